Context: an optimization exercise on an open-source flow, tuned for small area and a short achievable clock period. The choices shown serve that exercise and are no tape-out recipe. At most, simulation tests tie the RTL to the original design; equivalence was not proved. Order is by start time. A run may have started before the one above it ended, and the first run may already hold edits. Some runs may be left out. An edit can pass the tests and still lose a function that they never use. Function not checked in runs 2, 3, 7 to 9, 14 to 16, 19, 27, 29 to 32, 41, 42 and 44: the RTL went through the layout flow alone. Power is estimated from default activity; no workload was simulated.

===== design/flow/run.sh =====
#!/bin/bash
# synth_recipe.tcl (not shown) runs the flow's synth.tcl, then flattens the netlist and writes it again
# the make line also repeats each setting of config.mk as NAME=value (left out here)
make -C /OpenROAD-flow-scripts/flow DESIGN_CONFIG=/design/flow/config.mk WORK_HOME=/design/flow/orfs CLKGATE_MAP_FILE= SYNTH_SCRIPT=/design/flow/synth_recipe.tcl finish

===== design/flow/config.mk =====
export PLATFORM = sky130hd
export DESIGN_NAME = cpu8
export DESIGN_NICKNAME = cpu8
export VERILOG_FILES = /design/flow/design.v
export SDC_FILE = /design/flow/constraint.sdc
export NUM_CORES = 4
export LEC_CHECK = 0
export CAP_MARGIN = 20
export CORE_MARGIN = 2
export CORE_UTILIZATION = 40
export SLEW_MARGIN = 20

===== design/flow/constraint.sdc =====
create_clock -name core_clock -period 7.0 [get_ports {clk}]
set_input_delay 1.4000 -clock core_clock [delete_from_list [all_inputs] [get_ports {clk}]]
set_output_delay 1.4000 -clock core_clock [all_outputs]
set_load 0.01 [all_outputs]

===== design/flow/design.v =====
module register
#(parameter WIDTH=8)
(
    input                clk,
    input                load,
    input  [WIDTH-1: 0]  load_data,
    output [WIDTH-1: 0]  data
);
reg [WIDTH-1: 0]  d;
always @(posedge clk) begin
        if(load == 1'b1) begin
            d <= load_data;
        end
        else begin
            d <= d;
        end
    end
assign data = d;
endmodule
module mux (in1, in0, sel, out);
	input	[7:0]	in1;
	input	[7:0]	in0;
	input	sel;
	output	[7:0]	out;
	reg		[7:0]	out;
	always @(*) begin
		case (sel)
			1'b0:	out = in0;
			1'b1:	out = in1;
		endcase
	end
endmodule
module mux_8to1 (in7,in6,in5,in4,in3, in2, in1, in0, sel, out);
	input	[7:0]	in7,in6,in5,in4,in3,in2,in1,in0;
	input	[2:0]	sel;
	output	[7:0]	out;
	reg		[7:0]	out;
	always @(*) begin
		case (sel)
			3'b000:	out = in0;
			3'b001:	out = in1;
			3'b010:	out = in2;
			3'b011:	out = in3;
			3'b100:	out = in4;
			3'b101:	out = in5;
			3'b110:	out = in6;
			3'b111:	out = in7;
		endcase
	end
endmodule
module function_unit(G,A,B,Cin,S0,S1,S2,N,Z);
input [7:0] A,B;
input Cin,S0,S1,S2;
output [7:0] G;
output N,Z;
reg N,Z;
reg [7:0] G;
always @(*)begin
	case({S2,S1,S0,Cin})
	4'b0000:
		G=A;
	4'b0001:
		begin
		G=A+1;
		end
	4'b0010:
		begin
		G=A+B;
		end
	4'b0011:
		begin
		G=A+B+1;
		end
	4'b0100:
		begin
		G=A+~B;
		end
	4'b0101:
		begin
		G=A+~B+1;
		end
	4'b0110:
		begin
		G=A-1;
		end
	4'b0111:
		G=A;
	4'b1000:
		G=A&B;	
	4'b1001:
		G=A|B;
	4'b1010:
		G=A^B;
	4'b1011:
		G=~A;
	4'b1100:
		G=B;
   4'b1101:
		G={1'b0, B[7:1]};
   4'b1110:
		G={B[6:0], 1'b0};
   4'b1111:
		G=8'h00;
	endcase
	if(G[7]==1)
	N=1;
	else
	N=0;
	if(G==8'b00000000)
	Z=1;
	else
	Z=0;
end
endmodule
module datapath(AA,BA,DA,FS,CI,DI,LE,MD,MB,clk,BusD,Address_out,Data_out,N,Z,Bus_A,R0d,R1d,R2d,R3d,R4d,R5d,R6d,R7d);
input [2:0]AA,BA,DA;
input [3:0]FS;
input [7:0]CI,DI;
input LE,MD,MB,clk;
output[7:0]BusD,Data_out,R0d,R1d,R2d,R3d,R4d,R5d,R6d,R7d;
output[7:0]Address_out,Bus_A;
output N,Z;
reg [7:0]R0E,R1E,R2E,R3E,R4E,R5E,R6E,R7E;
wire[7:0]BusD,F,A,B_data,B,G,R0d,R1d,R2d,R3d,R4d,R5d,R6d,R7d,Bus_A;
wire[7:0]Address_out;
wire N,Z;
mux muxD(
	.in1(DI),
	.in0(F),
	.sel(MD),
	.out(BusD)
);
always @(*) begin
if(LE==1)begin
case(DA)
3'b000:
	begin
	R0E=1;
	R1E=0;
	R2E=0;
	R3E=0;
	R4E=0;
	R5E=0;
	R6E=0;
	R7E=0;
	end
3'b001:
	begin
	R0E=0;
	R1E=1;
	R2E=0;
	R3E=0;
	R4E=0;
	R5E=0;
	R6E=0;
	R7E=0;
	end
3'b010:
	begin
	R0E=0;
	R1E=0;
	R2E=1;
	R3E=0;
	R4E=0;
	R5E=0;
	R6E=0;
	R7E=0;
	end
3'b011:
	begin
	R0E=0;
	R1E=0;
	R2E=0;
	R3E=1;
	R4E=0;
	R5E=0;
	R6E=0;
	R7E=0;
	end
3'b100:
	begin
	R0E=0;
	R1E=0;
	R2E=0;
	R3E=0;
	R4E=1;
	R5E=0;
	R6E=0;
	R7E=0;
	end
3'b101:
	begin
	R0E=0;
	R1E=0;
	R2E=0;
	R3E=0;
	R4E=0;
	R5E=1;
	R6E=0;
	R7E=0;
	end
3'b110:
	begin
	R0E=0;
	R1E=0;
	R2E=0;
	R3E=0;
	R4E=0;
	R5E=0;
	R6E=1;
	R7E=0;
	end
3'b111:
	begin
	R0E=0;
	R1E=0;
	R2E=0;
	R3E=0;
	R4E=0;
	R5E=0;
	R6E=0;
	R7E=1;
	end
endcase
end
else begin
R0E=0;
R1E=0;
R2E=0;
R3E=0;
R4E=0;
R5E=0;
R6E=0;
R7E=0;
end
end
register R0(
	.clk(clk),
   .load(R0E),
   .load_data(BusD),
   .data(R0d)
);
register R1(
	.clk(clk),
   .load(R1E),
   .load_data(BusD),
   .data(R1d)
);
register R2(
	.clk(clk),
   .load(R2E),
   .load_data(BusD),
   .data(R2d)
);
register R3(
	.clk(clk),
   .load(R3E),
   .load_data(BusD),
   .data(R3d)
);
register R4(
	.clk(clk),
   .load(R4E),
   .load_data(BusD),
   .data(R4d)
);
register R5(
	.clk(clk),
   .load(R5E),
   .load_data(BusD),
   .data(R5d)
);
register R6(
	.clk(clk),
   .load(R6E),
   .load_data(BusD),
   .data(R6d)
);
register R7(
	.clk(clk),
   .load(R7E),
   .load_data(BusD),
   .data(R7d)
);
mux_8to1 MUXA(
	.in7(R7d),
	.in6(R6d),
	.in5(R5d),
	.in4(R4d),
	.in3(R3d),
	.in2(R2d),
	.in1(R1d),
	.in0(R0d),
	.sel(AA),
	.out(A)
);
assign Address_out=A;
assign Bus_A=A;
mux_8to1 MUXB(
	.in7(R7d),
	.in6(R6d),
	.in5(R5d),
	.in4(R4d),
	.in3(R3d),
	.in2(R2d),
	.in1(R1d),
	.in0(R0d),
	.sel(BA),
	.out(B_data)
);
mux muxB(
	.in1(CI),
	.in0(B_data),
	.sel(MB),
	.out(B)
);
assign Data_out=B;
function_unit FU(
	.A(A),
	.B(B),
	.Cin(FS[0]),
	.S0(FS[1]),
	.S1(FS[2]),
	.S2(FS[3]),
	.G(F),
	.N(N),
	.Z(Z)
);
endmodule
module instruction_decoder(IR,DA,AA,BA,FS,MB,MD,RW,MW,PL,JB,BC);
input [15:0]IR;
output[2:0]DA,AA,BA;
output[3:0]FS;
output MB,MD,RW,MW,PL,JB,BC;
reg	[2:0]DA,AA,BA;
reg	[3:0]FS;
reg	MB,MD,RW,MW,PL,JB,BC;
always @(*) begin
DA=IR[8:6];
AA=IR[5:3];
BA=IR[2:0];
MB=IR[15];
MD=IR[13];
RW=~IR[14];
JB=IR[13];
BC=IR[9];
MW=IR[14]&~IR[15];
PL=IR[14]&IR[15];
FS[3:1]=IR[12:10];
FS[0]=~PL&IR[9];
end
endmodule
module branch_control(PL,JB,BC,N,Z,IR,Bus_A,PC,clk,rst,CI);
input PL,JB,BC,N,Z,clk,rst;
input [15:0] IR;
input [7:0] Bus_A;
output [7:0] PC,CI;
reg [7:0] PC,M1,A_out,constant,CI;
reg S1,S2;
always @(*) begin
	constant={2'b00,IR[8:6],IR[2:0]};
	CI={5'b00000,IR[2:0]};
	if(PL==1&JB==1)
		begin 
		S1=0;
		S2=1;
		end
	else	if(PL==1&BC==0&Z==1)
		begin 
		S1=1;
		S2=0;
		end
	else if(PL==1&BC==1&N==1)
		begin
		S1=1;
		S2=0;
		end
	else
		begin
		S1=0;
		S2=0;
		end
end
always @(*) begin
case({S1,S2})
	2'b00:
		begin
		M1=8'b00000001;
		A_out=M1+PC;
		end
	2'b01:
		begin
		M1=8'b00000001;
		A_out=Bus_A;
		end
	2'b10:
		begin
		M1=constant;
		A_out=M1+PC;
		end
	default:
		begin
		M1=constant;
		A_out=Bus_A;
		end
endcase
end
always @(posedge clk) begin
	if(rst)
		PC<=8'b00000000;
	else
		PC<=A_out;
end
endmodule
module cpu8(clk,rst,IR,Data_in,PC,MW_out,Address,Data_out,R0d,R1d,R2d,R3d,R4d,R5d,R6d,R7d);
input clk,rst;
input [15:0] IR;
input [7:0] Data_in;
output [7:0] PC;
output MW_out;
output [7:0] Address,Data_out,R0d,R1d,R2d,R3d,R4d,R5d,R6d,R7d;
wire [2:0] DA,AA,BA;
wire [3:0] FS;
wire PL,JB,BC,N,Z,MB,MD,RW,MW;
wire [7:0] Bus_A,BusD,CI;
branch_control branch(
.PL(PL),
.JB(JB),
.BC(BC),
.N(N),
.Z(Z),
.IR(IR),
.Bus_A(Bus_A),
.PC(PC),
.clk(clk),
.rst(rst),
.CI(CI)
);
instruction_decoder ID(
.IR(IR),
.DA(DA),
.AA(AA),
.BA(BA),
.FS(FS),
.MB(MB),
.MD(MD),
.RW(RW),
.MW(MW),
.PL(PL),
.JB(JB),
.BC(BC)
);
assign MW_out = MW & ~rst;
datapath datapath(
.AA(AA),
.BA(BA),
.DA(DA),
.FS(FS),
.CI(CI),
.DI(Data_in),
.LE(RW & ~rst),
.MD(MD),
.MB(MB),
.clk(clk),
.BusD(BusD),
.Bus_A(Bus_A),
.Address_out(Address),
.Data_out(Data_out),
.N(N),
.Z(Z),
.R0d(R0d),
.R1d(R1d),
.R2d(R2d),
.R3d(R3d),
.R4d(R4d),
.R5d(R5d),
.R6d(R6d),
.R7d(R7d)
);
endmodule

==> results.sh, run 1 <==
export IMPL_vdd_drop_max_mv=0.142
export IMPL_crit_family="compound AO/OA/AOI/OAI gates"
export IMPL_syn_to_final_growth_pct=46.1
export IMPL_nets=996
export IMPL_cp_buffers_inverters=5
export IMPL_worst_hold_slack_ns=0.608
export IMPL_setup_viol_count_final=0
export IMPL_synth_ff_type="edfxtp_1"
export IMPL_wl_met2_um=11500
export IMPL_muxShareOfSynthArea_pct=9.23
export IMPL_dp_cells=1117
export IMPL_gr_total_overflow=0
export IMPL_holdPathEnd="branch.PC[7]"
export IMPL_final_cells=1144
export IMPL_start_util_pct=41.0
export IMPL_antenna_found_initial=0
export IMPL_cts_root_buffer="clkbuf_16"
export IMPL_grt_pass1_vias=6597
export IMPL_max_stage_delay_ns=0.41
export IMPL_cts_sink_count=72
export IMPL_synth_top_family_by_area="compound AO/OA/AOI/OAI gates"
export IMPL_r2r_end="branch.PC[6]"
export IMPL_worstRegToRegCells=30
export IMPL_p_leak_nw=3.74
export IMPL_synth_top_area_cell="edfxtp_1"
export IMPL_holdCritStartpoint="branch.PC[7]"
export IMPL_cp_max_fo=3
export IMPL_die_area_mm2=0.0166
export IMPL_power_density_mw_per_mm2=166
export IMPL_relSlewSlack_pct=26.3
export IMPL_met3_length_um=1680
export IMPL_fin_tns_setup_ns=0
export IMPL_drc_errors=0
export IMPL_htreeDepth=3
export IMPL_regArea_mm2=0.00208
export IMPL_avgSynthCellArea_um2=9.04
export IMPL_die_h_um=129
export IMPL_synth_area_mm2=0.00625
export IMPL_die_w_um=129
export IMPL_worst_pin_slew_ns=1.10
export IMPL_ant_nets=0
export IMPL_min_path_cells=2
export IMPL_grt_pass1_wl_um=37100
export IMPL_fillCellCount=1366
export IMPL_drtPass1Iterations=5
export IMPL_critPathCaptureType="flop"
export IMPL_maxUsedRoutingLayer="met4"
export IMPL_yosys_warnings=15
export IMPL_r2r_slack_ns=1.01
export IMPL_synth_edf_count=64
export IMPL_grt_max_degree=32
export IMPL_synthCells=691
export IMPL_antenna_cells=0
export IMPL_port_buffers=114
export IMPL_wire_per_inst_um=21.6
export IMPL_maxCapViolations=0
export IMPL_cp_slowest_cell="a2111o_1"
export IMPL_timing_rr_start="datapath.R7.d[0]"
export IMPL_clk_latency_ns=0.35
export IMPL_min_path_type="reg -> reg"
export IMPL_synthTopCellsByArea="edfxtp_1 (31%), ha_1 (7.6%), mux2i_1 (4.5%), a21oi_1 (3.3%), nor2_1 (3.1%)"
export IMPL_drt_wl_total_um=24700
export IMPL_clk_pin_slew_ns=0.06
export IMPL_via_per_inst=5.85
export IMPL_fmax_mhz=148
export IMPL_drt_met1_wl_um=10600
export IMPL_vias=6691
export IMPL_multiInputGateArea_mm2=0.00398
export IMPL_rows=45
export IMPL_dp_hpwl_um=19100
export IMPL_finalMaxSlewViolations=0
export IMPL_hold_buffers=0
export IMPL_cts_made_buffers=9
export IMPL_fin_crit_sh_pct=96.8
export IMPL_place_area_mm2=0.00859
export IMPL_timing_final_ws_setup_ns=0.221
export IMPL_synthSimpleGateAreaFrac_pct=18.8
export IMPL_coreArea_mm2=0.0153
export IMPL_synth_compound_area_share_pct=21.1
export IMPL_cp_required_ns=7.22
export IMPL_cts_tree="done"
export IMPL_arrival_ns=7.00
export IMPL_ys_types=80
export IMPL_pin_count=115
export IMPL_fin_crit_ns=6.78
export IMPL_ys_seq_elements=72
export IMPL_start_kind="input pin"
export IMPL_clock_path_buffers=2
export IMPL_synth_fa_ha_area_share_pct=9.05
export IMPL_drt_initial_drc_count=698
export IMPL_gp_congestion=0.938
export IMPL_stdcell_area_mm2=0.00913
export IMPL_drive_gt1_share_pct=26.8
export IMPL_globalRouteTotalUtil_pct=29.5
export IMPL_synth_top_area_share_pct=30.8
export IMPL_ys_seq_area_share_pct=33.3
export IMPL_place_ws_ns=-1.01
export IMPL_fin_skew_ns=0.0115
export IMPL_postSynth_asyncResetShare_pct=0
export IMPL_hold_viol_final=0
export IMPL_synth_fp_nets=759
export IMPL_crit_type="in -> reg"
export IMPL_status="no timing/DRC/antenna violations"
export IMPL_synthXorXnorAreaFrac_pct=2.52
state kept, by name, indices dropped and copies added, names as in the netlist:
| signal | cells |
|---|---|
| branch.PC | 8 |
| datapath.R0.d | 8 |
| datapath.R3.d | 8 |
| datapath.R6.d | 8 |
| datapath.R1.d | 8 |
| datapath.R7.d | 8 |
| datapath.R4.d | 8 |
| datapath.R2.d | 8 |
| datapath.R5.d | 8 |
how the worst max path moves through the flow:
| stage | end | cells past startpoint | slack [ns] | startpoint |
|---|---|---|---|---|
| 2_1_floorplan | branch.PC[7] | 31 | 0.04 | IR[1] |
| 3_3_place_gp | branch.PC[7] | 28 | -1.0 | IR[1] |
| 3_5_place_dp | branch.PC[7] | 28 | -1.01 | IR[1] |
| 4_1_cts | branch.PC[6] | 32 | 0.01 | IR[0] |
| 5_1_grt | branch.PC[6] | 31 | -0.03 | IR[1] |
| 6_report | branch.PC[6] | 31 | 0.22 | IR[1] |
where the power goes:
part	switching (W)	total (W)	internal [W]
Clock	0.000191	0.000432	0.000241
Sequential	0.00000842	0.000498	0.000489
Combinational	0.000306	0.000583	0.000277
synth_stat cells, types with 6 or more instances:
library cell / instances
edfxtp_1: 64
nor2_1: 52
nand2_1: 44
a21oi_1: 41
ha_1: 38
inv_1: 38
nand3_1: 38
o21ai_0: 35
clkbuf_1: 33
mux2i_1: 28
nor3_1: 23
a211oi_1: 15
nand2b_1: 14
mux2_2: 13
xnor2_1: 13
nor2b_1: 12
o22ai_1: 9
dfxtp_1: 8
o221ai_1: 8
a31oi_1: 7
nand3b_1: 7
a211o_1: 6
a21o_1: 6
a22oi_1: 6
o31ai_1: 6
or3_1: 6
tightest hold or removal path: stages, from the launching register on:
cell and delay [ns]:
dfxtp_1 0.33, xor2_1 0.15, a211oi_1 0.08
placed cells by master (no fill, tap or decap), drive strengths merged, types with 28 or more instances in the layout:
cell type,instances
buf,159
clkdlybuf4s50,108
edfxtp,64
nor2,54
nand2,44
inv,42
a21oi,42
nand3,38
ha,38
o21ai,35
mux2i,28
layer usage:
layer  vias to the layer above  track usage (%)
met5                         -                0
met4                         0             12.5
met3                        58             3.99
met2                       317             48.7
met1                      3235             39.0
li1                       3081                -
cells by family (layout without fill, tap and decap cells):
logic type                 Yosys count  count (layout)
and+or+nand+nor                    229             229
AOI/OAI and AO/OA                  191             191
buffers and inverters               89             331
DFF                                 72              72
muxes                               49              49
adders and majority gates           43              43
xor gates and xnor gates            18              18
per-stage QoR:
stage	total power, W	utilization [%]
2_1_floorplan	0.000789	-
3_3_place_gp	0.00104	56.3
3_5_place_dp	0.00104	56.3
4_1_cts	0.00149	58.8
5_1_grt	0.00158	59.8
6_report	0.00151	59.8
area by class of cell:
cell class	instances	area share, %
multi-input cells	530	43.6
repair buffers	273	26.0
flip-flops and latches	72	22.8
well taps	211	2.89
clock buffers	10	2.51
inverters	42	1.75
clock inverters	6	0.480
what timing repair did:
| item | CTS | global route |
|---|---|---|
| pin swaps | 8 | 14 |
| setup endpoints to repair | 7 | 4 |
| buffers inserted | 5 | 5 |
| cloned | 0 | 1 |
| gates resized for setup | 18 | 37 |
==> run 2: changes to the inputs <==
==> design/flow/design.v (replaced) <==
module cpu8(clk,rst,IR,Data_in,PC,MW_out,Address,Data_out,R0d,R1d,R2d,R3d,R4d,R5d,R6d,R7d);
input clk,rst;
input [15:0] IR;
input [7:0] Data_in;
output [7:0] PC;
output MW_out;
output [7:0] Address,Data_out,R0d,R1d,R2d,R3d,R4d,R5d,R6d,R7d;
reg [7:0] PC;
reg [7:0] R0d,R1d,R2d,R3d,R4d,R5d,R6d,R7d;
wire [2:0] DA = IR[8:6];
wire [2:0] AA = IR[5:3];
wire [2:0] BA = IR[2:0];
wire MB = IR[15];
wire MD = IR[13];
wire RW = ~IR[14];
wire MW = IR[14] & ~IR[15];
wire PL = IR[14] & IR[15];
wire JB = IR[13];
wire BC = IR[9];
wire [3:0] FS = {IR[12:10], ~PL & IR[9]};
reg [7:0] A, Bd;
always @(*) begin
	case (AA)
	3'd0: A = R0d; 3'd1: A = R1d; 3'd2: A = R2d; 3'd3: A = R3d;
	3'd4: A = R4d; 3'd5: A = R5d; 3'd6: A = R6d; default: A = R7d;
	endcase
	case (BA)
	3'd0: Bd = R0d; 3'd1: Bd = R1d; 3'd2: Bd = R2d; 3'd3: Bd = R3d;
	3'd4: Bd = R4d; 3'd5: Bd = R5d; 3'd6: Bd = R6d; default: Bd = R7d;
	endcase
end
wire [7:0] B = MB ? {5'b00000, IR[2:0]} : Bd;
wire [7:0] X = FS[2] ? (FS[1] ? 8'hFF : ~B) : (FS[1] ? B : 8'h00);
wire [8:0] S9 = {A, 1'b1} + {X, FS[0]};
wire [7:0] S = S9[8:1];
reg [7:0] L;
always @(*) begin
	case (FS[2:0])
	3'd0: L = A & B;
	3'd1: L = A | B;
	3'd2: L = A ^ B;
	3'd3: L = ~A;
	3'd4: L = B;
	3'd5: L = {1'b0, B[7:1]};
	3'd6: L = {B[6:0], 1'b0};
	default: L = 8'h00;
	endcase
end
wire [7:0] G = FS[3] ? L : S;
wire Z = ~|G;
wire N = G[7];
wire [7:0] BusD = MD ? Data_in : G;
wire WE = RW & ~rst;
always @(posedge clk) begin
	if (WE && DA == 3'd0) R0d <= BusD;
	if (WE && DA == 3'd1) R1d <= BusD;
	if (WE && DA == 3'd2) R2d <= BusD;
	if (WE && DA == 3'd3) R3d <= BusD;
	if (WE && DA == 3'd4) R4d <= BusD;
	if (WE && DA == 3'd5) R5d <= BusD;
	if (WE && DA == 3'd6) R6d <= BusD;
	if (WE && DA == 3'd7) R7d <= BusD;
end
assign MW_out = MW & ~rst;
assign Address = A;
assign Data_out = B;
wire jump = PL & JB;
wire branch = PL & ((~BC & Z) | (BC & N));
wire [7:0] PC_inc = PC + 8'd1;
wire [7:0] PC_br = PC + {2'b00, IR[8:6], IR[2:0]};
always @(posedge clk) begin
	if (rst) PC <= 8'd0;
	else if (jump) PC <= A;
	else if (branch) PC <= PC_br;
	else PC <= PC_inc;
end
endmodule
==> results.sh, run 2 <==
export IMPL_synth_compound_area_share_pct=22.2
export IMPL_syn_to_final_growth_pct=39.4
export IMPL_layout_commonest_cell="clkdlybuf4s50_1"
export IMPL_synthTopCellsByArea="edfxtp_1 (35%), ha_1 (6.6%), mux2i_1 (4.6%), mux2_2 (3.9%), o21ai_0 (3.4%)"
export IMPL_yosysMostFrequentCell="edfxtp_1"
export IMPL_rows=42
export IMPL_drt_met1_wl_um=9050
export IMPL_grt_pass1_vias=5389
export IMPL_postSynth_asyncResetShare_pct=0
export IMPL_fin_crit_sh_pct=94.9
export IMPL_cts_sink_count=72
export IMPL_ys_seq_area_share_pct=38.1
export IMPL_ant_nets=0
export IMPL_die_w_um=121
export IMPL_vdd_drop_max_mv=0.141
export IMPL_antenna_cells=0
export IMPL_drive_gt1_share_pct=20.6
export IMPL_critPathCaptureType="flop"
export IMPL_p_leak_nw=3.03
export IMPL_synth_edf_count=64
export IMPL_nets=796
export IMPL_drt_wl_total_um=21700
export IMPL_gr_total_overflow=0
export IMPL_synth_top_area_share_pct=35.2
export IMPL_pin_count=115
export IMPL_place_ws_ns=-0.00347
export IMPL_timing_final_ws_setup_ns=0.360
export IMPL_power_density_mw_per_mm2=182
export IMPL_synth_ff_type="edfxtp_1"
export IMPL_fmax_mhz=151
export IMPL_cp_required_ns=7.27
export IMPL_htreeDepth=3
export IMPL_globalRouteTotalUtil_pct=30.4
export IMPL_grt_setup_unrepaired="no"
export IMPL_synth_area_mm2=0.00546
export IMPL_coreArea_mm2=0.0133
export IMPL_antenna_found_initial=0
export IMPL_hold_buffers=0
export IMPL_maxCapViolations=0
export IMPL_cp_max_fo=24
export IMPL_avgSynthCellArea_um2=9.68
export IMPL_wl_met2_um=10600
export IMPL_cts_root_buffer="clkbuf_16"
export IMPL_ys_types=78
export IMPL_wire_per_inst_um=23.6
export IMPL_hold_viol_final=0
export IMPL_status="no timing/DRC/antenna violations"
export IMPL_die_area_mm2=0.0146
export IMPL_ys_seq_elements=72
export IMPL_yosys_warnings=1
export IMPL_cts_made_buffers=9
export IMPL_relSlewSlack_pct=22.8
export IMPL_arrival_ns=6.91
export IMPL_clk_pin_slew_ns=0.06
export IMPL_start_util_pct=41.1
export IMPL_finalMaxSlewViolations=0
export IMPL_synthSimpleGateAreaFrac_pct=15.5
export IMPL_cts_tree="done"
export IMPL_drt_initial_drc_count=379
export IMPL_met3_length_um=1380
export IMPL_muxShareOfSynthArea_pct=9.40
export IMPL_fin_skew_ns=0.00747
export IMPL_vias=5396
export IMPL_synth_fa_ha_area_share_pct=7.38
export IMPL_synth_fp_nets=621
export IMPL_grt_pass1_wl_um=32700
export IMPL_drc_errors=0
export IMPL_synthTopCellsByCount="edfxtp_1 (64), nor2_1 (47), nand2_1 (46), o21ai_0 (37), inv_1 (32)"
export IMPL_clk_latency_ns=0.34
export IMPL_synth_top_family_by_area="compound AO/OA/AOI/OAI gates"
export IMPL_synthXorXnorAreaFrac_pct=1.44
export IMPL_via_per_inst=5.87
export IMPL_crit_type="in -> reg"
export IMPL_min_path_type="reg -> reg"
export IMPL_synthCells=564
export IMPL_die_h_um=121
export IMPL_utilization_pct=57.2
export IMPL_place_area_mm2=0.00729
export IMPL_worst_pin_slew_ns=1.15
export IMPL_gp_congestion=0.983
export IMPL_start_kind="input pin"
export IMPL_grt_max_degree=25
export IMPL_synth_top_area_cell="edfxtp_1"
export IMPL_dp_hpwl_um=17100
export IMPL_port_buffers=114
export IMPL_worst_hold_slack_ns=0.588
export IMPL_stdcell_area_mm2=0.00761
export IMPL_clock_path_buffers=2
export IMPL_fin_crit_ns=6.64
export IMPL_setup_viol_count_final=0
export IMPL_drtPass1Iterations=5
export IMPL_layout_common_cells="clkdlybuf4s50_1 (114), buf_4 (80), edfxtp_1 (64), nor2_1 (47), nand2_1 (46)"
export IMPL_maxUsedRoutingLayer="met4"
run 2: cell count changes after synthesis, moves of 9 or more:
cell      before  now
a21oi_1       41   30
nor3_1        23   13
nand3_1       38   19
clkbuf_1      33    8
a211oi_1      15    4
ha_1          38   29
run 2: layer usage:
metal  track usage (%)  vias up
met5                 0        -
met4              9.96        0
met3              4.34       40
met2              51.7      239
met1              39.6     2643
li1                  -     2474
run 2: cell families after synthesis:
logic type,count (synthesis)
DFF,72
AOI/OAI and AO/OA,162
muxes,47
adders and majority gates,31
buffers and inverters,69
xor gates and xnor gates,9
and+or+nand+nor,174
run 2: path summary, 6_finish.rpt:
kind	from	endpoint	slack [ns]	depth (start not counted)
worst min-delay path	PC[7]	PC[7]	0.59	2
worst min register to register	PC[7]	PC[7]	0.59	2
worst max-delay path	IR[2]	PC[6]	0.36	27
worst max register to register	R1d[0]	PC[6]	1.58	27
run 2: layout make-up:
cell class / count / area (µm²)
repair buffers: 196 / 1780
fillers: 1169 / 5690
clock inverters: 6 / 50.0
inverters: 37 / 139
clock buffers: 10 / 229
well taps: 176 / 220
multi-input cells: 423 / 3110
flip-flops and latches: 72 / 2080
run 2: repair_timing:
action | CTS | global route
setup buffers | 0 | 0
resized for setup | 0 | 8
endpoints found under the setup margin | 0 | 2
run 2: worst max-delay path, stage by stage:
cell             delay (ns)
clkdlybuf4s50_1        0.51
buf_12                 0.18
buf_4                  0.17
mux2i_1                0.09
o311ai_0               0.41
a21oi_1                0.17
nor3_1                 0.34
inv_1                  0.09
ha_1                   0.29
mux2_2                 0.26
a21oi_1                0.15
o22ai_1                0.10
a221oi_2               0.36
o32ai_2                0.16
a21o_2                 0.28
o41a_1                 0.39
ha_1                   0.22
inv_1                  0.07
fa_1                   0.18
inv_1                  0.04
a21oi_1                0.16
o21bai_1               0.11
a21o_1                 0.18
a21oi_1                0.20
xnor2_1                0.15
nand2_1                0.07
a21oi_1                0.15
run 2: metrics by stage:
step / setup TNS, ns / total power [W] / instances
floorplan: 0 / 0.000743 / 564
global placement: 0 / 0.000945 / 904
detailed placement: -0.00411 / 0.000946 / 904
CTS: 0 / 0.00138 / 920
global route: 0 / 0.00144 / 920
finish: 0 / 0.00138 / 920
run 2: power by group:
group	leakage (nW)	internal, W	switching, W
Combinational	2.26	0.000202	0.000245
Sequential	0.645	0.000491	0.00000917
Clock	0.130	0.000244	0.000191
==> run 3: changes to the inputs <==
==> design/flow/flow/run.sh (new file) <==
#!/bin/bash
set -o pipefail
export BUFFER_PORTS_ARGS="-buffer_cell sky130_fd_sc_hd__buf_2"
bash standard.sh finish > standard.log 2>&1
==> design/flow/standard.sh (new file) <==
#!/bin/bash
# synth_recipe.tcl (not shown) runs the flow's synth.tcl, then flattens the netlist and writes it again
# the make line also repeats each setting of config.mk as NAME=value (left out here)
make -C /OpenROAD-flow-scripts/flow DESIGN_CONFIG=/design/flow/config.mk WORK_HOME=/design/flow/orfs CLKGATE_MAP_FILE= SYNTH_SCRIPT=/design/flow/synth_recipe.tcl "${@:-finish}"
removed: design/flow/run.sh
==> results.sh, run 3 <==
export IMPL_cts_tree="done"
export IMPL_synth_ff_type="edfxtp_1"
export IMPL_switchingPower_w=0.000413
export IMPL_worst_hold_slack_ns=0.585
export IMPL_synth_fp_nets=621
export IMPL_finalPower_w=0.00128
export IMPL_clk_latency_ns=0.34
export IMPL_start_kind="input pin"
export IMPL_gp_congestion=1.01
export IMPL_grt_pass1_vias=4956
export IMPL_layout_commonest_cell="buf_2"
export IMPL_clock_path_buffers=2
export IMPL_min_path_cells=2
export IMPL_cp_slowest_cell="a221o_1"
export IMPL_drt_initial_drc_count=488
export IMPL_relSlewSlack_pct=27.3
export IMPL_maxCapViolations=0
export IMPL_crit_family="compound AO/OA/AOI/OAI gates"
export IMPL_drc_errors=0
export IMPL_grt_max_degree=24
export IMPL_coreArea_mm2=0.0133
export IMPL_syn_to_final_growth_pct=20.8
export IMPL_die_area_mm2=0.0146
export IMPL_grt_pass1_wl_um=29100
export IMPL_cts_setup_buffers=0
export IMPL_pwr_share_comb_pct=28.1
export IMPL_vdd_drop_max_mv=0.122
export IMPL_clk_pin_slew_ns=0.06
export IMPL_grt_setup_unrepaired="no"
export IMPL_cp_max_fo=17
export IMPL_finalMaxSlewViolations=0
export IMPL_cts_made_buffers=9
export IMPL_cp_buffers_inverters=2
export IMPL_path_cells="buf_2 -> inv_1 -> a221o_1 -> a211oi_2 -> o21ai_0 -> ha_1 -> a21o_1 -> a221oi_1 -> o21ai_0 -> xnor2_1 -> and3_1 -> o32ai_2 -> a21o_2 -> o41ai_1 -> ha_1 -> a21o_1 -> a21oi_1 -> o21bai_1 -> a21oi_1 -> nor2b_1 -> o21ai_0 -> xor2_1 -> a211oi_1"
export IMPL_max_stage_delay_ns=0.45
export IMPL_layout_common_cells="buf_2 (113), edfxtp_1 (64), nor2_1 (47), nand2_1 (46), o21ai_0 (37)"
export IMPL_fmax_mhz=150
export IMPL_dp_cells=852
export IMPL_worstRegToRegCells=24
export IMPL_gr_total_overflow=0
export IMPL_hold_buffers=0
export IMPL_synthTopCellsByArea="edfxtp_1 (35%), ha_1 (6.6%), mux2i_1 (4.6%), mux2_2 (3.9%), o21ai_0 (3.4%)"
export IMPL_pwr_share_seq_pct=38.9
export IMPL_antenna_found_initial=2
export IMPL_cts_root_buffer="clkbuf_16"
export IMPL_via_per_inst=5.99
export IMPL_dp_hpwl_um=15000
export IMPL_fin_skew_ns=0.00956
export IMPL_cp_required_ns=7.26
export IMPL_synth_area_mm2=0.00546
export IMPL_ys_types=78
export IMPL_p_int_w=0.000870
export IMPL_timing_rr_start="R1d[0]"
export IMPL_vias=5203
export IMPL_fin_crit_ns=6.65
export IMPL_holdCritStartpoint="PC[7]"
export IMPL_cts_sink_count=72
export IMPL_fin_crit_sh_pct=95.0
export IMPL_worst_path_most_repeated_cell="o21ai_0"
export IMPL_ant_nets=0
export IMPL_crit_type="in -> reg"
export IMPL_ys_seq_elements=72
export IMPL_start_util_pct=41.1
export IMPL_p_leak_nw=2.79
export IMPL_setup_viol_count_final=0
export IMPL_critPathCaptureType="flop"
export IMPL_synth_top_area_share_pct=35.2
export IMPL_synthTopCellsByCount="edfxtp_1 (64), nor2_1 (47), nand2_1 (46), o21ai_0 (37), inv_1 (32)"
export IMPL_synth_top_area_cell="edfxtp_1"
export IMPL_arrival_ns=6.91
export IMPL_r2r_slack_ns=1.34
export IMPL_final_cells=869
export IMPL_die_h_um=121
export IMPL_p_sw_share_pct=32.2
export IMPL_avgSynthCellArea_um2=9.68
export IMPL_worst_pin_slew_ns=1.09
export IMPL_clock_power_share_pct=33.0
export IMPL_nets=744
export IMPL_hold_viol_final=0
export IMPL_globalRouteTotalUtil_pct=26.4
export IMPL_ys_seq_area_share_pct=38.1
export IMPL_htreeDepth=3
export IMPL_drt_wl_total_um=19200
export IMPL_port_buffers=114
export IMPL_wire_per_inst_um=22.1
export IMPL_r2r_end="PC[7]"
export IMPL_status="no timing/DRC/antenna violations"
export IMPL_min_path_type="reg -> reg"
export IMPL_pin_count=115
export IMPL_synth_edf_count=64
export IMPL_die_w_um=121
export IMPL_holdPathEnd="PC[7]"
export IMPL_power_density_mw_per_mm2=195
export IMPL_rows=42
export IMPL_drtPass1Iterations=6
export IMPL_synthCells=564
export IMPL_drive_gt1_share_pct=30.2
export IMPL_yosys_warnings=1
export IMPL_postSynth_asyncResetShare_pct=0
export IMPL_yosysMostFrequentCell="edfxtp_1"
==> run 3: cell counts after synthesis <==
No cell type changed its count.
==> run 3: power by group through the flow <==
stage / Sequential, W / Clock [W] / Combinational, W
finish: 0.000500 / 0.000423 / 0.000361
global placement: 0.000508 / 0 / 0.000352
CTS: 0.000499 / 0.000430 / 0.000357
global route: 0.000500 / 0.000446 / 0.000392
floorplan: 0.000510 / 0 / 0.000233
detailed placement: 0.000508 / 0 / 0.000356
==> run 3: logic make-up (layout without fill, tap and decap cells) <==
| logic type | Yosys count | count (layout) | share of synthesized area, % |
|---|---|---|---|
| AOI/OAI and AO/OA | 162 | 162 | 22.2 |
| xor gates and xnor gates | 9 | 9 | 1.44 |
| adders and majority gates | 31 | 31 | 7.38 |
| buffers and inverters | 69 | 197 | 5.96 |
| DFF | 72 | 72 | 38.1 |
| muxes | 47 | 47 | 9.40 |
| other | 0 | 1 | 0 |
| and+or+nand+nor | 174 | 174 | 15.5 |
==> run 3: worst max path at each step <==
stage,slack [ns],cells after the start,startpoint,endpoint
3_3_place_gp,0.14,24,IR[2],PC[7]
5_1_grt,0.009,24,IR[1],PC[7]
4_1_cts,0.31,23,IR[2],PC[7]
2_1_floorplan,0.47,24,IR[0],PC[7]
3_5_place_dp,-0.008,23,IR[2],PC[7]
6_report,0.35,23,IR[1],PC[7]
==> run 3: cell type report <==
type | instances | area, µm²
timing repair buffer | 144 | 798
tap | 176 | 220
fill | 1268 | 6700
clock buffer | 10 | 229
inverter | 37 | 139
sequential | 72 | 2080
antenna | 1 | 2.50
clock inverter | 6 | 42.5
multi-input combinational | 423 | 3080
==> run 3: per-stage QoR <==
| step | instance area [µm²] | util [%] | setup slack (ns) | setup TNS, ns |
|---|---|---|---|---|
| floorplan | 5460 | - | 0.474 | 0 |
| global placement | 6310 | 47.4 | 0.141 | 0 |
| detailed placement | 6310 | 47.4 | -0.00766 | -0.00766 |
| CTS | 6580 | 49.5 | 0.314 | 0 |
| global route | 6600 | 49.6 | 0.00900 | 0 |
| finish | 6600 | 49.6 | 0.349 | 0 |
==> run 3: worst min-delay path: stages, from the launching register on <==
cell and delay (ns):
dfxtp_1 0.32, xor2_1 0.14, a211oi_1 0.08
==> run 3: timing repair <==
| action | CTS | global route |
|---|---|---|
| setup endpoints to repair | 0 | 2 |
| endpoints found under the hold margin | 0 | 0 |
| gates resized for setup | 0 | 3 |
==> run 3: metal layers <==
layer  global-route usage [%]  wire (µm)
met1                     35.2       8030
met2                     42.4       9090
met3                     4.58       1520
met4                     10.6        583
met5                        0         11
==> run 4: changes to the inputs <==
--- a/design/flow/design.v
+++ b/design/flow/design.v
@@ -47,8 +47,6 @@
 	endcase
 end
 wire [7:0] G = FS[3] ? L : S;
-wire Z = ~|G;
-wire N = G[7];
 wire [7:0] BusD = MD ? Data_in : G;
 wire WE = RW & ~rst;
 always @(posedge clk) begin
@@ -64,9 +62,40 @@
 assign MW_out = MW & ~rst;
 assign Address = A;
 assign Data_out = B;
+wire [2:0] f = IR[12:10];
+wire [2:0] K = IR[2:0];
+wire hz = ~|A[7:3];
+wire h1 = (A[7:3] == 5'b00001);
+wire ho = &A[7:3];
+wire t0 = ~|A[6:3];
+wire t1 = &A[6:3];
+wire [3:0] lp = {1'b0, A[2:0]} + {1'b0, K};
+wire Zp = (lp[2:0] == 3'd0) & (lp[3] ? ho : hz);
+wire Np = A[7] ^ (lp[3] & t1);
+wire [2:0] Km = f[0] ? 3'd0 : K;
+wire [3:0] lm = {1'b0, A[2:0]} + {1'b0, ~Km};
+wire Zm = (lm[2:0] == 3'd0) & (lm[3] ? hz : h1);
+wire Nm = A[7] ^ (~lm[3] & t0);
+reg Zb, Nb;
+always @(*) begin
+	case (f)
+	3'd0: begin Zb = hz & (A[2:0] == 3'd0); Nb = A[7]; end
+	3'd1: begin Zb = Zp; Nb = Np; end
+	3'd2, 3'd3: begin Zb = Zm; Nb = Nm; end
+	3'd4: begin Zb = ((A[2:0] & K) == 3'd0); Nb = 1'b0; end
+	3'd5: begin Zb = hz & (A[2:0] == K); Nb = A[7]; end
+	default: begin Zb = (K == 3'd0); Nb = 1'b0; end
+	endcase
+end
 wire jump = PL & JB;
-wire branch = PL & ((~BC & Z) | (BC & N));
-wire [7:0] PC_inc = PC + 8'd1;
+wire branch = PL & ~JB & (BC ? Nb : Zb);
+wire [7:0] ic;
+assign ic[0] = 1'b1;
+genvar gi;
+generate for (gi = 1; gi < 8; gi = gi + 1) begin : inc
+	assign ic[gi] = ic[gi-1] & PC[gi-1];
+end endgenerate
+wire [7:0] PC_inc = PC ^ ic;
 wire [7:0] PC_br = PC + {2'b00, IR[8:6], IR[2:0]};
 always @(posedge clk) begin
 	if (rst) PC <= 8'd0;
==> results.sh, run 4 <==
export IMPL_drive_gt1_share_pct=27.9
export IMPL_coreArea_mm2=0.0139
export IMPL_stdcell_area_mm2=0.00671
export IMPL_synth_top_family_by_area="compound AO/OA/AOI/OAI gates"
export IMPL_avgSynthCellArea_um2=9.78
export IMPL_synth_top_area_cell="edfxtp_1"
export IMPL_cts_tree="done"
export IMPL_grt_pass1_vias=4765
export IMPL_postSynth_asyncResetShare_pct=0
export IMPL_finalPower_w=0.00137
export IMPL_grt_max_degree=44
export IMPL_relSlewSlack_pct=26.8
export IMPL_vias=5061
export IMPL_min_path_cells=2
export IMPL_hold_viol_final=0
export IMPL_synth_edf_count=64
export IMPL_drtPass1Iterations=5
export IMPL_muxShareOfSynthArea_pct=9.73
export IMPL_fin_skew_ns=0.00573
export IMPL_p_int_w=0.000976
export IMPL_yosysMostFrequentCell="edfxtp_1"
export IMPL_hold_buffers=0
export IMPL_wire_per_inst_um=20.6
export IMPL_port_buffers=114
export IMPL_holdPathEnd="PC[7]"
export IMPL_synthTopCellsByArea="edfxtp_1 (34%), ha_1 (9.4%), mux2_2 (3.8%), nor2_1 (3.6%), mux2i_1 (3.3%)"
export IMPL_finalMaxSlewViolations=0
export IMPL_fmax_mhz=172
export IMPL_start_kind="input pin"
export IMPL_ys_types=79
export IMPL_grt_pass1_wl_um=26800
export IMPL_synth_fp_nets=655
export IMPL_r2r_slack_ns=2.55
export IMPL_syn_to_final_growth_pct=17.8
export IMPL_p_sw_share_pct=29.0
export IMPL_cts_made_buffers=9
export IMPL_layout_commonest_cell="buf_2"
export IMPL_yosys_warnings=1
export IMPL_synth_ff_type="edfxtp_1"
export IMPL_dp_hpwl_um=13300
export IMPL_setup_viol_count_final=0
export IMPL_cts_root_buffer="clkbuf_16"
export IMPL_synthTopCellsByCount="edfxtp_1 (64), nor2_1 (55), ha_1 (43), nand2_1 (39), o21ai_0 (36)"
export IMPL_die_area_mm2=0.0152
export IMPL_htreeDepth=3
export IMPL_synth_top_area_share_pct=33.8
export IMPL_ys_seq_elements=72
export IMPL_grt_setup_unrepaired="no"
export IMPL_globalRouteTotalUtil_pct=23.3
export IMPL_vdd_drop_max_mv=0.126
export IMPL_critPathCaptureType="flop"
export IMPL_synthCells=582
export IMPL_power_density_mw_per_mm2=205
export IMPL_ys_seq_area_share_pct=36.6
export IMPL_layout_common_cells="buf_2 (114), edfxtp_1 (64), nor2_1 (55), ha_1 (43), nand2_1 (39)"
export IMPL_holdCritStartpoint="PC[7]"
export IMPL_nets=749
export IMPL_pwr_share_seq_pct=36.6
export IMPL_drc_errors=0
export IMPL_gp_congestion=0.861
export IMPL_synth_fa_ha_area_share_pct=10.9
export IMPL_antenna_cells=0
export IMPL_synth_compound_area_share_pct=19.6
export IMPL_clk_latency_ns=0.33
export IMPL_fillCellCount=1326
export IMPL_status="no timing/DRC/antenna violations"
export IMPL_synthSimpleGateAreaFrac_pct=15.4
export IMPL_utilization_pct=48.3
export IMPL_min_path_type="reg -> reg"
export IMPL_die_h_um=123
export IMPL_ant_nets=0
export IMPL_p_leak_nw=2.83
export IMPL_cp_max_fo=43
export IMPL_maxCapViolations=0
export IMPL_worstRegToRegCells=18
export IMPL_crit_type="in -> reg"
export IMPL_timing_rr_start="R3d[1]"
export IMPL_die_w_um=123
export IMPL_start_util_pct=41.0
export IMPL_rows=43
export IMPL_gr_total_overflow=0
export IMPL_antenna_found_initial=0
export IMPL_clk_pin_slew_ns=0.06
export IMPL_fin_tns_setup_ns=0
export IMPL_drt_wl_total_um=17800
export IMPL_synthXorXnorAreaFrac_pct=2.46
export IMPL_worst_hold_slack_ns=0.632
export IMPL_clock_power_share_pct=38.5
export IMPL_cp_required_ns=7.00
export IMPL_via_per_inst=5.88
export IMPL_drt_initial_drc_count=451
export IMPL_cts_sink_count=72
export IMPL_worst_pin_slew_ns=1.09
export IMPL_fin_crit_sh_pct=83.1
export IMPL_fin_crit_ns=5.82
export IMPL_clock_path_buffers=2
export IMPL_synth_area_mm2=0.00569
export IMPL_switchingPower_w=0.000398
export IMPL_cts_resized=0
export IMPL_r2r_end="R7d[7]"
export IMPL_pin_count=115
export IMPL_pwr_share_comb_pct=25.0
export IMPL_arrival_ns=5.81
export IMPL_place_area_mm2=0.00636
export IMPL_cts_setup_buffers=0
## run 4: worst max-delay path: stages
cell      delay [ns]
buf_2           0.57
nand3_1         0.39
nor2_1          0.19
a211oi_1        0.07
a21oi_1         0.42
inv_1           0.17
nand2_1         0.11
nand2_1         0.06
ha_1            0.34
nor2b_1         0.14
o21ai_0         0.19
a21oi_1         0.11
o21ai_0         0.15
nand2b_1        0.11
a21o_1          0.19
a21oi_1         0.18
xnor2_1         0.14
o21ai_0         0.09
o21ai_0         0.78
## run 4: routing by layer
layer	up-vias	track usage [%]	routed length, µm
met5	-	0	0
met4	0	5.82	234
met3	17	4.20	1050
met2	182	36.5	8300
met1	2513	33.4	8200
li1	2349	-	-
## run 4: metrics by stage
step / cells / setup slack [ns]
6_report: 861 / 1.18
2_1_floorplan: 582 / 1.79
3_3_place_gp: 845 / 1.21
5_1_grt: 861 / 0.740
3_5_place_dp: 845 / 0.952
4_1_cts: 861 / 1.28
## run 4: worst max-delay path by stage
stage	start	end	slack, ns	cells past startpoint
6_report	IR[0]	R7d[7]	1.18	19
5_1_grt	IR[0]	R4d[7]	0.74	19
4_1_cts	IR[0]	R5d[7]	1.28	19
3_5_place_dp	IR[0]	R3d[7]	0.95	19
3_3_place_gp	IR[0]	R0d[7]	1.21	19
2_1_floorplan	IR[2]	R0d[7]	1.79	20
## run 4: area by class of cell
type | count | area (µm²) | area share (%)
Tap cell | 180 | 225 | 3.36
Timing Repair Buffer | 120 | 616 | 9.18
Sequential cell | 72 | 2080 | 31.0
Multi-Input combinational cell | 441 | 3320 | 49.5
Clock buffer | 9 | 225 | 3.36
Clock inverter | 7 | 120 | 1.79
Inverter | 32 | 120 | 1.79
## run 4: cell families after synthesis
kind of cell	count (synthesis)
simple gates	175
compound gates	158
flops	72
buf+inv	69
fa+ha+maj	47
mux	45
xor+xnor	16
## run 4: power groups by stage
| stage | Clock [W] | Combinational [W] | Sequential (W) |
|---|---|---|---|
| 2_1_floorplan | 0 | 0.000239 | 0.000512 |
| 3_3_place_gp | 0 | 0.000331 | 0.000511 |
| 3_5_place_dp | 0 | 0.000339 | 0.000511 |
| 4_1_cts | 0.000533 | 0.000341 | 0.000502 |
| 5_1_grt | 0.000552 | 0.000381 | 0.000503 |
| 6_report | 0.000529 | 0.000343 | 0.000502 |
==> run 5: changes to the inputs <==
--- a/design/flow/config.mk
+++ b/design/flow/config.mk
@@ -8,4 +8,5 @@
 export CAP_MARGIN = 20
 export CORE_MARGIN = 2
 export CORE_UTILIZATION = 40
+export SETUP_SLACK_MARGIN = 3
 export SLEW_MARGIN = 20
==> results.sh, run 5 <==
export IMPL_status="no timing/DRC/antenna violations"
export IMPL_vdd_drop_max_mv=0.153
export IMPL_ys_seq_area_share_pct=36.6
export IMPL_layout_commonest_cell="buf_2"
export IMPL_drc_errors=0
export IMPL_grt_setup_unrepaired="yes"
export IMPL_fin_crit_sh_pct=62.1
export IMPL_yosysMostFrequentCell="edfxtp_1"
export IMPL_clock_path_buffers=2
export IMPL_ys_types=79
export IMPL_antenna_found_initial=0
export IMPL_fillCellCount=1153
export IMPL_worst_pin_slew_ns=1.12
export IMPL_setup_viol_count_final=0
export IMPL_rows=43
export IMPL_die_h_um=123
export IMPL_cp_required_ns=5.60
export IMPL_fin_skew_ns=0.00992
export IMPL_cts_sink_count=72
export IMPL_grt_pass1_vias=5159
export IMPL_clk_pin_slew_ns=0.06
export IMPL_port_buffers=114
export IMPL_avgSynthCellArea_um2=9.78
export IMPL_r2r_slack_ns=3.51
export IMPL_fin_crit_ns=4.35
export IMPL_ant_nets=0
export IMPL_cp_max_fo=5
export IMPL_synthTopCellsByArea="edfxtp_1 (34%), ha_1 (9.4%), mux2_2 (3.8%), nor2_1 (3.6%), mux2i_1 (3.3%)"
export IMPL_drt_initial_drc_count=615
export IMPL_utilization_pct=60.3
export IMPL_p_leak_nw=3.54
export IMPL_critPathCaptureType="primary output"
export IMPL_gp_congestion=0.884
export IMPL_wire_per_inst_um=22.7
export IMPL_htreeDepth=3
export IMPL_synthCells=582
export IMPL_power_density_mw_per_mm2=177
export IMPL_crit_type="in -> out"
export IMPL_ys_seq_elements=72
export IMPL_synth_edf_count=64
export IMPL_cts_tree="done"
export IMPL_cts_made_buffers=9
export IMPL_pin_count=115
export IMPL_syn_to_final_growth_pct=46.9
export IMPL_min_path_type="reg -> reg"
export IMPL_synthTopCellsByCount="edfxtp_1 (64), nor2_1 (55), ha_1 (43), nand2_1 (39), o21ai_0 (36)"
export IMPL_relSlewSlack_pct=24.9
export IMPL_drive_gt1_share_pct=47.1
export IMPL_grt_max_degree=47
export IMPL_coreArea_mm2=0.0139
export IMPL_layout_common_cells="buf_2 (102), buf_4 (67), edfxtp_1 (64), nor2_1 (50), ha_1 (37)"
export IMPL_maxCapViolations=0
export IMPL_synth_fp_nets=655
export IMPL_drt_wl_total_um=21400
export IMPL_die_area_mm2=0.0152
export IMPL_postSynth_asyncResetShare_pct=0
export IMPL_vias=5655
export IMPL_finalMaxSlewViolations=0
export IMPL_gr_total_overflow=0
export IMPL_start_kind="input pin"
export IMPL_start_util_pct=41.0
export IMPL_drtPass1Iterations=5
export IMPL_synth_area_mm2=0.00569
export IMPL_globalRouteTotalUtil_pct=27.3
export IMPL_dp_hpwl_um=13200
export IMPL_fmax_mhz=230
export IMPL_grt_pass1_wl_um=30600
export IMPL_via_per_inst=5.98
export IMPL_nets=833
export IMPL_clk_latency_ns=0.34
export IMPL_hold_viol_final=0
export IMPL_synth_ff_type="edfxtp_1"
export IMPL_fin_tns_setup_ns=0
export IMPL_cts_root_buffer="clkbuf_16"
export IMPL_antenna_cells=0
export IMPL_synth_top_area_cell="edfxtp_1"
export IMPL_yosys_warnings=1
export IMPL_synth_top_area_share_pct=33.8
export IMPL_die_w_um=123
export IMPL_arrival_ns=2.95
-- run 5: cells by family after synthesis --
group | Yosys count | synth area share, %
and+or+nand+nor | 175 | 15.4
AOI/OAI and AO/OA | 158 | 19.6
DFF | 72 | 36.6
buffers and inverters | 69 | 5.32
adders and majority gates | 47 | 10.9
muxes | 45 | 9.73
xor gates and xnor gates | 16 | 2.46
-- run 5: area by class of cell --
| class | instances | area (µm²) | share of cell area (%) |
|---|---|---|---|
| timing repair inverter | 1 | 5.00 | 0.0598 |
| tap | 180 | 225 | 2.69 |
| inverter | 32 | 144 | 1.72 |
| clock inverter | 7 | 77.6 | 0.927 |
| clock buffer | 9 | 225 | 2.69 |
| multi-input combinational | 442 | 3960 | 47.3 |
| timing repair buffer | 202 | 1650 | 19.7 |
| sequential | 72 | 2080 | 24.9 |
-- run 5: stage by stage --
stage	hold slack, ns	setup slack (ns)	cell area (µm²)	std cells	power (W)
final	0.619	2.65	8370	945	0.00148
after floorplan	0.628	2.43	5960	582	0.000771
after global placement	0.585	1.63	6510	840	0.000855
after detailed placement	0.604	1.50	6510	840	0.000863
after global routing	0.662	2.58	8370	945	0.00153
after CTS	0.613	2.75	7900	913	0.00142
-- run 5: final timing paths --
check,from,endpoint,depth (start not counted)
worst max-delay path,IR[0],Data_out[1],10
worst min-delay path,PC[7],PC[7],2
worst max register to register,R2d[0],R6d[7],19
worst min register to register,PC[7],PC[7],2
-- run 5: critical path: stages --
cell and delay (ns):
buf_16 0.12, nand2b_4 0.13, mux4_2 0.50, a211oi_2 0.23
a21oi_2 0.10, inv_2 0.09, buf_4 0.11, buf_6 0.08
buf_6 0.08, buf_6 0.09
-- run 5: layer usage --
metal	share of wire, %	up-vias	track usage (%)
met5	0	-	0
met4	2.9	0	9.80
met2	48	296	43.4
met1	41	2777	38.2
li1	-	2528	-
met3	8.0	54	3.69
-- run 5: where the power goes --
group / total [W] / switching [W] / internal, W / leakage [nW]
clock network: 0.000470 / 0.000191 / 0.000279 / 0.146
registers: 0.000503 / 0.0000106 / 0.000492 / 0.646
logic: 0.000506 / 0.000264 / 0.000242 / 2.75
total: 0.00148 / 0.000465 / 0.00101 / 3.54
-- run 5: timing repair --
| action | CTS | global route |
|---|---|---|
| setup buffers | 48 | 30 |
| gates cloned | 9 | 2 |
| hold buffers | 0 | 0 |
| gates resized for setup | 117 | 40 |
| setup endpoints to repair | 88 | 70 |
| pin swaps | 42 | 33 |
==> run 6: changes to the inputs <==
--- a/design/flow/config.mk
+++ b/design/flow/config.mk
@@ -8,5 +8,5 @@
 export CAP_MARGIN = 20
 export CORE_MARGIN = 2
 export CORE_UTILIZATION = 40
-export SETUP_SLACK_MARGIN = 3
+export SETUP_SLACK_MARGIN = 2
 export SLEW_MARGIN = 20
==> results.sh, run 6 <==
export IMPL_fmax_mhz=208
export IMPL_p_int_w=0.000904
export IMPL_synth_top_area_share_pct=33.8
export IMPL_fin_tns_setup_ns=0
export IMPL_yosys_warnings=1
export IMPL_yosysMostFrequentCell="edfxtp_1"
export IMPL_min_path_type="reg -> reg"
export IMPL_drt_initial_drc_count=473
export IMPL_htreeDepth=3
export IMPL_utilization_pct=48.2
export IMPL_place_area_mm2=0.00635
export IMPL_layout_commonest_cell="buf_2"
export IMPL_gp_congestion=0.898
export IMPL_pin_count=115
export IMPL_vdd_drop_max_mv=0.131
export IMPL_clk_latency_ns=0.34
export IMPL_fillCellCount=1333
export IMPL_maxCapViolations=0
export IMPL_min_path_cells=2
export IMPL_relSlewSlack_pct=28.5
export IMPL_setup_viol_count_final=0
export IMPL_synthTopCellsByCount="edfxtp_1 (64), nor2_1 (55), ha_1 (43), nand2_1 (39), o21ai_0 (36)"
export IMPL_vias=5109
export IMPL_clk_pin_slew_ns=0.06
export IMPL_drive_gt1_share_pct=28.3
export IMPL_clock_power_share_pct=34.3
export IMPL_nets=748
export IMPL_syn_to_final_growth_pct=17.6
export IMPL_switchingPower_w=0.000392
export IMPL_postSynth_asyncResetShare_pct=0
export IMPL_dp_hpwl_um=13200
export IMPL_synthTopCellsByArea="edfxtp_1 (34%), ha_1 (9.4%), mux2_2 (3.8%), nor2_1 (3.6%), mux2i_1 (3.3%)"
export IMPL_crit_type="in -> reg"
export IMPL_ant_nets=0
export IMPL_die_area_mm2=0.0152
export IMPL_hold_buffers=0
export IMPL_drtPass1Iterations=5
export IMPL_grt_pass1_vias=4703
export IMPL_grt_pass1_wl_um=27400
export IMPL_cp_required_ns=7.25
export IMPL_ys_seq_elements=72
export IMPL_antenna_found_initial=0
export IMPL_grt_max_degree=47
export IMPL_layout_common_cells="buf_2 (110), edfxtp_1 (64), nor2_1 (55), ha_1 (43), nand2_1 (39)"
export IMPL_rows=43
export IMPL_fin_skew_ns=0.00728
export IMPL_die_h_um=123
export IMPL_avgSynthCellArea_um2=9.78
export IMPL_antenna_cells=0
export IMPL_grt_setup_unrepaired="no"
export IMPL_pwr_share_comb_pct=27.0
export IMPL_via_per_inst=5.95
export IMPL_port_buffers=114
export IMPL_globalRouteTotalUtil_pct=24.0
export IMPL_fin_crit_sh_pct=68.7
export IMPL_critPathCaptureType="flop"
export IMPL_stdcell_area_mm2=0.00670
export IMPL_ys_seq_area_share_pct=36.6
export IMPL_worst_pin_slew_ns=1.07
export IMPL_coreArea_mm2=0.0139
export IMPL_die_w_um=123
export IMPL_drt_wl_total_um=17800
export IMPL_synthCells=582
export IMPL_synth_ff_type="edfxtp_1"
export IMPL_cts_made_buffers=9
export IMPL_gr_total_overflow=0
export IMPL_ys_types=79
export IMPL_synth_fp_nets=655
export IMPL_finalMaxSlewViolations=0
export IMPL_synth_edf_count=64
export IMPL_arrival_ns=5.06
export IMPL_hold_viol_final=0
export IMPL_worstRegToRegCells=15
export IMPL_p_sw_share_pct=30.3
export IMPL_pwr_share_seq_pct=38.8
export IMPL_wire_per_inst_um=20.8
export IMPL_drc_errors=0
export IMPL_p_leak_nw=2.81
export IMPL_cts_tree="done"
export IMPL_start_util_pct=41.0
export IMPL_cp_max_fo=31
export IMPL_cts_root_buffer="clkbuf_16"
export IMPL_fin_crit_ns=4.81
export IMPL_clock_path_buffers=2
export IMPL_power_density_mw_per_mm2=194
export IMPL_cts_sink_count=72
export IMPL_synth_area_mm2=0.00569
export IMPL_start_kind="input pin"
export IMPL_synth_top_area_cell="edfxtp_1"
export IMPL_status="no timing/DRC/antenna violations"
## run 6: cell types whose count changed in the layout (fill, tap and decap cells not counted), sizes merged
cell,previous run,this run
inv,33,32
buf,197,119
bufbuf,3,0
clkinv,3,2
a21oi,34,33
clkinvlp,3,1
## run 6: worst max-delay path, cell delays in order
cell       delay, ns
buf_4           0.33
mux2_2          0.38
a22oi_1         0.28
o2111ai_4       0.28
ha_1            0.33
fa_1            0.42
xnor2_1         0.19
nand3_1         0.09
a21oi_1         0.21
a311oi_1        0.12
o311ai_4        0.38
nand2_4         0.17
or2_0           0.25
a311oi_2        0.23
## run 6: logic make-up (layout without fill, tap and decap cells)
family	after synthesis	in the layout	synth area share [%]
and+or+nand+nor	175	175	15.4
AOI/OAI and AO/OA	158	158	19.6
DFF	72	72	36.6
buffers and inverters	69	166	5.32
adders and majority gates	47	47	10.9
muxes	45	45	9.73
xor gates and xnor gates	16	16	2.46
## run 6: routing by layer
layer / GRT usage [%] / routed length, µm
met1: 35.5 / 8150
met2: 35.8 / 7940
met3: 4.66 / 1450
met4: 6.75 / 303
met5: 0 / 0
## run 6: power by group through the flow
stage          combinational, W  clock [W]  sequential [W]
3_3_place_gp           0.000331          0        0.000511
6_report               0.000350   0.000444        0.000502
2_1_floorplan          0.000240          0        0.000512
3_5_place_dp           0.000340          0        0.000511
5_1_grt                0.000389   0.000468        0.000503
4_1_cts                0.000343   0.000449        0.000502
## run 6: stage by stage
stage | power (W) | hold WS, ns | worst slack (ns) | cells
2_1_floorplan | 0.000752 | 0.625 | 2.02 | 582
3_3_place_gp | 0.000842 | 0.582 | 1.43 | 843
3_5_place_dp | 0.000850 | 0.581 | 1.24 | 843
4_1_cts | 0.00129 | 0.589 | 2.02 | 858
5_1_grt | 0.00136 | 0.616 | 2.01 | 859
6_report | 0.00130 | 0.584 | 2.19 | 859
## run 6: cell type report
| type | instances | area [µm²] | area share [%] |
|---|---|---|---|
| clock buffer | 11 | 233 | 3.48 |
| clock inverter | 4 | 46.3 | 0.691 |
| inverter | 32 | 125 | 1.87 |
| multi-input combinational | 441 | 3350 | 50.1 |
| sequential | 72 | 2080 | 31.1 |
| tap | 180 | 225 | 3.36 |
| timing repair buffer | 119 | 631 | 9.42 |
## run 6: worst paths after layout
kind | from | endpoint | slack, ns
hold / removal | PC[7] | PC[7] | 0.58
setup reg to reg | R3d[0] | R4d[6] | 3.19
setup / recovery | IR[5] | PC[1] | 2.19
hold reg to reg | PC[7] | PC[7] | 0.58
## run 6: timing repair
action / CTS / global route
resized for setup: 5 / 14
buffers inserted: 0 / 1
hold endpoints to repair: 0 / 0
pin swaps: 0 / 1
gates cloned: 0 / 0
setup endpoints to repair: 26 / 41
==> run 7: changes to the inputs <==
--- a/design/flow/design.v
+++ b/design/flow/design.v
@@ -64,27 +64,38 @@
 assign Data_out = B;
 wire [2:0] f = IR[12:10];
 wire [2:0] K = IR[2:0];
-wire hz = ~|A[7:3];
+wire hz = ~|A[7:3];                  
+wire ho = &A[7:3];                   
 wire h1 = (A[7:3] == 5'b00001);
-wire ho = &A[7:3];
 wire t0 = ~|A[6:3];
 wire t1 = &A[6:3];
-wire [3:0] lp = {1'b0, A[2:0]} + {1'b0, K};
-wire Zp = (lp[2:0] == 3'd0) & (lp[3] ? ho : hz);
-wire Np = A[7] ^ (lp[3] & t1);
-wire [2:0] Km = f[0] ? 3'd0 : K;
-wire [3:0] lm = {1'b0, A[2:0]} + {1'b0, ~Km};
-wire Zm = (lm[2:0] == 3'd0) & (lm[3] ? hz : h1);
-wire Nm = A[7] ^ (~lm[3] & t0);
+wire kz = (K == 3'd0);
+wire [2:0] negK = 3'd0 - K;          
+wire [2:0] Km = f[0] ? 3'd0 : K;     
+wire [2:0] Km1 = Km + 3'd1;
+wire km7 = (Km == 3'd7);
+reg [2:0] tlo;
+reg sz, so, s1;
+always @(*) begin
+	tlo = 3'd0; sz = 1'b1; so = 1'b0; s1 = 1'b0;
+	case (f)
+	3'd1: begin tlo = negK; sz = kz; so = ~kz; end
+	3'd2, 3'd3: begin tlo = Km1; sz = ~km7; s1 = km7; end
+	3'd5: tlo = K;
+	default: ;
+	endcase
+end
+wire Zc = (A[2:0] == tlo) & ((sz & hz) | (so & ho) | (s1 & h1));
+wire c3p = ~kz & (A[2:0] >= negK);   
+wire c3m = ~km7 & (A[2:0] >= Km1);   
 reg Zb, Nb;
 always @(*) begin
 	case (f)
-	3'd0: begin Zb = hz & (A[2:0] == 3'd0); Nb = A[7]; end
-	3'd1: begin Zb = Zp; Nb = Np; end
-	3'd2, 3'd3: begin Zb = Zm; Nb = Nm; end
+	3'd0, 3'd5: begin Zb = Zc; Nb = A[7]; end
+	3'd1: begin Zb = Zc; Nb = A[7] ^ (c3p & t1); end
+	3'd2, 3'd3: begin Zb = Zc; Nb = A[7] ^ (~c3m & t0); end
 	3'd4: begin Zb = ((A[2:0] & K) == 3'd0); Nb = 1'b0; end
-	3'd5: begin Zb = hz & (A[2:0] == K); Nb = A[7]; end
-	default: begin Zb = (K == 3'd0); Nb = 1'b0; end
+	default: begin Zb = kz; Nb = 1'b0; end
 	endcase
 end
 wire jump = PL & JB;
--- a/design/flow/config.mk
+++ b/design/flow/config.mk
@@ -5,6 +5,7 @@
 export SDC_FILE = /design/flow/constraint.sdc
 export NUM_CORES = 4
 export LEC_CHECK = 0
+export ABC_AREA = 1
 export CAP_MARGIN = 20
 export CORE_MARGIN = 2
 export CORE_UTILIZATION = 40
==> results.sh, run 7 <==
export IMPL_status="no timing/DRC/antenna violations"
export IMPL_via_per_inst=5.69
export IMPL_fin_crit_sh_pct=68.2
export IMPL_cts_root_buffer="clkbuf_16"
export IMPL_port_buffers=114
export IMPL_synthTopCellsByArea="edfxtp_1 (34%), nand2_1 (11%), ha_1 (10%), nor2_1 (6.8%), inv_1 (6.0%)"
export IMPL_clk_latency_ns=0.34
export IMPL_ys_seq_area_share_pct=37.1
export IMPL_start_util_pct=40.8
export IMPL_p_leak_nw=3.25
export IMPL_fin_tns_setup_ns=0
export IMPL_crit_family="simple AND/OR/NAND/NOR gates"
export IMPL_antenna_cells=0
export IMPL_avgSynthCellArea_um2=7.68
export IMPL_grt_setup_unrepaired="no"
export IMPL_synth_top_area_share_pct=34.2
export IMPL_relSlewSlack_pct=26.3
export IMPL_cts_made_buffers=9
export IMPL_grt_pass1_vias=5439
export IMPL_yosys_warnings=1
export IMPL_hold_buffers=0
export IMPL_drt_initial_drc_count=643
export IMPL_maxCapViolations=0
export IMPL_synth_edf_count=64
export IMPL_postSynth_asyncResetShare_pct=0
export IMPL_crit_type="in -> reg"
export IMPL_fin_skew_ns=0.00667
export IMPL_synth_ff_type="edfxtp_1"
export IMPL_cts_sink_count=72
export IMPL_setup_viol_count_final=0
export IMPL_coreArea_mm2=0.0138
export IMPL_gr_total_overflow=0
export IMPL_fin_crit_ns=4.77
export IMPL_htreeDepth=3
export IMPL_finalMaxSlewViolations=0
export IMPL_synth_fp_nets=806
export IMPL_cts_tree="done"
export IMPL_syn_to_final_growth_pct=23.4
export IMPL_layout_common_cells="nand2_1 (156), buf_2 (111), nor2_1 (96), inv_1 (82), edfxtp_1 (64)"
export IMPL_cp_required_ns=7.05
export IMPL_start_kind="input pin"
export IMPL_globalRouteTotalUtil_pct=28.0
export IMPL_critPathCaptureType="flop"
export IMPL_grt_pass1_wl_um=31100
export IMPL_drtPass1Iterations=7
export IMPL_dp_hpwl_um=16300
export IMPL_min_path_type="reg -> reg"
export IMPL_cp_buffers_inverters=3
export IMPL_drc_errors=0
export IMPL_synth_top_area_cell="edfxtp_1"
export IMPL_power_density_mw_per_mm2=199
export IMPL_die_w_um=122
export IMPL_synthTopCellsByCount="nand2_1 (158), nor2_1 (101), inv_1 (89), edfxtp_1 (64), ha_1 (47)"
export IMPL_nets=928
export IMPL_place_area_mm2=0.00631
export IMPL_yosysMostFrequentCell="nand2_1"
export IMPL_ys_types=46
export IMPL_grt_max_degree=25
export IMPL_rows=43
export IMPL_worst_pin_slew_ns=1.10
export IMPL_ant_nets=0
export IMPL_hold_viol_final=0
export IMPL_antenna_found_initial=0
export IMPL_vias=5897
export IMPL_clk_pin_slew_ns=0.06
export IMPL_clock_path_buffers=2
export IMPL_worst_path_most_repeated_cell="nand2_1"
export IMPL_cp_max_fo=15
export IMPL_arrival_ns=4.83
export IMPL_die_area_mm2=0.0150
export IMPL_cp_slowest_cell="buf_2"
export IMPL_drt_wl_total_um=21100
export IMPL_fmax_mhz=210
export IMPL_layout_commonest_cell="nand2_1"
export IMPL_wire_per_inst_um=20.3
export IMPL_vdd_drop_max_mv=0.122
export IMPL_synthCells=731
export IMPL_die_h_um=122
export IMPL_path_cells="buf_2 -> nand2_2 -> nor2_2 -> nand2_1 -> o21ai_0 -> nor2_1 -> nand2_1 -> nand2_2 -> inv_1 -> ha_1 -> buf_4 -> a21oi_1 -> nand2_1 -> nand2_1 -> nand2_1 -> a21oi_1 -> nor2_1 -> nor2_1 -> o21bai_1 -> or2_2 -> nand3_1 -> a21oi_2"
export IMPL_ys_seq_elements=72
export IMPL_synth_area_mm2=0.00561
export IMPL_pin_count=115
export IMPL_gp_congestion=1.01
export IMPL_max_stage_delay_ns=0.34
export IMPL_finalPower_w=0.00138
export IMPL_stdcell_area_mm2=0.00693
export IMPL_drive_gt1_share_pct=23.8
## run 7: cell count changes after synthesis, moves of 31 or more
cell and delta:
nand2_1 +119, nand3_1 +31, nor2_1 +46, nand4_1 +34, inv_1 +62
## run 7: logic make-up (layout without fill, tap and decap cells)
kind of cell    count (synthesis)  in the layout  synth area share, %
xor+xnor                        9              9                 1.40
simple gates                  364            364                 28.5
buf+inv                       120            245                 8.51
compound gates                117            117                 13.3
fa+ha+maj                      49             49                 11.2
flops                          72             72                 37.1
## run 7: worst register-to-register path, cell delays in order (launching register included)
cell      delay, ns
edfxtp_1       0.43
nand2_1        0.10
nand2_1        0.06
a221oi_2       0.20
nand4_1        0.15
o21ai_2        0.13
o21a_1         0.18
inv_1          0.07
fa_1           0.50
o31ai_4        0.21
and2_1         0.17
nor2_1         0.04
nor2_1         0.09
nor2_1         0.06
nor2_1         0.14
nor2_1         0.06
inv_1          0.07
a21oi_2        0.05
or2_2          0.30
nand3_2        0.10
a21oi_4        0.10
## run 7: worst paths after layout
kind	from	endpoint	slack (ns)	cells past startpoint
setup / recovery	IR[4]	R2d[6]	2.23	22
hold / removal	PC[0]	PC[0]	0.63	3
setup reg to reg	R5d[0]	R5d[7]	3.52	20
hold reg to reg	PC[0]	PC[0]	0.63	3
## run 7: layout make-up
type | count | area [µm²]
Clock buffer | 9 | 225
Clock inverter | 5 | 97.6
Fill cell | 1402 | 6850
Inverter | 101 | 393
Multi-Input combinational cell | 539 | 3200
Sequential cell | 72 | 2080
Tap cell | 180 | 225
Timing Repair Buffer | 130 | 702
## run 7: layer usage
metal  global-route usage (%)  vias to the layer above  share of wire [%]  wire [µm]
li1                         -                     2745                  -          -
met4                     9.63                        0                3.2        677
met5                        0                        -                  0          0
met2                     42.4                      328                 45       9470
met1                     39.5                     2767                 43       9160
met3                     5.95                       57                8.4       1770
## run 7: metrics by stage
step | worst slack (ns) | std cells | hold slack [ns] | utilization [%]
finish | 2.23 | 1036 | 0.626 | 50.3
CTS | 2.00 | 1020 | 0.627 | 48.5
floorplan | 2.04 | 731 | 0.608 | -
global placement | 1.48 | 1006 | 0.613 | 45.8
detailed placement | 1.16 | 1006 | 0.607 | 45.8
global route | 1.97 | 1036 | 0.700 | 50.3
## run 7: report_power, final
group	total [W]	internal [W]	switching, W
Combinational	0.000371	0.000125	0.000245
Sequential	0.000500	0.000491	0.00000971
Clock	0.000509	0.000341	0.000168
## run 7: what timing repair did
| action | in CTS | in global routing |
|---|---|---|
| buffers inserted | 0 | 16 |
| hold endpoints to repair | 0 | 0 |
| gates cloned | 0 | 0 |
| pin swaps | 0 | 9 |
| resized for setup | 12 | 36 |
| endpoints found under the setup margin | 43 | 58 |
==> run 8: changes to the inputs <==
--- a/design/flow/config.mk
+++ b/design/flow/config.mk
@@ -5,7 +5,6 @@
 export SDC_FILE = /design/flow/constraint.sdc
 export NUM_CORES = 4
 export LEC_CHECK = 0
-export ABC_AREA = 1
 export CAP_MARGIN = 20
 export CORE_MARGIN = 2
 export CORE_UTILIZATION = 40
==> results.sh, run 8 <==
export IMPL_grt_setup_unrepaired="yes"
export IMPL_drive_gt1_share_pct=32.4
export IMPL_synth_edf_count=64
export IMPL_die_h_um=122
export IMPL_worstRegToRegCells=16
export IMPL_synthTopCellsByCount="edfxtp_1 (64), nand2_1 (48), ha_1 (47), inv_1 (35), o21ai_0 (35)"
export IMPL_via_per_inst=6.01
export IMPL_fin_crit_sh_pct=74.7
export IMPL_start_kind="input pin"
export IMPL_drt_initial_drc_count=404
export IMPL_fin_crit_ns=5.23
export IMPL_pin_count=115
export IMPL_layout_common_cells="buf_2 (108), edfxtp_1 (64), nand2_1 (48), ha_1 (42), inv_1 (32)"
export IMPL_ys_seq_elements=72
export IMPL_layout_commonest_cell="buf_2"
export IMPL_min_path_type="reg -> reg"
export IMPL_grt_pass1_vias=4916
export IMPL_avgSynthCellArea_um2=10.1
export IMPL_coreArea_mm2=0.0134
export IMPL_port_buffers=114
export IMPL_cts_tree="done"
export IMPL_synth_area_mm2=0.00553
export IMPL_wl_met2_um=9020
export IMPL_start_util_pct=41.3
export IMPL_globalRouteTotalUtil_pct=25.0
export IMPL_power_density_mw_per_mm2=204
export IMPL_synthCells=550
export IMPL_min_path_cells=1
export IMPL_synth_ff_type="edfxtp_1"
export IMPL_htreeDepth=3
export IMPL_finalMaxSlewViolations=0
export IMPL_synth_fp_nets=625
export IMPL_yosys_warnings=1
export IMPL_arrival_ns=3.83
export IMPL_cp_max_fo=7
export IMPL_postSynth_asyncResetShare_pct=0
export IMPL_syn_to_final_growth_pct=24.3
export IMPL_ant_nets=0
export IMPL_die_w_um=122
export IMPL_cts_made_buffers=9
export IMPL_fin_skew_ns=0.00593
export IMPL_clock_path_buffers=2
export IMPL_cp_required_ns=5.60
export IMPL_drtPass1Iterations=6
export IMPL_nets=739
export IMPL_gp_congestion=0.862
export IMPL_hold_viol_final=0
export IMPL_final_cells=845
export IMPL_ys_types=69
export IMPL_yosysMostFrequentCell="edfxtp_1"
export IMPL_drt_wl_total_um=18400
export IMPL_critPathCaptureType="primary output"
export IMPL_maxUsedRoutingLayer="met4"
export IMPL_antenna_cells=0
export IMPL_clk_latency_ns=0.34
export IMPL_grt_max_degree=45
export IMPL_met3_length_um=1570
export IMPL_drt_met1_wl_um=7380
export IMPL_drc_errors=0
export IMPL_relSlewSlack_pct=23.5
export IMPL_fin_tns_setup_ns=0
export IMPL_cts_sink_count=72
export IMPL_synth_top_area_share_pct=34.7
export IMPL_setup_viol_count_final=0
export IMPL_hold_buffers=0
export IMPL_worst_pin_slew_ns=1.14
export IMPL_vias=5079
export IMPL_dp_cells=811
export IMPL_crit_type="in -> out"
export IMPL_rows=42
export IMPL_wire_per_inst_um=21.8
export IMPL_utilization_pct=51.3
export IMPL_p_leak_nw=2.90
export IMPL_die_area_mm2=0.0148
export IMPL_synth_top_area_cell="edfxtp_1"
export IMPL_vdd_drop_max_mv=0.143
export IMPL_antenna_found_initial=0
export IMPL_place_ws_ns=0.972
export IMPL_gr_total_overflow=0
export IMPL_fmax_mhz=191
export IMPL_ys_seq_area_share_pct=37.6
export IMPL_clk_pin_slew_ns=0.06
export IMPL_timing_final_ws_setup_ns=1.77
export IMPL_synthTopCellsByArea="edfxtp_1 (35%), ha_1 (11%), mux2_2 (5.5%), mux2i_1 (3.4%), nand2_1 (3.3%)"
export IMPL_cts_root_buffer="clkbuf_16"
export IMPL_dp_hpwl_um=13300
export IMPL_maxCapViolations=0
export IMPL_grt_pass1_wl_um=27900
export IMPL_status="no timing/DRC/antenna violations"
export IMPL_r2r_slack_ns=3.09
==> run 8: cell count changes after synthesis, sizes merged, moves of 11 or more <==
cell    change
clkbuf     +15
nand4      -33
mux2       +28
nor2       -77
nand2     -116
mux2i      +19
a211oi     +11
inv        -64
a221oi     -11
a21o       +12
nand3      -40
==> run 8: worst max-delay path, cell delays in order <==
cell and delay [ns]:
buf_12 0.09, clkinvlp_4 0.13, ha_4 0.21, ha_4 0.17, or4_4 0.50, nor2_4 0.17
buf_4 0.16, nand2_1 0.05, a41oi_1 0.67, buf_2 0.27
==> run 8: per-layer routing <==
metal  vias up  GRT usage, %
met2       254          42.1
li1       2311             -
met1      2476          32.3
met4         0          7.90
met3        38          5.10
met5         -             0
==> run 8: logic make-up (layout without fill, tap and decap cells) <==
kind of cell    Yosys count  count (layout)  synth area share (%)
compound gates          155             155                  19.5
xor+xnor                 17              17                  2.69
fa+ha+maj                51              51                  11.7
buf+inv                  68             187                  5.18
flops                    72              72                  37.6
mux                      53              53                  11.6
simple gates            134             134                  11.6
==> run 8: final timing paths <==
| check | from | endpoint |
|---|---|---|
| min reg2reg | PC[0] | PC[0] |
| max | IR[1] | Data_out[5] |
| max reg2reg | R1d[2] | R7d[7] |
| min | PC[0] | PC[0] |
==> run 8: final cells by class <==
cell class	instances	area (µm²)
fillers	1244	6520
clock buffers	9	225
well taps	176	220
clock inverters	7	118
flip-flops and latches	72	2080
inverters	36	143
repair buffers	135	787
multi-input cells	410	3300
==> run 8: timing repair <==
item / CTS / global route
resized for setup: 20 / 6
pin swaps: 9 / 8
buffers inserted: 12 / 5
hold endpoints to repair: 0 / 0
endpoints found under the setup margin: 67 / 56
==> run 8: stage by stage <==
| stage | total power, W | instance area [µm²] | hold WS, ns |
|---|---|---|---|
| floorplan | 0.000757 | 5650 | 0.544 |
| global placement | 0.000849 | 6280 | 0.511 |
| detailed placement | 0.000857 | 6290 | 0.521 |
| CTS | 0.00140 | 6810 | 0.530 |
| global route | 0.00146 | 6880 | 0.576 |
| finish | 0.00140 | 6880 | 0.529 |
==> run 8: where the power goes <==
group	switching (W)	leakage (nW)	internal, W
Combinational	0.000215	2.08	0.000156
Sequential	0.00000912	0.647	0.000493
Clock	0.000181	0.170	0.000349
==> run 9: changes to the inputs <==
--- a/design/flow/design.v
+++ b/design/flow/design.v
@@ -70,24 +70,29 @@
 wire t0 = ~|A[6:3];
 wire t1 = &A[6:3];
 wire kz = (K == 3'd0);
-wire [2:0] negK = 3'd0 - K;          
-wire [2:0] Km = f[0] ? 3'd0 : K;     
-wire [2:0] Km1 = Km + 3'd1;
-wire km7 = (Km == 3'd7);
-reg [2:0] tlo;
-reg sz, so, s1;
-always @(*) begin
-	tlo = 3'd0; sz = 1'b1; so = 1'b0; s1 = 1'b0;
-	case (f)
-	3'd1: begin tlo = negK; sz = kz; so = ~kz; end
-	3'd2, 3'd3: begin tlo = Km1; sz = ~km7; s1 = km7; end
-	3'd5: tlo = K;
-	default: ;
-	endcase
-end
-wire Zc = (A[2:0] == tlo) & ((sz & hz) | (so & ho) | (s1 & h1));
-wire c3p = ~kz & (A[2:0] >= negK);   
-wire c3m = ~km7 & (A[2:0] >= Km1);   
+wire km7 = ~f[0] & (K == 3'd7);      
+wire [7:0] Ad, Kd, Kmd;              
+wire [7:0] Mz, Cp, Cm;               
+genvar gj;
+generate for (gj = 0; gj < 8; gj = gj + 1) begin : dec
+	assign Ad[gj] = (A[2:0] == gj);
+	assign Kd[gj] = (K == gj);
+	assign Kmd[gj] = f[0] ? (gj == 0) : Kd[gj];
+end endgenerate
+generate for (gj = 0; gj < 8; gj = gj + 1) begin : msk
+	assign Mz[gj] = (f == 3'd0) ? (gj == 0) :
+	                (f == 3'd1) ? Kd[(8 - gj) % 8] :
+	                (f == 3'd5) ? Kd[gj] :
+	                              Kmd[(gj + 7) % 8];
+	assign Cp[gj] = |(Kd >> (8 - gj)) ;
+	assign Cm[gj] = |(Kmd & ((8'd1 << gj) - 8'd1));
+end endgenerate
+wire Zlo = |(Ad & Mz);
+wire c3p = |(Ad & Cp);
+wire c3m = |(Ad & Cm);
+wire hsel = (f == 3'd1) ? (kz ? hz : ho) :
+            (f[2:1] == 2'b01) ? (km7 ? h1 : hz) : hz;
+wire Zc = Zlo & hsel;
 reg Zb, Nb;
 always @(*) begin
 	case (f)
==> results.sh, run 9 <==
export IMPL_status="no timing/DRC/antenna violations"
export IMPL_globalRouteTotalUtil_pct=24.5
export IMPL_synth_compound_area_share_pct=22.8
export IMPL_crit_type="in -> out"
export IMPL_critPathCaptureType="primary output"
export IMPL_die_w_um=126
export IMPL_worst_pin_slew_ns=0.978
export IMPL_arrival_ns=3.37
export IMPL_stdcell_area_mm2=0.00713
export IMPL_setup_viol_count_final=0
export IMPL_finalMaxSlewViolations=0
export IMPL_cp_slowest_cell="o21ai_0"
export IMPL_crit_family="compound AO/OA/AOI/OAI gates"
export IMPL_cp_required_ns=5.60
export IMPL_cp_buffers_inverters=4
export IMPL_hold_viol_final=0
export IMPL_cts_sink_count=72
export IMPL_drt_wl_total_um=19500
export IMPL_met3_length_um=1250
export IMPL_syn_to_final_growth_pct=20.5
export IMPL_gr_total_overflow=0
export IMPL_finalPower_w=0.00144
export IMPL_synth_top_family_by_area="compound AO/OA/AOI/OAI gates"
export IMPL_max_stage_delay_ns=0.69
export IMPL_utilization_pct=49.2
export IMPL_cts_root_buffer="clkbuf_16"
export IMPL_p_leak_nw=2.88
export IMPL_clk_pin_slew_ns=0.06
export IMPL_vdd_drop_max_mv=0.127
export IMPL_place_area_mm2=0.00655
export IMPL_pin_count=115
export IMPL_drive_gt1_share_pct=29.9
export IMPL_postSynth_asyncResetShare_pct=0
export IMPL_ant_nets=0
export IMPL_via_per_inst=6.10
export IMPL_synth_top_area_cell="edfxtp_1"
export IMPL_clock_path_buffers=2
export IMPL_fin_tns_setup_ns=0
export IMPL_ys_seq_area_share_pct=35.2
export IMPL_start_util_pct=40.9
export IMPL_drc_errors=0
export IMPL_port_buffers=114
export IMPL_rows=44
export IMPL_coreArea_mm2=0.0145
export IMPL_relSlewSlack_pct=34.6
export IMPL_synthSimpleGateAreaFrac_pct=15.2
export IMPL_path_cells="buf_12 -> clkinvlp_4 -> a311oi_1 -> a31oi_1 -> o21ai_0 -> inv_1 -> buf_2"
export IMPL_wl_met2_um=9480
export IMPL_regArea_mm2=0.00208
export IMPL_clk_latency_ns=0.34
export IMPL_synthCells=613
export IMPL_cts_tree="done"
export IMPL_drt_met1_wl_um=8330
export IMPL_gp_congestion=0.899
export IMPL_grt_max_degree=43
export IMPL_fillCellCount=1357
export IMPL_layout_common_cells="buf_2 (108), nor2_1 (66), edfxtp_1 (64), nand2_1 (46), ha_1 (35)"
export IMPL_synthTopCellsByCount="nor2_1 (66), edfxtp_1 (64), nand2_1 (46), a21oi_1 (35), ha_1 (35)"
export IMPL_nets=783
export IMPL_cts_made_buffers=9
export IMPL_min_path_type="reg -> reg"
export IMPL_worst_hold_slack_ns=0.637
export IMPL_ys_types=86
export IMPL_drt_initial_drc_count=621
export IMPL_synth_fp_nets=676
export IMPL_fin_skew_ns=0.00855
export IMPL_die_area_mm2=0.0158
export IMPL_fin_crit_sh_pct=68.2
export IMPL_avgSynthCellArea_um2=9.66
export IMPL_layout_commonest_cell="buf_2"
export IMPL_power_density_mw_per_mm2=202
export IMPL_synth_ff_type="edfxtp_1"
export IMPL_yosysMostFrequentCell="nor2_1"
export IMPL_dp_hpwl_um=14400
export IMPL_cp_max_fo=34
export IMPL_grt_setup_unrepaired="no"
export IMPL_vias=5553
export IMPL_yosys_warnings=1
export IMPL_muxShareOfSynthArea_pct=10.7
export IMPL_synthTopCellsByArea="edfxtp_1 (32%), ha_1 (7.4%), mux2i_1 (4.6%), nor2_1 (4.2%), a21oi_1 (3.0%)"
export IMPL_htreeDepth=3
export IMPL_start_kind="input pin"
export IMPL_grt_pass1_wl_um=30400
export IMPL_synth_edf_count=64
export IMPL_fmax_mhz=210
export IMPL_maxUsedRoutingLayer="met4"
export IMPL_maxCapViolations=0
export IMPL_grt_pass1_vias=5442
export IMPL_antenna_found_initial=1
export IMPL_synth_area_mm2=0.00592
export IMPL_drtPass1Iterations=5
export IMPL_synthXorXnorAreaFrac_pct=2.22
export IMPL_hold_buffers=0
export IMPL_die_h_um=126
export IMPL_ys_seq_elements=72
export IMPL_synth_fa_ha_area_share_pct=8.26
export IMPL_fin_crit_ns=4.77
export IMPL_synth_top_area_share_pct=32.5
export IMPL_multiInputGateArea_mm2=0.00354
export IMPL_wire_per_inst_um=21.4
-- run 9: cell types whose count changed in the layout (fill, tap and decap cells not counted), moves of 9 or more --
cell / delta
mux2_2: -9
nor2_1: +37
a222oi_1: -9
inv_1: -13
mux2i_1: +9
-- run 9: repair_timing --
action                                  4_1_cts  5_1_grt
setup buffers                                 0       15
resized for setup                             6       20
pin swaps                                     0        3
endpoints found under the setup margin       26       26
-- run 9: stage by stage --
stage,instances,setup WS [ns]
after global placement,877,1.35
after floorplan,613,2.07
final,910,2.23
after global routing,910,2.01
after detailed placement,877,1.26
after CTS,893,2.02
-- run 9: kinds of logic (layout without fill, tap and decap cells) --
family / count (synthesis) / count (layout)
AO/OA/AOI/OAI: 185 / 185
XOR/XNOR: 15 / 15
adder cells (fa/ha/maj): 38 / 38
buffers and inverters: 69 / 181
flip-flops: 72 / 72
multiplexers: 52 / 52
other: 0 / 1
AND/OR/NAND/NOR: 182 / 182
-- run 9: path summary, 6_finish.rpt --
| path | to | from | cells after the start | slack [ns] |
|---|---|---|---|---|
| worst max register to register | R5d[7] | R5d[1] | 19 | 3.24 |
| worst min register to register | PC[7] | PC[7] | 3 | 0.64 |
| worst max-delay path | Data_out[5] | IR[1] | 7 | 2.23 |
| worst min-delay path | PC[7] | PC[7] | 3 | 0.64 |
-- run 9: metal layers --
metal	track usage, %	up-vias
met1	33.6	2760
met5	0	-
li1	-	2536
met3	3.74	30
met4	8.69	0
met2	39.7	227
-- run 9: cell type report --
class,instances,area share (%)
Timing Repair Buffer,135,10.9
Multi-Input combinational cell,472,49.6
Inverter,30,1.77
Sequential cell,72,29.2
Clock inverter,7,2.02
Tap cell,184,3.23
Clock buffer,9,3.16
Antenna cell,1,0.0351
-- run 9: worst min-delay path, stage by stage, from the launching register on --
cell and delay (ns):
dfxtp_1 0.32, nand3b_1 0.07, or3_1 0.10, o311ai_1 0.08
-- run 9: power breakdown --
part,leakage [nW],internal (W),total (W),switching (W)
registers,0.646,0.000492,0.000501,0.00000949
clock network,0.172,0.000384,0.000567,0.000182
logic,2.07,0.000151,0.000375,0.000224
total,2.88,0.00103,0.00144,0.000416
==> run 10: changes to the inputs <==
--- a/design/flow/design.v
+++ b/design/flow/design.v
@@ -64,43 +64,27 @@
 assign Data_out = B;
 wire [2:0] f = IR[12:10];
 wire [2:0] K = IR[2:0];
-wire hz = ~|A[7:3];                  
-wire ho = &A[7:3];                   
+wire hz = ~|A[7:3];
 wire h1 = (A[7:3] == 5'b00001);
+wire ho = &A[7:3];
 wire t0 = ~|A[6:3];
 wire t1 = &A[6:3];
-wire kz = (K == 3'd0);
-wire km7 = ~f[0] & (K == 3'd7);      
-wire [7:0] Ad, Kd, Kmd;              
-wire [7:0] Mz, Cp, Cm;               
-genvar gj;
-generate for (gj = 0; gj < 8; gj = gj + 1) begin : dec
-	assign Ad[gj] = (A[2:0] == gj);
-	assign Kd[gj] = (K == gj);
-	assign Kmd[gj] = f[0] ? (gj == 0) : Kd[gj];
-end endgenerate
-generate for (gj = 0; gj < 8; gj = gj + 1) begin : msk
-	assign Mz[gj] = (f == 3'd0) ? (gj == 0) :
-	                (f == 3'd1) ? Kd[(8 - gj) % 8] :
-	                (f == 3'd5) ? Kd[gj] :
-	                              Kmd[(gj + 7) % 8];
-	assign Cp[gj] = |(Kd >> (8 - gj)) ;
-	assign Cm[gj] = |(Kmd & ((8'd1 << gj) - 8'd1));
-end endgenerate
-wire Zlo = |(Ad & Mz);
-wire c3p = |(Ad & Cp);
-wire c3m = |(Ad & Cm);
-wire hsel = (f == 3'd1) ? (kz ? hz : ho) :
-            (f[2:1] == 2'b01) ? (km7 ? h1 : hz) : hz;
-wire Zc = Zlo & hsel;
+wire [3:0] lp = {1'b0, A[2:0]} + {1'b0, K};
+wire Zp = (lp[2:0] == 3'd0) & (lp[3] ? ho : hz);
+wire Np = A[7] ^ (lp[3] & t1);
+wire [2:0] Km = f[0] ? 3'd0 : K;
+wire [3:0] lm = {1'b0, A[2:0]} + {1'b0, ~Km};
+wire Zm = (lm[2:0] == 3'd0) & (lm[3] ? hz : h1);
+wire Nm = A[7] ^ (~lm[3] & t0);
 reg Zb, Nb;
 always @(*) begin
 	case (f)
-	3'd0, 3'd5: begin Zb = Zc; Nb = A[7]; end
-	3'd1: begin Zb = Zc; Nb = A[7] ^ (c3p & t1); end
-	3'd2, 3'd3: begin Zb = Zc; Nb = A[7] ^ (~c3m & t0); end
+	3'd0: begin Zb = hz & (A[2:0] == 3'd0); Nb = A[7]; end
+	3'd1: begin Zb = Zp; Nb = Np; end
+	3'd2, 3'd3: begin Zb = Zm; Nb = Nm; end
 	3'd4: begin Zb = ((A[2:0] & K) == 3'd0); Nb = 1'b0; end
-	default: begin Zb = kz; Nb = 1'b0; end
+	3'd5: begin Zb = hz & (A[2:0] == K); Nb = A[7]; end
+	default: begin Zb = (K == 3'd0); Nb = 1'b0; end
 	endcase
 end
 wire jump = PL & JB;
--- a/design/flow/config.mk
+++ b/design/flow/config.mk
@@ -7,6 +7,6 @@
 export LEC_CHECK = 0
 export CAP_MARGIN = 20
 export CORE_MARGIN = 2
-export CORE_UTILIZATION = 40
+export CORE_UTILIZATION = 60
 export SETUP_SLACK_MARGIN = 2
 export SLEW_MARGIN = 20
==> results.sh, run 10 <==
export IMPL_status="no timing/DRC/antenna violations"
export IMPL_wire_per_inst_um=20.6
export IMPL_p_int_w=0.000797
export IMPL_cp_max_fo=31
export IMPL_synthTopCellsByArea="edfxtp_1 (34%), ha_1 (9.4%), mux2_2 (3.8%), nor2_1 (3.6%), mux2i_1 (3.3%)"
export IMPL_worstRegToRegCells=18
export IMPL_port_buffers=114
export IMPL_maxCapViolations=0
export IMPL_synth_fp_nets=655
export IMPL_grt_max_degree=47
export IMPL_synthSimpleGateAreaFrac_pct=15.4
export IMPL_die_w_um=101
export IMPL_pwr_share_seq_pct=42.1
export IMPL_yosysMostFrequentCell="edfxtp_1"
export IMPL_hold_viol_final=0
export IMPL_min_path_type="reg -> reg"
export IMPL_clk_latency_ns=0.36
export IMPL_synthCells=582
export IMPL_grt_pass1_vias=4604
export IMPL_timing_rr_start="R2d[0]"
export IMPL_synth_top_family_by_area="compound AO/OA/AOI/OAI gates"
export IMPL_finalMaxSlewViolations=0
export IMPL_cts_made_buffers=9
export IMPL_pwr_share_comb_pct=28.9
export IMPL_relSlewSlack_pct=22.7
export IMPL_finalPower_w=0.00119
export IMPL_drtPass1Iterations=7
export IMPL_p_leak_nw=2.77
export IMPL_critPathCaptureType="flop"
export IMPL_place_ws_ns=1.21
export IMPL_drt_initial_drc_count=489
export IMPL_ys_seq_area_share_pct=36.6
export IMPL_p_sw_share_pct=33.1
export IMPL_die_h_um=101
export IMPL_setup_viol_count_final=0
export IMPL_synth_top_area_cell="edfxtp_1"
export IMPL_fmax_mhz=209
export IMPL_clk_pin_slew_ns=0.09
export IMPL_pin_count=115
export IMPL_fin_crit_ns=4.79
export IMPL_hold_buffers=0
export IMPL_synth_top_area_share_pct=33.8
export IMPL_layout_common_cells="buf_2 (110), edfxtp_1 (64), nor2_1 (55), ha_1 (43), nand2_1 (39)"
export IMPL_cts_tree="done"
export IMPL_coreArea_mm2=0.00924
export IMPL_nets=747
export IMPL_rows=35
export IMPL_start_util_pct=61.6
export IMPL_antenna_cells=0
export IMPL_ys_seq_elements=72
export IMPL_fin_crit_sh_pct=68.4
export IMPL_globalRouteTotalUtil_pct=32.3
export IMPL_drc_errors=0
export IMPL_antenna_found_initial=0
export IMPL_timing_final_ws_setup_ns=2.21
export IMPL_start_kind="input pin"
export IMPL_synth_area_mm2=0.00569
export IMPL_fin_tns_setup_ns=0
export IMPL_gp_congestion=0.993
export IMPL_endpoint="PC[1]"
export IMPL_switchingPower_w=0.000394
export IMPL_yosys_warnings=1
export IMPL_muxShareOfSynthArea_pct=9.73
export IMPL_power_density_mw_per_mm2=182
export IMPL_die_area_mm2=0.0103
export IMPL_worst_pin_slew_ns=1.15
export IMPL_syn_to_final_growth_pct=15.0
export IMPL_vdd_drop_max_mv=0.112
export IMPL_cts_sink_count=72
export IMPL_drt_wl_total_um=16600
export IMPL_drive_gt1_share_pct=29.0
export IMPL_synthXorXnorAreaFrac_pct=2.46
export IMPL_crit_start="IR[5]"
export IMPL_fin_skew_ns=0.0144
export IMPL_r2r_end="R4d[7]"
export IMPL_synthTopCellsByCount="edfxtp_1 (64), nor2_1 (55), ha_1 (43), nand2_1 (39), o21ai_0 (36)"
export IMPL_cp_required_ns=7.28
export IMPL_grt_pass1_wl_um=25000
export IMPL_ys_types=79
export IMPL_grt_setup_unrepaired="no"
export IMPL_cts_root_buffer="clkbuf_8"
export IMPL_vias=5129
export IMPL_arrival_ns=5.07
export IMPL_htreeDepth=3
export IMPL_gr_total_overflow=0
export IMPL_layout_commonest_cell="buf_2"
export IMPL_via_per_inst=6.35
export IMPL_clock_path_buffers=2
export IMPL_crit_type="in -> reg"
export IMPL_ant_nets=0
export IMPL_clock_power_share_pct=29.1
export IMPL_synth_compound_area_share_pct=19.6
export IMPL_synth_ff_type="edfxtp_1"
export IMPL_avgSynthCellArea_um2=9.78
export IMPL_synth_edf_count=64
export IMPL_dp_hpwl_um=12000
export IMPL_postSynth_asyncResetShare_pct=0
export IMPL_synth_fa_ha_area_share_pct=10.9
export IMPL_r2r_slack_ns=3.20
run 10: how the worst min path moves through the flow:
stage                from     to  slack [ns]  cells past startpoint
floorplan           PC[7]  PC[7]        0.63                      2
global placement    PC[7]  PC[7]        0.57                      2
detailed placement  PC[7]  PC[7]        0.59                      2
CTS                 PC[7]  PC[7]        0.62                      2
global route        PC[7]  PC[7]        0.64                      2
finish              PC[7]  PC[7]        0.62                      2
run 10: power by group through the flow:
stage,sequential [W],combinational (W),clock [W]
3_3_place_gp,0.000510,0.000326,0
5_1_grt,0.000502,0.000378,0.000361
3_5_place_dp,0.000510,0.000335,0
6_report,0.000501,0.000344,0.000346
2_1_floorplan,0.000512,0.000240,0
4_1_cts,0.000501,0.000339,0.000348
run 10: area by class of cell:
class                   instances  area (µm²)
inverters                      32         123
fillers                       724        2690
clock inverters                 7        77.6
repair buffers                118         627
well taps                     129         161
multi-input cells             441        3360
flip-flops and latches         72        2080
clock buffers                   9         124
run 10: critical path, stage by stage:
cell       delay, ns
clkbuf_4        0.36
mux2_2          0.38
a22oi_1         0.19
o2111ai_2       0.36
ha_1            0.39
fa_1            0.41
xnor2_1         0.16
nand3_1         0.09
a21oi_1         0.18
a311oi_1        0.10
o311ai_4        0.38
nand2_4         0.16
or2_0           0.26
a311oi_2        0.23
run 10: metrics by stage:
stage	cells	instance area [µm²]	hold WS [ns]	utilization [%]
global route	808	6550	0.644	70.9
CTS	808	6510	0.615	70.5
finish	808	6550	0.617	70.9
global placement	792	6290	0.569	68.0
detailed placement	792	6290	0.591	68.0
floorplan	582	5700	0.625	-
run 10: routing by layer:
metal	vias up	GRT usage, %	part of all wire [%]
li1	2348	-	-
met1	2464	45.7	42
met2	280	51.7	47
met3	37	5.59	8.4
met4	0	8.63	2.4
met5	-	0	0
run 10: logic make-up (layout without fill, tap and decap cells):
logic type | Yosys count | after routing
DFF | 72 | 72
adders and majority gates | 47 | 47
buffers and inverters | 69 | 166
xor gates and xnor gates | 16 | 16
AOI/OAI and AO/OA | 158 | 158
muxes | 45 | 45
and+or+nand+nor | 175 | 175
run 10: timing repair:
item,4_1_cts,5_1_grt
setup buffers,0,0
gates resized for setup,6,11
setup endpoints to repair,25,33
pin swaps,0,2
==> run 11: changes to the inputs <==
==> design/flow/flow/run.sh (replaced) <==
#!/bin/bash
set -o pipefail
export BUFFER_PORTS_ARGS="-buffer_cell sky130_fd_sc_hd__buf_2"
export SETUP_MOVE_SEQUENCE="unbuffer,sizeup,swap"
bash standard.sh finish > standard.log 2>&1
--- a/design/flow/config.mk
+++ b/design/flow/config.mk
@@ -7,6 +7,6 @@
 export LEC_CHECK = 0
 export CAP_MARGIN = 20
 export CORE_MARGIN = 2
-export CORE_UTILIZATION = 60
-export SETUP_SLACK_MARGIN = 2
+export CORE_UTILIZATION = 40
+export SETUP_SLACK_MARGIN = 3
 export SLEW_MARGIN = 20
==> results.sh, run 11 <==
export IMPL_status="no timing/DRC/antenna violations"
export IMPL_power_density_mw_per_mm2=188
export IMPL_synth_area_mm2=0.00569
export IMPL_hold_viol_final=0
export IMPL_drive_gt1_share_pct=36.5
export IMPL_cts_tree="done"
export IMPL_ys_types=79
export IMPL_maxCapViolations=0
export IMPL_fin_crit_ns=4.39
export IMPL_synth_fp_nets=655
export IMPL_p_leak_nw=2.97
export IMPL_fillCellCount=1272
export IMPL_cts_setup_buffers=0
export IMPL_relSlewSlack_pct=24.5
export IMPL_yosys_warnings=1
export IMPL_hold_buffers=0
export IMPL_clk_latency_ns=0.34
export IMPL_syn_to_final_growth_pct=27.4
export IMPL_fin_skew_ns=0.0125
export IMPL_port_buffers=114
export IMPL_die_h_um=123
export IMPL_synthTopCellsByCount="edfxtp_1 (64), nor2_1 (55), ha_1 (43), nand2_1 (39), o21ai_0 (36)"
export IMPL_drt_wl_total_um=18100
export IMPL_ant_nets=0
export IMPL_htreeDepth=3
export IMPL_cts_sink_count=72
export IMPL_rows=43
export IMPL_clock_path_buffers=2
export IMPL_regArea_mm2=0.00208
export IMPL_grt_pass1_wl_um=27500
export IMPL_clk_pin_slew_ns=0.06
export IMPL_synth_top_area_cell="edfxtp_1"
export IMPL_drt_initial_drc_count=348
export IMPL_synth_ff_type="edfxtp_1"
export IMPL_synth_edf_count=64
export IMPL_layout_common_cells="buf_2 (100), edfxtp_1 (64), nor2_1 (53), ha_1 (39), nand2_1 (36)"
export IMPL_avgSynthCellArea_um2=9.78
export IMPL_coreArea_mm2=0.0139
export IMPL_fin_crit_sh_pct=62.7
export IMPL_nets=744
export IMPL_start_kind="input pin"
export IMPL_ys_seq_area_share_pct=36.6
export IMPL_setup_viol_count_final=0
export IMPL_gr_total_overflow=0
export IMPL_via_per_inst=5.89
export IMPL_critPathCaptureType="flop"
export IMPL_min_path_type="reg -> reg"
export IMPL_ys_seq_elements=72
export IMPL_yosysMostFrequentCell="edfxtp_1"
export IMPL_postSynth_asyncResetShare_pct=0
export IMPL_dp_hpwl_um=13200
export IMPL_worst_pin_slew_ns=1.13
export IMPL_gp_congestion=0.884
export IMPL_vias=5039
export IMPL_grt_setup_unrepaired="yes"
export IMPL_die_w_um=123
export IMPL_synthTopCellsByArea="edfxtp_1 (34%), ha_1 (9.4%), mux2_2 (3.8%), nor2_1 (3.6%), mux2i_1 (3.3%)"
export IMPL_grt_max_degree=47
export IMPL_arrival_ns=4.51
export IMPL_die_area_mm2=0.0152
export IMPL_cts_root_buffer="clkbuf_16"
export IMPL_crit_type="in -> reg"
export IMPL_drtPass1Iterations=5
export IMPL_cp_required_ns=7.12
export IMPL_wire_per_inst_um=21.2
export IMPL_vdd_drop_max_mv=0.110
export IMPL_synth_top_area_share_pct=33.8
export IMPL_finalPower_w=0.00136
export IMPL_multiInputGateArea_mm2=0.00374
export IMPL_finalMaxSlewViolations=0
export IMPL_globalRouteTotalUtil_pct=24.2
export IMPL_cts_made_buffers=9
export IMPL_grt_pass1_vias=4729
export IMPL_start_util_pct=41.0
export IMPL_layout_commonest_cell="buf_2"
export IMPL_fin_tns_setup_ns=0
export IMPL_pin_count=115
export IMPL_synthCells=582
export IMPL_fmax_mhz=228
export IMPL_drc_errors=0
export IMPL_antenna_cells=0
export IMPL_cp_max_fo=43
export IMPL_antenna_found_initial=1
run 11: cell counts after synthesis:
No cell type changed its count.
run 11: layer usage:
layer	routed length, µm	share of wire (%)	GRT usage [%]
met4	350	1.9	6.46
met3	1110	6.1	3.69
met1	7950	44	34.2
met2	8730	48	38.9
met5	0	0	0
run 11: path summary, 6_finish.rpt:
path / end / startpoint / slack [ns] / cells past startpoint
min: PC[7] / PC[7] / 0.63 / 2
max: R6d[7] / IR[0] / 2.61 / 19
min reg2reg: PC[7] / PC[7] / 0.63 / 2
max reg2reg: R3d[6] / R2d[0] / 3.46 / 15
run 11: logic make-up after synthesis:
logic type	after synthesis	share of synthesized area, %
multiplexers	45	9.73
buffers and inverters	69	5.32
flip-flops	72	36.6
AO/OA/AOI/OAI	158	19.6
AND/OR/NAND/NOR	175	15.4
XOR/XNOR	16	2.46
adder cells (fa/ha/maj)	47	10.9
run 11: through the flow:
stage	std cells	utilization [%]	instance area, µm²	setup WS [ns]	hold slack [ns]
after detailed placement	840	46.9	6510	1.50	0.604
after floorplan	582	-	5960	2.43	0.628
after CTS	856	51.6	7170	2.60	0.613
final	856	52.3	7260	2.61	0.632
after global routing	856	52.3	7260	2.41	0.657
after global placement	840	46.9	6510	1.63	0.585
run 11: critical path, stage by stage:
cell      delay, ns
buf_16         0.16
nand2b_4       0.16
mux4_2         0.50
a211oi_2       0.24
a21oi_2        0.12
inv_2          0.11
nand2_2        0.06
nand2_2        0.11
ha_4           0.21
nor2b_4        0.12
o21ai_2        0.17
a21oi_2        0.08
o21ai_1        0.14
nand2b_1       0.10
a21o_1         0.18
a21oi_2        0.13
xnor2_1        0.13
o21ai_1        0.10
o21ai_2        0.28
run 11: cell type report:
cell class,count,area share [%]
Clock buffer,9,3.10
Clock inverter,7,1.07
Inverter,32,1.98
Multi-Input combinational cell,441,51.6
Sequential cell,72,28.7
Tap cell,180,3.10
Timing Repair Buffer,115,10.4
run 11: report_power, final:
group | leakage, nW | switching [W] | internal [W]
registers | 0.646 | 0.0000103 | 0.000492
logic | 2.18 | 0.000229 | 0.000169
clock network | 0.146 | 0.000184 | 0.000279
total | 2.97 | 0.000423 | 0.000940
run 11: timing repair:
action,CTS,global route
hold endpoints to repair,0,0
resized for setup,84,20
pin swaps,40,16
endpoints found under the setup margin,88,72
==> run 12: changes to the inputs <==
--- a/design/flow/config.mk
+++ b/design/flow/config.mk
@@ -8,5 +8,5 @@
 export CAP_MARGIN = 20
 export CORE_MARGIN = 2
 export CORE_UTILIZATION = 40
-export SETUP_SLACK_MARGIN = 3
+export SETUP_SLACK_MARGIN = 4
 export SLEW_MARGIN = 20
==> results.sh, run 12 <==
export IMPL_status="no timing/DRC/antenna violations"
export IMPL_clk_latency_ns=0.35
export IMPL_avgSynthCellArea_um2=9.78
export IMPL_grt_setup_unrepaired="yes"
export IMPL_grt_max_degree=47
export IMPL_drive_gt1_share_pct=37.0
export IMPL_synthTopCellsByArea="edfxtp_1 (34%), ha_1 (9.4%), mux2_2 (3.8%), nor2_1 (3.6%), mux2i_1 (3.3%)"
export IMPL_relSlewSlack_pct=23.0
export IMPL_synthTopCellsByCount="edfxtp_1 (64), nor2_1 (55), ha_1 (43), nand2_1 (39), o21ai_0 (36)"
export IMPL_synth_ff_type="edfxtp_1"
export IMPL_coreArea_mm2=0.0139
export IMPL_antenna_found_initial=0
export IMPL_synth_edf_count=64
export IMPL_crit_type="in -> reg"
export IMPL_fin_skew_ns=0.00805
export IMPL_vias=5083
export IMPL_fin_crit_ns=4.39
export IMPL_max_stage_delay_ns=0.44
export IMPL_fin_tns_setup_ns=0
export IMPL_syn_to_final_growth_pct=29.4
export IMPL_muxShareOfSynthArea_pct=9.73
export IMPL_power_density_mw_per_mm2=180
export IMPL_cp_buffers_inverters=1
export IMPL_gp_congestion=0.908
export IMPL_ant_nets=0
export IMPL_grt_pass1_wl_um=27900
export IMPL_fmax_mhz=228
export IMPL_synth_fa_ha_area_share_pct=10.9
export IMPL_worst_pin_slew_ns=1.15
export IMPL_synth_top_area_cell="edfxtp_1"
export IMPL_globalRouteTotalUtil_pct=24.7
export IMPL_cts_root_buffer="clkbuf_16"
export IMPL_crit_family="compound AO/OA/AOI/OAI gates"
export IMPL_arrival_ns=4.65
export IMPL_clock_path_buffers=2
export IMPL_maxCapViolations=0
export IMPL_finalMaxSlewViolations=0
export IMPL_hold_viol_final=0
export IMPL_critPathCaptureType="flop"
export IMPL_final_cells=858
export IMPL_worst_hold_slack_ns=0.593
export IMPL_p_leak_nw=3.00
export IMPL_synth_top_family_by_area="compound AO/OA/AOI/OAI gates"
export IMPL_cp_required_ns=7.26
export IMPL_start_util_pct=41.0
export IMPL_cts_made_buffers=9
export IMPL_worst_path_most_repeated_cell="a311oi_2"
export IMPL_synthCells=582
export IMPL_die_h_um=123
export IMPL_clk_pin_slew_ns=0.06
export IMPL_synth_compound_area_share_pct=19.6
export IMPL_die_area_mm2=0.0152
export IMPL_port_buffers=114
export IMPL_ys_seq_area_share_pct=36.6
export IMPL_cts_tree="done"
export IMPL_layout_commonest_cell="buf_2"
export IMPL_synthSimpleGateAreaFrac_pct=15.4
export IMPL_gr_total_overflow=0
export IMPL_wire_per_inst_um=21.3
export IMPL_fillCellCount=1245
export IMPL_start_kind="input pin"
export IMPL_place_ws_ns=1.57
export IMPL_synthXorXnorAreaFrac_pct=2.46
export IMPL_min_path_type="reg -> reg"
export IMPL_utilization_pct=53.1
export IMPL_ys_seq_elements=72
export IMPL_htreeDepth=3
export IMPL_nets=746
export IMPL_cts_sink_count=72
export IMPL_yosys_warnings=1
export IMPL_antenna_cells=0
export IMPL_rows=43
export IMPL_vdd_drop_max_mv=0.129
export IMPL_postSynth_asyncResetShare_pct=0
export IMPL_cp_slowest_cell="o311ai_4"
export IMPL_die_w_um=123
export IMPL_cp_max_fo=31
export IMPL_yosysMostFrequentCell="edfxtp_1"
export IMPL_hold_buffers=0
export IMPL_synth_fp_nets=655
export IMPL_ys_types=79
export IMPL_timing_final_ws_setup_ns=2.61
export IMPL_fin_crit_sh_pct=62.7
export IMPL_layout_common_cells="buf_2 (96), edfxtp_1 (64), nor2_1 (51), ha_1 (39), nand2_1 (36)"
export IMPL_via_per_inst=5.92
export IMPL_dp_cells=842
export IMPL_drc_errors=0
export IMPL_drt_initial_drc_count=449
export IMPL_grt_pass1_vias=4903
export IMPL_pin_count=115
export IMPL_setup_viol_count_final=0
export IMPL_path_cells="buf_16 -> mux2_4 -> a22oi_2 -> o2111ai_4 -> ha_4 -> fa_2 -> nor2_2 -> nand3_1 -> a21oi_2 -> a311oi_2 -> o311ai_4 -> nand2_4 -> or2_0 -> a311oi_2"
export IMPL_drtPass1Iterations=4
export IMPL_synth_top_area_share_pct=33.8
export IMPL_dp_hpwl_um=13300
export IMPL_drt_wl_total_um=18300
export IMPL_synth_area_mm2=0.00569
==> run 12: cells by family after synthesis <==
family / count (synthesis)
xor gates and xnor gates: 16
DFF: 72
muxes: 45
and+or+nand+nor: 175
AOI/OAI and AO/OA: 158
adders and majority gates: 47
buffers and inverters: 69
==> run 12: layout make-up <==
type | instances | area, µm² | area share (%)
multi-input combinational | 441 | 3830 | 52.0
tap | 180 | 225 | 3.06
inverter | 32 | 154 | 2.09
clock buffer | 9 | 225 | 3.06
clock inverter | 7 | 47.5 | 0.645
timing repair buffer | 117 | 806 | 10.9
sequential | 72 | 2080 | 28.3
==> run 12: per-stage QoR <==
stage	instance area, µm²	total power [W]
final	7370	0.00133
after global routing	7370	0.00140
after CTS	7270	0.00132
after detailed placement	6620	0.000871
after global placement	6620	0.000864
after floorplan	6110	0.000783
==> run 12: path summary, 6_finish.rpt <==
path | startpoint | end | slack [ns] | depth (start not counted)
worst max-delay path | IR[5] | PC[1] | 2.61 | 14
worst min-delay path | PC[7] | PC[7] | 0.59 | 2
worst max register to register | R4d[0] | PC[1] | 3.44 | 13
worst min register to register | PC[7] | PC[7] | 0.59 | 2
==> run 12: worst min-delay path: stages, from the launching register on <==
cell and delay, ns:
dfxtp_1 0.35, o21a_1 0.14, o31ai_2 0.06
==> run 12: per-layer routing <==
layer	wire length, µm	track usage [%]
met2	8820	39.9
met1	8080	34.2
met4	238	5.54
met5	0	0
met3	1160	5.17
==> run 12: what timing repair did <==
item	in CTS	in global routing
pin swaps	40	25
buffers inserted	0	0
hold endpoints to repair	0	0
endpoints found under the setup margin	89	89
gates resized for setup	84	20
==> run 12: power by group <==
part           total (W)  leakage (nW)  switching (W)  internal (W)
Combinational   0.000408          2.23       0.000232      0.000177
Sequential      0.000502         0.646      0.0000103      0.000492
Clock           0.000419         0.123       0.000180      0.000239
==> run 13: changes to the inputs <==
==> design/flow/flow/run.sh (replaced) <==
#!/bin/bash
set -o pipefail
export BUFFER_PORTS_ARGS="-buffer_cell sky130_fd_sc_hd__buf_2"
bash standard.sh finish > standard.log 2>&1
--- a/design/flow/config.mk
+++ b/design/flow/config.mk
@@ -8,5 +8,5 @@
 export CAP_MARGIN = 20
 export CORE_MARGIN = 2
 export CORE_UTILIZATION = 40
-export SETUP_SLACK_MARGIN = 4
+export SETUP_SLACK_MARGIN = 2.5
 export SLEW_MARGIN = 20
==> results.sh, run 13 <==
export IMPL_p_int_w=0.000923
export IMPL_cts_sink_count=72
export IMPL_globalRouteTotalUtil_pct=23.9
export IMPL_clk_pin_slew_ns=0.06
export IMPL_drt_initial_drc_count=458
export IMPL_worst_pin_slew_ns=1.06
export IMPL_crit_type="in -> reg"
export IMPL_synth_area_mm2=0.00569
export IMPL_fin_crit_ns=4.41
export IMPL_timing_rr_start="R2d[0]"
export IMPL_die_area_mm2=0.0152
export IMPL_path_cells="buf_16 -> nand2b_1 -> mux4_2 -> a211oi_4 -> a21oi_4 -> inv_2 -> nand2_1 -> nand2_2 -> ha_4 -> nor2b_1 -> o21ai_1 -> a21oi_2 -> o21ai_1 -> nand2b_1 -> buf_4 -> xnor2_1 -> o22ai_1 -> mux2_4"
export IMPL_cts_tree="done"
export IMPL_ys_seq_elements=72
export IMPL_gp_congestion=0.874
export IMPL_max_stage_delay_ns=0.51
export IMPL_pin_count=115
export IMPL_fin_skew_ns=0.0103
export IMPL_min_path_type="reg -> reg"
export IMPL_ys_types=79
export IMPL_fin_crit_sh_pct=62.9
export IMPL_min_path_cells=2
export IMPL_grt_setup_unrepaired="no"
export IMPL_die_h_um=123
export IMPL_vdd_drop_max_mv=0.130
export IMPL_grt_pass1_wl_um=27100
export IMPL_maxCapViolations=0
export IMPL_p_sw_share_pct=31.4
export IMPL_rows=43
export IMPL_start_kind="input pin"
export IMPL_gr_total_overflow=0
export IMPL_synthTopCellsByCount="edfxtp_1 (64), nor2_1 (55), ha_1 (43), nand2_1 (39), o21ai_0 (36)"
export IMPL_cts_root_buffer="clkbuf_16"
export IMPL_nets=756
export IMPL_cp_required_ns=7.08
export IMPL_drt_wl_total_um=18600
export IMPL_yosys_warnings=1
export IMPL_synth_ff_type="edfxtp_1"
export IMPL_fmax_mhz=227
export IMPL_syn_to_final_growth_pct=22.7
export IMPL_arrival_ns=4.48
export IMPL_hold_viol_final=0
export IMPL_layout_commonest_cell="buf_2"
export IMPL_antenna_found_initial=0
export IMPL_die_w_um=123
export IMPL_pwr_share_seq_pct=37.3
export IMPL_pwr_share_comb_pct=28.2
export IMPL_holdPathEnd="PC[7]"
export IMPL_synth_fp_nets=655
export IMPL_via_per_inst=6.00
export IMPL_grt_pass1_vias=4710
export IMPL_antenna_cells=0
export IMPL_wire_per_inst_um=21.4
export IMPL_grt_max_degree=47
export IMPL_r2r_end="R6d[6]"
export IMPL_ant_nets=0
export IMPL_synth_edf_count=64
export IMPL_r2r_slack_ns=3.43
export IMPL_worstRegToRegCells=15
export IMPL_cp_slowest_cell="mux4_2"
export IMPL_status="no timing/DRC/antenna violations"
export IMPL_synthTopCellsByArea="edfxtp_1 (34%), ha_1 (9.4%), mux2_2 (3.8%), nor2_1 (3.6%), mux2i_1 (3.3%)"
export IMPL_drive_gt1_share_pct=32.3
export IMPL_setup_viol_count_final=0
export IMPL_utilization_pct=50.4
export IMPL_drc_errors=0
export IMPL_ys_seq_area_share_pct=36.6
export IMPL_synth_top_area_share_pct=33.8
export IMPL_dp_hpwl_um=13100
export IMPL_synth_top_area_cell="edfxtp_1"
export IMPL_p_leak_nw=2.89
export IMPL_yosysMostFrequentCell="edfxtp_1"
export IMPL_switchingPower_w=0.000423
export IMPL_finalMaxSlewViolations=0
export IMPL_power_density_mw_per_mm2=193
export IMPL_htreeDepth=3
export IMPL_coreArea_mm2=0.0139
export IMPL_clock_path_buffers=2
export IMPL_postSynth_asyncResetShare_pct=0
export IMPL_drtPass1Iterations=5
export IMPL_holdCritStartpoint="PC[7]"
export IMPL_synthCells=582
export IMPL_fin_tns_setup_ns=0
export IMPL_cp_max_fo=22
export IMPL_critPathCaptureType="flop"
export IMPL_start_util_pct=41.0
export IMPL_clk_latency_ns=0.35
export IMPL_port_buffers=114
export IMPL_layout_common_cells="buf_2 (108), edfxtp_1 (64), nor2_1 (55), ha_1 (41), nand2_1 (38)"
export IMPL_clock_power_share_pct=34.5
export IMPL_relSlewSlack_pct=29.0
export IMPL_cts_made_buffers=9
export IMPL_vias=5210
export IMPL_avgSynthCellArea_um2=9.78
## run 13: cell counts after synthesis
Identical to the previous run, type by type.
## run 13: critical path: cells and delay by family
family                   cells  cell delay (ns)
AO/OA/AOI/OAI                6             0.93
multiplexers                 2             0.87
AND/OR/NAND/NOR              5             0.55
buffers and inverters        3             0.36
adder cells (fa/ha/maj)      1             0.21
XOR/XNOR                     1             0.15
## run 13: metrics by stage
step / instances / total power [W] / setup slack (ns) / hold slack [ns] / cell area [µm²]
after global placement: 841 / 0.000846 / 1.58 / 0.581 / 6380
after floorplan: 582 / 0.000759 / 2.43 / 0.625 / 5800
final: 868 / 0.00135 / 2.59 / 0.597 / 6990
after global routing: 868 / 0.00140 / 2.46 / 0.645 / 6990
after detailed placement: 841 / 0.000853 / 1.45 / 0.589 / 6380
after CTS: 862 / 0.00133 / 2.50 / 0.597 / 6830
## run 13: routing by layer
metal	global-route usage [%]	wire length (µm)
met1	34.2	8510
met2	36.8	8530
met3	4.11	1190
met4	7.67	314
met5	0	0
## run 13: what timing repair did
item	in CTS	in global routing
hold buffers	0	0
gates cloned	0	2
pin swaps	5	13
setup endpoints to repair	71	34
resized for setup	28	23
setup buffers	5	4
## run 13: layout make-up
cell class                 instances  area [µm²]
multi-input combinational        441        3500
timing repair buffer             126         744
timing repair inverter             1        5.00
fill                            1307        6890
clock inverter                     7        71.3
sequential                        72        2080
clock buffer                       9         225
tap                              180         225
inverter                          32         136
## run 13: how the worst max path moves through the flow
stage / to / slack (ns) / startpoint
floorplan: R0d[6] / 2.43 / IR[2]
global placement: R2d[7] / 1.58 / IR[0]
detailed placement: R1d[7] / 1.45 / IR[0]
CTS: R0d[7] / 2.50 / IR[0]
global route: R3d[7] / 2.46 / IR[0]
finish: R4d[5] / 2.59 / IR[0]
## run 13: cell families (layout without fill, tap and decap cells)
logic type,count (synthesis),after routing,share of synthesized area (%)
compound gates,158,158,19.6
xor+xnor,16,16,2.46
fa+ha+maj,47,47,10.9
buf+inv,69,175,5.32
flops,72,72,36.6
mux,45,45,9.73
simple gates,175,175,15.4
## run 13: power groups by stage
stage          sequential, W  combinational [W]  clock [W]
4_1_cts             0.000502           0.000357   0.000470
2_1_floorplan       0.000512           0.000247          0
3_3_place_gp        0.000510           0.000335          0
3_5_place_dp        0.000511           0.000342          0
6_report            0.000502           0.000380   0.000464
5_1_grt             0.000503           0.000414   0.000483
==> run 14: changes to the inputs <==
--- a/design/flow/design.v
+++ b/design/flow/design.v
@@ -30,22 +30,58 @@
 	endcase
 end
 wire [7:0] B = MB ? {5'b00000, IR[2:0]} : Bd;
-wire [7:0] X = FS[2] ? (FS[1] ? 8'hFF : ~B) : (FS[1] ? B : 8'h00);
-wire [8:0] S9 = {A, 1'b1} + {X, FS[0]};
-wire [7:0] S = S9[8:1];
-reg [7:0] L;
+wire [7:0] x1, x0;    
+genvar gx;
+generate for (gx = 0; gx < 8; gx = gx + 1) begin : xs
+	if (gx < 3) begin : lo
+		wire xk = IR[gx] ? FS[1] : FS[2];    
+		assign x1[gx] = MB ? xk : FS[1];
+		assign x0[gx] = MB ? xk : FS[2];
+	end else begin : hi
+		assign x1[gx] = MB ? FS[2] : FS[1];
+		assign x0[gx] = FS[2];
+	end
+end endgenerate
+wire [7:0] X = (Bd & x1) | (~Bd & x0);
+wire ci = FS[0];
+wire [7:0] g = A & X;
+wire [7:0] t = A | X;
+wire [7:0] G1, T1, G2, T2, G3;
+assign G1[0] = g[0] | (t[0] & ci);
+assign T1[0] = 1'b0;
+generate for (gx = 1; gx < 8; gx = gx + 1) begin : k1
+	assign G1[gx] = g[gx] | (t[gx] & g[gx-1]);
+	assign T1[gx] = t[gx] & t[gx-1];
+end endgenerate
+assign G2[0] = G1[0];
+assign T2[0] = 1'b0;
+assign G2[1] = G1[1] | (T1[1] & ci);
+assign T2[1] = 1'b0;
+generate for (gx = 2; gx < 8; gx = gx + 1) begin : k2
+	assign G2[gx] = G1[gx] | (T1[gx] & G1[gx-2]);
+	assign T2[gx] = T1[gx] & T1[gx-2];
+end endgenerate
+assign G3[1:0] = G2[1:0];
+assign G3[3:2] = G2[3:2] | (T2[3:2] & {2{ci}});
+generate for (gx = 4; gx < 8; gx = gx + 1) begin : k3
+	assign G3[gx] = G2[gx] | (T2[gx] & G2[gx-4]);
+end endgenerate
+wire [7:0] c = {G3[6:0], ci};          
+wire [7:0] S = A ^ (X ^ c);
+reg [3:0] tt;
 always @(*) begin
-	case (FS[2:0])
-	3'd0: L = A & B;
-	3'd1: L = A | B;
-	3'd2: L = A ^ B;
-	3'd3: L = ~A;
-	3'd4: L = B;
-	3'd5: L = {1'b0, B[7:1]};
-	3'd6: L = {B[6:0], 1'b0};
-	default: L = 8'h00;
+	case (FS[1:0])
+	2'd0: tt = 4'b1000;    
+	2'd1: tt = 4'b1110;    
+	2'd2: tt = 4'b0110;    
+	default: tt = 4'b0011;  
 	endcase
 end
+wire [7:0] Bs = FS[1] ? (FS[0] ? 8'h00 : {B[6:0], 1'b0}) : (FS[0] ? {1'b0, B[7:1]} : B);
+wire [7:0] L;
+generate for (gx = 0; gx < 8; gx = gx + 1) begin : lu
+	assign L[gx] = FS[2] ? Bs[gx] : tt[{A[gx], B[gx]}];
+end endgenerate
 wire [7:0] G = FS[3] ? L : S;
 wire [7:0] BusD = MD ? Data_in : G;
 wire WE = RW & ~rst;
@@ -97,10 +133,9 @@
 end endgenerate
 wire [7:0] PC_inc = PC ^ ic;
 wire [7:0] PC_br = PC + {2'b00, IR[8:6], IR[2:0]};
-always @(posedge clk) begin
-	if (rst) PC <= 8'd0;
-	else if (jump) PC <= A;
-	else if (branch) PC <= PC_br;
-	else PC <= PC_inc;
-end
+wire sj = ~rst & jump;
+wire sb = ~rst & branch;
+wire si = ~rst & ~jump & ~branch;
+always @(posedge clk)
+	PC <= ({8{sj}} & A) | ({8{sb}} & PC_br) | ({8{si}} & PC_inc);
 endmodule
==> results.sh, run 14 <==
export IMPL_synth_edf_count=64
export IMPL_dp_hpwl_um=13600
export IMPL_cts_sink_count=72
export IMPL_arrival_ns=4.82
export IMPL_drive_gt1_share_pct=33.4
export IMPL_cts_root_buffer="clkbuf_16"
export IMPL_cts_made_buffers=9
export IMPL_synthTopCellsByCount="edfxtp_1 (64), nand2_1 (59), nor2_1 (40), a21oi_1 (31), mux2i_1 (29)"
export IMPL_fmax_mhz=217
export IMPL_yosys_warnings=1
export IMPL_postSynth_asyncResetShare_pct=0
export IMPL_avgSynthCellArea_um2=9.53
export IMPL_status="no timing/DRC/antenna violations"
export IMPL_clk_latency_ns=0.34
export IMPL_finalPower_w=0.00133
export IMPL_antenna_found_initial=0
export IMPL_grt_max_degree=37
export IMPL_synth_top_family_by_area="compound AO/OA/AOI/OAI gates"
export IMPL_die_area_mm2=0.0147
export IMPL_clock_path_buffers=2
export IMPL_synth_fa_ha_area_share_pct=7.48
export IMPL_coreArea_mm2=0.0133
export IMPL_synth_fp_nets=631
export IMPL_relSlewSlack_pct=35.0
export IMPL_drt_initial_drc_count=624
export IMPL_synth_top_area_share_pct=34.9
export IMPL_vdd_drop_max_mv=0.137
export IMPL_port_buffers=114
export IMPL_clk_pin_slew_ns=0.06
export IMPL_drt_wl_total_um=19500
export IMPL_htreeDepth=3
export IMPL_min_path_type="reg -> reg"
export IMPL_drtPass1Iterations=5
export IMPL_worst_pin_slew_ns=0.971
export IMPL_antenna_cells=0
export IMPL_power_density_mw_per_mm2=185
export IMPL_final_cells=888
export IMPL_critPathCaptureType="flop"
export IMPL_vias=5474
export IMPL_synth_compound_area_share_pct=21.8
export IMPL_cp_max_fo=30
export IMPL_ant_nets=0
export IMPL_fin_crit_ns=4.60
export IMPL_synthXorXnorAreaFrac_pct=2.39
export IMPL_synthSimpleGateAreaFrac_pct=16.8
export IMPL_globalRouteTotalUtil_pct=25.7
export IMPL_ys_seq_elements=72
export IMPL_layout_common_cells="buf_2 (109), edfxtp_1 (64), nand2_1 (58), nor2_1 (38), buf_4 (35)"
export IMPL_muxShareOfSynthArea_pct=8.76
export IMPL_wire_per_inst_um=21.9
export IMPL_worst_hold_slack_ns=0.617
export IMPL_gp_congestion=0.929
export IMPL_die_h_um=121
export IMPL_p_leak_nw=2.89
export IMPL_finalMaxSlewViolations=0
export IMPL_start_kind="input pin"
export IMPL_maxCapViolations=0
export IMPL_via_per_inst=6.16
export IMPL_pin_count=115
export IMPL_synth_ff_type="edfxtp_1"
export IMPL_rows=42
export IMPL_cts_tree="done"
export IMPL_drc_errors=0
export IMPL_fin_tns_setup_ns=0
export IMPL_fin_skew_ns=0.00629
export IMPL_synth_area_mm2=0.00550
export IMPL_layout_commonest_cell="buf_2"
export IMPL_syn_to_final_growth_pct=30.5
export IMPL_ys_types=83
export IMPL_die_w_um=121
export IMPL_nets=761
export IMPL_synthTopCellsByArea="edfxtp_1 (35%), ha_1 (5.5%), mux2i_1 (5.3%), nand2_1 (4.0%), dfxtp_1 (2.9%)"
export IMPL_grt_pass1_wl_um=28600
export IMPL_yosysMostFrequentCell="edfxtp_1"
export IMPL_grt_setup_unrepaired="yes"
export IMPL_crit_type="in -> reg"
export IMPL_grt_pass1_vias=4993
export IMPL_hold_viol_final=0
export IMPL_setup_viol_count_final=0
export IMPL_cp_required_ns=7.22
export IMPL_gr_total_overflow=0
export IMPL_synthCells=577
export IMPL_start_util_pct=41.2
export IMPL_dp_cells=838
export IMPL_ys_seq_area_share_pct=37.9
export IMPL_utilization_pct=53.8
export IMPL_fin_crit_sh_pct=65.7
export IMPL_synth_top_area_cell="edfxtp_1"
[run 14: cell type report]
| type | instances | area [µm²] |
|---|---|---|
| Clock buffer | 9 | 225 |
| Clock inverter | 7 | 60.1 |
| Fill cell | 1217 | 6170 |
| Inverter | 25 | 106 |
| Multi-Input combinational cell | 444 | 3460 |
| Sequential cell | 72 | 2080 |
| Tap cell | 176 | 220 |
| Timing Repair Buffer | 155 | 1020 |
[run 14: cell families (layout without fill, tap and decap cells)]
kind of cell               after synthesis  after routing
xor gates and xnor gates                15             15
muxes                                   44             44
and+or+nand+nor                        183            183
buffers and inverters                   61            196
AOI/OAI and AO/OA                      171            171
DFF                                     72             72
adders and majority gates               31             31
[run 14: worst paths after layout]
kind         startpoint  endpoint  slack (ns)  depth (start not counted)
min reg2reg       PC[7]     PC[7]        0.62                          3
max reg2reg      R3d[0]     PC[7]        3.17                         17
min               PC[7]     PC[7]        0.62                          3
max               IR[4]     PC[7]        2.40                         18
[run 14: report_power, final]
| group | leakage [nW] | switching [W] | internal (W) |
|---|---|---|---|
| logic | 2.11 | 0.000229 | 0.000162 |
| registers | 0.646 | 0.00000939 | 0.000489 |
| clock network | 0.131 | 0.000191 | 0.000246 |
| total | 2.89 | 0.000430 | 0.000896 |
[run 14: worst max-delay path, cell delays in order]
cell and delay, ns:
buf_8 0.16, nor2_4 0.17, a21oi_1 0.10, o22ai_1 0.17, o22ai_2 0.15, inv_2 0.17
ha_4 0.17, inv_2 0.04, fa_1 0.44, xor2_1 0.19, and4b_1 0.23, a311oi_2 0.23
nand3_1 0.17, a221oi_4 0.37, nor2_1 0.11, mux2i_1 0.13, nor4b_1 0.32, nor3_1 0.09
[run 14: what timing repair did]
action,4_1_cts,5_1_grt
resized for setup,39,31
pin swaps,7,22
endpoints found under the setup margin,85,74
gates cloned,0,2
hold buffers,0,0
setup buffers,12,20
[run 14: routing by layer]
metal | routed length (µm) | track usage, % | vias up | share of wire (%)
met5 | 0 | 0 | - | 0
met4 | 572 | 10.1 | 0 | 2.9
met3 | 1520 | 3.81 | 40 | 7.8
met2 | 9140 | 40.5 | 269 | 47
met1 | 8260 | 35.5 | 2704 | 42
li1 | - | - | 2461 | -
[run 14: per-stage QoR]
step           setup WS (ns)  cell area, µm²
3_5_place_dp            1.33            6260
5_1_grt                 2.26            7180
4_1_cts                 2.50            6820
2_1_floorplan           2.28            5630
6_report                2.40            7180
3_3_place_gp            1.40            6250
==> run 15: changes to the inputs <==
--- a/design/flow/design.v
+++ b/design/flow/design.v
@@ -30,44 +30,9 @@
 	endcase
 end
 wire [7:0] B = MB ? {5'b00000, IR[2:0]} : Bd;
-wire [7:0] x1, x0;    
-genvar gx;
-generate for (gx = 0; gx < 8; gx = gx + 1) begin : xs
-	if (gx < 3) begin : lo
-		wire xk = IR[gx] ? FS[1] : FS[2];    
-		assign x1[gx] = MB ? xk : FS[1];
-		assign x0[gx] = MB ? xk : FS[2];
-	end else begin : hi
-		assign x1[gx] = MB ? FS[2] : FS[1];
-		assign x0[gx] = FS[2];
-	end
-end endgenerate
-wire [7:0] X = (Bd & x1) | (~Bd & x0);
-wire ci = FS[0];
-wire [7:0] g = A & X;
-wire [7:0] t = A | X;
-wire [7:0] G1, T1, G2, T2, G3;
-assign G1[0] = g[0] | (t[0] & ci);
-assign T1[0] = 1'b0;
-generate for (gx = 1; gx < 8; gx = gx + 1) begin : k1
-	assign G1[gx] = g[gx] | (t[gx] & g[gx-1]);
-	assign T1[gx] = t[gx] & t[gx-1];
-end endgenerate
-assign G2[0] = G1[0];
-assign T2[0] = 1'b0;
-assign G2[1] = G1[1] | (T1[1] & ci);
-assign T2[1] = 1'b0;
-generate for (gx = 2; gx < 8; gx = gx + 1) begin : k2
-	assign G2[gx] = G1[gx] | (T1[gx] & G1[gx-2]);
-	assign T2[gx] = T1[gx] & T1[gx-2];
-end endgenerate
-assign G3[1:0] = G2[1:0];
-assign G3[3:2] = G2[3:2] | (T2[3:2] & {2{ci}});
-generate for (gx = 4; gx < 8; gx = gx + 1) begin : k3
-	assign G3[gx] = G2[gx] | (T2[gx] & G2[gx-4]);
-end endgenerate
-wire [7:0] c = {G3[6:0], ci};          
-wire [7:0] S = A ^ (X ^ c);
+wire [7:0] X = FS[2] ? (FS[1] ? 8'hFF : ~B) : (FS[1] ? B : 8'h00);
+wire [8:0] S9 = {A, 1'b1} + {X, FS[0]};
+wire [7:0] S = S9[8:1];
 reg [3:0] tt;
 always @(*) begin
 	case (FS[1:0])
@@ -79,8 +44,9 @@
 end
 wire [7:0] Bs = FS[1] ? (FS[0] ? 8'h00 : {B[6:0], 1'b0}) : (FS[0] ? {1'b0, B[7:1]} : B);
 wire [7:0] L;
-generate for (gx = 0; gx < 8; gx = gx + 1) begin : lu
-	assign L[gx] = FS[2] ? Bs[gx] : tt[{A[gx], B[gx]}];
+genvar gl;
+generate for (gl = 0; gl < 8; gl = gl + 1) begin : lu
+	assign L[gl] = FS[2] ? Bs[gl] : tt[{A[gl], B[gl]}];
 end endgenerate
 wire [7:0] G = FS[3] ? L : S;
 wire [7:0] BusD = MD ? Data_in : G;
==> results.sh, run 15 <==
export IMPL_layout_common_cells="buf_2 (107), edfxtp_1 (64), mux2i_1 (46), nor2_1 (35), buf_4 (35)"
export IMPL_finalMaxSlewViolations=0
export IMPL_dp_cells=787
export IMPL_wire_per_inst_um=22.0
export IMPL_use_met2_pct=41.4
export IMPL_clk_pin_slew_ns=0.06
export IMPL_synth_area_mm2=0.00539
export IMPL_synth_ff_type="edfxtp_1"
export IMPL_drtPass1Iterations=5
export IMPL_grt_setup_unrepaired="yes"
export IMPL_min_path_type="reg -> reg"
export IMPL_dp_hpwl_um=13100
export IMPL_setup_viol_count_final=0
export IMPL_layout_commonest_cell="buf_2"
export IMPL_postSynth_asyncResetShare_pct=0
export IMPL_cts_made_buffers=9
export IMPL_die_area_mm2=0.0144
export IMPL_cts_tree="done"
export IMPL_vias=4966
export IMPL_busiest_layer="met2"
export IMPL_pin_count=115
export IMPL_fin_crit_ns=4.59
export IMPL_antenna_cells=0
export IMPL_drive_gt1_share_pct=38.7
export IMPL_grt_pass1_vias=5005
export IMPL_critPathCaptureType="flop"
export IMPL_drt_initial_drc_count=374
export IMPL_port_buffers=114
export IMPL_cts_sink_count=72
export IMPL_crit_type="in -> reg"
export IMPL_ys_seq_area_share_pct=38.7
export IMPL_clock_path_buffers=2
export IMPL_synth_edf_count=64
export IMPL_fillCellCount=1177
export IMPL_yosysMostFrequentCell="edfxtp_1"
export IMPL_fin_crit_sh_pct=65.6
export IMPL_use_met1_pct=34.8
export IMPL_gp_congestion=0.918
export IMPL_synthTopCellsByCount="edfxtp_1 (64), mux2i_1 (47), nor2_1 (36), nand2_1 (31), ha_1 (29)"
export IMPL_final_cells=843
export IMPL_drt_wl_total_um=18500
export IMPL_ys_seq_elements=72
export IMPL_gr_total_overflow=0
export IMPL_regArea_mm2=0.00208
export IMPL_syn_to_final_growth_pct=33.7
export IMPL_min_path_cells=2
export IMPL_cts_root_buffer="clkbuf_16"
export IMPL_cp_max_fo=8
export IMPL_grt_pass1_wl_um=28200
export IMPL_htreeDepth=3
export IMPL_maxCapViolations=0
export IMPL_fin_tns_setup_ns=0
export IMPL_coreArea_mm2=0.0132
export IMPL_hold_buffers=0
export IMPL_place_ws_ns=1.10
export IMPL_cp_required_ns=7.09
export IMPL_antenna_found_initial=0
export IMPL_finalPower_w=0.00138
export IMPL_relSlewSlack_pct=21.2
export IMPL_worstRegToRegCells=16
export IMPL_worst_pin_slew_ns=1.18
export IMPL_fmax_mhz=218
export IMPL_synthTopCellsByArea="edfxtp_1 (36%), mux2i_1 (8.7%), ha_1 (6.7%), dfxtp_1 (3.0%), nor2_1 (2.5%)"
export IMPL_yosys_warnings=1
export IMPL_clk_latency_ns=0.34
export IMPL_grt_util_met3_pct=4.52
export IMPL_synth_fp_nets=580
export IMPL_nets=721
export IMPL_synth_top_area_share_pct=35.7
export IMPL_multiInputGateArea_mm2=0.00340
export IMPL_via_per_inst=5.89
export IMPL_fin_skew_ns=0.00749
export IMPL_synth_top_area_cell="edfxtp_1"
export IMPL_power_density_mw_per_mm2=191
export IMPL_hold_viol_final=0
export IMPL_arrival_ns=4.69
export IMPL_ant_nets=0
export IMPL_p_leak_nw=3.01
export IMPL_rows=42
export IMPL_die_h_um=120
export IMPL_avgSynthCellArea_um2=10.3
export IMPL_status="no timing/DRC/antenna violations"
export IMPL_vdd_drop_max_mv=0.158
export IMPL_start_kind="input pin"
export IMPL_die_w_um=120
export IMPL_ys_types=70
export IMPL_timing_final_ws_setup_ns=2.41
export IMPL_grt_max_degree=29
export IMPL_globalRouteTotalUtil_pct=25.8
export IMPL_drc_errors=0
export IMPL_start_util_pct=40.8
export IMPL_synthCells=521
-- run 15: worst max-delay path, stage by stage --
cell	delay [ns]
buf_16	0.12
or3b_4	0.40
a21oi_4	0.15
a221oi_4	0.06
o31ai_4	0.31
mux2_4	0.35
ha_4	0.22
nor2b_1	0.14
o21ai_2	0.17
a21boi_2	0.08
o21ai_1	0.14
nand2b_1	0.10
maj3_2	0.30
maj3_2	0.32
xnor2_2	0.19
a21oi_4	0.08
buf_12	0.15
-- run 15: what timing repair did --
action	in CTS	in global routing
gates resized for setup	40	28
setup endpoints to repair	73	64
pin swaps	20	21
setup buffers	22	14
gates cloned	3	1
-- run 15: power by group --
part | internal [W] | total, W | switching (W) | leakage, nW
registers | 0.000491 | 0.000502 | 0.0000110 | 0.645
logic | 0.000193 | 0.000425 | 0.000232 | 2.22
clock network | 0.000276 | 0.000452 | 0.000176 | 0.143
total | 0.000960 | 0.00138 | 0.000419 | 3.01
-- run 15: final cells by class --
| type | instances | share of cell area [%] |
|---|---|---|
| inverter | 27 | 1.53 |
| clock inverter | 5 | 0.799 |
| clock buffer | 11 | 3.23 |
| sequential | 72 | 28.9 |
| tap | 176 | 3.06 |
| timing repair buffer | 156 | 15.2 |
| multi-input combinational | 396 | 47.2 |
-- run 15: per-layer routing --
metal  vias up  part of all wire [%]
li1       2278                     -
met4         0                   2.3
met1      2449                    43
met5         -                     0
met3        28                   6.9
met2       211                    48
-- run 15: kinds of logic after synthesis --
group           Yosys count  share of synthesized area (%)
fa+ha+maj                35                           8.59
flops                    72                           38.7
xor+xnor                 18                           2.93
mux                      65                           13.5
simple gates            141                           13.4
compound gates          137                           18.6
buf+inv                  53                           4.30
-- run 15: through the flow --
stage | area (µm²) | hold WS [ns] | util [%]
after global placement | 6220 | 0.569 | 47.2
after CTS | 6960 | 0.598 | 52.8
final | 7200 | 0.611 | 54.6
after detailed placement | 6220 | 0.582 | 47.2
after global routing | 7200 | 0.622 | 54.6
after floorplan | 5560 | 0.580 | -
-- run 15: worst paths after layout --
check / slack (ns) / start / endpoint
max: 2.41 / IR[1] / R3d[7]
min: 0.61 / PC[0] / PC[0]
max reg2reg: 3.20 / R1d[1] / R3d[7]
min reg2reg: 0.61 / PC[0] / PC[0]
==> run 16: changes to the inputs <==
--- a/design/flow/design.v
+++ b/design/flow/design.v
@@ -66,26 +66,157 @@
 assign Data_out = B;
 wire [2:0] f = IR[12:10];
 wire [2:0] K = IR[2:0];
-wire hz = ~|A[7:3];
-wire h1 = (A[7:3] == 5'b00001);
-wire ho = &A[7:3];
+reg [7:0] T8, MC;
+always @(*) begin
+	case ({f, K})
+	6'd0: T8 = 8'h00;
+	6'd1: T8 = 8'h00;
+	6'd2: T8 = 8'h00;
+	6'd3: T8 = 8'h00;
+	6'd4: T8 = 8'h00;
+	6'd5: T8 = 8'h00;
+	6'd6: T8 = 8'h00;
+	6'd7: T8 = 8'h00;
+	6'd8: T8 = 8'h00;
+	6'd9: T8 = 8'hff;
+	6'd10: T8 = 8'hfe;
+	6'd11: T8 = 8'hfd;
+	6'd12: T8 = 8'hfc;
+	6'd13: T8 = 8'hfb;
+	6'd14: T8 = 8'hfa;
+	6'd15: T8 = 8'hf9;
+	6'd16: T8 = 8'h01;
+	6'd17: T8 = 8'h02;
+	6'd18: T8 = 8'h03;
+	6'd19: T8 = 8'h04;
+	6'd20: T8 = 8'h05;
+	6'd21: T8 = 8'h06;
+	6'd22: T8 = 8'h07;
+	6'd23: T8 = 8'h08;
+	6'd24: T8 = 8'h01;
+	6'd25: T8 = 8'h01;
+	6'd26: T8 = 8'h01;
+	6'd27: T8 = 8'h01;
+	6'd28: T8 = 8'h01;
+	6'd29: T8 = 8'h01;
+	6'd30: T8 = 8'h01;
+	6'd31: T8 = 8'h01;
+	6'd32: T8 = 8'h00;
+	6'd33: T8 = 8'h00;
+	6'd34: T8 = 8'h00;
+	6'd35: T8 = 8'h00;
+	6'd36: T8 = 8'h00;
+	6'd37: T8 = 8'h00;
+	6'd38: T8 = 8'h00;
+	6'd39: T8 = 8'h00;
+	6'd40: T8 = 8'h00;
+	6'd41: T8 = 8'h01;
+	6'd42: T8 = 8'h02;
+	6'd43: T8 = 8'h03;
+	6'd44: T8 = 8'h04;
+	6'd45: T8 = 8'h05;
+	6'd46: T8 = 8'h06;
+	6'd47: T8 = 8'h07;
+	6'd48: T8 = 8'h00;
+	6'd49: T8 = 8'h00;
+	6'd50: T8 = 8'h00;
+	6'd51: T8 = 8'h00;
+	6'd52: T8 = 8'h00;
+	6'd53: T8 = 8'h00;
+	6'd54: T8 = 8'h00;
+	6'd55: T8 = 8'h00;
+	6'd56: T8 = 8'h00;
+	6'd57: T8 = 8'h00;
+	6'd58: T8 = 8'h00;
+	6'd59: T8 = 8'h00;
+	6'd60: T8 = 8'h00;
+	6'd61: T8 = 8'h00;
+	6'd62: T8 = 8'h00;
+	6'd63: T8 = 8'h00;
+	endcase
+	case ({f, K})
+	6'd0: MC = 8'hfe;
+	6'd1: MC = 8'hfc;
+	6'd2: MC = 8'hf8;
+	6'd3: MC = 8'hf0;
+	6'd4: MC = 8'he0;
+	6'd5: MC = 8'hc0;
+	6'd6: MC = 8'h80;
+	6'd7: MC = 8'h00;
+	6'd8: MC = 8'h00;
+	6'd9: MC = 8'h80;
+	6'd10: MC = 8'hc0;
+	6'd11: MC = 8'he0;
+	6'd12: MC = 8'hf0;
+	6'd13: MC = 8'hf8;
+	6'd14: MC = 8'hfc;
+	6'd15: MC = 8'hfe;
+	6'd16: MC = 8'hfe;
+	6'd17: MC = 8'hfc;
+	6'd18: MC = 8'hf8;
+	6'd19: MC = 8'hf0;
+	6'd20: MC = 8'he0;
+	6'd21: MC = 8'hc0;
+	6'd22: MC = 8'h80;
+	6'd23: MC = 8'h00;
+	6'd24: MC = 8'hfe;
+	6'd25: MC = 8'hfe;
+	6'd26: MC = 8'hfe;
+	6'd27: MC = 8'hfe;
+	6'd28: MC = 8'hfe;
+	6'd29: MC = 8'hfe;
+	6'd30: MC = 8'hfe;
+	6'd31: MC = 8'hfe;
+	6'd32: MC = 8'hfe;
+	6'd33: MC = 8'hfc;
+	6'd34: MC = 8'hf8;
+	6'd35: MC = 8'hf0;
+	6'd36: MC = 8'he0;
+	6'd37: MC = 8'hc0;
+	6'd38: MC = 8'h80;
+	6'd39: MC = 8'h00;
+	6'd40: MC = 8'hfe;
+	6'd41: MC = 8'hfe;
+	6'd42: MC = 8'hfe;
+	6'd43: MC = 8'hfe;
+	6'd44: MC = 8'hfe;
+	6'd45: MC = 8'hfe;
+	6'd46: MC = 8'hfe;
+	6'd47: MC = 8'hfe;
+	6'd48: MC = 8'hfe;
+	6'd49: MC = 8'hfc;
+	6'd50: MC = 8'hf8;
+	6'd51: MC = 8'hf0;
+	6'd52: MC = 8'he0;
+	6'd53: MC = 8'hc0;
+	6'd54: MC = 8'h80;
+	6'd55: MC = 8'h00;
+	6'd56: MC = 8'hfe;
+	6'd57: MC = 8'hfe;
+	6'd58: MC = 8'hfe;
+	6'd59: MC = 8'hfe;
+	6'd60: MC = 8'hfe;
+	6'd61: MC = 8'hfe;
+	6'd62: MC = 8'hfe;
+	6'd63: MC = 8'hfe;
+	endcase
+end
+wire [7:0] Ad;
+genvar gj;
+generate for (gj = 0; gj < 8; gj = gj + 1) begin : dec
+	assign Ad[gj] = (A[2:0] == gj);
+end endgenerate
+wire c3 = |(Ad & MC);
 wire t0 = ~|A[6:3];
 wire t1 = &A[6:3];
-wire [3:0] lp = {1'b0, A[2:0]} + {1'b0, K};
-wire Zp = (lp[2:0] == 3'd0) & (lp[3] ? ho : hz);
-wire Np = A[7] ^ (lp[3] & t1);
-wire [2:0] Km = f[0] ? 3'd0 : K;
-wire [3:0] lm = {1'b0, A[2:0]} + {1'b0, ~Km};
-wire Zm = (lm[2:0] == 3'd0) & (lm[3] ? hz : h1);
-wire Nm = A[7] ^ (~lm[3] & t0);
+wire Zc = (A == T8);
 reg Zb, Nb;
 always @(*) begin
 	case (f)
-	3'd0: begin Zb = hz & (A[2:0] == 3'd0); Nb = A[7]; end
-	3'd1: begin Zb = Zp; Nb = Np; end
-	3'd2, 3'd3: begin Zb = Zm; Nb = Nm; end
+	3'd0, 3'd5: begin Zb = Zc; Nb = A[7]; end
+	3'd1: begin Zb = Zc; Nb = A[7] ^ (c3 & t1); end
+	3'd2, 3'd3: begin Zb = Zc; Nb = A[7] ^ (~c3 & t0); end
 	3'd4: begin Zb = ((A[2:0] & K) == 3'd0); Nb = 1'b0; end
-	3'd5: begin Zb = hz & (A[2:0] == K); Nb = A[7]; end
 	default: begin Zb = (K == 3'd0); Nb = 1'b0; end
 	endcase
 end
==> results.sh, run 16 <==
export IMPL_antenna_found_initial=0
export IMPL_wire_per_inst_um=21.7
export IMPL_holdCritStartpoint="PC[0]"
export IMPL_grt_pass1_vias=4923
export IMPL_drt_wl_total_um=18800
export IMPL_yosys_warnings=1
export IMPL_yosysMostFrequentCell="edfxtp_1"
export IMPL_maxCapViolations=0
export IMPL_cts_tree="done"
export IMPL_nets=746
export IMPL_finalMaxSlewViolations=0
export IMPL_synthTopCellsByCount="edfxtp_1 (64), a21oi_1 (43), nand2_1 (43), nor2_1 (43), ha_1 (31)"
export IMPL_clock_power_share_pct=34.0
export IMPL_synth_top_area_cell="edfxtp_1"
export IMPL_fmax_mhz=225
export IMPL_grt_setup_unrepaired="yes"
export IMPL_ys_seq_area_share_pct=38.1
export IMPL_power_density_mw_per_mm2=192
export IMPL_worstRegToRegCells=17
export IMPL_layout_common_cells="buf_2 (108), edfxtp_1 (64), nand2_1 (42), buf_4 (41), nor2_1 (38)"
export IMPL_path_cells="buf_12 -> inv_8 -> ha_4 -> buf_4 -> a222oi_1 -> nand2_1 -> a222oi_1 -> nor2_2 -> buf_2"
export IMPL_r2r_slack_ns=3.54
export IMPL_rows=42
export IMPL_synth_ff_type="edfxtp_1"
export IMPL_p_leak_nw=2.92
export IMPL_setup_viol_count_final=0
export IMPL_grt_max_degree=41
export IMPL_synth_edf_count=64
export IMPL_synth_area_mm2=0.00546
export IMPL_fin_crit_sh_pct=63.5
export IMPL_globalRouteTotalUtil_pct=25.4
export IMPL_relSlewSlack_pct=25.5
export IMPL_drt_initial_drc_count=512
export IMPL_synthTopCellsByArea="edfxtp_1 (35%), ha_1 (7.1%), mux2i_1 (5.1%), a21oi_1 (3.9%), nand2_1 (3.0%)"
export IMPL_max_stage_delay_ns=0.42
export IMPL_avgSynthCellArea_um2=9.81
export IMPL_worst_pin_slew_ns=1.11
export IMPL_timing_rr_start="R6d[1]"
export IMPL_hold_viol_final=0
export IMPL_drive_gt1_share_pct=35.1
export IMPL_clock_path_buffers=2
export IMPL_postSynth_asyncResetShare_pct=0
export IMPL_dp_cells=809
export IMPL_clk_pin_slew_ns=0.06
export IMPL_start_util_pct=41.1
export IMPL_die_h_um=121
export IMPL_cts_sink_count=72
export IMPL_cp_slowest_cell="a222oi_1"
export IMPL_gp_congestion=0.878
export IMPL_fin_crit_ns=4.45
export IMPL_hold_buffers=0
export IMPL_gr_total_overflow=0
export IMPL_pwr_share_seq_pct=37.2
export IMPL_via_per_inst=5.98
export IMPL_p_sw_share_pct=30.8
export IMPL_p_int_w=0.000933
export IMPL_pin_count=115
export IMPL_critPathCaptureType="primary output"
export IMPL_crit_type="in -> out"
export IMPL_start_kind="input pin"
export IMPL_vdd_drop_max_mv=0.169
export IMPL_antenna_cells=0
export IMPL_ys_types=70
export IMPL_worst_path_most_repeated_cell="a222oi_1"
export IMPL_die_area_mm2=0.0146
export IMPL_port_buffers=114
export IMPL_vias=5189
export IMPL_grt_pass1_wl_um=28100
export IMPL_dp_hpwl_um=13000
export IMPL_switchingPower_w=0.000415
export IMPL_drc_errors=0
export IMPL_cts_root_buffer="clkbuf_16"
export IMPL_cp_required_ns=5.60
export IMPL_fin_skew_ns=0.00850
export IMPL_synth_fp_nets=616
export IMPL_clk_latency_ns=0.34
export IMPL_min_path_type="reg -> reg"
export IMPL_layout_commonest_cell="buf_2"
export IMPL_coreArea_mm2=0.0133
export IMPL_utilization_pct=52.8
export IMPL_htreeDepth=3
export IMPL_fin_tns_setup_ns=0
export IMPL_ant_nets=0
export IMPL_cts_made_buffers=9
export IMPL_drtPass1Iterations=5
export IMPL_cp_max_fo=12
export IMPL_synth_top_area_share_pct=35.2
export IMPL_holdPathEnd="PC[0]"
export IMPL_r2r_end="R7d[7]"
export IMPL_die_w_um=121
export IMPL_status="no timing/DRC/antenna violations"
export IMPL_min_path_cells=2
export IMPL_ys_seq_elements=72
export IMPL_arrival_ns=3.05
export IMPL_final_cells=868
export IMPL_syn_to_final_growth_pct=28.5
export IMPL_synthCells=557
export IMPL_pwr_share_comb_pct=28.8
[run 16: critical path: cells and delay by family]
kind	cells	cell delay, ns
fa+ha+maj	1	0.19
simple gates	2	0.20
compound gates	2	0.74
buf+inv	4	0.51
[run 16: metrics by stage]
step / power, W / setup slack, ns / instance area, µm² / hold slack (ns)
2_1_floorplan: 0.000748 / 2.27 / 5580 / 0.548
3_3_place_gp: 0.000834 / 1.67 / 6180 / 0.527
3_5_place_dp: 0.000841 / 1.47 / 6180 / 0.532
4_1_cts: 0.00132 / 2.52 / 6730 / 0.547
5_1_grt: 0.00141 / 2.38 / 7020 / 0.593
6_report: 0.00135 / 2.55 / 7020 / 0.542
[run 16: layer usage]
metal	track usage, %	share of wire (%)	up-vias
met1	35.2	43	2533
met4	8.28	1.9	0
met5	0	0	-
li1	-	-	2389
met2	40.8	48	244
met3	3.67	7.4	23
[run 16: logic make-up after synthesis]
family	synth area share [%]
XOR/XNOR	2.89
AO/OA/AOI/OAI	21.9
AND/OR/NAND/NOR	13.7
multiplexers	10.8
buffers and inverters	4.72
adder cells (fa/ha/maj)	7.83
flip-flops	38.1
[run 16: how the worst max path moves through the flow]
stage          slack [ns]   start  cells after the start          end
6_report             2.55   IR[1]                      9  Data_out[6]
4_1_cts              2.52  IR[15]                     11       R0d[0]
3_5_place_dp         1.47   IR[0]                     18       R5d[7]
5_1_grt              2.38   IR[0]                     20       R5d[7]
3_3_place_gp         1.67   IR[0]                     18       R0d[7]
2_1_floorplan        2.27   IR[1]                     20       R0d[7]
[run 16: final cells by class]
type                       count  area [µm²]
tap                          176         220
fill                        1195        6270
inverter                      21        96.3
sequential                    72        2080
multi-input combinational    425        3350
clock inverter                 6        67.6
clock buffer                  10         229
timing repair buffer         158         972
[run 16: timing repair]
action	CTS	global route
setup buffers	16	26
gates resized for setup	30	28
endpoints found under the setup margin	79	61
gates cloned	1	0
pin swaps	9	22
[run 16: power by group through the flow]
stage / combinational (W) / clock, W / sequential, W
after floorplan: 0.000237 / 0 / 0.000512
after global placement: 0.000324 / 0 / 0.000510
after detailed placement: 0.000331 / 0 / 0.000510
after CTS: 0.000357 / 0.000466 / 0.000501
after global routing: 0.000420 / 0.000485 / 0.000502
final: 0.000388 / 0.000458 / 0.000501
==> run 17: changes to the inputs <==
==> design/flow/design.v: back to that of run 4 <==
==> design/flow/flow/run.sh (replaced) <==
#!/bin/bash
set -o pipefail
export BUFFER_PORTS_ARGS="-buffer_cell sky130_fd_sc_hd__buf_2"
export POST_GLOBAL_PLACE_TCL=$(pwd)/flow/small_out_bufs.tcl
export CTS_ARGS="-sink_clustering_enable -repair_clock_nets -dont_use_dummy_load -buf_list sky130_fd_sc_hd__clkbuf_8"
bash standard.sh finish > standard.log 2>&1
==> design/flow/flow/small_out_bufs.tcl (new file) <==
# Ports fed straight from registers (R0d..R7d, PC) are not timing-critical:
# give them the smallest buffer instead of the one buffer_ports used.
set db [ord::get_db]
set block [ord::get_db_block]
set small [$db findMaster sky130_fd_sc_hd__buf_1]
set n 0
foreach bt [$block getBTerms] {
  if {![regexp {^(R[0-7]d|PC)\[} [$bt getName]]} { continue }
  set net [$bt getNet]
  if {$net eq "NULL"} { continue }
  foreach it [$net getITerms] {
    if {[$it isOutputSignal]} {
      set inst [$it getInst]
      if {[[$inst getMaster] getName] eq "sky130_fd_sc_hd__buf_2"} { $inst swapMaster $small; incr n }
    }
  }
}
puts "small_out_bufs: $n output buffers resized to buf_1"
==> results.sh, run 17 <==
export IMPL_cp_buffers_inverters=3
export IMPL_cts_sink_count=72
export IMPL_drtPass1Iterations=6
export IMPL_arrival_ns=4.48
export IMPL_path_cells="buf_16 -> nand2b_1 -> mux4_2 -> a211oi_4 -> a21oi_4 -> inv_2 -> nand2_1 -> nand2_2 -> ha_4 -> nor2b_1 -> o21ai_1 -> a21oi_2 -> o21ai_1 -> nand2b_1 -> a21o_1 -> a21oi_2 -> xnor2_1 -> o21ai_1 -> o21ai_2 -> buf_6"
export IMPL_synth_top_area_cell="edfxtp_1"
export IMPL_yosysMostFrequentCell="edfxtp_1"
export IMPL_drt_initial_drc_count=472
export IMPL_avgSynthCellArea_um2=9.78
export IMPL_ys_seq_elements=72
export IMPL_cts_made_buffers=9
export IMPL_synth_ff_type="edfxtp_1"
export IMPL_cts_tree="done"
export IMPL_power_density_mw_per_mm2=168
export IMPL_fin_skew_ns=0.0163
export IMPL_cts_root_buffer="clkbuf_8"
export IMPL_start_util_pct=41.0
export IMPL_synthTopCellsByArea="edfxtp_1 (34%), ha_1 (9.4%), mux2_2 (3.8%), nor2_1 (3.6%), mux2i_1 (3.3%)"
export IMPL_drt_wl_total_um=18400
export IMPL_clk_latency_ns=0.36
export IMPL_ys_seq_area_share_pct=36.6
export IMPL_grt_max_degree=47
export IMPL_grt_setup_unrepaired="no"
export IMPL_synth_top_area_share_pct=33.8
export IMPL_p_leak_nw=2.63
export IMPL_ys_types=79
export IMPL_globalRouteTotalUtil_pct=23.6
export IMPL_antenna_found_initial=0
export IMPL_drive_gt1_share_pct=21.5
export IMPL_yosys_warnings=1
export IMPL_via_per_inst=6.00
export IMPL_ant_nets=0
export IMPL_cp_slowest_cell="mux4_2"
export IMPL_die_w_um=123
export IMPL_grt_pass1_vias=4731
export IMPL_crit_family="compound AO/OA/AOI/OAI gates"
export IMPL_rows=43
export IMPL_port_buffers=114
export IMPL_coreArea_mm2=0.0139
export IMPL_hold_buffers=0
export IMPL_clock_path_buffers=2
export IMPL_die_area_mm2=0.0152
export IMPL_layout_commonest_cell="buf_1"
export IMPL_htreeDepth=3
export IMPL_wire_per_inst_um=21.3
export IMPL_synth_edf_count=64
export IMPL_gr_total_overflow=0
export IMPL_critPathCaptureType="flop"
export IMPL_maxCapViolations=0
export IMPL_grt_pass1_wl_um=26800
export IMPL_postSynth_asyncResetShare_pct=0
export IMPL_fin_crit_sh_pct=62.5
export IMPL_timing_final_ws_setup_ns=2.62
export IMPL_antenna_cells=0
export IMPL_drc_errors=0
export IMPL_max_stage_delay_ns=0.51
export IMPL_nets=759
export IMPL_finalMaxSlewViolations=0
export IMPL_vdd_drop_max_mv=0.0830
export IMPL_synth_area_mm2=0.00569
export IMPL_clk_pin_slew_ns=0.07
export IMPL_syn_to_final_growth_pct=18.4
export IMPL_place_ws_ns=1.45
export IMPL_synthTopCellsByCount="edfxtp_1 (64), nor2_1 (55), ha_1 (43), nand2_1 (39), o21ai_0 (36)"
export IMPL_crit_type="in -> reg"
export IMPL_synth_fp_nets=655
export IMPL_fin_tns_setup_ns=0
export IMPL_die_h_um=123
export IMPL_dp_hpwl_um=13100
export IMPL_cp_required_ns=7.10
export IMPL_min_path_type="reg -> reg"
export IMPL_synthCells=582
export IMPL_status="no timing/DRC/antenna violations"
export IMPL_hold_viol_final=0
export IMPL_cp_max_fo=22
export IMPL_fin_crit_ns=4.38
export IMPL_worst_path_most_repeated_cell="o21ai_1"
export IMPL_layout_common_cells="buf_1 (72), edfxtp_1 (64), nor2_1 (55), ha_1 (41), nand2_1 (38)"
export IMPL_pin_count=115
export IMPL_relSlewSlack_pct=31.1
export IMPL_start_kind="input pin"
export IMPL_fmax_mhz=228
export IMPL_setup_viol_count_final=0
export IMPL_vias=5180
export IMPL_worst_pin_slew_ns=1.03
[run 17: layout make-up]
cell class / instances / area (µm²)
tap: 180 / 225
clock buffer: 9 / 124
fill: 1323 / 7140
inverter: 32 / 131
sequential: 72 / 2080
multi-input combinational: 441 / 3500
timing repair inverter: 1 / 5.00
timing repair buffer: 129 / 672
[run 17: stage by stage]
| stage | hold WS [ns] | total power (W) | instances | cell area (µm²) | utilization, % |
|---|---|---|---|---|---|
| after global routing | 0.649 | 0.00119 | 864 | 6740 | 48.6 |
| after floorplan | 0.625 | 0.000759 | 582 | 5800 | - |
| after CTS | 0.600 | 0.00112 | 856 | 6560 | 47.3 |
| final | 0.596 | 0.00113 | 864 | 6740 | 48.6 |
| after detailed placement | 0.589 | 0.000852 | 841 | 6290 | 45.3 |
| after global placement | 0.581 | 0.000846 | 841 | 6380 | 46.0 |
[run 17: what timing repair did]
action,CTS,global route
endpoints found under the setup margin,71,35
cloned,0,2
pin swaps,4,13
setup buffers,6,6
gates resized for setup,27,23
[run 17: where the power goes]
part | internal, W | switching, W | total [W]
registers | 0.000492 | 0.0000100 | 0.000502
logic | 0.000154 | 0.000224 | 0.000378
clock network | 0.000115 | 0.000138 | 0.000252
total | 0.000761 | 0.000372 | 0.00113
[run 17: kinds of logic after synthesis]
group                    share of synthesized area, %
XOR/XNOR                                         2.46
multiplexers                                     9.73
AND/OR/NAND/NOR                                  15.4
AO/OA/AOI/OAI                                    19.6
flip-flops                                       36.6
buffers and inverters                            5.32
adder cells (fa/ha/maj)                          10.9
[run 17: worst paths after layout]
| kind | startpoint | to | slack [ns] | depth (start not counted) |
|---|---|---|---|---|
| worst max-delay path | IR[0] | R1d[7] | 2.62 | 20 |
| worst min-delay path | PC[7] | PC[7] | 0.60 | 2 |
| worst max register to register | R2d[0] | R5d[6] | 3.42 | 15 |
| worst min register to register | PC[7] | PC[7] | 0.60 | 2 |
[run 17: per-layer routing]
layer	vias to the layer above	GRT usage (%)	part of all wire, %
met2	230	37.2	47
li1	2369	-	-
met5	-	0	0
met4	0	5.26	1.4
met1	2559	34.0	45
met3	22	4.15	6.9
[run 17: tightest hold or removal path: stages (launching register included)]
cell     delay (ns)
dfxtp_1        0.35
o21a_1         0.14
o31ai_2        0.06
==> run 18: changes to the inputs <==
--- a/design/flow/config.mk
+++ b/design/flow/config.mk
@@ -7,6 +7,6 @@
 export LEC_CHECK = 0
 export CAP_MARGIN = 20
 export CORE_MARGIN = 2
-export CORE_UTILIZATION = 40
+export CORE_UTILIZATION = 65
 export SETUP_SLACK_MARGIN = 2.5
 export SLEW_MARGIN = 20
==> results.sh, run 18 <==
export IMPL_status="no timing/DRC/antenna violations"
export IMPL_worst_pin_slew_ns=1.14
export IMPL_start_util_pct=66.3
export IMPL_p_sw_share_pct=32.8
export IMPL_gr_total_overflow=0
export IMPL_grt_pass1_vias=4863
export IMPL_fin_skew_ns=0.0305
export IMPL_dp_hpwl_um=11700
export IMPL_synth_ff_type="edfxtp_1"
export IMPL_drtPass1Iterations=7
export IMPL_ant_nets=0
export IMPL_cts_sink_count=72
export IMPL_cts_root_buffer="clkbuf_8"
export IMPL_yosysMostFrequentCell="edfxtp_1"
export IMPL_clock_path_buffers=2
export IMPL_htreeDepth=3
export IMPL_ys_seq_elements=72
export IMPL_cp_required_ns=7.06
export IMPL_fin_crit_ns=4.44
export IMPL_rows=34
export IMPL_clk_pin_slew_ns=0.07
export IMPL_ys_seq_area_share_pct=36.6
export IMPL_drc_errors=0
export IMPL_avgSynthCellArea_um2=9.78
export IMPL_synth_area_mm2=0.00569
export IMPL_crit_type="in -> reg"
export IMPL_crit_family="compound AO/OA/AOI/OAI gates"
export IMPL_clock_power_share_pct=22.8
export IMPL_switchingPower_w=0.000373
export IMPL_relSlewSlack_pct=23.9
export IMPL_maxCapViolations=0
export IMPL_grt_max_degree=47
export IMPL_clk_latency_ns=0.36
export IMPL_holdCritStartpoint="PC[7]"
export IMPL_synthTopCellsByCount="edfxtp_1 (64), nor2_1 (55), ha_1 (43), nand2_1 (39), o21ai_0 (36)"
export IMPL_drt_wl_total_um=17000
export IMPL_hold_viol_final=0
export IMPL_drive_gt1_share_pct=22.4
export IMPL_power_density_mw_per_mm2=170
export IMPL_via_per_inst=6.74
export IMPL_cp_max_fo=22
export IMPL_port_buffers=114
export IMPL_cts_made_buffers=9
export IMPL_r2r_end="R7d[6]"
export IMPL_fin_crit_sh_pct=63.5
export IMPL_pwr_share_comb_pct=33.0
export IMPL_pwr_share_seq_pct=44.2
export IMPL_vias=5339
export IMPL_path_cells="buf_16 -> mux2_2 -> a211oi_2 -> a31oi_1 -> o22ai_2 -> o21ai_4 -> mux2_4 -> ha_4 -> a21o_1 -> a21o_1 -> a21oi_2 -> o21bai_1 -> a31o_2 -> xnor2_1 -> o22ai_1 -> mux2_4"
export IMPL_grt_setup_unrepaired="no"
export IMPL_r2r_slack_ns=3.37
export IMPL_pin_count=115
export IMPL_hold_buffers=0
export IMPL_cp_buffers_inverters=1
export IMPL_synth_edf_count=64
export IMPL_syn_to_final_growth_pct=17.2
export IMPL_min_path_cells=2
export IMPL_critPathCaptureType="flop"
export IMPL_die_area_mm2=0.00952
export IMPL_holdPathEnd="PC[7]"
export IMPL_setup_viol_count_final=0
export IMPL_p_leak_nw=2.64
export IMPL_layout_commonest_cell="buf_1"
export IMPL_synth_top_area_share_pct=33.8
export IMPL_p_int_w=0.000762
export IMPL_synthCells=582
export IMPL_cts_tree="done"
export IMPL_wire_per_inst_um=21.5
export IMPL_finalMaxSlewViolations=0
export IMPL_antenna_found_initial=0
export IMPL_nets=759
export IMPL_fin_tns_setup_ns=0
export IMPL_fmax_mhz=225
export IMPL_synth_top_area_cell="edfxtp_1"
export IMPL_globalRouteTotalUtil_pct=35.1
export IMPL_worstRegToRegCells=15
export IMPL_postSynth_asyncResetShare_pct=0
export IMPL_start_kind="input pin"
export IMPL_die_w_um=97.6
export IMPL_max_stage_delay_ns=0.36
export IMPL_vdd_drop_max_mv=0.116
export IMPL_ys_types=79
export IMPL_cp_slowest_cell="mux2_2"
export IMPL_arrival_ns=4.51
export IMPL_grt_pass1_wl_um=26100
export IMPL_worst_hold_slack_ns=0.614
export IMPL_synthTopCellsByArea="edfxtp_1 (34%), ha_1 (9.4%), mux2_2 (3.8%), nor2_1 (3.6%), mux2i_1 (3.3%)"
export IMPL_die_h_um=97.6
export IMPL_coreArea_mm2=0.00859
export IMPL_min_path_type="reg -> reg"
export IMPL_layout_common_cells="buf_1 (72), edfxtp_1 (64), nor2_1 (55), ha_1 (40), nand2_1 (38)"
export IMPL_drt_initial_drc_count=503
export IMPL_synth_fp_nets=655
export IMPL_antenna_cells=0
export IMPL_yosys_warnings=1
export IMPL_timing_rr_start="R2d[0]"
## run 18: per-stage QoR
| stage | utilization (%) | std cells | cell area (µm²) | power, W | setup WS, ns |
|---|---|---|---|---|---|
| 5_1_grt | 77.7 | 792 | 6680 | 0.00118 | 2.46 |
| 6_report | 77.7 | 792 | 6680 | 0.00113 | 2.56 |
| 3_5_place_dp | 72.1 | 768 | 6190 | 0.000840 | 1.46 |
| 2_1_floorplan | - | 582 | 5800 | 0.000759 | 2.43 |
| 3_3_place_gp | 73.1 | 768 | 6280 | 0.000834 | 1.59 |
| 4_1_cts | 75.8 | 784 | 6510 | 0.00111 | 2.50 |
## run 18: routing by layer
| layer | GRT usage [%] | share of wire (%) | routed length, µm |
|---|---|---|---|
| met1 | 48.8 | 39 | 6710 |
| met2 | 55.2 | 47 | 7990 |
| met3 | 8.56 | 11 | 1870 |
| met4 | 9.72 | 2.7 | 468 |
| met5 | 0 | 0 | 0 |
## run 18: worst reg2reg max path, cell delays in order, from the launching register on
cell and delay (ns):
edfxtp_1 0.44, mux2_2 0.31, a211oi_2 0.22, a31oi_1 0.07, o22ai_2 0.22, o21ai_4 0.11, mux2_4 0.34, ha_4 0.21
a21o_1 0.16, a21o_1 0.19, a21oi_2 0.13, o21bai_1 0.11, a31o_2 0.25, xnor2_1 0.16, o22ai_1 0.09, mux2_4 0.35
## run 18: what timing repair did
action	in CTS	in global routing
pin swaps	7	12
endpoints found under the setup margin	77	37
buffers inserted	6	7
gates cloned	1	1
gates resized for setup	29	26
## run 18: how the worst max path moves through the flow
stage	startpoint	end	slack, ns	cells past startpoint
6_report	IR[0]	R7d[6]	2.56	16
5_1_grt	IR[0]	R0d[7]	2.46	20
4_1_cts	IR[1]	R0d[7]	2.50	20
3_5_place_dp	IR[0]	R5d[7]	1.46	19
3_3_place_gp	IR[0]	R5d[7]	1.59	19
2_1_floorplan	IR[2]	R0d[6]	2.43	17
## run 18: area by class of cell
class                      count  area [µm²]
clock buffer                   9         124
tap                          108         135
sequential                    72        2080
inverter                      32         131
timing repair inverter         1        5.00
fill                         605        1920
timing repair buffer         129         693
multi-input combinational    441        3500
## run 18: power groups by stage
stage	clock network (W)	logic (W)	registers (W)
global route	0.000271	0.000409	0.000503
detailed placement	0	0.000329	0.000510
floorplan	0	0.000247	0.000512
CTS	0.000257	0.000348	0.000501
global placement	0	0.000324	0.000510
finish	0.000259	0.000374	0.000502
## run 18: cells by family (layout without fill, tap and decap cells)
family / count (synthesis) / count (layout) / synth area share [%]
adders and majority gates: 47 / 47 / 10.9
muxes: 45 / 45 / 9.73
buffers and inverters: 69 / 171 / 5.32
xor gates and xnor gates: 16 / 16 / 2.46
and+or+nand+nor: 175 / 175 / 15.4
AOI/OAI and AO/OA: 158 / 158 / 19.6
DFF: 72 / 72 / 36.6
==> run 19: changes to the inputs <==
==> design/flow/design.v: back to that of run 16 <==
--- a/design/flow/config.mk
+++ b/design/flow/config.mk
@@ -7,6 +7,6 @@
 export LEC_CHECK = 0
 export CAP_MARGIN = 20
 export CORE_MARGIN = 2
-export CORE_UTILIZATION = 65
+export CORE_UTILIZATION = 40
 export SETUP_SLACK_MARGIN = 2.5
 export SLEW_MARGIN = 20
==> results.sh, run 19 <==
export IMPL_synth_top_area_share_pct=35.2
export IMPL_drive_gt1_share_pct=22.1
export IMPL_gr_total_overflow=0
export IMPL_synth_fp_nets=616
export IMPL_layout_commonest_cell="buf_1"
export IMPL_hold_viol_final=0
export IMPL_htreeDepth=3
export IMPL_dp_hpwl_um=12900
export IMPL_setup_viol_count_final=0
export IMPL_yosysMostFrequentCell="edfxtp_1"
export IMPL_grt_max_degree=41
export IMPL_arrival_ns=3.13
export IMPL_synthCells=557
export IMPL_timing_rr_start="R4d[1]"
export IMPL_multiInputGateArea_mm2=0.00335
export IMPL_relSlewSlack_pct=25.2
export IMPL_fin_tns_setup_ns=0
export IMPL_fmax_mhz=221
export IMPL_drc_errors=0
export IMPL_critPathCaptureType="primary output"
export IMPL_hold_buffers=0
export IMPL_cp_slowest_cell="a222oi_1"
export IMPL_grt_util_met3_pct=2.87
export IMPL_min_path_cells=2
export IMPL_via_per_inst=6.15
export IMPL_cts_root_buffer="clkbuf_8"
export IMPL_cp_max_fo=10
export IMPL_ys_seq_area_share_pct=38.1
export IMPL_r2r_slack_ns=3.54
export IMPL_globalRouteTotalUtil_pct=24.6
export IMPL_grt_pass1_wl_um=27400
export IMPL_dp_cells=809
export IMPL_wire_per_inst_um=21.6
export IMPL_min_path_type="reg -> reg"
export IMPL_final_cells=846
export IMPL_synth_area_mm2=0.00546
export IMPL_cts_tree="done"
export IMPL_use_met1_pct=35.8
export IMPL_cts_sink_count=72
export IMPL_synthTopCellsByCount="edfxtp_1 (64), a21oi_1 (43), nand2_1 (43), nor2_1 (43), ha_1 (31)"
export IMPL_worst_pin_slew_ns=1.12
export IMPL_die_w_um=121
export IMPL_max_stage_delay_ns=0.41
export IMPL_fin_crit_sh_pct=64.8
export IMPL_vdd_drop_max_mv=0.116
export IMPL_postSynth_asyncResetShare_pct=0
export IMPL_path_cells="buf_12 -> inv_8 -> ha_4 -> buf_4 -> buf_6 -> a222oi_1 -> nand2_1 -> a222oi_1 -> nor2_2 -> buf_2"
export IMPL_drtPass1Iterations=6
export IMPL_pin_count=115
export IMPL_synthTopCellsByArea="edfxtp_1 (35%), ha_1 (7.1%), mux2i_1 (5.1%), a21oi_1 (3.9%), nand2_1 (3.0%)"
export IMPL_layout_common_cells="buf_1 (72), edfxtp_1 (64), nand2_1 (42), nor2_1 (39)"
export IMPL_coreArea_mm2=0.0133
export IMPL_vias=5203
export IMPL_drt_wl_total_um=18300
export IMPL_fin_skew_ns=0.0263
export IMPL_holdCritStartpoint="PC[0]"
export IMPL_clk_latency_ns=0.35
export IMPL_p_leak_nw=2.56
export IMPL_die_h_um=121
export IMPL_die_area_mm2=0.0146
export IMPL_finalMaxSlewViolations=0
export IMPL_use_met2_pct=37.9
export IMPL_port_buffers=114
export IMPL_status="no timing/DRC/antenna violations"
export IMPL_r2r_end="PC[1]"
export IMPL_fin_crit_ns=4.53
export IMPL_worst_path_most_repeated_cell="a222oi_1"
export IMPL_worstRegToRegCells=10
export IMPL_utilization_pct=49.9
export IMPL_grt_setup_unrepaired="yes"
export IMPL_synth_edf_count=64
export IMPL_synth_ff_type="edfxtp_1"
export IMPL_maxCapViolations=0
export IMPL_start_util_pct=41.1
export IMPL_nets=731
export IMPL_antenna_found_initial=0
export IMPL_cp_required_ns=5.60
export IMPL_antenna_cells=0
export IMPL_ys_seq_elements=72
export IMPL_syn_to_final_growth_pct=21.6
export IMPL_yosys_warnings=1
export IMPL_power_density_mw_per_mm2=169
export IMPL_crit_type="in -> out"
export IMPL_ys_types=70
export IMPL_clock_path_buffers=2
export IMPL_grt_pass1_vias=4829
export IMPL_start_kind="input pin"
export IMPL_regArea_mm2=0.00208
export IMPL_clk_pin_slew_ns=0.06
export IMPL_ant_nets=0
export IMPL_synth_top_area_cell="edfxtp_1"
export IMPL_worst_hold_slack_ns=0.543
export IMPL_drt_initial_drc_count=566
export IMPL_cts_made_buffers=9
export IMPL_holdPathEnd="PC[0]"
export IMPL_fillCellCount=1219
export IMPL_busiest_layer="met2"
export IMPL_rows=42
export IMPL_avgSynthCellArea_um2=9.81
-- run 19: cell types whose count changed in the layout (fill, tap and decap cells not counted), moves of 11 or more --
cell	before	now
nor2_1	55	39
a21oi_1	25	36
a22oi_1	2	15
buf_4	13	28
ha_1	40	27
-- run 19: cell type report --
| cell class | count | share of cell area (%) |
|---|---|---|
| Clock buffer | 9 | 1.87 |
| Inverter | 21 | 1.45 |
| Multi-Input combinational cell | 425 | 50.4 |
| Sequential cell | 72 | 31.4 |
| Tap cell | 176 | 3.32 |
| Timing Repair Buffer | 143 | 11.6 |
-- run 19: worst max path at each step --
stage          start     endpoint
3_5_place_dp   IR[1]       R5d[7]
5_1_grt        IR[0]       R3d[7]
2_1_floorplan  IR[1]       R0d[7]
4_1_cts        IR[0]  Data_out[6]
3_3_place_gp   IR[0]       R0d[7]
6_report       IR[0]  Data_out[6]
-- run 19: cells by family after synthesis --
logic type | count (synthesis) | synth area share [%]
xor gates and xnor gates | 18 | 2.89
AOI/OAI and AO/OA | 173 | 21.9
and+or+nand+nor | 151 | 13.7
buffers and inverters | 61 | 4.72
DFF | 72 | 38.1
adders and majority gates | 33 | 7.83
muxes | 49 | 10.8
-- run 19: critical path: cells and delay by family --
kind | cells | cell delay [ns]
buffers and inverters | 5 | 0.60
AOI/OAI and AO/OA | 2 | 0.74
adders and majority gates | 1 | 0.19
and+or+nand+nor | 2 | 0.18
-- run 19: through the flow --
step | power [W] | setup WS [ns] | instance area, µm²
3_3_place_gp | 0.000834 | 1.67 | 6180
3_5_place_dp | 0.000839 | 1.46 | 6090
4_1_cts | 0.00111 | 2.51 | 6460
6_report | 0.00112 | 2.47 | 6640
2_1_floorplan | 0.000748 | 2.27 | 5580
5_1_grt | 0.00117 | 2.33 | 6640
-- run 19: report_power, final --
part           switching (W)  leakage, nW  total, W  internal [W]
combinational       0.000220         1.85  0.000372      0.000153
sequential         0.0000100        0.646  0.000501      0.000491
clock               0.000133       0.0647  0.000248      0.000115
-- run 19: metal layers --
metal	routed length (µm)	vias up
met3	1530	48
met4	609	0
li1	-	2354
met2	8180	312
met1	7940	2489
met5	0	-
-- run 19: what timing repair did --
item                       in CTS  in global routing
cloned                          1                  0
setup endpoints to repair      81                 51
pin swaps                      10                 19
gates resized for setup        31                 20
setup buffers                  12                 15
==> run 20: changes to the inputs <==
==> design/flow/design.v: back to that of run 4 <==
--- a/design/flow/config.mk
+++ b/design/flow/config.mk
@@ -8,5 +8,5 @@
 export CAP_MARGIN = 20
 export CORE_MARGIN = 2
 export CORE_UTILIZATION = 40
-export SETUP_SLACK_MARGIN = 2.5
+export SETUP_SLACK_MARGIN = 2.75
 export SLEW_MARGIN = 20
==> results.sh, run 20 <==
export IMPL_cts_sink_count=72
export IMPL_hold_viol_final=0
export IMPL_worst_pin_slew_ns=1.07
export IMPL_synth_area_mm2=0.00569
export IMPL_coreArea_mm2=0.0139
export IMPL_synth_ff_type="edfxtp_1"
export IMPL_vias=5367
export IMPL_synth_top_area_share_pct=33.8
export IMPL_wire_per_inst_um=21.4
export IMPL_die_w_um=123
export IMPL_drt_initial_drc_count=500
export IMPL_clk_latency_ns=0.36
export IMPL_clk_pin_slew_ns=0.06
export IMPL_antenna_cells=0
export IMPL_fin_tns_setup_ns=0
export IMPL_cts_tree="done"
export IMPL_clock_path_buffers=2
export IMPL_cts_root_buffer="clkbuf_8"
export IMPL_port_buffers=114
export IMPL_holdPathEnd="PC[7]"
export IMPL_power_density_mw_per_mm2=163
export IMPL_die_h_um=123
export IMPL_vdd_drop_max_mv=0.0976
export IMPL_grt_pass1_wl_um=27800
export IMPL_fin_crit_sh_pct=62.0
export IMPL_holdCritStartpoint="PC[7]"
export IMPL_globalRouteTotalUtil_pct=24.7
export IMPL_drtPass1Iterations=5
export IMPL_gr_total_overflow=0
export IMPL_cts_made_buffers=9
export IMPL_synth_edf_count=64
export IMPL_drc_errors=0
export IMPL_grt_pass1_vias=4841
export IMPL_min_path_type="reg -> reg"
export IMPL_via_per_inst=5.96
export IMPL_cp_required_ns=7.10
export IMPL_finalPower_w=0.00119
export IMPL_synthCells=582
export IMPL_fmax_mhz=230
export IMPL_layout_commonest_cell="buf_1"
export IMPL_ys_types=79
export IMPL_fin_crit_ns=4.34
export IMPL_nets=795
export IMPL_rows=43
export IMPL_hold_buffers=0
export IMPL_path_cells="buf_8 -> mux2i_1 -> or3_1 -> a311oi_4 -> mux2_2 -> ha_1 -> inv_1 -> a21oi_2 -> o21ai_1 -> nand2b_1 -> a21o_1 -> a21oi_2 -> xnor2_1 -> o21ai_1 -> o21ai_2 -> buf_6"
export IMPL_critPathCaptureType="flop"
export IMPL_setup_viol_count_final=0
export IMPL_maxCapViolations=0
export IMPL_pin_count=115
export IMPL_timing_rr_start="R2d[0]"
export IMPL_crit_type="in -> reg"
export IMPL_syn_to_final_growth_pct=28.1
export IMPL_fin_skew_ns=0.0185
export IMPL_synth_fp_nets=655
export IMPL_synthTopCellsByArea="edfxtp_1 (34%), ha_1 (9.4%), mux2_2 (3.8%), nor2_1 (3.6%), mux2i_1 (3.3%)"
export IMPL_timing_final_ws_setup_ns=2.66
export IMPL_htreeDepth=3
export IMPL_place_ws_ns=1.43
export IMPL_max_stage_delay_ns=0.39
export IMPL_layout_common_cells="buf_1 (72), edfxtp_1 (64), nor2_1 (54), buf_4 (44), ha_1 (40)"
export IMPL_cp_buffers_inverters=3
export IMPL_min_path_cells=2
export IMPL_grt_setup_unrepaired="yes"
export IMPL_relSlewSlack_pct=28.4
export IMPL_avgSynthCellArea_um2=9.78
export IMPL_synthTopCellsByCount="edfxtp_1 (64), nor2_1 (55), ha_1 (43), nand2_1 (39), o21ai_0 (36)"
export IMPL_ys_seq_area_share_pct=36.6
export IMPL_drive_gt1_share_pct=28.3
export IMPL_grt_max_degree=47
export IMPL_dp_hpwl_um=13300
export IMPL_yosys_warnings=1
export IMPL_antenna_found_initial=0
export IMPL_p_leak_nw=2.92
export IMPL_r2r_slack_ns=3.36
export IMPL_start_util_pct=41.0
export IMPL_ant_nets=0
export IMPL_cp_max_fo=36
export IMPL_worstRegToRegCells=19
export IMPL_arrival_ns=4.44
export IMPL_postSynth_asyncResetShare_pct=0
export IMPL_drt_wl_total_um=19300
export IMPL_synth_top_area_cell="edfxtp_1"
export IMPL_status="no timing/DRC/antenna violations"
export IMPL_yosysMostFrequentCell="edfxtp_1"
export IMPL_crit_family="compound AO/OA/AOI/OAI gates"
export IMPL_die_area_mm2=0.0152
export IMPL_start_kind="input pin"
export IMPL_finalMaxSlewViolations=0
export IMPL_ys_seq_elements=72
export IMPL_r2r_end="R7d[7]"
export IMPL_cp_slowest_cell="a311oi_4"
[run 20: changes by cell type in the layout (fill, tap and decap cells not counted), moves of 10 or more]
cell	previous run	this run
ha_1	27	40
nor3_1	14	4
nor2_1	39	54
a21oi_1	36	26
buf_4	28	44
a22oi_1	15	2
[run 20: how the worst max path moves through the flow]
stage	startpoint	end	slack (ns)	cells past startpoint
floorplan	IR[2]	R0d[6]	2.43	17
global placement	IR[0]	R1d[7]	1.67	19
detailed placement	IR[0]	R6d[7]	1.43	19
CTS	IR[0]	R7d[7]	2.73	20
global route	IR[0]	R7d[7]	2.51	20
finish	IR[2]	R7d[7]	2.66	16
[run 20: cell families (layout without fill, tap and decap cells)]
kind of cell	count (synthesis)	after routing	synth area share, %
buffers and inverters	69	207	5.32
DFF	72	72	36.6
adders and majority gates	47	47	10.9
xor gates and xnor gates	16	16	2.46
and+or+nand+nor	175	175	15.4
muxes	45	45	9.73
AOI/OAI and AO/OA	158	158	19.6
[run 20: worst reg2reg max path: stages, from the launching register on]
cell and delay [ns]:
edfxtp_1 0.49, mux2_4 0.32, a211oi_2 0.23, a31oi_1 0.06, o22ai_1 0.17, o21ai_2 0.10, mux2_4 0.33, inv_1 0.07
fa_2 0.23, nor2b_4 0.05, o21ai_2 0.15, a21oi_2 0.09, o21ai_1 0.14, nand2b_1 0.10, a21o_1 0.19, a21oi_2 0.15
xnor2_1 0.09, o21ai_1 0.19, o21ai_2 0.08, buf_6 0.15
[run 20: power by group]
| group | total [W] | switching (W) | internal (W) |
|---|---|---|---|
| registers | 0.000502 | 0.0000101 | 0.000492 |
| logic | 0.000428 | 0.000235 | 0.000193 |
| clock network | 0.000260 | 0.000146 | 0.000115 |
| total | 0.00119 | 0.000391 | 0.000799 |
[run 20: per-stage QoR]
step	util [%]	area, µm²	cells	hold WS (ns)
after floorplan	-	5900	582	0.625
after global placement	46.6	6470	840	0.572
after detailed placement	46.0	6380	840	0.598
after CTS	50.0	6940	873	0.608
after global routing	52.6	7300	900	0.679
final	52.6	7300	900	0.625
[run 20: layout make-up]
cell class | instances | area, µm²
Inverter | 32 | 136
Clock buffer | 9 | 124
Tap cell | 180 | 225
Timing Repair Buffer | 165 | 1090
Fill cell | 1288 | 6580
Timing Repair inverter | 1 | 5.00
Sequential cell | 72 | 2080
Multi-Input combinational cell | 441 | 3640
[run 20: routing by layer]
layer,share of wire (%),GRT usage [%]
met2,46,38.3
met4,2.6,8.66
met1,43,34.7
met3,7.9,4.34
met5,0,0
[run 20: repair_timing]
| item | in CTS | in global routing |
|---|---|---|
| pin swaps | 19 | 31 |
| cloned | 3 | 2 |
| buffers inserted | 21 | 25 |
| setup endpoints to repair | 88 | 65 |
| gates resized for setup | 46 | 32 |
| hold endpoints to repair | 0 | 0 |
==> run 21: changes to the inputs <==
--- a/design/flow/config.mk
+++ b/design/flow/config.mk
@@ -8,5 +8,5 @@
 export CAP_MARGIN = 20
 export CORE_MARGIN = 2
 export CORE_UTILIZATION = 40
-export SETUP_SLACK_MARGIN = 2.75
+export SETUP_SLACK_MARGIN = 3.0
 export SLEW_MARGIN = 20
==> results.sh, run 21 <==
export IMPL_drtPass1Iterations=7
export IMPL_nets=832
export IMPL_met3_length_um=1760
export IMPL_cts_root_buffer="clkbuf_8"
export IMPL_fin_crit_ns=4.36
export IMPL_synthTopCellsByArea="edfxtp_1 (34%), ha_1 (9.4%), mux2_2 (3.8%), nor2_1 (3.6%), mux2i_1 (3.3%)"
export IMPL_wire_per_inst_um=22.6
export IMPL_p_sw_share_pct=32.7
export IMPL_antenna_cells=0
export IMPL_synth_fp_nets=655
export IMPL_r2r_slack_ns=3.37
export IMPL_layout_common_cells="buf_1 (72), edfxtp_1 (64), buf_4 (57), nor2_1 (50), nand2_1 (37)"
export IMPL_fin_skew_ns=0.0380
export IMPL_ys_seq_area_share_pct=36.6
export IMPL_yosys_warnings=1
export IMPL_rows=43
export IMPL_crit_type="in -> reg"
export IMPL_setup_viol_count_final=0
export IMPL_stdcell_area_mm2=0.00817
export IMPL_switchingPower_w=0.000416
export IMPL_drc_errors=0
export IMPL_path_cells="buf_16 -> buf_4 -> nor3b_4 -> a211oi_2 -> a31oi_1 -> o22ai_2 -> o21ai_4 -> mux2_4 -> ha_4 -> a21o_1 -> a21o_1 -> a21oi_2 -> o21bai_1 -> a31o_2 -> xnor2_1 -> o22ai_1 -> mux2_4"
export IMPL_worst_pin_slew_ns=1.20
export IMPL_dp_hpwl_um=13200
export IMPL_avgSynthCellArea_um2=9.78
export IMPL_status="no timing/DRC/antenna violations"
export IMPL_port_buffers=114
export IMPL_drt_met1_wl_um=8650
export IMPL_cts_tree="done"
export IMPL_vias=5704
export IMPL_place_area_mm2=0.00642
export IMPL_postSynth_asyncResetShare_pct=0
export IMPL_ant_nets=0
export IMPL_crit_start="IR[0]"
export IMPL_drive_gt1_share_pct=36.9
export IMPL_die_area_mm2=0.0152
export IMPL_gr_total_overflow=0
export IMPL_min_path_cells=2
export IMPL_p_int_w=0.000854
export IMPL_via_per_inst=6.09
export IMPL_clock_power_share_pct=19.7
export IMPL_synth_edf_count=64
export IMPL_grt_pass1_vias=5218
export IMPL_globalRouteTotalUtil_pct=27.5
export IMPL_synth_top_area_share_pct=33.8
export IMPL_fin_tns_setup_ns=0
export IMPL_synthCells=582
export IMPL_pwr_share_seq_pct=39.6
export IMPL_antenna_found_initial=0
export IMPL_clk_latency_ns=0.37
export IMPL_max_stage_delay_ns=0.35
export IMPL_htreeDepth=3
export IMPL_start_util_pct=41.0
export IMPL_cts_sink_count=72
export IMPL_cts_made_buffers=9
export IMPL_grt_pass1_wl_um=30800
export IMPL_wl_met2_um=10100
export IMPL_drt_wl_total_um=21200
export IMPL_coreArea_mm2=0.0139
export IMPL_hold_viol_final=0
export IMPL_synth_ff_type="edfxtp_1"
export IMPL_fmax_mhz=229
export IMPL_grt_max_degree=47
export IMPL_vdd_drop_max_mv=0.0750
export IMPL_worstRegToRegCells=15
export IMPL_timing_rr_start="R2d[0]"
export IMPL_ys_seq_elements=72
export IMPL_synthTopCellsByCount="edfxtp_1 (64), nor2_1 (55), ha_1 (43), nand2_1 (39), o21ai_0 (36)"
export IMPL_cp_slowest_cell="mux2_4"
export IMPL_maxCapViolations=0
export IMPL_clk_pin_slew_ns=0.06
export IMPL_place_ws_ns=1.53
export IMPL_cp_depth=17
export IMPL_die_w_um=123
export IMPL_drt_initial_drc_count=564
export IMPL_ys_types=79
export IMPL_pwr_share_comb_pct=40.7
export IMPL_die_h_um=123
export IMPL_critPathCaptureType="flop"
export IMPL_synth_area_mm2=0.00569
export IMPL_cp_max_fo=8
export IMPL_yosysMostFrequentCell="edfxtp_1"
export IMPL_holdCritStartpoint="PC[7]"
export IMPL_arrival_ns=4.44
export IMPL_timing_final_ws_setup_ns=2.64
export IMPL_grt_setup_unrepaired="yes"
export IMPL_p_leak_nw=3.27
export IMPL_maxUsedRoutingLayer="met4"
export IMPL_fillCellCount=1181
export IMPL_layout_commonest_cell="buf_1"
export IMPL_min_path_type="reg -> reg"
export IMPL_holdPathEnd="PC[7]"
export IMPL_r2r_end="R7d[6]"
export IMPL_fin_crit_sh_pct=62.3
export IMPL_clock_path_buffers=2
export IMPL_finalMaxSlewViolations=0
export IMPL_cp_required_ns=7.08
export IMPL_start_kind="input pin"
export IMPL_power_density_mw_per_mm2=155
export IMPL_synth_top_area_cell="edfxtp_1"
export IMPL_relSlewSlack_pct=19.6
export IMPL_syn_to_final_growth_pct=43.4
export IMPL_cp_buffers_inverters=2
export IMPL_crit_family="compound AO/OA/AOI/OAI gates"
export IMPL_pin_count=115
==> run 21: worst min-delay path, cell delays in order, from the launching register on <==
cell,delay (ns)
dfxtp_1,0.37
nor3_2,0.07
o31ai_2,0.15
==> run 21: worst max-delay path by stage <==
stage | to | slack, ns
after floorplan | R0d[6] | 2.43
after global placement | R6d[7] | 1.63
after detailed placement | R3d[7] | 1.53
after CTS | Data_out[1] | 2.72
after global routing | R4d[7] | 2.56
final | R7d[6] | 2.64
==> run 21: cells by family (layout without fill, tap and decap cells) <==
family,Yosys count,after routing,synth area share [%]
AOI/OAI and AO/OA,158,159,19.6
adders and majority gates,47,47,10.9
DFF,72,72,36.6
and+or+nand+nor,175,175,15.4
xor gates and xnor gates,16,16,2.46
buffers and inverters,69,243,5.32
muxes,45,45,9.73
==> run 21: routing by layer <==
| metal | GRT usage (%) | vias up |
|---|---|---|
| met3 | 4.75 | 60 |
| li1 | - | 2529 |
| met1 | 37.4 | 2815 |
| met2 | 44.8 | 300 |
| met5 | 0 | - |
| met4 | 8.03 | 0 |
==> run 21: cell type report <==
type	instances	area, µm²	share of cell area (%)
Clock buffer	9	124	1.52
Timing Repair Buffer	201	1580	19.4
Sequential cell	72	2080	25.5
Timing Repair inverter	1	5.00	0.0613
Inverter	32	141	1.73
Multi-Input combinational cell	442	4000	49.0
Tap cell	180	225	2.76
==> run 21: timing repair <==
| item | CTS | global route |
|---|---|---|
| hold buffers | 0 | 0 |
| gates cloned | 9 | 0 |
| setup endpoints to repair | 88 | 71 |
| gates resized for setup | 123 | 45 |
| pin swaps | 60 | 48 |
| buffers inserted | 57 | 21 |
==> run 21: per-stage QoR <==
step	power [W]	hold WS (ns)	util, %	instances
finish	0.00127	0.626	58.8	937
global route	0.00132	0.680	58.8	937
CTS	0.00122	0.613	56.1	915
detailed placement	0.000861	0.611	46.3	840
global placement	0.000855	0.585	46.9	840
floorplan	0.000771	0.628	-	582
==> run 21: power by group through the flow <==
stage / Combinational, W / Clock [W] / Sequential [W]
after CTS: 0.000466 / 0.000251 / 0.000502
after floorplan: 0.000259 / 0 / 0.000512
after detailed placement: 0.000350 / 0 / 0.000511
final: 0.000517 / 0.000250 / 0.000502
after global routing: 0.000553 / 0.000268 / 0.000503
after global placement: 0.000344 / 0 / 0.000511
==> run 22: changes to the inputs <==
--- a/design/flow/design.v
+++ b/design/flow/design.v
@@ -30,22 +30,58 @@
 	endcase
 end
 wire [7:0] B = MB ? {5'b00000, IR[2:0]} : Bd;
-wire [7:0] X = FS[2] ? (FS[1] ? 8'hFF : ~B) : (FS[1] ? B : 8'h00);
-wire [8:0] S9 = {A, 1'b1} + {X, FS[0]};
-wire [7:0] S = S9[8:1];
-reg [7:0] L;
-always @(*) begin
-	case (FS[2:0])
-	3'd0: L = A & B;
-	3'd1: L = A | B;
-	3'd2: L = A ^ B;
-	3'd3: L = ~A;
-	3'd4: L = B;
-	3'd5: L = {1'b0, B[7:1]};
-	3'd6: L = {B[6:0], 1'b0};
-	default: L = 8'h00;
-	endcase
-end
+wire [7:0] x1, x0;    
+genvar gx;
+generate for (gx = 0; gx < 8; gx = gx + 1) begin : xs
+	if (gx < 3) begin : lo
+		wire xk = IR[gx] ? FS[1] : FS[2];    
+		assign x1[gx] = MB ? xk : FS[1];
+		assign x0[gx] = MB ? xk : FS[2];
+	end else begin : hi
+		assign x1[gx] = MB ? FS[2] : FS[1];
+		assign x0[gx] = FS[2];
+	end
+end endgenerate
+wire [7:0] X = (Bd & x1) | (~Bd & x0);
+wire ci = FS[0];
+wire [7:0] g = A & X;
+wire [7:0] t = A | X;
+wire [7:0] G1, T1, G2, T2, G3;
+assign G1[0] = g[0] | (t[0] & ci);
+assign T1[0] = 1'b0;
+generate for (gx = 1; gx < 8; gx = gx + 1) begin : k1
+	assign G1[gx] = g[gx] | (t[gx] & g[gx-1]);
+	assign T1[gx] = t[gx] & t[gx-1];
+end endgenerate
+assign G2[0] = G1[0];
+assign T2[0] = 1'b0;
+assign G2[1] = G1[1] | (T1[1] & ci);
+assign T2[1] = 1'b0;
+generate for (gx = 2; gx < 8; gx = gx + 1) begin : k2
+	assign G2[gx] = G1[gx] | (T1[gx] & G1[gx-2]);
+	assign T2[gx] = T1[gx] & T1[gx-2];
+end endgenerate
+assign G3[1:0] = G2[1:0];
+assign G3[3:2] = G2[3:2] | (T2[3:2] & {2{ci}});
+generate for (gx = 4; gx < 8; gx = gx + 1) begin : k3
+	assign G3[gx] = G2[gx] | (T2[gx] & G2[gx-4]);
+end endgenerate
+wire [7:0] c = {G3[6:0], ci};          
+wire [7:0] S = A ^ (X ^ c);
+reg [3:0] tt;
+always @(*) begin
+	case (FS[1:0])
+	2'd0: tt = 4'b1000;    
+	2'd1: tt = 4'b1110;    
+	2'd2: tt = 4'b0110;    
+	default: tt = 4'b0011;  
+	endcase
+end
+wire [7:0] Bs = FS[1] ? (FS[0] ? 8'h00 : {B[6:0], 1'b0}) : (FS[0] ? {1'b0, B[7:1]} : B);
+wire [7:0] L;
+generate for (gx = 0; gx < 8; gx = gx + 1) begin : lu
+	assign L[gx] = FS[2] ? Bs[gx] : tt[{A[gx], B[gx]}];
+end endgenerate
 wire [7:0] G = FS[3] ? L : S;
 wire [7:0] BusD = MD ? Data_in : G;
 wire WE = RW & ~rst;
@@ -64,26 +100,157 @@
 assign Data_out = B;
 wire [2:0] f = IR[12:10];
 wire [2:0] K = IR[2:0];
-wire hz = ~|A[7:3];
-wire h1 = (A[7:3] == 5'b00001);
-wire ho = &A[7:3];
+reg [7:0] T8, MC;
+always @(*) begin
+	case ({f, K})
+	6'd0: T8 = 8'h00;
+	6'd1: T8 = 8'h00;
+	6'd2: T8 = 8'h00;
+	6'd3: T8 = 8'h00;
+	6'd4: T8 = 8'h00;
+	6'd5: T8 = 8'h00;
+	6'd6: T8 = 8'h00;
+	6'd7: T8 = 8'h00;
+	6'd8: T8 = 8'h00;
+	6'd9: T8 = 8'hff;
+	6'd10: T8 = 8'hfe;
+	6'd11: T8 = 8'hfd;
+	6'd12: T8 = 8'hfc;
+	6'd13: T8 = 8'hfb;
+	6'd14: T8 = 8'hfa;
+	6'd15: T8 = 8'hf9;
+	6'd16: T8 = 8'h01;
+	6'd17: T8 = 8'h02;
+	6'd18: T8 = 8'h03;
+	6'd19: T8 = 8'h04;
+	6'd20: T8 = 8'h05;
+	6'd21: T8 = 8'h06;
+	6'd22: T8 = 8'h07;
+	6'd23: T8 = 8'h08;
+	6'd24: T8 = 8'h01;
+	6'd25: T8 = 8'h01;
+	6'd26: T8 = 8'h01;
+	6'd27: T8 = 8'h01;
+	6'd28: T8 = 8'h01;
+	6'd29: T8 = 8'h01;
+	6'd30: T8 = 8'h01;
+	6'd31: T8 = 8'h01;
+	6'd32: T8 = 8'h00;
+	6'd33: T8 = 8'h00;
+	6'd34: T8 = 8'h00;
+	6'd35: T8 = 8'h00;
+	6'd36: T8 = 8'h00;
+	6'd37: T8 = 8'h00;
+	6'd38: T8 = 8'h00;
+	6'd39: T8 = 8'h00;
+	6'd40: T8 = 8'h00;
+	6'd41: T8 = 8'h01;
+	6'd42: T8 = 8'h02;
+	6'd43: T8 = 8'h03;
+	6'd44: T8 = 8'h04;
+	6'd45: T8 = 8'h05;
+	6'd46: T8 = 8'h06;
+	6'd47: T8 = 8'h07;
+	6'd48: T8 = 8'h00;
+	6'd49: T8 = 8'h00;
+	6'd50: T8 = 8'h00;
+	6'd51: T8 = 8'h00;
+	6'd52: T8 = 8'h00;
+	6'd53: T8 = 8'h00;
+	6'd54: T8 = 8'h00;
+	6'd55: T8 = 8'h00;
+	6'd56: T8 = 8'h00;
+	6'd57: T8 = 8'h00;
+	6'd58: T8 = 8'h00;
+	6'd59: T8 = 8'h00;
+	6'd60: T8 = 8'h00;
+	6'd61: T8 = 8'h00;
+	6'd62: T8 = 8'h00;
+	6'd63: T8 = 8'h00;
+	endcase
+	case ({f, K})
+	6'd0: MC = 8'hfe;
+	6'd1: MC = 8'hfc;
+	6'd2: MC = 8'hf8;
+	6'd3: MC = 8'hf0;
+	6'd4: MC = 8'he0;
+	6'd5: MC = 8'hc0;
+	6'd6: MC = 8'h80;
+	6'd7: MC = 8'h00;
+	6'd8: MC = 8'h00;
+	6'd9: MC = 8'h80;
+	6'd10: MC = 8'hc0;
+	6'd11: MC = 8'he0;
+	6'd12: MC = 8'hf0;
+	6'd13: MC = 8'hf8;
+	6'd14: MC = 8'hfc;
+	6'd15: MC = 8'hfe;
+	6'd16: MC = 8'hfe;
+	6'd17: MC = 8'hfc;
+	6'd18: MC = 8'hf8;
+	6'd19: MC = 8'hf0;
+	6'd20: MC = 8'he0;
+	6'd21: MC = 8'hc0;
+	6'd22: MC = 8'h80;
+	6'd23: MC = 8'h00;
+	6'd24: MC = 8'hfe;
+	6'd25: MC = 8'hfe;
+	6'd26: MC = 8'hfe;
+	6'd27: MC = 8'hfe;
+	6'd28: MC = 8'hfe;
+	6'd29: MC = 8'hfe;
+	6'd30: MC = 8'hfe;
+	6'd31: MC = 8'hfe;
+	6'd32: MC = 8'hfe;
+	6'd33: MC = 8'hfc;
+	6'd34: MC = 8'hf8;
+	6'd35: MC = 8'hf0;
+	6'd36: MC = 8'he0;
+	6'd37: MC = 8'hc0;
+	6'd38: MC = 8'h80;
+	6'd39: MC = 8'h00;
+	6'd40: MC = 8'hfe;
+	6'd41: MC = 8'hfe;
+	6'd42: MC = 8'hfe;
+	6'd43: MC = 8'hfe;
+	6'd44: MC = 8'hfe;
+	6'd45: MC = 8'hfe;
+	6'd46: MC = 8'hfe;
+	6'd47: MC = 8'hfe;
+	6'd48: MC = 8'hfe;
+	6'd49: MC = 8'hfc;
+	6'd50: MC = 8'hf8;
+	6'd51: MC = 8'hf0;
+	6'd52: MC = 8'he0;
+	6'd53: MC = 8'hc0;
+	6'd54: MC = 8'h80;
+	6'd55: MC = 8'h00;
+	6'd56: MC = 8'hfe;
+	6'd57: MC = 8'hfe;
+	6'd58: MC = 8'hfe;
+	6'd59: MC = 8'hfe;
+	6'd60: MC = 8'hfe;
+	6'd61: MC = 8'hfe;
+	6'd62: MC = 8'hfe;
+	6'd63: MC = 8'hfe;
+	endcase
+end
+wire [7:0] Ad;
+genvar gj;
+generate for (gj = 0; gj < 8; gj = gj + 1) begin : dec
+	assign Ad[gj] = (A[2:0] == gj);
+end endgenerate
+wire c3 = |(Ad & MC);
 wire t0 = ~|A[6:3];
 wire t1 = &A[6:3];
-wire [3:0] lp = {1'b0, A[2:0]} + {1'b0, K};
-wire Zp = (lp[2:0] == 3'd0) & (lp[3] ? ho : hz);
-wire Np = A[7] ^ (lp[3] & t1);
-wire [2:0] Km = f[0] ? 3'd0 : K;
-wire [3:0] lm = {1'b0, A[2:0]} + {1'b0, ~Km};
-wire Zm = (lm[2:0] == 3'd0) & (lm[3] ? hz : h1);
-wire Nm = A[7] ^ (~lm[3] & t0);
+wire Zc = (A == T8);
 reg Zb, Nb;
 always @(*) begin
 	case (f)
-	3'd0: begin Zb = hz & (A[2:0] == 3'd0); Nb = A[7]; end
-	3'd1: begin Zb = Zp; Nb = Np; end
-	3'd2, 3'd3: begin Zb = Zm; Nb = Nm; end
+	3'd0, 3'd5: begin Zb = Zc; Nb = A[7]; end
+	3'd1: begin Zb = Zc; Nb = A[7] ^ (c3 & t1); end
+	3'd2, 3'd3: begin Zb = Zc; Nb = A[7] ^ (~c3 & t0); end
 	3'd4: begin Zb = ((A[2:0] & K) == 3'd0); Nb = 1'b0; end
-	3'd5: begin Zb = hz & (A[2:0] == K); Nb = A[7]; end
 	default: begin Zb = (K == 3'd0); Nb = 1'b0; end
 	endcase
 end
@@ -97,10 +264,9 @@
 end endgenerate
 wire [7:0] PC_inc = PC ^ ic;
 wire [7:0] PC_br = PC + {2'b00, IR[8:6], IR[2:0]};
-always @(posedge clk) begin
-	if (rst) PC <= 8'd0;
-	else if (jump) PC <= A;
-	else if (branch) PC <= PC_br;
-	else PC <= PC_inc;
-end
+wire sj = ~rst & jump;
+wire sb = ~rst & branch;
+wire si = ~rst & ~jump & ~branch;
+always @(posedge clk)
+	PC <= ({8{sj}} & A) | ({8{sb}} & PC_br) | ({8{si}} & PC_inc);
 endmodule
--- a/design/flow/config.mk
+++ b/design/flow/config.mk
@@ -8,5 +8,5 @@
 export CAP_MARGIN = 20
 export CORE_MARGIN = 2
 export CORE_UTILIZATION = 40
-export SETUP_SLACK_MARGIN = 3.0
+export SETUP_SLACK_MARGIN = 2.5
 export SLEW_MARGIN = 20
==> results.sh, run 22 <==
export IMPL_status="no timing/DRC/antenna violations"
export IMPL_globalRouteTotalUtil_pct=26.9
export IMPL_synthSimpleGateAreaFrac_pct=16.2
export IMPL_clk_latency_ns=0.36
export IMPL_worst_hold_slack_ns=0.651
export IMPL_grt_pass1_wl_um=33300
export IMPL_synth_ff_type="edfxtp_1"
export IMPL_syn_to_final_growth_pct=19.5
export IMPL_layout_common_cells="buf_1 (72), edfxtp_1 (64), nor2_1 (47), nand2_1 (39), buf_4 (38)"
export IMPL_synthCells=615
export IMPL_via_per_inst=6.43
export IMPL_synth_edf_count=64
export IMPL_synthTopCellsByCount="edfxtp_1 (64), nor2_1 (51), nand2_1 (41), mux2i_1 (31), o21ai_0 (26)"
export IMPL_pin_count=115
export IMPL_fin_tns_setup_ns=0
export IMPL_relSlewSlack_pct=34.9
export IMPL_setup_viol_count_final=0
export IMPL_synth_fa_ha_area_share_pct=6.62
export IMPL_coreArea_mm2=0.0150
export IMPL_ys_types=94
export IMPL_start_util_pct=40.3
export IMPL_stdcell_area_mm2=0.00725
export IMPL_grt_max_degree=33
export IMPL_drtPass1Iterations=5
export IMPL_fin_crit_ns=4.56
export IMPL_ys_seq_area_share_pct=34.3
export IMPL_port_buffers=114
export IMPL_cts_sink_count=72
export IMPL_wire_per_inst_um=23.7
export IMPL_die_h_um=127
export IMPL_cts_root_buffer="clkbuf_8"
export IMPL_nets=788
export IMPL_drive_gt1_share_pct=23.3
export IMPL_clock_path_buffers=2
export IMPL_drt_initial_drc_count=505
export IMPL_synthTopCellsByArea="edfxtp_1 (32%), mux2i_1 (5.1%), ha_1 (5.0%), nor2_1 (3.2%), dfxtp_1 (2.6%)"
export IMPL_arrival_ns=3.16
export IMPL_synth_fp_nets=667
export IMPL_timing_rr_start="R5d[2]"
export IMPL_start_kind="input pin"
export IMPL_min_path_type="reg -> reg"
export IMPL_avgSynthCellArea_um2=9.86
export IMPL_htreeDepth=3
export IMPL_synth_compound_area_share_pct=25.2
export IMPL_worstRegToRegCells=11
export IMPL_fmax_mhz=219
export IMPL_crit_type="in -> out"
export IMPL_synth_top_area_share_pct=31.7
export IMPL_fin_crit_sh_pct=65.1
export IMPL_synth_top_family_by_area="compound AO/OA/AOI/OAI gates"
export IMPL_critPathCaptureType="primary output"
export IMPL_antenna_cells=0
export IMPL_ys_seq_elements=72
export IMPL_utilization_pct=48.2
export IMPL_grt_pass1_vias=5682
export IMPL_drt_wl_total_um=21800
export IMPL_yosys_warnings=1
export IMPL_place_area_mm2=0.00661
export IMPL_cts_made_buffers=9
export IMPL_worst_pin_slew_ns=0.971
export IMPL_cp_required_ns=5.60
export IMPL_hold_viol_final=0
export IMPL_muxShareOfSynthArea_pct=9.82
export IMPL_layout_commonest_cell="buf_1"
export IMPL_cts_tree="done"
export IMPL_maxCapViolations=0
export IMPL_rows=45
export IMPL_cp_max_fo=9
export IMPL_r2r_slack_ns=3.66
export IMPL_finalMaxSlewViolations=0
export IMPL_endpoint="Data_out[2]"
export IMPL_gr_total_overflow=0
export IMPL_r2r_end="PC[1]"
export IMPL_clk_pin_slew_ns=0.07
export IMPL_synthXorXnorAreaFrac_pct=2.45
export IMPL_postSynth_asyncResetShare_pct=0
export IMPL_dp_hpwl_um=15800
export IMPL_grt_setup_unrepaired="yes"
export IMPL_power_density_mw_per_mm2=163
export IMPL_synth_top_area_cell="edfxtp_1"
export IMPL_drc_errors=0
export IMPL_antenna_found_initial=0
export IMPL_die_area_mm2=0.0162
export IMPL_fin_skew_ns=0.0212
export IMPL_crit_start="IR[1]"
export IMPL_ant_nets=0
export IMPL_synth_area_mm2=0.00607
export IMPL_p_leak_nw=2.67
export IMPL_vias=5925
export IMPL_vdd_drop_max_mv=0.112
export IMPL_yosysMostFrequentCell="edfxtp_1"
export IMPL_die_w_um=127
-- run 22: critical path, stage by stage --
cell	delay (ns)
buf_12	0.09
clkinvlp_4	0.14
ha_4	0.23
buf_4	0.14
buf_4	0.15
a22o_1	0.22
a211oi_1	0.39
o22ai_4	0.20
buf_2	0.19
-- run 22: logic make-up after synthesis --
logic type / after synthesis
muxes: 48
and+or+nand+nor: 190
adders and majority gates: 32
DFF: 72
AOI/OAI and AO/OA: 191
xor gates and xnor gates: 17
buffers and inverters: 65
-- run 22: area by class of cell --
class / instances / area (µm²)
Timing Repair Buffer: 151 / 815
Fill cell: 1435 / 7790
Multi-Input combinational cell: 478 / 3890
Inverter: 24 / 98.8
Clock buffer: 9 / 124
Sequential cell: 72 / 2080
Tap cell: 188 / 235
-- run 22: worst min-delay path by stage --
stage / to / from / cells past startpoint
floorplan: PC[7] / PC[7] / 2
global placement: PC[4] / PC[4] / 2
detailed placement: PC[4] / PC[4] / 2
CTS: PC[3] / PC[3] / 2
global route: PC[4] / PC[4] / 2
finish: PC[3] / PC[3] / 2
-- run 22: report_power, final --
group / switching (W) / internal, W / leakage, nW
Combinational: 0.000258 / 0.000169 / 1.96
Sequential: 0.00000897 / 0.000489 / 0.644
Clock: 0.000142 / 0.000115 / 0.0647
-- run 22: metrics by stage --
stage / worst slack [ns] / std cells / total power [W]
final: 2.44 / 922 / 0.00118
after global routing: 2.38 / 922 / 0.00124
after CTS: 2.40 / 898 / 0.00116
after detailed placement: 1.43 / 880 / 0.000874
after global placement: 1.56 / 880 / 0.000872
after floorplan: 2.51 / 615 / 0.000771
-- run 22: timing repair --
action,4_1_cts,5_1_grt
hold buffers,0,0
endpoints found under the setup margin,84,71
setup buffers,9,24
endpoints found under the hold margin,0,0
pin swaps,10,16
resized for setup,44,17
-- run 22: layer usage --
layer	vias up	track usage [%]	wire length, µm
met5	-	0	0
met1	2923	37.5	9520
li1	2634	-	-
met2	318	41.1	9890
met4	0	12.6	793
met3	50	4.40	1640
==> run 23: changes to the inputs <==
--- a/design/flow/config.mk
+++ b/design/flow/config.mk
@@ -8,5 +8,5 @@
 export CAP_MARGIN = 20
 export CORE_MARGIN = 2
 export CORE_UTILIZATION = 40
-export SETUP_SLACK_MARGIN = 2.5
+export SETUP_SLACK_MARGIN = 3.0
 export SLEW_MARGIN = 20
==> results.sh, run 23 <==
export IMPL_status="no timing/DRC/antenna violations"
export IMPL_dp_hpwl_um=15500
export IMPL_worstRegToRegCells=11
export IMPL_cts_tree="done"
export IMPL_crit_type="in -> out"
export IMPL_synthTopCellsByArea="edfxtp_1 (32%), mux2i_1 (5.1%), ha_1 (5.0%), nor2_1 (3.2%), dfxtp_1 (2.6%)"
export IMPL_grt_pass1_vias=5770
export IMPL_globalRouteTotalUtil_pct=27.7
export IMPL_use_met2_pct=44.4
export IMPL_cp_depth=8
export IMPL_cts_sink_count=72
export IMPL_crit_family="compound AO/OA/AOI/OAI gates"
export IMPL_layout_commonest_cell="buf_1"
export IMPL_synth_top_area_cell="edfxtp_1"
export IMPL_dp_cells=881
export IMPL_drt_initial_drc_count=650
export IMPL_layout_common_cells="buf_1 (72), edfxtp_1 (64), buf_4 (62), nor2_1 (46), nand2_1 (39)"
export IMPL_syn_to_final_growth_pct=34.3
export IMPL_avgSynthCellArea_um2=9.86
export IMPL_synth_fp_nets=667
export IMPL_grt_max_degree=32
export IMPL_finalMaxSlewViolations=0
export IMPL_vias=6195
export IMPL_critPathCaptureType="primary output"
export IMPL_fmax_mhz=222
export IMPL_path_cells="buf_12 -> clkinvlp_4 -> buf_6 -> ha_4 -> a222oi_1 -> a21oi_1 -> a211o_4 -> buf_6"
export IMPL_grt_pass1_wl_um=34000
export IMPL_synth_ff_type="edfxtp_1"
export IMPL_setup_viol_count_final=0
export IMPL_postSynth_asyncResetShare_pct=0
export IMPL_maxCapViolations=0
export IMPL_worst_path_most_repeated_cell="buf_6"
export IMPL_synthTopCellsByCount="edfxtp_1 (64), nor2_1 (51), nand2_1 (41), mux2i_1 (31), o21ai_0 (26)"
export IMPL_coreArea_mm2=0.0150
export IMPL_arrival_ns=3.10
export IMPL_via_per_inst=6.42
export IMPL_antenna_cells=0
export IMPL_clk_latency_ns=0.37
export IMPL_htreeDepth=3
export IMPL_vdd_drop_max_mv=0.153
export IMPL_fin_skew_ns=0.0184
export IMPL_synthCells=615
export IMPL_cp_buffers_inverters=4
export IMPL_pin_count=115
export IMPL_start_kind="input pin"
export IMPL_wire_per_inst_um=24.2
export IMPL_yosysMostFrequentCell="edfxtp_1"
export IMPL_ant_nets=0
export IMPL_synth_edf_count=64
export IMPL_rows=45
export IMPL_nets=831
export IMPL_cp_slowest_cell="a211o_4"
export IMPL_cts_root_buffer="clkbuf_8"
export IMPL_die_h_um=127
export IMPL_busiest_layer="met2"
export IMPL_grt_util_met3_pct=5.07
export IMPL_die_area_mm2=0.0162
export IMPL_port_buffers=114
export IMPL_cp_max_fo=6
export IMPL_start_util_pct=40.3
export IMPL_gr_total_overflow=0
export IMPL_hold_buffers=0
export IMPL_relSlewSlack_pct=38.7
export IMPL_min_path_type="reg -> reg"
export IMPL_fin_crit_sh_pct=64.3
export IMPL_max_stage_delay_ns=0.43
export IMPL_p_leak_nw=3.03
export IMPL_yosys_warnings=1
export IMPL_crit_start="IR[0]"
export IMPL_synth_top_area_share_pct=31.7
export IMPL_power_density_mw_per_mm2=157
export IMPL_worst_pin_slew_ns=0.917
export IMPL_use_met1_pct=36.2
export IMPL_cts_made_buffers=9
export IMPL_grt_setup_unrepaired="yes"
export IMPL_drtPass1Iterations=5
export IMPL_drt_wl_total_um=23400
export IMPL_min_path_cells=2
export IMPL_utilization_pct=54.2
export IMPL_timing_rr_start="R4d[0]"
export IMPL_antenna_found_initial=0
export IMPL_drc_errors=0
export IMPL_cp_required_ns=5.60
export IMPL_fin_crit_ns=4.50
export IMPL_die_w_um=127
export IMPL_clock_path_buffers=2
export IMPL_ys_types=94
export IMPL_hold_viol_final=0
export IMPL_final_cells=965
export IMPL_synth_area_mm2=0.00607
export IMPL_fin_tns_setup_ns=0
export IMPL_ys_seq_area_share_pct=34.3
export IMPL_drive_gt1_share_pct=31.8
export IMPL_clk_pin_slew_ns=0.08
export IMPL_ys_seq_elements=72
export IMPL_holdCritStartpoint="PC[7]"
## run 23: cell counts after synthesis
No cell type changed its count.
## run 23: power breakdown
part | switching, W | leakage (nW) | internal, W | total (W)
Sequential | 0.00000937 | 0.644 | 0.000489 | 0.000499
Combinational | 0.000291 | 2.32 | 0.000229 | 0.000520
Clock | 0.000147 | 0.0647 | 0.000115 | 0.000262
Total | 0.000448 | 3.03 | 0.000833 | 0.00128
## run 23: final timing paths
path | endpoint | slack [ns]
worst max-delay path | Data_out[1] | 2.50
worst min-delay path | PC[7] | 0.65
worst max register to register | R5d[5] | 3.62
worst min register to register | PC[7] | 0.65
## run 23: metrics by stage
step	hold WS (ns)	total power (W)	setup WS [ns]	area [µm²]
finish	0.654	0.00128	2.50	8140
global placement	0.624	0.000877	1.68	6790
detailed placement	0.643	0.000880	1.51	6700
global route	0.706	0.00134	2.47	8140
CTS	0.662	0.00122	2.51	7640
floorplan	0.643	0.000784	2.54	6210
## run 23: final cells by class
| cell class | instances | area, µm² |
|---|---|---|
| fill | 1307 | 6890 |
| multi-input combinational | 478 | 4190 |
| sequential | 72 | 2080 |
| timing repair buffer | 194 | 1390 |
| tap | 188 | 235 |
| inverter | 24 | 125 |
| clock buffer | 9 | 124 |
## run 23: logic make-up (layout without fill, tap and decap cells)
family,after synthesis,in the layout,synth area share (%)
simple gates,190,190,16.2
mux,48,48,9.82
compound gates,191,191,25.2
xor+xnor,17,17,2.45
fa+ha+maj,32,32,6.62
buf+inv,65,227,5.38
flops,72,72,34.3
## run 23: what timing repair did
action                     4_1_cts  5_1_grt
setup buffers                   46       26
cloned                           1        2
resized for setup               93       52
setup endpoints to repair       88       87
pin swaps                       33       39
## run 23: metal layers
layer | share of wire (%) | up-vias | routed length (µm)
li1 | - | 2729 | -
met1 | 41 | 3007 | 9530
met2 | 46 | 370 | 10800
met3 | 7.7 | 89 | 1790
met4 | 5.3 | 0 | 1230
met5 | 0 | - | 0
## run 23: worst min-delay path, cell delays in order (launching register included)
cell	delay [ns]
dfxtp_1	0.34
xor2_1	0.13
a221o_1	0.15
==> run 24: changes to the inputs <==
==> design/flow/design.v: back to that of run 4 <==
==> design/flow/flow/run.sh (replaced) <==
#!/bin/bash
# Layout flow: the standard ORFS flow (standard.sh) with these changes:
#  - synthesis leaves adders to ABC (no half/full adder cell extraction), so
#    the carry logic is mapped for delay together with the rest; registers
#    are the same as in the standard synthesis
#  - plain buffers (not delay cells) on the ports; the smallest one on ports
#    driven straight by registers (R0d..R7d, PC)
#  - a clock tree of clkbuf_8 without dummy loads
# Every tool's output is in the ORFS logs under orfs/logs; make's in standard.log.
set -o pipefail
export ADDER_MAP_FILE=
export BUFFER_PORTS_ARGS="-buffer_cell sky130_fd_sc_hd__buf_2"
export POST_GLOBAL_PLACE_TCL=$(pwd)/flow/small_out_bufs.tcl
export CTS_ARGS="-sink_clustering_enable -repair_clock_nets -dont_use_dummy_load -buf_list sky130_fd_sc_hd__clkbuf_8"
bash standard.sh finish > standard.log 2>&1
--- a/design/flow/config.mk
+++ b/design/flow/config.mk
@@ -8,5 +8,5 @@
 export CAP_MARGIN = 20
 export CORE_MARGIN = 2
 export CORE_UTILIZATION = 40
-export SETUP_SLACK_MARGIN = 3.0
+export SETUP_SLACK_MARGIN = 2.5
 export SLEW_MARGIN = 20
==> results.sh, run 24 <==
export IMPL_status="no timing/DRC/antenna violations"
export IMPL_ys_seq_area_share_pct=36.6
export IMPL_start_kind="input pin"
export IMPL_synth_top_area_share_pct=33.8
export IMPL_vias=5675
export IMPL_yosysMostFrequentCell="edfxtp_1"
export IMPL_clock_path_buffers=2
export IMPL_clk_latency_ns=0.35
export IMPL_holdPathEnd="PC[7]"
export IMPL_port_buffers=114
export IMPL_clk_pin_slew_ns=0.06
export IMPL_synth_top_area_cell="edfxtp_1"
export IMPL_fmax_mhz=226
export IMPL_fin_crit_ns=4.43
export IMPL_place_ws_ns=1.42
export IMPL_antenna_cells=0
export IMPL_crit_type="in -> reg"
export IMPL_antenna_found_initial=0
export IMPL_drt_initial_drc_count=503
export IMPL_drt_wl_total_um=19600
export IMPL_cts_sink_count=72
export IMPL_min_path_type="reg -> reg"
export IMPL_crit_family="compound AO/OA/AOI/OAI gates"
export IMPL_cp_slowest_cell="or4_1"
export IMPL_postSynth_asyncResetShare_pct=0
export IMPL_cp_buffers_inverters=1
export IMPL_finalMaxSlewViolations=0
export IMPL_pwr_share_comb_pct=32.5
export IMPL_min_path_cells=2
export IMPL_grt_pass1_wl_um=29600
export IMPL_relSlewSlack_pct=31.3
export IMPL_synthTopCellsByCount="edfxtp_1 (64), nor2_1 (56), nand2_1 (50), a21oi_1 (46), clkbuf_1 (29)"
export IMPL_drc_errors=0
export IMPL_p_leak_nw=2.30
export IMPL_max_stage_delay_ns=0.53
export IMPL_setup_viol_count_final=0
export IMPL_drive_gt1_share_pct=21.3
export IMPL_finalPower_w=0.00113
export IMPL_rows=43
export IMPL_grt_max_degree=44
export IMPL_via_per_inst=6.33
export IMPL_synth_ff_type="edfxtp_1"
export IMPL_drtPass1Iterations=7
export IMPL_nets=745
export IMPL_grt_pass1_vias=5285
export IMPL_hold_viol_final=0
export IMPL_cts_root_buffer="clkbuf_8"
export IMPL_timing_final_ws_setup_ns=2.57
export IMPL_pin_count=115
export IMPL_die_w_um=123
export IMPL_die_h_um=123
export IMPL_layout_common_cells="buf_1 (72), edfxtp_1 (64), nor2_1 (56), nand2_1 (49), a21oi_1 (42)"
export IMPL_syn_to_final_growth_pct=19.1
export IMPL_layout_commonest_cell="buf_1"
export IMPL_ant_nets=0
export IMPL_dp_hpwl_um=13900
export IMPL_synth_edf_count=64
export IMPL_gr_total_overflow=0
export IMPL_avgSynthCellArea_um2=9.08
export IMPL_cp_required_ns=7.12
export IMPL_fin_skew_ns=0.0174
export IMPL_coreArea_mm2=0.0139
export IMPL_r2r_slack_ns=3.41
export IMPL_synth_area_mm2=0.00569
export IMPL_fin_tns_setup_ns=0
export IMPL_grt_setup_unrepaired="yes"
export IMPL_die_area_mm2=0.0152
export IMPL_start_util_pct=41.0
export IMPL_clock_power_share_pct=22.9
export IMPL_synthCells=626
export IMPL_critPathCaptureType="flop"
export IMPL_wire_per_inst_um=21.9
export IMPL_arrival_ns=4.55
export IMPL_yosys_warnings=1
export IMPL_globalRouteTotalUtil_pct=25.7
export IMPL_crit_start="IR[5]"
export IMPL_fin_crit_sh_pct=63.3
export IMPL_path_cells="buf_12 -> mux2_2 -> a21oi_1 -> o21ai_1 -> a21oi_2 -> mux2_2 -> a211oi_2 -> o31ai_2 -> maj3_2 -> a21oi_2 -> or4_1 -> a32oi_4"
export IMPL_power_density_mw_per_mm2=166
export IMPL_cts_made_buffers=9
export IMPL_r2r_end="PC[0]"
export IMPL_p_int_w=0.000744
export IMPL_timing_rr_start="R1d[0]"
export IMPL_maxCapViolations=0
export IMPL_cp_max_fo=41
export IMPL_worst_pin_slew_ns=1.02
export IMPL_switchingPower_w=0.000383
export IMPL_p_sw_share_pct=34.0
export IMPL_htreeDepth=3
export IMPL_synth_fp_nets=652
export IMPL_ys_seq_elements=72
export IMPL_cts_tree="done"
export IMPL_pwr_share_seq_pct=44.5
export IMPL_vdd_drop_max_mv=0.0875
export IMPL_synthTopCellsByArea="edfxtp_1 (34%), a21oi_1 (4.0%), nor2_1 (3.7%), mux2i_1 (3.5%), nand2_1 (3.3%)"
export IMPL_worstRegToRegCells=14
export IMPL_ys_types=88
export IMPL_holdCritStartpoint="PC[7]"
export IMPL_worst_hold_slack_ns=0.550
[run 24: cells by family after synthesis]
kind of cell             after synthesis  synth area share, %
AO/OA/AOI/OAI                        200                 25.2
XOR/XNOR                              16                 2.46
adder cells (fa/ha/maj)               12                 2.13
buffers and inverters                 72                 6.03
flip-flops                            72                 36.6
multiplexers                          40                 8.08
AND/OR/NAND/NOR                      214                 19.5
[run 24: layer usage]
metal / up-vias / part of all wire [%] / global-route usage (%)
met5: - / 0 / 0
met4: 0 / 2.1 / 7.46
met3: 34 / 8.7 / 5.26
met2: 262 / 45 / 38.9
met1: 2779 / 44 / 36.9
li1: 2600 / - / -
[run 24: power groups by stage]
stage                     Sequential, W  Combinational, W  Clock, W
after floorplan                0.000511          0.000241         0
after global placement         0.000510          0.000321         0
after detailed placement       0.000511          0.000325         0
after CTS                      0.000501          0.000340  0.000261
after global routing           0.000503          0.000399  0.000277
final                          0.000502          0.000366  0.000258
[run 24: worst reg2reg max path: cells and delay by family, from the launching register on]
family                 cells  cell delay (ns)
buffers and inverters      3             0.52
AOI/OAI and AO/OA          5             0.97
DFF                        1             0.46
and+or+nand+nor            6             1.52
[run 24: layout make-up]
cell class / instances / area (µm²)
Fill cell: 1351 / 7110
Multi-Input combinational cell: 482 / 3550
Sequential cell: 72 / 2080
Timing Repair Buffer: 133 / 694
Tap cell: 180 / 225
Clock buffer: 9 / 124
Inverter: 20 / 88.8
Timing Repair inverter: 1 / 5.00
[run 24: how the worst max path moves through the flow]
stage | end | slack [ns] | cells past startpoint
finish | R3d[7] | 2.57 | 12
global route | R3d[7] | 2.41 | 13
detailed placement | R2d[7] | 1.42 | 12
floorplan | PC[1] | 2.53 | 15
CTS | R3d[7] | 2.51 | 12
global placement | PC[1] | 1.48 | 13
[run 24: timing repair]
action	CTS	global route
resized for setup	30	27
cloned	0	1
setup buffers	4	13
setup endpoints to repair	71	39
pin swaps	2	11
hold buffers	0	0
[run 24: stage by stage]
stage | utilization [%] | instances | instance area [µm²]
global route | 48.8 | 897 | 6770
global placement | 45.7 | 870 | 6350
floorplan | - | 626 | 5790
CTS | 47.1 | 883 | 6540
detailed placement | 45.1 | 870 | 6260
finish | 48.8 | 897 | 6770
==> run 25: changes to the inputs <==
==> design/flow/design.v: back to that of run 22 <==
--- a/design/flow/config.mk
+++ b/design/flow/config.mk
@@ -8,5 +8,5 @@
 export CAP_MARGIN = 20
 export CORE_MARGIN = 2
 export CORE_UTILIZATION = 40
-export SETUP_SLACK_MARGIN = 2.5
+export SETUP_SLACK_MARGIN = 3.0
 export SLEW_MARGIN = 20
==> results.sh, run 25 <==
export IMPL_status="no timing/DRC/antenna violations"
export IMPL_coreArea_mm2=0.0138
export IMPL_dp_cells=852
export IMPL_synthCells=599
export IMPL_cts_tree="done"
export IMPL_drc_errors=0
export IMPL_htreeDepth=3
export IMPL_cts_root_buffer="clkbuf_8"
export IMPL_dp_hpwl_um=13400
export IMPL_layout_common_cells="buf_4 (74), buf_1 (72), edfxtp_1 (64), nand2_1 (60), nor2_1 (54)"
export IMPL_vdd_drop_max_mv=0.116
export IMPL_nets=798
export IMPL_worst_pin_slew_ns=1.06
export IMPL_use_met2_pct=41.3
export IMPL_fin_crit_sh_pct=58.6
export IMPL_critPathCaptureType="primary output"
export IMPL_synth_ff_type="edfxtp_1"
export IMPL_min_path_type="reg -> reg"
export IMPL_start_util_pct=40.6
export IMPL_cts_sink_count=72
export IMPL_wire_per_inst_um=22.5
export IMPL_synth_edf_count=64
export IMPL_die_w_um=122
export IMPL_synthXorXnorAreaFrac_pct=4.54
export IMPL_globalRouteTotalUtil_pct=26.9
export IMPL_final_cells=951
export IMPL_busiest_layer="met2"
export IMPL_start_kind="input pin"
export IMPL_cp_required_ns=5.60
export IMPL_grt_pass1_wl_um=30600
export IMPL_grt_setup_unrepaired="yes"
export IMPL_ys_seq_elements=72
export IMPL_synth_area_mm2=0.00560
export IMPL_die_h_um=122
export IMPL_drive_gt1_share_pct=32.9
export IMPL_gr_total_overflow=0
export IMPL_hold_viol_final=0
export IMPL_ys_seq_area_share_pct=37.2
export IMPL_clock_path_buffers=2
export IMPL_regArea_mm2=0.00208
export IMPL_clk_latency_ns=0.35
export IMPL_pin_count=115
export IMPL_use_met1_pct=38.0
export IMPL_power_density_mw_per_mm2=154
export IMPL_synth_top_area_cell="edfxtp_1"
export IMPL_holdCritStartpoint="PC[4]"
export IMPL_vias=5951
export IMPL_crit_start="IR[0]"
export IMPL_arrival_ns=2.70
export IMPL_yosysMostFrequentCell="edfxtp_1"
export IMPL_timing_rr_start="R5d[2]"
export IMPL_drt_wl_total_um=21400
export IMPL_fillCellCount=1192
export IMPL_synth_fa_ha_area_share_pct=1.81
export IMPL_synth_compound_area_share_pct=22.5
export IMPL_drtPass1Iterations=6
export IMPL_fin_crit_ns=4.10
export IMPL_avgSynthCellArea_um2=9.34
export IMPL_synthTopCellsByCount="edfxtp_1 (64), nand2_1 (63), nor2_1 (58), a21oi_1 (38), o21ai_0 (33)"
export IMPL_drt_initial_drc_count=617
export IMPL_relSlewSlack_pct=29.1
export IMPL_layout_commonest_cell="buf_4"
export IMPL_grt_max_degree=41
export IMPL_grt_util_met3_pct=5.02
export IMPL_finalMaxSlewViolations=0
export IMPL_synthSimpleGateAreaFrac_pct=18.1
export IMPL_antenna_found_initial=0
export IMPL_syn_to_final_growth_pct=41.1
export IMPL_synth_top_area_share_pct=34.3
export IMPL_yosys_warnings=1
export IMPL_postSynth_asyncResetShare_pct=0
export IMPL_cts_made_buffers=9
export IMPL_ant_nets=0
export IMPL_ys_types=83
export IMPL_rows=43
export IMPL_maxCapViolations=0
export IMPL_via_per_inst=6.26
export IMPL_setup_viol_count_final=0
export IMPL_synth_fp_nets=625
export IMPL_finalPower_w=0.00121
export IMPL_fin_tns_setup_ns=0
export IMPL_hold_buffers=0
export IMPL_crit_type="in -> out"
export IMPL_multiInputGateArea_mm2=0.00381
export IMPL_synthTopCellsByArea="edfxtp_1 (34%), nand2_1 (4.2%), mux2i_1 (4.1%), mux4_2 (4.0%), xnor2_1 (3.9%)"
export IMPL_clk_pin_slew_ns=0.07
export IMPL_cp_max_fo=7
export IMPL_muxShareOfSynthArea_pct=10.7
export IMPL_p_leak_nw=2.86
export IMPL_fmax_mhz=244
export IMPL_synth_top_family_by_area="compound AO/OA/AOI/OAI gates"
export IMPL_fin_skew_ns=0.0204
export IMPL_grt_pass1_vias=5428
export IMPL_die_area_mm2=0.0150
export IMPL_port_buffers=114
-- run 25: timing repair --
item,CTS,global route
cloned,6,3
setup endpoints to repair,88,84
resized for setup,89,53
setup buffers,36,44
pin swaps,26,25
-- run 25: report_power, final --
group | switching, W | internal [W] | total (W)
clock network | 0.000138 | 0.000115 | 0.000253
registers | 0.0000118 | 0.000488 | 0.000500
logic | 0.000250 | 0.000209 | 0.000459
total | 0.000400 | 0.000812 | 0.00121
-- run 25: cells by family after synthesis --
logic type | Yosys count
multiplexers | 45
buffers and inverters | 61
flip-flops | 72
XOR/XNOR | 29
adder cells (fa/ha/maj) | 10
AND/OR/NAND/NOR | 205
AO/OA/AOI/OAI | 177
-- run 25: per-layer routing --
metal	wire length [µm]	share of wire, %
met1	8810	41
met5	0	0
met4	687	3.2
met2	9920	46
met3	1960	9.1
-- run 25: final cells by class --
cell class	count	area share [%]
Multi-Input combinational cell	467	48.2
Sequential cell	72	26.4
Timing Repair Buffer	203	19.8
Tap cell	180	2.85
Clock buffer	9	1.57
Inverter	19	1.11
Antenna cell	1	0.0317
-- run 25: metrics by stage --
stage / setup slack (ns) / utilization (%) / hold slack (ns) / area (µm²)
after floorplan: 2.74 / - / 0.594 / 5700
after global placement: 1.59 / 45.5 / 0.589 / 6260
after detailed placement: 1.38 / 44.8 / 0.606 / 6170
after CTS: 2.95 / 52.4 / 0.620 / 7210
after global routing: 2.83 / 57.3 / 0.658 / 7890
final: 2.90 / 57.3 / 0.615 / 7900
-- run 25: worst max-delay path, stage by stage --
cell and delay, ns:
buf_16 0.12, buf_12 0.13, buf_4 0.14, mux4_2 0.32, nand2_1 0.09, a21oi_4 0.30, buf_2 0.19
-- run 25: path summary, 6_finish.rpt --
| path | end | cells after the start | slack, ns |
|---|---|---|---|
| max | Data_out[5] | 7 | 2.90 |
| min | PC[4] | 2 | 0.61 |
| max reg2reg | R7d[6] | 11 | 3.65 |
| min reg2reg | PC[4] | 2 | 0.61 |
==> run 26: changes to the inputs <==
--- a/design/flow/config.mk
+++ b/design/flow/config.mk
@@ -8,5 +8,5 @@
 export CAP_MARGIN = 20
 export CORE_MARGIN = 2
 export CORE_UTILIZATION = 40
-export SETUP_SLACK_MARGIN = 3.0
+export SETUP_SLACK_MARGIN = 2.75
 export SLEW_MARGIN = 20
==> results.sh, run 26 <==
export IMPL_dp_cells=852
export IMPL_worstRegToRegCells=13
export IMPL_synth_area_mm2=0.00560
export IMPL_drc_errors=0
export IMPL_antenna_cells=0
export IMPL_syn_to_final_growth_pct=24.6
export IMPL_vias=5546
export IMPL_cts_made_buffers=9
export IMPL_avgSynthCellArea_um2=9.34
export IMPL_synth_ff_type="edfxtp_1"
export IMPL_crit_type="in -> reg"
export IMPL_ys_seq_area_share_pct=37.2
export IMPL_setup_viol_count_final=0
export IMPL_globalRouteTotalUtil_pct=25.0
export IMPL_holdPathEnd="PC[4]"
export IMPL_wire_per_inst_um=21.5
export IMPL_muxShareOfSynthArea_pct=10.7
export IMPL_p_sw_share_pct=33.1
export IMPL_postSynth_asyncResetShare_pct=0
export IMPL_final_cells=894
export IMPL_pwr_share_seq_pct=44.4
export IMPL_vdd_drop_max_mv=0.121
export IMPL_synth_edf_count=64
export IMPL_maxCapViolations=0
export IMPL_start_kind="input pin"
export IMPL_drtPass1Iterations=8
export IMPL_synthXorXnorAreaFrac_pct=4.54
export IMPL_fin_crit_ns=4.20
export IMPL_synth_fp_nets=625
export IMPL_cp_max_fo=36
export IMPL_clock_path_buffers=2
export IMPL_layout_common_cells="buf_1 (72), edfxtp_1 (64), nand2_1 (62), nor2_1 (57), buf_2 (34)"
export IMPL_synth_top_family_by_area="compound AO/OA/AOI/OAI gates"
export IMPL_drt_wl_total_um=19300
export IMPL_pwr_share_comb_pct=33.0
export IMPL_min_path_cells=2
export IMPL_via_per_inst=6.20
export IMPL_fillCellCount=1311
export IMPL_die_area_mm2=0.0150
export IMPL_grt_pass1_vias=5000
export IMPL_r2r_end="PC[2]"
export IMPL_die_h_um=122
export IMPL_htreeDepth=3
export IMPL_finalMaxSlewViolations=0
export IMPL_cp_required_ns=7.06
export IMPL_pin_count=115
export IMPL_synthTopCellsByCount="edfxtp_1 (64), nand2_1 (63), nor2_1 (58), a21oi_1 (38), o21ai_0 (33)"
export IMPL_clk_pin_slew_ns=0.08
export IMPL_antenna_found_initial=0
export IMPL_p_leak_nw=2.42
export IMPL_r2r_slack_ns=3.58
export IMPL_port_buffers=114
export IMPL_synthSimpleGateAreaFrac_pct=18.1
export IMPL_clk_latency_ns=0.36
export IMPL_hold_viol_final=0
export IMPL_fmax_mhz=238
export IMPL_drive_gt1_share_pct=23.2
export IMPL_yosys_warnings=1
export IMPL_grt_pass1_wl_um=28400
export IMPL_ant_nets=0
export IMPL_fin_skew_ns=0.0264
export IMPL_synth_top_area_share_pct=34.3
export IMPL_min_path_type="reg -> reg"
export IMPL_worst_pin_slew_ns=1.09
export IMPL_hold_buffers=0
export IMPL_switchingPower_w=0.000372
export IMPL_grt_max_degree=41
export IMPL_arrival_ns=4.27
export IMPL_synth_top_area_cell="edfxtp_1"
export IMPL_dp_hpwl_um=13300
export IMPL_synthTopCellsByArea="edfxtp_1 (34%), nand2_1 (4.2%), mux2i_1 (4.1%), mux4_2 (4.0%), xnor2_1 (3.9%)"
export IMPL_status="no timing/DRC/antenna violations"
export IMPL_cts_sink_count=72
export IMPL_fin_tns_setup_ns=0
export IMPL_layout_commonest_cell="buf_1"
export IMPL_gr_total_overflow=0
export IMPL_start_util_pct=40.6
export IMPL_rows=43
export IMPL_critPathCaptureType="flop"
export IMPL_yosysMostFrequentCell="edfxtp_1"
export IMPL_coreArea_mm2=0.0138
export IMPL_synth_compound_area_share_pct=22.5
export IMPL_cts_root_buffer="clkbuf_8"
export IMPL_grt_setup_unrepaired="yes"
export IMPL_synthCells=599
export IMPL_die_w_um=122
export IMPL_utilization_pct=50.6
export IMPL_timing_rr_start="R3d[2]"
export IMPL_ys_types=83
export IMPL_drt_initial_drc_count=478
export IMPL_clock_power_share_pct=22.6
export IMPL_holdCritStartpoint="PC[4]"
export IMPL_finalPower_w=0.00113
export IMPL_relSlewSlack_pct=27.0
export IMPL_p_int_w=0.000753
export IMPL_ys_seq_elements=72
export IMPL_cts_tree="done"
export IMPL_nets=742
export IMPL_fin_crit_sh_pct=60.1
export IMPL_power_density_mw_per_mm2=161
export IMPL_synth_fa_ha_area_share_pct=1.81
==> run 26: cell count changes in the layout (fill, tap and decap cells not counted), moves of 4 or more <==
cell,change
o21ai_4,-4
mux2i_1,+4
o31ai_4,+5
buf_16,-4
buf_2,+4
buf_6,-6
bufbuf_16,-5
o31ai_2,-4
buf_4,-43
==> run 26: power groups by stage <==
stage / Combinational, W / Clock, W / Sequential (W)
CTS: 0.000338 / 0.000257 / 0.000499
global route: 0.000404 / 0.000271 / 0.000501
global placement: 0.000307 / 0 / 0.000508
floorplan: 0.000230 / 0 / 0.000509
finish: 0.000372 / 0.000254 / 0.000500
detailed placement: 0.000311 / 0 / 0.000509
==> run 26: area by class of cell <==
type / count / area [µm²] / area share, %
Inverter: 19 / 86.3 / 1.24
Sequential cell: 72 / 2080 / 29.8
Tap cell: 180 / 225 / 3.23
Timing Repair Buffer: 147 / 890 / 12.8
Multi-Input combinational cell: 467 / 3570 / 51.2
Clock buffer: 9 / 124 / 1.78
==> run 26: layer usage <==
layer,global-route usage (%),up-vias,part of all wire [%]
li1,-,2503,-
met3,3.53,34,7.1
met5,0,-,0
met2,38.4,273,47
met4,8.55,0,2.1
met1,36.0,2736,44
==> run 26: what timing repair did <==
action | CTS | global route
cloned | 1 | 3
setup buffers | 9 | 20
resized for setup | 50 | 34
pin swaps | 7 | 18
setup endpoints to repair | 80 | 61
endpoints found under the hold margin | 0 | 0
==> run 26: worst max-delay path by stage <==
stage          slack [ns]  depth (start not counted)   from      to
2_1_floorplan        2.74                         14  IR[5]  R0d[6]
3_3_place_gp         1.59                         12  IR[5]   PC[3]
3_5_place_dp         1.43                         12  IR[5]   PC[3]
5_1_grt              2.66                         13  IR[0]  R2d[6]
4_1_cts              2.73                         13  IR[4]  R2d[6]
6_report             2.80                         12  IR[2]  R2d[6]
==> run 26: worst max-delay path: stages <==
cell	delay, ns
buf_12	0.15
or2_2	0.31
o22ai_1	0.25
o21ai_2	0.14
mux2i_1	0.18
maj3_2	0.35
o31a_1	0.34
maj3_2	0.36
a21oi_4	0.22
maj3_2	0.25
xor2_2	0.19
a21oi_4	0.13
==> run 26: cell families after synthesis <==
| group | count (synthesis) |
|---|---|
| simple gates | 205 |
| mux | 45 |
| buf+inv | 61 |
| compound gates | 177 |
| xor+xnor | 29 |
| flops | 72 |
| fa+ha+maj | 10 |
==> run 26: per-stage QoR <==
stage | cell area [µm²] | hold WS (ns) | setup slack (ns)
after floorplan | 5650 | 0.594 | 2.74
after global placement | 6240 | 0.588 | 1.59
after detailed placement | 6150 | 0.615 | 1.43
after CTS | 6580 | 0.639 | 2.73
after global routing | 6980 | 0.659 | 2.66
final | 6980 | 0.634 | 2.80
==> run 27: changes to the inputs <==
--- a/design/flow/design.v
+++ b/design/flow/design.v
@@ -34,12 +34,12 @@
 genvar gx;
 generate for (gx = 0; gx < 8; gx = gx + 1) begin : xs
 	if (gx < 3) begin : lo
-		wire xk = IR[gx] ? FS[1] : FS[2];    
-		assign x1[gx] = MB ? xk : FS[1];
-		assign x0[gx] = MB ? xk : FS[2];
+		wire xk = IR[gx] ? (FS[3] | FS[1]) : (~FS[3] & FS[2]);    
+		assign x1[gx] = MB ? xk : (FS[3] | FS[1]);
+		assign x0[gx] = MB ? xk : (~FS[3] & FS[2]);
 	end else begin : hi
-		assign x1[gx] = MB ? FS[2] : FS[1];
-		assign x0[gx] = FS[2];
+		assign x1[gx] = MB ? (~FS[3] & FS[2]) : (FS[3] | FS[1]);
+		assign x0[gx] = ~FS[3] & FS[2];
 	end
 end endgenerate
 wire [7:0] X = (Bd & x1) | (~Bd & x0);
@@ -68,20 +68,17 @@
 end endgenerate
 wire [7:0] c = {G3[6:0], ci};          
 wire [7:0] S = A ^ (X ^ c);
-reg [3:0] tt;
-always @(*) begin
-	case (FS[1:0])
-	2'd0: tt = 4'b1000;    
-	2'd1: tt = 4'b1110;    
-	2'd2: tt = 4'b0110;    
-	default: tt = 4'b0011;  
-	endcase
-end
 wire [7:0] Bs = FS[1] ? (FS[0] ? 8'h00 : {B[6:0], 1'b0}) : (FS[0] ? {1'b0, B[7:1]} : B);
-wire [7:0] L;
-generate for (gx = 0; gx < 8; gx = gx + 1) begin : lu
-	assign L[gx] = FS[2] ? Bs[gx] : tt[{A[gx], B[gx]}];
-end endgenerate
+reg [7:0] L;
+always @(*) begin
+	case (FS[2:0])
+	3'd0: L = g;           
+	3'd1: L = t;           
+	3'd2: L = t & ~g;      
+	3'd3: L = ~A;
+	default: L = Bs;
+	endcase
+end
 wire [7:0] G = FS[3] ? L : S;
 wire [7:0] BusD = MD ? Data_in : G;
 wire WE = RW & ~rst;
--- a/design/flow/config.mk
+++ b/design/flow/config.mk
@@ -8,5 +8,5 @@
 export CAP_MARGIN = 20
 export CORE_MARGIN = 2
 export CORE_UTILIZATION = 40
-export SETUP_SLACK_MARGIN = 2.75
+export SETUP_SLACK_MARGIN = 2.5
 export SLEW_MARGIN = 20
==> results.sh, run 27 <==
export IMPL_die_h_um=122
export IMPL_finalPower_w=0.00109
export IMPL_antenna_found_initial=0
export IMPL_power_density_mw_per_mm2=170
export IMPL_fin_crit_ns=4.39
export IMPL_p_leak_nw=2.18
export IMPL_drt_wl_total_um=18000
export IMPL_worstRegToRegCells=11
export IMPL_vdd_drop_max_mv=0.0988
export IMPL_synth_ff_type="edfxtp_1"
export IMPL_syn_to_final_growth_pct=15.8
export IMPL_port_buffers=114
export IMPL_gr_total_overflow=0
export IMPL_drtPass1Iterations=5
export IMPL_finalMaxSlewViolations=0
export IMPL_r2r_slack_ns=3.60
export IMPL_cp_max_fo=26
export IMPL_ant_nets=0
export IMPL_holdCritStartpoint="PC[6]"
export IMPL_coreArea_mm2=0.0137
export IMPL_grt_pass1_vias=4813
export IMPL_fin_crit_sh_pct=62.7
export IMPL_synth_fp_nets=627
export IMPL_fin_skew_ns=0.0297
export IMPL_avgSynthCellArea_um2=9.25
export IMPL_status="no timing/DRC/antenna violations"
export IMPL_globalRouteTotalUtil_pct=24.0
export IMPL_setup_viol_count_final=0
export IMPL_die_w_um=122
export IMPL_cts_tree="done"
export IMPL_dp_cells=853
export IMPL_clk_latency_ns=0.35
export IMPL_cp_required_ns=5.60
export IMPL_synth_top_area_share_pct=34.6
export IMPL_wire_per_inst_um=20.7
export IMPL_clock_path_buffers=2
export IMPL_crit_type="in -> out"
export IMPL_synthCells=601
export IMPL_nets=719
export IMPL_cts_sink_count=72
export IMPL_cp_slowest_cell="a221o_1"
export IMPL_antenna_cells=0
export IMPL_fin_tns_setup_ns=0
export IMPL_htreeDepth=3
export IMPL_rows=43
export IMPL_worst_pin_slew_ns=1.12
export IMPL_ys_seq_area_share_pct=37.5
export IMPL_ys_types=77
export IMPL_grt_pass1_wl_um=27300
export IMPL_synth_area_mm2=0.00556
export IMPL_dp_hpwl_um=13100
export IMPL_yosysMostFrequentCell="nor2_1"
export IMPL_maxCapViolations=0
export IMPL_drt_initial_drc_count=501
export IMPL_cp_buffers_inverters=3
export IMPL_critPathCaptureType="primary output"
export IMPL_relSlewSlack_pct=24.9
export IMPL_pin_count=115
export IMPL_synth_top_area_cell="edfxtp_1"
export IMPL_max_stage_delay_ns=0.31
export IMPL_r2r_end="R7d[5]"
export IMPL_clk_pin_slew_ns=0.06
export IMPL_grt_max_degree=40
export IMPL_hold_buffers=0
export IMPL_path_cells="buf_4 -> nand2b_2 -> o221a_1 -> a221o_1 -> o21ai_2 -> inv_2 -> buf_2"
export IMPL_yosys_warnings=1
export IMPL_ys_seq_elements=72
export IMPL_min_path_type="reg -> reg"
export IMPL_cts_made_buffers=9
export IMPL_start_util_pct=40.5
export IMPL_drc_errors=0
export IMPL_final_cells=871
export IMPL_fmax_mhz=228
export IMPL_layout_common_cells="nor2_1 (78), buf_1 (72), edfxtp_1 (64), a21oi_1 (43), nand2_1 (42)"
export IMPL_via_per_inst=6.11
export IMPL_crit_family="compound AO/OA/AOI/OAI gates"
export IMPL_min_path_cells=2
export IMPL_vias=5322
export IMPL_layout_commonest_cell="nor2_1"
export IMPL_timing_rr_start="R7d[0]"
export IMPL_arrival_ns=2.99
export IMPL_drive_gt1_share_pct=17.8
export IMPL_postSynth_asyncResetShare_pct=0
export IMPL_synthTopCellsByArea="edfxtp_1 (35%), nor2_1 (5.5%), mux2i_1 (5.2%), a21oi_1 (4.1%), xnor2_1 (3.8%)"
export IMPL_holdPathEnd="PC[6]"
export IMPL_synth_edf_count=64
export IMPL_cts_root_buffer="clkbuf_8"
export IMPL_synthTopCellsByCount="nor2_1 (81), edfxtp_1 (64), a21oi_1 (46), nand2_1 (42), mux2i_1 (29)"
export IMPL_start_kind="input pin"
export IMPL_die_area_mm2=0.0149
export IMPL_grt_setup_unrepaired="no"
export IMPL_hold_viol_final=0
run 27: power by group:
part,internal [W],leakage (nW),switching (W)
Clock,0.000115,0.0647,0.000137
Combinational,0.000133,1.47,0.000207
Sequential,0.000490,0.645,0.0000112
Total,0.000737,2.18,0.000355
run 27: tightest hold or removal path, stage by stage, from the launching register on:
cell and delay [ns]:
dfxtp_1 0.34, mux2i_1 0.15, a21oi_1 0.07
run 27: layout make-up:
| class | count | area, µm² |
|---|---|---|
| inverter | 18 | 70.1 |
| multi-input combinational | 466 | 3300 |
| fill | 1337 | 7280 |
| clock buffer | 9 | 124 |
| sequential | 72 | 2080 |
| timing repair buffer | 126 | 636 |
| tap | 180 | 225 |
run 27: routing by layer:
layer	GRT usage, %	wire length [µm]	vias to the layer above
li1	-	-	2416
met1	34.4	7830	2588
met2	37.6	8240	287
met3	3.56	1570	31
met4	7.47	393	0
met5	0	0	-
run 27: logic make-up (layout without fill, tap and decap cells):
logic type / after synthesis / count (layout) / synth area share, %
XOR/XNOR: 33 / 33 / 5.20
buffers and inverters: 63 / 153 / 5.31
AND/OR/NAND/NOR: 197 / 197 / 16.6
adder cells (fa/ha/maj): 9 / 9 / 1.73
multiplexers: 56 / 56 / 12.2
flip-flops: 72 / 72 / 37.5
AO/OA/AOI/OAI: 171 / 171 / 21.5
run 27: repair_timing:
action                     4_1_cts  5_1_grt
gates cloned                     0        0
pin swaps                        2        1
setup endpoints to repair       77       63
resized for setup               19       21
buffers inserted                 5        4
run 27: worst max path at each step:
stage,from,cells after the start,to,slack [ns]
final,IR[4],7,Address[2],2.61
after global routing,IR[4],15,PC[7],2.51
after CTS,IR[0],12,R7d[5],2.51
after detailed placement,IR[4],12,PC[3],1.60
after global placement,IR[4],12,PC[5],1.59
after floorplan,IR[0],10,R0d[6],2.55
run 27: stage by stage:
step           util [%]  cell area [µm²]  hold WS [ns]  setup slack (ns)
3_5_place_dp       44.3             6070         0.602              1.60
5_1_grt            46.9             6440         0.640              2.51
2_1_floorplan         -             5560         0.609              2.55
3_3_place_gp       44.9             6160         0.588              1.59
6_report           46.9             6440         0.606              2.61
4_1_cts            46.0             6310         0.611              2.51
==> run 28: changes to the inputs <==
--- a/design/flow/design.v
+++ b/design/flow/design.v
@@ -34,12 +34,12 @@
 genvar gx;
 generate for (gx = 0; gx < 8; gx = gx + 1) begin : xs
 	if (gx < 3) begin : lo
-		wire xk = IR[gx] ? (FS[3] | FS[1]) : (~FS[3] & FS[2]);    
-		assign x1[gx] = MB ? xk : (FS[3] | FS[1]);
-		assign x0[gx] = MB ? xk : (~FS[3] & FS[2]);
+		wire xk = IR[gx] ? FS[1] : FS[2];    
+		assign x1[gx] = MB ? xk : FS[1];
+		assign x0[gx] = MB ? xk : FS[2];
 	end else begin : hi
-		assign x1[gx] = MB ? (~FS[3] & FS[2]) : (FS[3] | FS[1]);
-		assign x0[gx] = ~FS[3] & FS[2];
+		assign x1[gx] = MB ? FS[2] : FS[1];
+		assign x0[gx] = FS[2];
 	end
 end endgenerate
 wire [7:0] X = (Bd & x1) | (~Bd & x0);
@@ -68,17 +68,20 @@
 end endgenerate
 wire [7:0] c = {G3[6:0], ci};          
 wire [7:0] S = A ^ (X ^ c);
+reg [3:0] tt;
+always @(*) begin
+	case (FS[1:0])
+	2'd0: tt = 4'b1000;    
+	2'd1: tt = 4'b1110;    
+	2'd2: tt = 4'b0110;    
+	default: tt = 4'b0011;  
+	endcase
+end
 wire [7:0] Bs = FS[1] ? (FS[0] ? 8'h00 : {B[6:0], 1'b0}) : (FS[0] ? {1'b0, B[7:1]} : B);
-reg [7:0] L;
-always @(*) begin
-	case (FS[2:0])
-	3'd0: L = g;           
-	3'd1: L = t;           
-	3'd2: L = t & ~g;      
-	3'd3: L = ~A;
-	default: L = Bs;
-	endcase
-end
+wire [7:0] L;
+generate for (gx = 0; gx < 8; gx = gx + 1) begin : lu
+	assign L[gx] = FS[2] ? Bs[gx] : tt[{A[gx], B[gx]}];
+end endgenerate
 wire [7:0] G = FS[3] ? L : S;
 wire [7:0] BusD = MD ? Data_in : G;
 wire WE = RW & ~rst;
==> results.sh, run 28 <==
export IMPL_status="no timing/DRC/antenna violations"
export IMPL_path_cells="buf_6 -> inv_1 -> nand2_1 -> a21oi_1 -> buf_2"
export IMPL_multiInputGateArea_mm2=0.00338
export IMPL_antenna_cells=0
export IMPL_utilization_pct=47.4
export IMPL_vdd_drop_max_mv=0.105
export IMPL_vias=5392
export IMPL_synth_fp_nets=625
export IMPL_timing_rr_start="R5d[2]"
export IMPL_power_density_mw_per_mm2=167
export IMPL_clock_path_buffers=2
export IMPL_regArea_mm2=0.00208
export IMPL_cts_root_buffer="clkbuf_8"
export IMPL_die_h_um=122
export IMPL_grt_max_degree=41
export IMPL_clk_pin_slew_ns=0.08
export IMPL_ys_seq_elements=72
export IMPL_r2r_slack_ns=3.49
export IMPL_max_stage_delay_ns=0.73
export IMPL_ant_nets=0
export IMPL_layout_commonest_cell="buf_1"
export IMPL_crit_start="IR[2]"
export IMPL_nets=720
export IMPL_ys_types=83
export IMPL_grt_setup_unrepaired="yes"
export IMPL_min_path_type="reg -> reg"
export IMPL_fmax_mhz=223
export IMPL_fin_tns_setup_ns=0
export IMPL_layout_common_cells="buf_1 (72), edfxtp_1 (64), nand2_1 (63), nor2_1 (58), buf_2 (35)"
export IMPL_drt_initial_drc_count=561
export IMPL_fillCellCount=1379
export IMPL_yosysMostFrequentCell="edfxtp_1"
export IMPL_antenna_found_initial=0
export IMPL_grt_pass1_vias=4969
export IMPL_cp_required_ns=5.60
export IMPL_cp_max_fo=36
export IMPL_relSlewSlack_pct=25.3
export IMPL_cts_tree="done"
export IMPL_hold_viol_final=0
export IMPL_globalRouteTotalUtil_pct=24.5
export IMPL_ys_seq_area_share_pct=37.2
export IMPL_fin_crit_sh_pct=63.9
export IMPL_grt_util_met3_pct=4.32
export IMPL_cts_sink_count=72
export IMPL_cp_slowest_cell="a21oi_1"
export IMPL_finalMaxSlewViolations=0
export IMPL_worst_pin_slew_ns=1.12
export IMPL_die_area_mm2=0.0150
export IMPL_r2r_end="R7d[6]"
export IMPL_yosys_warnings=1
export IMPL_die_w_um=122
export IMPL_min_path_cells=2
export IMPL_use_met2_pct=39.2
export IMPL_crit_type="in -> out"
export IMPL_critPathCaptureType="primary output"
export IMPL_grt_pass1_wl_um=28000
export IMPL_port_buffers=114
export IMPL_arrival_ns=3.08
export IMPL_clk_latency_ns=0.35
export IMPL_holdPathEnd="PC[2]"
export IMPL_drc_errors=0
export IMPL_synthCells=599
export IMPL_fin_skew_ns=0.0153
export IMPL_synthTopCellsByCount="edfxtp_1 (64), nand2_1 (63), nor2_1 (58), a21oi_1 (38), o21ai_0 (33)"
export IMPL_synth_top_area_cell="edfxtp_1"
export IMPL_gr_total_overflow=0
export IMPL_p_leak_nw=2.25
export IMPL_fin_crit_ns=4.48
export IMPL_setup_viol_count_final=0
export IMPL_cts_made_buffers=9
export IMPL_htreeDepth=3
export IMPL_synthTopCellsByArea="edfxtp_1 (34%), nand2_1 (4.2%), mux2i_1 (4.1%), mux4_2 (4.0%), xnor2_1 (3.9%)"
export IMPL_pin_count=115
export IMPL_drt_wl_total_um=18500
export IMPL_drive_gt1_share_pct=18.1
export IMPL_worstRegToRegCells=11
export IMPL_syn_to_final_growth_pct=16.5
export IMPL_maxCapViolations=0
export IMPL_drtPass1Iterations=7
export IMPL_synth_area_mm2=0.00560
export IMPL_avgSynthCellArea_um2=9.34
export IMPL_synth_edf_count=64
export IMPL_start_kind="input pin"
export IMPL_start_util_pct=40.6
export IMPL_use_met1_pct=34.9
export IMPL_postSynth_asyncResetShare_pct=0
export IMPL_coreArea_mm2=0.0138
export IMPL_synth_ff_type="edfxtp_1"
export IMPL_busiest_layer="met2"
export IMPL_holdCritStartpoint="PC[2]"
export IMPL_via_per_inst=6.18
export IMPL_wire_per_inst_um=21.2
export IMPL_worst_hold_slack_ns=0.619
export IMPL_rows=43
export IMPL_dp_hpwl_um=13200
export IMPL_synth_top_area_share_pct=34.3
-- run 28: cell type report --
type | count | area share (%)
inverters | 19 | 1.11
well taps | 180 | 3.45
repair buffers | 126 | 9.80
clock buffers | 9 | 1.90
flip-flops and latches | 72 | 31.9
multi-input cells | 466 | 51.8
-- run 28: repair_timing --
action / CTS / global route
hold buffers: 0 / 0
buffers inserted: 4 / 6
setup endpoints to repair: 62 / 58
pin swaps: 2 / 5
gates resized for setup: 20 / 25
-- run 28: worst max path at each step --
stage	to	slack, ns
floorplan	Data_out[7]	2.51
CTS	PC[4]	2.39
global route	PC[4]	2.43
detailed placement	PC[5]	1.19
global placement	PC[5]	1.30
finish	Data_out[4]	2.52
-- run 28: worst max-delay path: cells and delay by family --
kind            cells  cell delay [ns]
compound gates      1             0.73
simple gates        1             0.10
buf+inv             3             0.81
-- run 28: stage by stage --
stage	power [W]	instance area [µm²]	instances	setup WS, ns
final	0.00109	6520	872	2.52
after global routing	0.00114	6520	872	2.43
after CTS	0.00108	6350	866	2.39
after detailed placement	0.000814	6110	853	1.19
after global placement	0.000810	6200	853	1.30
after floorplan	0.000732	5600	599	2.51
-- run 28: cell families after synthesis --
logic type | count (synthesis) | synth area share (%)
muxes | 45 | 10.7
adders and majority gates | 10 | 1.81
buffers and inverters | 61 | 5.19
AOI/OAI and AO/OA | 177 | 22.5
DFF | 72 | 37.2
and+or+nand+nor | 205 | 18.1
xor gates and xnor gates | 29 | 4.54
-- run 28: metal layers --
metal	vias up	wire, µm
met5	-	0
met4	0	258
met3	23	1310
met2	258	8690
met1	2655	8240
li1	2456	-
-- run 28: report_power, final --
group          total [W]  internal (W)  leakage (nW)  switching, W
Combinational   0.000336      0.000129          1.54      0.000207
Sequential      0.000499      0.000488         0.644     0.0000109
Clock           0.000255      0.000115        0.0647      0.000140
Total            0.00109      0.000732          2.25      0.000359
==> run 29: changes to the inputs <==
--- a/design/flow/design.v
+++ b/design/flow/design.v
@@ -34,12 +34,12 @@
 genvar gx;
 generate for (gx = 0; gx < 8; gx = gx + 1) begin : xs
 	if (gx < 3) begin : lo
-		wire xk = IR[gx] ? FS[1] : FS[2];    
-		assign x1[gx] = MB ? xk : FS[1];
-		assign x0[gx] = MB ? xk : FS[2];
+		wire xk = IR[gx] ? (FS[3] | FS[1]) : (~FS[3] & FS[2]);    
+		assign x1[gx] = MB ? xk : (FS[3] | FS[1]);
+		assign x0[gx] = MB ? xk : (~FS[3] & FS[2]);
 	end else begin : hi
-		assign x1[gx] = MB ? FS[2] : FS[1];
-		assign x0[gx] = FS[2];
+		assign x1[gx] = MB ? (~FS[3] & FS[2]) : (FS[3] | FS[1]);
+		assign x0[gx] = ~FS[3] & FS[2];
 	end
 end endgenerate
 wire [7:0] X = (Bd & x1) | (~Bd & x0);
@@ -68,20 +68,17 @@
 end endgenerate
 wire [7:0] c = {G3[6:0], ci};          
 wire [7:0] S = A ^ (X ^ c);
-reg [3:0] tt;
-always @(*) begin
-	case (FS[1:0])
-	2'd0: tt = 4'b1000;    
-	2'd1: tt = 4'b1110;    
-	2'd2: tt = 4'b0110;    
-	default: tt = 4'b0011;  
-	endcase
-end
 wire [7:0] Bs = FS[1] ? (FS[0] ? 8'h00 : {B[6:0], 1'b0}) : (FS[0] ? {1'b0, B[7:1]} : B);
-wire [7:0] L;
-generate for (gx = 0; gx < 8; gx = gx + 1) begin : lu
-	assign L[gx] = FS[2] ? Bs[gx] : tt[{A[gx], B[gx]}];
-end endgenerate
+reg [7:0] L;
+always @(*) begin
+	case (FS[2:0])
+	3'd0: L = g;           
+	3'd1: L = t;           
+	3'd2: L = t & ~g;      
+	3'd3: L = ~A;
+	default: L = Bs;
+	endcase
+end
 wire [7:0] G = FS[3] ? L : S;
 wire [7:0] BusD = MD ? Data_in : G;
 wire WE = RW & ~rst;
--- a/design/flow/config.mk
+++ b/design/flow/config.mk
@@ -5,8 +5,9 @@
 export SDC_FILE = /design/flow/constraint.sdc
 export NUM_CORES = 4
 export LEC_CHECK = 0
+export ABC_AREA = 1
 export CAP_MARGIN = 20
 export CORE_MARGIN = 2
 export CORE_UTILIZATION = 40
-export SETUP_SLACK_MARGIN = 2.5
+export SETUP_SLACK_MARGIN = 3.0
 export SLEW_MARGIN = 20
==> results.sh, run 29 <==
export IMPL_maxCapViolations=0
export IMPL_vias=6632
export IMPL_antenna_found_initial=0
export IMPL_grt_pass1_wl_um=32800
export IMPL_start_kind="input pin"
export IMPL_rows=43
export IMPL_postSynth_asyncResetShare_pct=0
export IMPL_r2r_end="R4d[6]"
export IMPL_cts_sink_count=72
export IMPL_ant_nets=0
export IMPL_finalMaxSlewViolations=0
export IMPL_dp_hpwl_um=16700
export IMPL_cts_root_buffer="clkbuf_8"
export IMPL_min_path_cells=3
export IMPL_cp_required_ns=5.60
export IMPL_regArea_mm2=0.00208
export IMPL_power_density_mw_per_mm2=161
export IMPL_place_area_mm2=0.00628
export IMPL_setup_viol_count_final=0
export IMPL_worstRegToRegCells=15
export IMPL_hold_viol_final=0
export IMPL_syn_to_final_growth_pct=29.1
export IMPL_die_area_mm2=0.0151
export IMPL_globalRouteTotalUtil_pct=29.2
export IMPL_synthTopCellsByCount="nand2_1 (324), nor2_1 (96), inv_1 (87), nand3_1 (73), edfxtp_1 (64)"
export IMPL_worst_pin_slew_ns=1.19
export IMPL_cts_tree="done"
export IMPL_port_buffers=114
export IMPL_min_path_type="reg -> reg"
export IMPL_critPathCaptureType="primary output"
export IMPL_cts_made_buffers=9
export IMPL_wire_per_inst_um=18.6
export IMPL_status="no timing/DRC/antenna violations"
export IMPL_relSlewSlack_pct=20.1
export IMPL_r2r_slack_ns=4.22
export IMPL_ys_seq_elements=72
export IMPL_synthCells=865
export IMPL_antenna_cells=0
export IMPL_coreArea_mm2=0.0139
export IMPL_layout_common_cells="nand2_1 (302), nor2_1 (89), inv_1 (75), buf_1 (72), nand3_1 (69)"
export IMPL_grt_setup_unrepaired="yes"
export IMPL_fin_crit_ns=4.10
export IMPL_drt_wl_total_um=22200
export IMPL_yosys_warnings=1
export IMPL_synth_ff_type="edfxtp_1"
export IMPL_htreeDepth=3
export IMPL_fin_crit_sh_pct=58.6
export IMPL_synth_top_area_cell="edfxtp_1"
export IMPL_ys_types=40
export IMPL_stdcell_area_mm2=0.00732
export IMPL_yosysMostFrequentCell="nand2_1"
export IMPL_grt_max_degree=21
export IMPL_die_h_um=123
export IMPL_fillCellCount=1399
export IMPL_cp_max_fo=7
export IMPL_crit_type="in -> out"
export IMPL_clk_latency_ns=0.37
export IMPL_pin_count=115
export IMPL_holdCritStartpoint="PC[0]"
export IMPL_start_util_pct=40.8
export IMPL_gr_total_overflow=0
export IMPL_fin_skew_ns=0.0186
export IMPL_holdPathEnd="PC[0]"
export IMPL_vdd_drop_max_mv=0.111
export IMPL_multiInputGateArea_mm2=0.00340
export IMPL_synth_edf_count=64
export IMPL_drc_errors=0
export IMPL_synth_fp_nets=891
export IMPL_synth_area_mm2=0.00567
export IMPL_synthTopCellsByArea="edfxtp_1 (34%), nand2_1 (21%), nand3_1 (6.4%), nor2_1 (6.4%), inv_1 (5.8%)"
export IMPL_die_w_um=123
export IMPL_clock_path_buffers=2
export IMPL_via_per_inst=5.55
export IMPL_drive_gt1_share_pct=18.9
export IMPL_fmax_mhz=244
export IMPL_drt_initial_drc_count=958
export IMPL_clk_pin_slew_ns=0.08
export IMPL_nets=1043
export IMPL_drtPass1Iterations=8
export IMPL_arrival_ns=2.70
export IMPL_grt_pass1_vias=5855
export IMPL_ys_seq_area_share_pct=36.7
export IMPL_layout_commonest_cell="nand2_1"
export IMPL_fin_tns_setup_ns=0
export IMPL_avgSynthCellArea_um2=6.55
export IMPL_p_leak_nw=3.41
export IMPL_timing_rr_start="R6d[4]"
export IMPL_synth_top_area_share_pct=33.9
==> run 29: cell count changes after synthesis, moves of 13 or more <==
cell,delta
nand4_1,+43
nor2_1,+38
a21oi_1,-15
xnor2_1,-18
mux2i_1,-23
nand2_1,+261
nand3_1,+58
inv_1,+72
inv_2,+13
==> run 29: repair_timing <==
item                                    CTS  global route
resized for setup                        99            44
pin swaps                                22            23
cloned                                    1             1
endpoints found under the setup margin   53            72
hold buffers                              0             0
setup buffers                            30            12
==> run 29: per-layer routing <==
| layer | global-route usage (%) | routed length, µm | vias to the layer above |
|---|---|---|---|
| li1 | - | - | 3152 |
| met1 | 41.4 | 9560 | 3024 |
| met2 | 44.8 | 9990 | 394 |
| met3 | 6.00 | 2020 | 62 |
| met4 | 9.09 | 623 | 0 |
| met5 | 0 | 0 | - |
==> run 29: worst max path at each step <==
stage           from          end  cells past startpoint
2_1_floorplan  IR[2]  Data_out[1]                      9
3_3_place_gp   IR[0]  Data_out[0]                      8
3_5_place_dp   IR[0]  Data_out[0]                      8
4_1_cts        IR[1]  Data_out[0]                     11
5_1_grt        IR[1]  Data_out[1]                     10
6_report       IR[1]  Data_out[1]                     10
==> run 29: final cells by class <==
| class | instances | share of cell area (%) |
|---|---|---|
| timing repair inverter | 1 | 0.103 |
| inverter | 104 | 6.16 |
| tap | 180 | 3.08 |
| timing repair buffer | 158 | 14.0 |
| clock buffer | 9 | 1.69 |
| multi-input combinational | 671 | 46.5 |
| sequential | 72 | 28.5 |
==> run 29: kinds of logic (layout without fill, tap and decap cells) <==
group                     count (synthesis)  in the layout  synth area share, %
AOI/OAI and AO/OA                        78             78                 7.86
xor gates and xnor gates                 19             19                 2.94
buffers and inverters                   122            272                 8.61
DFF                                      72             72                 36.7
and+or+nand+nor                         574            574                 43.9
==> run 29: report_power, final <==
part           leakage (nW)  internal [W]  total, W  switching (W)
Sequential            0.644      0.000490  0.000502      0.0000122
Clock                0.0647      0.000114  0.000249       0.000134
Combinational          2.70      0.000147  0.000424       0.000278
Total                  3.41      0.000751   0.00118       0.000424
==> run 29: worst max-delay path: stages <==
cell,delay [ns]
buf_12,0.13
nor2_4,0.16
nand2_4,0.10
buf_12,0.14
clkinvlp_4,0.14
nand2_1,0.09
nand3_2,0.13
nand2_2,0.08
o21ai_2,0.18
buf_2,0.16
==> run 29: metrics by stage <==
step	total power, W	worst slack (ns)	util, %	hold WS (ns)	std cells
2_1_floorplan	0.000744	3.05	-	0.564	865
3_3_place_gp	0.000857	2.29	45.9	0.592	1142
3_5_place_dp	0.000850	2.29	45.3	0.590	1142
4_1_cts	0.00114	2.90	50.4	0.612	1182
5_1_grt	0.00124	2.84	52.7	0.663	1195
6_report	0.00118	2.90	52.7	0.613	1195
==> run 30: changes to the inputs <==
--- a/design/flow/design.v
+++ b/design/flow/design.v
@@ -30,55 +30,24 @@
 	endcase
 end
 wire [7:0] B = MB ? {5'b00000, IR[2:0]} : Bd;
-wire [7:0] x1, x0;    
-genvar gx;
-generate for (gx = 0; gx < 8; gx = gx + 1) begin : xs
-	if (gx < 3) begin : lo
-		wire xk = IR[gx] ? (FS[3] | FS[1]) : (~FS[3] & FS[2]);    
-		assign x1[gx] = MB ? xk : (FS[3] | FS[1]);
-		assign x0[gx] = MB ? xk : (~FS[3] & FS[2]);
-	end else begin : hi
-		assign x1[gx] = MB ? (~FS[3] & FS[2]) : (FS[3] | FS[1]);
-		assign x0[gx] = ~FS[3] & FS[2];
-	end
+wire [7:0] X = FS[2] ? (FS[1] ? 8'hFF : ~B) : (FS[1] ? B : 8'h00);
+wire [8:0] S9 = {A, 1'b1} + {X, FS[0]};
+wire [7:0] S = S9[8:1];
+reg [3:0] tt;
+always @(*) begin
+	case (FS[1:0])
+	2'd0: tt = 4'b1000;    
+	2'd1: tt = 4'b1110;    
+	2'd2: tt = 4'b0110;    
+	default: tt = 4'b0011;  
+	endcase
+end
+wire [7:0] Bs = FS[1] ? (FS[0] ? 8'h00 : {B[6:0], 1'b0}) : (FS[0] ? {1'b0, B[7:1]} : B);
+wire [7:0] L;
+genvar gl;
+generate for (gl = 0; gl < 8; gl = gl + 1) begin : lu
+	assign L[gl] = FS[2] ? Bs[gl] : tt[{A[gl], B[gl]}];
 end endgenerate
-wire [7:0] X = (Bd & x1) | (~Bd & x0);
-wire ci = FS[0];
-wire [7:0] g = A & X;
-wire [7:0] t = A | X;
-wire [7:0] G1, T1, G2, T2, G3;
-assign G1[0] = g[0] | (t[0] & ci);
-assign T1[0] = 1'b0;
-generate for (gx = 1; gx < 8; gx = gx + 1) begin : k1
-	assign G1[gx] = g[gx] | (t[gx] & g[gx-1]);
-	assign T1[gx] = t[gx] & t[gx-1];
-end endgenerate
-assign G2[0] = G1[0];
-assign T2[0] = 1'b0;
-assign G2[1] = G1[1] | (T1[1] & ci);
-assign T2[1] = 1'b0;
-generate for (gx = 2; gx < 8; gx = gx + 1) begin : k2
-	assign G2[gx] = G1[gx] | (T1[gx] & G1[gx-2]);
-	assign T2[gx] = T1[gx] & T1[gx-2];
-end endgenerate
-assign G3[1:0] = G2[1:0];
-assign G3[3:2] = G2[3:2] | (T2[3:2] & {2{ci}});
-generate for (gx = 4; gx < 8; gx = gx + 1) begin : k3
-	assign G3[gx] = G2[gx] | (T2[gx] & G2[gx-4]);
-end endgenerate
-wire [7:0] c = {G3[6:0], ci};          
-wire [7:0] S = A ^ (X ^ c);
-wire [7:0] Bs = FS[1] ? (FS[0] ? 8'h00 : {B[6:0], 1'b0}) : (FS[0] ? {1'b0, B[7:1]} : B);
-reg [7:0] L;
-always @(*) begin
-	case (FS[2:0])
-	3'd0: L = g;           
-	3'd1: L = t;           
-	3'd2: L = t & ~g;      
-	3'd3: L = ~A;
-	default: L = Bs;
-	endcase
-end
 wire [7:0] G = FS[3] ? L : S;
 wire [7:0] BusD = MD ? Data_in : G;
 wire WE = RW & ~rst;
==> results.sh, run 30 <==
export IMPL_synth_area_mm2=0.00556
export IMPL_synthCells=816
export IMPL_clock_path_buffers=2
export IMPL_drt_wl_total_um=19800
export IMPL_status="no timing/DRC/antenna violations"
export IMPL_grt_max_degree=19
export IMPL_p_leak_nw=3.13
export IMPL_cp_max_fo=8
export IMPL_stdcell_area_mm2=0.00673
export IMPL_avgSynthCellArea_um2=6.82
export IMPL_ys_seq_area_share_pct=37.4
export IMPL_crit_type="in -> out"
export IMPL_hold_viol_final=0
export IMPL_die_w_um=122
export IMPL_setup_viol_count_final=0
export IMPL_gr_total_overflow=0
export IMPL_drive_gt1_share_pct=17.4
export IMPL_worstRegToRegCells=16
export IMPL_synth_fp_nets=842
export IMPL_vdd_drop_max_mv=0.0878
export IMPL_power_density_mw_per_mm2=165
export IMPL_ys_seq_elements=72
export IMPL_maxCapViolations=0
export IMPL_arrival_ns=2.61
export IMPL_synth_top_area_cell="edfxtp_1"
export IMPL_ant_nets=0
export IMPL_worst_pin_slew_ns=0.989
export IMPL_r2r_end="R5d[7]"
export IMPL_cts_tree="done"
export IMPL_drt_initial_drc_count=726
export IMPL_layout_common_cells="nand2_1 (265), nor2_1 (104), inv_1 (72), buf_1 (72)"
export IMPL_min_path_type="reg -> reg"
export IMPL_final_cells=1131
export IMPL_nets=979
export IMPL_crit_start="IR[1]"
export IMPL_die_h_um=122
export IMPL_ys_types=44
export IMPL_r2r_slack_ns=4.11
export IMPL_drc_errors=0
export IMPL_coreArea_mm2=0.0137
export IMPL_timing_rr_start="R3d[6]"
export IMPL_clk_pin_slew_ns=0.07
export IMPL_synthTopCellsByArea="edfxtp_1 (35%), nand2_1 (18%), nor2_1 (7.2%), nand3_1 (6.0%), inv_1 (5.2%)"
export IMPL_port_buffers=114
export IMPL_fin_crit_ns=4.01
export IMPL_synthTopCellsByCount="nand2_1 (272), nor2_1 (106), inv_1 (77), nand3_1 (67), edfxtp_1 (64)"
export IMPL_synth_top_area_share_pct=34.5
export IMPL_layout_commonest_cell="nand2_1"
export IMPL_start_util_pct=40.5
export IMPL_globalRouteTotalUtil_pct=26.3
export IMPL_dp_cells=1097
export IMPL_dp_hpwl_um=15400
export IMPL_htreeDepth=3
export IMPL_finalPower_w=0.00111
export IMPL_fin_skew_ns=0.0281
export IMPL_cp_required_ns=5.60
export IMPL_endpoint="Data_out[5]"
export IMPL_synth_edf_count=64
export IMPL_drtPass1Iterations=6
export IMPL_fin_crit_sh_pct=57.3
export IMPL_postSynth_asyncResetShare_pct=0
export IMPL_critPathCaptureType="primary output"
export IMPL_synth_ff_type="edfxtp_1"
export IMPL_via_per_inst=5.42
export IMPL_clk_latency_ns=0.36
export IMPL_syn_to_final_growth_pct=20.9
export IMPL_hold_buffers=0
export IMPL_cts_sink_count=72
export IMPL_antenna_cells=0
export IMPL_vias=6133
export IMPL_grt_pass1_wl_um=29600
export IMPL_grt_setup_unrepaired="yes"
export IMPL_grt_pass1_vias=5349
export IMPL_cts_made_buffers=9
export IMPL_start_kind="input pin"
export IMPL_fmax_mhz=250
export IMPL_fin_tns_setup_ns=0
export IMPL_antenna_found_initial=0
export IMPL_die_area_mm2=0.0149
export IMPL_place_area_mm2=0.00619
export IMPL_wire_per_inst_um=17.5
export IMPL_relSlewSlack_pct=33.8
export IMPL_rows=43
export IMPL_pin_count=115
export IMPL_yosysMostFrequentCell="nand2_1"
export IMPL_finalMaxSlewViolations=0
export IMPL_yosys_warnings=1
export IMPL_cts_root_buffer="clkbuf_8"
-- run 30: cell count changes after synthesis, moves of 4 or more --
cell	delta
nor2_1	+10
o211ai_1	+13
nand3_1	-6
nand2_1	-52
inv_1	-10
inv_2	+9
nand3_2	+6
nand2_2	+4
o21ai_1	+11
nand4_1	-24
-- run 30: area by class of cell --
type / count / area, µm²
fillers: 1437 / 6990
well taps: 180 / 225
multi-input cells: 626 / 3120
repair buffers: 140 / 769
clock buffers: 9 / 124
inverters: 104 / 408
flip-flops and latches: 72 / 2080
-- run 30: logic make-up (layout without fill, tap and decap cells) --
group / Yosys count / count (layout) / share of synthesized area [%]
DFF: 72 / 72 / 37.4
and+or+nand+nor: 511 / 511 / 40.8
AOI/OAI and AO/OA: 98 / 98 / 10.6
buffers and inverters: 118 / 253 / 8.50
xor gates and xnor gates: 17 / 17 / 2.68
-- run 30: report_power, final --
part           total (W)  switching, W  internal [W]
Combinational   0.000355      0.000237      0.000119
Clock           0.000255      0.000140      0.000115
Sequential      0.000499     0.0000116      0.000488
Total            0.00111      0.000388      0.000721
-- run 30: worst min path at each step --
stage	startpoint	to	cells past startpoint
2_1_floorplan	PC[0]	PC[0]	3
3_3_place_gp	PC[0]	PC[0]	3
3_5_place_dp	PC[0]	PC[0]	3
4_1_cts	PC[0]	PC[0]	3
5_1_grt	PC[7]	PC[7]	3
6_report	PC[0]	PC[0]	3
-- run 30: through the flow --
| stage | util (%) | hold WS [ns] | worst slack (ns) |
|---|---|---|---|
| 6_report | 49.0 | 0.641 | 2.99 |
| 5_1_grt | 49.0 | 0.714 | 2.94 |
| 4_1_cts | 47.5 | 0.646 | 3.00 |
| 3_5_place_dp | 45.1 | 0.626 | 2.48 |
| 3_3_place_gp | 45.8 | 0.624 | 2.49 |
| 2_1_floorplan | - | 0.564 | 3.26 |
-- run 30: routing by layer --
layer | vias up | part of all wire [%] | GRT usage, % | routed length (µm)
met5 | - | 0 | 0 | 0
met4 | 0 | 3.0 | 8.98 | 594
met2 | 308 | 45 | 41.4 | 9020
met3 | 46 | 8.1 | 4.45 | 1610
li1 | 2954 | - | - | -
met1 | 2825 | 43 | 36.8 | 8610
-- run 30: timing repair --
action | CTS | global route
setup buffers | 12 | 13
endpoints found under the hold margin | 0 | 0
setup endpoints to repair | 56 | 55
resized for setup | 35 | 29
pin swaps | 8 | 8
-- run 30: worst max-delay path, stage by stage --
cell,delay (ns)
buf_12,0.13
inv_2,0.13
nand3_2,0.17
inv_4,0.13
nand2_1,0.06
nand3_1,0.11
nor2_1,0.06
nand2_1,0.09
nand2_2,0.10
inv_1,0.09
buf_2,0.13
==> run 31: changes to the inputs <==
--- a/design/flow/design.v
+++ b/design/flow/design.v
@@ -30,24 +30,55 @@
 	endcase
 end
 wire [7:0] B = MB ? {5'b00000, IR[2:0]} : Bd;
-wire [7:0] X = FS[2] ? (FS[1] ? 8'hFF : ~B) : (FS[1] ? B : 8'h00);
-wire [8:0] S9 = {A, 1'b1} + {X, FS[0]};
-wire [7:0] S = S9[8:1];
-reg [3:0] tt;
-always @(*) begin
-	case (FS[1:0])
-	2'd0: tt = 4'b1000;    
-	2'd1: tt = 4'b1110;    
-	2'd2: tt = 4'b0110;    
-	default: tt = 4'b0011;  
-	endcase
-end
+wire [7:0] x1, x0;    
+genvar gx;
+generate for (gx = 0; gx < 8; gx = gx + 1) begin : xs
+	if (gx < 3) begin : lo
+		wire xk = IR[gx] ? (FS[3] | FS[1]) : (~FS[3] & FS[2]);    
+		assign x1[gx] = MB ? xk : (FS[3] | FS[1]);
+		assign x0[gx] = MB ? xk : (~FS[3] & FS[2]);
+	end else begin : hi
+		assign x1[gx] = MB ? (~FS[3] & FS[2]) : (FS[3] | FS[1]);
+		assign x0[gx] = ~FS[3] & FS[2];
+	end
+end endgenerate
+wire [7:0] X = (Bd & x1) | (~Bd & x0);
+wire ci = FS[0];
+wire [7:0] g = A & X;
+wire [7:0] t = A | X;
+wire [7:0] G1, T1, G2, T2, G3;
+assign G1[0] = g[0] | (t[0] & ci);
+assign T1[0] = 1'b0;
+generate for (gx = 1; gx < 8; gx = gx + 1) begin : k1
+	assign G1[gx] = g[gx] | (t[gx] & g[gx-1]);
+	assign T1[gx] = t[gx] & t[gx-1];
+end endgenerate
+assign G2[0] = G1[0];
+assign T2[0] = 1'b0;
+assign G2[1] = G1[1] | (T1[1] & ci);
+assign T2[1] = 1'b0;
+generate for (gx = 2; gx < 8; gx = gx + 1) begin : k2
+	assign G2[gx] = G1[gx] | (T1[gx] & G1[gx-2]);
+	assign T2[gx] = T1[gx] & T1[gx-2];
+end endgenerate
+assign G3[1:0] = G2[1:0];
+assign G3[3:2] = G2[3:2] | (T2[3:2] & {2{ci}});
+generate for (gx = 4; gx < 8; gx = gx + 1) begin : k3
+	assign G3[gx] = G2[gx] | (T2[gx] & G2[gx-4]);
+end endgenerate
+wire [7:0] c = {G3[6:0], ci};          
+wire [7:0] S = A ^ (X ^ c);
 wire [7:0] Bs = FS[1] ? (FS[0] ? 8'h00 : {B[6:0], 1'b0}) : (FS[0] ? {1'b0, B[7:1]} : B);
-wire [7:0] L;
-genvar gl;
-generate for (gl = 0; gl < 8; gl = gl + 1) begin : lu
-	assign L[gl] = FS[2] ? Bs[gl] : tt[{A[gl], B[gl]}];
-end endgenerate
+reg [7:0] L;
+always @(*) begin
+	case (FS[2:0])
+	3'd0: L = g;           
+	3'd1: L = t;           
+	3'd2: L = t & ~g;      
+	3'd3: L = ~A;
+	default: L = Bs;
+	endcase
+end
 wire [7:0] G = FS[3] ? L : S;
 wire [7:0] BusD = MD ? Data_in : G;
 wire WE = RW & ~rst;
--- a/design/flow/config.mk
+++ b/design/flow/config.mk
@@ -9,5 +9,5 @@
 export CAP_MARGIN = 20
 export CORE_MARGIN = 2
 export CORE_UTILIZATION = 40
-export SETUP_SLACK_MARGIN = 3.0
+export SETUP_SLACK_MARGIN = 2.5
 export SLEW_MARGIN = 20
==> results.sh, run 31 <==
export IMPL_setup_viol_count_final=0
export IMPL_drc_errors=0
export IMPL_postSynth_asyncResetShare_pct=0
export IMPL_cts_setup_buffers=0
export IMPL_fillCellCount=1487
export IMPL_clk_latency_ns=0.37
export IMPL_drive_gt1_share_pct=10.7
export IMPL_synth_ff_type="edfxtp_1"
export IMPL_nets=999
export IMPL_ys_seq_area_share_pct=36.7
export IMPL_fin_skew_ns=0.0203
export IMPL_critPathCaptureType="primary output"
export IMPL_ys_types=40
export IMPL_holdCritStartpoint="PC[0]"
export IMPL_avgSynthCellArea_um2=6.55
export IMPL_grt_pass1_vias=5535
export IMPL_layout_common_cells="nand2_1 (322), nor2_1 (92), inv_1 (83), nand3_1 (73), buf_1 (72)"
export IMPL_antenna_cells=0
export IMPL_fin_tns_setup_ns=0
export IMPL_synthCells=865
export IMPL_synth_top_area_cell="edfxtp_1"
export IMPL_crit_start="IR[1]"
export IMPL_htreeDepth=3
export IMPL_synth_edf_count=64
export IMPL_yosys_warnings=1
export IMPL_via_per_inst=5.47
export IMPL_gr_total_overflow=0
export IMPL_status="no timing/DRC/antenna violations"
export IMPL_clock_path_buffers=2
export IMPL_power_density_mw_per_mm2=171
export IMPL_die_area_mm2=0.0151
export IMPL_grt_setup_unrepaired="yes"
export IMPL_use_met1_pct=40.9
export IMPL_synth_fp_nets=891
export IMPL_relSlewSlack_pct=25.8
export IMPL_hold_viol_final=0
export IMPL_cts_root_buffer="clkbuf_8"
export IMPL_clk_pin_slew_ns=0.08
export IMPL_start_kind="input pin"
export IMPL_pin_count=115
export IMPL_grt_max_degree=21
export IMPL_synth_area_mm2=0.00567
export IMPL_cp_required_ns=5.60
export IMPL_arrival_ns=2.99
export IMPL_maxCapViolations=0
export IMPL_timing_final_ws_setup_ns=2.61
export IMPL_crit_type="in -> out"
export IMPL_syn_to_final_growth_pct=14.2
export IMPL_min_path_type="reg -> reg"
export IMPL_fin_crit_ns=4.39
export IMPL_coreArea_mm2=0.0139
export IMPL_hold_buffers=0
export IMPL_globalRouteTotalUtil_pct=28.2
export IMPL_worst_pin_slew_ns=1.10
export IMPL_drt_initial_drc_count=807
export IMPL_synthTopCellsByArea="edfxtp_1 (34%), nand2_1 (21%), nand3_1 (6.4%), nor2_1 (6.4%), inv_1 (5.8%)"
export IMPL_cp_max_fo=8
export IMPL_grt_pass1_wl_um=31500
export IMPL_p_leak_nw=3.07
export IMPL_cts_made_buffers=9
export IMPL_timing_rr_start="R4d[2]"
export IMPL_grt_util_met3_pct=5.67
export IMPL_fin_crit_sh_pct=62.7
export IMPL_synthTopCellsByCount="nand2_1 (324), nor2_1 (96), inv_1 (87), nand3_1 (73), edfxtp_1 (64)"
export IMPL_antenna_found_initial=0
export IMPL_layout_commonest_cell="nand2_1"
export IMPL_place_ws_ns=2.29
export IMPL_busiest_layer="met2"
export IMPL_wire_per_inst_um=18.4
export IMPL_cts_tree="done"
export IMPL_use_met2_pct=42.7
export IMPL_vdd_drop_max_mv=0.109
export IMPL_finalMaxSlewViolations=0
export IMPL_die_h_um=123
export IMPL_yosysMostFrequentCell="nand2_1"
export IMPL_synth_top_area_share_pct=33.9
export IMPL_die_w_um=123
export IMPL_port_buffers=114
export IMPL_dp_hpwl_um=16700
export IMPL_ys_seq_elements=72
export IMPL_drtPass1Iterations=6
export IMPL_ant_nets=0
export IMPL_cts_sink_count=72
export IMPL_drt_wl_total_um=21100
export IMPL_fmax_mhz=228
export IMPL_vias=6292
export IMPL_start_util_pct=40.8
export IMPL_rows=43
## run 31: cell count changes in the layout (fill, tap and decap cells not counted), moves of 9 or more
cell	before	now
nand4_1	22	46
buf_4	23	1
buf_6	9	0
inv_1	72	83
o21ai_1	17	4
nor2_1	104	92
nand3_1	64	73
nand2_1	265	322
o211ai_1	15	2
## run 31: cell families after synthesis
| group | Yosys count | synth area share [%] |
|---|---|---|
| buf+inv | 122 | 8.61 |
| compound gates | 78 | 7.86 |
| xor+xnor | 19 | 2.94 |
| simple gates | 574 | 43.9 |
| flops | 72 | 36.7 |
## run 31: per-layer routing
layer / wire length (µm) / share of wire, %
met5: 0 / 0
met4: 486 / 2.3
met3: 2080 / 9.8
met2: 9350 / 44
met1: 9220 / 44
## run 31: critical path, cell delays in order
cell	delay [ns]
buf_2	0.22
nand2_1	0.19
nor2_4	0.30
nand2_1	0.09
nand4_1	0.11
nand3b_1	0.15
nand2_1	0.09
nor2_1	0.25
buf_2	0.19
## run 31: metrics by stage
step	std cells	instance area (µm²)	util (%)	hold WS, ns	power (W)
after detailed placement	1142	6280	45.3	0.590	0.000850
after floorplan	865	5670	-	0.564	0.000744
after CTS	1151	6420	46.3	0.612	0.00110
final	1151	6470	46.6	0.612	0.00110
after global routing	1151	6470	46.6	0.663	0.00116
after global placement	1142	6370	45.9	0.592	0.000857
## run 31: path summary, 6_finish.rpt
| check | to | slack (ns) | cells after the start |
|---|---|---|---|
| max reg2reg | R7d[3] | 4.05 | 14 |
| max | Data_out[3] | 2.61 | 9 |
| min | PC[0] | 0.61 | 3 |
| min reg2reg | PC[0] | 0.61 | 3 |
## run 31: repair_timing
action	4_1_cts	5_1_grt
resized for setup	7	17
cloned	0	0
endpoints found under the setup margin	6	12
pin swaps	0	1
endpoints found under the hold margin	0	0
## run 31: report_power, final
part | total (W) | leakage [nW] | internal, W | switching (W)
clock network | 0.000251 | 0.0647 | 0.000114 | 0.000136
registers | 0.000502 | 0.644 | 0.000490 | 0.0000119
logic | 0.000351 | 2.37 | 0.000101 | 0.000250
total | 0.00110 | 3.07 | 0.000706 | 0.000398
## run 31: final cells by class
cell class                 instances  area (µm²)  area share, %
multi-input combinational        671        3150           48.6
sequential                        72        2080           32.2
timing repair buffer             115         498           7.70
inverter                         104         397           6.13
tap                              180         225           3.48
clock buffer                       9         124           1.91
==> run 32: changes to the inputs <==
--- a/design/flow/design.v
+++ b/design/flow/design.v
@@ -30,55 +30,24 @@
 	endcase
 end
 wire [7:0] B = MB ? {5'b00000, IR[2:0]} : Bd;
-wire [7:0] x1, x0;    
-genvar gx;
-generate for (gx = 0; gx < 8; gx = gx + 1) begin : xs
-	if (gx < 3) begin : lo
-		wire xk = IR[gx] ? (FS[3] | FS[1]) : (~FS[3] & FS[2]);    
-		assign x1[gx] = MB ? xk : (FS[3] | FS[1]);
-		assign x0[gx] = MB ? xk : (~FS[3] & FS[2]);
-	end else begin : hi
-		assign x1[gx] = MB ? (~FS[3] & FS[2]) : (FS[3] | FS[1]);
-		assign x0[gx] = ~FS[3] & FS[2];
-	end
+wire [7:0] X = FS[2] ? (FS[1] ? 8'hFF : ~B) : (FS[1] ? B : 8'h00);
+wire [8:0] S9 = {A, 1'b1} + {X, FS[0]};
+wire [7:0] S = S9[8:1];
+reg [3:0] tt;
+always @(*) begin
+	case (FS[1:0])
+	2'd0: tt = 4'b1000;    
+	2'd1: tt = 4'b1110;    
+	2'd2: tt = 4'b0110;    
+	default: tt = 4'b0011;  
+	endcase
+end
+wire [7:0] Bs = FS[1] ? (FS[0] ? 8'h00 : {B[6:0], 1'b0}) : (FS[0] ? {1'b0, B[7:1]} : B);
+wire [7:0] L;
+genvar gl;
+generate for (gl = 0; gl < 8; gl = gl + 1) begin : lu
+	assign L[gl] = FS[2] ? Bs[gl] : tt[{A[gl], B[gl]}];
 end endgenerate
-wire [7:0] X = (Bd & x1) | (~Bd & x0);
-wire ci = FS[0];
-wire [7:0] g = A & X;
-wire [7:0] t = A | X;
-wire [7:0] G1, T1, G2, T2, G3;
-assign G1[0] = g[0] | (t[0] & ci);
-assign T1[0] = 1'b0;
-generate for (gx = 1; gx < 8; gx = gx + 1) begin : k1
-	assign G1[gx] = g[gx] | (t[gx] & g[gx-1]);
-	assign T1[gx] = t[gx] & t[gx-1];
-end endgenerate
-assign G2[0] = G1[0];
-assign T2[0] = 1'b0;
-assign G2[1] = G1[1] | (T1[1] & ci);
-assign T2[1] = 1'b0;
-generate for (gx = 2; gx < 8; gx = gx + 1) begin : k2
-	assign G2[gx] = G1[gx] | (T1[gx] & G1[gx-2]);
-	assign T2[gx] = T1[gx] & T1[gx-2];
-end endgenerate
-assign G3[1:0] = G2[1:0];
-assign G3[3:2] = G2[3:2] | (T2[3:2] & {2{ci}});
-generate for (gx = 4; gx < 8; gx = gx + 1) begin : k3
-	assign G3[gx] = G2[gx] | (T2[gx] & G2[gx-4]);
-end endgenerate
-wire [7:0] c = {G3[6:0], ci};          
-wire [7:0] S = A ^ (X ^ c);
-wire [7:0] Bs = FS[1] ? (FS[0] ? 8'h00 : {B[6:0], 1'b0}) : (FS[0] ? {1'b0, B[7:1]} : B);
-reg [7:0] L;
-always @(*) begin
-	case (FS[2:0])
-	3'd0: L = g;           
-	3'd1: L = t;           
-	3'd2: L = t & ~g;      
-	3'd3: L = ~A;
-	default: L = Bs;
-	endcase
-end
 wire [7:0] G = FS[3] ? L : S;
 wire [7:0] BusD = MD ? Data_in : G;
 wire WE = RW & ~rst;
==> results.sh, run 32 <==
export IMPL_synthTopCellsByArea="edfxtp_1 (35%), nand2_1 (18%), nor2_1 (7.2%), nand3_1 (6.0%), inv_1 (5.2%)"
export IMPL_path_cells="buf_2 -> inv_2 -> nor3_2 -> nand2_1 -> nand2_1 -> nor2_1 -> a21boi_2 -> buf_2"
export IMPL_yosysMostFrequentCell="nand2_1"
export IMPL_crit_type="in -> out"
export IMPL_syn_to_final_growth_pct=13.8
export IMPL_crit_family="buffers and inverters"
export IMPL_nets=954
export IMPL_finalPower_w=0.00107
export IMPL_dp_hpwl_um=15400
export IMPL_synthXorXnorAreaFrac_pct=2.68
export IMPL_synth_top_family_by_area="simple AND/OR/NAND/NOR gates"
export IMPL_clock_power_share_pct=23.8
export IMPL_die_h_um=122
export IMPL_clock_path_buffers=2
export IMPL_grt_pass1_vias=5251
export IMPL_vdd_drop_max_mv=0.0879
export IMPL_gr_total_overflow=0
export IMPL_relSlewSlack_pct=33.9
export IMPL_synthCells=816
export IMPL_layout_commonest_cell="nand2_1"
export IMPL_via_per_inst=5.36
export IMPL_cts_tree="done"
export IMPL_coreArea_mm2=0.0137
export IMPL_p_int_w=0.000698
export IMPL_grt_max_degree=19
export IMPL_rows=43
export IMPL_start_kind="input pin"
export IMPL_synthTopCellsByCount="nand2_1 (272), nor2_1 (106), inv_1 (77), nand3_1 (67), edfxtp_1 (64)"
export IMPL_p_leak_nw=2.95
export IMPL_critPathCaptureType="primary output"
export IMPL_pwr_share_comb_pct=29.7
export IMPL_hold_viol_final=0
export IMPL_globalRouteTotalUtil_pct=26.0
export IMPL_antenna_found_initial=0
export IMPL_switchingPower_w=0.000377
export IMPL_grt_pass1_wl_um=29200
export IMPL_muxShareOfSynthArea_pct=0
export IMPL_synth_fp_nets=842
export IMPL_min_path_type="reg -> reg"
export IMPL_cp_max_fo=13
export IMPL_fin_tns_setup_ns=0
export IMPL_maxCapViolations=0
export IMPL_layout_common_cells="nand2_1 (272), nor2_1 (106), inv_1 (77), buf_1 (72), nand3_1 (67)"
export IMPL_status="no timing/DRC/antenna violations"
export IMPL_ant_nets=0
export IMPL_die_area_mm2=0.0149
export IMPL_pwr_share_seq_pct=46.5
export IMPL_htreeDepth=3
export IMPL_power_density_mw_per_mm2=170
export IMPL_ys_seq_area_share_pct=37.4
export IMPL_synth_fa_ha_area_share_pct=0
export IMPL_fin_crit_sh_pct=62.3
export IMPL_drive_gt1_share_pct=12.7
export IMPL_setup_viol_count_final=0
export IMPL_cts_root_buffer="clkbuf_8"
export IMPL_arrival_ns=2.96
export IMPL_worst_pin_slew_ns=0.988
export IMPL_fin_skew_ns=0.0289
export IMPL_start_util_pct=40.5
export IMPL_max_stage_delay_ns=0.34
export IMPL_drt_wl_total_um=19300
export IMPL_fmax_mhz=229
export IMPL_fin_crit_ns=4.36
export IMPL_pin_count=115
export IMPL_cp_required_ns=5.60
export IMPL_wire_per_inst_um=17.5
export IMPL_synth_compound_area_share_pct=10.6
export IMPL_synth_top_area_cell="edfxtp_1"
export IMPL_clk_pin_slew_ns=0.07
export IMPL_synth_top_area_share_pct=34.5
export IMPL_cts_made_buffers=9
export IMPL_finalMaxSlewViolations=0
export IMPL_cts_setup_buffers=0
export IMPL_ys_seq_elements=72
export IMPL_cp_slowest_cell="a21boi_2"
export IMPL_port_buffers=114
export IMPL_ys_types=44
export IMPL_grt_setup_unrepaired="no"
export IMPL_avgSynthCellArea_um2=6.82
export IMPL_vias=5932
export IMPL_drtPass1Iterations=5
export IMPL_fillCellCount=1458
export IMPL_die_w_um=122
export IMPL_antenna_cells=0
export IMPL_drc_errors=0
export IMPL_drt_initial_drc_count=617
export IMPL_synth_edf_count=64
export IMPL_cp_buffers_inverters=3
export IMPL_synth_area_mm2=0.00556
export IMPL_synthSimpleGateAreaFrac_pct=40.8
export IMPL_synth_ff_type="edfxtp_1"
export IMPL_p_sw_share_pct=35.1
export IMPL_yosys_warnings=1
export IMPL_cts_sink_count=72
export IMPL_clk_latency_ns=0.36
export IMPL_postSynth_asyncResetShare_pct=0
run 32: path summary, 6_finish.rpt:
check         start  slack, ns          to  depth (start not counted)
max           IR[5]       2.64  Address[7]                          8
min           PC[0]       0.64       PC[0]                          3
max reg2reg  R3d[6]       4.01      R5d[7]                         14
min reg2reg   PC[0]       0.64       PC[0]                          3
run 32: metal layers:
layer	share of wire, %	global-route usage, %
met3	8.4	4.59
met5	0	0
met1	44	36.7
met4	2.3	7.83
met2	45	40.9
run 32: what timing repair did:
| action | CTS | global route |
|---|---|---|
| setup endpoints to repair | 0 | 2 |
| gates resized for setup | 0 | 1 |
| hold buffers | 0 | 0 |
run 32: final cells by class:
class	instances	area, µm²	share of cell area [%]
tap	180	225	3.56
inverter	104	390	6.17
timing repair buffer	115	488	7.71
multi-input combinational	626	3020	47.7
clock buffer	9	124	1.96
sequential	72	2080	32.9
run 32: power groups by stage:
stage	logic, W	registers [W]	clock network (W)
after global routing	0.000357	0.000500	0.000271
final	0.000319	0.000499	0.000256
after CTS	0.000315	0.000499	0.000258
after global placement	0.000316	0.000508	0
after detailed placement	0.000313	0.000509	0
after floorplan	0.000218	0.000508	0
run 32: worst reg2reg max path: stages (launching register included):
cell      delay [ns]
edfxtp_1        0.47
o21ai_0         0.18
o21ai_0         0.10
nor2_1          0.11
nand4_1         0.20
nand2_1         0.22
nand2_1         0.07
nand3_1         0.11
nand2_1         0.11
nor2_1          0.16
and2_1          0.15
nand2_1         0.08
nand3_1         0.07
nand3_1         0.07
a21oi_1         0.58
run 32: metrics by stage:
step           cell area [µm²]  instances  hold WS [ns]  utilization, %  worst slack [ns]
6_report                  6330       1106         0.635            46.1              2.64
2_1_floorplan             5560        816         0.564               -              3.26
5_1_grt                   6330       1106         0.714            46.1              2.56
4_1_cts                   6320       1106         0.646            46.0              2.60
3_5_place_dp              6190       1097         0.626            45.1              2.48
3_3_place_gp              6280       1097         0.624            45.8              2.49
run 32: cells by family after synthesis:
kind of cell,after synthesis
compound gates,98
xor+xnor,17
flops,72
buf+inv,118
simple gates,511
==> run 33: changes to the inputs <==
==> design/flow/design.v (replaced) <==
module cpu8(clk,rst,IR,Data_in,PC,MW_out,Address,Data_out,R0d,R1d,R2d,R3d,R4d,R5d,R6d,R7d);
input clk,rst;
input [15:0] IR;
input [7:0] Data_in;
output [7:0] PC;
output MW_out;
output [7:0] Address,Data_out,R0d,R1d,R2d,R3d,R4d,R5d,R6d,R7d;
reg [7:0] PC;
reg [7:0] R0d,R1d,R2d,R3d,R4d,R5d,R6d,R7d;
wire [2:0] DA = IR[8:6];
wire [2:0] AA = IR[5:3];
wire [2:0] BA = IR[2:0];
wire MB = IR[15];
wire MD = IR[13];
wire RW = ~IR[14];
wire MW = IR[14] & ~IR[15];
wire PL = IR[14] & IR[15];
wire JB = IR[13];
wire BC = IR[9];
wire [3:0] FS = {IR[12:10], ~PL & IR[9]};
reg [7:0] A, Bd;
always @(*) begin
	case (AA)
	3'd0: A = R0d; 3'd1: A = R1d; 3'd2: A = R2d; 3'd3: A = R3d;
	3'd4: A = R4d; 3'd5: A = R5d; 3'd6: A = R6d; default: A = R7d;
	endcase
	case (BA)
	3'd0: Bd = R0d; 3'd1: Bd = R1d; 3'd2: Bd = R2d; 3'd3: Bd = R3d;
	3'd4: Bd = R4d; 3'd5: Bd = R5d; 3'd6: Bd = R6d; default: Bd = R7d;
	endcase
end
wire [7:0] B = MB ? {5'b00000, IR[2:0]} : Bd;
wire [7:0] X = FS[2] ? (FS[1] ? 8'hFF : ~B) : (FS[1] ? B : 8'h00);
wire [8:0] S9 = {A, 1'b1} + {X, FS[0]};
wire [7:0] S = S9[8:1];
reg [3:0] tt;
always @(*) begin
	case (FS[1:0])
	2'd0: tt = 4'b1000;    
	2'd1: tt = 4'b1110;    
	2'd2: tt = 4'b0110;    
	default: tt = 4'b0011;  
	endcase
end
wire [7:0] Bs = FS[1] ? (FS[0] ? 8'h00 : {B[6:0], 1'b0}) : (FS[0] ? {1'b0, B[7:1]} : B);
wire [7:0] L;
genvar gl;
generate for (gl = 0; gl < 8; gl = gl + 1) begin : lu
	assign L[gl] = FS[2] ? Bs[gl] : tt[{A[gl], B[gl]}];
end endgenerate
wire [7:0] G = FS[3] ? L : S;
wire [7:0] BusD = MD ? Data_in : G;
wire WE = RW & ~rst;
always @(posedge clk) begin
	if (WE && DA == 3'd0) R0d <= BusD;
	if (WE && DA == 3'd1) R1d <= BusD;
	if (WE && DA == 3'd2) R2d <= BusD;
	if (WE && DA == 3'd3) R3d <= BusD;
	if (WE && DA == 3'd4) R4d <= BusD;
	if (WE && DA == 3'd5) R5d <= BusD;
	if (WE && DA == 3'd6) R6d <= BusD;
	if (WE && DA == 3'd7) R7d <= BusD;
end
assign MW_out = MW & ~rst;
assign Address = A;
assign Data_out = B;
wire Zb = ~|G;
wire Nb = G[7];
wire jump = PL & JB;
wire branch = PL & ~JB & (BC ? Nb : Zb);
wire [7:0] ic;
assign ic[0] = 1'b1;
genvar gi;
generate for (gi = 1; gi < 8; gi = gi + 1) begin : inc
	assign ic[gi] = ic[gi-1] & PC[gi-1];
end endgenerate
wire [7:0] PC_inc = PC ^ ic;
wire [7:0] PC_br = PC + {2'b00, IR[8:6], IR[2:0]};
wire sj = ~rst & jump;
wire sb = ~rst & branch;
wire si = ~rst & ~jump & ~branch;
always @(posedge clk)
	PC <= ({8{sj}} & A) | ({8{sb}} & PC_br) | ({8{si}} & PC_inc);
endmodule
--- a/design/flow/config.mk
+++ b/design/flow/config.mk
@@ -9,5 +9,5 @@
 export CAP_MARGIN = 20
 export CORE_MARGIN = 2
 export CORE_UTILIZATION = 40
-export SETUP_SLACK_MARGIN = 2.5
+export SETUP_SLACK_MARGIN = 3.0
 export SLEW_MARGIN = 20
==> results.sh, run 33 <==
export IMPL_endpoint="Data_out[7]"
export IMPL_avgSynthCellArea_um2=7.15
export IMPL_clock_path_buffers=2
export IMPL_antenna_found_initial=0
export IMPL_synthTopCellsByArea="edfxtp_1 (38%), nand2_1 (14%), inv_1 (7.5%), nand3_1 (6.9%), nor2_1 (5.6%)"
export IMPL_die_h_um=117
export IMPL_synth_top_area_cell="edfxtp_1"
export IMPL_cts_made_buffers=9
export IMPL_coreArea_mm2=0.0126
export IMPL_synth_top_area_share_pct=37.5
export IMPL_syn_to_final_growth_pct=29.6
export IMPL_postSynth_asyncResetShare_pct=0
export IMPL_layout_common_cells="nand2_1 (177), inv_1 (86), buf_1 (72), nor2_1 (69), edfxtp_1 (64)"
export IMPL_fmax_mhz=248
export IMPL_fin_skew_ns=0.0238
export IMPL_synth_edf_count=64
export IMPL_power_density_mw_per_mm2=172
export IMPL_drc_errors=0
export IMPL_p_sw_share_pct=35.5
export IMPL_cts_tree="done"
export IMPL_hold_viol_final=0
export IMPL_fin_tns_setup_ns=0
export IMPL_timing_rr_start="R4d[7]"
export IMPL_port_buffers=114
export IMPL_drt_wl_total_um=19300
export IMPL_grt_pass1_vias=5050
export IMPL_cp_required_ns=5.60
export IMPL_p_int_w=0.000734
export IMPL_nets=896
export IMPL_grt_setup_unrepaired="yes"
export IMPL_arrival_ns=2.64
export IMPL_rows=41
export IMPL_grt_max_degree=17
export IMPL_vdd_drop_max_mv=0.0886
export IMPL_gr_total_overflow=0
export IMPL_layout_commonest_cell="nand2_1"
export IMPL_crit_type="in -> out"
export IMPL_min_path_type="reg -> reg"
export IMPL_crit_start="IR[0]"
export IMPL_via_per_inst=5.38
export IMPL_ys_seq_elements=72
export IMPL_ys_seq_area_share_pct=40.6
export IMPL_r2r_end="PC[7]"
export IMPL_yosysMostFrequentCell="nand2_1"
export IMPL_setup_viol_count_final=0
export IMPL_clk_latency_ns=0.37
export IMPL_dp_hpwl_um=14600
export IMPL_fin_crit_ns=4.04
export IMPL_drt_initial_drc_count=539
export IMPL_synth_ff_type="edfxtp_1"
export IMPL_htreeDepth=3
export IMPL_yosys_warnings=1
export IMPL_pwr_share_comb_pct=33.3
export IMPL_cts_sink_count=72
export IMPL_p_leak_nw=3.03
export IMPL_r2r_slack_ns=4.12
export IMPL_worst_hold_slack_ns=0.611
export IMPL_ant_nets=0
export IMPL_die_area_mm2=0.0137
export IMPL_pin_count=115
export IMPL_synth_area_mm2=0.00512
export IMPL_clock_power_share_pct=22.8
export IMPL_worstRegToRegCells=19
export IMPL_finalMaxSlewViolations=0
export IMPL_stdcell_area_mm2=0.00664
export IMPL_pwr_share_seq_pct=43.8
export IMPL_cts_root_buffer="clkbuf_8"
export IMPL_globalRouteTotalUtil_pct=27.7
export IMPL_start_util_pct=40.8
export IMPL_cp_max_fo=13
export IMPL_relSlewSlack_pct=33.6
export IMPL_die_w_um=117
export IMPL_ys_types=37
export IMPL_status="no timing/DRC/antenna violations"
export IMPL_drive_gt1_share_pct=23.6
export IMPL_antenna_cells=0
export IMPL_place_area_mm2=0.00575
export IMPL_start_kind="input pin"
export IMPL_grt_pass1_wl_um=28200
export IMPL_wire_per_inst_um=18.5
export IMPL_worst_pin_slew_ns=0.992
export IMPL_synth_fp_nets=743
export IMPL_synthCells=717
export IMPL_switchingPower_w=0.000404
export IMPL_maxCapViolations=0
export IMPL_critPathCaptureType="primary output"
export IMPL_clk_pin_slew_ns=0.06
export IMPL_drtPass1Iterations=7
export IMPL_fin_crit_sh_pct=57.7
export IMPL_synthTopCellsByCount="nand2_1 (197), inv_1 (103), nor2_1 (76), nand3_1 (71), edfxtp_1 (64)"
export IMPL_vias=5591
export IMPL_hold_buffers=0
run 33: cell types whose count changed in the layout (fill, tap and decap cells not counted), sizes merged, moves of 3 or more:
cell and delta:
a21oi -10, buf +38, clkinvlp +3, inv +11, nand2 -73, nor2 -33, o211ai -3, o22ai +9
run 33: worst min-delay path by stage:
stage	slack, ns	end	cells past startpoint	from
floorplan	0.56	PC[0]	3	PC[0]
detailed placement	0.58	PC[0]	3	PC[0]
finish	0.61	PC[0]	3	PC[0]
CTS	0.60	PC[0]	3	PC[0]
global route	0.64	PC[0]	3	PC[0]
global placement	0.57	PC[0]	3	PC[0]
run 33: logic make-up (layout without fill, tap and decap cells):
family                   count (synthesis)  after routing  share of synthesized area, %
adder cells (fa/ha/maj)                  2              2                         0.391
XOR/XNOR                                17             17                          2.91
AND/OR/NAND/NOR                        402            402                          35.1
buffers and inverters                  130            281                          10.1
flip-flops                              72             72                          40.6
AO/OA/AOI/OAI                           94             94                          10.9
run 33: final cells by class:
class / count / area (µm²)
clock buffer: 9 / 124
timing repair buffer: 154 / 895
inverter: 118 / 469
sequential: 72 / 2080
multi-input combinational: 515 / 2860
tap: 172 / 215
fill: 1270 / 5930
run 33: what timing repair did:
| item | CTS | global route |
|---|---|---|
| buffers inserted | 16 | 24 |
| gates resized for setup | 42 | 93 |
| pin swaps | 5 | 29 |
| endpoints found under the setup margin | 80 | 85 |
run 33: layer usage:
metal | GRT usage [%] | vias up | part of all wire [%]
met5 | 0 | - | 0
met4 | 9.57 | 0 | 3.5
met3 | 3.71 | 52 | 6.5
met2 | 45.2 | 280 | 47
met1 | 38.1 | 2588 | 43
li1 | - | 2671 | -
run 33: per-stage QoR:
| step | power (W) | setup WS, ns | utilization [%] | cells |
|---|---|---|---|---|
| after detailed placement | 0.000811 | 1.86 | 45.7 | 991 |
| after CTS | 0.00109 | 2.89 | 48.6 | 1016 |
| after floorplan | 0.000711 | 3.32 | - | 717 |
| after global routing | 0.00120 | 2.90 | 52.8 | 1040 |
| after global placement | 0.000813 | 1.82 | 46.4 | 991 |
| final | 0.00114 | 2.96 | 52.8 | 1040 |
run 33: power by group through the flow:
| stage | clock network, W | logic [W] | registers [W] |
|---|---|---|---|
| final | 0.000260 | 0.000380 | 0.000499 |
| after global routing | 0.000280 | 0.000415 | 0.000500 |
| after CTS | 0.000265 | 0.000326 | 0.000499 |
| after global placement | 0 | 0.000306 | 0.000508 |
| after detailed placement | 0 | 0.000302 | 0.000509 |
| after floorplan | 0 | 0.000202 | 0.000509 |
run 33: critical path: stages:
cell,delay [ns]
buf_12,0.13
nor2_4,0.06
buf_6,0.12
nand2_4,0.07
inv_2,0.05
nand2_1,0.05
nand2_1,0.06
a211oi_2,0.25
nand3_1,0.13
nand2_2,0.12
inv_2,0.07
buf_6,0.12
==> run 34: changes to the inputs <==
--- a/design/flow/flow/run.sh
+++ b/design/flow/flow/run.sh
@@ -6,10 +6,12 @@
 #  - plain buffers (not delay cells) on the ports; the smallest one on ports
 #    driven straight by registers (R0d..R7d, PC)
 #  - a clock tree of clkbuf_8 without dummy loads
+#  - timing repair by resizing and pin swaps only (no buffer insertion)
 # Every tool's output is in the ORFS logs under orfs/logs; make's in standard.log.
 set -o pipefail
 export ADDER_MAP_FILE=
 export BUFFER_PORTS_ARGS="-buffer_cell sky130_fd_sc_hd__buf_2"
 export POST_GLOBAL_PLACE_TCL=$(pwd)/flow/small_out_bufs.tcl
+export SETUP_MOVE_SEQUENCE="unbuffer,sizeup,swap"
 export CTS_ARGS="-sink_clustering_enable -repair_clock_nets -dont_use_dummy_load -buf_list sky130_fd_sc_hd__clkbuf_8"
 bash standard.sh finish > standard.log 2>&1
==> results.sh, run 34 <==
export IMPL_maxCapViolations=0
export IMPL_die_w_um=117
export IMPL_p_leak_nw=2.83
export IMPL_clk_pin_slew_ns=0.06
export IMPL_layout_common_cells="nand2_1 (176), inv_1 (86), buf_1 (72), nor2_1 (69), edfxtp_1 (64)"
export IMPL_cp_max_fo=13
export IMPL_status="no timing/DRC/antenna violations"
export IMPL_nets=856
export IMPL_relSlewSlack_pct=36.0
export IMPL_grt_max_degree=17
export IMPL_min_path_type="reg -> reg"
export IMPL_yosys_warnings=1
export IMPL_busiest_layer="met2"
export IMPL_clock_path_buffers=2
export IMPL_die_h_um=117
export IMPL_ys_seq_area_share_pct=40.6
export IMPL_drt_initial_drc_count=499
export IMPL_synth_fp_nets=743
export IMPL_vias=5370
export IMPL_use_met1_pct=38.0
export IMPL_syn_to_final_growth_pct=24.5
export IMPL_die_area_mm2=0.0137
export IMPL_cts_sink_count=72
export IMPL_antenna_found_initial=0
export IMPL_cts_setup_buffers=0
export IMPL_r2r_slack_ns=4.03
export IMPL_start_kind="input pin"
export IMPL_r2r_end="PC[7]"
export IMPL_avgSynthCellArea_um2=7.15
export IMPL_muxShareOfSynthArea_pct=0
export IMPL_synthCells=717
export IMPL_use_met2_pct=45.4
export IMPL_synth_edf_count=64
export IMPL_stdcell_area_mm2=0.00638
export IMPL_cp_required_ns=5.60
export IMPL_fin_tns_setup_ns=0
export IMPL_fin_crit_sh_pct=58.3
export IMPL_cts_root_buffer="clkbuf_8"
export IMPL_grt_pass1_wl_um=28000
export IMPL_synth_compound_area_share_pct=10.9
export IMPL_worstRegToRegCells=18
export IMPL_synth_ff_type="edfxtp_1"
export IMPL_fin_skew_ns=0.0220
export IMPL_path_cells="buf_16 -> clkinvlp_4 -> nand3_4 -> inv_4 -> nand2_1 -> o21ai_1 -> nor2_1 -> nand2_1 -> nand2_2 -> inv_2 -> buf_6"
export IMPL_synth_top_family_by_area="simple AND/OR/NAND/NOR gates"
export IMPL_cp_buffers_inverters=5
export IMPL_crit_type="in -> out"
export IMPL_max_stage_delay_ns=0.19
export IMPL_drc_errors=0
export IMPL_ys_types=37
export IMPL_antenna_cells=0
export IMPL_synthTopCellsByCount="nand2_1 (197), inv_1 (103), nor2_1 (76), nand3_1 (71), edfxtp_1 (64)"
export IMPL_htreeDepth=3
export IMPL_holdCritStartpoint="PC[0]"
export IMPL_fmax_mhz=245
export IMPL_synthSimpleGateAreaFrac_pct=35.1
export IMPL_drt_wl_total_um=18600
export IMPL_cp_depth=11
export IMPL_clk_latency_ns=0.37
export IMPL_drtPass1Iterations=5
export IMPL_crit_family="simple AND/OR/NAND/NOR gates"
export IMPL_utilization_pct=50.8
export IMPL_wire_per_inst_um=18.6
export IMPL_critPathCaptureType="primary output"
export IMPL_finalMaxSlewViolations=0
export IMPL_setup_viol_count_final=0
export IMPL_synth_area_mm2=0.00512
export IMPL_min_path_cells=3
export IMPL_endpoint="Data_out[5]"
export IMPL_rows=41
export IMPL_synthXorXnorAreaFrac_pct=2.91
export IMPL_start_util_pct=40.8
export IMPL_dp_hpwl_um=14600
export IMPL_cts_tree="done"
export IMPL_port_buffers=114
export IMPL_synthTopCellsByArea="edfxtp_1 (38%), nand2_1 (14%), inv_1 (7.5%), nand3_1 (6.9%), nor2_1 (5.6%)"
export IMPL_cp_slowest_cell="clkinvlp_4"
export IMPL_postSynth_asyncResetShare_pct=0
export IMPL_worst_pin_slew_ns=0.956
export IMPL_power_density_mw_per_mm2=174
export IMPL_hold_viol_final=0
export IMPL_globalRouteTotalUtil_pct=27.5
export IMPL_synth_fa_ha_area_share_pct=0.391
export IMPL_timing_rr_start="R0d[0]"
export IMPL_via_per_inst=5.37
export IMPL_vdd_drop_max_mv=0.0886
export IMPL_crit_start="IR[1]"
export IMPL_grt_util_met3_pct=3.50
export IMPL_worst_path_most_repeated_cell="nand2_1"
export IMPL_layout_commonest_cell="nand2_1"
export IMPL_fin_crit_ns=4.08
export IMPL_synth_top_area_share_pct=37.5
export IMPL_synth_top_area_cell="edfxtp_1"
export IMPL_yosysMostFrequentCell="nand2_1"
export IMPL_ys_seq_elements=72
export IMPL_grt_setup_unrepaired="yes"
export IMPL_coreArea_mm2=0.0126
export IMPL_drive_gt1_share_pct=20.0
export IMPL_grt_pass1_vias=4947
export IMPL_cts_made_buffers=9
export IMPL_gr_total_overflow=0
export IMPL_ant_nets=0
export IMPL_pin_count=115
export IMPL_arrival_ns=2.68
export IMPL_place_area_mm2=0.00575
## run 34: cell type report
type                       count  area [µm²]
multi-input combinational    515        2860
tap                          172         215
fill                        1276        6190
inverter                     118         494
clock buffer                   9         124
sequential                    72        2080
timing repair buffer         114         606
## run 34: what timing repair did
| item | 4_1_cts | 5_1_grt |
|---|---|---|
| hold buffers | 0 | 0 |
| pin swaps | 9 | 26 |
| resized for setup | 70 | 79 |
| setup endpoints to repair | 80 | 86 |
## run 34: logic make-up after synthesis
| group | after synthesis |
|---|---|
| and+or+nand+nor | 402 |
| buffers and inverters | 130 |
| AOI/OAI and AO/OA | 94 |
| DFF | 72 |
| xor gates and xnor gates | 17 |
| adders and majority gates | 2 |
## run 34: how the worst min path moves through the flow
| stage | end | slack [ns] |
|---|---|---|
| after floorplan | PC[0] | 0.56 |
| after global placement | PC[0] | 0.57 |
| after detailed placement | PC[0] | 0.58 |
| after CTS | PC[0] | 0.60 |
| after global routing | PC[0] | 0.64 |
| final | PC[0] | 0.60 |
## run 34: where the power goes
| part | switching, W | internal [W] | total (W) | leakage, nW |
|---|---|---|---|---|
| clock network | 0.000146 | 0.000115 | 0.000260 | 0.0647 |
| registers | 0.0000117 | 0.000488 | 0.000499 | 0.645 |
| logic | 0.000241 | 0.000111 | 0.000352 | 2.12 |
| total | 0.000399 | 0.000713 | 0.00111 | 2.83 |
## run 34: metal layers
layer	vias to the layer above	part of all wire, %
met5	-	0
met4	0	2.1
met3	27	5.7
met2	240	48
met1	2507	44
li1	2596	-
## run 34: worst register-to-register path: cells and delay by family, from the launching register on
| kind | cells | cell delay (ns) |
|---|---|---|
| DFF | 1 | 0.44 |
| and+or+nand+nor | 16 | 2.13 |
| buffers and inverters | 2 | 0.28 |
## run 34: through the flow
step,std cells,total power (W),hold WS (ns),setup slack (ns)
final,1000,0.00111,0.604,2.92
after floorplan,717,0.000711,0.564,3.32
after global routing,1000,0.00117,0.639,2.86
after detailed placement,991,0.000811,0.584,1.86
after global placement,991,0.000813,0.571,1.82
after CTS,1000,0.00108,0.598,2.97
==> run 35: changes to the inputs <==
--- a/design/flow/flow/run.sh
+++ b/design/flow/flow/run.sh
@@ -6,12 +6,10 @@
 #  - plain buffers (not delay cells) on the ports; the smallest one on ports
 #    driven straight by registers (R0d..R7d, PC)
 #  - a clock tree of clkbuf_8 without dummy loads
-#  - timing repair by resizing and pin swaps only (no buffer insertion)
 # Every tool's output is in the ORFS logs under orfs/logs; make's in standard.log.
 set -o pipefail
 export ADDER_MAP_FILE=
 export BUFFER_PORTS_ARGS="-buffer_cell sky130_fd_sc_hd__buf_2"
 export POST_GLOBAL_PLACE_TCL=$(pwd)/flow/small_out_bufs.tcl
-export SETUP_MOVE_SEQUENCE="unbuffer,sizeup,swap"
 export CTS_ARGS="-sink_clustering_enable -repair_clock_nets -dont_use_dummy_load -buf_list sky130_fd_sc_hd__clkbuf_8"
 bash standard.sh finish > standard.log 2>&1
--- a/design/flow/config.mk
+++ b/design/flow/config.mk
@@ -9,5 +9,5 @@
 export CAP_MARGIN = 20
 export CORE_MARGIN = 2
 export CORE_UTILIZATION = 40
-export SETUP_SLACK_MARGIN = 3.0
+export SETUP_SLACK_MARGIN = 2.5
 export SLEW_MARGIN = 20
==> results.sh, run 35 <==
export IMPL_power_density_mw_per_mm2=181
export IMPL_synth_area_mm2=0.00512
export IMPL_layout_commonest_cell="nand2_1"
export IMPL_globalRouteTotalUtil_pct=27.2
export IMPL_grt_pass1_wl_um=27700
export IMPL_r2r_end="R2d[1]"
export IMPL_drt_wl_total_um=18400
export IMPL_p_leak_nw=2.76
export IMPL_worst_hold_slack_ns=0.607
export IMPL_avgSynthCellArea_um2=7.15
export IMPL_die_w_um=117
export IMPL_finalMaxSlewViolations=0
export IMPL_fin_skew_ns=0.0242
export IMPL_synth_top_area_share_pct=37.5
export IMPL_crit_start="IR[3]"
export IMPL_synth_compound_area_share_pct=10.9
export IMPL_ys_seq_elements=72
export IMPL_clk_pin_slew_ns=0.06
export IMPL_cp_max_fo=7
export IMPL_hold_buffers=0
export IMPL_fmax_mhz=228
export IMPL_cts_setup_buffers=0
export IMPL_postSynth_asyncResetShare_pct=0
export IMPL_synthSimpleGateAreaFrac_pct=35.1
export IMPL_min_path_type="reg -> reg"
export IMPL_final_cells=1000
export IMPL_ys_types=37
export IMPL_cts_sink_count=72
export IMPL_dp_cells=991
export IMPL_muxShareOfSynthArea_pct=0
export IMPL_start_util_pct=40.8
export IMPL_hold_viol_final=0
export IMPL_relSlewSlack_pct=25.0
export IMPL_min_path_cells=3
export IMPL_synth_fp_nets=743
export IMPL_cts_root_buffer="clkbuf_8"
export IMPL_ys_seq_area_share_pct=40.6
export IMPL_drc_errors=0
export IMPL_via_per_inst=5.35
export IMPL_holdCritStartpoint="PC[0]"
export IMPL_use_met2_pct=44.3
export IMPL_dp_hpwl_um=14600
export IMPL_crit_type="in -> out"
export IMPL_ant_nets=0
export IMPL_fin_crit_ns=4.39
export IMPL_cp_required_ns=5.60
export IMPL_busiest_layer="met2"
export IMPL_grt_pass1_vias=4921
export IMPL_syn_to_final_growth_pct=15.8
export IMPL_rows=41
export IMPL_pin_count=115
export IMPL_synth_top_family_by_area="simple AND/OR/NAND/NOR gates"
export IMPL_synth_ff_type="edfxtp_1"
export IMPL_setup_viol_count_final=0
export IMPL_synth_edf_count=64
export IMPL_utilization_pct=47.2
export IMPL_holdPathEnd="PC[0]"
export IMPL_timing_rr_start="R0d[0]"
export IMPL_cts_made_buffers=9
export IMPL_drtPass1Iterations=5
export IMPL_synthXorXnorAreaFrac_pct=2.91
export IMPL_grt_max_degree=17
export IMPL_maxCapViolations=0
export IMPL_vias=5354
export IMPL_start_kind="input pin"
export IMPL_nets=856
export IMPL_die_h_um=117
export IMPL_status="no timing/DRC/antenna violations"
export IMPL_arrival_ns=2.99
export IMPL_gr_total_overflow=0
export IMPL_htreeDepth=3
export IMPL_antenna_cells=0
export IMPL_fin_crit_sh_pct=62.7
export IMPL_grt_util_met3_pct=4.02
export IMPL_synth_top_area_cell="edfxtp_1"
export IMPL_use_met1_pct=37.4
export IMPL_worstRegToRegCells=11
export IMPL_wire_per_inst_um=18.4
export IMPL_drt_initial_drc_count=456
export IMPL_synthTopCellsByArea="edfxtp_1 (38%), nand2_1 (14%), inv_1 (7.5%), nand3_1 (6.9%), nor2_1 (5.6%)"
export IMPL_layout_common_cells="nand2_1 (196), inv_1 (102), nor2_1 (76), buf_1 (72), nand3_1 (69)"
export IMPL_grt_setup_unrepaired="no"
export IMPL_synthTopCellsByCount="nand2_1 (197), inv_1 (103), nor2_1 (76), nand3_1 (71), edfxtp_1 (64)"
export IMPL_synth_fa_ha_area_share_pct=0.391
export IMPL_clock_path_buffers=2
export IMPL_yosys_warnings=1
export IMPL_clk_latency_ns=0.36
export IMPL_die_area_mm2=0.0137
export IMPL_drive_gt1_share_pct=12.4
export IMPL_critPathCaptureType="primary output"
export IMPL_finalPower_w=0.00107
export IMPL_synthCells=717
export IMPL_coreArea_mm2=0.0126
export IMPL_antenna_found_initial=0
export IMPL_vdd_drop_max_mv=0.0886
export IMPL_cts_tree="done"
export IMPL_fin_tns_setup_ns=0
export IMPL_r2r_slack_ns=3.87
export IMPL_yosysMostFrequentCell="nand2_1"
export IMPL_port_buffers=114
export IMPL_worst_pin_slew_ns=1.11
==> run 35: cell count changes in the layout (fill, tap and decap cells not counted), moves of 5 or more <==
| cell | delta |
|---|---|
| nand2_1 | +20 |
| inv_1 | +16 |
| nand2_2 | -13 |
| nand3_1 | +11 |
| buf_2 | +9 |
| inv_4 | -8 |
| nand3_4 | -7 |
| nor2_1 | +7 |
| o21ai_0 | +7 |
| buf_6 | -6 |
| nand2_4 | -6 |
| nor2_2 | -5 |
==> run 35: area by class of cell <==
class                   instances  area, µm²
fillers                      1336       6640
multi-input cells             515       2570
flip-flops and latches         72       2080
repair buffers                114        488
inverters                     118        449
well taps                     172        215
clock buffers                   9        124
==> run 35: power by group <==
part           leakage (nW)  switching (W)  internal [W]
Sequential            0.645      0.0000114      0.000488
Combinational          2.05       0.000222     0.0000911
Clock                0.0647       0.000145      0.000115
==> run 35: logic make-up after synthesis <==
family | count (synthesis)
fa+ha+maj | 2
compound gates | 94
flops | 72
simple gates | 402
buf+inv | 130
xor+xnor | 17
==> run 35: how the worst max path moves through the flow <==
| stage | endpoint | slack [ns] | depth (start not counted) |
|---|---|---|---|
| after floorplan | R0d[7] | 3.32 | 22 |
| after global placement | R3d[7] | 1.82 | 21 |
| after detailed placement | R3d[7] | 1.86 | 20 |
| after CTS | R2d[7] | 2.50 | 20 |
| after global routing | PC[7] | 2.51 | 26 |
| final | Address[7] | 2.61 | 11 |
==> run 35: per-layer routing <==
layer	vias to the layer above	routed length, µm
li1	2586	-
met1	2500	8100
met2	231	8700
met3	37	1070
met4	0	517
met5	-	0
==> run 35: stage by stage <==
stage	setup WS [ns]	area, µm²
finish	2.61	5930
global placement	1.82	5840
floorplan	3.32	5120
detailed placement	1.86	5750
global route	2.51	5930
CTS	2.50	5870
==> run 35: worst max-delay path: stages <==
cell,delay (ns)
buf_2,0.14
inv_1,0.08
nand3_1,0.11
inv_2,0.10
nand2_1,0.07
o21ai_0,0.10
a221oi_1,0.39
nand3_1,0.12
o21ai_0,0.11
inv_1,0.18
buf_2,0.19
==> run 35: what timing repair did <==
| item | in CTS | in global routing |
|---|---|---|
| gates resized for setup | 1 | 19 |
| endpoints found under the hold margin | 0 | 0 |
| endpoints found under the setup margin | 8 | 54 |
==> run 36: changes to the inputs <==
--- a/design/flow/config.mk
+++ b/design/flow/config.mk
@@ -9,5 +9,5 @@
 export CAP_MARGIN = 20
 export CORE_MARGIN = 2
 export CORE_UTILIZATION = 40
-export SETUP_SLACK_MARGIN = 2.5
+export SETUP_SLACK_MARGIN = 2.75
 export SLEW_MARGIN = 20
==> results.sh, run 36 <==
export IMPL_status="no timing/DRC/antenna violations"
export IMPL_synth_top_area_share_pct=37.5
export IMPL_cts_tree="done"
export IMPL_die_w_um=117
export IMPL_cp_slowest_cell="buf_2"
export IMPL_p_leak_nw=2.82
export IMPL_gr_total_overflow=0
export IMPL_wire_per_inst_um=18.3
export IMPL_critPathCaptureType="primary output"
export IMPL_start_kind="input pin"
export IMPL_maxCapViolations=0
export IMPL_stdcell_area_mm2=0.00608
export IMPL_synth_top_area_cell="edfxtp_1"
export IMPL_coreArea_mm2=0.0126
export IMPL_relSlewSlack_pct=33.1
export IMPL_synthTopCellsByArea="edfxtp_1 (38%), nand2_1 (14%), inv_1 (7.5%), nand3_1 (6.9%), nor2_1 (5.6%)"
export IMPL_worstRegToRegCells=18
export IMPL_nets=869
export IMPL_synthTopCellsByCount="nand2_1 (197), inv_1 (103), nor2_1 (76), nand3_1 (71), edfxtp_1 (64)"
export IMPL_htreeDepth=3
export IMPL_cts_root_buffer="clkbuf_8"
export IMPL_rows=41
export IMPL_drtPass1Iterations=5
export IMPL_fin_tns_setup_ns=0
export IMPL_die_h_um=117
export IMPL_drt_wl_total_um=18500
export IMPL_via_per_inst=5.33
export IMPL_max_stage_delay_ns=0.15
export IMPL_worst_path_most_repeated_cell="nand2_1"
export IMPL_use_met2_pct=44.8
export IMPL_final_cells=1013
export IMPL_grt_pass1_wl_um=27700
export IMPL_min_path_type="reg -> reg"
export IMPL_setup_viol_count_final=0
export IMPL_fin_crit_sh_pct=59.7
export IMPL_vdd_drop_max_mv=0.0888
export IMPL_globalRouteTotalUtil_pct=27.2
export IMPL_busiest_layer="met2"
export IMPL_layout_commonest_cell="nand2_1"
export IMPL_ys_seq_elements=72
export IMPL_cp_max_fo=6
export IMPL_antenna_cells=0
export IMPL_clk_latency_ns=0.36
export IMPL_die_area_mm2=0.0137
export IMPL_fin_skew_ns=0.0204
export IMPL_dp_hpwl_um=14600
export IMPL_grt_pass1_vias=4918
export IMPL_crit_type="in -> out"
export IMPL_cp_buffers_inverters=4
export IMPL_ys_types=37
export IMPL_drt_initial_drc_count=610
export IMPL_ant_nets=0
export IMPL_pin_count=115
export IMPL_cts_made_buffers=9
export IMPL_finalMaxSlewViolations=0
export IMPL_power_density_mw_per_mm2=179
export IMPL_synth_fp_nets=743
export IMPL_yosysMostFrequentCell="nand2_1"
export IMPL_syn_to_final_growth_pct=18.7
export IMPL_crit_family="simple AND/OR/NAND/NOR gates"
export IMPL_r2r_slack_ns=3.99
export IMPL_timing_final_ws_setup_ns=2.82
export IMPL_cp_required_ns=5.60
export IMPL_synth_edf_count=64
export IMPL_endpoint="Address[6]"
export IMPL_fillCellCount=1323
export IMPL_hold_buffers=0
export IMPL_synth_area_mm2=0.00512
export IMPL_synth_ff_type="edfxtp_1"
export IMPL_path_cells="buf_2 -> nor2_1 -> nand2_1 -> inv_2 -> nand2_1 -> o21ai_0 -> nor2_1 -> nand2_1 -> nand2_1 -> inv_2 -> buf_2"
export IMPL_fin_crit_ns=4.18
export IMPL_arrival_ns=2.78
export IMPL_grt_util_met3_pct=3.81
export IMPL_dp_cells=991
export IMPL_clock_path_buffers=2
export IMPL_start_util_pct=40.8
export IMPL_postSynth_asyncResetShare_pct=0
export IMPL_grt_max_degree=17
export IMPL_drc_errors=0
export IMPL_vias=5399
export IMPL_grt_setup_unrepaired="no"
export IMPL_layout_common_cells="nand2_1 (195), inv_1 (96), nor2_1 (75), buf_1 (72), nand3_1 (67)"
export IMPL_drive_gt1_share_pct=15.2
export IMPL_r2r_end="PC[7]"
export IMPL_crit_start="IR[4]"
export IMPL_port_buffers=114
export IMPL_use_met1_pct=37.3
export IMPL_cp_depth=11
export IMPL_fmax_mhz=239
export IMPL_place_area_mm2=0.00575
export IMPL_clk_pin_slew_ns=0.06
export IMPL_place_ws_ns=1.86
export IMPL_avgSynthCellArea_um2=7.15
export IMPL_timing_rr_start="R0d[0]"
export IMPL_worst_pin_slew_ns=1.00
export IMPL_synthCells=717
export IMPL_yosys_warnings=1
export IMPL_antenna_found_initial=0
export IMPL_ys_seq_area_share_pct=40.6
export IMPL_cts_sink_count=72
export IMPL_hold_viol_final=0
-- run 36: power breakdown --
group / internal (W) / switching [W] / total (W)
logic: 0.000102 / 0.000227 / 0.000329
clock network: 0.000115 / 0.000144 / 0.000259
registers: 0.000488 / 0.0000115 / 0.000499
-- run 36: per-stage QoR --
step	utilization (%)	hold slack (ns)	total power, W
after floorplan	-	0.564	0.000711
after global placement	46.4	0.571	0.000813
after detailed placement	45.7	0.584	0.000811
after CTS	47.0	0.598	0.00107
after global routing	48.4	0.639	0.00115
final	48.4	0.599	0.00109
-- run 36: final cells by class --
class                      instances  area, µm²  share of cell area (%)
clock buffer                       9        124                    2.04
inverter                         118        459                    7.55
multi-input combinational        515       2600                    42.8
sequential                        72       2080                    34.2
tap                              172        215                    3.54
timing repair buffer             127        597                    9.82
-- run 36: timing repair --
| action | CTS | global route |
|---|---|---|
| gates resized for setup | 15 | 25 |
| pin swaps | 0 | 5 |
| buffers inserted | 0 | 13 |
| endpoints found under the setup margin | 37 | 72 |
-- run 36: per-layer routing --
metal / routed length [µm] / vias up
met5: 0 / -
met4: 429 / 0
met3: 1030 / 28
met2: 8870 / 225
met1: 8210 / 2536
li1: - / 2610
-- run 36: worst reg2reg max path, stage by stage (launching register included) --
cell and delay [ns]:
edfxtp_1 0.44, inv_1 0.09, nor2_1 0.05, nor3_1 0.21, nand4_1 0.32, nand3_2 0.26
nand3_2 0.12, nand2_1 0.16, nand2_1 0.09, nand2_1 0.13, nand3_2 0.09, nand3_1 0.08
nand3_1 0.12, nand2_4 0.14, clkinvlp_4 0.18, nand2_4 0.15, nand2_4 0.09, nand3_1 0.10
nand3_1 0.08
-- run 36: how the worst min path moves through the flow --
stage | startpoint | end | slack, ns | cells past startpoint
2_1_floorplan | PC[0] | PC[0] | 0.56 | 3
3_3_place_gp | PC[0] | PC[0] | 0.57 | 3
3_5_place_dp | PC[0] | PC[0] | 0.58 | 3
4_1_cts | PC[0] | PC[0] | 0.60 | 3
5_1_grt | PC[0] | PC[0] | 0.64 | 3
6_report | PC[0] | PC[0] | 0.60 | 3
-- run 36: kinds of logic after synthesis --
logic type	Yosys count	synth area share, %
DFF	72	40.6
buffers and inverters	130	10.1
xor gates and xnor gates	17	2.91
and+or+nand+nor	402	35.1
adders and majority gates	2	0.391
AOI/OAI and AO/OA	94	10.9
==> run 37: changes to the inputs <==
--- a/design/flow/flow/run.sh
+++ b/design/flow/flow/run.sh
@@ -6,10 +6,12 @@
 #  - plain buffers (not delay cells) on the ports; the smallest one on ports
 #    driven straight by registers (R0d..R7d, PC)
 #  - a clock tree of clkbuf_8 without dummy loads
+#  - timing repair by resizing and pin swaps only (no buffer insertion)
 # Every tool's output is in the ORFS logs under orfs/logs; make's in standard.log.
 set -o pipefail
 export ADDER_MAP_FILE=
 export BUFFER_PORTS_ARGS="-buffer_cell sky130_fd_sc_hd__buf_2"
 export POST_GLOBAL_PLACE_TCL=$(pwd)/flow/small_out_bufs.tcl
-export CTS_ARGS="-sink_clustering_enable -repair_clock_nets -dont_use_dummy_load -buf_list sky130_fd_sc_hd__clkbuf_8"
+export SETUP_MOVE_SEQUENCE="unbuffer,sizeup,swap"
+export CTS_ARGS="-sink_clustering_enable -repair_clock_nets -dont_use_dummy_load -buf_list sky130_fd_sc_hd__clkbuf_8 -sink_clustering_size 24 -sink_clustering_max_diameter 100"
 bash standard.sh finish > standard.log 2>&1
==> results.sh, run 37 <==
export IMPL_status="no timing/DRC/antenna violations"
export IMPL_coreArea_mm2=0.0126
export IMPL_crit_type="in -> out"
export IMPL_drt_initial_drc_count=512
export IMPL_crit_family="simple AND/OR/NAND/NOR gates"
export IMPL_yosys_warnings=1
export IMPL_synthTopCellsByCount="nand2_1 (197), inv_1 (103), nor2_1 (76), nand3_1 (71), edfxtp_1 (64)"
export IMPL_synth_top_area_cell="edfxtp_1"
export IMPL_yosysMostFrequentCell="nand2_1"
export IMPL_grt_pass1_vias=4918
export IMPL_cp_buffers_inverters=4
export IMPL_ant_nets=0
export IMPL_port_buffers=114
export IMPL_relSlewSlack_pct=33.6
export IMPL_grt_setup_unrepaired="yes"
export IMPL_ys_seq_area_share_pct=40.6
export IMPL_finalMaxSlewViolations=0
export IMPL_clock_path_buffers=2
export IMPL_min_path_type="reg -> reg"
export IMPL_gr_total_overflow=0
export IMPL_postSynth_asyncResetShare_pct=0
export IMPL_hold_viol_final=0
export IMPL_regArea_mm2=0.00208
export IMPL_synth_ff_type="edfxtp_1"
export IMPL_clk_latency_ns=0.36
export IMPL_grt_pass1_wl_um=27700
export IMPL_htreeDepth=3
export IMPL_synth_top_area_share_pct=37.5
export IMPL_antenna_cells=0
export IMPL_die_area_mm2=0.0137
export IMPL_die_w_um=117
export IMPL_drive_gt1_share_pct=14.9
export IMPL_arrival_ns=2.81
export IMPL_layout_common_cells="nand2_1 (193), inv_1 (95), nor2_1 (75), buf_1 (72), nand3_1 (65)"
export IMPL_ys_types=37
export IMPL_cts_made_buffers=9
export IMPL_nets=856
export IMPL_synth_fp_nets=743
export IMPL_cp_slowest_cell="nand4_1"
export IMPL_critPathCaptureType="primary output"
export IMPL_cts_sink_count=72
export IMPL_globalRouteTotalUtil_pct=27.2
export IMPL_worst_pin_slew_ns=0.992
export IMPL_fin_crit_sh_pct=60.1
export IMPL_start_util_pct=40.8
export IMPL_fillCellCount=1320
export IMPL_syn_to_final_growth_pct=17.4
export IMPL_vias=5353
export IMPL_die_h_um=117
export IMPL_fmax_mhz=238
export IMPL_fin_tns_setup_ns=0
export IMPL_drt_wl_total_um=18400
export IMPL_cts_root_buffer="clkbuf_8"
export IMPL_avgSynthCellArea_um2=7.15
export IMPL_rows=41
export IMPL_ys_seq_elements=72
export IMPL_maxCapViolations=0
export IMPL_synthTopCellsByArea="edfxtp_1 (38%), nand2_1 (14%), inv_1 (7.5%), nand3_1 (6.9%), nor2_1 (5.6%)"
export IMPL_cp_required_ns=5.60
export IMPL_vdd_drop_max_mv=0.0888
export IMPL_setup_viol_count_final=0
export IMPL_hold_buffers=0
export IMPL_power_density_mw_per_mm2=179
export IMPL_via_per_inst=5.35
export IMPL_synthCells=717
export IMPL_multiInputGateArea_mm2=0.00264
export IMPL_dp_hpwl_um=14600
export IMPL_start_kind="input pin"
export IMPL_drtPass1Iterations=6
export IMPL_cp_max_fo=6
export IMPL_wire_per_inst_um=18.4
export IMPL_cts_setup_buffers=0
export IMPL_worst_hold_slack_ns=0.608
export IMPL_synth_area_mm2=0.00512
export IMPL_grt_max_degree=17
export IMPL_fin_crit_ns=4.21
export IMPL_synth_edf_count=64
export IMPL_p_leak_nw=2.76
export IMPL_drc_errors=0
export IMPL_pin_count=115
export IMPL_max_stage_delay_ns=0.39
export IMPL_cts_tree="done"
export IMPL_path_cells="buf_2 -> inv_2 -> nand3_2 -> inv_2 -> nand2_1 -> o21ai_1 -> a21oi_1 -> nand4_1 -> buf_2"
export IMPL_clk_pin_slew_ns=0.06
export IMPL_layout_commonest_cell="nand2_1"
export IMPL_fin_skew_ns=0.0209
export IMPL_antenna_found_initial=0
run 37: cell counts after synthesis:
Identical to the previous run, type by type.
run 37: repair_timing:
item / CTS / global route
endpoints found under the setup margin: 37 / 72
gates cloned: 0 / 0
gates resized for setup: 15 / 34
pin swaps: 0 / 5
run 37: cell type report:
type	instances	share of cell area, %
Inverter	118	7.63
Clock buffer	9	2.06
Tap cell	172	3.58
Sequential cell	72	34.6
Timing Repair Buffer	114	8.24
Multi-Input combinational cell	515	43.9
run 37: logic make-up after synthesis:
family	synth area share, %
adder cells (fa/ha/maj)	0.391
AO/OA/AOI/OAI	10.9
flip-flops	40.6
AND/OR/NAND/NOR	35.1
XOR/XNOR	2.91
buffers and inverters	10.1
run 37: path summary, 6_finish.rpt:
kind              slack (ns)          to    from  cells past startpoint
hold / removal          0.61       PC[0]   PC[0]                      3
setup / recovery        2.79  Address[3]   IR[5]                      9
hold reg to reg         0.61       PC[0]   PC[0]                      3
setup reg to reg        3.96       PC[6]  R0d[0]                     18
run 37: report_power, final:
group          internal (W)  total [W]  switching (W)
logic             0.0000945   0.000320       0.000226
registers          0.000488   0.000499      0.0000115
clock network      0.000115   0.000260       0.000145
run 37: per-stage QoR:
stage / area, µm² / instances / power, W / utilization (%) / setup slack [ns]
floorplan: 5120 / 717 / 0.000711 / - / 3.32
global placement: 5840 / 991 / 0.000813 / 46.4 / 1.82
detailed placement: 5750 / 991 / 0.000811 / 45.7 / 1.86
CTS: 5910 / 1000 / 0.00107 / 47.0 / 2.73
global route: 6010 / 1000 / 0.00114 / 47.9 / 2.70
finish: 6010 / 1000 / 0.00108 / 47.9 / 2.79
run 37: worst register-to-register path: stages (launching register included):
cell	delay, ns
edfxtp_1	0.44
inv_1	0.09
nor2_1	0.05
nor3_1	0.21
nand4_1	0.33
nand3_2	0.26
nand3_2	0.12
nand2_1	0.16
nand2_1	0.09
nand2_1	0.12
nand3_2	0.09
nand3_1	0.08
nand3_1	0.13
nand2_4	0.15
clkinvlp_4	0.18
nand2_4	0.16
nand2_4	0.10
nand3_1	0.09
nand3_1	0.08
run 37: layer usage:
layer,routed length [µm],vias up,GRT usage [%]
met4,496,0,8.47
met3,1030,33,3.81
met1,8180,2494,37.3
li1,-,2590,-
met5,0,-,0
met2,8690,236,44.8
==> run 38: changes to the inputs <==
--- a/design/flow/flow/run.sh
+++ b/design/flow/flow/run.sh
@@ -13,5 +13,5 @@
 export BUFFER_PORTS_ARGS="-buffer_cell sky130_fd_sc_hd__buf_2"
 export POST_GLOBAL_PLACE_TCL=$(pwd)/flow/small_out_bufs.tcl
 export SETUP_MOVE_SEQUENCE="unbuffer,sizeup,swap"
-export CTS_ARGS="-sink_clustering_enable -repair_clock_nets -dont_use_dummy_load -buf_list sky130_fd_sc_hd__clkbuf_8 -sink_clustering_size 24 -sink_clustering_max_diameter 100"
+export CTS_ARGS="-sink_clustering_enable -repair_clock_nets -dont_use_dummy_load -buf_list sky130_fd_sc_hd__clkbuf_8"
 bash standard.sh finish > standard.log 2>&1
--- a/design/flow/config.mk
+++ b/design/flow/config.mk
@@ -8,6 +8,6 @@
 export ABC_AREA = 1
 export CAP_MARGIN = 20
 export CORE_MARGIN = 2
-export CORE_UTILIZATION = 40
+export CORE_UTILIZATION = 55
 export SETUP_SLACK_MARGIN = 2.75
 export SLEW_MARGIN = 20
==> results.sh, run 38 <==
export IMPL_start_util_pct=56.0
export IMPL_cts_sink_count=72
export IMPL_cts_made_buffers=9
export IMPL_grt_setup_unrepaired="yes"
export IMPL_fin_tns_setup_ns=0
export IMPL_cp_max_fo=13
export IMPL_nets=857
export IMPL_relSlewSlack_pct=26.5
export IMPL_synth_top_area_cell="edfxtp_1"
export IMPL_globalRouteTotalUtil_pct=33.8
export IMPL_antenna_cells=0
export IMPL_syn_to_final_growth_pct=17.1
export IMPL_synthTopCellsByArea="edfxtp_1 (38%), nand2_1 (14%), inv_1 (7.5%), nand3_1 (6.9%), nor2_1 (5.6%)"
export IMPL_max_stage_delay_ns=0.22
export IMPL_synth_fa_ha_area_share_pct=0.391
export IMPL_use_met2_pct=53.3
export IMPL_drtPass1Iterations=6
export IMPL_place_ws_ns=2.05
export IMPL_setup_viol_count_final=0
export IMPL_clk_pin_slew_ns=0.06
export IMPL_layout_commonest_cell="nand2_1"
export IMPL_rows=35
export IMPL_cp_required_ns=5.60
export IMPL_layout_common_cells="nand2_1 (189), inv_1 (98), nor2_1 (74), buf_1 (72), edfxtp_1 (64)"
export IMPL_cp_slowest_cell="a211oi_2"
export IMPL_busiest_layer="met2"
export IMPL_fin_crit_sh_pct=59.9
export IMPL_hold_viol_final=0
export IMPL_min_path_type="reg -> reg"
export IMPL_finalMaxSlewViolations=0
export IMPL_ys_seq_elements=72
export IMPL_grt_pass1_vias=4777
export IMPL_postSynth_asyncResetShare_pct=0
export IMPL_r2r_end="PC[6]"
export IMPL_fin_skew_ns=0.0257
export IMPL_yosysMostFrequentCell="nand2_1"
export IMPL_cts_root_buffer="clkbuf_8"
export IMPL_grt_util_met3_pct=6.10
export IMPL_cts_setup_buffers=0
export IMPL_hold_buffers=0
export IMPL_synthSimpleGateAreaFrac_pct=35.1
export IMPL_min_path_cells=3
export IMPL_fmax_mhz=238
export IMPL_gr_total_overflow=0
export IMPL_die_w_um=101
export IMPL_final_cells=940
export IMPL_via_per_inst=5.90
export IMPL_maxCapViolations=0
export IMPL_holdCritStartpoint="PC[0]"
export IMPL_ant_nets=0
export IMPL_p_leak_nw=2.77
export IMPL_worst_pin_slew_ns=1.10
export IMPL_synthCells=717
export IMPL_worstRegToRegCells=20
export IMPL_cp_buffers_inverters=4
export IMPL_vdd_drop_max_mv=0.102
export IMPL_dp_cells=930
export IMPL_synth_top_family_by_area="simple AND/OR/NAND/NOR gates"
export IMPL_crit_family="buffers and inverters"
export IMPL_timing_rr_start="R1d[3]"
export IMPL_drt_wl_total_um=17300
export IMPL_grt_pass1_wl_um=25500
export IMPL_drt_initial_drc_count=583
export IMPL_antenna_found_initial=0
export IMPL_arrival_ns=2.79
export IMPL_synthXorXnorAreaFrac_pct=2.91
export IMPL_holdPathEnd="PC[0]"
export IMPL_drc_errors=0
export IMPL_crit_type="in -> out"
export IMPL_synthTopCellsByCount="nand2_1 (197), inv_1 (103), nor2_1 (76), nand3_1 (71), edfxtp_1 (64)"
export IMPL_coreArea_mm2=0.00915
export IMPL_muxShareOfSynthArea_pct=0
export IMPL_use_met1_pct=47.9
export IMPL_clock_path_buffers=2
export IMPL_synth_edf_count=64
export IMPL_timing_final_ws_setup_ns=2.81
export IMPL_power_density_mw_per_mm2=178
export IMPL_die_h_um=101
export IMPL_htreeDepth=3
export IMPL_status="no timing/DRC/antenna violations"
export IMPL_port_buffers=114
export IMPL_synth_fp_nets=743
export IMPL_yosys_warnings=1
export IMPL_avgSynthCellArea_um2=7.15
export IMPL_die_area_mm2=0.0101
export IMPL_wire_per_inst_um=18.4
export IMPL_drive_gt1_share_pct=15.0
export IMPL_ys_types=37
export IMPL_dp_hpwl_um=13300
export IMPL_fin_crit_ns=4.19
export IMPL_synth_area_mm2=0.00512
export IMPL_synth_ff_type="edfxtp_1"
export IMPL_synth_top_area_share_pct=37.5
export IMPL_r2r_slack_ns=4.12
export IMPL_ys_seq_area_share_pct=40.6
export IMPL_pin_count=115
export IMPL_path_cells="buf_6 -> clkinvlp_4 -> nand3_2 -> nor2_1 -> a211oi_2 -> nand3_1 -> nand2_1 -> inv_1 -> buf_2"
export IMPL_clk_latency_ns=0.35
export IMPL_vias=5546
export IMPL_start_kind="input pin"
export IMPL_synth_compound_area_share_pct=10.9
export IMPL_grt_max_degree=17
export IMPL_critPathCaptureType="primary output"
export IMPL_cts_tree="done"
[run 38: logic make-up after synthesis]
| kind of cell | after synthesis |
|---|---|
| adders and majority gates | 2 |
| and+or+nand+nor | 402 |
| AOI/OAI and AO/OA | 94 |
| xor gates and xnor gates | 17 |
| buffers and inverters | 130 |
| DFF | 72 |
[run 38: how the worst max path moves through the flow]
| stage | start | endpoint | slack (ns) | depth (start not counted) |
|---|---|---|---|---|
| CTS | IR[4] | Address[5] | 2.72 | 10 |
| floorplan | IR[1] | R0d[7] | 3.32 | 22 |
| global route | IR[1] | Data_out[7] | 2.73 | 9 |
| finish | IR[1] | Data_out[7] | 2.81 | 9 |
| detailed placement | IR[2] | R6d[7] | 2.05 | 22 |
| global placement | IR[2] | R6d[7] | 2.10 | 22 |
[run 38: worst min-delay path, delay by kind of cell, from the launching register on]
| kind | cells | cell delay [ns] |
|---|---|---|
| flip-flops | 1 | 0.36 |
| AND/OR/NAND/NOR | 2 | 0.13 |
| buffers and inverters | 1 | 0.07 |
[run 38: cell type report]
| cell class | instances | area, µm² |
|---|---|---|
| clock buffer | 9 | 124 |
| fill | 794 | 3150 |
| inverter | 118 | 463 |
| multi-input combinational | 515 | 2670 |
| sequential | 72 | 2080 |
| tap | 111 | 139 |
| timing repair buffer | 115 | 522 |
[run 38: repair_timing]
action,4_1_cts,5_1_grt
pin swaps,1,8
resized for setup,16,41
setup endpoints to repair,41,59
[run 38: per-layer routing]
metal	vias up	routed length [µm]
li1	2589	-
met1	2537	7270
met2	383	7920
met3	37	1820
met4	0	327
met5	-	0
[run 38: power by group]
group          internal [W]  switching, W
clock network      0.000115      0.000137
logic             0.0000954      0.000222
registers          0.000488     0.0000108
total              0.000698      0.000370
[run 38: stage by stage]
step | area, µm² | utilization (%) | hold slack, ns | total power [W]
floorplan | 5120 | - | 0.564 | 0.000711
global placement | 5760 | 62.9 | 0.569 | 0.000802
detailed placement | 5670 | 62.0 | 0.572 | 0.000802
CTS | 5840 | 63.8 | 0.586 | 0.00105
global route | 6000 | 65.5 | 0.674 | 0.00111
finish | 6000 | 65.5 | 0.593 | 0.00107
==> run 39: changes to the inputs <==
--- a/design/flow/config.mk
+++ b/design/flow/config.mk
@@ -8,6 +8,6 @@
 export ABC_AREA = 1
 export CAP_MARGIN = 20
 export CORE_MARGIN = 2
-export CORE_UTILIZATION = 55
-export SETUP_SLACK_MARGIN = 2.75
+export CORE_UTILIZATION = 40
+export SETUP_SLACK_MARGIN = 2.9
 export SLEW_MARGIN = 20
==> results.sh, run 39 <==
export IMPL_start_util_pct=40.8
export IMPL_clock_power_share_pct=23.6
export IMPL_cp_slowest_cell="a221oi_2"
export IMPL_cp_required_ns=5.60
export IMPL_synth_top_area_cell="edfxtp_1"
export IMPL_busiest_layer="met2"
export IMPL_avgSynthCellArea_um2=7.15
export IMPL_postSynth_asyncResetShare_pct=0
export IMPL_dp_cells=991
export IMPL_cts_made_buffers=9
export IMPL_relSlewSlack_pct=34.7
export IMPL_wire_per_inst_um=18.4
export IMPL_drt_wl_total_um=18400
export IMPL_layout_common_cells="nand2_1 (182), inv_1 (88), buf_1 (72), nor2_1 (71), edfxtp_1 (64)"
export IMPL_hold_viol_final=0
export IMPL_synth_fp_nets=743
export IMPL_dp_hpwl_um=14600
export IMPL_setup_viol_count_final=0
export IMPL_p_leak_nw=2.79
export IMPL_port_buffers=114
export IMPL_grt_pass1_wl_um=27900
export IMPL_max_stage_delay_ns=0.26
export IMPL_coreArea_mm2=0.0126
export IMPL_synth_top_area_share_pct=37.5
export IMPL_grt_max_degree=17
export IMPL_crit_type="in -> out"
export IMPL_layout_commonest_cell="nand2_1"
export IMPL_fmax_mhz=245
export IMPL_clk_pin_slew_ns=0.06
export IMPL_status="no timing/DRC/antenna violations"
export IMPL_cts_root_buffer="clkbuf_8"
export IMPL_nets=856
export IMPL_use_met2_pct=45.6
export IMPL_rows=41
export IMPL_cts_sink_count=72
export IMPL_drc_errors=0
export IMPL_use_met1_pct=37.8
export IMPL_yosysMostFrequentCell="nand2_1"
export IMPL_globalRouteTotalUtil_pct=27.4
export IMPL_drive_gt1_share_pct=18.4
export IMPL_worst_pin_slew_ns=0.975
export IMPL_antenna_found_initial=0
export IMPL_pwr_share_seq_pct=45.7
export IMPL_ys_seq_area_share_pct=40.6
export IMPL_min_path_type="reg -> reg"
export IMPL_clock_path_buffers=2
export IMPL_gr_total_overflow=0
export IMPL_worst_path_most_repeated_cell="inv_2"
export IMPL_path_cells="buf_4 -> inv_2 -> nand3_2 -> inv_4 -> nand2_1 -> o21ai_1 -> a221oi_2 -> nand3_1 -> o21ai_2 -> inv_2 -> buf_2"
export IMPL_drtPass1Iterations=6
export IMPL_fin_crit_sh_pct=58.4
export IMPL_ys_seq_elements=72
export IMPL_maxCapViolations=0
export IMPL_vdd_drop_max_mv=0.0887
export IMPL_power_density_mw_per_mm2=176
export IMPL_antenna_cells=0
export IMPL_worstRegToRegCells=20
export IMPL_switchingPower_w=0.000388
export IMPL_die_w_um=117
export IMPL_vias=5334
export IMPL_holdCritStartpoint="PC[0]"
export IMPL_synthTopCellsByArea="edfxtp_1 (38%), nand2_1 (14%), inv_1 (7.5%), nand3_1 (6.9%), nor2_1 (5.6%)"
export IMPL_cp_max_fo=7
export IMPL_r2r_slack_ns=4.03
export IMPL_start_kind="input pin"
export IMPL_r2r_end="PC[7]"
export IMPL_fin_tns_setup_ns=0
export IMPL_grt_setup_unrepaired="yes"
export IMPL_final_cells=1000
export IMPL_ant_nets=0
export IMPL_place_area_mm2=0.00575
export IMPL_yosys_warnings=1
export IMPL_pin_count=115
export IMPL_cts_setup_buffers=0
export IMPL_stdcell_area_mm2=0.00619
export IMPL_p_sw_share_pct=35.5
export IMPL_synth_edf_count=64
export IMPL_p_int_w=0.000705
export IMPL_via_per_inst=5.33
export IMPL_cts_tree="done"
export IMPL_min_path_cells=3
export IMPL_ys_types=37
export IMPL_timing_rr_start="R0d[0]"
export IMPL_arrival_ns=2.69
export IMPL_critPathCaptureType="primary output"
export IMPL_syn_to_final_growth_pct=20.9
export IMPL_drt_initial_drc_count=458
export IMPL_clk_latency_ns=0.36
export IMPL_synthTopCellsByCount="nand2_1 (197), inv_1 (103), nor2_1 (76), nand3_1 (71), edfxtp_1 (64)"
export IMPL_synth_ff_type="edfxtp_1"
export IMPL_fin_skew_ns=0.0222
export IMPL_holdPathEnd="PC[0]"
export IMPL_fin_crit_ns=4.09
export IMPL_die_area_mm2=0.0137
export IMPL_pwr_share_comb_pct=30.7
export IMPL_die_h_um=117
export IMPL_htreeDepth=3
export IMPL_grt_pass1_vias=4937
export IMPL_finalMaxSlewViolations=0
export IMPL_synthCells=717
export IMPL_synth_area_mm2=0.00512
export IMPL_grt_util_met3_pct=3.50
==> run 39: cell counts after synthesis <==
Identical to the previous run, type by type.
==> run 39: worst max-delay path: cells and delay by family <==
family	cells	cell delay [ns]
compound gates	3	0.44
buf+inv	5	0.53
simple gates	3	0.31
==> run 39: per-stage QoR <==
stage / total power [W] / utilization [%] / setup slack [ns] / hold WS [ns]
6_report: 0.00109 / 49.3 / 2.91 / 0.614
5_1_grt: 0.00115 / 49.3 / 2.86 / 0.639
4_1_cts: 0.00108 / 47.7 / 2.88 / 0.598
3_5_place_dp: 0.000811 / 45.7 / 1.86 / 0.584
3_3_place_gp: 0.000813 / 46.4 / 1.82 / 0.571
2_1_floorplan: 0.000711 / - / 3.32 / 0.564
==> run 39: repair_timing <==
action / CTS / global route
hold buffers: 0 / 0
endpoints found under the setup margin: 78 / 73
gates resized for setup: 43 / 63
pin swaps: 4 / 23
==> run 39: power by group through the flow <==
stage               Clock [W]  Sequential (W)  Combinational (W)
finish               0.000258        0.000499           0.000336
CTS                  0.000265        0.000499           0.000313
detailed placement          0        0.000509           0.000302
global placement            0        0.000508           0.000306
floorplan                   0        0.000509           0.000202
global route         0.000280        0.000500           0.000372
==> run 39: layout make-up <==
cell class / count / area [µm²]
tap: 172 / 215
sequential: 72 / 2080
clock buffer: 9 / 124
fill: 1302 / 6370
timing repair buffer: 114 / 538
multi-input combinational: 515 / 2760
inverter: 118 / 474
==> run 39: cells by family after synthesis <==
logic type               Yosys count  synth area share, %
AND/OR/NAND/NOR                  402                 35.1
buffers and inverters            130                 10.1
AO/OA/AOI/OAI                     94                 10.9
flip-flops                        72                 40.6
XOR/XNOR                          17                 2.91
adder cells (fa/ha/maj)            2                0.391
==> run 39: worst max-delay path by stage <==
stage | startpoint | end | slack, ns | depth (start not counted)
after detailed placement | IR[0] | R3d[7] | 1.86 | 20
after global placement | IR[2] | R3d[7] | 1.82 | 21
final | IR[3] | Address[7] | 2.91 | 11
after global routing | IR[15] | PC[7] | 2.86 | 22
after floorplan | IR[1] | R0d[7] | 3.32 | 22
after CTS | IR[3] | Address[7] | 2.88 | 11
==> run 39: metal layers <==
metal | routed length, µm | up-vias
met3 | 983 | 30
li1 | - | 2591
met5 | 0 | -
met4 | 416 | 0
met2 | 8840 | 220
met1 | 8210 | 2493
==> run 40: changes to the inputs <==
--- a/design/flow/config.mk
+++ b/design/flow/config.mk
@@ -9,5 +9,5 @@
 export CAP_MARGIN = 20
 export CORE_MARGIN = 2
 export CORE_UTILIZATION = 40
-export SETUP_SLACK_MARGIN = 2.9
+export SETUP_SLACK_MARGIN = 2.6
 export SLEW_MARGIN = 20
==> results.sh, run 40 <==
export IMPL_port_buffers=114
export IMPL_synthCells=717
export IMPL_via_per_inst=5.36
export IMPL_finalMaxSlewViolations=0
export IMPL_setup_viol_count_final=0
export IMPL_min_path_type="reg -> reg"
export IMPL_hold_viol_final=0
export IMPL_clock_power_share_pct=24.2
export IMPL_drive_gt1_share_pct=12.3
export IMPL_critPathCaptureType="primary output"
export IMPL_p_leak_nw=2.76
export IMPL_arrival_ns=2.92
export IMPL_syn_to_final_growth_pct=15.8
export IMPL_gr_total_overflow=0
export IMPL_clk_latency_ns=0.36
export IMPL_hold_buffers=0
export IMPL_antenna_found_initial=0
export IMPL_fin_tns_setup_ns=0
export IMPL_fillCellCount=1338
export IMPL_cts_sink_count=72
export IMPL_timing_final_ws_setup_ns=2.68
export IMPL_multiInputGateArea_mm2=0.00257
export IMPL_vias=5356
export IMPL_nets=856
export IMPL_grt_max_degree=17
export IMPL_pwr_share_comb_pct=29.3
export IMPL_synth_edf_count=64
export IMPL_coreArea_mm2=0.0126
export IMPL_start_util_pct=40.8
export IMPL_cts_made_buffers=9
export IMPL_drtPass1Iterations=8
export IMPL_grt_pass1_vias=4932
export IMPL_worst_pin_slew_ns=0.981
export IMPL_synth_top_area_share_pct=37.5
export IMPL_cp_required_ns=5.60
export IMPL_cts_tree="done"
export IMPL_cts_root_buffer="clkbuf_8"
export IMPL_place_ws_ns=1.86
export IMPL_busiest_layer="met2"
export IMPL_crit_type="in -> out"
export IMPL_synthTopCellsByArea="edfxtp_1 (38%), nand2_1 (14%), inv_1 (7.5%), nand3_1 (6.9%), nor2_1 (5.6%)"
export IMPL_p_int_w=0.000694
export IMPL_pwr_share_seq_pct=46.5
export IMPL_fin_skew_ns=0.0224
export IMPL_fmax_mhz=231
export IMPL_dp_hpwl_um=14600
export IMPL_antenna_cells=0
export IMPL_yosysMostFrequentCell="nand2_1"
export IMPL_maxCapViolations=0
export IMPL_layout_common_cells="nand2_1 (196), inv_1 (102), nor2_1 (76), buf_1 (72), nand3_1 (69)"
export IMPL_avgSynthCellArea_um2=7.15
export IMPL_die_w_um=117
export IMPL_die_area_mm2=0.0137
export IMPL_synth_top_area_cell="edfxtp_1"
export IMPL_synth_ff_type="edfxtp_1"
export IMPL_synth_area_mm2=0.00512
export IMPL_regArea_mm2=0.00208
export IMPL_cp_max_fo=13
export IMPL_wire_per_inst_um=18.4
export IMPL_use_met2_pct=44.6
export IMPL_drt_wl_total_um=18400
export IMPL_synth_fp_nets=743
export IMPL_synthTopCellsByCount="nand2_1 (197), inv_1 (103), nor2_1 (76), nand3_1 (71), edfxtp_1 (64)"
export IMPL_die_h_um=117
export IMPL_postSynth_asyncResetShare_pct=0
export IMPL_globalRouteTotalUtil_pct=27.2
export IMPL_relSlewSlack_pct=34.4
export IMPL_use_met1_pct=37.2
export IMPL_pin_count=115
export IMPL_drt_initial_drc_count=462
export IMPL_drc_errors=0
export IMPL_ys_seq_area_share_pct=40.6
export IMPL_ys_seq_elements=72
export IMPL_status="no timing/DRC/antenna violations"
export IMPL_fin_crit_sh_pct=61.8
export IMPL_start_kind="input pin"
export IMPL_power_density_mw_per_mm2=181
export IMPL_htreeDepth=3
export IMPL_grt_setup_unrepaired="yes"
export IMPL_ant_nets=0
export IMPL_vdd_drop_max_mv=0.0888
export IMPL_clock_path_buffers=2
export IMPL_grt_pass1_wl_um=27700
export IMPL_fin_crit_ns=4.32
export IMPL_switchingPower_w=0.000379
export IMPL_ys_types=37
export IMPL_clk_pin_slew_ns=0.06
export IMPL_p_sw_share_pct=35.3
export IMPL_rows=41
export IMPL_layout_commonest_cell="nand2_1"
export IMPL_yosys_warnings=1
export IMPL_grt_util_met3_pct=3.91
export IMPL_cts_setup_buffers=0
[run 40: worst max-delay path, stage by stage]
cell,delay [ns]
clkbuf_4,0.23
nor2_4,0.09
nand2_1,0.16
inv_1,0.11
nand2_1,0.07
nand2_1,0.05
a211oi_1,0.29
nand3_1,0.13
nand2_1,0.15
inv_1,0.11
buf_2,0.15
[run 40: timing repair]
action | in CTS | in global routing
setup endpoints to repair | 27 | 63
pin swaps | 0 | 1
resized for setup | 7 | 17
[run 40: area by class of cell]
cell class                 instances  share of cell area [%]
sequential                        72                    35.1
clock buffer                       9                    2.09
tap                              172                    3.63
inverter                         118                    7.61
timing repair buffer             114                    8.22
multi-input combinational        515                    43.4
[run 40: kinds of logic after synthesis]
kind of cell    after synthesis  share of synthesized area (%)
compound gates               94                           10.9
simple gates                402                           35.1
fa+ha+maj                     2                          0.391
xor+xnor                     17                           2.91
buf+inv                     130                           10.1
flops                        72                           40.6
[run 40: layer usage]
layer  part of all wire, %  up-vias
met5                     0        -
met4                   2.9        0
met3                   6.3       38
met2                    47      234
met1                    44     2501
li1                      -     2583
[run 40: final timing paths]
check | start | endpoint | slack, ns | cells past startpoint
max | IR[1] | Data_out[7] | 2.68 | 11
min | PC[0] | PC[0] | 0.61 | 3
max reg2reg | R0d[0] | PC[6] | 3.96 | 18
min reg2reg | PC[0] | PC[0] | 0.61 | 3
[run 40: power by group through the flow]
stage | registers, W | logic [W] | clock network [W]
4_1_cts | 0.000499 | 0.000305 | 0.000265
2_1_floorplan | 0.000509 | 0.000202 | 0
6_report | 0.000499 | 0.000314 | 0.000260
3_5_place_dp | 0.000509 | 0.000302 | 0
5_1_grt | 0.000500 | 0.000349 | 0.000282
3_3_place_gp | 0.000508 | 0.000306 | 0
[run 40: stage by stage]
step | cells | util [%] | hold WS [ns] | area (µm²) | power, W
finish | 1000 | 47.2 | 0.608 | 5940 | 0.00107
global route | 1000 | 47.2 | 0.639 | 5940 | 0.00113
CTS | 1000 | 46.8 | 0.598 | 5880 | 0.00107
detailed placement | 991 | 45.7 | 0.584 | 5750 | 0.000811
global placement | 991 | 46.4 | 0.571 | 5840 | 0.000813
floorplan | 717 | - | 0.564 | 5120 | 0.000711
==> run 41: changes to the inputs <==
--- a/design/flow/design.v
+++ b/design/flow/design.v
@@ -33,21 +33,19 @@
 wire [7:0] X = FS[2] ? (FS[1] ? 8'hFF : ~B) : (FS[1] ? B : 8'h00);
 wire [8:0] S9 = {A, 1'b1} + {X, FS[0]};
 wire [7:0] S = S9[8:1];
-reg [3:0] tt;
+reg [7:0] L;
 always @(*) begin
-	case (FS[1:0])
-	2'd0: tt = 4'b1000;    
-	2'd1: tt = 4'b1110;    
-	2'd2: tt = 4'b0110;    
-	default: tt = 4'b0011;  
+	case (FS[2:0])
+	3'd0: L = A & B;
+	3'd1: L = A | B;
+	3'd2: L = A ^ B;
+	3'd3: L = ~A;
+	3'd4: L = B;
+	3'd5: L = {1'b0, B[7:1]};
+	3'd6: L = {B[6:0], 1'b0};
+	default: L = 8'h00;
 	endcase
 end
-wire [7:0] Bs = FS[1] ? (FS[0] ? 8'h00 : {B[6:0], 1'b0}) : (FS[0] ? {1'b0, B[7:1]} : B);
-wire [7:0] L;
-genvar gl;
-generate for (gl = 0; gl < 8; gl = gl + 1) begin : lu
-	assign L[gl] = FS[2] ? Bs[gl] : tt[{A[gl], B[gl]}];
-end endgenerate
 wire [7:0] G = FS[3] ? L : S;
 wire [7:0] BusD = MD ? Data_in : G;
 wire WE = RW & ~rst;
--- a/design/flow/config.mk
+++ b/design/flow/config.mk
@@ -9,5 +9,5 @@
 export CAP_MARGIN = 20
 export CORE_MARGIN = 2
 export CORE_UTILIZATION = 40
-export SETUP_SLACK_MARGIN = 2.6
+export SETUP_SLACK_MARGIN = 2.75
 export SLEW_MARGIN = 20
==> results.sh, run 41 <==
export IMPL_crit_type="in -> out"
export IMPL_die_h_um=119
export IMPL_relSlewSlack_pct=31.3
export IMPL_fillCellCount=1348
export IMPL_fin_crit_ns=4.23
export IMPL_critPathCaptureType="primary output"
export IMPL_power_density_mw_per_mm2=175
export IMPL_finalMaxSlewViolations=0
export IMPL_die_w_um=119
export IMPL_fin_skew_ns=0.0217
export IMPL_start_kind="input pin"
export IMPL_synth_edf_count=64
export IMPL_cp_required_ns=5.60
export IMPL_globalRouteTotalUtil_pct=26.7
export IMPL_ys_seq_elements=72
export IMPL_grt_setup_unrepaired="yes"
export IMPL_cts_root_buffer="clkbuf_8"
export IMPL_fin_crit_sh_pct=60.4
export IMPL_avgSynthCellArea_um2=7.13
export IMPL_coreArea_mm2=0.0131
export IMPL_vias=5736
export IMPL_cts_tree="done"
export IMPL_pwr_share_comb_pct=29.9
export IMPL_syn_to_final_growth_pct=16.3
export IMPL_cts_setup_buffers=0
export IMPL_drtPass1Iterations=6
export IMPL_endpoint="Address[6]"
export IMPL_ys_types=41
export IMPL_port_buffers=114
export IMPL_p_sw_share_pct=35.0
export IMPL_clock_path_buffers=2
export IMPL_yosysMostFrequentCell="nand2_1"
export IMPL_timing_rr_start="R1d[0]"
export IMPL_crit_start="IR[3]"
export IMPL_worst_pin_slew_ns=1.02
export IMPL_vdd_drop_max_mv=0.129
export IMPL_clock_power_share_pct=23.6
export IMPL_cts_made_buffers=9
export IMPL_antenna_cells=0
export IMPL_hold_viol_final=0
export IMPL_synthCells=745
export IMPL_grt_max_degree=21
export IMPL_postSynth_asyncResetShare_pct=0
export IMPL_holdCritStartpoint="PC[0]"
export IMPL_via_per_inst=5.56
export IMPL_worstRegToRegCells=15
export IMPL_cts_sink_count=72
export IMPL_min_path_type="reg -> reg"
export IMPL_maxCapViolations=0
export IMPL_fin_tns_setup_ns=0
export IMPL_drc_errors=0
export IMPL_synth_fp_nets=771
export IMPL_clk_pin_slew_ns=0.07
export IMPL_wire_per_inst_um=18.1
export IMPL_drt_wl_total_um=18700
export IMPL_status="no timing/DRC/antenna violations"
export IMPL_cp_max_fo=7
export IMPL_hold_buffers=0
export IMPL_fmax_mhz=237
export IMPL_synth_top_area_share_pct=36.2
export IMPL_arrival_ns=2.83
export IMPL_gr_total_overflow=0
export IMPL_synth_ff_type="edfxtp_1"
export IMPL_r2r_end="R6d[7]"
export IMPL_clk_latency_ns=0.37
export IMPL_layout_commonest_cell="nand2_1"
export IMPL_synthTopCellsByArea="edfxtp_1 (36%), nand2_1 (13%), nor2_1 (7.3%), inv_1 (6.6%), nand3_1 (6.5%)"
export IMPL_grt_pass1_vias=5305
export IMPL_drive_gt1_share_pct=14.3
export IMPL_min_path_cells=3
export IMPL_synth_top_area_cell="edfxtp_1"
export IMPL_synthTopCellsByCount="nand2_1 (184), nor2_1 (103), inv_1 (94), nand3_1 (69), edfxtp_1 (64)"
export IMPL_synth_area_mm2=0.00531
export IMPL_dp_hpwl_um=14600
export IMPL_antenna_found_initial=0
export IMPL_p_leak_nw=2.75
export IMPL_finalPower_w=0.00108
export IMPL_htreeDepth=3
export IMPL_die_area_mm2=0.0142
export IMPL_ant_nets=0
export IMPL_start_util_pct=40.6
export IMPL_nets=884
export IMPL_grt_pass1_wl_um=28800
export IMPL_r2r_slack_ns=4.01
export IMPL_rows=42
export IMPL_pin_count=115
export IMPL_layout_common_cells="nand2_1 (179), nor2_1 (101), inv_1 (92), buf_1 (72), nand3_1 (65)"
export IMPL_pwr_share_seq_pct=46.5
export IMPL_setup_viol_count_final=0
export IMPL_switchingPower_w=0.000377
export IMPL_p_int_w=0.000701
export IMPL_yosys_warnings=1
export IMPL_drt_initial_drc_count=555
export IMPL_ys_seq_area_share_pct=39.2
==> run 41: what timing repair did <==
action | in CTS | in global routing
resized for setup | 14 | 27
cloned | 0 | 0
pin swaps | 0 | 5
setup endpoints to repair | 61 | 46
==> run 41: worst max-delay path: stages <==
cell and delay (ns):
clkbuf_4 0.17, nor2_2 0.18, nand2_2 0.13, inv_2 0.14, nand2_1 0.06, o21ai_0 0.07
nor2_1 0.07, nand2_1 0.11, nand2_1 0.15, inv_1 0.19, buf_2 0.16
==> run 41: logic make-up (layout without fill, tap and decap cells) <==
family,Yosys count,in the layout,synth area share (%)
buf+inv,118,229,9.31
compound gates,114,114,12.6
simple gates,427,427,36.6
xor+xnor,14,14,2.31
flops,72,72,39.2
==> run 41: per-layer routing <==
metal,global-route usage (%),wire (µm)
met1,36.0,7890
met5,0,0
met3,6.90,1640
met4,8.18,504
met2,42.3,8680
==> run 41: how the worst min path moves through the flow <==
stage | endpoint | slack (ns)
detailed placement | PC[0] | 0.58
floorplan | PC[0] | 0.56
global route | PC[0] | 0.66
global placement | PC[0] | 0.57
CTS | PC[0] | 0.60
finish | PC[0] | 0.60
==> run 41: cell type report <==
class                      count  area, µm²  area share [%]
multi-input combinational    555       2820            45.7
sequential                    72       2080            33.7
timing repair buffer         115        522            8.45
inverter                     105        404            6.55
tap                          176        220            3.57
clock buffer                   9        124            2.01
==> run 41: metrics by stage <==
stage	hold slack (ns)	instances	area, µm²	worst slack [ns]	utilization [%]
2_1_floorplan	0.564	745	5310	3.23	-
3_3_place_gp	0.568	1022	6000	1.96	45.9
3_5_place_dp	0.578	1022	5910	1.85	45.2
4_1_cts	0.597	1031	6070	2.75	46.4
5_1_grt	0.660	1032	6170	2.64	47.2
6_report	0.604	1032	6170	2.77	47.2
==> run 41: power groups by stage <==
stage          registers [W]  clock network [W]  logic (W)
2_1_floorplan       0.000512                  0   0.000211
3_3_place_gp        0.000510                  0   0.000308
3_5_place_dp        0.000510                  0   0.000308
4_1_cts             0.000501           0.000260   0.000312
5_1_grt             0.000502           0.000276   0.000359
6_report            0.000501           0.000254   0.000323
==> run 42: changes to the inputs <==
--- a/design/flow/design.v
+++ b/design/flow/design.v
@@ -30,23 +30,27 @@
 	endcase
 end
 wire [7:0] B = MB ? {5'b00000, IR[2:0]} : Bd;
-wire [7:0] X = FS[2] ? (FS[1] ? 8'hFF : ~B) : (FS[1] ? B : 8'h00);
+wire xff = FS[3] ? (FS[2:0] == 3'b011) : (FS[2] & FS[1]);
+wire xinv = ~FS[3] & FS[2] & ~FS[1];
+wire xzero = ~FS[3] & ~FS[2] & ~FS[1];
+wire [7:0] X = xff ? 8'hFF : xzero ? 8'h00 : (B ^ {8{xinv}});
 wire [8:0] S9 = {A, 1'b1} + {X, FS[0]};
 wire [7:0] S = S9[8:1];
-reg [7:0] L;
+wire [7:0] p = A ^ X;
+wire [7:0] g = A & X;
+reg [7:0] G;
 always @(*) begin
-	case (FS[2:0])
-	3'd0: L = A & B;
-	3'd1: L = A | B;
-	3'd2: L = A ^ B;
-	3'd3: L = ~A;
-	3'd4: L = B;
-	3'd5: L = {1'b0, B[7:1]};
-	3'd6: L = {B[6:0], 1'b0};
-	default: L = 8'h00;
+	case (FS)
+	4'b1000: G = g;
+	4'b1001: G = p | g;
+	4'b1010, 4'b1011: G = p;
+	4'b1100: G = B;
+	4'b1101: G = {1'b0, B[7:1]};
+	4'b1110: G = {B[6:0], 1'b0};
+	4'b1111: G = 8'h00;
+	default: G = S;
 	endcase
 end
-wire [7:0] G = FS[3] ? L : S;
 wire [7:0] BusD = MD ? Data_in : G;
 wire WE = RW & ~rst;
 always @(posedge clk) begin
==> results.sh, run 42 <==
export IMPL_p_int_w=0.000699
export IMPL_fin_tns_setup_ns=0
export IMPL_power_density_mw_per_mm2=173
export IMPL_path_cells="clkbuf_4 -> inv_2 -> nand3_2 -> inv_2 -> a211oi_1 -> nand2_1 -> nor2_2 -> inv_1 -> buf_2"
export IMPL_drtPass1Iterations=6
export IMPL_arrival_ns=2.86
export IMPL_worst_pin_slew_ns=1.11
export IMPL_synth_edf_count=64
export IMPL_synth_area_mm2=0.00527
export IMPL_clock_path_buffers=2
export IMPL_place_ws_ns=2.17
export IMPL_globalRouteTotalUtil_pct=26.4
export IMPL_pwr_share_comb_pct=29.3
export IMPL_clk_pin_slew_ns=0.08
export IMPL_setup_viol_count_final=0
export IMPL_cp_slowest_cell="a211oi_1"
export IMPL_worstRegToRegCells=24
export IMPL_yosysMostFrequentCell="nand2_1"
export IMPL_synth_top_area_share_pct=36.5
export IMPL_cts_root_buffer="clkbuf_8"
export IMPL_p_sw_share_pct=34.8
export IMPL_port_buffers=114
export IMPL_nets=846
export IMPL_antenna_cells=0
export IMPL_switchingPower_w=0.000373
export IMPL_synthTopCellsByArea="edfxtp_1 (36%), nand2_1 (10%), inv_1 (7.6%), nor2_1 (6.2%), nand3_1 (6.1%)"
export IMPL_cp_buffers_inverters=5
export IMPL_cts_setup_buffers=0
export IMPL_drc_errors=0
export IMPL_rows=41
export IMPL_cts_made_buffers=9
export IMPL_fin_crit_sh_pct=60.8
export IMPL_die_area_mm2=0.0141
export IMPL_yosys_warnings=1
export IMPL_via_per_inst=5.59
export IMPL_antenna_found_initial=0
export IMPL_grt_pass1_wl_um=28400
export IMPL_synth_top_area_cell="edfxtp_1"
export IMPL_worst_hold_slack_ns=0.611
export IMPL_relSlewSlack_pct=25.6
export IMPL_fin_crit_ns=4.26
export IMPL_avgSynthCellArea_um2=7.48
export IMPL_htreeDepth=3
export IMPL_grt_pass1_vias=5159
export IMPL_pin_count=115
export IMPL_hold_viol_final=0
export IMPL_syn_to_final_growth_pct=17.3
export IMPL_synthCells=704
export IMPL_cts_tree="done"
export IMPL_vdd_drop_max_mv=0.0790
export IMPL_cp_depth=9
export IMPL_ys_types=42
export IMPL_synthTopCellsByCount="nand2_1 (147), inv_1 (106), nor2_1 (87), edfxtp_1 (64), nand3_1 (64)"
export IMPL_die_w_um=119
export IMPL_start_kind="input pin"
export IMPL_timing_final_ws_setup_ns=2.74
export IMPL_cts_sink_count=72
export IMPL_crit_type="in -> out"
export IMPL_p_leak_nw=2.81
export IMPL_layout_commonest_cell="nand2_1"
export IMPL_fmax_mhz=235
export IMPL_crit_family="buffers and inverters"
export IMPL_grt_setup_unrepaired="yes"
export IMPL_clk_latency_ns=0.36
export IMPL_synth_ff_type="edfxtp_1"
export IMPL_layout_common_cells="nand2_1 (146), inv_1 (106), nor2_1 (84), buf_1 (72), edfxtp_1 (64)"
export IMPL_utilization_pct=48.6
export IMPL_coreArea_mm2=0.0127
export IMPL_gr_total_overflow=0
export IMPL_worst_path_most_repeated_cell="inv_2"
export IMPL_critPathCaptureType="primary output"
export IMPL_clock_power_share_pct=24.4
export IMPL_hold_buffers=0
export IMPL_cp_required_ns=5.60
export IMPL_finalMaxSlewViolations=0
export IMPL_ys_seq_area_share_pct=39.5
export IMPL_maxCapViolations=0
export IMPL_ant_nets=0
export IMPL_dp_hpwl_um=14200
export IMPL_die_h_um=119
export IMPL_wire_per_inst_um=19.0
export IMPL_min_path_type="reg -> reg"
export IMPL_ys_seq_elements=72
export IMPL_postSynth_asyncResetShare_pct=0
export IMPL_drt_wl_total_um=18800
export IMPL_vias=5538
export IMPL_synth_fp_nets=730
export IMPL_cp_max_fo=9
export IMPL_grt_max_degree=19
export IMPL_max_stage_delay_ns=0.28
export IMPL_pwr_share_seq_pct=46.3
export IMPL_status="no timing/DRC/antenna violations"
export IMPL_min_path_cells=3
export IMPL_drt_initial_drc_count=558
export IMPL_fin_skew_ns=0.0196
export IMPL_start_util_pct=41.4
export IMPL_drive_gt1_share_pct=17.1
==> run 42: metrics by stage <==
stage                     instances  area [µm²]  power [W]
after CTS                       989        6020    0.00106
final                           990        6180    0.00107
after detailed placement        980        5880   0.000802
after global routing            990        6180    0.00111
after floorplan                 704        5270   0.000714
after global placement          980        5970   0.000802
==> run 42: cell families after synthesis <==
logic type	count (synthesis)	share of synthesized area (%)
buf+inv	134	10.6
xor+xnor	14	2.33
simple gates	392	36.4
flops	72	39.5
compound gates	92	11.2
==> run 42: power groups by stage <==
stage | registers [W] | clock network (W) | logic, W
floorplan | 0.000507 | 0 | 0.000207
global placement | 0.000506 | 0 | 0.000296
detailed placement | 0.000506 | 0 | 0.000296
CTS | 0.000497 | 0.000260 | 0.000298
global route | 0.000498 | 0.000273 | 0.000344
finish | 0.000497 | 0.000261 | 0.000314
==> run 42: final cells by class <==
cell class	instances	area [µm²]
inverter	123	472
multi-input combinational	498	2760
tap	172	215
timing repair buffer	116	533
sequential	72	2080
clock buffer	9	124
fill	1348	6540
==> run 42: final timing paths <==
check        startpoint          to  slack, ns
max               IR[5]  Address[6]       2.74
min               PC[0]       PC[0]       0.61
max reg2reg      R1d[1]       PC[1]       4.05
min reg2reg       PC[0]       PC[0]       0.61
==> run 42: repair_timing <==
item                       4_1_cts  5_1_grt
cloned                           0        0
pin swaps                        0        3
setup endpoints to repair       41       76
resized for setup                7       31
==> run 42: per-layer routing <==
layer | part of all wire [%] | global-route usage (%) | up-vias
met4 | 3.2 | 10.4 | 0
met1 | 43 | 37.6 | 2571
li1 | - | - | 2592
met3 | 9.2 | 3.76 | 50
met5 | 0 | 0 | -
met2 | 45 | 40.3 | 325
==> run 42: worst register-to-register path, delay by kind of cell (launching register included) <==
| family | cells | cell delay [ns] |
|---|---|---|
| flops | 1 | 0.46 |
| simple gates | 24 | 2.37 |
==> run 43: changes to the inputs <==
--- a/design/flow/design.v
+++ b/design/flow/design.v
@@ -30,27 +30,25 @@
 	endcase
 end
 wire [7:0] B = MB ? {5'b00000, IR[2:0]} : Bd;
-wire xff = FS[3] ? (FS[2:0] == 3'b011) : (FS[2] & FS[1]);
-wire xinv = ~FS[3] & FS[2] & ~FS[1];
-wire xzero = ~FS[3] & ~FS[2] & ~FS[1];
-wire [7:0] X = xff ? 8'hFF : xzero ? 8'h00 : (B ^ {8{xinv}});
+wire [7:0] X = FS[2] ? (FS[1] ? 8'hFF : ~B) : (FS[1] ? B : 8'h00);
 wire [8:0] S9 = {A, 1'b1} + {X, FS[0]};
 wire [7:0] S = S9[8:1];
-wire [7:0] p = A ^ X;
-wire [7:0] g = A & X;
-reg [7:0] G;
+reg [3:0] tt;
 always @(*) begin
-	case (FS)
-	4'b1000: G = g;
-	4'b1001: G = p | g;
-	4'b1010, 4'b1011: G = p;
-	4'b1100: G = B;
-	4'b1101: G = {1'b0, B[7:1]};
-	4'b1110: G = {B[6:0], 1'b0};
-	4'b1111: G = 8'h00;
-	default: G = S;
+	case (FS[1:0])
+	2'd0: tt = 4'b1000;    
+	2'd1: tt = 4'b1110;    
+	2'd2: tt = 4'b0110;    
+	default: tt = 4'b0011;  
 	endcase
 end
+wire [7:0] Bs = FS[1] ? (FS[0] ? 8'h00 : {B[6:0], 1'b0}) : (FS[0] ? {1'b0, B[7:1]} : B);
+wire [7:0] L;
+genvar gl;
+generate for (gl = 0; gl < 8; gl = gl + 1) begin : lu
+	assign L[gl] = FS[2] ? Bs[gl] : tt[{A[gl], B[gl]}];
+end endgenerate
+wire [7:0] G = FS[3] ? L : S;
 wire [7:0] BusD = MD ? Data_in : G;
 wire WE = RW & ~rst;
 always @(posedge clk) begin
==> results.sh, run 43 <==
export IMPL_status="no timing/DRC/antenna violations"
export IMPL_worstRegToRegCells=18
export IMPL_holdCritStartpoint="PC[0]"
export IMPL_yosys_warnings=1
export IMPL_fin_tns_setup_ns=0
export IMPL_drt_initial_drc_count=512
export IMPL_place_area_mm2=0.00575
export IMPL_cp_max_fo=6
export IMPL_vdd_drop_max_mv=0.0888
export IMPL_drc_errors=0
export IMPL_syn_to_final_growth_pct=17.4
export IMPL_hold_buffers=0
export IMPL_grt_pass1_wl_um=27700
export IMPL_synth_ff_type="edfxtp_1"
export IMPL_cts_setup_buffers=0
export IMPL_clock_power_share_pct=24.1
export IMPL_start_util_pct=40.8
export IMPL_synth_area_mm2=0.00512
export IMPL_cts_made_buffers=9
export IMPL_avgSynthCellArea_um2=7.15
export IMPL_maxUsedRoutingLayer="met4"
export IMPL_synthCells=717
export IMPL_fin_skew_ns=0.0209
export IMPL_finalMaxSlewViolations=0
export IMPL_synth_edf_count=64
export IMPL_p_int_w=0.000697
export IMPL_postSynth_asyncResetShare_pct=0
export IMPL_switchingPower_w=0.000383
export IMPL_maxCapViolations=0
export IMPL_vias=5353
export IMPL_timing_rr_start="R0d[0]"
export IMPL_layout_common_cells="nand2_1 (193), inv_1 (95), nor2_1 (75), buf_1 (72), nand3_1 (65)"
export IMPL_nets=856
export IMPL_clk_latency_ns=0.36
export IMPL_antenna_cells=0
export IMPL_grt_pass1_vias=4918
export IMPL_ys_types=37
export IMPL_dp_hpwl_um=14600
export IMPL_place_ws_ns=1.86
export IMPL_antenna_found_initial=0
export IMPL_relSlewSlack_pct=33.6
export IMPL_globalRouteTotalUtil_pct=27.2
export IMPL_timing_final_ws_setup_ns=2.79
export IMPL_ys_seq_area_share_pct=40.6
export IMPL_drtPass1Iterations=6
export IMPL_drive_gt1_share_pct=14.9
export IMPL_fin_crit_sh_pct=60.1
export IMPL_start_kind="input pin"
export IMPL_met3_length_um=1030
export IMPL_pin_count=115
export IMPL_setup_viol_count_final=0
export IMPL_power_density_mw_per_mm2=179
export IMPL_synth_fp_nets=743
export IMPL_die_h_um=117
export IMPL_cts_root_buffer="clkbuf_8"
export IMPL_die_area_mm2=0.0137
export IMPL_wire_per_inst_um=18.4
export IMPL_critPathCaptureType="primary output"
export IMPL_crit_start="IR[5]"
export IMPL_p_sw_share_pct=35.4
export IMPL_stdcell_area_mm2=0.00601
export IMPL_coreArea_mm2=0.0126
export IMPL_arrival_ns=2.81
export IMPL_synth_top_area_cell="edfxtp_1"
export IMPL_fin_crit_ns=4.21
export IMPL_die_w_um=117
export IMPL_drt_wl_total_um=18400
export IMPL_gr_total_overflow=0
export IMPL_clock_path_buffers=2
export IMPL_grt_setup_unrepaired="yes"
export IMPL_min_path_cells=3
export IMPL_layout_commonest_cell="nand2_1"
export IMPL_cp_required_ns=5.60
export IMPL_cts_tree="done"
export IMPL_p_leak_nw=2.76
export IMPL_r2r_end="PC[6]"
export IMPL_synthTopCellsByArea="edfxtp_1 (38%), nand2_1 (14%), inv_1 (7.5%), nand3_1 (6.9%), nor2_1 (5.6%)"
export IMPL_hold_viol_final=0
export IMPL_wl_met2_um=8690
export IMPL_port_buffers=114
export IMPL_clk_pin_slew_ns=0.06
export IMPL_via_per_inst=5.35
export IMPL_worst_pin_slew_ns=0.992
export IMPL_crit_type="in -> out"
export IMPL_pwr_share_comb_pct=29.7
export IMPL_yosysMostFrequentCell="nand2_1"
export IMPL_rows=41
export IMPL_fmax_mhz=238
export IMPL_ys_seq_elements=72
export IMPL_htreeDepth=3
export IMPL_cts_sink_count=72
export IMPL_ant_nets=0
export IMPL_pwr_share_seq_pct=46.2
export IMPL_r2r_slack_ns=3.96
export IMPL_min_path_type="reg -> reg"
export IMPL_holdPathEnd="PC[0]"
export IMPL_synth_top_area_share_pct=37.5
export IMPL_drt_met1_wl_um=8180
export IMPL_synthTopCellsByCount="nand2_1 (197), inv_1 (103), nor2_1 (76), nand3_1 (71), edfxtp_1 (64)"
export IMPL_grt_max_degree=17
export IMPL_utilization_pct=47.9
[run 43: worst max path at each step]
stage / end / slack (ns) / cells past startpoint
after floorplan: R0d[7] / 3.32 / 22
after global placement: R3d[7] / 1.82 / 21
after detailed placement: R3d[7] / 1.86 / 20
after CTS: Address[6] / 2.73 / 11
after global routing: PC[7] / 2.70 / 26
final: Address[3] / 2.79 / 9
[run 43: critical path, stage by stage]
cell	delay, ns
buf_2	0.15
inv_2	0.08
nand3_2	0.17
inv_2	0.08
nand2_1	0.06
o21ai_1	0.06
a21oi_1	0.12
nand4_1	0.39
buf_2	0.30
[run 43: power by group through the flow]
stage	logic [W]	registers, W	clock network, W
finish	0.000320	0.000499	0.000260
global route	0.000355	0.000500	0.000281
CTS	0.000308	0.000499	0.000265
detailed placement	0.000302	0.000509	0
global placement	0.000306	0.000508	0
floorplan	0.000202	0.000509	0
[run 43: cell families (layout without fill, tap and decap cells)]
kind of cell	count (synthesis)	after routing	synth area share, %
xor gates and xnor gates	17	17	2.91
buffers and inverters	130	241	10.1
DFF	72	72	40.6
adders and majority gates	2	2	0.391
AOI/OAI and AO/OA	94	94	10.9
and+or+nand+nor	402	402	35.1
[run 43: area by class of cell]
cell class,instances,area (µm²)
fill,1320,6550
clock buffer,9,124
timing repair buffer,114,495
inverter,118,459
tap,172,215
sequential,72,2080
multi-input combinational,515,2640
[run 43: repair_timing]
action,CTS,global route
resized for setup,15,34
setup endpoints to repair,37,72
pin swaps,0,5
cloned,0,0
[run 43: metrics by stage]
stage	total power, W	hold WS (ns)	instances
finish	0.00108	0.608	1000
global route	0.00114	0.639	1000
CTS	0.00107	0.598	1000
detailed placement	0.000811	0.584	991
global placement	0.000813	0.571	991
floorplan	0.000711	0.564	717
[run 43: metal layers]
metal | vias to the layer above | GRT usage (%)
li1 | 2590 | -
met1 | 2494 | 37.3
met2 | 236 | 44.8
met3 | 33 | 3.81
met4 | 0 | 8.47
met5 | - | 0
==> run 44: changes to the inputs <==
--- a/design/flow/design.v
+++ b/design/flow/design.v
@@ -18,16 +18,19 @@
 wire JB = IR[13];
 wire BC = IR[9];
 wire [3:0] FS = {IR[12:10], ~PL & IR[9]};
+wire [7:0] Rf [0:7];
+assign Rf[0] = R0d; assign Rf[1] = R1d; assign Rf[2] = R2d; assign Rf[3] = R3d;
+assign Rf[4] = R4d; assign Rf[5] = R5d; assign Rf[6] = R6d; assign Rf[7] = R7d;
+wire [7:0] sela = 8'd1 << AA;
+wire [7:0] selb = 8'd1 << BA;
 reg [7:0] A, Bd;
+integer ri;
 always @(*) begin
-	case (AA)
-	3'd0: A = R0d; 3'd1: A = R1d; 3'd2: A = R2d; 3'd3: A = R3d;
-	3'd4: A = R4d; 3'd5: A = R5d; 3'd6: A = R6d; default: A = R7d;
-	endcase
-	case (BA)
-	3'd0: Bd = R0d; 3'd1: Bd = R1d; 3'd2: Bd = R2d; 3'd3: Bd = R3d;
-	3'd4: Bd = R4d; 3'd5: Bd = R5d; 3'd6: Bd = R6d; default: Bd = R7d;
-	endcase
+	A = 8'h00; Bd = 8'h00;
+	for (ri = 0; ri < 8; ri = ri + 1) begin
+		A = A | (Rf[ri] & {8{sela[ri]}});
+		Bd = Bd | (Rf[ri] & {8{selb[ri]}});
+	end
 end
 wire [7:0] B = MB ? {5'b00000, IR[2:0]} : Bd;
 wire [7:0] X = FS[2] ? (FS[1] ? 8'hFF : ~B) : (FS[1] ? B : 8'h00);
==> results.sh, run 44 <==
export IMPL_grt_pass1_wl_um=29400
export IMPL_dp_hpwl_um=15100
export IMPL_die_w_um=118
export IMPL_fin_crit_ns=4.17
export IMPL_drtPass1Iterations=6
export IMPL_drt_initial_drc_count=632
export IMPL_final_cells=1006
export IMPL_yosys_warnings=1
export IMPL_ys_seq_elements=72
export IMPL_synth_edf_count=64
export IMPL_clk_pin_slew_ns=0.06
export IMPL_setup_viol_count_final=0
export IMPL_status="no timing/DRC/antenna violations"
export IMPL_globalRouteTotalUtil_pct=27.2
export IMPL_vdd_drop_max_mv=0.0883
export IMPL_pin_count=115
export IMPL_cts_tree="done"
export IMPL_hold_buffers=0
export IMPL_gr_total_overflow=0
export IMPL_path_cells="buf_12 -> nor2_4 -> nand2_2 -> inv_2 -> nand2_1 -> o21ai_1 -> a21oi_1 -> nand3b_1 -> nand2_2 -> inv_2 -> buf_6"
export IMPL_critPathCaptureType="primary output"
export IMPL_cts_sink_count=72
export IMPL_drt_wl_total_um=19500
export IMPL_via_per_inst=5.61
export IMPL_avgSynthCellArea_um2=7.20
export IMPL_power_density_mw_per_mm2=177
export IMPL_cp_buffers_inverters=4
export IMPL_relSlewSlack_pct=28.9
export IMPL_worst_pin_slew_ns=1.06
export IMPL_nets=862
export IMPL_fmax_mhz=240
export IMPL_antenna_cells=0
export IMPL_postSynth_asyncResetShare_pct=0
export IMPL_die_h_um=118
export IMPL_grt_pass1_vias=5345
export IMPL_drc_errors=0
export IMPL_min_path_type="reg -> reg"
export IMPL_fillCellCount=1346
export IMPL_syn_to_final_growth_pct=15.6
export IMPL_synthCells=727
export IMPL_fin_tns_setup_ns=0
export IMPL_crit_family="simple AND/OR/NAND/NOR gates"
export IMPL_ant_nets=0
export IMPL_start_util_pct=41.2
export IMPL_coreArea_mm2=0.0127
export IMPL_arrival_ns=2.77
export IMPL_port_buffers=114
export IMPL_cp_max_fo=26
export IMPL_drive_gt1_share_pct=14.6
export IMPL_wire_per_inst_um=19.3
export IMPL_synth_top_area_share_pct=36.7
export IMPL_htreeDepth=3
export IMPL_synth_ff_type="edfxtp_1"
export IMPL_finalMaxSlewViolations=0
export IMPL_maxCapViolations=0
export IMPL_ys_seq_area_share_pct=39.8
export IMPL_clock_path_buffers=2
export IMPL_worst_hold_slack_ns=0.618
export IMPL_synthTopCellsByCount="nand2_1 (208), inv_1 (79), nand3_1 (76), nor2_1 (71), edfxtp_1 (64)"
export IMPL_synth_area_mm2=0.00524
export IMPL_dp_cells=996
export IMPL_fin_skew_ns=0.0236
export IMPL_cts_root_buffer="clkbuf_8"
export IMPL_max_stage_delay_ns=0.29
export IMPL_cp_required_ns=5.60
export IMPL_hold_viol_final=0
export IMPL_layout_commonest_cell="nand2_1"
export IMPL_start_kind="input pin"
export IMPL_vias=5644
export IMPL_die_area_mm2=0.0140
export IMPL_synth_top_area_cell="edfxtp_1"
export IMPL_antenna_found_initial=0
export IMPL_cts_made_buffers=9
export IMPL_crit_type="in -> out"
export IMPL_ys_types=39
export IMPL_yosysMostFrequentCell="nand2_1"
export IMPL_rows=41
export IMPL_cp_slowest_cell="nor2_4"
export IMPL_grt_setup_unrepaired="yes"
export IMPL_clk_latency_ns=0.36
export IMPL_layout_common_cells="nand2_1 (204), inv_1 (76), nand3_1 (75), buf_1 (72), nor2_1 (69)"
export IMPL_synthTopCellsByArea="edfxtp_1 (37%), nand2_1 (15%), nand3_1 (7.3%), inv_1 (5.7%), nor2_1 (5.1%)"
export IMPL_cts_setup_buffers=0
export IMPL_fin_crit_sh_pct=59.6
export IMPL_synth_fp_nets=753
export IMPL_p_leak_nw=2.77
export IMPL_grt_max_degree=27
==> run 44: what timing repair did <==
item | 4_1_cts | 5_1_grt
gates resized for setup | 12 | 21
hold endpoints to repair | 0 | 0
setup endpoints to repair | 48 | 38
pin swaps | 1 | 2
==> run 44: logic make-up (layout without fill, tap and decap cells) <==
logic type,count (synthesis),after routing,synth area share [%]
AOI/OAI and AO/OA,91,91,10.8
DFF,72,72,39.8
buffers and inverters,119,226,9.39
xor gates and xnor gates,15,15,2.51
and+or+nand+nor,430,430,37.5
==> run 44: final timing paths <==
path,slack [ns],cells after the start,endpoint,startpoint
max,2.83,11,Data_out[7],IR[0]
min,0.62,3,PC[0],PC[0]
max reg2reg,4.07,15,R6d[4],R7d[2]
min reg2reg,0.62,3,PC[0],PC[0]
==> run 44: worst min-delay path: cells and delay by family, from the launching register on <==
kind / cells / cell delay [ns]
flip-flops: 1 / 0.38
AND/OR/NAND/NOR: 2 / 0.13
buffers and inverters: 1 / 0.08
==> run 44: routing by layer <==
layer	up-vias	routed length [µm]	global-route usage (%)
met1	2643	8330	35.3
li1	2665	-	-
met2	293	8980	45.0
met3	43	1560	5.07
met5	-	0	0
met4	0	601	10.4
==> run 44: power by group <==
part | internal (W) | switching [W] | leakage (nW)
registers | 0.000488 | 0.0000119 | 0.645
logic | 0.0000957 | 0.000224 | 2.06
clock network | 0.000115 | 0.000140 | 0.0647
total | 0.000698 | 0.000376 | 2.77
==> run 44: final cells by class <==
cell class,instances,area (µm²),share of cell area [%]
multi-input combinational,536,2700,44.6
sequential,72,2080,34.4
timing repair buffer,118,548,9.05
inverter,99,382,6.30
tap,172,215,3.56
clock buffer,9,124,2.05
==> run 44: metrics by stage <==
step           instance area, µm²  utilization (%)  setup WS, ns  total power (W)
3_5_place_dp                 5830             45.9          2.00         0.000814
6_report                     6050             47.6          2.83          0.00107
3_3_place_gp                 5920             46.6          2.03         0.000816
2_1_floorplan                5240                -          3.28         0.000719
4_1_cts                      5990             47.1          2.78          0.00107
5_1_grt                      6050             47.6          2.69          0.00113

[what the ideal ports hide]
How much do the figures lean on ideal ports? The routed layouts below were timed once more, with nothing changed but the port constraints.
Step 1 assumes that a clkbuf_16 drives the clock port and a buf_2 every other input.
Step 2 adds t to the input delays and takes it off the output delays; t is the mean of the earliest and latest rising clock arrival at the registers after step 1. Input paths then give back, and output paths get back, about the clock's delay inside the block.
Three values: ideal, step 1, step 2; two values: the first two.
| run | shift t [ns] | setup WS [ns] | worst setup path at the end | latest minus earliest clock arrival (ns) | slew at the worst register clock pin (ns) |
|---|---|---|---|---|---|
| run 1 | 0.388 | 0.221 / 0.230 / -0.157 | input to register | 0.011 / 0.011 | 0.07 / 0.07 |
| run 2 | 0.380 | 0.360 / 0.375 / -0.005 | input to register | 0.007 / 0.007 | 0.06 / 0.06 |
| run 3 | 0.375 | 0.349 / 0.357 / -0.018 | input to register | 0.009 / 0.010 | 0.06 / 0.06 |
| run 4 | 0.370 | 1.184 / 1.191 / 0.821 | input to register | 0.005 / 0.006 | 0.06 / 0.06 |
| run 5 | 0.385 | 2.654 / 2.442 / 2.209 | input to register | 0.010 / 0.010 | 0.06 / 0.06 |
| run 6 | 0.377 | 2.192 / 2.195 / 1.821 | input to register | 0.008 / 0.007 | 0.06 / 0.06 |
| run 7 | 0.379 | 2.228 / 2.236 / 1.858 | input to register | 0.006 / 0.007 | 0.06 / 0.06 |
| run 8 | 0.370 | 1.772 / 1.708 / 1.448 | input to register | 0.005 / 0.006 | 0.06 / 0.06 |
| run 9 | 0.378 | 2.229 / 2.167 / 1.934 | input to register | 0.008 / 0.008 | 0.06 / 0.06 |
| run 10 | 0.386 | 2.209 / 2.215 / 1.829 | input to register | 0.015 / 0.014 | 0.09 / 0.09 |
| run 11 | 0.375 | 2.608 / 2.582 / 2.207 | input to register | 0.012 / 0.012 | 0.06 / 0.06 |
| run 12 | 0.383 | 2.613 / 2.563 / 2.180 | input to register | 0.008 / 0.008 | 0.06 / 0.06 |
| run 13 | 0.386 | 2.595 / 2.415 / 2.063 | input to register | 0.010 / 0.010 | 0.06 / 0.06 |
| run 14 | 0.376 | 2.400 / 2.350 / 1.974 | input to register | 0.006 / 0.006 | 0.06 / 0.06 |
| run 15 | 0.381 | 2.405 / 2.298 / 1.917 | input to register | 0.008 / 0.007 | 0.06 / 0.06 |
| run 16 | 0.375 | 2.553 / 2.487 / 2.175 | input to register | 0.009 / 0.008 | 0.06 / 0.06 |
| run 17 | 0.388 | 2.622 / 2.467 / 2.094 | input to register | 0.017 / 0.017 | 0.08 / 0.08 |
| run 18 | 0.375 | 2.557 / 2.444 / 2.069 | input to register | 0.031 / 0.030 | 0.09 / 0.09 |
| run 19 | 0.371 | 2.465 / 2.383 / 2.149 | input to register | 0.026 / 0.026 | 0.08 / 0.08 |
| run 20 | 0.382 | 2.659 / 2.507 / 2.125 | input to register | 0.018 / 0.018 | 0.08 / 0.08 |
| run 21 | 0.384 | 2.641 / 2.437 / 2.053 | input to register | 0.038 / 0.038 | 0.09 / 0.09 |
| run 22 | 0.389 | 2.440 / 2.375 / 2.153 | input to register | 0.021 / 0.021 | 0.08 / 0.08 |
| run 23 | 0.396 | 2.497 / 2.435 / 2.123 | input to register | 0.018 / 0.019 | 0.08 / 0.08 |
| run 24 | 0.382 | 2.567 / 2.524 / 2.143 | input to register | 0.017 / 0.017 | 0.08 / 0.08 |
| run 25 | 0.374 | 2.900 / 2.787 / 2.414 | input to register | 0.021 / 0.021 | 0.08 / 0.08 |
| run 26 | 0.381 | 2.796 / 2.664 / 2.306 | input to register | 0.027 / 0.027 | 0.08 / 0.08 |
| run 27 | 0.371 | 2.613 / 2.585 / 2.290 | input to register | 0.030 / 0.029 | 0.08 / 0.08 |
| run 28 | 0.376 | 2.525 / 2.495 / 2.228 | input to register | 0.016 / 0.016 | 0.08 / 0.08 |
| run 29 | 0.396 | 2.897 / 2.848 / 2.728 | input to register | 0.019 / 0.019 | 0.08 / 0.08 |
| run 30 | 0.378 | 2.992 / 2.941 / 2.797 | input to register | 0.028 / 0.028 | 0.08 / 0.08 |
| run 31 | 0.396 | 2.610 / 2.584 / 2.368 | input to register | 0.020 / 0.021 | 0.08 / 0.08 |
| run 32 | 0.379 | 2.639 / 2.617 / 2.507 | input to register | 0.029 / 0.029 | 0.08 / 0.08 |
| run 33 | 0.388 | 2.964 / 2.892 / 2.751 | input to register | 0.024 / 0.024 | 0.09 / 0.09 |
| run 34 | 0.392 | 2.922 / 2.834 / 2.679 | input to register | 0.022 / 0.022 | 0.09 / 0.09 |
| run 35 | 0.388 | 2.612 / 2.588 / 2.381 | input to register | 0.024 / 0.024 | 0.09 / 0.09 |
| run 36 | 0.387 | 2.823 / 2.786 / 2.560 | input to register | 0.021 / 0.020 | 0.09 / 0.09 |
| run 37 | 0.389 | 2.794 / 2.763 / 2.581 | input to register | 0.021 / 0.021 | 0.09 / 0.09 |
| run 38 | 0.371 | 2.806 / 2.769 / 2.614 | input to register | 0.025 / 0.026 | 0.08 / 0.08 |
| run 39 | 0.387 | 2.914 / 2.877 / 2.707 | input to register | 0.022 / 0.022 | 0.09 / 0.09 |
| run 40 | 0.389 | 2.676 / 2.652 / 2.441 | input to register | 0.022 / 0.023 | 0.09 / 0.09 |
| run 41 | 0.396 | 2.773 / 2.752 / 2.577 | input to register | 0.022 / 0.022 | 0.08 / 0.08 |
| run 42 | 0.382 | 2.744 / 2.717 / 2.559 | input to register | 0.020 / 0.019 | 0.08 / 0.08 |
| run 43 | 0.389 | 2.794 / 2.763 / 2.581 | input to register | 0.021 / 0.021 | 0.09 / 0.09 |
| run 44 | 0.384 | 2.825 / 2.779 / 2.639 | input to register | 0.024 / 0.023 | 0.08 / 0.08 |
With both steps, setup timing fails in run 1, run 2 and run 3, where it was met with ideal ports. The setup slack of run 21, which loses most, moves by -0.204 ns with the drivers and by -0.588 ns with both steps.
